Context: an optimization exercise on an open-source flow, tuned for small area. The choices shown serve that exercise and are no tape-out recipe.
Where RTL was checked, it was by simulation tests only, not by an equivalence proof against the original.
The runs stand in the order in which they began. Some may have run side by side, so a run need not build on the results above it, and the first need not be the original design.
The series may have gaps, and a smaller design here may also do less where the tests do not look.
Only the layout flow was run in runs 3, 8, 11 and 12; the RTL was not checked for function there.
Power and IR drop assume default switching activity.

--- run.sh ---
#!/bin/bash
# synth_recipe.tcl (not shown) runs the flow's synth.tcl, then flattens the netlist and writes it again
# the make line also repeats each setting of config.mk as NAME=value (left out here)
make -C /OpenROAD-flow-scripts/flow DESIGN_CONFIG=/design/flow/config.mk WORK_HOME=/design/flow/orfs CLKGATE_MAP_FILE= SYNTH_SCRIPT=/design/flow/synth_recipe.tcl finish
--- config.mk ---
export PLATFORM = sky130hd
export DESIGN_NAME = wal_video
export DESIGN_NICKNAME = wal_video
export VERILOG_FILES = /design/flow/design.v
export SDC_FILE = /design/flow/constraint.sdc
export NUM_CORES = 4
export LEC_CHECK = 0
export CAP_MARGIN = 20
export CORE_MARGIN = 2
export CORE_UTILIZATION = 40
export SLEW_MARGIN = 20
export SYNTH_MEMORY_MAX_BITS = 32768
--- constraint.sdc ---
create_clock -name core_clock -period 18.0 [get_ports {clk}]
set_input_delay 3.6000 -clock core_clock [delete_from_list [all_inputs] [get_ports {clk}]]
set_output_delay 3.6000 -clock core_clock [all_outputs]
set_load 0.01 [all_outputs]
--- design.v ---
`timescale 1ns / 1ps
module sprite_rom(
        input [7:0]	  addr,
		output logic [63:0]  data );
	always_comb begin
		case (addr)
			8'd0: data = 64'h0000000001000000;
			8'd1: data = 64'h0000100012101000;
			8'd2: data = 64'h0001210132212100;
			8'd3: data = 64'h0013231233232100;
			8'd4: data = 64'h0012323233332100;
			8'd5: data = 64'h0012323333333100;
			8'd6: data = 64'h0013333333333100;
			8'd7: data = 64'h0013313333133100;
			8'd8: data = 64'h0013141331413100;
			8'd9: data = 64'h0012313333133100;
			8'd10: data = 64'h0012333333332100;
			8'd11: data = 64'h0012333333332100;
			8'd12: data = 64'h0012313333332100;
			8'd13: data = 64'h0001331111321000;
			8'd14: data = 64'h0000133333310000;
			8'd15: data = 64'h0000011111100000;
			8'd16: data = 64'h0000001331000000;
			8'd17: data = 64'h0000013333100000;
			8'd18: data = 64'h0000133333310000;
			8'd19: data = 64'h0001333333331000;
			8'd20: data = 64'h0013333333333100;
			8'd21: data = 64'h0133113333113310;
			8'd22: data = 64'h0131013333101310;
			8'd23: data = 64'h0010013333100100;
			8'd24: data = 64'h0000013333100000;
			8'd25: data = 64'h0000013333100000;
			8'd26: data = 64'h0000133113310000;
			8'd27: data = 64'h0000131001310000;
			8'd28: data = 64'h0000131001310000;
			8'd29: data = 64'h0000131001310000;
			8'd30: data = 64'h0000131001310000;
			8'd31: data = 64'h0000111001110000;
			8'd32: data = 64'h0001100000000000;
			8'd33: data = 64'h0013310000000000;
			8'd34: data = 64'h0112331000000000;
			8'd35: data = 64'h1231233100000000;
			8'd36: data = 64'h0123123310000000;
			8'd37: data = 64'h1313313311100000;
			8'd38: data = 64'h1231331333310000;
			8'd39: data = 64'h0123323333331000;
			8'd40: data = 64'h1312332331333100;
			8'd41: data = 64'h1231333314133100;
			8'd42: data = 64'h0133333331333100;
			8'd43: data = 64'h0123333333333100;
			8'd44: data = 64'h0012333133333100;
			8'd45: data = 64'h0001233311131000;
			8'd46: data = 64'h0000132223310000;
			8'd47: data = 64'h0000011111100000;
			8'd48: data = 64'h0000001331000000;
			8'd49: data = 64'h0000001331000000;
			8'd50: data = 64'h0000001331000000;
			8'd51: data = 64'h0000011331000000;
			8'd52: data = 64'h0000131333100000;
			8'd53: data = 64'h0001331333310000;
			8'd54: data = 64'h0013311331331000;
			8'd55: data = 64'h0013101331131000;
			8'd56: data = 64'h0001001331010000;
			8'd57: data = 64'h0000001331000000;
			8'd58: data = 64'h0000001331000000;
			8'd59: data = 64'h0000013331100000;
			8'd60: data = 64'h0000133313310000;
			8'd61: data = 64'h0001333101331000;
			8'd62: data = 64'h0001331000131000;
			8'd63: data = 64'h0000110000011000;
			8'd64: data = 64'h0000000000000000;
			8'd65: data = 64'h0000000000000000;
			8'd66: data = 64'h0000000000000000;
			8'd67: data = 64'h0000000000000000;
			8'd68: data = 64'h0000000000000000;
			8'd69: data = 64'h0000000000000000;
			8'd70: data = 64'h0000000000000000;
			8'd71: data = 64'h0000000000000000;
			8'd72: data = 64'h0000000000000000;
			8'd73: data = 64'h0000000000000000;
			8'd74: data = 64'h0000000000000000;
			8'd75: data = 64'h0000000000000000;
			8'd76: data = 64'h0000000000000000;
			8'd77: data = 64'h0000000000000000;
			8'd78: data = 64'h0000000000000000;
			8'd79: data = 64'h0000000000000000;
			8'd80: data = 64'h0000000000000000;
			8'd81: data = 64'h0000000000000000;
			8'd82: data = 64'h0000000000000000;
			8'd83: data = 64'h0000000000000000;
			8'd84: data = 64'h0000000000000000;
			8'd85: data = 64'h0000000000000000;
			8'd86: data = 64'h0000000000000000;
			8'd87: data = 64'h0000000000000000;
			8'd88: data = 64'h0000000000000000;
			8'd89: data = 64'h0000000000000000;
			8'd90: data = 64'h0000000000000000;
			8'd91: data = 64'h0000000000000000;
			8'd92: data = 64'h0000000000000000;
			8'd93: data = 64'h0000000000000000;
			8'd94: data = 64'h0000000000000000;
			8'd95: data = 64'h0000000000000000;
			8'd96: data = 64'h0000001000000000;
			8'd97: data = 64'h0000013100000000;
			8'd98: data = 64'h0000132310000000;
			8'd99: data = 64'h0001113111110000;
			8'd100: data = 64'h0013321333321000;
			8'd101: data = 64'h0133231333233100;
			8'd102: data = 64'h1332331332333310;
			8'd103: data = 64'h1323313123333331;
			8'd104: data = 64'h0111133311111131;
			8'd105: data = 64'h0013313333133110;
			8'd106: data = 64'h0013121331213100;
			8'd107: data = 64'h0013333333333100;
			8'd108: data = 64'h0013333333133100;
			8'd109: data = 64'h0131331111231000;
			8'd110: data = 64'h0133133332210000;
			8'd111: data = 64'h1331011111100000;
			8'd112: data = 64'h1310001331000000;
			8'd113: data = 64'h0100013333100000;
			8'd114: data = 64'h0000133333310000;
			8'd115: data = 64'h0001333333331000;
			8'd116: data = 64'h0013333333333100;
			8'd117: data = 64'h0133113333113310;
			8'd118: data = 64'h0131013333101310;
			8'd119: data = 64'h0010013333100100;
			8'd120: data = 64'h0000013333100000;
			8'd121: data = 64'h0000013333100000;
			8'd122: data = 64'h0000133113310000;
			8'd123: data = 64'h0000131001310000;
			8'd124: data = 64'h0000131001310000;
			8'd125: data = 64'h0000131001310000;
			8'd126: data = 64'h0000131001310000;
			8'd127: data = 64'h0000111001110000;
			8'd128: data = 64'h0000000000000000;
			8'd129: data = 64'h0000000000000000;
			8'd130: data = 64'h0000011111010000;
			8'd131: data = 64'h0000133233131000;
			8'd132: data = 64'h0001332333133100;
			8'd133: data = 64'h0013323331333210;
			8'd134: data = 64'h0133233111332331;
			8'd135: data = 64'h1332311333123331;
			8'd136: data = 64'h1321133333311110;
			8'd137: data = 64'h1213333331333100;
			8'd138: data = 64'h1313323312133100;
			8'd139: data = 64'h1313232333333100;
			8'd140: data = 64'h1313323133333100;
			8'd141: data = 64'h1331333311131000;
			8'd142: data = 64'h1310133333310000;
			8'd143: data = 64'h0100011111100000;
			8'd144: data = 64'h0000001331000000;
			8'd145: data = 64'h0000001331000000;
			8'd146: data = 64'h0000001331000000;
			8'd147: data = 64'h0000011331000000;
			8'd148: data = 64'h0000131333100000;
			8'd149: data = 64'h0001331333310000;
			8'd150: data = 64'h0013311331331000;
			8'd151: data = 64'h0013101331131000;
			8'd152: data = 64'h0001001331010000;
			8'd153: data = 64'h0000001331000000;
			8'd154: data = 64'h0000001331000000;
			8'd155: data = 64'h0000013331100000;
			8'd156: data = 64'h0000133313310000;
			8'd157: data = 64'h0001333101331000;
			8'd158: data = 64'h0001331000131000;
			8'd159: data = 64'h0000110000011000;
			8'd160: data = 64'h0000000000000000;
			8'd161: data = 64'h0000000000000000;
			8'd162: data = 64'h0000000000000000;
			8'd163: data = 64'h0000000000000000;
			8'd164: data = 64'h0000000000000000;
			8'd165: data = 64'h0000000000000000;
			8'd166: data = 64'h0000000000000000;
			8'd167: data = 64'h0000000000000000;
			8'd168: data = 64'h0000000000000000;
			8'd169: data = 64'h0000000000000000;
			8'd170: data = 64'h0000000000000000;
			8'd171: data = 64'h0000000000000000;
			8'd172: data = 64'h0000000000000000;
			8'd173: data = 64'h0000000000000000;
			8'd174: data = 64'h0000000000000000;
			8'd175: data = 64'h0000000000000000;
			8'd176: data = 64'h0000000000000000;
			8'd177: data = 64'h0000000000000000;
			8'd178: data = 64'h0000000000000000;
			8'd179: data = 64'h0000000000000000;
			8'd180: data = 64'h0000000000000000;
			8'd181: data = 64'h0000000000000000;
			8'd182: data = 64'h0000000000000000;
			8'd183: data = 64'h0000000000000000;
			8'd184: data = 64'h0000000000000000;
			8'd185: data = 64'h0000000000000000;
			8'd186: data = 64'h0000000000000000;
			8'd187: data = 64'h0000000000000000;
			8'd188: data = 64'h0000000000000000;
			8'd189: data = 64'h0000000000000000;
			8'd190: data = 64'h0000000000000000;
			8'd191: data = 64'h0000000000000000;
			8'd192: data = 64'h0000000000000000;
			8'd193: data = 64'h0000000000000000;
			8'd194: data = 64'h0000000000000000;
			8'd195: data = 64'h0000000000000000;
			8'd196: data = 64'h0000000000000000;
			8'd197: data = 64'h0000000000000000;
			8'd198: data = 64'h0000000000000000;
			8'd199: data = 64'h0000000000000000;
			8'd200: data = 64'h0000000000000000;
			8'd201: data = 64'h0000000000000000;
			8'd202: data = 64'h0000000000000000;
			8'd203: data = 64'h0000000000000000;
			8'd204: data = 64'h0000000000000000;
			8'd205: data = 64'h0000000000000000;
			8'd206: data = 64'h0000000000000000;
			8'd207: data = 64'h0000000000000000;
			8'd208: data = 64'h0000000000000000;
			8'd209: data = 64'h0000000000000000;
			8'd210: data = 64'h0000000000000000;
			8'd211: data = 64'h0000000000000000;
			8'd212: data = 64'h0000000000000000;
			8'd213: data = 64'h0000000000000000;
			8'd214: data = 64'h0000000000000000;
			8'd215: data = 64'h0000000000000000;
			8'd216: data = 64'h0000000000000000;
			8'd217: data = 64'h0000000000000000;
			8'd218: data = 64'h0000000000000000;
			8'd219: data = 64'h0000000000000000;
			8'd220: data = 64'h0000000000000000;
			8'd221: data = 64'h0000000000000000;
			8'd222: data = 64'h0000000000000000;
			8'd223: data = 64'h0000000000000000;
			8'd224: data = 64'h0000000000000000;
			8'd225: data = 64'h0000000000000000;
			8'd226: data = 64'h0000000000000000;
			8'd227: data = 64'h0000000000000000;
			8'd228: data = 64'h0000000000000000;
			8'd229: data = 64'h0000000000000000;
			8'd230: data = 64'h0000000000000000;
			8'd231: data = 64'h0000000000000000;
			8'd232: data = 64'h0000000000000000;
			8'd233: data = 64'h0000000000000000;
			8'd234: data = 64'h0000000000000000;
			8'd235: data = 64'h0000000000000000;
			8'd236: data = 64'h0000000000000000;
			8'd237: data = 64'h0000000000000000;
			8'd238: data = 64'h0000000000000000;
			8'd239: data = 64'h0000000000000000;
			8'd240: data = 64'h0000000000000000;
			8'd241: data = 64'h0000000000000000;
			8'd242: data = 64'h0000000000000000;
			8'd243: data = 64'h0000000000000000;
			8'd244: data = 64'h0000000000000000;
			8'd245: data = 64'h0000000000000000;
			8'd246: data = 64'h0000000000000000;
			8'd247: data = 64'h0000000000000000;
			8'd248: data = 64'h0000000000000000;
			8'd249: data = 64'h0000000000000000;
			8'd250: data = 64'h0000000000000000;
			8'd251: data = 64'h0000000000000000;
			8'd252: data = 64'h0000000000000000;
			8'd253: data = 64'h0000000000000000;
			8'd254: data = 64'h0000000000000000;
			8'd255: data = 64'h0000000000000000;
			default: data = 64'h0;
		endcase
	end
endmodule
`timescale 1ns / 1ps
module tile_rom(
        input [7:0]	  addr,
		output logic [7:0]  data );
	always_comb begin
		case (addr)
			8'd0: data = 8'b10000011;
			8'd1: data = 8'b01100011;
			8'd2: data = 8'b01110000;
			8'd3: data = 8'b00010000;
			8'd4: data = 8'b00011000;
			8'd5: data = 8'b00001110;
			8'd6: data = 8'b00000010;
			8'd7: data = 8'b00000011;
			8'd8: data = 8'b10000011;
			8'd9: data = 8'b01100011;
			8'd10: data = 8'b01110000;
			8'd11: data = 8'b00010000;
			8'd12: data = 8'b00011000;
			8'd13: data = 8'b00001110;
			8'd14: data = 8'b00000010;
			8'd15: data = 8'b00000011;
			8'd16: data = 8'b10000011;
			8'd17: data = 8'b01100011;
			8'd18: data = 8'b01110000;
			8'd19: data = 8'b00010000;
			8'd20: data = 8'b00011000;
			8'd21: data = 8'b00001110;
			8'd22: data = 8'b00000010;
			8'd23: data = 8'b00000011;
			8'd24: data = 8'b10000011;
			8'd25: data = 8'b01100011;
			8'd26: data = 8'b01110000;
			8'd27: data = 8'b00010000;
			8'd28: data = 8'b00011000;
			8'd29: data = 8'b00001110;
			8'd30: data = 8'b00000010;
			8'd31: data = 8'b00000011;
			8'd32: data = 8'b11111111;
			8'd33: data = 8'b10100001;
			8'd34: data = 8'b10010001;
			8'd35: data = 8'b10100011;
			8'd36: data = 8'b11000101;
			8'd37: data = 8'b10001001;
			8'd38: data = 8'b10010001;
			8'd39: data = 8'b10001001;
			8'd40: data = 8'b11111111;
			8'd41: data = 8'b10100001;
			8'd42: data = 8'b10010001;
			8'd43: data = 8'b10100011;
			8'd44: data = 8'b11000101;
			8'd45: data = 8'b10001001;
			8'd46: data = 8'b10010001;
			8'd47: data = 8'b10001001;
			8'd48: data = 8'b11111111;
			8'd49: data = 8'b10100001;
			8'd50: data = 8'b10010001;
			8'd51: data = 8'b10100011;
			8'd52: data = 8'b11000101;
			8'd53: data = 8'b10001001;
			8'd54: data = 8'b10010001;
			8'd55: data = 8'b10001001;
			8'd56: data = 8'b11111111;
			8'd57: data = 8'b10100001;
			8'd58: data = 8'b10010001;
			8'd59: data = 8'b10100011;
			8'd60: data = 8'b11000101;
			8'd61: data = 8'b10001001;
			8'd62: data = 8'b10010001;
			8'd63: data = 8'b10001001;
			8'd64: data = 8'b01000100;
			8'd65: data = 8'b00101000;
			8'd66: data = 8'b00010000;
			8'd67: data = 8'b00101000;
			8'd68: data = 8'b01000100;
			8'd69: data = 8'b10000010;
			8'd70: data = 8'b01000001;
			8'd71: data = 8'b00100010;
			8'd72: data = 8'b00010100;
			8'd73: data = 8'b00001000;
			8'd74: data = 8'b00001000;
			8'd75: data = 8'b00010100;
			8'd76: data = 8'b00100010;
			8'd77: data = 8'b01000001;
			8'd78: data = 8'b10000010;
			8'd79: data = 8'b01000100;
			8'd80: data = 8'b00000100;
			8'd81: data = 8'b00001010;
			8'd82: data = 8'b00000100;
			8'd83: data = 8'b00000000;
			8'd84: data = 8'b00100000;
			8'd85: data = 8'b01010000;
			8'd86: data = 8'b00100000;
			8'd87: data = 8'b00000000;
			8'd88: data = 8'b00000100;
			8'd89: data = 8'b00001010;
			8'd90: data = 8'b00000100;
			8'd91: data = 8'b00000000;
			8'd92: data = 8'b00100000;
			8'd93: data = 8'b01010000;
			8'd94: data = 8'b00100000;
			8'd95: data = 8'b00000000;
			8'd96: data = 8'b00000000;
			8'd97: data = 8'b00000000;
			8'd98: data = 8'b00011000;
			8'd99: data = 8'b00011000;
			8'd100: data = 8'b00011000;
			8'd101: data = 8'b00011000;
			8'd102: data = 8'b01111110;
			8'd103: data = 8'b01000010;
			8'd104: data = 8'b00100100;
			8'd105: data = 8'b00011000;
			8'd106: data = 8'b00000000;
			8'd107: data = 8'b00000000;
			8'd108: data = 8'b00000000;
			8'd109: data = 8'b01111110;
			8'd110: data = 8'b10000001;
			8'd111: data = 8'b10000001;
			8'd112: data = 8'b11111111;
			8'd113: data = 8'b10000001;
			8'd114: data = 8'b10000001;
			8'd115: data = 8'b10000001;
			8'd116: data = 8'b10011001;
			8'd117: data = 8'b10100101;
			8'd118: data = 8'b10100101;
			8'd119: data = 8'b10011001;
			8'd120: data = 8'b10010001;
			8'd121: data = 8'b10011001;
			8'd122: data = 8'b10010001;
			8'd123: data = 8'b10011001;
			8'd124: data = 8'b10000001;
			8'd125: data = 8'b10000001;
			8'd126: data = 8'b10000001;
			8'd127: data = 8'b11111111;
			8'd128: data = 8'b00010000;
			8'd129: data = 8'b00100000;
			8'd130: data = 8'b00010000;
			8'd131: data = 8'b00001000;
			8'd132: data = 8'b00010000;
			8'd133: data = 8'b00101000;
			8'd134: data = 8'b01000100;
			8'd135: data = 8'b00101000;
			8'd136: data = 8'b00010000;
			8'd137: data = 8'b00001000;
			8'd138: data = 8'b00000100;
			8'd139: data = 8'b00001000;
			8'd140: data = 8'b00010000;
			8'd141: data = 8'b00100000;
			8'd142: data = 8'b00010000;
			8'd143: data = 8'b00001000;
			8'd144: data = 8'b00000000;
			8'd145: data = 8'b00000000;
			8'd146: data = 8'b00000000;
			8'd147: data = 8'b00000000;
			8'd148: data = 8'b00000000;
			8'd149: data = 8'b00000000;
			8'd150: data = 8'b00000000;
			8'd151: data = 8'b00000000;
			8'd152: data = 8'b00000000;
			8'd153: data = 8'b00000000;
			8'd154: data = 8'b00000000;
			8'd155: data = 8'b00000000;
			8'd156: data = 8'b00000000;
			8'd157: data = 8'b00000000;
			8'd158: data = 8'b00000000;
			8'd159: data = 8'b00000000;
			8'd160: data = 8'b00000000;
			8'd161: data = 8'b00000000;
			8'd162: data = 8'b00000000;
			8'd163: data = 8'b00000000;
			8'd164: data = 8'b00000000;
			8'd165: data = 8'b00000000;
			8'd166: data = 8'b00000000;
			8'd167: data = 8'b00000000;
			8'd168: data = 8'b00000000;
			8'd169: data = 8'b00000000;
			8'd170: data = 8'b00000000;
			8'd171: data = 8'b00000000;
			8'd172: data = 8'b00000000;
			8'd173: data = 8'b00000000;
			8'd174: data = 8'b00000000;
			8'd175: data = 8'b00000000;
			8'd176: data = 8'b00000000;
			8'd177: data = 8'b00000000;
			8'd178: data = 8'b00000000;
			8'd179: data = 8'b00000000;
			8'd180: data = 8'b00000000;
			8'd181: data = 8'b00000000;
			8'd182: data = 8'b00000000;
			8'd183: data = 8'b00000000;
			8'd184: data = 8'b00000000;
			8'd185: data = 8'b00000000;
			8'd186: data = 8'b00000000;
			8'd187: data = 8'b00000000;
			8'd188: data = 8'b00000000;
			8'd189: data = 8'b00000000;
			8'd190: data = 8'b00000000;
			8'd191: data = 8'b00000000;
			8'd192: data = 8'b00000000;
			8'd193: data = 8'b00000000;
			8'd194: data = 8'b00000000;
			8'd195: data = 8'b00000000;
			8'd196: data = 8'b00000000;
			8'd197: data = 8'b00000000;
			8'd198: data = 8'b00000000;
			8'd199: data = 8'b00000000;
			8'd200: data = 8'b00000000;
			8'd201: data = 8'b00000000;
			8'd202: data = 8'b00000000;
			8'd203: data = 8'b00000000;
			8'd204: data = 8'b00000000;
			8'd205: data = 8'b00000000;
			8'd206: data = 8'b00000000;
			8'd207: data = 8'b00000000;
			8'd208: data = 8'b00000000;
			8'd209: data = 8'b00000000;
			8'd210: data = 8'b00000000;
			8'd211: data = 8'b00000000;
			8'd212: data = 8'b00000000;
			8'd213: data = 8'b00000000;
			8'd214: data = 8'b00000000;
			8'd215: data = 8'b00000000;
			8'd216: data = 8'b00000000;
			8'd217: data = 8'b00000000;
			8'd218: data = 8'b00000000;
			8'd219: data = 8'b00000000;
			8'd220: data = 8'b00000000;
			8'd221: data = 8'b00000000;
			8'd222: data = 8'b00000000;
			8'd223: data = 8'b00000000;
			8'd224: data = 8'b00000000;
			8'd225: data = 8'b00000000;
			8'd226: data = 8'b00000000;
			8'd227: data = 8'b00000000;
			8'd228: data = 8'b00000000;
			8'd229: data = 8'b00000000;
			8'd230: data = 8'b00000000;
			8'd231: data = 8'b00000000;
			8'd232: data = 8'b00000000;
			8'd233: data = 8'b00000000;
			8'd234: data = 8'b00000000;
			8'd235: data = 8'b00000000;
			8'd236: data = 8'b00000000;
			8'd237: data = 8'b00000000;
			8'd238: data = 8'b00000000;
			8'd239: data = 8'b00000000;
			8'd240: data = 8'b00000000;
			8'd241: data = 8'b00000000;
			8'd242: data = 8'b00000000;
			8'd243: data = 8'b00000000;
			8'd244: data = 8'b00000000;
			8'd245: data = 8'b00000000;
			8'd246: data = 8'b00000000;
			8'd247: data = 8'b00000000;
			8'd248: data = 8'b00000000;
			8'd249: data = 8'b00000000;
			8'd250: data = 8'b00000000;
			8'd251: data = 8'b00000000;
			8'd252: data = 8'b00000000;
			8'd253: data = 8'b00000000;
			8'd254: data = 8'b00000000;
			8'd255: data = 8'b00000000;
			default: data = 8'b0;
		endcase
	end
endmodule
module  vga_controller ( input        pixel_clk,         
                                      reset,             
                         output logic hs,                
								      vs,                
									  active_nblank,     
									  sync,       
						 output [9:0] drawX,      
						              drawY );    
    parameter [9:0] hpixels = 10'b1100011111;
    parameter [9:0] vlines = 10'b1000001100;
    logic [9:0] hc, vc;
	 logic display;
    assign sync = 1'b0;
   always_ff @ (posedge pixel_clk)
	begin: counter_proc
		  if ( reset ) 
			begin 
				 hc <= 10'b0000000000;
				 vc <= 10'b0000000000;
			end
		  else 
			 if ( hc == hpixels )   
			  begin 
					hc <= 10'b0000000000;
					if ( vc == vlines )    
						 vc <= 10'b0000000000;
					else 
						 vc <= (vc + 1);
			  end
			 else 
				  hc <= (hc + 1);   
	 end 
    assign drawX = hc;
    assign drawY = vc;
    always_ff @ (posedge pixel_clk)
    begin : hsync_proc
        if ( reset ) 
            hs <= 1'b0;
        else  
            if ((((hc + 1) >= 10'b1010010000) & ((hc + 1) < 10'b1011110000))) 
                hs <= 1'b0;
            else 
				    hs <= 1'b1;
    end
    always_ff @ (posedge pixel_clk)
    begin : vsync_proc
        if ( reset ) 
           vs <= 1'b0;
        else 
            if ( ((vc + 1) == 9'b111101010) | ((vc + 1) == 9'b111101011) ) 
			       vs <= 1'b0;
            else 
			       vs <= 1'b1;
    end
    always_comb
    begin 
        if ( (hc >= 10'b1010000000) | (vc >= 10'b0111100000) ) 
            display = 1'b0;
        else 
            display = 1'b1;
    end 
    assign active_nblank = display;    
endmodule
module  color_mapper ( input  logic [9:0] DrawX, DrawY,
                       output logic [3:0]  Red, Green, Blue,
                       output logic [11:0] VRAM_ADDR_IN,
                       input logic [31:0] VRAM_DATA_OUT,
                       input logic [31:0] SCENE_SELECT,
                       input logic [9:0][31:0] SPRITE_REG
                       );
	logic [11:0] fg_color;
	logic [11:0] bg_color;
	logic [7:0] ELM0, ELM1, ELM2, ELM3;
	logic shape_on;
	logic [10:0] shape_x;
	logic [10:0] shape_y;
	localparam logic [10:0] shape_size_x = 8;
	localparam logic [10:0] shape_size_y = 16;
	logic [7:0] current_elm;
	logic [11:0] vram_op;
	logic [7:0] tile_addr;
	logic [7:0] tile_data;
    assign vram_op = DrawX[9:3] + (DrawY[9:4]*80);
    assign VRAM_ADDR_IN = vram_op[11:2] + (SCENE_SELECT[7:0] << 9) + (SCENE_SELECT[7:0] << 6) + (SCENE_SELECT[7:0] << 4) + (SCENE_SELECT[7:0] << 3);
    logic sprite_on;
    logic [11:0] sprite_color;
	logic [10:0] sprite_x;
	logic [10:0] sprite_y;
	localparam logic [10:0] sprite_size_x = 16;
	localparam logic [10:0] sprite_size_y = 32; 
	logic [7:0] sprite_addr;
	logic [63:0] sprite_data;
	logic [6:0] active_sprite;
	int i;
	logic found;  
	sprite_rom sr(.addr(sprite_addr), .data(sprite_data));
    tile_rom tr(.addr(tile_addr), .data(tile_data));
 always_comb
    begin:Ball_on_proc
        ELM3 = VRAM_DATA_OUT[31:24];
        ELM2 = VRAM_DATA_OUT[23:16];
        ELM1 = VRAM_DATA_OUT[15:8];
        ELM0 = VRAM_DATA_OUT[7:0];
        case ( DrawX[4:3] )
            0 : current_elm = ELM0;
            1 : current_elm = ELM1;
            2 : current_elm = ELM2;
            3 : current_elm = ELM3;
            default : current_elm = 8'b0;
        endcase
        case ( current_elm[6:0] )
            0 : begin  
                fg_color = 'h630;
                bg_color = 'h0;
            end 
            1 : begin  
                fg_color = 'h630;
                bg_color = 'h0;
            end 
            2 : begin  
                fg_color = 'hf00;
                bg_color = 'ha20;
            end
            3 : begin  
                fg_color = 'h00f;
                bg_color = 'h019;
            end
            4 : begin  
                fg_color = 'hc60;
                bg_color = 'hf00;
            end
            5 : begin  
                fg_color = 'h0bf;
                bg_color = 'h00f;
            end
            6 : begin  
                fg_color = 'h000;
                bg_color = 'ha30;
            end
            7 : begin  
                fg_color = 'h000;
                bg_color = 'ha30;
            end
            8 : begin  
                fg_color = 'h070;
                bg_color = 'h330;
            end
            default : begin
                fg_color = 'hfff;
                bg_color = 'h0;
            end
        endcase
        shape_x = DrawX[9:3];
        shape_y = DrawY[9:4];
        tile_addr = DrawY[3:0] + (current_elm[3:0] << 4);
        shape_on = tile_data[3'd7-DrawX[2:0]];
        sprite_addr = 0;
        active_sprite = 'h7f;
        sprite_x = 0;
        found = 1'b0;
        for(i=0; i<10; i++) begin
            if( !found && SPRITE_REG[i][31] == 1'b1 && DrawX >= SPRITE_REG[i][23:12] && DrawX < SPRITE_REG[i][23:12] + sprite_size_x 
                && DrawY >= SPRITE_REG[i][11:0] && DrawY < SPRITE_REG[i][11:0] + sprite_size_y ) begin
                if( SPRITE_REG[i][30:24] == 2 )
                    sprite_addr = DrawY - SPRITE_REG[i][11:0] + 'h20;
                else if( SPRITE_REG[i][30:24] == 5 )
                    sprite_addr = DrawY - SPRITE_REG[i][11:0] + 'h80;
                else
                    sprite_addr = DrawY - SPRITE_REG[i][11:0] + (SPRITE_REG[i][30:24] << 5);
                active_sprite = SPRITE_REG[i][30:24];
                sprite_x = SPRITE_REG[i][23:12];
                found = 1'b1;
            end
        end
        case (active_sprite)
            0 : begin 
                case (sprite_data[(DrawX - sprite_x) << 2 +: 4])
                    0 : begin
                        sprite_color = 12'h0;
                        sprite_on = 0;
                    end
                    1 : begin
                        sprite_color = 12'h000;
                        sprite_on = 1;
                    end
                    2 : begin
                        sprite_color = 12'hf40;
                        sprite_on = 1;
                    end
                    3 : begin
                        sprite_color = 12'hf30;
                        sprite_on = 1;
                    end
                    4 : begin
                        sprite_color = 12'hef8;
                        sprite_on = 1;
                    end
                    default : begin
                        sprite_color = 12'h0;
                        sprite_on = 0;
                    end
                endcase
            end
            1 : begin
                case (sprite_data[(DrawX - sprite_x) << 2 +: 4])
                    0 : begin
                        sprite_color = 12'h0;
                        sprite_on = 0;
                    end
                    1 : begin
                        sprite_color = 12'h000;
                        sprite_on = 1;
                    end
                    2 : begin
                        sprite_color = 12'hf40;
                        sprite_on = 1;
                    end
                    3 : begin
                        sprite_color = 12'hf30;
                        sprite_on = 1;
                    end
                    4 : begin
                        sprite_color = 12'hef8;
                        sprite_on = 1;
                    end
                    default : begin
                        sprite_color = 12'h0;
                        sprite_on = 0;
                    end
                endcase
            end
            2 : begin
                case (sprite_data[( 10'd15 - (DrawX - sprite_x) ) << 2 +: 4])
                    0 : begin
                        sprite_color = 12'h0;
                        sprite_on = 0;
                    end
                    1 : begin
                        sprite_color = 12'h000;
                        sprite_on = 1;
                    end
                    2 : begin
                        sprite_color = 12'hf40;
                        sprite_on = 1;
                    end
                    3 : begin
                        sprite_color = 12'hf30;
                        sprite_on = 1;
                    end
                    4 : begin
                        sprite_color = 12'hef8;
                        sprite_on = 1;
                    end
                    default : begin
                        sprite_color = 12'h0;
                        sprite_on = 0;
                    end
                endcase
            end
            3 : begin
                case (sprite_data[(DrawX - sprite_x) << 2 +: 4])
                    0 : begin
                        sprite_color = 12'h0;
                        sprite_on = 0;
                    end
                    1 : begin
                        sprite_color = 12'h000;
                        sprite_on = 1;
                    end
                    2 : begin
                        sprite_color = 12'h1cf;
                        sprite_on = 1;
                    end
                    3 : begin
                        sprite_color = 12'h0af;
                        sprite_on = 1;
                    end
                    default : begin
                        sprite_color = 12'h0;
                        sprite_on = 0;
                    end
                endcase
            end
            4 : begin
                case (sprite_data[(DrawX - sprite_x) << 2 +: 4])
                    0 : begin
                        sprite_color = 12'h0;
                        sprite_on = 0;
                    end
                    1 : begin
                        sprite_color = 12'h000;
                        sprite_on = 1;
                    end
                    2 : begin
                        sprite_color = 12'h1cf;
                        sprite_on = 1;
                    end
                    3 : begin
                        sprite_color = 12'h0af;
                        sprite_on = 1;
                    end
                    default : begin
                        sprite_color = 12'h0;
                        sprite_on = 0;
                    end
                endcase
            end
            5 : begin
                case (sprite_data[( 10'd15 - (DrawX - sprite_x) ) << 2 +: 4])
                    0 : begin
                        sprite_color = 12'h0;
                        sprite_on = 0;
                    end
                    1 : begin
                        sprite_color = 12'h000;
                        sprite_on = 1;
                    end
                    2 : begin
                        sprite_color = 12'h1cf;
                        sprite_on = 1;
                    end
                    3 : begin
                        sprite_color = 12'h0af;
                        sprite_on = 1;
                    end
                    default : begin
                        sprite_color = 12'h0;
                        sprite_on = 0;
                    end
                endcase
            end
            default : begin
                sprite_on = 0;
                sprite_color = 12'h0;
            end
        endcase
     end 
    always_comb
    begin:RGB_Display
        if( sprite_on == 1'b1 ) begin
            Red = sprite_color[11:8];
            Green = sprite_color[9:4];
            Blue = sprite_color[3:0];
        end
        else if ( shape_on == 1'b1 ) begin 
            Red = fg_color[11:8];
            Green = fg_color[9:4];
            Blue = fg_color[3:0];
        end 
        else begin 
            Red = bg_color[11:8];
            Green = bg_color[9:4];
            Blue = bg_color[3:0];
        end      
    end 
endmodule
module wal_video (
    input  logic        clk,
    input  logic        rst,         
    input  logic        reg_we,
    input  logic [3:0]  reg_addr,    
    input  logic [31:0] reg_wdata,
    output logic [11:0] vram_addr,
    input  logic [31:0] vram_rdata,
    output logic        hs,
    output logic        vs,
    output logic        vde,
    output logic [3:0]  red,
    output logic [3:0]  green,
    output logic [3:0]  blue
);
    logic [31:0] scene_select;
    logic [9:0][31:0] sprite_reg;
    logic [9:0]  drawX, drawY;
    logic        sync;
    always_ff @(posedge clk) begin
        if (reg_we) begin
            if (reg_addr == 4'd10)
                scene_select <= reg_wdata;
            else if (reg_addr < 4'd10)
                sprite_reg[reg_addr] <= reg_wdata;
        end
    end
    vga_controller vga (
        .pixel_clk(clk),
        .reset(rst),
        .hs(hs),
        .vs(vs),
        .active_nblank(vde),
        .sync(sync),
        .drawX(drawX),
        .drawY(drawY)
    );
    color_mapper color_instance (
        .DrawX(drawX),
        .DrawY(drawY),
        .Red(red),
        .Green(green),
        .Blue(blue),
        .SCENE_SELECT(scene_select),
        .VRAM_ADDR_IN(vram_addr),
        .VRAM_DATA_OUT(vram_rdata),
        .SPRITE_REG(sprite_reg)
    );
endmodule
==> results of run 1 <==
[metal layers]
metal	routed length (µm)	share of wire (%)	GRT usage (%)
met1	62000	42	36.6
met2	66600	45	44.9
met3	10900	7.4	3.65
met4	8460	5.7	13.5
met5	0	0	0
[how the worst max path moves through the flow]
stage | slack, ns | cells after the start | start | endpoint
2_1_floorplan | 6.11 | 4 | reg_addr[0] | sprite_reg[0]
3_3_place_gp | 3.89 | 29 | vga.vc[2] | blue[2]
3_5_place_dp | 3.92 | 29 | vga.vc[2] | blue[2]
4_1_cts | 3.23 | 29 | vga.vc[2] | blue[2]
5_1_grt | 2.52 | 29 | vga.vc[2] | blue[1]
6_report | 2.94 | 29 | vga.vc[2] | blue[2]
[per-stage QoR]
stage	cells	area, µm²	total power (W)	setup WS, ns	utilization (%)
final	5964	44400	0.00241	2.94	44.2
after global routing	5962	44400	0.00251	2.52	44.2
after CTS	5961	44300	0.00243	3.23	44.2
after detailed placement	5882	42900	0.00150	3.92	42.7
after global placement	5882	42900	0.00149	3.89	42.7
after floorplan	4573	40600	0.00135	6.11	-
[report_power, final]
group          internal (W)  switching (W)
Combinational      0.000210       0.000279
Clock              0.000534       0.000391
Sequential         0.000949      0.0000505
Total               0.00169       0.000720
[layout make-up]
type                            count  area (µm²)
Tap cell                         1357        1700
Fill cell                        9924       56100
Clock inverter                     30         350
Inverter                          414        1550
Timing Repair Buffer              171        1530
Sequential cell                   350       10300
Antenna cell                        2        5.00
Multi-Input combinational cell   3591       27800
Clock buffer                       49        1110
[logic make-up (layout without fill, tap and decap cells)]
family / count (synthesis) / in the layout
adder cells (fa/ha/maj): 538 / 538
multiplexers: 289 / 289
other: 0 / 2
flip-flops: 350 / 350
AO/OA/AOI/OAI: 1218 / 1218
AND/OR/NAND/NOR: 1302 / 1302
XOR/XNOR: 244 / 244
buffers and inverters: 632 / 664
[placed cells by master, fill, tap and decap left out, drive strengths merged, types with 111 or more instances in the layout]
master  instances
a21oi         259
edfxtp        328
ha            451
inv           416
mux2          260
nand2         362
nand3         154
nor2          289
nor3          111
o21ai         251
xnor2         183
[critical path: cells and delay by family (launching register included)]
family,cells,cell delay [ns]
AOI/OAI and AO/OA,13,3.69
and+or+nand+nor,7,2.90
buffers and inverters,6,2.18
adders and majority gates,3,1.27
DFF,1,0.75
==> metrics.md, run 1 <==
| Metric | Value |
|---|---|
| Status | finished clean |
| HP Class | reg2reg |
| Syn Nets | slightly above 5000 |
| Drt via density | roughly 6.2 |
| Synth async-reset ratio | 0% |
| Pwr/cell area | 54.4 nW/µm² |
| Die H | between 300 and 400 µm |
| Cell Area, Synth | 40600 µm² |
| Ys Warns | 5 |
| Port-buffer cells | 93 |
| Hold Path Cell Cnt | 2 |
| Critical path class | reg2out |
| Fin nets | ~5200 |
| Fmax | ~66 MHz |
| Leak | 18.1 nW |
| Slowest cell delay on critical path | roughly 0.79 ns |
| Initial antenna violation count | 3 |
| Routed vias | ~37000 |
| Reg2reg path depth | 9 |
| Max stage delay cell, worst path | a2111oi_1 |
| Die area | 104000 µm² |
| Iter 0 DRT Violations | 3913 |
| CP required | between 10 and 15 ns |
| Global route total overflow | 0 |
| Largest register FFs | 320 |
| Critical path capture point type | primary output |
| Detail Placement HPWL | 107 mm |
| Register bit total from synthesis | 350 |
| Chip Width | 323 µm |
| Worst Hold Slack | ~0.54 ns |
| Max VDD drop | approximately 0.080 mV |
| # rows | 116 |
| Worst slew pin tran | around 1.3 ns |
| Hold path start | sprite_reg[319] |
| Startpoint Class | flip-flop |
| Core ar. | between 100000 and 150000 µm² |
| PostCTS Resize Cnt | 0 |
| Syn Inst Count | 4573 |
| Main combinational cell family by area after synthesis | compound AO/OA/AOI/OAI gates |
| Clk pin slew, worst setup/hold paths | 0.06 ns |
| Number of global-route vias before repair | about 35000 |
| Clock root cell | clkbuf_16 |
| Number of CTS-inserted buffers | between 40 and 50 |
| TritonCTS clock tree | done |
| Flop-to-flop setup slack | about 14 ns |
| Routed Antenna Nets | 0 |
| Global-route wire length before repair | ~220 mm |
| Worst hold endpoint | sprite_reg[319] |
| DRC | 0 |
| Most frequent cell after synthesis | ha_1 |
| RSZ-0062 raised after global routing | false |
| GRT Total Usage | 27.8% |
| Post-CTS Setup Inserts | 0 |
| Post-synth EDFFs | approximately 330 |
| Slew Limit Fails | 0 |
| Clock Skew | ~0.035 ns |
| Setup TNS | 0 ns |
| WL final | roughly 150 mm |
| Final min period | roughly 15 ns |
| Most frequent cells after synthesis | ha_1 (451), inv_1 (410), nand2_1 (360) |
| Largest net degree at the start of global routing | ~180 |
| I/O Pins | 98 |
| Synth Area in XOR/XNOR | between 5 and 6% |
| Synth area leader | edfxtp_1 |
| H-tree Lvls | 2 |
| Synth top area cells | edfxtp_1 (24%), ha_1 (14%), mux2_2 (7.2%) |
| Share of layout cells above drive strength 1 | between 10% and 20% |
| Clock latency on the worst-skew pair | 0.60 ns |
| Yosys top cell area share | around 24% |
| Simple-gate area share of the yosys netlist | around 16% |
| Seq/Total Area, Yosys | roughly 25% |
| Final worst path period share | a little over four fifths |
| Max Cap Viol | 0 |
| R2r endpoint | vga.vc[9] |
| Post-DR wirelength/cell | roughly 25 µm |
| Reg-to-reg startpoint | vga.vc[2] |
| GPL Wtd Cong | a little over 1 |
| Synth Area in Adders | between 10% and 20% |
| Most used flip-flop cell after synthesis | edfxtp_1 |
| Hold buffers post-CTS | 0 |
| WP data arrival | roughly 11 ns |
| Mux cell area share after synthesis | around 8% |
| Endpoints failing hold | 0 |
| TritonRoute pass-1 iters | 6 |
| Clock Tree Buf Depth | 3 |
| Synth Area in Compound Gates | about a fifth |
| Starting Density | between 40 and 50% |
| Setup violators final | 0 |
| Netlist cell types | around 120 |
| Clock sink total | 350 |
| Max Fanout on Critical Path | 34 |
| Slew Limit Headroom | ~16% |
| Area Overhead vs Synth | 9.20% |
| Synth Area per Inst | between 8 and 9 µm² |
==> run 2, diff against run 1 <==
==> design.v (replaced) <==
module sprite_rom (
    input  logic [1:0] img,
    input  logic [4:0] dy,
    input  logic [3:0] c,
    output logic [2:0] code
);
    always_comb begin
        case ({img, dy, c})
            11'd6: code = 3'd1;
            11'd19: code = 3'd1;
            11'd21: code = 3'd1;
            11'd22: code = 3'd2;
            11'd23: code = 3'd1;
            11'd27: code = 3'd1;
            11'd34: code = 3'd1;
            11'd35: code = 3'd2;
            11'd36: code = 3'd1;
            11'd37: code = 3'd2;
            11'd38: code = 3'd2;
            11'd39: code = 3'd3;
            11'd40: code = 3'd1;
            11'd42: code = 3'd1;
            11'd43: code = 3'd2;
            11'd44: code = 3'd1;
            11'd50: code = 3'd1;
            11'd51: code = 3'd2;
            11'd52: code = 3'd3;
            11'd53: code = 3'd2;
            11'd54: code = 3'd3;
            11'd55: code = 3'd3;
            11'd56: code = 3'd2;
            11'd57: code = 3'd1;
            11'd58: code = 3'd3;
            11'd59: code = 3'd2;
            11'd60: code = 3'd3;
            11'd61: code = 3'd1;
            11'd66: code = 3'd1;
            11'd67: code = 3'd2;
            11'd68: code = 3'd3;
            11'd69: code = 3'd3;
            11'd70: code = 3'd3;
            11'd71: code = 3'd3;
            11'd72: code = 3'd2;
            11'd73: code = 3'd3;
            11'd74: code = 3'd2;
            11'd75: code = 3'd3;
            11'd76: code = 3'd2;
            11'd77: code = 3'd1;
            11'd82: code = 3'd1;
            11'd83: code = 3'd3;
            11'd84: code = 3'd3;
            11'd85: code = 3'd3;
            11'd86: code = 3'd3;
            11'd87: code = 3'd3;
            11'd88: code = 3'd3;
            11'd89: code = 3'd3;
            11'd90: code = 3'd2;
            11'd91: code = 3'd3;
            11'd92: code = 3'd2;
            11'd93: code = 3'd1;
            11'd98: code = 3'd1;
            11'd99: code = 3'd3;
            11'd100: code = 3'd3;
            11'd101: code = 3'd3;
            11'd102: code = 3'd3;
            11'd103: code = 3'd3;
            11'd104: code = 3'd3;
            11'd105: code = 3'd3;
            11'd106: code = 3'd3;
            11'd107: code = 3'd3;
            11'd108: code = 3'd3;
            11'd109: code = 3'd1;
            11'd114: code = 3'd1;
            11'd115: code = 3'd3;
            11'd116: code = 3'd3;
            11'd117: code = 3'd1;
            11'd118: code = 3'd3;
            11'd119: code = 3'd3;
            11'd120: code = 3'd3;
            11'd121: code = 3'd3;
            11'd122: code = 3'd1;
            11'd123: code = 3'd3;
            11'd124: code = 3'd3;
            11'd125: code = 3'd1;
            11'd130: code = 3'd1;
            11'd131: code = 3'd3;
            11'd132: code = 3'd1;
            11'd133: code = 3'd4;
            11'd134: code = 3'd1;
            11'd135: code = 3'd3;
            11'd136: code = 3'd3;
            11'd137: code = 3'd1;
            11'd138: code = 3'd4;
            11'd139: code = 3'd1;
            11'd140: code = 3'd3;
            11'd141: code = 3'd1;
            11'd146: code = 3'd1;
            11'd147: code = 3'd3;
            11'd148: code = 3'd3;
            11'd149: code = 3'd1;
            11'd150: code = 3'd3;
            11'd151: code = 3'd3;
            11'd152: code = 3'd3;
            11'd153: code = 3'd3;
            11'd154: code = 3'd1;
            11'd155: code = 3'd3;
            11'd156: code = 3'd2;
            11'd157: code = 3'd1;
            11'd162: code = 3'd1;
            11'd163: code = 3'd2;
            11'd164: code = 3'd3;
            11'd165: code = 3'd3;
            11'd166: code = 3'd3;
            11'd167: code = 3'd3;
            11'd168: code = 3'd3;
            11'd169: code = 3'd3;
            11'd170: code = 3'd3;
            11'd171: code = 3'd3;
            11'd172: code = 3'd2;
            11'd173: code = 3'd1;
            11'd178: code = 3'd1;
            11'd179: code = 3'd2;
            11'd180: code = 3'd3;
            11'd181: code = 3'd3;
            11'd182: code = 3'd3;
            11'd183: code = 3'd3;
            11'd184: code = 3'd3;
            11'd185: code = 3'd3;
            11'd186: code = 3'd3;
            11'd187: code = 3'd3;
            11'd188: code = 3'd2;
            11'd189: code = 3'd1;
            11'd194: code = 3'd1;
            11'd195: code = 3'd2;
            11'd196: code = 3'd3;
            11'd197: code = 3'd3;
            11'd198: code = 3'd3;
            11'd199: code = 3'd3;
            11'd200: code = 3'd3;
            11'd201: code = 3'd3;
            11'd202: code = 3'd1;
            11'd203: code = 3'd3;
            11'd204: code = 3'd2;
            11'd205: code = 3'd1;
            11'd211: code = 3'd1;
            11'd212: code = 3'd2;
            11'd213: code = 3'd3;
            11'd214: code = 3'd1;
            11'd215: code = 3'd1;
            11'd216: code = 3'd1;
            11'd217: code = 3'd1;
            11'd218: code = 3'd3;
            11'd219: code = 3'd3;
            11'd220: code = 3'd1;
            11'd228: code = 3'd1;
            11'd229: code = 3'd3;
            11'd230: code = 3'd3;
            11'd231: code = 3'd3;
            11'd232: code = 3'd3;
            11'd233: code = 3'd3;
            11'd234: code = 3'd3;
            11'd235: code = 3'd1;
            11'd245: code = 3'd1;
            11'd246: code = 3'd1;
            11'd247: code = 3'd1;
            11'd248: code = 3'd1;
            11'd249: code = 3'd1;
            11'd250: code = 3'd1;
            11'd262: code = 3'd1;
            11'd263: code = 3'd3;
            11'd264: code = 3'd3;
            11'd265: code = 3'd1;
            11'd277: code = 3'd1;
            11'd278: code = 3'd3;
            11'd279: code = 3'd3;
            11'd280: code = 3'd3;
            11'd281: code = 3'd3;
            11'd282: code = 3'd1;
            11'd292: code = 3'd1;
            11'd293: code = 3'd3;
            11'd294: code = 3'd3;
            11'd295: code = 3'd3;
            11'd296: code = 3'd3;
            11'd297: code = 3'd3;
            11'd298: code = 3'd3;
            11'd299: code = 3'd1;
            11'd307: code = 3'd1;
            11'd308: code = 3'd3;
            11'd309: code = 3'd3;
            11'd310: code = 3'd3;
            11'd311: code = 3'd3;
            11'd312: code = 3'd3;
            11'd313: code = 3'd3;
            11'd314: code = 3'd3;
            11'd315: code = 3'd3;
            11'd316: code = 3'd1;
            11'd322: code = 3'd1;
            11'd323: code = 3'd3;
            11'd324: code = 3'd3;
            11'd325: code = 3'd3;
            11'd326: code = 3'd3;
            11'd327: code = 3'd3;
            11'd328: code = 3'd3;
            11'd329: code = 3'd3;
            11'd330: code = 3'd3;
            11'd331: code = 3'd3;
            11'd332: code = 3'd3;
            11'd333: code = 3'd1;
            11'd337: code = 3'd1;
            11'd338: code = 3'd3;
            11'd339: code = 3'd3;
            11'd340: code = 3'd1;
            11'd341: code = 3'd1;
            11'd342: code = 3'd3;
            11'd343: code = 3'd3;
            11'd344: code = 3'd3;
            11'd345: code = 3'd3;
            11'd346: code = 3'd1;
            11'd347: code = 3'd1;
            11'd348: code = 3'd3;
            11'd349: code = 3'd3;
            11'd350: code = 3'd1;
            11'd353: code = 3'd1;
            11'd354: code = 3'd3;
            11'd355: code = 3'd1;
            11'd357: code = 3'd1;
            11'd358: code = 3'd3;
            11'd359: code = 3'd3;
            11'd360: code = 3'd3;
            11'd361: code = 3'd3;
            11'd362: code = 3'd1;
            11'd364: code = 3'd1;
            11'd365: code = 3'd3;
            11'd366: code = 3'd1;
            11'd370: code = 3'd1;
            11'd373: code = 3'd1;
            11'd374: code = 3'd3;
            11'd375: code = 3'd3;
            11'd376: code = 3'd3;
            11'd377: code = 3'd3;
            11'd378: code = 3'd1;
            11'd381: code = 3'd1;
            11'd389: code = 3'd1;
            11'd390: code = 3'd3;
            11'd391: code = 3'd3;
            11'd392: code = 3'd3;
            11'd393: code = 3'd3;
            11'd394: code = 3'd1;
            11'd405: code = 3'd1;
            11'd406: code = 3'd3;
            11'd407: code = 3'd3;
            11'd408: code = 3'd3;
            11'd409: code = 3'd3;
            11'd410: code = 3'd1;
            11'd420: code = 3'd1;
            11'd421: code = 3'd3;
            11'd422: code = 3'd3;
            11'd423: code = 3'd1;
            11'd424: code = 3'd1;
            11'd425: code = 3'd3;
            11'd426: code = 3'd3;
            11'd427: code = 3'd1;
            11'd436: code = 3'd1;
            11'd437: code = 3'd3;
            11'd438: code = 3'd1;
            11'd441: code = 3'd1;
            11'd442: code = 3'd3;
            11'd443: code = 3'd1;
            11'd452: code = 3'd1;
            11'd453: code = 3'd3;
            11'd454: code = 3'd1;
            11'd457: code = 3'd1;
            11'd458: code = 3'd3;
            11'd459: code = 3'd1;
            11'd468: code = 3'd1;
            11'd469: code = 3'd3;
            11'd470: code = 3'd1;
            11'd473: code = 3'd1;
            11'd474: code = 3'd3;
            11'd475: code = 3'd1;
            11'd484: code = 3'd1;
            11'd485: code = 3'd3;
            11'd486: code = 3'd1;
            11'd489: code = 3'd1;
            11'd490: code = 3'd3;
            11'd491: code = 3'd1;
            11'd500: code = 3'd1;
            11'd501: code = 3'd1;
            11'd502: code = 3'd1;
            11'd505: code = 3'd1;
            11'd506: code = 3'd1;
            11'd507: code = 3'd1;
            11'd523: code = 3'd1;
            11'd524: code = 3'd1;
            11'd538: code = 3'd1;
            11'd539: code = 3'd3;
            11'd540: code = 3'd3;
            11'd541: code = 3'd1;
            11'd553: code = 3'd1;
            11'd554: code = 3'd3;
            11'd555: code = 3'd3;
            11'd556: code = 3'd2;
            11'd557: code = 3'd1;
            11'd558: code = 3'd1;
            11'd568: code = 3'd1;
            11'd569: code = 3'd3;
            11'd570: code = 3'd3;
            11'd571: code = 3'd2;
            11'd572: code = 3'd1;
            11'd573: code = 3'd3;
            11'd574: code = 3'd2;
            11'd575: code = 3'd1;
            11'd583: code = 3'd1;
            11'd584: code = 3'd3;
            11'd585: code = 3'd3;
            11'd586: code = 3'd2;
            11'd587: code = 3'd1;
            11'd588: code = 3'd3;
            11'd589: code = 3'd2;
            11'd590: code = 3'd1;
            11'd597: code = 3'd1;
            11'd598: code = 3'd1;
            11'd599: code = 3'd1;
            11'd600: code = 3'd3;
            11'd601: code = 3'd3;
            11'd602: code = 3'd1;
            11'd603: code = 3'd3;
            11'd604: code = 3'd3;
            11'd605: code = 3'd1;
            11'd606: code = 3'd3;
            11'd607: code = 3'd1;
            11'd612: code = 3'd1;
            11'd613: code = 3'd3;
            11'd614: code = 3'd3;
            11'd615: code = 3'd3;
            11'd616: code = 3'd3;
            11'd617: code = 3'd1;
            11'd618: code = 3'd3;
            11'd619: code = 3'd3;
            11'd620: code = 3'd1;
            11'd621: code = 3'd3;
            11'd622: code = 3'd2;
            11'd623: code = 3'd1;
            11'd627: code = 3'd1;
            11'd628: code = 3'd3;
            11'd629: code = 3'd3;
            11'd630: code = 3'd3;
            11'd631: code = 3'd3;
            11'd632: code = 3'd3;
            11'd633: code = 3'd3;
            11'd634: code = 3'd2;
            11'd635: code = 3'd3;
            11'd636: code = 3'd3;
            11'd637: code = 3'd2;
            11'd638: code = 3'd1;
            11'd642: code = 3'd1;
            11'd643: code = 3'd3;
            11'd644: code = 3'd3;
            11'd645: code = 3'd3;
            11'd646: code = 3'd1;
            11'd647: code = 3'd3;
            11'd648: code = 3'd3;
            11'd649: code = 3'd2;
            11'd650: code = 3'd3;
            11'd651: code = 3'd3;
            11'd652: code = 3'd2;
            11'd653: code = 3'd1;
            11'd654: code = 3'd3;
            11'd655: code = 3'd1;
            11'd658: code = 3'd1;
            11'd659: code = 3'd3;
            11'd660: code = 3'd3;
            11'd661: code = 3'd1;
            11'd662: code = 3'd4;
            11'd663: code = 3'd1;
            11'd664: code = 3'd3;
            11'd665: code = 3'd3;
            11'd666: code = 3'd3;
            11'd667: code = 3'd3;
            11'd668: code = 3'd1;
            11'd669: code = 3'd3;
            11'd670: code = 3'd2;
            11'd671: code = 3'd1;
            11'd674: code = 3'd1;
            11'd675: code = 3'd3;
            11'd676: code = 3'd3;
            11'd677: code = 3'd3;
            11'd678: code = 3'd1;
            11'd679: code = 3'd3;
            11'd680: code = 3'd3;
            11'd681: code = 3'd3;
            11'd682: code = 3'd3;
            11'd683: code = 3'd3;
            11'd684: code = 3'd3;
            11'd685: code = 3'd3;
            11'd686: code = 3'd1;
            11'd690: code = 3'd1;
            11'd691: code = 3'd3;
            11'd692: code = 3'd3;
            11'd693: code = 3'd3;
            11'd694: code = 3'd3;
            11'd695: code = 3'd3;
            11'd696: code = 3'd3;
            11'd697: code = 3'd3;
            11'd698: code = 3'd3;
            11'd699: code = 3'd3;
            11'd700: code = 3'd3;
            11'd701: code = 3'd2;
            11'd702: code = 3'd1;
            11'd706: code = 3'd1;
            11'd707: code = 3'd3;
            11'd708: code = 3'd3;
            11'd709: code = 3'd3;
            11'd710: code = 3'd3;
            11'd711: code = 3'd3;
            11'd712: code = 3'd1;
            11'd713: code = 3'd3;
            11'd714: code = 3'd3;
            11'd715: code = 3'd3;
            11'd716: code = 3'd2;
            11'd717: code = 3'd1;
            11'd723: code = 3'd1;
            11'd724: code = 3'd3;
            11'd725: code = 3'd1;
            11'd726: code = 3'd1;
            11'd727: code = 3'd1;
            11'd728: code = 3'd3;
            11'd729: code = 3'd3;
            11'd730: code = 3'd3;
            11'd731: code = 3'd2;
            11'd732: code = 3'd1;
            11'd740: code = 3'd1;
            11'd741: code = 3'd3;
            11'd742: code = 3'd3;
            11'd743: code = 3'd2;
            11'd744: code = 3'd2;
            11'd745: code = 3'd2;
            11'd746: code = 3'd3;
            11'd747: code = 3'd1;
            11'd757: code = 3'd1;
            11'd758: code = 3'd1;
            11'd759: code = 3'd1;
            11'd760: code = 3'd1;
            11'd761: code = 3'd1;
            11'd762: code = 3'd1;
            11'd774: code = 3'd1;
            11'd775: code = 3'd3;
            11'd776: code = 3'd3;
            11'd777: code = 3'd1;
            11'd790: code = 3'd1;
            11'd791: code = 3'd3;
            11'd792: code = 3'd3;
            11'd793: code = 3'd1;
            11'd806: code = 3'd1;
            11'd807: code = 3'd3;
            11'd808: code = 3'd3;
            11'd809: code = 3'd1;
            11'd822: code = 3'd1;
            11'd823: code = 3'd3;
            11'd824: code = 3'd3;
            11'd825: code = 3'd1;
            11'd826: code = 3'd1;
            11'd837: code = 3'd1;
            11'd838: code = 3'd3;
            11'd839: code = 3'd3;
            11'd840: code = 3'd3;
            11'd841: code = 3'd1;
            11'd842: code = 3'd3;
            11'd843: code = 3'd1;
            11'd852: code = 3'd1;
            11'd853: code = 3'd3;
            11'd854: code = 3'd3;
            11'd855: code = 3'd3;
            11'd856: code = 3'd3;
            11'd857: code = 3'd1;
            11'd858: code = 3'd3;
            11'd859: code = 3'd3;
            11'd860: code = 3'd1;
            11'd867: code = 3'd1;
            11'd868: code = 3'd3;
            11'd869: code = 3'd3;
            11'd870: code = 3'd1;
            11'd871: code = 3'd3;
            11'd872: code = 3'd3;
            11'd873: code = 3'd1;
            11'd874: code = 3'd1;
            11'd875: code = 3'd3;
            11'd876: code = 3'd3;
            11'd877: code = 3'd1;
            11'd883: code = 3'd1;
            11'd884: code = 3'd3;
            11'd885: code = 3'd1;
            11'd886: code = 3'd1;
            11'd887: code = 3'd3;
            11'd888: code = 3'd3;
            11'd889: code = 3'd1;
            11'd891: code = 3'd1;
            11'd892: code = 3'd3;
            11'd893: code = 3'd1;
            11'd900: code = 3'd1;
            11'd902: code = 3'd1;
            11'd903: code = 3'd3;
            11'd904: code = 3'd3;
            11'd905: code = 3'd1;
            11'd908: code = 3'd1;
            11'd918: code = 3'd1;
            11'd919: code = 3'd3;
            11'd920: code = 3'd3;
            11'd921: code = 3'd1;
            11'd934: code = 3'd1;
            11'd935: code = 3'd3;
            11'd936: code = 3'd3;
            11'd937: code = 3'd1;
            11'd949: code = 3'd1;
            11'd950: code = 3'd1;
            11'd951: code = 3'd3;
            11'd952: code = 3'd3;
            11'd953: code = 3'd3;
            11'd954: code = 3'd1;
            11'd964: code = 3'd1;
            11'd965: code = 3'd3;
            11'd966: code = 3'd3;
            11'd967: code = 3'd1;
            11'd968: code = 3'd3;
            11'd969: code = 3'd3;
            11'd970: code = 3'd3;
            11'd971: code = 3'd1;
            11'd979: code = 3'd1;
            11'd980: code = 3'd3;
            11'd981: code = 3'd3;
            11'd982: code = 3'd1;
            11'd984: code = 3'd1;
            11'd985: code = 3'd3;
            11'd986: code = 3'd3;
            11'd987: code = 3'd3;
            11'd988: code = 3'd1;
            11'd995: code = 3'd1;
            11'd996: code = 3'd3;
            11'd997: code = 3'd1;
            11'd1001: code = 3'd1;
            11'd1002: code = 3'd3;
            11'd1003: code = 3'd3;
            11'd1004: code = 3'd1;
            11'd1011: code = 3'd1;
            11'd1012: code = 3'd1;
            11'd1018: code = 3'd1;
            11'd1019: code = 3'd1;
            11'd1033: code = 3'd1;
            11'd1048: code = 3'd1;
            11'd1049: code = 3'd3;
            11'd1050: code = 3'd1;
            11'd1063: code = 3'd1;
            11'd1064: code = 3'd3;
            11'd1065: code = 3'd2;
            11'd1066: code = 3'd3;
            11'd1067: code = 3'd1;
            11'd1076: code = 3'd1;
            11'd1077: code = 3'd1;
            11'd1078: code = 3'd1;
            11'd1079: code = 3'd1;
            11'd1080: code = 3'd1;
            11'd1081: code = 3'd3;
            11'd1082: code = 3'd1;
            11'd1083: code = 3'd1;
            11'd1084: code = 3'd1;
            11'd1091: code = 3'd1;
            11'd1092: code = 3'd2;
            11'd1093: code = 3'd3;
            11'd1094: code = 3'd3;
            11'd1095: code = 3'd3;
            11'd1096: code = 3'd3;
            11'd1097: code = 3'd1;
            11'd1098: code = 3'd2;
            11'd1099: code = 3'd3;
            11'd1100: code = 3'd3;
            11'd1101: code = 3'd1;
            11'd1106: code = 3'd1;
            11'd1107: code = 3'd3;
            11'd1108: code = 3'd3;
            11'd1109: code = 3'd2;
            11'd1110: code = 3'd3;
            11'd1111: code = 3'd3;
            11'd1112: code = 3'd3;
            11'd1113: code = 3'd1;
            11'd1114: code = 3'd3;
            11'd1115: code = 3'd2;
            11'd1116: code = 3'd3;
            11'd1117: code = 3'd3;
            11'd1118: code = 3'd1;
            11'd1121: code = 3'd1;
            11'd1122: code = 3'd3;
            11'd1123: code = 3'd3;
            11'd1124: code = 3'd3;
            11'd1125: code = 3'd3;
            11'd1126: code = 3'd2;
            11'd1127: code = 3'd3;
            11'd1128: code = 3'd3;
            11'd1129: code = 3'd1;
            11'd1130: code = 3'd3;
            11'd1131: code = 3'd3;
            11'd1132: code = 3'd2;
            11'd1133: code = 3'd3;
            11'd1134: code = 3'd3;
            11'd1135: code = 3'd1;
            11'd1136: code = 3'd1;
            11'd1137: code = 3'd3;
            11'd1138: code = 3'd3;
            11'd1139: code = 3'd3;
            11'd1140: code = 3'd3;
            11'd1141: code = 3'd3;
            11'd1142: code = 3'd3;
            11'd1143: code = 3'd2;
            11'd1144: code = 3'd1;
            11'd1145: code = 3'd3;
            11'd1146: code = 3'd1;
            11'd1147: code = 3'd3;
            11'd1148: code = 3'd3;
            11'd1149: code = 3'd2;
            11'd1150: code = 3'd3;
            11'd1151: code = 3'd1;
            11'd1152: code = 3'd1;
            11'd1153: code = 3'd3;
            11'd1154: code = 3'd1;
            11'd1155: code = 3'd1;
            11'd1156: code = 3'd1;
            11'd1157: code = 3'd1;
            11'd1158: code = 3'd1;
            11'd1159: code = 3'd1;
            11'd1160: code = 3'd3;
            11'd1161: code = 3'd3;
            11'd1162: code = 3'd3;
            11'd1163: code = 3'd1;
            11'd1164: code = 3'd1;
            11'd1165: code = 3'd1;
            11'd1166: code = 3'd1;
            11'd1169: code = 3'd1;
            11'd1170: code = 3'd1;
            11'd1171: code = 3'd3;
            11'd1172: code = 3'd3;
            11'd1173: code = 3'd1;
            11'd1174: code = 3'd3;
            11'd1175: code = 3'd3;
            11'd1176: code = 3'd3;
            11'd1177: code = 3'd3;
            11'd1178: code = 3'd1;
            11'd1179: code = 3'd3;
            11'd1180: code = 3'd3;
            11'd1181: code = 3'd1;
            11'd1186: code = 3'd1;
            11'd1187: code = 3'd3;
            11'd1188: code = 3'd1;
            11'd1189: code = 3'd2;
            11'd1190: code = 3'd1;
            11'd1191: code = 3'd3;
            11'd1192: code = 3'd3;
            11'd1193: code = 3'd1;
            11'd1194: code = 3'd2;
            11'd1195: code = 3'd1;
            11'd1196: code = 3'd3;
            11'd1197: code = 3'd1;
            11'd1202: code = 3'd1;
            11'd1203: code = 3'd3;
            11'd1204: code = 3'd3;
            11'd1205: code = 3'd3;
            11'd1206: code = 3'd3;
            11'd1207: code = 3'd3;
            11'd1208: code = 3'd3;
            11'd1209: code = 3'd3;
            11'd1210: code = 3'd3;
            11'd1211: code = 3'd3;
            11'd1212: code = 3'd3;
            11'd1213: code = 3'd1;
            11'd1218: code = 3'd1;
            11'd1219: code = 3'd3;
            11'd1220: code = 3'd3;
            11'd1221: code = 3'd1;
            11'd1222: code = 3'd3;
            11'd1223: code = 3'd3;
            11'd1224: code = 3'd3;
            11'd1225: code = 3'd3;
            11'd1226: code = 3'd3;
            11'd1227: code = 3'd3;
            11'd1228: code = 3'd3;
            11'd1229: code = 3'd1;
            11'd1235: code = 3'd1;
            11'd1236: code = 3'd3;
            11'd1237: code = 3'd2;
            11'd1238: code = 3'd1;
            11'd1239: code = 3'd1;
            11'd1240: code = 3'd1;
            11'd1241: code = 3'd1;
            11'd1242: code = 3'd3;
            11'd1243: code = 3'd3;
            11'd1244: code = 3'd1;
            11'd1245: code = 3'd3;
            11'd1246: code = 3'd1;
            11'd1252: code = 3'd1;
            11'd1253: code = 3'd2;
            11'd1254: code = 3'd2;
            11'd1255: code = 3'd3;
            11'd1256: code = 3'd3;
            11'd1257: code = 3'd3;
            11'd1258: code = 3'd3;
            11'd1259: code = 3'd1;
            11'd1260: code = 3'd3;
            11'd1261: code = 3'd3;
            11'd1262: code = 3'd1;
            11'd1269: code = 3'd1;
            11'd1270: code = 3'd1;
            11'd1271: code = 3'd1;
            11'd1272: code = 3'd1;
            11'd1273: code = 3'd1;
            11'd1274: code = 3'd1;
            11'd1276: code = 3'd1;
            11'd1277: code = 3'd3;
            11'd1278: code = 3'd3;
            11'd1279: code = 3'd1;
            11'd1286: code = 3'd1;
            11'd1287: code = 3'd3;
            11'd1288: code = 3'd3;
            11'd1289: code = 3'd1;
            11'd1293: code = 3'd1;
            11'd1294: code = 3'd3;
            11'd1295: code = 3'd1;
            11'd1301: code = 3'd1;
            11'd1302: code = 3'd3;
            11'd1303: code = 3'd3;
            11'd1304: code = 3'd3;
            11'd1305: code = 3'd3;
            11'd1306: code = 3'd1;
            11'd1310: code = 3'd1;
            11'd1316: code = 3'd1;
            11'd1317: code = 3'd3;
            11'd1318: code = 3'd3;
            11'd1319: code = 3'd3;
            11'd1320: code = 3'd3;
            11'd1321: code = 3'd3;
            11'd1322: code = 3'd3;
            11'd1323: code = 3'd1;
            11'd1331: code = 3'd1;
            11'd1332: code = 3'd3;
            11'd1333: code = 3'd3;
            11'd1334: code = 3'd3;
            11'd1335: code = 3'd3;
            11'd1336: code = 3'd3;
            11'd1337: code = 3'd3;
            11'd1338: code = 3'd3;
            11'd1339: code = 3'd3;
            11'd1340: code = 3'd1;
            11'd1346: code = 3'd1;
            11'd1347: code = 3'd3;
            11'd1348: code = 3'd3;
            11'd1349: code = 3'd3;
            11'd1350: code = 3'd3;
            11'd1351: code = 3'd3;
            11'd1352: code = 3'd3;
            11'd1353: code = 3'd3;
            11'd1354: code = 3'd3;
            11'd1355: code = 3'd3;
            11'd1356: code = 3'd3;
            11'd1357: code = 3'd1;
            11'd1361: code = 3'd1;
            11'd1362: code = 3'd3;
            11'd1363: code = 3'd3;
            11'd1364: code = 3'd1;
            11'd1365: code = 3'd1;
            11'd1366: code = 3'd3;
            11'd1367: code = 3'd3;
            11'd1368: code = 3'd3;
            11'd1369: code = 3'd3;
            11'd1370: code = 3'd1;
            11'd1371: code = 3'd1;
            11'd1372: code = 3'd3;
            11'd1373: code = 3'd3;
            11'd1374: code = 3'd1;
            11'd1377: code = 3'd1;
            11'd1378: code = 3'd3;
            11'd1379: code = 3'd1;
            11'd1381: code = 3'd1;
            11'd1382: code = 3'd3;
            11'd1383: code = 3'd3;
            11'd1384: code = 3'd3;
            11'd1385: code = 3'd3;
            11'd1386: code = 3'd1;
            11'd1388: code = 3'd1;
            11'd1389: code = 3'd3;
            11'd1390: code = 3'd1;
            11'd1394: code = 3'd1;
            11'd1397: code = 3'd1;
            11'd1398: code = 3'd3;
            11'd1399: code = 3'd3;
            11'd1400: code = 3'd3;
            11'd1401: code = 3'd3;
            11'd1402: code = 3'd1;
            11'd1405: code = 3'd1;
            11'd1413: code = 3'd1;
            11'd1414: code = 3'd3;
            11'd1415: code = 3'd3;
            11'd1416: code = 3'd3;
            11'd1417: code = 3'd3;
            11'd1418: code = 3'd1;
            11'd1429: code = 3'd1;
            11'd1430: code = 3'd3;
            11'd1431: code = 3'd3;
            11'd1432: code = 3'd3;
            11'd1433: code = 3'd3;
            11'd1434: code = 3'd1;
            11'd1444: code = 3'd1;
            11'd1445: code = 3'd3;
            11'd1446: code = 3'd3;
            11'd1447: code = 3'd1;
            11'd1448: code = 3'd1;
            11'd1449: code = 3'd3;
            11'd1450: code = 3'd3;
            11'd1451: code = 3'd1;
            11'd1460: code = 3'd1;
            11'd1461: code = 3'd3;
            11'd1462: code = 3'd1;
            11'd1465: code = 3'd1;
            11'd1466: code = 3'd3;
            11'd1467: code = 3'd1;
            11'd1476: code = 3'd1;
            11'd1477: code = 3'd3;
            11'd1478: code = 3'd1;
            11'd1481: code = 3'd1;
            11'd1482: code = 3'd3;
            11'd1483: code = 3'd1;
            11'd1492: code = 3'd1;
            11'd1493: code = 3'd3;
            11'd1494: code = 3'd1;
            11'd1497: code = 3'd1;
            11'd1498: code = 3'd3;
            11'd1499: code = 3'd1;
            11'd1508: code = 3'd1;
            11'd1509: code = 3'd3;
            11'd1510: code = 3'd1;
            11'd1513: code = 3'd1;
            11'd1514: code = 3'd3;
            11'd1515: code = 3'd1;
            11'd1524: code = 3'd1;
            11'd1525: code = 3'd1;
            11'd1526: code = 3'd1;
            11'd1529: code = 3'd1;
            11'd1530: code = 3'd1;
            11'd1531: code = 3'd1;
            11'd1572: code = 3'd1;
            11'd1574: code = 3'd1;
            11'd1575: code = 3'd1;
            11'd1576: code = 3'd1;
            11'd1577: code = 3'd1;
            11'd1578: code = 3'd1;
            11'd1587: code = 3'd1;
            11'd1588: code = 3'd3;
            11'd1589: code = 3'd1;
            11'd1590: code = 3'd3;
            11'd1591: code = 3'd3;
            11'd1592: code = 3'd2;
            11'd1593: code = 3'd3;
            11'd1594: code = 3'd3;
            11'd1595: code = 3'd1;
            11'd1602: code = 3'd1;
            11'd1603: code = 3'd3;
            11'd1604: code = 3'd3;
            11'd1605: code = 3'd1;
            11'd1606: code = 3'd3;
            11'd1607: code = 3'd3;
            11'd1608: code = 3'd3;
            11'd1609: code = 3'd2;
            11'd1610: code = 3'd3;
            11'd1611: code = 3'd3;
            11'd1612: code = 3'd1;
            11'd1617: code = 3'd1;
            11'd1618: code = 3'd2;
            11'd1619: code = 3'd3;
            11'd1620: code = 3'd3;
            11'd1621: code = 3'd3;
            11'd1622: code = 3'd1;
            11'd1623: code = 3'd3;
            11'd1624: code = 3'd3;
            11'd1625: code = 3'd3;
            11'd1626: code = 3'd2;
            11'd1627: code = 3'd3;
            11'd1628: code = 3'd3;
            11'd1629: code = 3'd1;
            11'd1632: code = 3'd1;
            11'd1633: code = 3'd3;
            11'd1634: code = 3'd3;
            11'd1635: code = 3'd2;
            11'd1636: code = 3'd3;
            11'd1637: code = 3'd3;
            11'd1638: code = 3'd1;
            11'd1639: code = 3'd1;
            11'd1640: code = 3'd1;
            11'd1641: code = 3'd3;
            11'd1642: code = 3'd3;
            11'd1643: code = 3'd2;
            11'd1644: code = 3'd3;
            11'd1645: code = 3'd3;
            11'd1646: code = 3'd1;
            11'd1648: code = 3'd1;
            11'd1649: code = 3'd3;
            11'd1650: code = 3'd3;
            11'd1651: code = 3'd3;
            11'd1652: code = 3'd2;
            11'd1653: code = 3'd1;
            11'd1654: code = 3'd3;
            11'd1655: code = 3'd3;
            11'd1656: code = 3'd3;
            11'd1657: code = 3'd1;
            11'd1658: code = 3'd1;
            11'd1659: code = 3'd3;
            11'd1660: code = 3'd2;
            11'd1661: code = 3'd3;
            11'd1662: code = 3'd3;
            11'd1663: code = 3'd1;
            11'd1665: code = 3'd1;
            11'd1666: code = 3'd1;
            11'd1667: code = 3'd1;
            11'd1668: code = 3'd1;
            11'd1669: code = 3'd3;
            11'd1670: code = 3'd3;
            11'd1671: code = 3'd3;
            11'd1672: code = 3'd3;
            11'd1673: code = 3'd3;
            11'd1674: code = 3'd3;
            11'd1675: code = 3'd1;
            11'd1676: code = 3'd1;
            11'd1677: code = 3'd2;
            11'd1678: code = 3'd3;
            11'd1679: code = 3'd1;
            11'd1682: code = 3'd1;
            11'd1683: code = 3'd3;
            11'd1684: code = 3'd3;
            11'd1685: code = 3'd3;
            11'd1686: code = 3'd1;
            11'd1687: code = 3'd3;
            11'd1688: code = 3'd3;
            11'd1689: code = 3'd3;
            11'd1690: code = 3'd3;
            11'd1691: code = 3'd3;
            11'd1692: code = 3'd3;
            11'd1693: code = 3'd1;
            11'd1694: code = 3'd2;
            11'd1695: code = 3'd1;
            11'd1698: code = 3'd1;
            11'd1699: code = 3'd3;
            11'd1700: code = 3'd3;
            11'd1701: code = 3'd1;
            11'd1702: code = 3'd2;
            11'd1703: code = 3'd1;
            11'd1704: code = 3'd3;
            11'd1705: code = 3'd3;
            11'd1706: code = 3'd2;
            11'd1707: code = 3'd3;
            11'd1708: code = 3'd3;
            11'd1709: code = 3'd1;
            11'd1710: code = 3'd3;
            11'd1711: code = 3'd1;
            11'd1714: code = 3'd1;
            11'd1715: code = 3'd3;
            11'd1716: code = 3'd3;
            11'd1717: code = 3'd3;
            11'd1718: code = 3'd3;
            11'd1719: code = 3'd3;
            11'd1720: code = 3'd3;
            11'd1721: code = 3'd2;
            11'd1722: code = 3'd3;
            11'd1723: code = 3'd2;
            11'd1724: code = 3'd3;
            11'd1725: code = 3'd1;
            11'd1726: code = 3'd3;
            11'd1727: code = 3'd1;
            11'd1730: code = 3'd1;
            11'd1731: code = 3'd3;
            11'd1732: code = 3'd3;
            11'd1733: code = 3'd3;
            11'd1734: code = 3'd3;
            11'd1735: code = 3'd3;
            11'd1736: code = 3'd1;
            11'd1737: code = 3'd3;
            11'd1738: code = 3'd2;
            11'd1739: code = 3'd3;
            11'd1740: code = 3'd3;
            11'd1741: code = 3'd1;
            11'd1742: code = 3'd3;
            11'd1743: code = 3'd1;
            11'd1747: code = 3'd1;
            11'd1748: code = 3'd3;
            11'd1749: code = 3'd1;
            11'd1750: code = 3'd1;
            11'd1751: code = 3'd1;
            11'd1752: code = 3'd3;
            11'd1753: code = 3'd3;
            11'd1754: code = 3'd3;
            11'd1755: code = 3'd3;
            11'd1756: code = 3'd1;
            11'd1757: code = 3'd3;
            11'd1758: code = 3'd3;
            11'd1759: code = 3'd1;
            11'd1764: code = 3'd1;
            11'd1765: code = 3'd3;
            11'd1766: code = 3'd3;
            11'd1767: code = 3'd3;
            11'd1768: code = 3'd3;
            11'd1769: code = 3'd3;
            11'd1770: code = 3'd3;
            11'd1771: code = 3'd1;
            11'd1773: code = 3'd1;
            11'd1774: code = 3'd3;
            11'd1775: code = 3'd1;
            11'd1781: code = 3'd1;
            11'd1782: code = 3'd1;
            11'd1783: code = 3'd1;
            11'd1784: code = 3'd1;
            11'd1785: code = 3'd1;
            11'd1786: code = 3'd1;
            11'd1790: code = 3'd1;
            11'd1798: code = 3'd1;
            11'd1799: code = 3'd3;
            11'd1800: code = 3'd3;
            11'd1801: code = 3'd1;
            11'd1814: code = 3'd1;
            11'd1815: code = 3'd3;
            11'd1816: code = 3'd3;
            11'd1817: code = 3'd1;
            11'd1830: code = 3'd1;
            11'd1831: code = 3'd3;
            11'd1832: code = 3'd3;
            11'd1833: code = 3'd1;
            11'd1846: code = 3'd1;
            11'd1847: code = 3'd3;
            11'd1848: code = 3'd3;
            11'd1849: code = 3'd1;
            11'd1850: code = 3'd1;
            11'd1861: code = 3'd1;
            11'd1862: code = 3'd3;
            11'd1863: code = 3'd3;
            11'd1864: code = 3'd3;
            11'd1865: code = 3'd1;
            11'd1866: code = 3'd3;
            11'd1867: code = 3'd1;
            11'd1876: code = 3'd1;
            11'd1877: code = 3'd3;
            11'd1878: code = 3'd3;
            11'd1879: code = 3'd3;
            11'd1880: code = 3'd3;
            11'd1881: code = 3'd1;
            11'd1882: code = 3'd3;
            11'd1883: code = 3'd3;
            11'd1884: code = 3'd1;
            11'd1891: code = 3'd1;
            11'd1892: code = 3'd3;
            11'd1893: code = 3'd3;
            11'd1894: code = 3'd1;
            11'd1895: code = 3'd3;
            11'd1896: code = 3'd3;
            11'd1897: code = 3'd1;
            11'd1898: code = 3'd1;
            11'd1899: code = 3'd3;
            11'd1900: code = 3'd3;
            11'd1901: code = 3'd1;
            11'd1907: code = 3'd1;
            11'd1908: code = 3'd3;
            11'd1909: code = 3'd1;
            11'd1910: code = 3'd1;
            11'd1911: code = 3'd3;
            11'd1912: code = 3'd3;
            11'd1913: code = 3'd1;
            11'd1915: code = 3'd1;
            11'd1916: code = 3'd3;
            11'd1917: code = 3'd1;
            11'd1924: code = 3'd1;
            11'd1926: code = 3'd1;
            11'd1927: code = 3'd3;
            11'd1928: code = 3'd3;
            11'd1929: code = 3'd1;
            11'd1932: code = 3'd1;
            11'd1942: code = 3'd1;
            11'd1943: code = 3'd3;
            11'd1944: code = 3'd3;
            11'd1945: code = 3'd1;
            11'd1958: code = 3'd1;
            11'd1959: code = 3'd3;
            11'd1960: code = 3'd3;
            11'd1961: code = 3'd1;
            11'd1973: code = 3'd1;
            11'd1974: code = 3'd1;
            11'd1975: code = 3'd3;
            11'd1976: code = 3'd3;
            11'd1977: code = 3'd3;
            11'd1978: code = 3'd1;
            11'd1988: code = 3'd1;
            11'd1989: code = 3'd3;
            11'd1990: code = 3'd3;
            11'd1991: code = 3'd1;
            11'd1992: code = 3'd3;
            11'd1993: code = 3'd3;
            11'd1994: code = 3'd3;
            11'd1995: code = 3'd1;
            11'd2003: code = 3'd1;
            11'd2004: code = 3'd3;
            11'd2005: code = 3'd3;
            11'd2006: code = 3'd1;
            11'd2008: code = 3'd1;
            11'd2009: code = 3'd3;
            11'd2010: code = 3'd3;
            11'd2011: code = 3'd3;
            11'd2012: code = 3'd1;
            11'd2019: code = 3'd1;
            11'd2020: code = 3'd3;
            11'd2021: code = 3'd1;
            11'd2025: code = 3'd1;
            11'd2026: code = 3'd3;
            11'd2027: code = 3'd3;
            11'd2028: code = 3'd1;
            11'd2035: code = 3'd1;
            11'd2036: code = 3'd1;
            11'd2042: code = 3'd1;
            11'd2043: code = 3'd1;
            default: code = 3'd0;
        endcase
    end
endmodule
module tile_rom (
    input  logic [3:0] t,
    input  logic [3:0] y,
    input  logic [2:0] x,
    output logic       fg
);
    always_comb begin
        case ({t, y, x})
            11'd0: fg = 1'b1;
            11'd6: fg = 1'b1;
            11'd7: fg = 1'b1;
            11'd9: fg = 1'b1;
            11'd10: fg = 1'b1;
            11'd14: fg = 1'b1;
            11'd15: fg = 1'b1;
            11'd17: fg = 1'b1;
            11'd18: fg = 1'b1;
            11'd19: fg = 1'b1;
            11'd27: fg = 1'b1;
            11'd35: fg = 1'b1;
            11'd36: fg = 1'b1;
            11'd44: fg = 1'b1;
            11'd45: fg = 1'b1;
            11'd46: fg = 1'b1;
            11'd54: fg = 1'b1;
            11'd62: fg = 1'b1;
            11'd63: fg = 1'b1;
            11'd64: fg = 1'b1;
            11'd70: fg = 1'b1;
            11'd71: fg = 1'b1;
            11'd73: fg = 1'b1;
            11'd74: fg = 1'b1;
            11'd78: fg = 1'b1;
            11'd79: fg = 1'b1;
            11'd81: fg = 1'b1;
            11'd82: fg = 1'b1;
            11'd83: fg = 1'b1;
            11'd91: fg = 1'b1;
            11'd99: fg = 1'b1;
            11'd100: fg = 1'b1;
            11'd108: fg = 1'b1;
            11'd109: fg = 1'b1;
            11'd110: fg = 1'b1;
            11'd118: fg = 1'b1;
            11'd126: fg = 1'b1;
            11'd127: fg = 1'b1;
            11'd128: fg = 1'b1;
            11'd134: fg = 1'b1;
            11'd135: fg = 1'b1;
            11'd137: fg = 1'b1;
            11'd138: fg = 1'b1;
            11'd142: fg = 1'b1;
            11'd143: fg = 1'b1;
            11'd145: fg = 1'b1;
            11'd146: fg = 1'b1;
            11'd147: fg = 1'b1;
            11'd155: fg = 1'b1;
            11'd163: fg = 1'b1;
            11'd164: fg = 1'b1;
            11'd172: fg = 1'b1;
            11'd173: fg = 1'b1;
            11'd174: fg = 1'b1;
            11'd182: fg = 1'b1;
            11'd190: fg = 1'b1;
            11'd191: fg = 1'b1;
            11'd192: fg = 1'b1;
            11'd198: fg = 1'b1;
            11'd199: fg = 1'b1;
            11'd201: fg = 1'b1;
            11'd202: fg = 1'b1;
            11'd206: fg = 1'b1;
            11'd207: fg = 1'b1;
            11'd209: fg = 1'b1;
            11'd210: fg = 1'b1;
            11'd211: fg = 1'b1;
            11'd219: fg = 1'b1;
            11'd227: fg = 1'b1;
            11'd228: fg = 1'b1;
            11'd236: fg = 1'b1;
            11'd237: fg = 1'b1;
            11'd238: fg = 1'b1;
            11'd246: fg = 1'b1;
            11'd254: fg = 1'b1;
            11'd255: fg = 1'b1;
            11'd256: fg = 1'b1;
            11'd257: fg = 1'b1;
            11'd258: fg = 1'b1;
            11'd259: fg = 1'b1;
            11'd260: fg = 1'b1;
            11'd261: fg = 1'b1;
            11'd262: fg = 1'b1;
            11'd263: fg = 1'b1;
            11'd264: fg = 1'b1;
            11'd266: fg = 1'b1;
            11'd271: fg = 1'b1;
            11'd272: fg = 1'b1;
            11'd275: fg = 1'b1;
            11'd279: fg = 1'b1;
            11'd280: fg = 1'b1;
            11'd282: fg = 1'b1;
            11'd286: fg = 1'b1;
            11'd287: fg = 1'b1;
            11'd288: fg = 1'b1;
            11'd289: fg = 1'b1;
            11'd293: fg = 1'b1;
            11'd295: fg = 1'b1;
            11'd296: fg = 1'b1;
            11'd300: fg = 1'b1;
            11'd303: fg = 1'b1;
            11'd304: fg = 1'b1;
            11'd307: fg = 1'b1;
            11'd311: fg = 1'b1;
            11'd312: fg = 1'b1;
            11'd316: fg = 1'b1;
            11'd319: fg = 1'b1;
            11'd320: fg = 1'b1;
            11'd321: fg = 1'b1;
            11'd322: fg = 1'b1;
            11'd323: fg = 1'b1;
            11'd324: fg = 1'b1;
            11'd325: fg = 1'b1;
            11'd326: fg = 1'b1;
            11'd327: fg = 1'b1;
            11'd328: fg = 1'b1;
            11'd330: fg = 1'b1;
            11'd335: fg = 1'b1;
            11'd336: fg = 1'b1;
            11'd339: fg = 1'b1;
            11'd343: fg = 1'b1;
            11'd344: fg = 1'b1;
            11'd346: fg = 1'b1;
            11'd350: fg = 1'b1;
            11'd351: fg = 1'b1;
            11'd352: fg = 1'b1;
            11'd353: fg = 1'b1;
            11'd357: fg = 1'b1;
            11'd359: fg = 1'b1;
            11'd360: fg = 1'b1;
            11'd364: fg = 1'b1;
            11'd367: fg = 1'b1;
            11'd368: fg = 1'b1;
            11'd371: fg = 1'b1;
            11'd375: fg = 1'b1;
            11'd376: fg = 1'b1;
            11'd380: fg = 1'b1;
            11'd383: fg = 1'b1;
            11'd384: fg = 1'b1;
            11'd385: fg = 1'b1;
            11'd386: fg = 1'b1;
            11'd387: fg = 1'b1;
            11'd388: fg = 1'b1;
            11'd389: fg = 1'b1;
            11'd390: fg = 1'b1;
            11'd391: fg = 1'b1;
            11'd392: fg = 1'b1;
            11'd394: fg = 1'b1;
            11'd399: fg = 1'b1;
            11'd400: fg = 1'b1;
            11'd403: fg = 1'b1;
            11'd407: fg = 1'b1;
            11'd408: fg = 1'b1;
            11'd410: fg = 1'b1;
            11'd414: fg = 1'b1;
            11'd415: fg = 1'b1;
            11'd416: fg = 1'b1;
            11'd417: fg = 1'b1;
            11'd421: fg = 1'b1;
            11'd423: fg = 1'b1;
            11'd424: fg = 1'b1;
            11'd428: fg = 1'b1;
            11'd431: fg = 1'b1;
            11'd432: fg = 1'b1;
            11'd435: fg = 1'b1;
            11'd439: fg = 1'b1;
            11'd440: fg = 1'b1;
            11'd444: fg = 1'b1;
            11'd447: fg = 1'b1;
            11'd448: fg = 1'b1;
            11'd449: fg = 1'b1;
            11'd450: fg = 1'b1;
            11'd451: fg = 1'b1;
            11'd452: fg = 1'b1;
            11'd453: fg = 1'b1;
            11'd454: fg = 1'b1;
            11'd455: fg = 1'b1;
            11'd456: fg = 1'b1;
            11'd458: fg = 1'b1;
            11'd463: fg = 1'b1;
            11'd464: fg = 1'b1;
            11'd467: fg = 1'b1;
            11'd471: fg = 1'b1;
            11'd472: fg = 1'b1;
            11'd474: fg = 1'b1;
            11'd478: fg = 1'b1;
            11'd479: fg = 1'b1;
            11'd480: fg = 1'b1;
            11'd481: fg = 1'b1;
            11'd485: fg = 1'b1;
            11'd487: fg = 1'b1;
            11'd488: fg = 1'b1;
            11'd492: fg = 1'b1;
            11'd495: fg = 1'b1;
            11'd496: fg = 1'b1;
            11'd499: fg = 1'b1;
            11'd503: fg = 1'b1;
            11'd504: fg = 1'b1;
            11'd508: fg = 1'b1;
            11'd511: fg = 1'b1;
            11'd513: fg = 1'b1;
            11'd517: fg = 1'b1;
            11'd522: fg = 1'b1;
            11'd524: fg = 1'b1;
            11'd531: fg = 1'b1;
            11'd538: fg = 1'b1;
            11'd540: fg = 1'b1;
            11'd545: fg = 1'b1;
            11'd549: fg = 1'b1;
            11'd552: fg = 1'b1;
            11'd558: fg = 1'b1;
            11'd561: fg = 1'b1;
            11'd567: fg = 1'b1;
            11'd570: fg = 1'b1;
            11'd574: fg = 1'b1;
            11'd579: fg = 1'b1;
            11'd581: fg = 1'b1;
            11'd588: fg = 1'b1;
            11'd596: fg = 1'b1;
            11'd603: fg = 1'b1;
            11'd605: fg = 1'b1;
            11'd610: fg = 1'b1;
            11'd614: fg = 1'b1;
            11'd617: fg = 1'b1;
            11'd623: fg = 1'b1;
            11'd624: fg = 1'b1;
            11'd630: fg = 1'b1;
            11'd633: fg = 1'b1;
            11'd637: fg = 1'b1;
            11'd645: fg = 1'b1;
            11'd652: fg = 1'b1;
            11'd654: fg = 1'b1;
            11'd661: fg = 1'b1;
            11'd674: fg = 1'b1;
            11'd681: fg = 1'b1;
            11'd683: fg = 1'b1;
            11'd690: fg = 1'b1;
            11'd709: fg = 1'b1;
            11'd716: fg = 1'b1;
            11'd718: fg = 1'b1;
            11'd725: fg = 1'b1;
            11'd738: fg = 1'b1;
            11'd745: fg = 1'b1;
            11'd747: fg = 1'b1;
            11'd754: fg = 1'b1;
            11'd787: fg = 1'b1;
            11'd788: fg = 1'b1;
            11'd795: fg = 1'b1;
            11'd796: fg = 1'b1;
            11'd803: fg = 1'b1;
            11'd804: fg = 1'b1;
            11'd811: fg = 1'b1;
            11'd812: fg = 1'b1;
            11'd817: fg = 1'b1;
            11'd818: fg = 1'b1;
            11'd819: fg = 1'b1;
            11'd820: fg = 1'b1;
            11'd821: fg = 1'b1;
            11'd822: fg = 1'b1;
            11'd825: fg = 1'b1;
            11'd830: fg = 1'b1;
            11'd834: fg = 1'b1;
            11'd837: fg = 1'b1;
            11'd843: fg = 1'b1;
            11'd844: fg = 1'b1;
            11'd873: fg = 1'b1;
            11'd874: fg = 1'b1;
            11'd875: fg = 1'b1;
            11'd876: fg = 1'b1;
            11'd877: fg = 1'b1;
            11'd878: fg = 1'b1;
            11'd880: fg = 1'b1;
            11'd887: fg = 1'b1;
            11'd888: fg = 1'b1;
            11'd895: fg = 1'b1;
            11'd896: fg = 1'b1;
            11'd897: fg = 1'b1;
            11'd898: fg = 1'b1;
            11'd899: fg = 1'b1;
            11'd900: fg = 1'b1;
            11'd901: fg = 1'b1;
            11'd902: fg = 1'b1;
            11'd903: fg = 1'b1;
            11'd904: fg = 1'b1;
            11'd911: fg = 1'b1;
            11'd912: fg = 1'b1;
            11'd919: fg = 1'b1;
            11'd920: fg = 1'b1;
            11'd927: fg = 1'b1;
            11'd928: fg = 1'b1;
            11'd931: fg = 1'b1;
            11'd932: fg = 1'b1;
            11'd935: fg = 1'b1;
            11'd936: fg = 1'b1;
            11'd938: fg = 1'b1;
            11'd941: fg = 1'b1;
            11'd943: fg = 1'b1;
            11'd944: fg = 1'b1;
            11'd946: fg = 1'b1;
            11'd949: fg = 1'b1;
            11'd951: fg = 1'b1;
            11'd952: fg = 1'b1;
            11'd955: fg = 1'b1;
            11'd956: fg = 1'b1;
            11'd959: fg = 1'b1;
            11'd960: fg = 1'b1;
            11'd963: fg = 1'b1;
            11'd967: fg = 1'b1;
            11'd968: fg = 1'b1;
            11'd971: fg = 1'b1;
            11'd972: fg = 1'b1;
            11'd975: fg = 1'b1;
            11'd976: fg = 1'b1;
            11'd979: fg = 1'b1;
            11'd983: fg = 1'b1;
            11'd984: fg = 1'b1;
            11'd987: fg = 1'b1;
            11'd988: fg = 1'b1;
            11'd991: fg = 1'b1;
            11'd992: fg = 1'b1;
            11'd999: fg = 1'b1;
            11'd1000: fg = 1'b1;
            11'd1007: fg = 1'b1;
            11'd1008: fg = 1'b1;
            11'd1015: fg = 1'b1;
            11'd1016: fg = 1'b1;
            11'd1017: fg = 1'b1;
            11'd1018: fg = 1'b1;
            11'd1019: fg = 1'b1;
            11'd1020: fg = 1'b1;
            11'd1021: fg = 1'b1;
            11'd1022: fg = 1'b1;
            11'd1023: fg = 1'b1;
            11'd1027: fg = 1'b1;
            11'd1034: fg = 1'b1;
            11'd1043: fg = 1'b1;
            11'd1052: fg = 1'b1;
            11'd1059: fg = 1'b1;
            11'd1066: fg = 1'b1;
            11'd1068: fg = 1'b1;
            11'd1073: fg = 1'b1;
            11'd1077: fg = 1'b1;
            11'd1082: fg = 1'b1;
            11'd1084: fg = 1'b1;
            11'd1091: fg = 1'b1;
            11'd1100: fg = 1'b1;
            11'd1109: fg = 1'b1;
            11'd1116: fg = 1'b1;
            11'd1123: fg = 1'b1;
            11'd1130: fg = 1'b1;
            11'd1139: fg = 1'b1;
            11'd1148: fg = 1'b1;
            default: fg = 1'b0;
        endcase
    end
endmodule
module vga_controller (
    input  logic       clk,
    input  logic       rst,
    output logic [9:0] x,        
    output logic [9:0] y,        
    output logic [9:0] yn,       
    output logic       hs,
    output logic       vs,
    output logic       vde
);
    logic       xlast;
    logic [9:0] xn;
    assign xlast = (x == 10'd799);
    assign xn = (rst | xlast) ? 10'd0 : x + 10'd1;
    assign yn = rst ? 10'd0 : xlast ? ((y == 10'd524) ? 10'd0 : y + 10'd1) : y;
    always_ff @(posedge clk) begin
        x <= xn;
        y <= yn;
        hs <= ~rst & ~((x >= 10'd655) & (x <= 10'd750));
        vs <= ~rst & ~((y == 10'd489) | (y == 10'd490));
    end
    assign vde = (x < 10'd640) & (y < 10'd480);
endmodule
module color_mapper (
    input  logic [9:0]      x,
    input  logic [9:0]      y,
    input  logic [7:0]      scene,
    output logic [11:0]     vram_addr,
    input  logic [31:0]     vram_rdata,
    input  logic [9:0]      hit,       
    input  logic [9:0][2:0] ty,        
    input  logic [9:0][3:0] sxl,       
    input  logic [9:0][4:0] syl,       
    output logic [3:0]      red,
    output logic [3:0]      green,
    output logic [3:0]      blue
);
    assign vram_addr = {7'd0, x[9:5]} + {y[8:4], 4'd0} + {2'd0, y[8:4], 2'd0}
                     + {scene, 3'd0} + {scene[7:0], 4'd0} + {scene[5:0], 6'd0} + {scene[2:0], 9'd0};
    logic [6:0] t;
    always_comb begin
        case (x[4:3])
            2'd0: t = vram_rdata[6:0];
            2'd1: t = vram_rdata[14:8];
            2'd2: t = vram_rdata[22:16];
            default: t = vram_rdata[30:24];
        endcase
    end
    logic tfg;
    tile_rom tr (.t(t[3:0]), .y(y[3:0]), .x(x[2:0]), .fg(tfg));
    logic [11:0] tcol;
    always_comb begin
        case (t)
            7'd0, 7'd1: tcol = tfg ? 12'h630 : 12'h000;
            7'd2:       tcol = tfg ? 12'hf00 : 12'ha20;
            7'd3:       tcol = tfg ? 12'h00f : 12'h019;
            7'd4:       tcol = tfg ? 12'hc60 : 12'hf00;
            7'd5:       tcol = tfg ? 12'h0bf : 12'h00f;
            7'd6, 7'd7: tcol = tfg ? 12'h000 : 12'ha30;
            7'd8:       tcol = tfg ? 12'h070 : 12'h330;
            default:    tcol = tfg ? 12'hfff : 12'h000;
        endcase
    end
    logic [9:0] win;
    always_comb begin
        for (int i = 0; i < 10; i++) begin
            win[i] = hit[i];
            for (int j = 0; j < i; j++)
                if (hit[j]) win[i] = 1'b0;
        end
    end
    logic       any;
    logic [2:0] wty;
    logic [3:0] wsx;
    logic [4:0] wsy;
    always_comb begin
        any = |hit;
        wty = 3'd0;
        wsx = 4'd0;
        wsy = 5'd0;
        for (int i = 0; i < 10; i++) begin
            wty = wty | (ty[i]  & {3{win[i]}});
            wsx = wsx | (sxl[i] & {4{win[i]}});
            wsy = wsy | (syl[i] & {5{win[i]}});
        end
    end
    logic [3:0] dx, c;
    logic [4:0] dy;
    logic [2:0] code;
    assign dx = x[3:0] - wsx;
    assign dy = y[4:0] - wsy;
    assign c  = dx ^ {4{wty[0]}};
    sprite_rom sr (.img(wty[2:1]), .dy(dy), .c(c), .code(code));
    logic        son;
    logic [11:0] scol;
    always_comb begin
        son  = 1'b0;
        scol = 12'h000;
        if (wty[2]) begin
            case (code)
                3'd1: begin son = 1'b1; scol = 12'h000; end
                3'd2: begin son = 1'b1; scol = 12'h1cf; end
                3'd3: begin son = 1'b1; scol = 12'h0af; end
                default: ;
            endcase
        end else begin
            case (code)
                3'd1: begin son = 1'b1; scol = 12'h000; end
                3'd2: begin son = 1'b1; scol = 12'hf40; end
                3'd3: begin son = 1'b1; scol = 12'hf30; end
                3'd4: begin son = 1'b1; scol = 12'hef8; end
                default: ;
            endcase
        end
        if (~any | (~wty[1] & wty[0])) son = 1'b0;
    end
    assign {red, green, blue} = son ? scol : tcol;
endmodule
module wal_video (
    input  logic        clk,
    input  logic        rst,         
    input  logic        reg_we,
    input  logic [3:0]  reg_addr,    
    input  logic [31:0] reg_wdata,
    output logic [11:0] vram_addr,
    input  logic [31:0] vram_rdata,
    output logic        hs,
    output logic        vs,
    output logic        vde,
    output logic [3:0]  red,
    output logic [3:0]  green,
    output logic [3:0]  blue
);
    logic [9:0] x, y, yn;
    vga_controller vga (
        .clk(clk), .rst(rst), .x(x), .y(y), .yn(yn),
        .hs(hs), .vs(vs), .vde(vde)
    );
    logic [7:0]      scene;
    logic [9:0][9:0] sx;
    logic [9:0][8:0] sy;
    logic [9:0][2:0] ty;
    logic [9:0]      fx, fy, hx, hit;
    logic [9:0][3:0] sxl;
    logic [9:0][4:0] syl;
    logic [11:0] wsx, wsy;
    logic [6:0]  wtype;
    logic        wvalid, wfx, wfy;
    logic [2:0]  wty;
    logic [11:0] ddx, ddy;
    assign wsx    = reg_wdata[23:12];
    assign wsy    = reg_wdata[11:0];
    assign wtype  = reg_wdata[30:24];
    assign wvalid = reg_wdata[31] & (wsx < 12'd640) & (wsy < 12'd480);
    assign ddx    = {2'd0, x} - wsx;
    assign ddy    = {2'd0, yn} - wsy;
    assign wfx    = ~rst & (ddx < 12'd16);
    assign wfy    = wvalid & (ddy < 12'd32);
    always_comb begin
        case (wtype)
            7'd0:    wty = 3'b000;
            7'd1:    wty = 3'b010;
            7'd2:    wty = 3'b011;
            7'd3:    wty = 3'b100;
            7'd4:    wty = 3'b110;
            7'd5:    wty = 3'b111;
            default: wty = 3'b001;
        endcase
    end
    always_ff @(posedge clk) begin
        if (reg_we && reg_addr == 4'd10)
            scene <= reg_wdata[7:0];
    end
    for (genvar i = 0; i < 10; i++) begin : g_spr
        logic we;
        assign we = reg_we && (reg_addr == 4'(i));
        assign hx[i]  = (x == sx[i]) | (fx[i] & (x[3:0] != sx[i][3:0]));
        assign hit[i] = hx[i] & fy[i];
        assign sxl[i] = sx[i][3:0];
        assign syl[i] = sy[i][4:0];
        always_ff @(posedge clk) begin
            if (we) begin
                sx[i] <= wsx[9:0];
                sy[i] <= wvalid ? wsy[8:0] : 9'h1ff;
                ty[i] <= wty;
                fx[i] <= wfx;
                fy[i] <= wfy;
            end else begin
                fx[i] <= ~rst & hx[i];
                fy[i] <= (yn[8:0] == sy[i]) | (fy[i] & (yn != 10'd0) & (yn[4:0] != sy[i][4:0]));
            end
        end
    end
    color_mapper cm (
        .x(x), .y(y), .scene(scene),
        .vram_addr(vram_addr), .vram_rdata(vram_rdata),
        .hit(hit), .ty(ty), .sxl(sxl), .syl(syl),
        .red(red), .green(green), .blue(blue)
    );
endmodule
--- a/config.mk
+++ b/config.mk
@@ -6,4 +6,5 @@
 export NUM_CORES = 4
 export LEC_CHECK = 0
+export ABC_AREA = 1
 export CAP_MARGIN = 20
 export CORE_MARGIN = 2
==> run 2 against run 1 <==
Design area is 50% lower. Critical path type unchanged. Wire length is 54% lower. Register-to-register slack worse by 2.1 ns. Largest power group unchanged. Critical endpoint is now red[3]. Total power is 35% lower. Non-clock buffer count is 51 lower. Clock-buffer cell count is 18 lower. Still clean on timing, DRC and antenna. Clock power is 36% lower. Via count is 51% lower. Largest cell class unchanged. Global-route usage is 1.3 points lower. Critical path depth is 7 higher. Die area is 51% lower.
==> metrics.md, run 2 <==
| Metric | Value |
|---|---|
| Most common cell after layout, fill and taps aside | nand2_1 |
| Final worst path period share | 71.1% (-13 points) |
| Sw Share | 27.4% (-2.5 points) |
| Ys Warns | 5 (unchanged) |
| TritonRoute pass-1 iters | 7 (+1) |
| Drt via density | 5.41 (-12%) |
| Post-CTS Setup Inserts | 0 (unchanged) |
| Syn Inst Count | 2566 (-44%) |
| Clk pin slew, worst setup/hold paths | 0.06 ns (about the same) |
| Die area | 51000 µm² (-51%) |
| Max VDD drop | 0.0802 mV (+0.74%) |
| Synth Area in Adders | 6.30% (-12 points) |
| Critical path capture point type | primary output |
| Clock latency on the worst-skew pair | 0.55 ns (-0.05 ns) |
| Combinational power share | 17.3% (-3.0 points) |
| Cell Area, Synth | 19700 µm² (-52%) |
| Initial antenna violation count | 0 (-3) |
| Endpoints failing hold | 0 (unchanged) |
| Slew Limit Fails | 0 (unchanged) |
| Max Fanout on Critical Path | 18 (-47%) |
| Global route total overflow | 0 (unchanged) |
| Setup violators final | 0 (unchanged) |
| Startpoint Class | flip-flop |
| Register bit total from synthesis | 270 (-23%) |
| Global-route wire length before repair | 103 mm (-53%) |
| Main combinational cell family by area after synthesis | simple AND/OR/NAND/NOR gates |
| Mux cell area share after synthesis | 0% (-8.0 points) |
| Largest net degree at the start of global routing | 53 (-70%) |
| Number of global-route vias before repair | 17300 (-51%) |
| Leading cell types in the layout, fill and taps excluded | nand2_1 (734), inv_1 (328), nor2_1 (237), edfxtp_1 (228), nand3_1 (200) |
| RSZ-0062 raised after global routing | false |
| Util after Layout | 45.5% (+1.3 points) |
| Fmax | 78.1 MHz (+18%) |
| Syn Nets | 2724 (-47%) |
| Synth Area in Compound Gates | 9.67% (-11 points) |
| WL final | 68.1 mm (-54%) |
| Seq/Total Area, Yosys | 39.1% (+14 points) |
| Fin nets | 2806 (-46%) |
| Final min period | 12.80 ns (-2.26 ns) |
| Setup WS pre-CTS | 5.99 ns (+2.07 ns) |
| TritonCTS clock tree | done |
| Starting Density | 40.4% (-0.090 points) |
| Slowest cell delay on critical path | 0.88 ns (+0.09 ns) |
| Yosys top cell area share | 34.8% (+11 points) |
| H-tree Lvls | 1 (-1) |
| Setup TNS | 0 ns (unchanged) |
| PostCTS Resize Cnt | 0 (unchanged) |
| Hold buffers post-CTS | 0 (unchanged) |
| Chip Width | 226 µm (-30%) |
| Reg2reg path depth | 20 (+11) |
| Pwr/cell area | 70.3 nW/µm² (+29%) |
| Final setup margin | 5.20 ns (+2.26 ns) |
| # rows | 81 (-30%) |
| Critical path class | reg2out |
| Power share of the clock group | 38.1% (-0.2 points) |
| Routed Antenna Nets | 0 (unchanged) |
| Number of CTS-inserted buffers | 27 (-37%) |
| GRT Total Usage | 26.4% (-1.3 points) |
| Leak | 9.95 nW (-45%) |
| Largest register FFs | 100 (-69%) |
| Reg area | 7690 µm² (-25%) |
| Most used flip-flop cell after synthesis | edfxtp_1 |
| WP data arrival | 9.20 ns (-2.26 ns) |
| Die H | 226 µm (-30%) |
| Post-synth EDFFs | 228 (-30%) |
| Share of layout cells above drive strength 1 | 5.89% (-5.5 points) |
| Clock root cell | clkbuf_16 |
| I/O Pins | 98 (unchanged) |
| HP Class | reg2reg |
| Netlist cell types | 63 (-49%) |
| Synth area leader | edfxtp_1 |
| Simple-gate area share of the yosys netlist | 29.4% (+13 points) |
| Core ar. | 48700 µm² (-51%) |
| Clock Skew | 0.0145 ns (-0.0206 ns) |
| Clock Tree Buf Depth | 3 (unchanged) |
| Max Cap Viol | 0 (unchanged) |
| Int Power | 0.00113 W (-33%) |
| Slew Limit Headroom | 36.6% (+21 points) |
| Port-buffer cells | 93 (unchanged) |
| Iter 0 DRT Violations | 1471 (-62%) |
| Routed vias | 18000 (-51%) |
| Hold Path Cell Cnt | 4 (+2) |
| Synth top area cells | edfxtp_1 (35%), nand2_1 (14%), inv_1 (6.3%) |
| DRC | 0 (unchanged) |
| Worst slew pin tran | 0.941 ns (-0.322 ns) |
| Sequential power share | 44.6% (+3.2 points) |
| Status | finished clean |
| Area Overhead vs Synth | 12.7% |
| Post-DR wirelength/cell | 20.4 µm (-18%) |
| GPL Wtd Cong | 0.994 (-1.2%) |
| Detail Placement HPWL | 51.8 mm (-52%) |
| CP required | 14.40 ns (about the same) |
| Area of the multi-input gates | 10300 µm² (-63%) |
| Most frequent cell after synthesis | nand2_1 |
| Flop-to-flop setup slack | 12.38 ns (-2.09 ns) |
| Synth async-reset ratio | 0% (unchanged) |
| Most frequent cells after synthesis | nand2_1 (734), inv_1 (328), nor2_1 (247) |
| Max stage delay cell, worst path | dfxtp_1 |
| Sw Pwr | 0.000427 W (-41%) |
| Filler instances | 4849 (-51%) |
| Clock sink total | 270 (-23%) |
| Synth Area per Inst | 7.67 µm² (-14%) |
| Most used cell, CP | nand2_1 |
| Synth Area in XOR/XNOR | 6.77% (+1.5 points) |
[run 2: logic make-up (layout without fill, tap and decap cells)]
| group | count (synthesis) | count (layout) |
|---|---|---|
| flops | 270 | 270 |
| buf+inv | 417 | 517 |
| compound gates | 308 | 308 |
| simple gates | 1332 | 1332 |
| xor+xnor | 152 | 152 |
| fa+ha+maj | 87 | 87 |
| other cells | 0 | 1 |
[run 2: cell type report]
cell class,instances,share of cell area (%)
Antenna cell,1,0.0113
Clock buffer,31,3.21
Clock inverter,16,0.965
Inverter,350,5.94
Multi-Input combinational cell,1879,46.3
Sequential cell,270,34.7
Tap cell,664,3.75
Timing Repair Buffer,120,5.11
[run 2: metrics by stage]
step	hold slack [ns]	instances	power (W)	area, µm²
after global routing	0.637	3330	0.00162	22200
after CTS	0.597	3330	0.00156	22200
after floorplan	0.532	2566	0.000878	19700
final	0.589	3331	0.00156	22200
after detailed placement	0.585	3283	0.000974	21200
after global placement	0.564	3283	0.000977	21200
[run 2: worst max-delay path, delay by kind of cell, from the launching register on]
kind / cells / cell delay [ns]
flip-flops: 1 / 0.88
AO/OA/AOI/OAI: 6 / 1.44
adder cells (fa/ha/maj): 2 / 1.07
AND/OR/NAND/NOR: 23 / 3.79
buffers and inverters: 5 / 1.41
[run 2: power by group through the flow]
stage,logic [W],registers (W),clock network (W)
finish,0.000270,0.000695,0.000593
global route,0.000297,0.000696,0.000623
CTS,0.000267,0.000695,0.000600
detailed placement,0.000266,0.000709,0
global placement,0.000269,0.000708,0
floorplan,0.000171,0.000707,0
[run 2: per-layer routing]
layer / share of wire (%) / global-route usage, % / routed length (µm)
met1: 44 / 35.2 / 29700
met2: 47 / 45.2 / 32000
met3: 6.4 / 2.71 / 4340
met4: 3.0 / 8.18 / 2010
met5: 0 / 0 / 0
[run 2: final timing paths]
| kind | startpoint | end |
|---|---|---|
| worst min register to register | fx[4] | fx[4] |
| worst min-delay path | fx[4] | fx[4] |
| worst max-delay path | vga.x[7] | red[3] |
| worst max register to register | vga.x[1] | fy[5] |
==> run 3, diff against run 2 <==
--- a/design.v
+++ b/design.v
@@ -1122,367 +1122,288 @@
     end
 endmodule
-module tile_rom (
-    input  logic [3:0] t,
-    input  logic [3:0] y,
-    input  logic [2:0] x,
-    output logic       fg
-);
-    always_comb begin
-        case ({t, y, x})
-            11'd0: fg = 1'b1;
-            11'd6: fg = 1'b1;
-            11'd7: fg = 1'b1;
-            11'd9: fg = 1'b1;
-            11'd10: fg = 1'b1;
-            11'd14: fg = 1'b1;
-            11'd15: fg = 1'b1;
-            11'd17: fg = 1'b1;
-            11'd18: fg = 1'b1;
-            11'd19: fg = 1'b1;
-            11'd27: fg = 1'b1;
-            11'd35: fg = 1'b1;
-            11'd36: fg = 1'b1;
-            11'd44: fg = 1'b1;
-            11'd45: fg = 1'b1;
-            11'd46: fg = 1'b1;
-            11'd54: fg = 1'b1;
-            11'd62: fg = 1'b1;
-            11'd63: fg = 1'b1;
-            11'd64: fg = 1'b1;
-            11'd70: fg = 1'b1;
-            11'd71: fg = 1'b1;
-            11'd73: fg = 1'b1;
-            11'd74: fg = 1'b1;
-            11'd78: fg = 1'b1;
-            11'd79: fg = 1'b1;
-            11'd81: fg = 1'b1;
-            11'd82: fg = 1'b1;
-            11'd83: fg = 1'b1;
-            11'd91: fg = 1'b1;
-            11'd99: fg = 1'b1;
-            11'd100: fg = 1'b1;
-            11'd108: fg = 1'b1;
-            11'd109: fg = 1'b1;
-            11'd110: fg = 1'b1;
-            11'd118: fg = 1'b1;
-            11'd126: fg = 1'b1;
-            11'd127: fg = 1'b1;
-            11'd128: fg = 1'b1;
-            11'd134: fg = 1'b1;
-            11'd135: fg = 1'b1;
-            11'd137: fg = 1'b1;
-            11'd138: fg = 1'b1;
-            11'd142: fg = 1'b1;
-            11'd143: fg = 1'b1;
-            11'd145: fg = 1'b1;
-            11'd146: fg = 1'b1;
-            11'd147: fg = 1'b1;
-            11'd155: fg = 1'b1;
-            11'd163: fg = 1'b1;
-            11'd164: fg = 1'b1;
-            11'd172: fg = 1'b1;
-            11'd173: fg = 1'b1;
-            11'd174: fg = 1'b1;
-            11'd182: fg = 1'b1;
-            11'd190: fg = 1'b1;
-            11'd191: fg = 1'b1;
-            11'd192: fg = 1'b1;
-            11'd198: fg = 1'b1;
-            11'd199: fg = 1'b1;
-            11'd201: fg = 1'b1;
-            11'd202: fg = 1'b1;
-            11'd206: fg = 1'b1;
-            11'd207: fg = 1'b1;
-            11'd209: fg = 1'b1;
-            11'd210: fg = 1'b1;
-            11'd211: fg = 1'b1;
-            11'd219: fg = 1'b1;
-            11'd227: fg = 1'b1;
-            11'd228: fg = 1'b1;
-            11'd236: fg = 1'b1;
-            11'd237: fg = 1'b1;
-            11'd238: fg = 1'b1;
-            11'd246: fg = 1'b1;
-            11'd254: fg = 1'b1;
-            11'd255: fg = 1'b1;
-            11'd256: fg = 1'b1;
-            11'd257: fg = 1'b1;
-            11'd258: fg = 1'b1;
-            11'd259: fg = 1'b1;
-            11'd260: fg = 1'b1;
-            11'd261: fg = 1'b1;
-            11'd262: fg = 1'b1;
-            11'd263: fg = 1'b1;
-            11'd264: fg = 1'b1;
-            11'd266: fg = 1'b1;
-            11'd271: fg = 1'b1;
-            11'd272: fg = 1'b1;
-            11'd275: fg = 1'b1;
-            11'd279: fg = 1'b1;
-            11'd280: fg = 1'b1;
-            11'd282: fg = 1'b1;
-            11'd286: fg = 1'b1;
-            11'd287: fg = 1'b1;
-            11'd288: fg = 1'b1;
-            11'd289: fg = 1'b1;
-            11'd293: fg = 1'b1;
-            11'd295: fg = 1'b1;
-            11'd296: fg = 1'b1;
-            11'd300: fg = 1'b1;
-            11'd303: fg = 1'b1;
-            11'd304: fg = 1'b1;
-            11'd307: fg = 1'b1;
-            11'd311: fg = 1'b1;
-            11'd312: fg = 1'b1;
-            11'd316: fg = 1'b1;
-            11'd319: fg = 1'b1;
-            11'd320: fg = 1'b1;
-            11'd321: fg = 1'b1;
-            11'd322: fg = 1'b1;
-            11'd323: fg = 1'b1;
-            11'd324: fg = 1'b1;
-            11'd325: fg = 1'b1;
-            11'd326: fg = 1'b1;
-            11'd327: fg = 1'b1;
-            11'd328: fg = 1'b1;
-            11'd330: fg = 1'b1;
-            11'd335: fg = 1'b1;
-            11'd336: fg = 1'b1;
-            11'd339: fg = 1'b1;
-            11'd343: fg = 1'b1;
-            11'd344: fg = 1'b1;
-            11'd346: fg = 1'b1;
-            11'd350: fg = 1'b1;
-            11'd351: fg = 1'b1;
-            11'd352: fg = 1'b1;
-            11'd353: fg = 1'b1;
-            11'd357: fg = 1'b1;
-            11'd359: fg = 1'b1;
-            11'd360: fg = 1'b1;
-            11'd364: fg = 1'b1;
-            11'd367: fg = 1'b1;
-            11'd368: fg = 1'b1;
-            11'd371: fg = 1'b1;
-            11'd375: fg = 1'b1;
-            11'd376: fg = 1'b1;
-            11'd380: fg = 1'b1;
-            11'd383: fg = 1'b1;
-            11'd384: fg = 1'b1;
-            11'd385: fg = 1'b1;
-            11'd386: fg = 1'b1;
-            11'd387: fg = 1'b1;
-            11'd388: fg = 1'b1;
-            11'd389: fg = 1'b1;
-            11'd390: fg = 1'b1;
-            11'd391: fg = 1'b1;
-            11'd392: fg = 1'b1;
-            11'd394: fg = 1'b1;
-            11'd399: fg = 1'b1;
-            11'd400: fg = 1'b1;
-            11'd403: fg = 1'b1;
-            11'd407: fg = 1'b1;
-            11'd408: fg = 1'b1;
-            11'd410: fg = 1'b1;
-            11'd414: fg = 1'b1;
-            11'd415: fg = 1'b1;
-            11'd416: fg = 1'b1;
-            11'd417: fg = 1'b1;
-            11'd421: fg = 1'b1;
-            11'd423: fg = 1'b1;
-            11'd424: fg = 1'b1;
-            11'd428: fg = 1'b1;
-            11'd431: fg = 1'b1;
-            11'd432: fg = 1'b1;
-            11'd435: fg = 1'b1;
-            11'd439: fg = 1'b1;
-            11'd440: fg = 1'b1;
-            11'd444: fg = 1'b1;
-            11'd447: fg = 1'b1;
-            11'd448: fg = 1'b1;
-            11'd449: fg = 1'b1;
-            11'd450: fg = 1'b1;
-            11'd451: fg = 1'b1;
-            11'd452: fg = 1'b1;
-            11'd453: fg = 1'b1;
-            11'd454: fg = 1'b1;
-            11'd455: fg = 1'b1;
-            11'd456: fg = 1'b1;
-            11'd458: fg = 1'b1;
-            11'd463: fg = 1'b1;
-            11'd464: fg = 1'b1;
-            11'd467: fg = 1'b1;
-            11'd471: fg = 1'b1;
-            11'd472: fg = 1'b1;
-            11'd474: fg = 1'b1;
-            11'd478: fg = 1'b1;
-            11'd479: fg = 1'b1;
-            11'd480: fg = 1'b1;
-            11'd481: fg = 1'b1;
-            11'd485: fg = 1'b1;
-            11'd487: fg = 1'b1;
-            11'd488: fg = 1'b1;
-            11'd492: fg = 1'b1;
-            11'd495: fg = 1'b1;
-            11'd496: fg = 1'b1;
-            11'd499: fg = 1'b1;
-            11'd503: fg = 1'b1;
-            11'd504: fg = 1'b1;
-            11'd508: fg = 1'b1;
-            11'd511: fg = 1'b1;
-            11'd513: fg = 1'b1;
-            11'd517: fg = 1'b1;
-            11'd522: fg = 1'b1;
-            11'd524: fg = 1'b1;
-            11'd531: fg = 1'b1;
-            11'd538: fg = 1'b1;
-            11'd540: fg = 1'b1;
-            11'd545: fg = 1'b1;
-            11'd549: fg = 1'b1;
-            11'd552: fg = 1'b1;
-            11'd558: fg = 1'b1;
-            11'd561: fg = 1'b1;
-            11'd567: fg = 1'b1;
-            11'd570: fg = 1'b1;
-            11'd574: fg = 1'b1;
-            11'd579: fg = 1'b1;
-            11'd581: fg = 1'b1;
-            11'd588: fg = 1'b1;
-            11'd596: fg = 1'b1;
-            11'd603: fg = 1'b1;
-            11'd605: fg = 1'b1;
-            11'd610: fg = 1'b1;
-            11'd614: fg = 1'b1;
-            11'd617: fg = 1'b1;
-            11'd623: fg = 1'b1;
-            11'd624: fg = 1'b1;
-            11'd630: fg = 1'b1;
-            11'd633: fg = 1'b1;
-            11'd637: fg = 1'b1;
-            11'd645: fg = 1'b1;
-            11'd652: fg = 1'b1;
-            11'd654: fg = 1'b1;
-            11'd661: fg = 1'b1;
-            11'd674: fg = 1'b1;
-            11'd681: fg = 1'b1;
-            11'd683: fg = 1'b1;
-            11'd690: fg = 1'b1;
-            11'd709: fg = 1'b1;
-            11'd716: fg = 1'b1;
-            11'd718: fg = 1'b1;
-            11'd725: fg = 1'b1;
-            11'd738: fg = 1'b1;
-            11'd745: fg = 1'b1;
-            11'd747: fg = 1'b1;
-            11'd754: fg = 1'b1;
-            11'd787: fg = 1'b1;
-            11'd788: fg = 1'b1;
-            11'd795: fg = 1'b1;
-            11'd796: fg = 1'b1;
-            11'd803: fg = 1'b1;
-            11'd804: fg = 1'b1;
-            11'd811: fg = 1'b1;
-            11'd812: fg = 1'b1;
-            11'd817: fg = 1'b1;
-            11'd818: fg = 1'b1;
-            11'd819: fg = 1'b1;
-            11'd820: fg = 1'b1;
-            11'd821: fg = 1'b1;
-            11'd822: fg = 1'b1;
-            11'd825: fg = 1'b1;
-            11'd830: fg = 1'b1;
-            11'd834: fg = 1'b1;
-            11'd837: fg = 1'b1;
-            11'd843: fg = 1'b1;
-            11'd844: fg = 1'b1;
-            11'd873: fg = 1'b1;
-            11'd874: fg = 1'b1;
-            11'd875: fg = 1'b1;
-            11'd876: fg = 1'b1;
-            11'd877: fg = 1'b1;
-            11'd878: fg = 1'b1;
-            11'd880: fg = 1'b1;
-            11'd887: fg = 1'b1;
-            11'd888: fg = 1'b1;
-            11'd895: fg = 1'b1;
-            11'd896: fg = 1'b1;
-            11'd897: fg = 1'b1;
-            11'd898: fg = 1'b1;
-            11'd899: fg = 1'b1;
-            11'd900: fg = 1'b1;
-            11'd901: fg = 1'b1;
-            11'd902: fg = 1'b1;
-            11'd903: fg = 1'b1;
-            11'd904: fg = 1'b1;
-            11'd911: fg = 1'b1;
-            11'd912: fg = 1'b1;
-            11'd919: fg = 1'b1;
-            11'd920: fg = 1'b1;
-            11'd927: fg = 1'b1;
-            11'd928: fg = 1'b1;
-            11'd931: fg = 1'b1;
-            11'd932: fg = 1'b1;
-            11'd935: fg = 1'b1;
-            11'd936: fg = 1'b1;
-            11'd938: fg = 1'b1;
-            11'd941: fg = 1'b1;
-            11'd943: fg = 1'b1;
-            11'd944: fg = 1'b1;
-            11'd946: fg = 1'b1;
-            11'd949: fg = 1'b1;
-            11'd951: fg = 1'b1;
-            11'd952: fg = 1'b1;
-            11'd955: fg = 1'b1;
-            11'd956: fg = 1'b1;
-            11'd959: fg = 1'b1;
-            11'd960: fg = 1'b1;
-            11'd963: fg = 1'b1;
-            11'd967: fg = 1'b1;
-            11'd968: fg = 1'b1;
-            11'd971: fg = 1'b1;
-            11'd972: fg = 1'b1;
-            11'd975: fg = 1'b1;
-            11'd976: fg = 1'b1;
-            11'd979: fg = 1'b1;
-            11'd983: fg = 1'b1;
-            11'd984: fg = 1'b1;
-            11'd987: fg = 1'b1;
-            11'd988: fg = 1'b1;
-            11'd991: fg = 1'b1;
-            11'd992: fg = 1'b1;
-            11'd999: fg = 1'b1;
-            11'd1000: fg = 1'b1;
-            11'd1007: fg = 1'b1;
-            11'd1008: fg = 1'b1;
-            11'd1015: fg = 1'b1;
-            11'd1016: fg = 1'b1;
-            11'd1017: fg = 1'b1;
-            11'd1018: fg = 1'b1;
-            11'd1019: fg = 1'b1;
-            11'd1020: fg = 1'b1;
-            11'd1021: fg = 1'b1;
-            11'd1022: fg = 1'b1;
-            11'd1023: fg = 1'b1;
-            11'd1027: fg = 1'b1;
-            11'd1034: fg = 1'b1;
-            11'd1043: fg = 1'b1;
-            11'd1052: fg = 1'b1;
-            11'd1059: fg = 1'b1;
-            11'd1066: fg = 1'b1;
-            11'd1068: fg = 1'b1;
-            11'd1073: fg = 1'b1;
-            11'd1077: fg = 1'b1;
-            11'd1082: fg = 1'b1;
-            11'd1084: fg = 1'b1;
-            11'd1091: fg = 1'b1;
-            11'd1100: fg = 1'b1;
-            11'd1109: fg = 1'b1;
-            11'd1116: fg = 1'b1;
-            11'd1123: fg = 1'b1;
-            11'd1130: fg = 1'b1;
-            11'd1139: fg = 1'b1;
-            11'd1148: fg = 1'b1;
-            default: fg = 1'b0;
-        endcase
-    end
+module tile_rom(t, y, x, fg);
+  input [3:0] t;
+  wire [3:0] t;
+  input [3:0] y;
+  wire [3:0] y;
+  input [2:0] x;
+  wire [2:0] x;
+  output fg;
+  wire fg;
+  wire _0_;
+  wire _100_;
+  wire _101_;
+  wire _102_;
+  wire _103_;
+  wire _104_;
+  wire _105_;
+  wire _106_;
+  wire _107_;
+  wire _108_;
+  wire _109_;
+  wire _10_;
+  wire _110_;
+  wire _111_;
+  wire _112_;
+  wire _113_;
+  wire _114_;
+  wire _115_;
+  wire _116_;
+  wire _117_;
+  wire _118_;
+  wire _119_;
+  wire _11_;
+  wire _120_;
+  wire _121_;
+  wire _122_;
+  wire _123_;
+  wire _124_;
+  wire _125_;
+  wire _126_;
+  wire _127_;
+  wire _128_;
+  wire _129_;
+  wire _12_;
+  wire _130_;
+  wire _131_;
+  wire _132_;
+  wire _133_;
+  wire _134_;
+  wire _135_;
+  wire _136_;
+  wire _13_;
+  wire _14_;
+  wire _15_;
+  wire _16_;
+  wire _17_;
+  wire _18_;
+  wire _19_;
+  wire _1_;
+  wire _20_;
+  wire _21_;
+  wire _22_;
+  wire _23_;
+  wire _24_;
+  wire _25_;
+  wire _26_;
+  wire _27_;
+  wire _28_;
+  wire _29_;
+  wire _2_;
+  wire _30_;
+  wire _31_;
+  wire _32_;
+  wire _33_;
+  wire _34_;
+  wire _35_;
+  wire _36_;
+  wire _37_;
+  wire _38_;
+  wire _39_;
+  wire _3_;
+  wire _40_;
+  wire _41_;
+  wire _42_;
+  wire _43_;
+  wire _44_;
+  wire _45_;
+  wire _46_;
+  wire _47_;
+  wire _48_;
+  wire _49_;
+  wire _4_;
+  wire _50_;
+  wire _51_;
+  wire _52_;
+  wire _53_;
+  wire _54_;
+  wire _55_;
+  wire _56_;
+  wire _57_;
+  wire _58_;
+  wire _59_;
+  wire _5_;
+  wire _60_;
+  wire _61_;
+  wire _62_;
+  wire _63_;
+  wire _64_;
+  wire _65_;
+  wire _66_;
+  wire _67_;
+  wire _68_;
+  wire _69_;
+  wire _6_;
+  wire _70_;
+  wire _71_;
+  wire _72_;
+  wire _73_;
+  wire _74_;
+  wire _75_;
+  wire _76_;
+  wire _77_;
+  wire _78_;
+  wire _79_;
+  wire _7_;
+  wire _80_;
+  wire _81_;
+  wire _82_;
+  wire _83_;
+  wire _84_;
+  wire _85_;
+  wire _86_;
+  wire _87_;
+  wire _88_;
+  wire _89_;
+  wire _8_;
+  wire _90_;
+  wire _91_;
+  wire _92_;
+  wire _93_;
+  wire _94_;
+  wire _95_;
+  wire _96_;
+  wire _97_;
+  wire _98_;
+  wire _99_;
+  wire _9_;
+  assign _124_ = 4'h4 >> { x[2], y[0] };
+  assign _123_ = 4'h1 >> { _124_, x[1] };
+  assign _122_ = 4'h4 >> { y[2], x[0] };
+  assign _121_ = 4'h4 >> { _122_, _123_ };
+  assign _120_ = 4'h8 >> x[1:0];
+  assign _119_ = 4'h1 >> x[1:0];
+  assign _118_ = 4'h1 >> { _119_, _120_ };
+  assign _117_ = 4'h4 >> y[1:0];
+  assign _116_ = 4'h8 >> { _117_, _118_ };
+  assign _115_ = 4'h8 >> x[2:1];
+  assign _114_ = 4'h8 >> { y[0], x[0] };
+  assign _113_ = 4'h4 >> { _114_, _115_ };
+  assign _112_ = 4'h2 >> { _113_, t[1] };
+  assign _111_ = 4'h4 >> { _112_, _116_ };
+  assign _110_ = 4'h4 >> { _111_, _121_ };
+  assign _109_ = 4'h4 >> { y[2], x[2] };
+  assign _108_ = 4'h1 >> { x[2], x[0] };
+  assign _107_ = 4'h2 >> { _108_, y[1] };
+  assign _106_ = 4'h2 >> { _107_, _109_ };
+  assign _105_ = 4'h8 >> { _106_, _120_ };
+  assign _104_ = 4'h2 >> { y[2], x[2] };
+  assign _103_ = 4'h4 >> { y[1], x[1] };
+  assign _102_ = 4'h2 >> y[1:0];
+  assign _101_ = 4'h4 >> { _102_, x[0] };
+  assign _100_ = 4'h1 >> { _101_, _103_ };
+  assign _99_ = 4'h2 >> { _100_, _104_ };
+  assign _98_ = 4'h1 >> { _99_, _105_ };
+  assign _97_ = 4'h8 >> { _98_, _110_ };
+  assign _96_ = 4'h1 >> { _97_, t[2] };
+  assign _95_ = 4'h1 >> { _96_, t[3] };
+  assign _94_ = 4'h2 >> { y[1], x[1] };
+  assign _93_ = 4'h2 >> { y[0], x[0] };
+  assign _92_ = 4'h2 >> y[2:1];
+  assign _91_ = 4'h2 >> { _92_, _93_ };
+  assign _90_ = 4'h4 >> { y[0], x[0] };
+  assign _89_ = 4'h1 >> { _90_, _104_ };
+  assign _88_ = 4'h1 >> { _89_, y[2] };
+  assign _87_ = 4'h1 >> { _88_, _91_ };
+  assign _86_ = 4'h1 >> { _87_, _94_ };
+  assign _85_ = 4'h1 >> { _103_, _109_ };
+  assign _84_ = 4'h1 >> { _85_, _93_ };
+  assign _83_ = 4'h4 >> { _94_, _109_ };
+  assign _82_ = 4'h8 >> { _83_, _89_ };
+  assign _81_ = 4'h1 >> { _82_, t[3] };
+  assign _80_ = 4'h4 >> { _81_, _84_ };
+  assign _79_ = 4'h4 >> { _80_, _86_ };
+  assign _78_ = 4'h4 >> y[3:2];
+  assign _77_ = 4'h2 >> y[3:2];
+  assign _76_ = 4'h1 >> { _77_, _78_ };
+  assign _75_ = 4'h2 >> { _76_, _117_ };
+  assign _74_ = 4'h8 >> { x[2], y[0] };
+  assign _73_ = 4'h1 >> { _74_, x[1] };
+  assign _72_ = 4'h8 >> y[1:0];
+  assign _71_ = 4'h2 >> { _72_, x[1] };
+  assign _70_ = 4'h4 >> { _76_, _103_ };
+  assign _69_ = 4'h4 >> { _70_, _71_ };
+  assign _68_ = 4'h1 >> { _69_, _73_ };
+  assign _67_ = 4'h4 >> { _78_, _124_ };
+  assign _66_ = 4'h1 >> { _67_, _68_ };
+  assign _65_ = 4'h2 >> { _66_, _75_ };
+  assign _64_ = 4'h1 >> { _68_, _75_ };
+  assign _63_ = 4'h8 >> { x[2], x[0] };
+  assign _62_ = 4'h1 >> { _63_, _108_ };
+  assign _61_ = 4'h2 >> { _62_, _78_ };
+  assign _60_ = 4'h2 >> { _61_, _90_ };
+  assign _59_ = 4'h1 >> { _60_, _93_ };
+  assign _58_ = 4'h1 >> { t[2], t[0] };
+  assign _57_ = 4'h8 >> { _58_, t[3] };
+  assign _56_ = 4'h4 >> { _57_, _115_ };
+  assign _55_ = 4'h4 >> { _56_, _59_ };
+  assign _54_ = 4'h4 >> { _55_, _64_ };
+  assign _53_ = 4'h4 >> { _54_, _65_ };
+  assign _52_ = 4'h1 >> { _53_, _79_ };
+  assign _51_ = 4'h1 >> { _52_, t[1] };
+  assign _50_ = 4'h1 >> { _51_, _95_ };
+  assign _49_ = 4'h4 >> { _72_, y[3] };
+  assign _48_ = 4'h8 >> { _72_, y[2] };
+  assign _47_ = 4'h1 >> y[1:0];
+  assign _46_ = 4'h4 >> { _47_, y[3] };
+  assign _45_ = 4'h1 >> { _46_, _48_ };
+  assign _44_ = 4'h2 >> { _47_, _109_ };
+  assign _43_ = 4'h2 >> { _44_, _45_ };
+  assign _42_ = 4'h1 >> { _43_, _49_ };
+  assign _41_ = 4'h1 >> { _42_, _104_ };
+  assign _40_ = 4'h2 >> { y[3], x[0] };
+  assign _39_ = 4'h4 >> { _40_, _91_ };
+  assign _38_ = 4'h1 >> { _39_, x[1] };
+  assign _37_ = 4'h4 >> { _38_, _41_ };
+  assign _36_ = 4'h8 >> { _41_, x[1] };
+  assign _35_ = 4'h1 >> { _36_, t[0] };
+  assign _34_ = 4'h4 >> { _35_, _37_ };
+  assign _33_ = 4'h1 >> { _107_, y[2] };
+  assign _32_ = 4'h4 >> { y[3], t[0] };
+  assign _31_ = 4'h4 >> { _32_, _33_ };
+  assign _30_ = 4'h4 >> { _106_, _119_ };
+  assign _29_ = 4'h1 >> { _30_, _31_ };
+  assign _28_ = 4'h8 >> { _29_, _59_ };
+  assign _27_ = 4'h4 >> { y[1], x[0] };
+  assign _26_ = 4'h4 >> { _104_, _120_ };
+  assign _25_ = 4'h4 >> { _26_, _27_ };
+  assign _24_ = 4'h2 >> { _25_, t[0] };
+  assign _23_ = 4'h1 >> { _24_, _31_ };
+  assign _22_ = 4'h1 >> { _23_, _59_ };
+  assign _21_ = 4'h1 >> { _22_, t[1] };
+  assign _20_ = 4'h4 >> { _21_, _28_ };
+  assign _19_ = 4'h4 >> { _20_, _34_ };
+  assign _18_ = 4'h4 >> { _62_, _67_ };
+  assign _17_ = 4'h2 >> { _77_, _118_ };
+  assign _16_ = 4'h1 >> { _17_, _18_ };
+  assign _15_ = 4'h2 >> { _45_, t[0] };
+  assign _14_ = 4'h1 >> { _15_, _16_ };
+  assign _13_ = 4'h8 >> y[2:1];
+  assign _12_ = 4'h8 >> { _13_, y[3] };
+  assign _11_ = 4'h1 >> { _12_, t[0] };
+  assign _10_ = 4'h8 >> { _77_, _118_ };
+  assign _9_ = 4'h4 >> { _10_, _45_ };
+  assign _8_ = 4'h1 >> { _9_, _11_ };
+  assign _7_ = 4'h4 >> { _8_, _14_ };
+  assign _6_ = 4'h8 >> { _47_, _61_ };
+  assign _5_ = 4'h2 >> { _118_, y[2] };
+  assign _4_ = 4'h1 >> { y[3], y[1] };
+  assign _3_ = 4'h4 >> { _4_, _5_ };
+  assign _2_ = 4'h4 >> { _118_, y[2] };
+  assign _1_ = 4'h4 >> { _48_, _118_ };
+  assign _0_ = 4'h2 >> { _102_, y[3] };
+  assign _136_ = 4'h1 >> { _0_, _1_ };
+  assign _135_ = 4'h4 >> { _136_, _2_ };
+  assign _134_ = 4'h4 >> { _135_, _3_ };
+  assign _133_ = 4'h1 >> { _134_, _6_ };
+  assign _132_ = 4'h2 >> { _72_, _118_ };
+  assign _131_ = 4'h1 >> { _132_, _62_ };
+  assign _130_ = 4'h1 >> { _131_, t[0] };
+  assign _129_ = 4'h4 >> { _130_, _133_ };
+  assign _128_ = 4'h1 >> { _129_, _7_ };
+  assign _127_ = 4'h2 >> { _128_, t[1] };
+  assign _126_ = 4'h2 >> { _127_, t[2] };
+  assign _125_ = 4'h4 >> { _126_, _19_ };
+  assign fg = 4'h1 >> { _125_, _50_ };
 endmodule
 module vga_controller (
--- a/config.mk
+++ b/config.mk
@@ -9,5 +9,5 @@
 export CAP_MARGIN = 20
 export CORE_MARGIN = 2
-export CORE_UTILIZATION = 40
+export CORE_UTILIZATION = 70
 export SLEW_MARGIN = 20
 export SYNTH_MEMORY_MAX_BITS = 32768
==> run 3 against run 2 <==
Area after synthesis fell by 4.4%. Total power grew 3.6%. Design area is 5.7% lower. Worst setup slack got worse by 0.79 ns. Die area shrank 45%. Combinational power is 1% lower. Critical endpoint is now red[1].
==> metrics.md, run 3 <==
| Metric | Value |
|---|---|
| CP Capture Point | red[1] |
| Filler instances | 1593 (-67%) |
| Startpoint Class | flip-flop |
| Hold buffers post-CTS | 0 (unchanged) |
| Slew Limit Headroom | 16.0% (-21 points) |
| Core ar. | 26700 µm² (-45%) |
| Synth Area per Inst | 7.88 µm² (+2.8%) |
| Placed cells | 2766 (-16%) |
| Layout Cells excl Fill | 2819 (-15%) |
| Placed cell area | 19900 µm² (-6.3%) |
| Most common cell after layout, fill and taps aside | nand2_1 |
| R2r endpoint | fy[3] |
| Ys Warns | 4 (-1) |
| Iter 0 DRT Violations | 4048 (+180%) |
| Clk pin slew, worst setup/hold paths | 0.06 ns (about the same) |
| Slowest cell delay on critical path | 0.98 ns (+0.10 ns) |
| Largest register FFs | 100 (unchanged) |
| RSZ-0062 raised after global routing | false |
| Cell Area, Synth | 18800 µm² (-4.4%) |
| Register bit total from synthesis | 270 (unchanged) |
| Combinational power share | 16.4% (-0.9 points) |
| Critical path class | reg2out |
| WP data arrival | 9.99 ns (+0.79 ns) |
| Clock Skew | 0.0236 ns (+0.00911 ns) |
| Setup violators final | 0 (unchanged) |
| Max stage delay cell, worst path | dfxtp_1 |
| Final worst path period share | 75.5% (+4.4 points) |
| Number of CTS-inserted buffers | 28 (+3.7%) |
| HP Class | reg2reg |
| DRC | 0 (unchanged) |
| Synth top area cells | edfxtp_1 (36%), nand2_1 (14%), nand3_1 (6.4%) |
| Most frequent cells after synthesis | nand2_1 (706), inv_1 (274), nand3_1 (240) |
| Clock Tree Buf Depth | 3 (unchanged) |
| Sw Share | 28.1% (+0.73 points) |
| Endpoints failing hold | 0 (unchanged) |
| Max Cap Viol | 0 (unchanged) |
| Reg-to-reg startpoint | vga.x[0] |
| Synth area leader | edfxtp_1 |
| Global route total overflow | 0 (unchanged) |
| Die area | 28200 µm² (-45%) |
| Most used cell, CP | nand2_1 |
| CP required | 14.40 ns (about the same) |
| Syn Nets | 2547 (-6.5%) |
| Clock sink total | 270 (unchanged) |
| Leading cell types in the layout, fill and taps excluded | nand2_1 (706), inv_1 (274), nand3_1 (240), edfxtp_1 (228), nor2_1 (162) |
| Status | finished clean |
| Sw Pwr | 0.000454 W (+6.3%) |
| Worst Hold Slack | 0.602 ns (+0.0131 ns) |
| Yosys top cell area share | 36.4% (+1.6 points) |
| GPL Wtd Cong | 0.990 (-0.34%) |
| Number of global-route vias before repair | 18700 (+8.2%) |
| Drt via density | 6.87 (+27%) |
| Reg2reg path depth | 21 (+5.0%) |
| GRT Total Usage | 50.5% (+24 points) |
| Routed Antenna Nets | 0 (unchanged) |
| Most used flip-flop cell after synthesis | edfxtp_1 |
| Most frequent cell after synthesis | nand2_1 |
| Critical path capture point type | primary output |
| Pwr/cell area | 77.2 nW/µm² (+9.8%) |
| Area Overhead vs Synth | 11.2% |
| Syn Inst Count | 2386 (-7.0%) |
| WL final | 71.8 mm (+5.5%) |
| Fmax | 73.6 MHz (-5.8%) |
| Share of layout cells above drive strength 1 | 5.81% (-0.075 points) |
| Setup TNS | 0 ns (unchanged) |
| Die H | 168 µm (-26%) |
| Flop-to-flop setup slack | 10.83 ns (-1.55 ns) |
| Routed vias | 19400 (+7.6%) |
| Post-DR wirelength/cell | 25.5 µm (+25%) |
| H-tree Lvls | 1 (unchanged) |
| Detail Placement HPWL | 46.0 mm (-11%) |
| Max VDD drop | 0.0998 mV (+24%) |
| Port-buffer cells | 93 (unchanged) |
| TritonRoute pass-1 iters | 8 (+1) |
| Starting Density | 70.6% (+30 points) |
| Clock root cell | clkbuf_16 |
| Design Area, Final | 20900 µm² (-5.7%) |
| Worst slew pin tran | 1.25 ns (+0.308 ns) |
| Crit path launch | vga.x[0] |
| Post-CTS Setup Inserts | 0 (unchanged) |
| Initial antenna violation count | 0 (unchanged) |
| Seq/Total Area, Yosys | 40.9% (+1.8 points) |
| Hold path start | fx[5] |
| Leak | 9.64 nW (-3.2%) |
| Chip Width | 168 µm (-26%) |
| # rows | 60 (-26%) |
| Power share of the clock group | 40.2% (+2.1 points) |
| Largest net degree at the start of global routing | 53 (unchanged) |
| Synth async-reset ratio | 0% (unchanged) |
| PostCTS Resize Cnt | 0 (unchanged) |
| I/O Pins | 98 (unchanged) |
| Netlist cell types | 62 (-1.6%) |
| Max Fanout on Critical Path | 18 (unchanged) |
| Global-route wire length before repair | 108 mm (+5.0%) |
| Slew Limit Fails | 0 (unchanged) |
| Fin nets | 2616 (-6.8%) |
| Int Power | 0.00116 W (+2.5%) |
| Clock latency on the worst-skew pair | 0.57 ns (+0.02 ns) |
| Post-synth EDFFs | 228 (unchanged) |
| TritonCTS clock tree | done |
| Sequential power share | 43.4% (-1.2 points) |
| Final min period | 13.59 ns (+0.791 ns) |
## run 3: cell count changes in the layout (fill, tap and decap cells not counted), sizes merged, moves of 11 or more
cell / previous run / this run
a21oi: 91 / 73
inv: 343 / 290
nand2: 766 / 729
nand3: 214 / 246
nand4: 41 / 18
nor2: 253 / 185
nor4: 24 / 13
o21ai: 103 / 119
xor2: 95 / 83
## run 3: layer usage
metal / vias to the layer above / track usage [%] / part of all wire (%)
met1: 8679 / 62.2 / 32
met2: 2025 / 77.1 / 43
met4: 0 / 36.3 / 9.5
li1: 8020 / - / -
met3: 652 / 13.7 / 15
met5: - / 0 / 0
## run 3: how the worst min path moves through the flow
stage | cells after the start | endpoint
5_1_grt | 4 | fx[5]
6_report | 4 | fx[5]
3_5_place_dp | 2 | fy[9]
2_1_floorplan | 2 | fy[4]
4_1_cts | 4 | fx[5]
3_3_place_gp | 4 | fx[4]
## run 3: critical path: cells and delay by family, from the launching register on
family | cells | cell delay, ns
flip-flops | 1 | 0.98
AO/OA/AOI/OAI | 7 | 2.13
AND/OR/NAND/NOR | 22 | 3.15
buffers and inverters | 5 | 1.71
adder cells (fa/ha/maj) | 4 | 1.44
## run 3: cell type report
class	count	area, µm²	share of cell area, %
clock buffers	31	712	3.40
diodes	1	2.50	0.0120
inverters	295	1110	5.29
flip-flops and latches	270	7690	36.8
multi-input cells	1744	9580	45.8
clock inverters	21	302	1.44
repair buffers	116	1100	5.28
well taps	341	427	2.04
## run 3: stage by stage
step | util (%) | setup WS [ns] | total power [W]
floorplan | - | 8.75 | 0.000871
global placement | 74.7 | 6.24 | 0.000950
detailed placement | 74.7 | 6.00 | 0.000957
CTS | 78.5 | 5.20 | 0.00159
global route | 78.5 | 4.20 | 0.00164
finish | 78.5 | 4.41 | 0.00161
## run 3: cells by family after synthesis
| logic type | count (synthesis) | share of synthesized area (%) |
|---|---|---|
| and+or+nand+nor | 1217 | 27.7 |
| xor gates and xnor gates | 147 | 6.84 |
| adders and majority gates | 90 | 6.79 |
| DFF | 270 | 40.9 |
| buffers and inverters | 372 | 8.43 |
| AOI/OAI and AO/OA | 290 | 9.41 |
## run 3: power by group through the flow
stage                     logic, W  clock network [W]  registers (W)
after floorplan           0.000164                  0       0.000707
after global placement    0.000240                  0       0.000710
after detailed placement  0.000246                  0       0.000712
after CTS                 0.000252           0.000637       0.000699
after global routing      0.000283           0.000661       0.000700
final                     0.000266           0.000648       0.000700
==> run 4, diff against run 3 <==
==> design.v (replaced) <==
module sprite_rom(img, dy, c, code);
  input [1:0] img;
  wire [1:0] img;
  input [4:0] dy;
  wire [4:0] dy;
  input [3:0] c;
  wire [3:0] c;
  output [2:0] code;
  wire [2:0] code;
  wire _0_;
  wire _100_;
  wire _101_;
  wire _102_;
  wire _103_;
  wire _104_;
  wire _105_;
  wire _106_;
  wire _107_;
  wire _108_;
  wire _109_;
  wire _10_;
  wire _110_;
  wire _111_;
  wire _112_;
  wire _113_;
  wire _114_;
  wire _115_;
  wire _116_;
  wire _117_;
  wire _118_;
  wire _119_;
  wire _11_;
  wire _120_;
  wire _121_;
  wire _122_;
  wire _123_;
  wire _124_;
  wire _125_;
  wire _126_;
  wire _127_;
  wire _128_;
  wire _129_;
  wire _12_;
  wire _130_;
  wire _131_;
  wire _132_;
  wire _133_;
  wire _134_;
  wire _135_;
  wire _136_;
  wire _137_;
  wire _138_;
  wire _139_;
  wire _13_;
  wire _140_;
  wire _141_;
  wire _142_;
  wire _143_;
  wire _144_;
  wire _145_;
  wire _146_;
  wire _147_;
  wire _148_;
  wire _149_;
  wire _14_;
  wire _150_;
  wire _151_;
  wire _152_;
  wire _153_;
  wire _154_;
  wire _155_;
  wire _156_;
  wire _157_;
  wire _158_;
  wire _159_;
  wire _15_;
  wire _160_;
  wire _161_;
  wire _162_;
  wire _163_;
  wire _164_;
  wire _165_;
  wire _166_;
  wire _167_;
  wire _168_;
  wire _169_;
  wire _16_;
  wire _170_;
  wire _171_;
  wire _172_;
  wire _173_;
  wire _174_;
  wire _175_;
  wire _176_;
  wire _177_;
  wire _178_;
  wire _179_;
  wire _17_;
  wire _180_;
  wire _181_;
  wire _182_;
  wire _183_;
  wire _184_;
  wire _185_;
  wire _186_;
  wire _187_;
  wire _188_;
  wire _189_;
  wire _18_;
  wire _190_;
  wire _191_;
  wire _192_;
  wire _193_;
  wire _194_;
  wire _195_;
  wire _196_;
  wire _197_;
  wire _198_;
  wire _199_;
  wire _19_;
  wire _1_;
  wire _200_;
  wire _201_;
  wire _202_;
  wire _203_;
  wire _204_;
  wire _205_;
  wire _206_;
  wire _207_;
  wire _208_;
  wire _209_;
  wire _20_;
  wire _210_;
  wire _211_;
  wire _212_;
  wire _213_;
  wire _214_;
  wire _215_;
  wire _216_;
  wire _217_;
  wire _218_;
  wire _219_;
  wire _21_;
  wire _220_;
  wire _221_;
  wire _222_;
  wire _223_;
  wire _224_;
  wire _225_;
  wire _226_;
  wire _227_;
  wire _228_;
  wire _229_;
  wire _22_;
  wire _230_;
  wire _231_;
  wire _232_;
  wire _233_;
  wire _234_;
  wire _235_;
  wire _236_;
  wire _237_;
  wire _238_;
  wire _239_;
  wire _23_;
  wire _240_;
  wire _241_;
  wire _242_;
  wire _243_;
  wire _244_;
  wire _245_;
  wire _246_;
  wire _247_;
  wire _248_;
  wire _249_;
  wire _24_;
  wire _250_;
  wire _251_;
  wire _252_;
  wire _253_;
  wire _254_;
  wire _255_;
  wire _256_;
  wire _257_;
  wire _258_;
  wire _259_;
  wire _25_;
  wire _260_;
  wire _261_;
  wire _262_;
  wire _263_;
  wire _264_;
  wire _265_;
  wire _266_;
  wire _267_;
  wire _268_;
  wire _269_;
  wire _26_;
  wire _270_;
  wire _271_;
  wire _272_;
  wire _273_;
  wire _274_;
  wire _275_;
  wire _276_;
  wire _277_;
  wire _278_;
  wire _279_;
  wire _27_;
  wire _280_;
  wire _281_;
  wire _282_;
  wire _283_;
  wire _284_;
  wire _285_;
  wire _286_;
  wire _287_;
  wire _288_;
  wire _289_;
  wire _28_;
  wire _290_;
  wire _291_;
  wire _292_;
  wire _293_;
  wire _294_;
  wire _295_;
  wire _296_;
  wire _297_;
  wire _298_;
  wire _299_;
  wire _29_;
  wire _2_;
  wire _300_;
  wire _301_;
  wire _302_;
  wire _303_;
  wire _304_;
  wire _305_;
  wire _306_;
  wire _307_;
  wire _308_;
  wire _309_;
  wire _30_;
  wire _310_;
  wire _311_;
  wire _312_;
  wire _313_;
  wire _314_;
  wire _315_;
  wire _316_;
  wire _317_;
  wire _318_;
  wire _319_;
  wire _31_;
  wire _320_;
  wire _321_;
  wire _322_;
  wire _323_;
  wire _324_;
  wire _325_;
  wire _326_;
  wire _327_;
  wire _328_;
  wire _329_;
  wire _32_;
  wire _330_;
  wire _331_;
  wire _332_;
  wire _333_;
  wire _334_;
  wire _335_;
  wire _336_;
  wire _337_;
  wire _338_;
  wire _339_;
  wire _33_;
  wire _340_;
  wire _341_;
  wire _342_;
  wire _343_;
  wire _344_;
  wire _345_;
  wire _346_;
  wire _347_;
  wire _348_;
  wire _349_;
  wire _34_;
  wire _350_;
  wire _351_;
  wire _352_;
  wire _353_;
  wire _354_;
  wire _355_;
  wire _356_;
  wire _357_;
  wire _358_;
  wire _359_;
  wire _35_;
  wire _360_;
  wire _361_;
  wire _362_;
  wire _363_;
  wire _364_;
  wire _365_;
  wire _366_;
  wire _367_;
  wire _368_;
  wire _369_;
  wire _36_;
  wire _370_;
  wire _371_;
  wire _372_;
  wire _373_;
  wire _374_;
  wire _375_;
  wire _376_;
  wire _377_;
  wire _378_;
  wire _379_;
  wire _37_;
  wire _380_;
  wire _381_;
  wire _382_;
  wire _383_;
  wire _384_;
  wire _385_;
  wire _386_;
  wire _387_;
  wire _388_;
  wire _389_;
  wire _38_;
  wire _390_;
  wire _391_;
  wire _392_;
  wire _393_;
  wire _394_;
  wire _395_;
  wire _396_;
  wire _397_;
  wire _398_;
  wire _399_;
  wire _39_;
  wire _3_;
  wire _400_;
  wire _401_;
  wire _402_;
  wire _403_;
  wire _404_;
  wire _405_;
  wire _406_;
  wire _407_;
  wire _408_;
  wire _409_;
  wire _40_;
  wire _410_;
  wire _411_;
  wire _412_;
  wire _413_;
  wire _414_;
  wire _415_;
  wire _416_;
  wire _417_;
  wire _418_;
  wire _419_;
  wire _41_;
  wire _420_;
  wire _421_;
  wire _422_;
  wire _423_;
  wire _424_;
  wire _425_;
  wire _426_;
  wire _427_;
  wire _428_;
  wire _429_;
  wire _42_;
  wire _430_;
  wire _431_;
  wire _432_;
  wire _433_;
  wire _434_;
  wire _435_;
  wire _436_;
  wire _437_;
  wire _438_;
  wire _439_;
  wire _43_;
  wire _440_;
  wire _441_;
  wire _442_;
  wire _443_;
  wire _444_;
  wire _445_;
  wire _446_;
  wire _447_;
  wire _448_;
  wire _449_;
  wire _44_;
  wire _450_;
  wire _451_;
  wire _452_;
  wire _453_;
  wire _454_;
  wire _455_;
  wire _456_;
  wire _457_;
  wire _458_;
  wire _459_;
  wire _45_;
  wire _460_;
  wire _461_;
  wire _462_;
  wire _463_;
  wire _464_;
  wire _465_;
  wire _466_;
  wire _467_;
  wire _468_;
  wire _469_;
  wire _46_;
  wire _470_;
  wire _471_;
  wire _472_;
  wire _473_;
  wire _474_;
  wire _475_;
  wire _476_;
  wire _477_;
  wire _478_;
  wire _479_;
  wire _47_;
  wire _480_;
  wire _481_;
  wire _482_;
  wire _48_;
  wire _49_;
  wire _4_;
  wire _50_;
  wire _51_;
  wire _52_;
  wire _53_;
  wire _54_;
  wire _55_;
  wire _56_;
  wire _57_;
  wire _58_;
  wire _59_;
  wire _5_;
  wire _60_;
  wire _61_;
  wire _62_;
  wire _63_;
  wire _64_;
  wire _65_;
  wire _66_;
  wire _67_;
  wire _68_;
  wire _69_;
  wire _6_;
  wire _70_;
  wire _71_;
  wire _72_;
  wire _73_;
  wire _74_;
  wire _75_;
  wire _76_;
  wire _77_;
  wire _78_;
  wire _79_;
  wire _7_;
  wire _80_;
  wire _81_;
  wire _82_;
  wire _83_;
  wire _84_;
  wire _85_;
  wire _86_;
  wire _87_;
  wire _88_;
  wire _89_;
  wire _8_;
  wire _90_;
  wire _91_;
  wire _92_;
  wire _93_;
  wire _94_;
  wire _95_;
  wire _96_;
  wire _97_;
  wire _98_;
  wire _99_;
  wire _9_;
  assign _468_ = 4'h8 >> dy[3:2];
  assign _467_ = 4'h1 >> c[1:0];
  assign _466_ = 4'h8 >> { _467_, c[2] };
  assign _465_ = 4'h2 >> { dy[0], c[0] };
  assign _464_ = 4'h8 >> { c[1], c[2] };
  assign _463_ = 4'h1 >> { c[1], c[2] };
  assign _462_ = 4'h1 >> { _463_, _464_ };
  assign _461_ = 4'h8 >> { _462_, _465_ };
  assign _460_ = 4'h1 >> { _461_, _466_ };
  assign _459_ = 4'h1 >> { _460_, dy[1] };
  assign _458_ = 4'h4 >> c[1:0];
  assign _457_ = 4'h8 >> { _458_, dy[1] };
  assign _456_ = 4'h2 >> c[1:0];
  assign _455_ = 4'h8 >> dy[1:0];
  assign _454_ = 4'h1 >> { _455_, c[2] };
  assign _453_ = 4'h8 >> { _454_, _456_ };
  assign _452_ = 4'h1 >> { _453_, _457_ };
  assign _451_ = 4'h4 >> { _452_, _459_ };
  assign _450_ = 4'h1 >> { _451_, _468_ };
  assign _449_ = 4'h8 >> c[3:2];
  assign _448_ = 4'h1 >> c[3:2];
  assign _447_ = 4'h1 >> { _448_, _449_ };
  assign _446_ = 4'h1 >> { _447_, _466_ };
  assign _445_ = 4'h2 >> { _446_, dy[2] };
  assign _444_ = 4'h1 >> { c[3], c[0] };
  assign _443_ = 4'h8 >> { c[3], c[1] };
  assign _442_ = 4'h1 >> { c[3], c[1] };
  assign _441_ = 4'h1 >> { _442_, _443_ };
  assign _440_ = 4'h8 >> { _441_, _447_ };
  assign _439_ = 4'h4 >> { _440_, _444_ };
  assign _438_ = 4'h1 >> { _439_, _445_ };
  assign _437_ = 4'h2 >> { dy[3], c[0] };
  assign _436_ = 4'h4 >> { _455_, _464_ };
  assign _435_ = 4'h8 >> { _436_, _437_ };
  assign _434_ = 4'h1 >> { _435_, _438_ };
  assign _433_ = 4'h4 >> { _434_, _450_ };
  assign _432_ = 4'h1 >> { _456_, _458_ };
  assign _431_ = 4'h4 >> { c[3], c[1] };
  assign _430_ = 4'h1 >> { _431_, _464_ };
  assign _429_ = 4'h4 >> { _430_, dy[0] };
  assign _428_ = 4'h8 >> { _429_, _432_ };
  assign _427_ = 4'h1 >> dy[1:0];
  assign _426_ = 4'h4 >> { _427_, c[0] };
  assign _425_ = 4'h4 >> { _426_, c[1] };
  assign _424_ = 4'h4 >> { _447_, _455_ };
  assign _423_ = 4'h4 >> { _424_, _425_ };
  assign _422_ = 4'h4 >> { _423_, _428_ };
  assign _421_ = 4'h2 >> dy[1:0];
  assign _420_ = 4'h8 >> { _421_, c[2] };
  assign _419_ = 4'h4 >> { _441_, _456_ };
  assign _418_ = 4'h8 >> { _419_, _420_ };
  assign _417_ = 4'h4 >> { _456_, c[3] };
  assign _416_ = 4'h8 >> { _417_, _421_ };
  assign _415_ = 4'h8 >> c[1:0];
  assign _414_ = 4'h2 >> { _415_, _448_ };
  assign _413_ = 4'h2 >> { _414_, dy[3] };
  assign _412_ = 4'h4 >> { _413_, _416_ };
  assign _411_ = 4'h4 >> { _412_, _418_ };
  assign _410_ = 4'h8 >> { _458_, c[3] };
  assign _409_ = 4'h1 >> { _410_, _417_ };
  assign _408_ = 4'h4 >> { _409_, _411_ };
  assign _407_ = 4'h8 >> dy[2:1];
  assign _406_ = 4'h4 >> { _407_, _408_ };
  assign _405_ = 4'h4 >> { _406_, _422_ };
  assign _404_ = 4'h1 >> { c[0], c[2] };
  assign _403_ = 4'h4 >> dy[1:0];
  assign _402_ = 4'h8 >> { _403_, _467_ };
  assign _401_ = 4'h1 >> { _402_, _442_ };
  assign _400_ = 4'h2 >> { _401_, _404_ };
  assign _399_ = 4'h4 >> { dy[0], c[0] };
  assign _398_ = 4'h1 >> { _399_, dy[1] };
  assign _397_ = 4'h2 >> { _455_, _464_ };
  assign _396_ = 4'h4 >> { _397_, _398_ };
  assign _395_ = 4'h1 >> { _396_, _400_ };
  assign _394_ = 4'h1 >> dy[3:2];
  assign _393_ = 4'h4 >> { _394_, dy[1] };
  assign _392_ = 4'h8 >> { _393_, _395_ };
  assign _391_ = 4'h2 >> { _467_, dy[1] };
  assign _390_ = 4'h8 >> { dy[2], dy[0] };
  assign _389_ = 4'h8 >> { _441_, dy[3] };
  assign _388_ = 4'h8 >> { _389_, _390_ };
  assign _387_ = 4'h2 >> dy[3:2];
  assign _386_ = 4'h1 >> { _387_, _390_ };
  assign _385_ = 4'h8 >> { _386_, _410_ };
  assign _384_ = 4'h1 >> { dy[2], dy[0] };
  assign _383_ = 4'h8 >> { c[3], c[0] };
  assign _382_ = 4'h2 >> { _383_, dy[3] };
  assign _381_ = 4'h2 >> { _382_, _384_ };
  assign _380_ = 4'h1 >> { _381_, _385_ };
  assign _379_ = 4'h4 >> { _380_, _388_ };
  assign _378_ = 4'h1 >> { _379_, _391_ };
  assign _377_ = 4'h4 >> { _415_, c[2] };
  assign _376_ = 4'h1 >> { _377_, _466_ };
  assign _375_ = 4'h4 >> { _376_, _447_ };
  assign _374_ = 4'h2 >> { dy[3], c[3] };
  assign _373_ = 4'h1 >> { dy[1], c[3] };
  assign _372_ = 4'h8 >> { _373_, dy[3] };
  assign _371_ = 4'h1 >> { _372_, _374_ };
  assign _370_ = 4'h1 >> { _371_, dy[2] };
  assign _369_ = 4'h1 >> { _399_, _415_ };
  assign _368_ = 4'h8 >> { _369_, _370_ };
  assign _367_ = 4'h1 >> { _368_, _375_ };
  assign _366_ = 4'h4 >> { _367_, _378_ };
  assign _365_ = 4'h4 >> { _366_, _392_ };
  assign _364_ = 4'h4 >> { _365_, _405_ };
  assign _363_ = 4'h4 >> { _449_, c[1] };
  assign _362_ = 4'h1 >> { _363_, _370_ };
  assign _361_ = 4'h1 >> { _362_, _399_ };
  assign _360_ = 4'h1 >> { _361_, _364_ };
  assign _359_ = 4'h1 >> { _410_, dy[0] };
  assign _358_ = 4'h8 >> { _359_, _360_ };
  assign _357_ = 4'h1 >> { _359_, _360_ };
  assign _356_ = 4'h4 >> { _369_, dy[1] };
  assign _355_ = 4'h4 >> { _356_, _466_ };
  assign _354_ = 4'h2 >> { _355_, _468_ };
  assign _353_ = 4'h4 >> { _354_, _357_ };
  assign _352_ = 4'h4 >> { _353_, _358_ };
  assign _351_ = 4'h2 >> { _352_, _433_ };
  assign _350_ = 4'h2 >> { _351_, dy[4] };
  assign _349_ = 4'h8 >> { dy[0], c[0] };
  assign _348_ = 4'h8 >> { _349_, _449_ };
  assign _347_ = 4'h1 >> { _387_, _414_ };
  assign _346_ = 4'h4 >> { _347_, _348_ };
  assign _345_ = 4'h8 >> { _437_, _462_ };
  assign _344_ = 4'h8 >> { _377_, _427_ };
  assign _343_ = 4'h4 >> { _394_, _455_ };
  assign _342_ = 4'h1 >> { _343_, _468_ };
  assign _341_ = 4'h4 >> { _342_, _344_ };
  assign _340_ = 4'h4 >> { _341_, _345_ };
  assign _339_ = 4'h8 >> { _340_, _346_ };
  assign _338_ = 4'h8 >> { _465_, dy[1] };
  assign _337_ = 4'h1 >> { _338_, _374_ };
  assign _336_ = 4'h4 >> { _337_, _425_ };
  assign _335_ = 4'h2 >> { _336_, c[2] };
  assign _334_ = 4'h2 >> { c[3], c[1] };
  assign _333_ = 4'h4 >> { _399_, dy[1] };
  assign _332_ = 4'h8 >> { _333_, _334_ };
  assign _331_ = 4'h1 >> { _332_, _335_ };
  assign _330_ = 4'h8 >> { _331_, _339_ };
  assign _329_ = 4'h2 >> { _376_, _427_ };
  assign _328_ = 4'h2 >> { _329_, dy[2] };
  assign _327_ = 4'h4 >> { _328_, _422_ };
  assign _326_ = 4'h4 >> { _327_, _432_ };
  assign _325_ = 4'h4 >> { _326_, _334_ };
  assign _324_ = 4'h8 >> { _325_, _365_ };
  assign _323_ = 4'h4 >> { _356_, _447_ };
  assign _322_ = 4'h8 >> { _417_, _427_ };
  assign _321_ = 4'h2 >> { _322_, _387_ };
  assign _320_ = 4'h8 >> { _321_, _395_ };
  assign _319_ = 4'h4 >> { _320_, _323_ };
  assign _318_ = 4'h4 >> { _319_, _324_ };
  assign _317_ = 4'h1 >> { _318_, _330_ };
  assign _316_ = 4'h8 >> { _415_, _449_ };
  assign _315_ = 4'h1 >> { _316_, _317_ };
  assign _314_ = 4'h4 >> { img[1], dy[4] };
  assign _313_ = 4'h8 >> { _456_, dy[0] };
  assign _312_ = 4'h1 >> { _313_, _458_ };
  assign _311_ = 4'h8 >> { _312_, _327_ };
  assign _310_ = 4'h8 >> { _411_, dy[2] };
  assign _309_ = 4'h4 >> { _310_, _311_ };
  assign _308_ = 4'h4 >> { _309_, _455_ };
  assign _307_ = 4'h2 >> { _308_, _314_ };
  assign _306_ = 4'h4 >> { _307_, _315_ };
  assign _305_ = 4'h4 >> { _427_, _447_ };
  assign _304_ = 4'h4 >> { _305_, _441_ };
  assign _303_ = 4'h2 >> { _304_, _387_ };
  assign _302_ = 4'h8 >> { _455_, c[3] };
  assign _301_ = 4'h2 >> { _464_, dy[0] };
  assign _300_ = 4'h1 >> { _301_, _302_ };
  assign _299_ = 4'h2 >> { _300_, c[1] };
  assign _298_ = 4'h8 >> { c[0], c[2] };
  assign _297_ = 4'h1 >> { _298_, _404_ };
  assign _296_ = 4'h4 >> { _403_, _458_ };
  assign _295_ = 4'h8 >> { _296_, _297_ };
  assign _294_ = 4'h1 >> { _348_, _448_ };
  assign _293_ = 4'h8 >> { _383_, c[1] };
  assign _292_ = 4'h1 >> { _293_, _373_ };
  assign _291_ = 4'h8 >> { _292_, _294_ };
  assign _290_ = 4'h4 >> { _291_, _295_ };
  assign _289_ = 4'h4 >> { _290_, _299_ };
  assign _288_ = 4'h8 >> { _289_, _303_ };
  assign _287_ = 4'h8 >> { _384_, _444_ };
  assign _286_ = 4'h1 >> { dy[1], c[0] };
  assign _285_ = 4'h2 >> { _286_, _449_ };
  assign _284_ = 4'h1 >> { _285_, _287_ };
  assign _283_ = 4'h4 >> { _427_, _442_ };
  assign _282_ = 4'h1 >> { _283_, c[1] };
  assign _281_ = 4'h1 >> { _282_, _284_ };
  assign _280_ = 4'h2 >> { _281_, _411_ };
  assign _279_ = 4'h4 >> { _280_, _327_ };
  assign _278_ = 4'h1 >> { _403_, _421_ };
  assign _277_ = 4'h2 >> { _278_, _466_ };
  assign _276_ = 4'h8 >> { _455_, _458_ };
  assign _275_ = 4'h1 >> { _276_, _277_ };
  assign _274_ = 4'h2 >> { _275_, _370_ };
  assign _273_ = 4'h8 >> { _455_, _456_ };
  assign _272_ = 4'h8 >> { _273_, _374_ };
  assign _271_ = 4'h1 >> { _349_, dy[1] };
  assign _270_ = 4'h1 >> { dy[3], c[2] };
  assign _269_ = 4'h8 >> { _270_, _443_ };
  assign _268_ = 4'h4 >> { _269_, _271_ };
  assign _267_ = 4'h1 >> { img[1], dy[4] };
  assign _266_ = 4'h4 >> { _267_, _268_ };
  assign _265_ = 4'h4 >> { _266_, _272_ };
  assign _264_ = 4'h4 >> { _265_, _274_ };
  assign _263_ = 4'h4 >> { _264_, _279_ };
  assign _262_ = 4'h4 >> { _263_, _288_ };
  assign _261_ = 4'h2 >> { _262_, img[0] };
  assign _260_ = 4'h4 >> { _261_, _306_ };
  assign _259_ = 4'h4 >> { _260_, _350_ };
  assign _258_ = 4'h1 >> { _399_, _465_ };
  assign _257_ = 4'h2 >> { _258_, _464_ };
  assign _256_ = 4'h8 >> { _257_, _302_ };
  assign _255_ = 4'h1 >> { _360_, _427_ };
  assign _254_ = 4'h1 >> { _255_, _256_ };
  assign _253_ = 4'h8 >> { dy[2], c[1] };
  assign _252_ = 4'h1 >> { _253_, _463_ };
  assign _251_ = 4'h2 >> { _327_, _427_ };
  assign _250_ = 4'h4 >> { _251_, _408_ };
  assign _249_ = 4'h4 >> { _250_, _252_ };
  assign _248_ = 4'h2 >> { _426_, dy[2] };
  assign _247_ = 4'h1 >> { _383_, _444_ };
  assign _246_ = 4'h4 >> { _398_, _443_ };
  assign _245_ = 4'h2 >> { _246_, _247_ };
  assign _244_ = 4'h2 >> { _245_, _384_ };
  assign _243_ = 4'h1 >> { _244_, _248_ };
  assign _242_ = 4'h1 >> { _305_, dy[3] };
  assign _241_ = 4'h8 >> { _302_, _404_ };
  assign _240_ = 4'h1 >> { _241_, _453_ };
  assign _239_ = 4'h8 >> { _240_, _242_ };
  assign _238_ = 4'h1 >> { _239_, _243_ };
  assign _237_ = 4'h2 >> { _271_, _326_ };
  assign _236_ = 4'h4 >> { _376_, _429_ };
  assign _235_ = 4'h1 >> dy[2:1];
  assign _234_ = 4'h4 >> { _235_, _236_ };
  assign _233_ = 4'h1 >> { _234_, _365_ };
  assign _232_ = 4'h4 >> { _233_, _237_ };
  assign _231_ = 4'h1 >> { _232_, _238_ };
  assign _230_ = 4'h1 >> { _231_, _249_ };
  assign _229_ = 4'h4 >> { _270_, dy[2] };
  assign _228_ = 4'h8 >> { _229_, _230_ };
  assign _227_ = 4'h1 >> { _228_, _468_ };
  assign _226_ = 4'h1 >> { _227_, _254_ };
  assign _225_ = 4'h1 >> { _230_, _394_ };
  assign _224_ = 4'h2 >> { _225_, _314_ };
  assign _223_ = 4'h4 >> { _224_, _226_ };
  assign _222_ = 4'h1 >> { _346_, _441_ };
  assign _221_ = 4'h2 >> { _389_, _447_ };
  assign _220_ = 4'h4 >> { _421_, _443_ };
  assign _219_ = 4'h1 >> { _444_, _456_ };
  assign _218_ = 4'h2 >> { _219_, _403_ };
  assign _217_ = 4'h1 >> { _218_, _220_ };
  assign _216_ = 4'h4 >> { _217_, _221_ };
  assign _215_ = 4'h1 >> { _216_, _222_ };
  assign _214_ = 4'h1 >> { _215_, _329_ };
  assign _213_ = 4'h4 >> { _214_, _250_ };
  assign _212_ = 4'h1 >> { _409_, _455_ };
  assign _211_ = 4'h2 >> { _212_, _468_ };
  assign _210_ = 4'h4 >> { img[1], dy[1] };
  assign _209_ = 4'h1 >> { _210_, _447_ };
  assign _208_ = 4'h4 >> { _209_, _301_ };
  assign _207_ = 4'h1 >> { _208_, _234_ };
  assign _206_ = 4'h1 >> { _441_, dy[1] };
  assign _205_ = 4'h2 >> { _206_, _447_ };
  assign _204_ = 4'h4 >> { _205_, _428_ };
  assign _203_ = 4'h2 >> { _455_, dy[3] };
  assign _202_ = 4'h1 >> { _427_, dy[3] };
  assign _201_ = 4'h2 >> { _202_, _297_ };
  assign _200_ = 4'h4 >> { _201_, _203_ };
  assign _199_ = 4'h4 >> { _200_, _204_ };
  assign _198_ = 4'h8 >> { _199_, _207_ };
  assign _197_ = 4'h2 >> { _200_, _204_ };
  assign _196_ = 4'h1 >> { _197_, dy[2] };
  assign _195_ = 4'h4 >> { _196_, _198_ };
  assign _194_ = 4'h1 >> { _195_, _211_ };
  assign _193_ = 4'h4 >> { _194_, _213_ };
  assign _192_ = 4'h2 >> { _193_, dy[4] };
  assign _191_ = 4'h4 >> { _267_, _364_ };
  assign _190_ = 4'h1 >> { _191_, img[0] };
  assign _189_ = 4'h4 >> { _190_, _192_ };
  assign _188_ = 4'h4 >> { _189_, _223_ };
  assign code[1] = 4'he >> { _188_, _259_ };
  assign _187_ = 4'h8 >> { _333_, _464_ };
  assign _186_ = 4'h8 >> { _415_, dy[1] };
  assign _185_ = 4'h1 >> { _186_, _463_ };
  assign _184_ = 4'h1 >> { _185_, _364_ };
  assign _183_ = 4'h1 >> { _184_, _187_ };
  assign _182_ = 4'h1 >> { _183_, _433_ };
  assign _181_ = 4'h1 >> { _273_, _425_ };
  assign _180_ = 4'h1 >> { _253_, _407_ };
  assign _179_ = 4'h8 >> { _180_, _181_ };
  assign _178_ = 4'h2 >> { _179_, _449_ };
  assign _177_ = 4'h4 >> dy[3:2];
  assign _176_ = 4'h8 >> { _296_, _460_ };
  assign _175_ = 4'h2 >> { _398_, _448_ };
  assign _174_ = 4'h2 >> { _175_, dy[3] };
  assign _173_ = 4'h8 >> { _455_, _466_ };
  assign _172_ = 4'h2 >> { _463_, c[3] };
  assign _171_ = 4'h8 >> { _172_, _349_ };
  assign _170_ = 4'h1 >> { _171_, _173_ };
  assign _169_ = 4'h8 >> { _170_, _174_ };
  assign _168_ = 4'h4 >> { _169_, _176_ };
  assign _167_ = 4'h1 >> { _168_, _177_ };
  assign _166_ = 4'h1 >> { _167_, _178_ };
  assign _165_ = 4'h4 >> { _166_, _182_ };
  assign _164_ = 4'h2 >> { _320_, _406_ };
  assign _163_ = 4'h4 >> { _420_, _467_ };
  assign _162_ = 4'h8 >> { _377_, _455_ };
  assign _161_ = 4'h4 >> { _373_, _415_ };
  assign _160_ = 4'h1 >> { _161_, _448_ };
  assign _159_ = 4'h1 >> { _160_, _162_ };
  assign _158_ = 4'h1 >> { _283_, _302_ };
  assign _157_ = 4'h4 >> { _172_, _297_ };
  assign _156_ = 4'h4 >> { _157_, _158_ };
  assign _155_ = 4'h1 >> { _156_, _159_ };
  assign _154_ = 4'h1 >> { _155_, _163_ };
  assign _153_ = 4'h2 >> { _154_, _387_ };
  assign _152_ = 4'h1 >> { _432_, dy[0] };
  assign _151_ = 4'h2 >> { _152_, _462_ };
  assign _150_ = 4'h1 >> { _151_, dy[1] };
  assign _149_ = 4'h1 >> { _257_, _402_ };
  assign _148_ = 4'h4 >> { _149_, _162_ };
  assign _147_ = 4'h8 >> { _148_, _370_ };
  assign _146_ = 4'h4 >> { _147_, _150_ };
  assign _145_ = 4'h1 >> { _146_, _153_ };
  assign _144_ = 4'h1 >> { _145_, _164_ };
  assign _143_ = 4'h2 >> { _144_, _267_ };
  assign _142_ = 4'h4 >> { _143_, _165_ };
  assign _141_ = 4'h8 >> { _443_, c[2] };
  assign _140_ = 4'h8 >> { _141_, _279_ };
  assign _139_ = 4'h4 >> { _463_, c[3] };
  assign _138_ = 4'h1 >> { _139_, _140_ };
  assign _137_ = 4'h1 >> { _138_, _250_ };
  assign _136_ = 4'h2 >> { _280_, _431_ };
  assign _135_ = 4'h8 >> { _136_, _250_ };
  assign _134_ = 4'h1 >> { _171_, _466_ };
  assign _133_ = 4'h2 >> { _134_, dy[1] };
  assign _132_ = 4'h4 >> { _443_, c[2] };
  assign _131_ = 4'h8 >> { _132_, _426_ };
  assign _130_ = 4'h2 >> { _131_, _174_ };
  assign _129_ = 4'h4 >> { _130_, _133_ };
  assign _128_ = 4'h1 >> { _129_, _177_ };
  assign _127_ = 4'h1 >> { _377_, _447_ };
  assign _126_ = 4'h2 >> { _390_, dy[1] };
  assign _125_ = 4'h8 >> { _399_, _431_ };
  assign _124_ = 4'h2 >> { _125_, _126_ };
  assign _123_ = 4'h4 >> { _124_, _461_ };
  assign _122_ = 4'h4 >> { _123_, _127_ };
  assign _121_ = 4'h2 >> { _122_, _128_ };
  assign _120_ = 4'h1 >> { _200_, _457_ };
  assign _119_ = 4'h4 >> { _177_, _399_ };
  assign _118_ = 4'h8 >> { _119_, _447_ };
  assign _117_ = 4'h4 >> { _118_, _120_ };
  assign _116_ = 4'h1 >> { _117_, _121_ };
  assign _115_ = 4'h4 >> { _116_, _135_ };
  assign _114_ = 4'h4 >> { _115_, _137_ };
  assign _113_ = 4'h1 >> { dy[0], c[0] };
  assign _112_ = 4'h2 >> { _113_, _141_ };
  assign _111_ = 4'h4 >> { _112_, _278_ };
  assign _110_ = 4'h8 >> { _403_, _415_ };
  assign _109_ = 4'h1 >> { _110_, _173_ };
  assign _108_ = 4'h8 >> { _283_, _456_ };
  assign _107_ = 4'h2 >> c[3:2];
  assign _106_ = 4'h1 >> { _107_, _431_ };
  assign _105_ = 4'h8 >> { _106_, _333_ };
  assign _104_ = 4'h1 >> { _105_, _108_ };
  assign _103_ = 4'h8 >> { _104_, _109_ };
  assign _102_ = 4'h4 >> { _103_, _111_ };
  assign _101_ = 4'h8 >> { _102_, _303_ };
  assign _100_ = 4'h2 >> { _101_, _314_ };
  assign _99_ = 4'h4 >> { _100_, _114_ };
  assign _98_ = 4'h8 >> { _158_, _468_ };
  assign _97_ = 4'h4 >> { _246_, _417_ };
  assign _96_ = 4'h2 >> { _97_, _387_ };
  assign _95_ = 4'h1 >> { _96_, _98_ };
  assign _94_ = 4'h2 >> { _419_, _424_ };
  assign _93_ = 4'h2 >> { _345_, _376_ };
  assign _92_ = 4'h4 >> { _93_, _94_ };
  assign _91_ = 4'h1 >> { _92_, _95_ };
  assign _90_ = 4'h2 >> { _181_, _339_ };
  assign _89_ = 4'h8 >> { _126_, _399_ };
  assign _88_ = 4'h1 >> { _89_, _468_ };
  assign _87_ = 4'h2 >> { _88_, _132_ };
  assign _86_ = 4'h2 >> { _271_, _468_ };
  assign _85_ = 4'h2 >> { _86_, _440_ };
  assign _84_ = 4'h2 >> { _85_, dy[4] };
  assign _83_ = 4'h4 >> { _84_, _87_ };
  assign _82_ = 4'h4 >> { _83_, _90_ };
  assign _81_ = 4'h4 >> { _82_, _91_ };
  assign _80_ = 4'h2 >> { _81_, img[0] };
  assign _79_ = 4'h4 >> { _80_, _99_ };
  assign _78_ = 4'h4 >> { _79_, _142_ };
  assign _77_ = 4'h4 >> { _441_, dy[1] };
  assign _76_ = 4'h4 >> { _77_, _309_ };
  assign _75_ = 4'h1 >> { _76_, _447_ };
  assign _74_ = 4'h8 >> { _431_, dy[0] };
  assign _73_ = 4'h1 >> { _74_, _152_ };
  assign _72_ = 4'h1 >> { _73_, dy[2] };
  assign _71_ = 4'h4 >> { _271_, dy[3] };
  assign _70_ = 4'h8 >> { _390_, _444_ };
  assign _69_ = 4'h8 >> { dy[1], c[0] };
  assign _68_ = 4'h4 >> { _69_, _334_ };
  assign _67_ = 4'h1 >> { _68_, _70_ };
  assign _66_ = 4'h4 >> { _67_, _71_ };
  assign _65_ = 4'h4 >> { _66_, _72_ };
  assign _64_ = 4'h4 >> { _65_, _75_ };
  assign _63_ = 4'h2 >> { _128_, _205_ };
  assign _62_ = 4'h1 >> { _373_, _442_ };
  assign _61_ = 4'h4 >> { _62_, _113_ };
  assign _60_ = 4'h1 >> { _61_, c[2] };
  assign _59_ = 4'h8 >> { _421_, _443_ };
  assign _58_ = 4'h4 >> { _387_, _449_ };
  assign _57_ = 4'h4 >> { _58_, _59_ };
  assign _56_ = 4'h4 >> { _57_, _60_ };
  assign _55_ = 4'h8 >> { _107_, _283_ };
  assign _54_ = 4'h2 >> { dy[3], dy[1] };
  assign _53_ = 4'h8 >> { _54_, _462_ };
  assign _52_ = 4'h1 >> { _53_, _55_ };
  assign _51_ = 4'h1 >> { _52_, c[0] };
  assign _50_ = 4'h1 >> { _219_, _442_ };
  assign _49_ = 4'h8 >> { _50_, _342_ };
  assign _48_ = 4'h2 >> { _49_, _267_ };
  assign _47_ = 4'h4 >> { _48_, _51_ };
  assign _46_ = 4'h4 >> { _47_, _56_ };
  assign _45_ = 4'h4 >> { _46_, _63_ };
  assign _44_ = 4'h4 >> { _45_, _64_ };
  assign _43_ = 4'h2 >> { _50_, _327_ };
  assign _42_ = 4'h2 >> { _43_, _303_ };
  assign _41_ = 4'h4 >> { _303_, _455_ };
  assign _40_ = 4'h1 >> { _203_, dy[2] };
  assign _39_ = 4'h4 >> { _447_, _468_ };
  assign _38_ = 4'h4 >> { _39_, _40_ };
  assign _37_ = 4'h1 >> { _38_, _41_ };
  assign _36_ = 4'h2 >> { _37_, _247_ };
  assign _469_ = 4'h8 >> { _247_, _441_ };
  assign _470_ = 4'h2 >> { _469_, _447_ };
  assign _471_ = 4'h2 >> { _470_, dy[3] };
  assign _472_ = 4'h2 >> { _471_, _346_ };
  assign _473_ = 4'h8 >> { _472_, _207_ };
  assign _474_ = 4'h2 >> { _473_, dy[4] };
  assign _475_ = 4'h4 >> { _474_, _36_ };
  assign _476_ = 4'h4 >> { _475_, _42_ };
  assign _477_ = 4'h8 >> { _286_, _429_ };
  assign _478_ = 4'h8 >> { _258_, c[2] };
  assign _479_ = 4'h8 >> { _441_, dy[1] };
  assign _480_ = 4'h8 >> { _479_, _478_ };
  assign _481_ = 4'h8 >> { _59_, c[0] };
  assign _482_ = 4'h1 >> { _481_, dy[3] };
  assign _0_ = 4'h4 >> { _482_, _480_ };
  assign _1_ = 4'h4 >> { _0_, _477_ };
  assign _2_ = 4'h8 >> { _200_, _430_ };
  assign _3_ = 4'h4 >> { _316_, _455_ };
  assign _4_ = 4'h4 >> { _403_, c[3] };
  assign _5_ = 4'h4 >> { _4_, _432_ };
  assign _6_ = 4'h1 >> { _5_, _3_ };
  assign _7_ = 4'h8 >> { _6_, _174_ };
  assign _8_ = 4'h4 >> { _7_, _2_ };
  assign _9_ = 4'h1 >> { _8_, _1_ };
  assign _10_ = 4'h2 >> { _113_, dy[1] };
  assign _11_ = 4'h2 >> { _10_, _139_ };
  assign _12_ = 4'h2 >> { _416_, dy[2] };
  assign _13_ = 4'h4 >> { _12_, _11_ };
  assign _14_ = 4'h4 >> { _13_, _304_ };
  assign _15_ = 4'h4 >> { _14_, _9_ };
  assign _16_ = 4'h4 >> { _174_, _391_ };
  assign _17_ = 4'h2 >> { _218_, _294_ };
  assign _18_ = 4'h1 >> { _10_, _270_ };
  assign _19_ = 4'h4 >> { _398_, _456_ };
  assign _20_ = 4'h1 >> { _19_, _18_ };
  assign _21_ = 4'h8 >> { _20_, _17_ };
  assign _22_ = 4'h1 >> { _21_, _389_ };
  assign _23_ = 4'h4 >> { _22_, _16_ };
  assign _24_ = 4'h1 >> { _112_, dy[2] };
  assign _25_ = 4'h4 >> { _24_, _23_ };
  assign _26_ = 4'h2 >> { _25_, _314_ };
  assign _27_ = 4'h4 >> { _26_, _15_ };
  assign _28_ = 4'h1 >> { _27_, img[0] };
  assign _29_ = 4'h4 >> { _28_, _476_ };
  assign _30_ = 4'h4 >> { _29_, _44_ };
  assign code[0] = 4'he >> { _30_, _78_ };
  assign _31_ = 4'h8 >> { _258_, c[3] };
  assign _32_ = 4'h1 >> { _31_, _107_ };
  assign _33_ = 4'h8 >> { _177_, _267_ };
  assign _34_ = 4'h4 >> { _33_, _478_ };
  assign _35_ = 4'h4 >> { _34_, _32_ };
  assign code[2] = 4'h4 >> { _35_, code[1] };
endmodule
module tile_rom(t, y, x, fg);
  input [3:0] t;
  wire [3:0] t;
  input [3:0] y;
  wire [3:0] y;
  input [2:0] x;
  wire [2:0] x;
  output fg;
  wire fg;
  wire _0_;
  wire _100_;
  wire _101_;
  wire _102_;
  wire _103_;
  wire _104_;
  wire _105_;
  wire _106_;
  wire _107_;
  wire _108_;
  wire _109_;
  wire _10_;
  wire _110_;
  wire _111_;
  wire _112_;
  wire _113_;
  wire _114_;
  wire _115_;
  wire _116_;
  wire _117_;
  wire _118_;
  wire _119_;
  wire _11_;
  wire _120_;
  wire _121_;
  wire _122_;
  wire _123_;
  wire _124_;
  wire _125_;
  wire _126_;
  wire _127_;
  wire _128_;
  wire _129_;
  wire _12_;
  wire _130_;
  wire _131_;
  wire _132_;
  wire _133_;
  wire _134_;
  wire _135_;
  wire _136_;
  wire _13_;
  wire _14_;
  wire _15_;
  wire _16_;
  wire _17_;
  wire _18_;
  wire _19_;
  wire _1_;
  wire _20_;
  wire _21_;
  wire _22_;
  wire _23_;
  wire _24_;
  wire _25_;
  wire _26_;
  wire _27_;
  wire _28_;
  wire _29_;
  wire _2_;
  wire _30_;
  wire _31_;
  wire _32_;
  wire _33_;
  wire _34_;
  wire _35_;
  wire _36_;
  wire _37_;
  wire _38_;
  wire _39_;
  wire _3_;
  wire _40_;
  wire _41_;
  wire _42_;
  wire _43_;
  wire _44_;
  wire _45_;
  wire _46_;
  wire _47_;
  wire _48_;
  wire _49_;
  wire _4_;
  wire _50_;
  wire _51_;
  wire _52_;
  wire _53_;
  wire _54_;
  wire _55_;
  wire _56_;
  wire _57_;
  wire _58_;
  wire _59_;
  wire _5_;
  wire _60_;
  wire _61_;
  wire _62_;
  wire _63_;
  wire _64_;
  wire _65_;
  wire _66_;
  wire _67_;
  wire _68_;
  wire _69_;
  wire _6_;
  wire _70_;
  wire _71_;
  wire _72_;
  wire _73_;
  wire _74_;
  wire _75_;
  wire _76_;
  wire _77_;
  wire _78_;
  wire _79_;
  wire _7_;
  wire _80_;
  wire _81_;
  wire _82_;
  wire _83_;
  wire _84_;
  wire _85_;
  wire _86_;
  wire _87_;
  wire _88_;
  wire _89_;
  wire _8_;
  wire _90_;
  wire _91_;
  wire _92_;
  wire _93_;
  wire _94_;
  wire _95_;
  wire _96_;
  wire _97_;
  wire _98_;
  wire _99_;
  wire _9_;
  assign _124_ = 4'h4 >> { x[2], y[0] };
  assign _123_ = 4'h1 >> { _124_, x[1] };
  assign _122_ = 4'h4 >> { y[2], x[0] };
  assign _121_ = 4'h4 >> { _122_, _123_ };
  assign _120_ = 4'h8 >> x[1:0];
  assign _119_ = 4'h1 >> x[1:0];
  assign _118_ = 4'h1 >> { _119_, _120_ };
  assign _117_ = 4'h4 >> y[1:0];
  assign _116_ = 4'h8 >> { _117_, _118_ };
  assign _115_ = 4'h8 >> x[2:1];
  assign _114_ = 4'h8 >> { y[0], x[0] };
  assign _113_ = 4'h4 >> { _114_, _115_ };
  assign _112_ = 4'h2 >> { _113_, t[1] };
  assign _111_ = 4'h4 >> { _112_, _116_ };
  assign _110_ = 4'h4 >> { _111_, _121_ };
  assign _109_ = 4'h4 >> { y[2], x[2] };
  assign _108_ = 4'h1 >> { x[2], x[0] };
  assign _107_ = 4'h2 >> { _108_, y[1] };
  assign _106_ = 4'h2 >> { _107_, _109_ };
  assign _105_ = 4'h8 >> { _106_, _120_ };
  assign _104_ = 4'h2 >> { y[2], x[2] };
  assign _103_ = 4'h4 >> { y[1], x[1] };
  assign _102_ = 4'h2 >> y[1:0];
  assign _101_ = 4'h4 >> { _102_, x[0] };
  assign _100_ = 4'h1 >> { _101_, _103_ };
  assign _99_ = 4'h2 >> { _100_, _104_ };
  assign _98_ = 4'h1 >> { _99_, _105_ };
  assign _97_ = 4'h8 >> { _98_, _110_ };
  assign _96_ = 4'h1 >> { _97_, t[2] };
  assign _95_ = 4'h1 >> { _96_, t[3] };
  assign _94_ = 4'h2 >> { y[1], x[1] };
  assign _93_ = 4'h2 >> { y[0], x[0] };
  assign _92_ = 4'h2 >> y[2:1];
  assign _91_ = 4'h2 >> { _92_, _93_ };
  assign _90_ = 4'h4 >> { y[0], x[0] };
  assign _89_ = 4'h1 >> { _90_, _104_ };
  assign _88_ = 4'h1 >> { _89_, y[2] };
  assign _87_ = 4'h1 >> { _88_, _91_ };
  assign _86_ = 4'h1 >> { _87_, _94_ };
  assign _85_ = 4'h1 >> { _103_, _109_ };
  assign _84_ = 4'h1 >> { _85_, _93_ };
  assign _83_ = 4'h4 >> { _94_, _109_ };
  assign _82_ = 4'h8 >> { _83_, _89_ };
  assign _81_ = 4'h1 >> { _82_, t[3] };
  assign _80_ = 4'h4 >> { _81_, _84_ };
  assign _79_ = 4'h4 >> { _80_, _86_ };
  assign _78_ = 4'h4 >> y[3:2];
  assign _77_ = 4'h2 >> y[3:2];
  assign _76_ = 4'h1 >> { _77_, _78_ };
  assign _75_ = 4'h2 >> { _76_, _117_ };
  assign _74_ = 4'h8 >> { x[2], y[0] };
  assign _73_ = 4'h1 >> { _74_, x[1] };
  assign _72_ = 4'h8 >> y[1:0];
  assign _71_ = 4'h2 >> { _72_, x[1] };
  assign _70_ = 4'h4 >> { _76_, _103_ };
  assign _69_ = 4'h4 >> { _70_, _71_ };
  assign _68_ = 4'h1 >> { _69_, _73_ };
  assign _67_ = 4'h4 >> { _78_, _124_ };
  assign _66_ = 4'h1 >> { _67_, _68_ };
  assign _65_ = 4'h2 >> { _66_, _75_ };
  assign _64_ = 4'h1 >> { _68_, _75_ };
  assign _63_ = 4'h8 >> { x[2], x[0] };
  assign _62_ = 4'h1 >> { _63_, _108_ };
  assign _61_ = 4'h2 >> { _62_, _78_ };
  assign _60_ = 4'h2 >> { _61_, _90_ };
  assign _59_ = 4'h1 >> { _60_, _93_ };
  assign _58_ = 4'h1 >> { t[2], t[0] };
  assign _57_ = 4'h8 >> { _58_, t[3] };
  assign _56_ = 4'h4 >> { _57_, _115_ };
  assign _55_ = 4'h4 >> { _56_, _59_ };
  assign _54_ = 4'h4 >> { _55_, _64_ };
  assign _53_ = 4'h4 >> { _54_, _65_ };
  assign _52_ = 4'h1 >> { _53_, _79_ };
  assign _51_ = 4'h1 >> { _52_, t[1] };
  assign _50_ = 4'h1 >> { _51_, _95_ };
  assign _49_ = 4'h4 >> { _72_, y[3] };
  assign _48_ = 4'h8 >> { _72_, y[2] };
  assign _47_ = 4'h1 >> y[1:0];
  assign _46_ = 4'h4 >> { _47_, y[3] };
  assign _45_ = 4'h1 >> { _46_, _48_ };
  assign _44_ = 4'h2 >> { _47_, _109_ };
  assign _43_ = 4'h2 >> { _44_, _45_ };
  assign _42_ = 4'h1 >> { _43_, _49_ };
  assign _41_ = 4'h1 >> { _42_, _104_ };
  assign _40_ = 4'h2 >> { y[3], x[0] };
  assign _39_ = 4'h4 >> { _40_, _91_ };
  assign _38_ = 4'h1 >> { _39_, x[1] };
  assign _37_ = 4'h4 >> { _38_, _41_ };
  assign _36_ = 4'h8 >> { _41_, x[1] };
  assign _35_ = 4'h1 >> { _36_, t[0] };
  assign _34_ = 4'h4 >> { _35_, _37_ };
  assign _33_ = 4'h1 >> { _107_, y[2] };
  assign _32_ = 4'h4 >> { y[3], t[0] };
  assign _31_ = 4'h4 >> { _32_, _33_ };
  assign _30_ = 4'h4 >> { _106_, _119_ };
  assign _29_ = 4'h1 >> { _30_, _31_ };
  assign _28_ = 4'h8 >> { _29_, _59_ };
  assign _27_ = 4'h4 >> { y[1], x[0] };
  assign _26_ = 4'h4 >> { _104_, _120_ };
  assign _25_ = 4'h4 >> { _26_, _27_ };
  assign _24_ = 4'h2 >> { _25_, t[0] };
  assign _23_ = 4'h1 >> { _24_, _31_ };
  assign _22_ = 4'h1 >> { _23_, _59_ };
  assign _21_ = 4'h1 >> { _22_, t[1] };
  assign _20_ = 4'h4 >> { _21_, _28_ };
  assign _19_ = 4'h4 >> { _20_, _34_ };
  assign _18_ = 4'h4 >> { _62_, _67_ };
  assign _17_ = 4'h2 >> { _77_, _118_ };
  assign _16_ = 4'h1 >> { _17_, _18_ };
  assign _15_ = 4'h2 >> { _45_, t[0] };
  assign _14_ = 4'h1 >> { _15_, _16_ };
  assign _13_ = 4'h8 >> y[2:1];
  assign _12_ = 4'h8 >> { _13_, y[3] };
  assign _11_ = 4'h1 >> { _12_, t[0] };
  assign _10_ = 4'h8 >> { _77_, _118_ };
  assign _9_ = 4'h4 >> { _10_, _45_ };
  assign _8_ = 4'h1 >> { _9_, _11_ };
  assign _7_ = 4'h4 >> { _8_, _14_ };
  assign _6_ = 4'h8 >> { _47_, _61_ };
  assign _5_ = 4'h2 >> { _118_, y[2] };
  assign _4_ = 4'h1 >> { y[3], y[1] };
  assign _3_ = 4'h4 >> { _4_, _5_ };
  assign _2_ = 4'h4 >> { _118_, y[2] };
  assign _1_ = 4'h4 >> { _48_, _118_ };
  assign _0_ = 4'h2 >> { _102_, y[3] };
  assign _136_ = 4'h1 >> { _0_, _1_ };
  assign _135_ = 4'h4 >> { _136_, _2_ };
  assign _134_ = 4'h4 >> { _135_, _3_ };
  assign _133_ = 4'h1 >> { _134_, _6_ };
  assign _132_ = 4'h2 >> { _72_, _118_ };
  assign _131_ = 4'h1 >> { _132_, _62_ };
  assign _130_ = 4'h1 >> { _131_, t[0] };
  assign _129_ = 4'h4 >> { _130_, _133_ };
  assign _128_ = 4'h1 >> { _129_, _7_ };
  assign _127_ = 4'h2 >> { _128_, t[1] };
  assign _126_ = 4'h2 >> { _127_, t[2] };
  assign _125_ = 4'h4 >> { _126_, _19_ };
  assign fg = 4'h1 >> { _125_, _50_ };
endmodule
module vga_controller (
    input  logic       clk,
    input  logic       rst,
    output logic [9:0] x,        
    output logic [9:0] y,        
    output logic [9:0] yn,       
    output logic       hs,
    output logic       vs,
    output logic       vde
);
    logic       xlast, ylast;
    logic [9:0] xi, yi;
    logic [10:0] cx, cy;
    assign cx[0] = 1'b1;
    assign cy[0] = 1'b1;
    for (genvar i = 0; i < 10; i++) begin : g_inc
        assign xi[i]   = x[i] ^ cx[i];
        assign cx[i+1] = x[i] & cx[i];
        assign yi[i]   = y[i] ^ cy[i];
        assign cy[i+1] = y[i] & cy[i];
    end
    assign xlast = (x == 10'd799);
    assign ylast = (y == 10'd524);
    assign yn = rst ? 10'd0 : xlast ? (ylast ? 10'd0 : yi) : y;
    always_ff @(posedge clk) begin
        x  <= (rst | xlast) ? 10'd0 : xi;
        y  <= yn;
        hs <= ~rst & ~((x >= 10'd655) & (x <= 10'd750));
        vs <= ~rst & ~((y == 10'd489) | (y == 10'd490));
    end
    assign vde = ~(x[9] & (x[8] | x[7])) & ~y[9] & ~(y[8] & y[7] & y[6] & y[5]);
endmodule
module rca #(parameter int W = 8) (
    input  logic [W-1:0] a,
    input  logic [W-1:0] b,
    input  logic         ci,
    output logic [W-1:0] s,
    output logic         co
);
    logic [W:0] c;
    assign c[0] = ci;
    for (genvar i = 0; i < W; i++) begin : g
        assign s[i]   = a[i] ^ b[i] ^ c[i];
        assign c[i+1] = (a[i] & b[i]) | (c[i] & (a[i] ^ b[i]));
    end
    assign co = c[W];
endmodule
module color_mapper (
    input  logic [9:0]      x,
    input  logic [9:0]      y,
    input  logic [7:0]      scene,
    output logic [11:0]     vram_addr,
    input  logic [31:0]     vram_rdata,
    input  logic [9:0]      hit,       
    input  logic [9:0][2:0] ty,        
    input  logic [9:0][3:0] sxl,       
    input  logic [9:0][4:0] syl,       
    output logic [3:0]      red,
    output logic [3:0]      green,
    output logic [3:0]      blue
);
    logic [9:0] u, v;
    logic [7:0] hi;
    logic       co1, co2, co3;
    rca #(10) a_u (.a({scene[4:0], y[8:4]}), .b(~{1'b0, scene, 1'b0}), .ci(1'b1), .s(u), .co(co1));
    rca #(10) a_v (.a(u), .b({7'd0, x[9:7]}), .ci(1'b0), .s(v), .co(co2));
    rca #(8)  a_h (.a(v[9:2]), .b(u[7:0]), .ci(1'b0), .s(hi), .co(co3));
    assign vram_addr = {hi, v[1:0], x[6:5]};
    logic [6:0] t;
    always_comb begin
        case (x[4:3])
            2'd0: t = vram_rdata[6:0];
            2'd1: t = vram_rdata[14:8];
            2'd2: t = vram_rdata[22:16];
            default: t = vram_rdata[30:24];
        endcase
    end
    logic tfg;
    tile_rom tr (.t(t[3:0]), .y(y[3:0]), .x(x[2:0]), .fg(tfg));
    logic [11:0] tcol;
    always_comb begin
        case (t)
            7'd0, 7'd1: tcol = tfg ? 12'h630 : 12'h000;
            7'd2:       tcol = tfg ? 12'hf00 : 12'ha20;
            7'd3:       tcol = tfg ? 12'h00f : 12'h019;
            7'd4:       tcol = tfg ? 12'hc60 : 12'hf00;
            7'd5:       tcol = tfg ? 12'h0bf : 12'h00f;
            7'd6, 7'd7: tcol = tfg ? 12'h000 : 12'ha30;
            7'd8:       tcol = tfg ? 12'h070 : 12'h330;
            default:    tcol = tfg ? 12'hfff : 12'h000;
        endcase
    end
    logic [9:0] win, prior;
    assign prior[0] = 1'b0;
    for (genvar i = 1; i < 10; i++) begin : g_pri
        assign prior[i] = prior[i-1] | hit[i-1];
    end
    assign win = hit & ~prior;
    logic       any;
    logic [2:0] wty;
    logic [3:0] wsx;
    logic [4:0] wsy;
    always_comb begin
        wty = 3'd0;
        wsx = 4'd0;
        wsy = 5'd0;
        for (int i = 0; i < 10; i++) begin
            wty = wty | (ty[i]  & {3{win[i]}});
            wsx = wsx | (sxl[i] & {4{win[i]}});
            wsy = wsy | (syl[i] & {5{win[i]}});
        end
    end
    assign any = prior[9] | hit[9];
    logic [3:0] dx, c;
    logic [4:0] dy;
    logic [2:0] code;
    logic       cox, coy;
    rca #(4) a_dx (.a(x[3:0]), .b(~wsx), .ci(1'b1), .s(dx), .co(cox));
    rca #(5) a_dy (.a(y[4:0]), .b(~wsy), .ci(1'b1), .s(dy), .co(coy));
    assign c = dx ^ {4{wty[0]}};
    sprite_rom sr (.img(wty[2:1]), .dy(dy), .c(c), .code(code));
    logic        son;
    logic [11:0] scol;
    always_comb begin
        son  = 1'b0;
        scol = 12'h000;
        if (wty[2]) begin
            case (code)
                3'd1: begin son = 1'b1; scol = 12'h000; end
                3'd2: begin son = 1'b1; scol = 12'h1cf; end
                3'd3: begin son = 1'b1; scol = 12'h0af; end
                default: ;
            endcase
        end else begin
            case (code)
                3'd1: begin son = 1'b1; scol = 12'h000; end
                3'd2: begin son = 1'b1; scol = 12'hf40; end
                3'd3: begin son = 1'b1; scol = 12'hf30; end
                3'd4: begin son = 1'b1; scol = 12'hef8; end
                default: ;
            endcase
        end
        if (~any | (~wty[1] & wty[0])) son = 1'b0;
    end
    assign {red, green, blue} = son ? scol : tcol;
endmodule
module wal_video (
    input  logic        clk,
    input  logic        rst,         
    input  logic        reg_we,
    input  logic [3:0]  reg_addr,    
    input  logic [31:0] reg_wdata,
    output logic [11:0] vram_addr,
    input  logic [31:0] vram_rdata,
    output logic        hs,
    output logic        vs,
    output logic        vde,
    output logic [3:0]  red,
    output logic [3:0]  green,
    output logic [3:0]  blue
);
    logic [9:0] x, y, yn;
    vga_controller vga (
        .clk(clk), .rst(rst), .x(x), .y(y), .yn(yn),
        .hs(hs), .vs(vs), .vde(vde)
    );
    logic [7:0]      scene;
    logic [9:0][9:0] sx;
    logic [9:0][8:0] sy;
    logic [9:0][2:0] ty;
    logic [9:0]      fx, fy, hx, hit;
    logic [9:0][3:0] sxl;
    logic [9:0][4:0] syl;
    logic [11:0] wsx, wsy;
    logic [6:0]  wtype;
    logic        wvalid, wfx, wfy;
    logic [2:0]  wty;
    logic [9:0]  ddx;
    logic [8:0]  ddy;
    assign wsx    = reg_wdata[23:12];
    assign wsy    = reg_wdata[11:0];
    assign wtype  = reg_wdata[30:24];
    assign wvalid = reg_wdata[31] & (wsx[11:10] == 2'd0) & ~(wsx[9] & (wsx[8] | wsx[7]))
                  & (wsy[11:9] == 3'd0) & ~(wsy[8] & wsy[7] & wsy[6] & wsy[5]);
    logic        cdx, cdy;
    rca #(10) a_dx (.a(x), .b(~wsx[9:0]), .ci(1'b1), .s(ddx), .co(cdx));
    rca #(9)  a_dy (.a(yn[8:0]), .b(~wsy[8:0]), .ci(1'b1), .s(ddy), .co(cdy));
    assign wfx    = ~rst & (ddx[9:4] == 6'd0);
    assign wfy    = wvalid & (ddy[8:5] == 4'd0);
    always_comb begin
        case (wtype)
            7'd0:    wty = 3'b000;
            7'd1:    wty = 3'b010;
            7'd2:    wty = 3'b011;
            7'd3:    wty = 3'b100;
            7'd4:    wty = 3'b110;
            7'd5:    wty = 3'b111;
            default: wty = 3'b001;
        endcase
    end
    always_ff @(posedge clk) begin
        if (reg_we && reg_addr == 4'd10)
            scene <= reg_wdata[7:0];
    end
    for (genvar i = 0; i < 10; i++) begin : g_spr
        logic we;
        assign we = reg_we && (reg_addr == 4'(i));
        assign hx[i]  = (x == sx[i]) | (fx[i] & (x[3:0] != sx[i][3:0]));
        assign hit[i] = hx[i] & fy[i];
        assign sxl[i] = sx[i][3:0];
        assign syl[i] = sy[i][4:0];
        always_ff @(posedge clk) begin
            if (we) begin
                sx[i] <= wsx[9:0];
                sy[i] <= wvalid ? wsy[8:0] : 9'h1ff;
                ty[i] <= wty;
                fx[i] <= wfx;
                fy[i] <= wfy;
            end else begin
                fx[i] <= ~rst & hx[i];
                fy[i] <= (yn[8:0] == sy[i]) | (fy[i] & (yn != 10'd0) & (yn[4:0] != sy[i][4:0]));
            end
        end
    end
    color_mapper cm (
        .x(x), .y(y), .scene(scene),
        .vram_addr(vram_addr), .vram_rdata(vram_rdata),
        .hit(hit), .ty(ty), .sxl(sxl), .syl(syl),
        .red(red), .green(green), .blue(blue)
    );
endmodule
==> flow/run.sh (new file) <==
#!/bin/bash
# Own layout flow: the standard layout (standard.sh), except that
#  - synthesis maps the combinational logic with an area-oriented ABC script
#    (flow/area.script); everything else in synthesis, including the
#    registers, is the standard synthesis (flow/my_synth.tcl is
#    synth_recipe.tcl with the abc call's script swapped);
#  - port buffers are the smallest buffer (sky130_fd_sc_hd__buf_1).
set -euo pipefail
W=$(pwd)
F=$W/flow
sed "s#SYNTH_SCRIPT=[^ ]*#SYNTH_SCRIPT=$F/my_synth.tcl#" standard.sh > $W/my_standard.sh
grep -q "SYNTH_SCRIPT=$F/my_synth.tcl" $W/my_standard.sh
export MY_ABC_SCRIPT=$F/area.script
export BUFFER_PORTS_ARGS="-buffer_cell sky130_fd_sc_hd__buf_1"
bash $W/my_standard.sh finish > $W/flow_make.log 2>&1
==> flow/area.script (new file) <==
strash
dch
amap
strash
dch
amap
topo
==> flow/my_synth.tcl (new file) <==
proc synth {args} { yosys synth -nofsm -noshare {*}$args }
proc abc {args} {
  set i [lsearch -exact $args -script]
  if {$i >= 0} { set args [lreplace $args $i [expr {$i+1}] -script $::env(MY_ABC_SCRIPT)] }
  yosys abc {*}$args
}
source $::env(SCRIPTS_DIR)/synth.tcl
# left out here: clear keep_hierarchy, flatten, clean up, hide names made inside functions, write 1_2_yosys.v
==> standard.sh (new file) <==
#!/bin/bash
# synth_recipe.tcl (not shown) runs the flow's synth.tcl, then flattens the netlist and writes it again
# the make line also repeats each setting of config.mk as NAME=value (left out here)
make -C /OpenROAD-flow-scripts/flow DESIGN_CONFIG=/design/flow/config.mk WORK_HOME=/design/flow/orfs CLKGATE_MAP_FILE= SYNTH_SCRIPT=/design/flow/synth_recipe.tcl "${@:-finish}"
--- a/config.mk
+++ b/config.mk
@@ -9,5 +9,5 @@
 export CAP_MARGIN = 20
 export CORE_MARGIN = 2
-export CORE_UTILIZATION = 70
+export CORE_UTILIZATION = 40
 export SLEW_MARGIN = 20
 export SYNTH_MEMORY_MAX_BITS = 32768
removed: run.sh
==> run 4 against run 3 <==
Via count decreased by 30%. Clock skew shrank 0.0076 ns. Global-route usage shrank 25 points. Utilization down 32 points. First-iteration DRC count decreased by 65%. Largest power group unchanged. Register-to-register slack worse by 0.37 ns. Clock power down 11%. Critical endpoint is now blue[2]. Worst setup slack got worse by 2.8 ns. Critical path depth rose by 12. Worst hold slack gained 0.015 ns. Area after synthesis shrank 18%.
==> metrics.md, run 4 <==
| Metric | Value |
|---|---|
| Max Cap Viol | 0 (unchanged) |
| Hold buffers post-CTS | 0 (unchanged) |
| Slew Limit Fails | 0 (unchanged) |
| Core ar. | 37800 µm² (+42%) |
| Number of global-route vias before repair | 13000 (-30%) |
| Final worst path period share | 91.2% (+16 points) |
| Worst slew pin tran | 0.959 ns (-0.290 ns) |
| Syn Inst Count | 1536 (-36%) |
| Detail Placement HPWL | 38.1 mm (-17%) |
| I/O Pins | 98 (unchanged) |
| Crit path buffers/inverters | 14 (+9) |
| Status | finished clean |
| HP Class | reg2reg |
| Die area | 40100 µm² (+42%) |
| Startpoint Class | flip-flop |
| Initial antenna violation count | 2 (+2) |
| Synth Area per Inst | 10.0 µm² (+27%) |
| Drt via density | 6.07 (-12%) |
| Routed Antenna Nets | 0 (unchanged) |
| Yosys top cell area share | 44.4% (+8.0 points) |
| Reg-to-reg startpoint | vga.x[2] |
| Ys Warns | 3 (-1) |
| Leak | 6.04 nW (-37%) |
| Critical path capture point type | primary output |
| Chip Width | 200 µm (+19%) |
| Max stage delay cell, worst path | dfxtp_1 |
| TritonRoute pass-1 iters | 8 (unchanged) |
| Max VDD drop | 0.0759 mV (-24%) |
| Worst hold endpoint | fy[5] |
| Clock root cell | clkbuf_16 |
| Most common cell after layout, fill and taps aside | edfxtp_1 |
| GRT Total Usage | 25.9% (-25 points) |
| Seq/Total Area, Yosys | 49.9% (+9.0 points) |
| CP top delay family | compound AO/OA/AOI/OAI gates |
| Synth area leader | edfxtp_1 |
| Port-buffer cells | 93 (unchanged) |
| Leading cell types in the layout, fill and taps excluded | edfxtp_1 (228), clkinv_1 (204), nor2_1 (204), o21ai_0 (97), nand2_1 (96) |
| Register bit total from synthesis | 270 (unchanged) |
| Fin nets | 1876 (-28%) |
| Most used cell, CP | nor2_1 |
| Slew Limit Headroom | 35.8% (+20 points) |
| Global route total overflow | 0 (unchanged) |
| Post-CTS Setup Inserts | 0 (unchanged) |
| PostCTS Resize Cnt | 0 (unchanged) |
| Share of layout cells above drive strength 1 | 6.17% (+0.36 points) |
| Synth async-reset ratio | 0% (unchanged) |
| WL final | 53.0 mm (-26%) |
| H-tree Lvls | 1 (unchanged) |
| Routed vias | 13600 (-30%) |
| Number of CTS-inserted buffers | 29 (+3.6%) |
| Design Area, Final | 17800 µm² (-15%) |
| # rows | 71 (+18%) |
| Hold Path Cell Cnt | 3 (-1) |
| Placed cell area | 16800 µm² (-15%) |
| Setup violators final | 0 (unchanged) |
| Clock latency on the worst-skew pair | 0.57 ns (about the same) |
| Critical path class | reg2out |
| Global-route wire length before repair | 80.3 mm (-26%) |
| Netlist cell types | 55 (-11%) |
| Final min period | 16.41 ns (+2.82 ns) |
| Clock Tree Buf Depth | 3 (unchanged) |
| Slowest cell delay on critical path | 0.75 ns (-0.23 ns) |
| Reg2reg path depth | 23 (+9.5%) |
| Most frequent cell after synthesis | edfxtp_1 |
| CP required | 14.40 ns (about the same) |
| Clk pin slew, worst setup/hold paths | 0.06 ns (about the same) |
| Fmax | 60.9 MHz (-17%) |
| Cell Area, Synth | 15400 µm² (-18%) |
| Iter 0 DRT Violations | 1398 (-65%) |
| Clock Skew | 0.0160 ns (-0.00762 ns) |
| Util after Layout | 46.9% (-32 points) |
| WP data arrival | 12.81 ns (+2.82 ns) |
| Filler instances | 3609 (+130%) |
| DRC | 0 (unchanged) |
| Endpoints failing hold | 0 (unchanged) |
| Post-DR wirelength/cell | 23.6 µm (-7.4%) |
| Most frequent cells after synthesis | edfxtp_1 (228), nor2_1 (212), clkinv_1 (202) |
| GPL Wtd Cong | 0.950 (-4.0%) |
| Pwr/cell area | 79.6 nW/µm² (+3.2%) |
| Syn Nets | 1701 (-33%) |
| Largest net degree at the start of global routing | 27 (-49%) |
| Hold path start | fy[5] |
| Flop-to-flop setup slack | 10.46 ns (-0.37 ns) |
| Largest register FFs | 100 (unchanged) |
| Clock sink total | 270 (unchanged) |
| Post-synth EDFFs | 228 (unchanged) |
| TritonCTS clock tree | done |
| RSZ-0062 raised after global routing | false |
| R2r endpoint | fy[9] |
| Die H | 200 µm (+19%) |
| Starting Density | 40.7% (-30 points) |
| Max Fanout on Critical Path | 20 (+2) |
| Synth top area cells | edfxtp_1 (44%), dfxtp_1 (5.5%), ha_1 (5.4%) |
| Area Overhead vs Synth | 15.2% |
| Most used flip-flop cell after synthesis | edfxtp_1 |
| Setup TNS | 0 ns (unchanged) |
-- run 4: changes by cell type after synthesis, moves of 26 or more --
cell       previous run  this run
nand2_1             706        96
inv_1               274         0
nand3_1             240        14
clkinv_1              7       202
xor2_1               83         3
xnor2_1              64         1
o221ai_1              3        53
o22ai_1               6        49
nor3_1               16        56
nor2_1              173       212
a2111oi_0             3        29
-- run 4: power breakdown --
| group | internal [W] | leakage (nW) | switching, W | total [W] |
|---|---|---|---|---|
| registers | 0.000688 | 2.63 | 0.00000764 | 0.000696 |
| logic | 0.0000453 | 2.97 | 0.0000978 | 0.000143 |
| clock network | 0.000330 | 0.443 | 0.000246 | 0.000576 |
-- run 4: layer usage --
metal / vias to the layer above / GRT usage [%] / part of all wire (%)
met4: 0 / 6.22 / 2.7
met1: 6659 / 37.5 / 45
met5: - / 0 / 0
met2: 573 / 41.4 / 45
met3: 108 / 3.38 / 7.5
li1: 6299 / - / -
-- run 4: worst max-delay path by stage --
| stage | start | to | slack [ns] | cells after the start |
|---|---|---|---|---|
| 2_1_floorplan | vga.x[3] | blue[2] | 3.97 | 44 |
| 3_3_place_gp | vga.x[3] | blue[1] | 2.51 | 50 |
| 3_5_place_dp | vga.x[3] | blue[2] | 2.51 | 50 |
| 4_1_cts | vga.x[9] | blue[2] | 1.86 | 51 |
| 5_1_grt | vga.x[3] | blue[2] | 0.76 | 50 |
| 6_report | vga.x[3] | blue[2] | 1.59 | 50 |
-- run 4: kinds of logic (layout without fill, tap and decap cells) --
kind of cell,after synthesis,in the layout,share of synthesized area (%)
buffers and inverters,205,403,5.06
adder cells (fa/ha/maj),94,94,8.99
AND/OR/NAND/NOR,454,454,12.9
XOR/XNOR,4,4,0.227
AO/OA/AOI/OAI,509,509,22.9
flip-flops,270,270,49.9
other,0,2,0
-- run 4: worst reg2reg max path: stages (launching register included) --
cell and delay, ns:
dfxtp_1 0.79, clkinv_1 0.65, nor3_1 0.45, nand2_1 0.43, clkinv_1 0.41, a31oi_1 0.42, o221ai_1 0.20, buf_4 0.23
clkinv_1 0.40, ha_1 0.44, a21boi_0 0.17, o21a_1 0.13, o21a_1 0.11, o21a_1 0.11, nor2_1 0.07, fa_1 0.42
fa_1 0.43, fa_1 0.41, xor2_1 0.16, nor2_1 0.09, a21oi_1 0.05, nor3_1 0.31, clkinv_1 0.34, o22ai_1 0.22
-- run 4: through the flow --
step | worst slack (ns) | instances | hold WS, ns | power [W]
2_1_floorplan | 3.97 | 1536 | 0.539 | 0.000790
3_3_place_gp | 2.51 | 2191 | 0.598 | 0.000849
3_5_place_dp | 2.51 | 2191 | 0.607 | 0.000848
4_1_cts | 1.86 | 2245 | 0.620 | 0.00142
5_1_grt | 0.756 | 2247 | 0.659 | 0.00146
6_report | 1.59 | 2247 | 0.617 | 0.00141
-- run 4: final cells by class --
class,instances,area [µm²],area share (%)
Antenna cell,2,5.00,0.0282
Clock buffer,45,826,4.65
Clock inverter,9,85.1,0.479
Inverter,202,758,4.27
Multi-Input combinational cell,1061,7000,39.4
Sequential cell,270,7690,43.3
Tap cell,511,639,3.60
Timing Repair Buffer,147,754,4.25
==> run 5, diff against run 4 <==
==> run.sh (new file) <==
#!/bin/bash
# synth_recipe.tcl (not shown) runs the flow's synth.tcl, then flattens the netlist and writes it again
# the make line also repeats each setting of config.mk as NAME=value (left out here)
make -C /OpenROAD-flow-scripts/flow DESIGN_CONFIG=/design/flow/config.mk WORK_HOME=/design/flow/orfs CLKGATE_MAP_FILE= SYNTH_SCRIPT=/design/flow/synth_recipe.tcl finish
removed: flow/run.sh
removed: flow/area.script
removed: flow/my_synth.tcl
removed: standard.sh
==> run 5 against run 4 <==
Non-clock buffer count shrank 23. Wire length grew 3.5%. Combinational power grew 21%. Flip-flop and latch count is the same. Critical path type unchanged.
==> metrics.md, run 5 <==
| Metric | Value |
|---|---|
| Status | finished clean |
| Synth async-reset ratio | 0% (unchanged) |
| Register bit total from synthesis | 270 (unchanged) |
| CP required | 14.40 ns (about the same) |
| Synth top area cells | edfxtp_1 (40%), nand2_1 (8.2%), xor2_1 (5.6%) |
| Max VDD drop | 0.0669 mV (-12%) |
| Endpoints failing hold | 0 (unchanged) |
| Largest register FFs | 100 (unchanged) |
| I/O Pins | 98 (unchanged) |
| Starting Density | 40.5% (-0.21 points) |
| Chip Width | 210 µm (+4.9%) |
| Post-CTS Setup Inserts | 0 (unchanged) |
| Routed Antenna Nets | 0 (unchanged) |
| Most frequent cells after synthesis | nand2_1 (370), edfxtp_1 (228), inv_1 (220) |
| Slowest cell delay on critical path | 0.84 ns (+0.09 ns) |
| GPL Wtd Cong | 0.944 (-0.65%) |
| Max Fanout on Critical Path | 19 (-5.0%) |
| Number of global-route vias before repair | 13800 (+5.9%) |
| Max stage delay cell, worst path | dfxtp_1 |
| Seq/Total Area, Yosys | 45.2% (-4.6 points) |
| # rows | 75 (+5.6%) |
| RSZ-0062 raised after global routing | false |
| Routed vias | 14100 (+3.4%) |
| Die H | 210 µm (+4.9%) |
| Clock root cell | clkbuf_16 |
| Max Cap Viol | 0 (unchanged) |
| PostCTS Resize Cnt | 0 (unchanged) |
| Largest net degree at the start of global routing | 27 (unchanged) |
| TritonRoute pass-1 iters | 6 (-2) |
| DRC | 0 (unchanged) |
| Hold path start | fx[7] |
| Setup TNS | 0 ns (unchanged) |
| Setup violators final | 0 (unchanged) |
| Crit. path cell count | 43 (-14%) |
| Slew Limit Fails | 0 (unchanged) |
| Post-DR wirelength/cell | 21.5 µm (-8.7%) |
| Initial antenna violation count | 0 (-2) |
| Clk pin slew, worst setup/hold paths | 0.06 ns (about the same) |
| Drt via density | 5.54 (-8.8%) |
| Reg-to-reg startpoint | vga.x[4] |
| Final worst path period share | 74.1% (-17 points) |
| Global route total overflow | 0 (unchanged) |
| Critical path class | reg2out |
| Flop-to-flop setup slack | 12.08 ns (+1.62 ns) |
| Final min period | 13.34 ns (-3.07 ns) |
| Core ar. | 41900 µm² (+11%) |
| Clock latency on the worst-skew pair | 0.57 ns (about the same) |
| Synth area leader | edfxtp_1 |
| Die area | 44200 µm² (+10%) |
| Global-route wire length before repair | 83.2 mm (+3.6%) |
| Startpoint Class | flip-flop |
| Placed cells | 2492 (+14%) |
| Leading cell types in the layout, fill and taps excluded | nand2_1 (370), edfxtp_1 (228), inv_1 (220), nor2_1 (174), nand3_1 (113) |
| Reg2reg path depth | 23 (unchanged) |
| Worst hold endpoint | fx[7] |
| Yosys top cell area share | 40.3% (-4.1 points) |
| Worst slew pin tran | 1.07 ns (+0.112 ns) |
| HP Class | reg2reg |
| Most frequent cell after synthesis | nand2_1 |
| Cell Area, Synth | 17000 µm² (+10%) |
| Fin nets | 2149 (+15%) |
| Slew Limit Headroom | 27.9% (-7.9 points) |
| Clock Tree Buf Depth | 3 (unchanged) |
| Hold Path Cell Cnt | 2 (-1) |
| Post-synth EDFFs | 228 (unchanged) |
| WL final | 54.9 mm (+3.5%) |
| Clock sink total | 270 (unchanged) |
| TritonCTS clock tree | done |
| Most common cell after layout, fill and taps aside | nand2_1 |
| H-tree Lvls | 1 (unchanged) |
| Port-buffer cells | 93 (unchanged) |
| Syn Inst Count | 1878 (+22%) |
| Share of layout cells above drive strength 1 | 8.32% (+2.2 points) |
| GRT Total Usage | 24.8% (-1.1 points) |
| Setup WS pre-CTS | 5.36 ns (+2.86 ns) |
| Clock Skew | 0.0124 ns (-0.00366 ns) |
| Most used flip-flop cell after synthesis | edfxtp_1 |
| Number of CTS-inserted buffers | 29 (unchanged) |
| Area Overhead vs Synth | 14.5% |
| Filler instances | 4011 (+11%) |
| Pwr/cell area | 74.9 nW/µm² (-6.0%) |
| Final setup margin | 4.66 ns (+3.07 ns) |
| Crit path buffers/inverters | 8 (-6) |
| Fmax | 75.0 MHz (+23%) |
| Ys Warns | 3 (unchanged) |
| WP data arrival | 9.74 ns (-3.07 ns) |
| Hold buffers post-CTS | 0 (unchanged) |
| CP top delay family | simple AND/OR/NAND/NOR gates |
| Leak | 8.59 nW (+42%) |
| Detail Placement HPWL | 39.9 mm (+4.8%) |
| R2r endpoint | fy[1] |
| Layout Cells excl Fill | 2547 (+13%) |
| Netlist cell types | 63 (+15%) |
| Most used cell, CP | nand2_1 |
| Syn Nets | 2043 (+20%) |
| Synth Area per Inst | 9.05 µm² (-9.8%) |
| Iter 0 DRT Violations | 1536 (+9.9%) |
| Critical path capture point type | primary output |
-- run 5: cell count changes in the layout (fill, tap and decap cells not counted), sizes merged, moves of 36 or more --
cell | previous run | this run
a21oi | 91 | 54
buf | 147 | 31
clkdlybuf4s50 | 0 | 93
clkinv | 208 | 13
inv | 1 | 236
nand2 | 96 | 396
nand3 | 14 | 136
nor3 | 56 | 19
o221ai | 53 | 2
o22ai | 49 | 13
xnor2 | 1 | 47
xor2 | 3 | 108
-- run 5: cell families after synthesis --
family | Yosys count | synth area share (%)
buffers and inverters | 289 | 7.31
muxes | 3 | 0.177
AOI/OAI and AO/OA | 246 | 9.01
xor gates and xnor gates | 155 | 7.98
DFF | 270 | 45.2
and+or+nand+nor | 821 | 22.2
adders and majority gates | 94 | 8.15
-- run 5: worst max path at each step --
stage	from	end	slack [ns]
after floorplan	vga.x[5]	blue[2]	8.56
after detailed placement	vga.x[4]	green[0]	5.36
final	vga.x[4]	green[0]	4.66
after global routing	vga.x[4]	green[0]	4.12
after global placement	vga.x[4]	green[0]	5.34
after CTS	vga.x[4]	green[0]	4.74
-- run 5: routing by layer --
layer,GRT usage [%],vias to the layer above,share of wire [%]
li1,-,6582,-
met1,35.9,6821,44
met2,39.7,605,45
met3,2.77,96,7.9
met4,6.53,0,2.6
met5,0,-,0
-- run 5: final cells by class --
cell class	count	area (µm²)	share of cell area, %
Inverter	240	907	4.66
Tap cell	539	674	3.46
Timing Repair Buffer	124	1160	5.97
Multi-Input combinational cell	1319	8110	41.6
Clock inverter	11	114	0.585
Antenna cell	1	2.50	0.0128
Sequential cell	270	7690	39.5
Clock buffer	43	818	4.20
-- run 5: stage by stage --
step	hold WS, ns	power, W	area [µm²]	utilization [%]
3_3_place_gp	0.487	0.000878	18500	44.2
2_1_floorplan	0.472	0.000804	17000	-
5_1_grt	0.577	0.00150	19500	46.4
3_5_place_dp	0.522	0.000877	18500	44.2
4_1_cts	0.535	0.00146	19500	46.4
6_report	0.529	0.00146	19500	46.4
-- run 5: where the power goes --
part	leakage [nW]	internal [W]	switching, W	total (W)
sequential	2.63	0.000688	0.00000681	0.000695
combinational	5.51	0.0000647	0.000108	0.000173
clock	0.456	0.000343	0.000249	0.000591
-- run 5: worst reg2reg max path: cells and delay by family (launching register included) --
kind | cells | cell delay (ns)
adders and majority gates | 4 | 1.59
buffers and inverters | 6 | 1.30
and+or+nand+nor | 4 | 0.96
DFF | 1 | 0.84
AOI/OAI and AO/OA | 7 | 0.79
xor gates and xnor gates | 2 | 0.30
==> run 6, diff against run 5 <==
==> flow/run.sh (new file) <==
#!/bin/bash
# Own layout flow: the standard layout (standard.sh), except that
#  - synthesis maps the combinational logic with an area-oriented ABC script
#    (flow/area.script); everything else in synthesis, including the
#    registers, is the standard synthesis (flow/my_synth.tcl is
#    synth_recipe.tcl with the abc call's script swapped);
#  - port buffers are the smallest buffer (sky130_fd_sc_hd__buf_1).
set -euo pipefail
W=$(pwd)
F=$W/flow
sed "s#SYNTH_SCRIPT=[^ ]*#SYNTH_SCRIPT=$F/my_synth.tcl#" standard.sh > $W/my_standard.sh
grep -q "SYNTH_SCRIPT=$F/my_synth.tcl" $W/my_standard.sh
export MY_ABC_SCRIPT=$F/area.script
export BUFFER_PORTS_ARGS="-buffer_cell sky130_fd_sc_hd__buf_1"
bash $W/my_standard.sh finish > $W/flow_make.log 2>&1
==> flow/area.script (new file) <==
strash
ifraig
scorr
dc2
dch -f
amap -m -F 2 -A 6
strash
dch -f
amap -m -F 2 -A 6
topo
==> flow/my_synth.tcl (new file) <==
proc synth {args} { yosys synth -nofsm -noshare {*}$args }
proc abc {args} {
  set i [lsearch -exact $args -script]
  if {$i >= 0} { set args [lreplace $args $i [expr {$i+1}] -script $::env(MY_ABC_SCRIPT)] }
  yosys abc {*}$args
}
source $::env(SCRIPTS_DIR)/synth.tcl
# left out here: clear keep_hierarchy, flatten, clean up, hide names made inside functions, write 1_2_yosys.v
==> standard.sh (new file) <==
#!/bin/bash
# synth_recipe.tcl (not shown) runs the flow's synth.tcl, then flattens the netlist and writes it again
# the make line also repeats each setting of config.mk as NAME=value (left out here)
make -C /OpenROAD-flow-scripts/flow DESIGN_CONFIG=/design/flow/config.mk WORK_HOME=/design/flow/orfs CLKGATE_MAP_FILE= SYNTH_SCRIPT=/design/flow/synth_recipe.tcl "${@:-finish}"
--- a/config.mk
+++ b/config.mk
@@ -7,7 +7,9 @@
 export LEC_CHECK = 0
 export ABC_AREA = 1
-export CAP_MARGIN = 20
+export CAP_MARGIN = 0
 export CORE_MARGIN = 2
 export CORE_UTILIZATION = 40
-export SLEW_MARGIN = 20
+export CTS_CLUSTER_DIAMETER = 80
+export CTS_CLUSTER_SIZE = 30
+export SLEW_MARGIN = 0
 export SYNTH_MEMORY_MAX_BITS = 32768
removed: run.sh
==> run 6 against run 5 <==
Still clean. Area after synthesis is 9.7% lower. Final cell count shrank 14%. Total power down 15%. Clock power decreased by 32%. Combinational power down 17%. Sequential share of layout area is 5.2 points higher. Clock skew rose by 0.0063 ns. Highest routed layer unchanged.
==> metrics.md, run 6 <==
| Metric | Value |
|---|---|
| Status | finished clean |
| Sw Pwr | 0.000316 W (-13%) |
| Drt via density | 6.19 (+12%) |
| Routed Antenna Nets | 0 (unchanged) |
| Most used flip-flop cell after synthesis | edfxtp_1 |
| CP required | 14.40 ns (about the same) |
| Most common cell after layout, fill and taps aside | edfxtp_1 |
| Netlist cell types | 56 (-11%) |
| Leading cell types in the layout, fill and taps excluded | edfxtp_1 (228), clkinv_1 (196), nor2_1 (183), a21oi_1 (103), o21ai_0 (102) |
| Util after Layout | 45.6% (-0.86 points) |
| Most used cell, CP | nor2_1 |
| Pwr/cell area | 72.2 nW/µm² (-3.6%) |
| Post-DR wirelength/cell | 23.5 µm (+9.1%) |
| Seq/Total Area, Yosys | 50.1% (+4.9 points) |
| # rows | 71 (-5.3%) |
| Core ar. | 37800 µm² (-10%) |
| Final worst path period share | 90.2% (+16 points) |
| Yosys top cell area share | 44.6% (+4.3 points) |
| DRC | 0 (unchanged) |
| Setup violators final | 0 (unchanged) |
| Leak | 5.70 nW (-34%) |
| GPL Wtd Cong | 0.934 (-1.1%) |
| Global-route wire length before repair | 76.8 mm (-7.7%) |
| Synth area leader | edfxtp_1 |
| Clock Tree Buf Depth | 3 (unchanged) |
| Area Overhead vs Synth | 12.1% |
| Final min period | 16.24 ns (+2.90 ns) |
| Cell Area, Synth | 15400 µm² (-9.7%) |
| Slowest cell delay on critical path | 0.74 ns (-0.10 ns) |
| H-tree Lvls | 1 (unchanged) |
| Chip Width | 200 µm (-4.9%) |
| TritonCTS clock tree | done |
| Critical path capture point type | primary output |
| Synth Area per Inst | 10.1 µm² (+12%) |
| Max Fanout on Critical Path | 20 (+1) |
| RSZ-0062 raised after global routing | false |
| Sequential power share | 56.0% (+8.4 points) |
| Clk pin slew, worst setup/hold paths | 0.12 ns (+0.06 ns) |
| Startpoint Class | flip-flop |
| Combinational power share | 11.5% (-0.3 points) |
| Synth async-reset ratio | 0% (unchanged) |
| Detail Placement HPWL | 36.8 mm (-7.8%) |
| Power share of the clock group | 32.5% (-8.0 points) |
| Fin nets | 1828 (-15%) |
| Endpoints failing hold | 0 (unchanged) |
| Clock latency on the worst-skew pair | 0.50 ns (-0.07 ns) |
| Flop-to-flop setup slack | 10.95 ns (-1.13 ns) |
| Area of the multi-input gates | 6960 µm² (-14%) |
| Max Cap Viol | 0 (unchanged) |
| Register bit total from synthesis | 270 (unchanged) |
| Post-synth EDFFs | 228 (unchanged) |
| Filler instances | 3558 (-11%) |
| Largest register FFs | 100 (unchanged) |
| Clock Skew | 0.0186 ns (+0.00628 ns) |
| Iter 0 DRT Violations | 1578 (+2.7%) |
| Clock root cell | clkbuf_16 |
| Port-buffer cells | 93 (unchanged) |
| Most frequent cell after synthesis | edfxtp_1 |
| HP Class | reg2reg |
| Post-CTS Setup Inserts | 0 (unchanged) |
| Largest net degree at the start of global routing | 31 (+15%) |
| WP data arrival | 12.64 ns (+2.90 ns) |
| Worst slew pin tran | 1.04 ns (-0.0291 ns) |
| Reg area | 7690 µm² (unchanged) |
| Slew Limit Headroom | 28.7% (+0.80 points) |
| Number of global-route vias before repair | 12900 (-6.7%) |
| Sw Share | 25.5% (+0.58 points) |
| Initial antenna violation count | 1 (+1) |
| Share of layout cells above drive strength 1 | 4.61% (-3.7 points) |
| Slew Limit Fails | 0 (unchanged) |
| Setup TNS | 0 ns (unchanged) |
| Int Power | 0.000925 W (-16%) |
| Starting Density | 40.7% (+0.12 points) |
| Syn Inst Count | 1515 (-19%) |
| Hold buffers post-CTS | 0 (unchanged) |
| Clock sink total | 270 (unchanged) |
| TritonRoute pass-1 iters | 6 (unchanged) |
| Most frequent cells after synthesis | edfxtp_1 (228), clkinv_1 (196), nor2_1 (183) |
| Number of CTS-inserted buffers | 14 (-52%) |
| Die H | 200 µm (-4.9%) |
| Die area | 40000 µm² (-9.5%) |
| Critical path class | reg2out |
| Ys Warns | 3 (unchanged) |
| Synth top area cells | edfxtp_1 (45%), dfxtp_1 (5.5%), ha_1 (5.4%) |
| Max VDD drop | 0.103 mV (+54%) |
| PostCTS Resize Cnt | 0 (unchanged) |
| Syn Nets | 1680 (-18%) |
| GRT Total Usage | 25.6% (+0.80 points) |
| Fmax | 61.6 MHz (-18%) |
| Global route total overflow | 0 (unchanged) |
| Routed vias | 13500 (-4.1%) |
| WL final | 51.3 mm (-6.5%) |
| Max stage delay cell, worst path | clkinv_1 |
| I/O Pins | 98 (unchanged) |
-- run 6: changes by cell type after synthesis, sizes merged, moves of 23 or more --
cell | before | now
buf | 34 | 3
nand2 | 396 | 94
clkinv | 5 | 196
inv | 235 | 0
nand4 | 29 | 4
nor3 | 19 | 67
a221oi | 17 | 40
a21oi | 54 | 103
nand3 | 136 | 9
o221ai | 2 | 34
o22ai | 13 | 54
xor2 | 108 | 1
xnor2 | 47 | 0
-- run 6: critical path: cells and delay by family, from the launching register on --
family                   cells  cell delay [ns]
AO/OA/AOI/OAI               20             5.30
buffers and inverters       11             2.71
AND/OR/NAND/NOR             16             2.28
adder cells (fa/ha/maj)      4             1.15
flip-flops                   1             0.73
-- run 6: kinds of logic after synthesis --
logic type / Yosys count / synth area share (%)
compound gates: 533 / 23.8
xor+xnor: 1 / 0.0571
fa+ha+maj: 94 / 9.03
buf+inv: 199 / 4.94
flops: 270 / 50.1
simple gates: 418 / 12.1
-- run 6: layout make-up --
cell class,count,share of cell area [%]
Tap cell,511,3.72
Timing Repair Buffer,135,3.86
Clock buffer,16,2.26
Multi-Input combinational cell,1046,40.5
Antenna cell,2,0.0291
Inverter,196,4.28
Clock inverter,8,0.713
Sequential cell,270,44.7
-- run 6: routing by layer --
layer	routed length, µm	up-vias	track usage, %
li1	-	6182	-
met1	21900	6532	36.4
met2	23400	706	41.3
met3	4580	103	3.48
met4	1400	0	7.00
met5	0	-	0
-- run 6: final timing paths --
check / from / cells after the start / endpoint
worst min-delay path: fy[6] / 3 / fy[6]
worst min register to register: fy[6] / 3 / fy[6]
worst max register to register: vga.x[3] / 24 / fy[2]
worst max-delay path: vga.x[3] / 51 / blue[1]
-- run 6: power groups by stage --
stage	logic [W]	registers, W	clock network [W]
final	0.000143	0.000695	0.000403
after global routing	0.000157	0.000697	0.000431
after CTS	0.000141	0.000695	0.000409
after detailed placement	0.000140	0.000709	0
after global placement	0.000141	0.000709	0
after floorplan	0.0000851	0.000707	0
-- run 6: per-stage QoR --
step | std cells | power, W | setup WS (ns) | hold slack (ns) | area (µm²)
2_1_floorplan | 1515 | 0.000792 | 4.17 | 0.506 | 15400
5_1_grt | 2183 | 0.00128 | 0.611 | 0.628 | 17200
3_5_place_dp | 2158 | 0.000849 | 2.59 | 0.584 | 16700
4_1_cts | 2182 | 0.00124 | 1.99 | 0.609 | 17200
3_3_place_gp | 2158 | 0.000850 | 2.73 | 0.569 | 16700
6_report | 2184 | 0.00124 | 1.76 | 0.609 | 17200
==> run 7, diff against run 6 <==
--- a/config.mk
+++ b/config.mk
@@ -10,6 +10,7 @@
 export CORE_MARGIN = 2
 export CORE_UTILIZATION = 40
-export CTS_CLUSTER_DIAMETER = 80
-export CTS_CLUSTER_SIZE = 30
+export CTS_BUF_LIST = sky130_fd_sc_hd__clkbuf_4 sky130_fd_sc_hd__clkbuf_8
+export CTS_CLUSTER_DIAMETER = 60
+export CTS_CLUSTER_SIZE = 20
 export SLEW_MARGIN = 0
 export SYNTH_MEMORY_MAX_BITS = 32768
==> run 7 against run 6 <==
Flip-flop and latch count unchanged. Die area did not move. Utilization about the same. Final cell count up 0.78%. Critical path depth is the same. Maximum frequency decreased by 0.47%. Area after synthesis unchanged. Worst hold slack worse by 0.0019 ns. Register-to-register slack improved by 0.04 ns. Highest routed layer unchanged.
==> metrics.md, run 7 <==
| Metric | Value |
|---|---|
| Synth top area cells | edfxtp_1 (45%), dfxtp_1 (5.5%), ha_1 (5.4%) |
| Ys Warns | 3 (unchanged) |
| Syn Inst Count | 1515 (unchanged) |
| TritonRoute pass-1 iters | 8 (+2) |
| Leading cell types in the layout, fill and taps excluded | edfxtp_1 (228), clkinv_1 (196), nor2_1 (183), a21oi_1 (103), o21ai_0 (102) |
| Clock sink total | 270 (unchanged) |
| WP data arrival | 12.71 ns (+0.07 ns) |
| Clock Tree Buf Depth | 3 (unchanged) |
| CP required | 14.40 ns (about the same) |
| Status | finished clean |
| I/O Pins | 98 (unchanged) |
| HP Class | reg2reg |
| Hold path start | fy[6] |
| Largest register FFs | 100 (unchanged) |
| DRC | 0 (unchanged) |
| Max Fanout on Critical Path | 20 (unchanged) |
| Post-DR wirelength/cell | 23.4 µm (-0.47%) |
| Netlist cell types | 56 (unchanged) |
| Starting Density | 40.7% (unchanged) |
| Share of layout cells above drive strength 1 | 5.62% (+1.0 points) |
| Filler instances | 3579 (+0.59%) |
| Worst slew pin tran | 1.03 ns (-0.0156 ns) |
| Final min period | 16.31 ns (+0.0759 ns) |
| Global-route wire length before repair | 77.0 mm (+0.24%) |
| Most used cell, CP | nor2_1 |
| Most frequent cells after synthesis | edfxtp_1 (228), clkinv_1 (196), nor2_1 (183) |
| Crit path buffers/inverters | 11 (unchanged) |
| PostCTS Resize Cnt | 0 (unchanged) |
| Setup TNS | 0 ns (unchanged) |
| TritonCTS clock tree | done |
| Slew Limit Headroom | 29.8% (+1.1 points) |
| Core ar. | 37800 µm² (unchanged) |
| Port-buffer cells | 93 (unchanged) |
| Flop-to-flop setup slack | 10.99 ns (+0.04 ns) |
| R2r endpoint | fy[2] |
| Clk pin slew, worst setup/hold paths | 0.12 ns (about the same) |
| GPL Wtd Cong | 0.934 (unchanged) |
| Reg2reg path depth | 24 (unchanged) |
| Clock root cell | clkbuf_8 |
| Initial antenna violation count | 1 (unchanged) |
| Area Overhead vs Synth | 12.1% (about the same) |
| Synth Area per Inst | 10.1 µm² (unchanged) |
| RSZ-0062 raised after global routing | false |
| Endpoints failing hold | 0 (unchanged) |
| Routed vias | 13600 (+0.38%) |
| Critical path class | reg2out |
| Synth area leader | edfxtp_1 |
| Reg-to-reg startpoint | vga.x[2] |
| Register bit total from synthesis | 270 (unchanged) |
| H-tree Lvls | 1 (unchanged) |
| Fin nets | 1837 (+0.49%) |
| Slowest cell delay on critical path | 0.73 ns (about the same) |
| Fmax | 61.3 MHz (-0.47%) |
| Global route total overflow | 0 (unchanged) |
| Hold Path Cell Cnt | 3 (unchanged) |
| Die H | 200 µm (unchanged) |
| Die area | 40000 µm² (unchanged) |
| Most frequent cell after synthesis | edfxtp_1 |
| Util after Layout | 45.6% (about the same) |
| Clock Skew | 0.0429 ns (+0.0242 ns) |
| Iter 0 DRT Violations | 1466 (-7.1%) |
| CP top delay family | compound AO/OA/AOI/OAI gates |
| Clock latency on the worst-skew pair | 0.59 ns (+0.09 ns) |
| Hold buffers post-CTS | 0 (unchanged) |
| Synth async-reset ratio | 0% (unchanged) |
| Setup violators final | 0 (unchanged) |
| Layout Cells excl Fill | 2201 (+0.78%) |
| Critical path capture point type | primary output |
| Pwr/cell area | 71.4 nW/µm² (-1.1%) |
| Startpoint Class | flip-flop |
| Leak | 5.71 nW (+0.32%) |
| Total power | 0.00123 W (-1.0%) |
| Placed cells | 2158 (unchanged) |
| Drt via density | 6.17 (-0.39%) |
| Chip Width | 200 µm (unchanged) |
| GRT Total Usage | 25.7% (+0.046 points) |
| WL final | 51.5 mm (+0.31%) |
| Max VDD drop | 0.0723 mV (-30%) |
| Final worst path period share | 90.6% (+0.42 points) |
| Largest net degree at the start of global routing | 27 (-13%) |
| Most common cell after layout, fill and taps aside | edfxtp_1 |
| Yosys top cell area share | 44.6% (unchanged) |
| Syn Nets | 1680 (unchanged) |
| Post-CTS Setup Inserts | 0 (unchanged) |
| # rows | 71 (unchanged) |
| Number of CTS-inserted buffers | 23 (+9) |
| Seq/Total Area, Yosys | 50.1% (unchanged) |
| Post-synth EDFFs | 228 (unchanged) |
| Most used flip-flop cell after synthesis | edfxtp_1 |
| Slew Limit Fails | 0 (unchanged) |
| Detail Placement HPWL | 36.8 mm (unchanged) |
| Cell Area, Synth | 15400 µm² (unchanged) |
| Routed Antenna Nets | 0 (unchanged) |
| Number of global-route vias before repair | 12900 (+0.14%) |
| Max Cap Viol | 0 (unchanged) |
| Worst hold endpoint | fy[6] |
| Max stage delay cell, worst path | dfxtp_1 |
[run 7: cell types whose count changed in the layout (fill, tap and decap cells not counted)]
cell	before	now
clkbuf_8	1	24
clkbuf_16	15	0
clkbuf_4	0	3
clkinv_8	0	3
inv_8	0	3
bufinv_16	2	0
clkinv_4	1	3
clkinv_2	2	1
diode_2	2	1
inv_4	0	1
inv_6	0	1
[run 7: layout make-up]
type                    instances  area [µm²]  area share, %
well taps                     511         639           3.71
flip-flops and latches        270        7690           44.7
repair buffers                135         664           3.86
multi-input cells            1046        6960           40.4
clock buffers                  27         353           2.05
clock inverters                15         173           1.00
inverters                     196         736           4.27
diodes                          1        2.50         0.0145
[run 7: per-stage QoR]
step | setup slack [ns] | area, µm² | hold WS [ns]
5_1_grt | 0.552 | 17200 | 0.629
2_1_floorplan | 4.17 | 15400 | 0.506
3_5_place_dp | 2.59 | 16700 | 0.584
4_1_cts | 1.92 | 17200 | 0.609
3_3_place_gp | 2.73 | 16700 | 0.569
6_report | 1.69 | 17200 | 0.607
[run 7: cell families after synthesis]
group	after synthesis	synth area share [%]
fa+ha+maj	94	9.03
simple gates	418	12.1
xor+xnor	1	0.0571
flops	270	50.1
buf+inv	199	4.94
compound gates	533	23.8
[run 7: power breakdown]
group / switching (W) / internal, W
clock network: 0.000242 / 0.000149
logic: 0.0000980 / 0.0000454
registers: 0.00000818 / 0.000687
[run 7: worst min-delay path, cell delays in order, from the launching register on]
cell      delay (ns)
dfxtp_1         0.32
clkinv_1        0.07
o21a_1          0.12
o31ai_1         0.06
[run 7: how the worst max path moves through the flow]
stage          cells after the start  endpoint  slack, ns      from
2_1_floorplan                     46   blue[2]       4.17  vga.x[1]
3_5_place_dp                      51   blue[1]       2.59  vga.x[3]
6_report                          51   blue[1]       1.69  vga.x[3]
5_1_grt                           51   blue[2]       0.55  vga.x[3]
3_3_place_gp                      51   blue[1]       2.73  vga.x[3]
4_1_cts                           51   blue[1]       1.92  vga.x[3]
[run 7: layer usage]
metal	global-route usage [%]	vias to the layer above	part of all wire [%]
met1	36.5	6553	43
met2	41.0	702	45
li1	-	6196	-
met4	7.57	0	3.2
met3	3.56	124	8.5
met5	0	-	0
==> run 8, diff against run 7 <==
--- a/design.v
+++ b/design.v
@@ -978,4 +978,152 @@
   assign code[2] = 4'h4 >> { _35_, code[1] };
 endmodule
+module colour_out(t, tfg, code, water, act, rgb);
+  input [6:0] t;
+  wire [6:0] t;
+  input tfg;
+  wire tfg;
+  input [2:0] code;
+  wire [2:0] code;
+  input water;
+  wire water;
+  input act;
+  wire act;
+  output [11:0] rgb;
+  wire [11:0] rgb;
+  wire _0_;
+  wire _10_;
+  wire _11_;
+  wire _12_;
+  wire _13_;
+  wire _14_;
+  wire _15_;
+  wire _16_;
+  wire _17_;
+  wire _18_;
+  wire _19_;
+  wire _1_;
+  wire _20_;
+  wire _21_;
+  wire _22_;
+  wire _23_;
+  wire _24_;
+  wire _25_;
+  wire _26_;
+  wire _27_;
+  wire _28_;
+  wire _29_;
+  wire _2_;
+  wire _30_;
+  wire _31_;
+  wire _32_;
+  wire _33_;
+  wire _34_;
+  wire _35_;
+  wire _36_;
+  wire _37_;
+  wire _38_;
+  wire _39_;
+  wire _3_;
+  wire _40_;
+  wire _41_;
+  wire _42_;
+  wire _43_;
+  wire _44_;
+  wire _45_;
+  wire _46_;
+  wire _47_;
+  wire _48_;
+  wire _49_;
+  wire _4_;
+  wire _50_;
+  wire _51_;
+  wire _52_;
+  wire _53_;
+  wire _54_;
+  wire _55_;
+  wire _56_;
+  wire _57_;
+  wire _58_;
+  wire _59_;
+  wire _5_;
+  wire _60_;
+  wire _6_;
+  wire _7_;
+  wire _8_;
+  wire _9_;
+  assign _60_ = 4'h4 >> { _0_, _33_ };
+  assign _59_ = 4'h1 >> { _60_, _23_ };
+  assign rgb[8] = 4'h8 >> { _59_, _7_ };
+  assign _58_ = 4'h2 >> { _5_, tfg };
+  assign _57_ = 4'h2 >> { _58_, _22_ };
+  assign _56_ = 4'h4 >> { _57_, _10_ };
+  assign _55_ = 4'h4 >> { _13_, _28_ };
+  assign _54_ = 4'h1 >> { _55_, _27_ };
+  assign _53_ = 4'h2 >> { _54_, t[0] };
+  assign _52_ = 4'h1 >> { _57_, _15_ };
+  assign _51_ = 4'h1 >> { _52_, _53_ };
+  assign _50_ = 4'h8 >> { code[1], water };
+  assign _49_ = 4'h1 >> { _50_, _22_ };
+  assign rgb[1] = 4'h1 >> { _49_, _51_ };
+  assign _48_ = 4'h4 >> { _56_, _3_ };
+  assign _47_ = 4'h8 >> { _48_, _4_ };
+  assign rgb[0] = 4'he >> { _47_, rgb[1] };
+  assign rgb[3] = 4'he >> { rgb[0], _23_ };
+  assign rgb[7] = 4'h4 >> { rgb[3], _56_ };
+  assign _46_ = 4'h1 >> { _57_, _0_ };
+  assign rgb[6] = 4'h4 >> { _46_, _9_ };
+  assign _45_ = 4'h8 >> code[1:0];
+  assign _44_ = 4'h2 >> { _45_, _34_ };
+  assign rgb[5] = 4'h1 >> { _44_, _48_ };
+  assign _43_ = 4'h4 >> { _4_, _21_ };
+  assign _42_ = 4'h2 >> { _43_, _56_ };
+  assign _41_ = 4'h1 >> { _26_, _34_ };
+  assign _40_ = 4'h8 >> { _0_, _33_ };
+  assign _39_ = 4'h1 >> { _40_, _23_ };
+  assign _38_ = 4'h4 >> { _39_, _41_ };
+  assign rgb[4] = 4'h1 >> { _38_, _42_ };
+  assign _37_ = 4'h2 >> { _3_, _14_ };
+  assign rgb[11] = 4'h1 >> { _37_, _32_ };
+  assign _36_ = 4'h1 >> code[1:0];
+  assign _35_ = 4'h4 >> { act, code[2] };
+  assign _34_ = 4'h4 >> { _35_, _36_ };
+  assign _33_ = 4'h4 >> { code[1], water };
+  assign _32_ = 4'h2 >> { _33_, _34_ };
+  assign _31_ = 4'h1 >> { t[5], t[6] };
+  assign _30_ = 4'h4 >> { _31_, t[4] };
+  assign _29_ = 4'h4 >> { _30_, t[3] };
+  assign _28_ = 4'h4 >> { _29_, t[1] };
+  assign _27_ = 4'h8 >> { _28_, t[2] };
+  assign _26_ = 4'h4 >> { _27_, t[0] };
+  assign _25_ = 4'h4 >> { code[2], water };
+  assign _24_ = 4'h8 >> { _25_, act };
+  assign _23_ = 4'h8 >> { _24_, _36_ };
+  assign _22_ = 4'h1 >> { _23_, _34_ };
+  assign _21_ = 4'h1 >> { t[2], t[0] };
+  assign _20_ = 4'h2 >> { _21_, _29_ };
+  assign _19_ = 4'h4 >> { _21_, t[1] };
+  assign _18_ = 4'h8 >> { _19_, _30_ };
+  assign _17_ = 4'h2 >> { _18_, tfg };
+  assign _16_ = 4'h4 >> { _17_, _20_ };
+  assign _15_ = 4'h2 >> { _16_, _22_ };
+  assign _14_ = 4'h4 >> { _15_, _26_ };
+  assign _13_ = 4'h4 >> { tfg, t[2] };
+  assign _12_ = 4'h8 >> { _13_, _28_ };
+  assign _11_ = 4'h2 >> { _12_, _14_ };
+  assign rgb[10] = 4'h1 >> { _11_, _32_ };
+  assign _10_ = 4'h8 >> { _18_, t[3] };
+  assign _9_ = 4'h2 >> { _10_, _14_ };
+  assign _8_ = 4'h8 >> { _15_, tfg };
+  assign _7_ = 4'h1 >> { _8_, _9_ };
+  assign _6_ = 4'h2 >> { t[2], t[0] };
+  assign _5_ = 4'h8 >> { _29_, t[1] };
+  assign _4_ = 4'h4 >> { _5_, tfg };
+  assign _3_ = 4'h4 >> { _4_, _6_ };
+  assign _2_ = 4'h1 >> { _3_, _12_ };
+  assign _1_ = 4'h4 >> { _2_, _7_ };
+  assign rgb[9] = 4'h1 >> { _1_, _32_ };
+  assign _0_ = 4'h8 >> { _35_, code[0] };
+  assign rgb[2] = rgb[1];
+endmodule
 module tile_rom(t, y, x, fg);
   input [3:0] t;
@@ -1342,17 +1490,4 @@
     logic tfg;
     tile_rom tr (.t(t[3:0]), .y(y[3:0]), .x(x[2:0]), .fg(tfg));
-    logic [11:0] tcol;
-    always_comb begin
-        case (t)
-            7'd0, 7'd1: tcol = tfg ? 12'h630 : 12'h000;
-            7'd2:       tcol = tfg ? 12'hf00 : 12'ha20;
-            7'd3:       tcol = tfg ? 12'h00f : 12'h019;
-            7'd4:       tcol = tfg ? 12'hc60 : 12'hf00;
-            7'd5:       tcol = tfg ? 12'h0bf : 12'h00f;
-            7'd6, 7'd7: tcol = tfg ? 12'h000 : 12'ha30;
-            7'd8:       tcol = tfg ? 12'h070 : 12'h330;
-            default:    tcol = tfg ? 12'hfff : 12'h000;
-        endcase
-    end
     logic [9:0] win, prior;
     assign prior[0] = 1'b0;
@@ -1384,28 +1519,9 @@
     assign c = dx ^ {4{wty[0]}};
     sprite_rom sr (.img(wty[2:1]), .dy(dy), .c(c), .code(code));
-    logic        son;
-    logic [11:0] scol;
-    always_comb begin
-        son  = 1'b0;
-        scol = 12'h000;
-        if (wty[2]) begin
-            case (code)
-                3'd1: begin son = 1'b1; scol = 12'h000; end
-                3'd2: begin son = 1'b1; scol = 12'h1cf; end
-                3'd3: begin son = 1'b1; scol = 12'h0af; end
-                default: ;
-            endcase
-        end else begin
-            case (code)
-                3'd1: begin son = 1'b1; scol = 12'h000; end
-                3'd2: begin son = 1'b1; scol = 12'hf40; end
-                3'd3: begin son = 1'b1; scol = 12'hf30; end
-                3'd4: begin son = 1'b1; scol = 12'hef8; end
-                default: ;
-            endcase
-        end
-        if (~any | (~wty[1] & wty[0])) son = 1'b0;
-    end
-    assign {red, green, blue} = son ? scol : tcol;
+    colour_out co (
+        .t(t), .tfg(tfg), .code(code), .water(wty[2]),
+        .act(any & ~(~wty[1] & wty[0])),    
+        .rgb({red, green, blue})
+    );
 endmodule
 module wal_video (
--- a/flow/run.sh
+++ b/flow/run.sh
@@ -5,4 +5,6 @@
 #    registers, is the standard synthesis (flow/my_synth.tcl is
 #    synth_recipe.tcl with the abc call's script swapped);
+#  - synthesis leaves adders to ABC instead of mapping them to the
+#    library's full/half-adder cells (ADDER_MAP_FILE empty);
 #  - port buffers are the smallest buffer (sky130_fd_sc_hd__buf_1).
 set -euo pipefail
@@ -12,4 +14,5 @@
 grep -q "SYNTH_SCRIPT=$F/my_synth.tcl" $W/my_standard.sh
 export MY_ABC_SCRIPT=$F/area.script
+export ADDER_MAP_FILE=
 export BUFFER_PORTS_ARGS="-buffer_cell sky130_fd_sc_hd__buf_1"
 bash $W/my_standard.sh finish > $W/flow_make.log 2>&1
--- a/config.mk
+++ b/config.mk
@@ -10,7 +10,6 @@
 export CORE_MARGIN = 2
 export CORE_UTILIZATION = 40
-export CTS_BUF_LIST = sky130_fd_sc_hd__clkbuf_4 sky130_fd_sc_hd__clkbuf_8
-export CTS_CLUSTER_DIAMETER = 60
-export CTS_CLUSTER_SIZE = 20
+export CTS_CLUSTER_DIAMETER = 70
+export CTS_CLUSTER_SIZE = 24
 export SLEW_MARGIN = 0
 export SYNTH_MEMORY_MAX_BITS = 32768
==> run 8 against run 7 <==
Sequential share of layout area grew 0.53 points. Register-to-register slack gained 0.19 ns. Synthesized cell count grew 5.9%. Combinational power grew 22%. Wire length grew 4.6%. Die area shrank 3.4%. Highest routed layer unchanged.
==> metrics.md, run 8 <==
| Metric | Value |
|---|---|
| Status | finished clean |
| GPL Wtd Cong | 1.04 (+12%) |
| Util after Layout | 46.6% (+0.98 points) |
| Layout Cells excl Fill | 2275 (+3.4%) |
| Number of CTS-inserted buffers | 19 (-17%) |
| Fin nets | 1865 (+1.5%) |
| Most frequent cell after synthesis | nor2_1 |
| DRC | 0 (unchanged) |
| Area Overhead vs Synth | 14.8% |
| Syn Inst Count | 1605 (+5.9%) |
| Reg2reg path depth | 22 (-8.3%) |
| Max stage delay cell, worst path | nor3_1 |
| Chip Width | 197 µm (-1.7%) |
| Largest net degree at the start of global routing | 30 (+11%) |
| Global route total overflow | 0 (unchanged) |
| Die H | 197 µm (-1.7%) |
| Clock Tree Buf Depth | 3 (unchanged) |
| Number of global-route vias before repair | 13200 (+2.1%) |
| Routed vias | 14200 (+5.0%) |
| Port-buffer cells | 93 (unchanged) |
| Core ar. | 36500 µm² (-3.3%) |
| Max VDD drop | 0.0909 mV (+26%) |
| Most used flip-flop cell after synthesis | edfxtp_1 |
| Final worst path period share | 89.7% (-0.95 points) |
| Die area | 38600 µm² (-3.4%) |
| Clock latency on the worst-skew pair | 0.52 ns (-0.07 ns) |
| Crit path launch | vga.x[3] |
| Drt via density | 6.26 (+1.5%) |
| Slowest cell delay on critical path | 0.89 ns (+0.16 ns) |
| Clock Skew | 0.0131 ns (-0.0298 ns) |
| Pwr/cell area | 77.3 nW/µm² (+8.3%) |
| Fmax | 61.9 MHz (+1.1%) |
| R2r endpoint | fy[4] |
| Filler instances | 3491 (-2.5%) |
| Ys Warns | 3 (unchanged) |
| Clk pin slew, worst setup/hold paths | 0.10 ns (-0.02 ns) |
| Most used cell, CP | nor2_1 |
| Hold buffers post-CTS | 0 (unchanged) |
| Synth top area cells | edfxtp_1 (46%), nor2_1 (6.9%), dfxtp_1 (5.7%) |
| Flop-to-flop setup slack | 11.18 ns (+0.19 ns) |
| Max Cap Viol | 0 (unchanged) |
| Synth area leader | edfxtp_1 |
| Detail Placement HPWL | 39.1 mm (+6.3%) |
| Leading cell types in the layout, fill and taps excluded | nor2_1 (273), edfxtp_1 (228), clkinv_1 (189), a21oi_1 (144), o21ai_0 (120) |
| Leak | 5.51 nW (-3.6%) |
| WP data arrival | 12.54 ns (-0.17 ns) |
| Critical path class | reg2out |
| Final setup margin | 1.86 ns (+0.170 ns) |
| HP Class | reg2reg |
| Post-CTS Setup Inserts | 0 (unchanged) |
| Slew Limit Fails | 0 (unchanged) |
| Setup violators final | 0 (unchanged) |
| Most common cell after layout, fill and taps aside | nor2_1 |
| Post-synth EDFFs | 228 (unchanged) |
| Yosys top cell area share | 46.2% (+1.6 points) |
| CP Capture Point | green[3] |
| I/O Pins | 98 (unchanged) |
| Iter 0 DRT Violations | 1911 (+30%) |
| RSZ-0062 raised after global routing | false |
| # rows | 70 (-1.4%) |
| WL final | 53.9 mm (+4.6%) |
| Initial antenna violation count | 0 (-1) |
| Syn Nets | 1676 (-0.24%) |
| Final min period | 16.14 ns (-0.170 ns) |
| TritonCTS clock tree | done |
| Synth async-reset ratio | 0% (unchanged) |
| Routed Antenna Nets | 0 (unchanged) |
| Most frequent cells after synthesis | nor2_1 (273), edfxtp_1 (228), clkinv_1 (188) |
| Worst slew pin tran | 1.18 ns (+0.155 ns) |
| Placed cells | 2241 (+3.8%) |
| Global-route wire length before repair | 80.7 mm (+4.7%) |
| GRT Total Usage | 27.5% (+1.8 points) |
| Share of layout cells above drive strength 1 | 6.70% (+1.1 points) |
| Synth Area per Inst | 9.24 µm² (-8.9%) |
| Endpoints failing hold | 0 (unchanged) |
| TritonRoute pass-1 iters | 8 (unchanged) |
| Startpoint Class | flip-flop |
| Slew Limit Headroom | 19.2% (-11 points) |
| Setup TNS | 0 ns (unchanged) |
| Cell Area, Synth | 14800 µm² (-3.4%) |
| Diode count | 0 (-1) |
| Clock root cell | clkbuf_16 |
| PostCTS Resize Cnt | 0 (unchanged) |
| Register bit total from synthesis | 270 (unchanged) |
| Post-DR wirelength/cell | 23.7 µm (+1.2%) |
| Setup WS pre-CTS | 2.76 ns (+0.172 ns) |
| H-tree Lvls | 1 (unchanged) |
| Reg-to-reg startpoint | vga.x[2] |
| Clock sink total | 270 (unchanged) |
| Critical path capture point type | primary output |
| Max Fanout on Critical Path | 15 (-25%) |
| CP required | 14.40 ns (about the same) |
| Starting Density | 40.6% (-0.074 points) |
| Seq/Total Area, Yosys | 51.9% (+1.8 points) |
| Netlist cell types | 54 (-3.6%) |
| Largest register FFs | 100 (unchanged) |
[run 8: cell types whose count changed in the layout (fill, tap and decap cells not counted), moves of 8 or more]
cell       previous run  this run
a21oi_1             103       144
a32oi_1              12         4
buf_4                42        78
clkbuf_16             0        19
clkbuf_8             24         0
fa_1                 28         0
ha_1                 66         0
nand2_1              94       111
nor2_1              183       273
o21ai_0             102       120
o22ai_1              54        78
o31ai_1              16         0
o32ai_1               6        18
[run 8: logic make-up after synthesis]
kind of cell | count (synthesis) | synth area share (%)
simple gates | 522 | 15.0
flops | 270 | 51.9
buf+inv | 191 | 4.91
compound gates | 622 | 28.2
[run 8: area by class of cell]
type | count | area [µm²] | share of cell area [%]
flip-flops and latches | 270 | 7690 | 45.2
multi-input cells | 1144 | 6460 | 38.0
repair buffers | 171 | 935 | 5.49
inverters | 188 | 706 | 4.15
well taps | 468 | 586 | 3.44
clock buffers | 20 | 479 | 2.82
clock inverters | 14 | 158 | 0.927
[run 8: worst max-delay path: cells and delay by family, from the launching register on]
family	cells	cell delay, ns
compound gates	22	6.01
flops	1	0.79
buf+inv	9	2.22
simple gates	14	2.98
[run 8: through the flow]
stage,instance area [µm²],total power [W],hold slack [ns]
2_1_floorplan,14800,0.000801,0.484
6_report,17000,0.00132,0.621
5_1_grt,17000,0.00136,0.622
3_5_place_dp,16400,0.000878,0.584
3_3_place_gp,16400,0.000881,0.560
4_1_cts,17000,0.00132,0.609
[run 8: worst min-delay path by stage]
stage / depth (start not counted) / end / slack, ns / start
2_1_floorplan: 1 / vga.y[9] / 0.48 / vga.y[9]
3_3_place_gp: 2 / fy[3] / 0.56 / fy[3]
3_5_place_dp: 2 / fy[3] / 0.58 / fy[3]
4_1_cts: 2 / fy[3] / 0.61 / fy[3]
5_1_grt: 2 / fy[3] / 0.62 / fy[3]
6_report: 2 / fy[3] / 0.62 / fy[3]
[run 8: power by group]
group	total, W	leakage (nW)	switching, W	internal [W]
Clock	0.000448	0.307	0.000238	0.000209
Combinational	0.000175	2.57	0.000120	0.0000541
Sequential	0.000694	2.63	0.00000674	0.000687
[run 8: layer usage]
metal,track usage [%],vias up,part of all wire (%)
met5,0,-,0
li1,-,6658,-
met3,2.98,98,8.9
met1,40.1,6750,44
met2,43.1,741,44
met4,8.64,0,3.1
==> run 9, diff against run 8 <==
--- a/design.v
+++ b/design.v
@@ -1416,5 +1416,4 @@
     output logic [9:0] x,        
     output logic [9:0] y,        
-    output logic [9:0] yn,       
     output logic       hs,
     output logic       vs,
@@ -1422,5 +1421,5 @@
 );
     logic       xlast, ylast;
-    logic [9:0] xi, yi;
+    logic [9:0] xi, yi, yn;
     logic [10:0] cx, cy;
     assign cx[0] = 1'b1;
@@ -1540,7 +1539,7 @@
     output logic [3:0]  blue
 );
-    logic [9:0] x, y, yn;
+    logic [9:0] x, y;
     vga_controller vga (
-        .clk(clk), .rst(rst), .x(x), .y(y), .yn(yn),
+        .clk(clk), .rst(rst), .x(x), .y(y),
         .hs(hs), .vs(vs), .vde(vde)
     );
@@ -1549,13 +1548,11 @@
     logic [9:0][8:0] sy;
     logic [9:0][2:0] ty;
-    logic [9:0]      fx, fy, hx, hit;
+    logic [9:0]      hit;
     logic [9:0][3:0] sxl;
     logic [9:0][4:0] syl;
     logic [11:0] wsx, wsy;
     logic [6:0]  wtype;
-    logic        wvalid, wfx, wfy;
+    logic        wvalid;
     logic [2:0]  wty;
-    logic [9:0]  ddx;
-    logic [8:0]  ddy;
     assign wsx    = reg_wdata[23:12];
     assign wsy    = reg_wdata[11:0];
@@ -1563,9 +1560,4 @@
     assign wvalid = reg_wdata[31] & (wsx[11:10] == 2'd0) & ~(wsx[9] & (wsx[8] | wsx[7]))
                   & (wsy[11:9] == 3'd0) & ~(wsy[8] & wsy[7] & wsy[6] & wsy[5]);
-    logic        cdx, cdy;
-    rca #(10) a_dx (.a(x), .b(~wsx[9:0]), .ci(1'b1), .s(ddx), .co(cdx));
-    rca #(9)  a_dy (.a(yn[8:0]), .b(~wsy[8:0]), .ci(1'b1), .s(ddy), .co(cdy));
-    assign wfx    = ~rst & (ddx[9:4] == 6'd0);
-    assign wfy    = wvalid & (ddy[8:5] == 4'd0);
     always_comb begin
         case (wtype)
@@ -1583,9 +1575,21 @@
             scene <= reg_wdata[7:0];
     end
+    logic [5:0] xh1;
+    logic [3:0] yh1;
+    logic       cxh, cyh;
+    rca #(6) a_xh (.a(x[9:4]), .b(6'h3f), .ci(1'b0), .s(xh1), .co(cxh));
+    rca #(4) a_yh (.a(y[8:5]), .b(4'hf), .ci(1'b0), .s(yh1), .co(cyh));
     for (genvar i = 0; i < 10; i++) begin : g_spr
-        logic we;
-        assign we = reg_we && (reg_addr == 4'(i));
-        assign hx[i]  = (x == sx[i]) | (fx[i] & (x[3:0] != sx[i][3:0]));
-        assign hit[i] = hx[i] & fy[i];
+        logic we, ltx, lty, hx, hy, nbx, nby;
+        logic [3:0] dxs;
+        logic [4:0] dys;
+        assign we  = reg_we && (reg_addr == 4'(i));
+        rca #(4) a_lx (.a(x[3:0]), .b(~sx[i][3:0]), .ci(1'b1), .s(dxs), .co(nbx));
+        rca #(5) a_ly (.a(y[4:0]), .b(~sy[i][4:0]), .ci(1'b1), .s(dys), .co(nby));
+        assign ltx = ~nbx;
+        assign lty = ~nby;
+        assign hx  = ltx ? (xh1 == sx[i][9:4]) : (x[9:4] == sx[i][9:4]);
+        assign hy  = lty ? (yh1 == sy[i][8:5]) : (y[8:5] == sy[i][8:5]);
+        assign hit[i] = hx & hy;
         assign sxl[i] = sx[i][3:0];
         assign syl[i] = sy[i][4:0];
@@ -1593,11 +1597,6 @@
             if (we) begin
                 sx[i] <= wsx[9:0];
-                sy[i] <= wvalid ? wsy[8:0] : 9'h1ff;
+                sy[i] <= wvalid ? wsy[8:0] : 9'd480;
                 ty[i] <= wty;
-                fx[i] <= wfx;
-                fy[i] <= wfy;
-            end else begin
-                fx[i] <= ~rst & hx[i];
-                fy[i] <= (yn[8:0] == sy[i]) | (fy[i] & (yn != 10'd0) & (yn[4:0] != sy[i][4:0]));
             end
         end
--- a/config.mk
+++ b/config.mk
@@ -12,4 +12,5 @@
 export CTS_CLUSTER_DIAMETER = 70
 export CTS_CLUSTER_SIZE = 24
+export GPL_TIMING_DRIVEN = 0
 export SLEW_MARGIN = 0
 export SYNTH_MEMORY_MAX_BITS = 32768
==> run 9 against run 8 <==
Still clean on timing, DRC and antenna. Via count rose by 0.65%. Worst hold slack got worse by 0.10 ns. Global-route usage fell by 0.22 points. Worst setup slack got worse by 0.81 ns. Synthesized cell count rose by 2.7%. Flip-flop and latch count fell by 20. Register-to-register slack improved by 2.0 ns. Sequential power fell by 6.8%. Sequential share of layout area fell by 1.7 points. Non-clock buffer count fell by 31. First-iteration DRC count fell by 8.9%.
==> metrics.md, run 9 <==
| Metric | Value |
|---|---|
| Detail Placement HPWL | 39.4 mm (+0.74%) |
| Core ar. | 35700 µm² (-2.1%) |
| Clk pin slew, worst setup/hold paths | 0.08 ns (-0.02 ns) |
| Ys Warns | 3 (unchanged) |
| Yosys top cell area share | 47.0% (+0.81 points) |
| Clock Skew | 0.0116 ns (-0.00147 ns) |
| Fin nets | 1881 (+0.86%) |
| Starting Density | 40.8% (+0.17 points) |
| CP required | 14.40 ns (about the same) |
| Global-route wire length before repair | 78.9 mm (-2.2%) |
| Syn Inst Count | 1649 (+2.7%) |
| Filler instances | 3442 (-1.4%) |
| Max Fanout on Critical Path | 11 (-4) |
| DRC | 0 (unchanged) |
| Clock sink total | 250 (-7.4%) |
| Diode count | 0 (unchanged) |
| Post-synth EDFFs | 228 (unchanged) |
| Clock root cell | clkbuf_16 |
| Port-buffer cells | 93 (unchanged) |
| WP data arrival | 13.35 ns (+0.81 ns) |
| Final worst path period share | 94.2% (+4.5 points) |
| Hold Path Cell Cnt | 1 (-1) |
| Reg-to-reg startpoint | vga.x[1] |
| Die H | 195 µm (-0.85%) |
| Reg area | 7290 µm² (-5.2%) |
| Util after Layout | 46.9% (+0.29 points) |
| Startpoint Class | flip-flop |
| Post-DR wirelength/cell | 23.5 µm (-0.81%) |
| Chip Width | 195 µm (-0.85%) |
| Synth Area per Inst | 8.84 µm² (-4.3%) |
| Clock latency on the worst-skew pair | 0.51 ns (about the same) |
| TritonCTS clock tree | done |
| Synth top area cells | edfxtp_1 (47%), nor2_1 (7.7%), a21oi_1 (6.1%) |
| H-tree Lvls | 1 (unchanged) |
| Most used cell, CP | nor2_1 |
| Critical path capture point type | primary output |
| Initial antenna violation count | 0 (unchanged) |
| GRT Total Usage | 27.3% (-0.22 points) |
| Fmax | 59.0 MHz (-4.8%) |
| Max Cap Viol | 0 (unchanged) |
| Hold path start | vga.y[9] |
| Most frequent cell after synthesis | nor2_1 |
| Routed vias | 14300 (+0.65%) |
| Worst slew pin tran | 1.39 ns (+0.206 ns) |
| Leading cell types in the layout, fill and taps excluded | nor2_1 (294), edfxtp_1 (228), clkinv_1 (184), a21oi_1 (174), o22ai_1 (118) |
| Drt via density | 6.28 (+0.29%) |
| Netlist cell types | 51 (-5.6%) |
| Flop-to-flop setup slack | 13.13 ns (+1.95 ns) |
| Status | finished clean |
| Slowest cell delay on critical path | 0.77 ns (-0.12 ns) |
| Iter 0 DRT Violations | 1741 (-8.9%) |
| Leak | 5.08 nW (-7.7%) |
| Slew Limit Headroom | 7.10% (-12 points) |
| Area of the multi-input gates | 6670 µm² (+3.3%) |
| Global route total overflow | 0 (unchanged) |
| Most used flip-flop cell after synthesis | edfxtp_1 |
| Synth area leader | edfxtp_1 |
| Share of layout cells above drive strength 1 | 6.97% (+0.27 points) |
| Setup TNS | 0 ns (unchanged) |
| WL final | 53.6 mm (-0.46%) |
| Syn Nets | 1720 (+2.6%) |
| Area Overhead vs Synth | 15.0% |
| Pwr/cell area | 72.5 nW/µm² (-6.3%) |
| Seq/Total Area, Yosys | 50.0% (-1.8 points) |
| Max stage delay cell, worst path | nor3_1 |
| Final min period | 16.95 ns (+0.811 ns) |
| R2r endpoint | vga.y[9] |
| Routed Antenna Nets | 0 (unchanged) |
| Cell Area, Synth | 14600 µm² (-1.7%) |
| Endpoints failing hold | 0 (unchanged) |
| GPL Wtd Cong | 0.958 (-8.2%) |
| Die area | 38000 µm² (-1.7%) |
| # rows | 69 (-1.4%) |
| Setup violators final | 0 (unchanged) |
| CP top delay family | simple AND/OR/NAND/NOR gates |
| Max VDD drop | 0.0683 mV (-25%) |
| Most frequent cells after synthesis | nor2_1 (297), edfxtp_1 (228), clkinv_1 (197) |
| Most common cell after layout, fill and taps aside | nor2_1 |
| Largest net degree at the start of global routing | 34 (+13%) |
| Slew Limit Fails | 0 (unchanged) |
| Reg2reg path depth | 18 (-18%) |
| Critical path class | reg2out |
| HP Class | reg2reg |
| Register bit total from synthesis | 250 (-7.4%) |
| Worst hold endpoint | vga.y[9] |
| RSZ-0062 raised after global routing | false |
| TritonRoute pass-1 iters | 6 (-2) |
| Number of global-route vias before repair | 13000 (-1.4%) |
| Synth async-reset ratio | 0% (unchanged) |
| Clock Tree Buf Depth | 3 (unchanged) |
| Largest register FFs | 100 (unchanged) |
| I/O Pins | 98 (unchanged) |
| Crit path buffers/inverters | 8 (-1) |
| Number of CTS-inserted buffers | 18 (-1) |
[run 9: cell count changes after synthesis, moves of 10 or more]
cell       change
a21oi_1       +33
a22o_1        +10
nor2_1        +24
o32ai_1       -12
o211ai_1      -10
a221oi_1      -19
o22ai_1       +42
o221ai_1      -21
a2111oi_0     -14
dfxtp_1       -20
[run 9: logic make-up after synthesis]
group                     synth area share (%)
buffers and inverters                     5.23
DFF                                       50.0
AOI/OAI and AO/OA                         28.1
and+or+nand+nor                           16.1
xor gates and xnor gates                 0.541
[run 9: worst max-delay path by stage]
stage,depth (start not counted),endpoint,slack (ns),startpoint
CTS,48,green[3],0.22,vga.x[2]
global placement,42,green[3],-2.19,vga.x[3]
detailed placement,48,green[3],-1.05,vga.x[3]
floorplan,46,green[3],4.24,vga.y[1]
global route,55,green[3],0.12,vga.x[6]
finish,55,green[3],1.05,vga.x[6]
[run 9: cell type report]
type	count	share of cell area, %
buffer	3	0.134
clock buffer	19	2.71
clock inverter	13	0.948
inverter	197	4.70
multi-input combinational	1199	39.8
sequential	250	43.5
tap	461	3.44
timing repair buffer	137	4.59
timing repair inverter	4	0.119
[run 9: layer usage]
| layer | part of all wire, % | global-route usage (%) | routed length (µm) |
|---|---|---|---|
| met4 | 2.5 | 7.52 | 1330 |
| met5 | 0 | 0 | 0 |
| met1 | 44 | 39.7 | 23500 |
| met2 | 43 | 41.2 | 23100 |
| met3 | 11 | 5.76 | 5660 |
[run 9: stage by stage]
| stage | cell area [µm²] | total power, W | cells | hold slack, ns | setup slack (ns) |
|---|---|---|---|---|---|
| floorplan | 14600 | 0.000738 | 1649 | 0.455 | 4.24 |
| global placement | 15500 | 0.000791 | 2203 | 0.485 | -2.19 |
| detailed placement | 15800 | 0.000791 | 2227 | 0.488 | -1.05 |
| CTS | 16500 | 0.00121 | 2259 | 0.509 | 0.222 |
| global route | 16800 | 0.00125 | 2283 | 0.566 | 0.116 |
| finish | 16800 | 0.00121 | 2283 | 0.520 | 1.05 |
[run 9: report_power, final]
group	switching, W	total [W]	internal (W)
Clock	0.000228	0.000426	0.000198
Combinational	0.0000993	0.000141	0.0000414
Sequential	0.00000760	0.000647	0.000640
[run 9: repair_timing]
| action | CTS | global route |
|---|---|---|
| setup buffers | 0 | 20 |
| gates resized for setup | 9 | 28 |
| hold buffers | 0 | 0 |
| gates cloned | 0 | 4 |
| setup endpoints to repair | 12 | 12 |
[run 9: worst register-to-register path, delay by kind of cell (launching register included)]
kind / cells / cell delay [ns]
AO/OA/AOI/OAI: 2 / 0.23
AND/OR/NAND/NOR: 10 / 2.43
buffers and inverters: 6 / 1.44
flip-flops: 1 / 0.70
==> run 10, diff against run 9 <==
--- a/config.mk
+++ b/config.mk
@@ -12,5 +12,4 @@
 export CTS_CLUSTER_DIAMETER = 70
 export CTS_CLUSTER_SIZE = 24
-export GPL_TIMING_DRIVEN = 0
 export SLEW_MARGIN = 0
 export SYNTH_MEMORY_MAX_BITS = 32768
==> run 10 against run 9 <==
Still clean. Synthesized cell count is the same. Clock-buffer cell count grew 1. Utilization shrank 0.20 points. Critical path type unchanged. Highest routed layer unchanged.
==> metrics.md, run 10 <==
| Metric | Value |
|---|---|
| Status | finished clean |
| Layout Cells excl Fill | 2298 (+0.66%) |
| Area Overhead vs Synth | 14.5% |
| Drt via density | 6.22 (-1.0%) |
| Max Cap Viol | 0 (unchanged) |
| Initial antenna violation count | 1 (+1) |
| Clock Skew | 0.0103 ns (-0.00127 ns) |
| Port-buffer cells | 93 (unchanged) |
| H-tree Lvls | 1 (unchanged) |
| Number of global-route vias before repair | 13100 (+1.2%) |
| Clock Tree Buf Depth | 3 (unchanged) |
| Slew Limit Fails | 0 (unchanged) |
| Starting Density | 40.8% (unchanged) |
| PostCTS Resize Cnt | 0 (-9) |
| DR WL met3 | 6.03 mm (+6.6%) |
| Synth Area in Adders | 0% (unchanged) |
| Routed Antenna Nets | 0 (unchanged) |
| Total power | 0.00125 W (+3.2%) |
| Pwr/cell area | 75.1 nW/µm² (+3.6%) |
| WL met1 | 23.5 mm (-0.31%) |
| Syn Nets | 1720 (unchanged) |
| Register bit total from synthesis | 250 (unchanged) |
| Clock root cell | clkbuf_16 |
| GPL Wtd Cong | 0.980 (+2.3%) |
| Number of CTS-inserted buffers | 19 (+1) |
| Critical path capture point type | primary output |
| Chip Width | 195 µm (unchanged) |
| GRT Total Usage | 27.9% (+0.57 points) |
| Synth Area in XOR/XNOR | 0.541% (unchanged) |
| Yosys top cell area share | 47.0% (unchanged) |
| Synth top area cells | edfxtp_1 (47%), nor2_1 (7.7%), a21oi_1 (6.1%) |
| Leading cell types in the layout, fill and taps excluded | nor2_1 (297), edfxtp_1 (228), clkinv_1 (198), a21oi_1 (177), o22ai_1 (120) |
| WP data arrival | 13.35 ns (about the same) |
| Placed cell area | 16000 µm² (+1.1%) |
| Synth area leader | edfxtp_1 |
| TritonCTS clock tree | done |
| Global-route wire length before repair | 80.7 mm (+2.3%) |
| Fmax | 59.0 MHz (about the same) |
| Synth Area per Inst | 8.84 µm² (unchanged) |
| Max VDD drop | 0.0934 mV (+37%) |
| Clock latency on the worst-skew pair | 0.50 ns (about the same) |
| HP Class | reg2reg |
| Cell Area, Synth | 14600 µm² (unchanged) |
| Placed cells | 2265 (+1.7%) |
| Most common cell after layout, fill and taps aside | nor2_1 |
| Leak | 5.18 nW (+1.9%) |
| Routed wl met2 | 23.4 mm (+1.3%) |
| Routed vias | 14300 (-0.38%) |
| Post-synth EDFFs | 228 (unchanged) |
| DRC | 0 (unchanged) |
| Clk pin slew, worst setup/hold paths | 0.07 ns (about the same) |
| Die H | 195 µm (unchanged) |
| Iter 0 DRT Violations | 1774 (+1.9%) |
| TritonRoute pass-1 iters | 7 (+1) |
| Top sig layer | met4 |
| Ys Warns | 3 (unchanged) |
| Final worst path period share | 94.2% (about the same) |
| Design Area, Final | 16700 µm² (-0.43%) |
| Worst slew pin tran | 1.16 ns (-0.228 ns) |
| Final min period | 16.95 ns (-0.00358 ns) |
| Endpoints failing hold | 0 (unchanged) |
| Max stage delay cell, worst path | clkinv_1 |
| Hold buffers post-CTS | 0 (unchanged) |
| Synth async-reset ratio | 0% (unchanged) |
| Filler instances | 3478 (+1.0%) |
| Die area | 38000 µm² (unchanged) |
| Clock sink total | 250 (unchanged) |
| Fin nets | 1896 (+0.80%) |
| Simple-gate area share of the yosys netlist | 16.1% (unchanged) |
| Slew Limit Headroom | 22.7% (+16 points) |
| Slowest cell delay on critical path | 0.77 ns (about the same) |
| Detail Placement HPWL | 39.7 mm (+0.82%) |
| Global route total overflow | 0 (unchanged) |
| Critical path class | reg2out |
| CP required | 14.40 ns (about the same) |
| Core ar. | 35700 µm² (unchanged) |
| Setup violators final | 0 (unchanged) |
| Startpoint Class | flip-flop |
| I/O Pins | 98 (unchanged) |
| Most frequent cells after synthesis | nor2_1 (297), edfxtp_1 (228), clkinv_1 (197) |
| Largest register FFs | 100 (unchanged) |
| WL final | 54.1 mm (+0.81%) |
| Share of layout cells above drive strength 1 | 5.82% (-1.1 points) |
| Setup TNS | 0 ns (unchanged) |
| Most used cell, CP | a21oi_1 |
| # rows | 69 (unchanged) |
| Main combinational cell family by area after synthesis | compound AO/OA/AOI/OAI gates |
| RSZ-0062 raised after global routing | false |
| Most frequent cell after synthesis | nor2_1 |
| Most used flip-flop cell after synthesis | edfxtp_1 |
| Post-DR wirelength/cell | 23.5 µm (+0.15%) |
| Synth Area in Compound Gates | 28.1% (unchanged) |
| Post-CTS Setup Inserts | 0 (unchanged) |
| Netlist cell types | 51 (unchanged) |
| Syn Inst Count | 1649 (unchanged) |
| Max Fanout on Critical Path | 24 (+13) |
| Largest net degree at the start of global routing | 34 (unchanged) |
| Mux cell area share after synthesis | 0% (unchanged) |
| Seq/Total Area, Yosys | 50.0% (unchanged) |
| Util after Layout | 46.7% (-0.20 points) |
| Diode count | 0 (unchanged) |
## run 10: metal layers
layer	track usage, %	vias up
li1	-	6702
met2	42.4	803
met5	0	-
met3	5.28	91
met1	41.0	6689
met4	6.62	0
## run 10: logic make-up after synthesis
family / after synthesis
AOI/OAI and AO/OA: 639
xor gates and xnor gates: 9
buffers and inverters: 200
DFF: 250
and+or+nand+nor: 551
## run 10: cell type report
class                           count  area (µm²)  share of cell area (%)
Multi-Input combinational cell   1199        6570                    39.4
Tap cell                          461         577                    3.46
Inverter                          197         739                    4.43
Clock buffer                       20         479                    2.87
Sequential cell                   250        7290                    43.7
Clock inverter                     13         189                    1.13
Timing Repair Buffer              158         837                    5.02
## run 10: path summary, 6_finish.rpt
kind	start	endpoint	slack, ns	depth (start not counted)
setup / recovery	vga.y[2]	green[3]	1.05	46
hold / removal	vga.y[9]	vga.y[9]	0.51	1
setup reg to reg	vga.x[0]	vga.y[9]	13.30	18
hold reg to reg	vga.y[9]	vga.y[9]	0.51	1
## run 10: power breakdown
part | switching (W) | total (W) | internal [W]
Sequential | 0.00000563 | 0.000645 | 0.000640
Combinational | 0.000101 | 0.000143 | 0.0000423
Clock | 0.000228 | 0.000464 | 0.000236
Total | 0.000335 | 0.00125 | 0.000918
## run 10: metrics by stage
step,hold WS (ns),setup slack (ns)
2_1_floorplan,0.455,4.24
3_3_place_gp,0.485,2.11
3_5_place_dp,0.498,2.05
4_1_cts,0.519,1.52
5_1_grt,0.566,0.00180
6_report,0.508,1.05
## run 10: critical path, delay by kind of cell (launching register included)
family	cells	cell delay (ns)
DFF	1	0.74
and+or+nand+nor	12	2.35
buffers and inverters	8	2.82
AOI/OAI and AO/OA	26	6.92
==> run 11, diff against run 10 <==
--- a/design.v
+++ b/design.v
@@ -403,34 +403,7 @@
   wire _454_;
   wire _455_;
-  wire _456_;
-  wire _457_;
-  wire _458_;
-  wire _459_;
   wire _45_;
-  wire _460_;
-  wire _461_;
-  wire _462_;
-  wire _463_;
-  wire _464_;
-  wire _465_;
-  wire _466_;
-  wire _467_;
-  wire _468_;
-  wire _469_;
   wire _46_;
-  wire _470_;
-  wire _471_;
-  wire _472_;
-  wire _473_;
-  wire _474_;
-  wire _475_;
-  wire _476_;
-  wire _477_;
-  wire _478_;
-  wire _479_;
   wire _47_;
-  wire _480_;
-  wire _481_;
-  wire _482_;
   wire _48_;
   wire _49_;
@@ -491,490 +464,463 @@
   wire _99_;
   wire _9_;
-  assign _468_ = 4'h8 >> dy[3:2];
-  assign _467_ = 4'h1 >> c[1:0];
-  assign _466_ = 4'h8 >> { _467_, c[2] };
-  assign _465_ = 4'h2 >> { dy[0], c[0] };
-  assign _464_ = 4'h8 >> { c[1], c[2] };
-  assign _463_ = 4'h1 >> { c[1], c[2] };
-  assign _462_ = 4'h1 >> { _463_, _464_ };
-  assign _461_ = 4'h8 >> { _462_, _465_ };
-  assign _460_ = 4'h1 >> { _461_, _466_ };
-  assign _459_ = 4'h1 >> { _460_, dy[1] };
-  assign _458_ = 4'h4 >> c[1:0];
-  assign _457_ = 4'h8 >> { _458_, dy[1] };
-  assign _456_ = 4'h2 >> c[1:0];
-  assign _455_ = 4'h8 >> dy[1:0];
-  assign _454_ = 4'h1 >> { _455_, c[2] };
-  assign _453_ = 4'h8 >> { _454_, _456_ };
-  assign _452_ = 4'h1 >> { _453_, _457_ };
-  assign _451_ = 4'h4 >> { _452_, _459_ };
-  assign _450_ = 4'h1 >> { _451_, _468_ };
-  assign _449_ = 4'h8 >> c[3:2];
-  assign _448_ = 4'h1 >> c[3:2];
-  assign _447_ = 4'h1 >> { _448_, _449_ };
-  assign _446_ = 4'h1 >> { _447_, _466_ };
-  assign _445_ = 4'h2 >> { _446_, dy[2] };
-  assign _444_ = 4'h1 >> { c[3], c[0] };
-  assign _443_ = 4'h8 >> { c[3], c[1] };
-  assign _442_ = 4'h1 >> { c[3], c[1] };
-  assign _441_ = 4'h1 >> { _442_, _443_ };
-  assign _440_ = 4'h8 >> { _441_, _447_ };
-  assign _439_ = 4'h4 >> { _440_, _444_ };
-  assign _438_ = 4'h1 >> { _439_, _445_ };
-  assign _437_ = 4'h2 >> { dy[3], c[0] };
-  assign _436_ = 4'h4 >> { _455_, _464_ };
-  assign _435_ = 4'h8 >> { _436_, _437_ };
-  assign _434_ = 4'h1 >> { _435_, _438_ };
-  assign _433_ = 4'h4 >> { _434_, _450_ };
-  assign _432_ = 4'h1 >> { _456_, _458_ };
-  assign _431_ = 4'h4 >> { c[3], c[1] };
-  assign _430_ = 4'h1 >> { _431_, _464_ };
-  assign _429_ = 4'h4 >> { _430_, dy[0] };
-  assign _428_ = 4'h8 >> { _429_, _432_ };
-  assign _427_ = 4'h1 >> dy[1:0];
-  assign _426_ = 4'h4 >> { _427_, c[0] };
-  assign _425_ = 4'h4 >> { _426_, c[1] };
-  assign _424_ = 4'h4 >> { _447_, _455_ };
-  assign _423_ = 4'h4 >> { _424_, _425_ };
-  assign _422_ = 4'h4 >> { _423_, _428_ };
-  assign _421_ = 4'h2 >> dy[1:0];
-  assign _420_ = 4'h8 >> { _421_, c[2] };
-  assign _419_ = 4'h4 >> { _441_, _456_ };
-  assign _418_ = 4'h8 >> { _419_, _420_ };
-  assign _417_ = 4'h4 >> { _456_, c[3] };
-  assign _416_ = 4'h8 >> { _417_, _421_ };
-  assign _415_ = 4'h8 >> c[1:0];
-  assign _414_ = 4'h2 >> { _415_, _448_ };
-  assign _413_ = 4'h2 >> { _414_, dy[3] };
-  assign _412_ = 4'h4 >> { _413_, _416_ };
-  assign _411_ = 4'h4 >> { _412_, _418_ };
-  assign _410_ = 4'h8 >> { _458_, c[3] };
-  assign _409_ = 4'h1 >> { _410_, _417_ };
-  assign _408_ = 4'h4 >> { _409_, _411_ };
-  assign _407_ = 4'h8 >> dy[2:1];
-  assign _406_ = 4'h4 >> { _407_, _408_ };
-  assign _405_ = 4'h4 >> { _406_, _422_ };
-  assign _404_ = 4'h1 >> { c[0], c[2] };
-  assign _403_ = 4'h4 >> dy[1:0];
-  assign _402_ = 4'h8 >> { _403_, _467_ };
-  assign _401_ = 4'h1 >> { _402_, _442_ };
-  assign _400_ = 4'h2 >> { _401_, _404_ };
-  assign _399_ = 4'h4 >> { dy[0], c[0] };
-  assign _398_ = 4'h1 >> { _399_, dy[1] };
-  assign _397_ = 4'h2 >> { _455_, _464_ };
-  assign _396_ = 4'h4 >> { _397_, _398_ };
-  assign _395_ = 4'h1 >> { _396_, _400_ };
-  assign _394_ = 4'h1 >> dy[3:2];
-  assign _393_ = 4'h4 >> { _394_, dy[1] };
-  assign _392_ = 4'h8 >> { _393_, _395_ };
-  assign _391_ = 4'h2 >> { _467_, dy[1] };
-  assign _390_ = 4'h8 >> { dy[2], dy[0] };
-  assign _389_ = 4'h8 >> { _441_, dy[3] };
-  assign _388_ = 4'h8 >> { _389_, _390_ };
-  assign _387_ = 4'h2 >> dy[3:2];
-  assign _386_ = 4'h1 >> { _387_, _390_ };
-  assign _385_ = 4'h8 >> { _386_, _410_ };
-  assign _384_ = 4'h1 >> { dy[2], dy[0] };
-  assign _383_ = 4'h8 >> { c[3], c[0] };
-  assign _382_ = 4'h2 >> { _383_, dy[3] };
-  assign _381_ = 4'h2 >> { _382_, _384_ };
-  assign _380_ = 4'h1 >> { _381_, _385_ };
-  assign _379_ = 4'h4 >> { _380_, _388_ };
-  assign _378_ = 4'h1 >> { _379_, _391_ };
-  assign _377_ = 4'h4 >> { _415_, c[2] };
-  assign _376_ = 4'h1 >> { _377_, _466_ };
-  assign _375_ = 4'h4 >> { _376_, _447_ };
-  assign _374_ = 4'h2 >> { dy[3], c[3] };
-  assign _373_ = 4'h1 >> { dy[1], c[3] };
-  assign _372_ = 4'h8 >> { _373_, dy[3] };
-  assign _371_ = 4'h1 >> { _372_, _374_ };
-  assign _370_ = 4'h1 >> { _371_, dy[2] };
-  assign _369_ = 4'h1 >> { _399_, _415_ };
-  assign _368_ = 4'h8 >> { _369_, _370_ };
-  assign _367_ = 4'h1 >> { _368_, _375_ };
-  assign _366_ = 4'h4 >> { _367_, _378_ };
-  assign _365_ = 4'h4 >> { _366_, _392_ };
-  assign _364_ = 4'h4 >> { _365_, _405_ };
-  assign _363_ = 4'h4 >> { _449_, c[1] };
-  assign _362_ = 4'h1 >> { _363_, _370_ };
-  assign _361_ = 4'h1 >> { _362_, _399_ };
-  assign _360_ = 4'h1 >> { _361_, _364_ };
-  assign _359_ = 4'h1 >> { _410_, dy[0] };
-  assign _358_ = 4'h8 >> { _359_, _360_ };
-  assign _357_ = 4'h1 >> { _359_, _360_ };
-  assign _356_ = 4'h4 >> { _369_, dy[1] };
-  assign _355_ = 4'h4 >> { _356_, _466_ };
-  assign _354_ = 4'h2 >> { _355_, _468_ };
-  assign _353_ = 4'h4 >> { _354_, _357_ };
-  assign _352_ = 4'h4 >> { _353_, _358_ };
-  assign _351_ = 4'h2 >> { _352_, _433_ };
-  assign _350_ = 4'h2 >> { _351_, dy[4] };
-  assign _349_ = 4'h8 >> { dy[0], c[0] };
-  assign _348_ = 4'h8 >> { _349_, _449_ };
-  assign _347_ = 4'h1 >> { _387_, _414_ };
-  assign _346_ = 4'h4 >> { _347_, _348_ };
-  assign _345_ = 4'h8 >> { _437_, _462_ };
-  assign _344_ = 4'h8 >> { _377_, _427_ };
-  assign _343_ = 4'h4 >> { _394_, _455_ };
-  assign _342_ = 4'h1 >> { _343_, _468_ };
-  assign _341_ = 4'h4 >> { _342_, _344_ };
-  assign _340_ = 4'h4 >> { _341_, _345_ };
-  assign _339_ = 4'h8 >> { _340_, _346_ };
-  assign _338_ = 4'h8 >> { _465_, dy[1] };
-  assign _337_ = 4'h1 >> { _338_, _374_ };
-  assign _336_ = 4'h4 >> { _337_, _425_ };
-  assign _335_ = 4'h2 >> { _336_, c[2] };
-  assign _334_ = 4'h2 >> { c[3], c[1] };
-  assign _333_ = 4'h4 >> { _399_, dy[1] };
-  assign _332_ = 4'h8 >> { _333_, _334_ };
-  assign _331_ = 4'h1 >> { _332_, _335_ };
-  assign _330_ = 4'h8 >> { _331_, _339_ };
-  assign _329_ = 4'h2 >> { _376_, _427_ };
-  assign _328_ = 4'h2 >> { _329_, dy[2] };
-  assign _327_ = 4'h4 >> { _328_, _422_ };
-  assign _326_ = 4'h4 >> { _327_, _432_ };
-  assign _325_ = 4'h4 >> { _326_, _334_ };
-  assign _324_ = 4'h8 >> { _325_, _365_ };
-  assign _323_ = 4'h4 >> { _356_, _447_ };
-  assign _322_ = 4'h8 >> { _417_, _427_ };
-  assign _321_ = 4'h2 >> { _322_, _387_ };
-  assign _320_ = 4'h8 >> { _321_, _395_ };
-  assign _319_ = 4'h4 >> { _320_, _323_ };
-  assign _318_ = 4'h4 >> { _319_, _324_ };
-  assign _317_ = 4'h1 >> { _318_, _330_ };
-  assign _316_ = 4'h8 >> { _415_, _449_ };
-  assign _315_ = 4'h1 >> { _316_, _317_ };
-  assign _314_ = 4'h4 >> { img[1], dy[4] };
-  assign _313_ = 4'h8 >> { _456_, dy[0] };
-  assign _312_ = 4'h1 >> { _313_, _458_ };
-  assign _311_ = 4'h8 >> { _312_, _327_ };
-  assign _310_ = 4'h8 >> { _411_, dy[2] };
-  assign _309_ = 4'h4 >> { _310_, _311_ };
-  assign _308_ = 4'h4 >> { _309_, _455_ };
-  assign _307_ = 4'h2 >> { _308_, _314_ };
-  assign _306_ = 4'h4 >> { _307_, _315_ };
-  assign _305_ = 4'h4 >> { _427_, _447_ };
-  assign _304_ = 4'h4 >> { _305_, _441_ };
-  assign _303_ = 4'h2 >> { _304_, _387_ };
-  assign _302_ = 4'h8 >> { _455_, c[3] };
-  assign _301_ = 4'h2 >> { _464_, dy[0] };
-  assign _300_ = 4'h1 >> { _301_, _302_ };
-  assign _299_ = 4'h2 >> { _300_, c[1] };
-  assign _298_ = 4'h8 >> { c[0], c[2] };
-  assign _297_ = 4'h1 >> { _298_, _404_ };
-  assign _296_ = 4'h4 >> { _403_, _458_ };
-  assign _295_ = 4'h8 >> { _296_, _297_ };
-  assign _294_ = 4'h1 >> { _348_, _448_ };
-  assign _293_ = 4'h8 >> { _383_, c[1] };
-  assign _292_ = 4'h1 >> { _293_, _373_ };
-  assign _291_ = 4'h8 >> { _292_, _294_ };
-  assign _290_ = 4'h4 >> { _291_, _295_ };
-  assign _289_ = 4'h4 >> { _290_, _299_ };
-  assign _288_ = 4'h8 >> { _289_, _303_ };
-  assign _287_ = 4'h8 >> { _384_, _444_ };
-  assign _286_ = 4'h1 >> { dy[1], c[0] };
-  assign _285_ = 4'h2 >> { _286_, _449_ };
-  assign _284_ = 4'h1 >> { _285_, _287_ };
-  assign _283_ = 4'h4 >> { _427_, _442_ };
-  assign _282_ = 4'h1 >> { _283_, c[1] };
-  assign _281_ = 4'h1 >> { _282_, _284_ };
-  assign _280_ = 4'h2 >> { _281_, _411_ };
-  assign _279_ = 4'h4 >> { _280_, _327_ };
-  assign _278_ = 4'h1 >> { _403_, _421_ };
-  assign _277_ = 4'h2 >> { _278_, _466_ };
-  assign _276_ = 4'h8 >> { _455_, _458_ };
-  assign _275_ = 4'h1 >> { _276_, _277_ };
-  assign _274_ = 4'h2 >> { _275_, _370_ };
-  assign _273_ = 4'h8 >> { _455_, _456_ };
-  assign _272_ = 4'h8 >> { _273_, _374_ };
-  assign _271_ = 4'h1 >> { _349_, dy[1] };
-  assign _270_ = 4'h1 >> { dy[3], c[2] };
-  assign _269_ = 4'h8 >> { _270_, _443_ };
-  assign _268_ = 4'h4 >> { _269_, _271_ };
-  assign _267_ = 4'h1 >> { img[1], dy[4] };
-  assign _266_ = 4'h4 >> { _267_, _268_ };
-  assign _265_ = 4'h4 >> { _266_, _272_ };
-  assign _264_ = 4'h4 >> { _265_, _274_ };
-  assign _263_ = 4'h4 >> { _264_, _279_ };
-  assign _262_ = 4'h4 >> { _263_, _288_ };
-  assign _261_ = 4'h2 >> { _262_, img[0] };
-  assign _260_ = 4'h4 >> { _261_, _306_ };
-  assign _259_ = 4'h4 >> { _260_, _350_ };
-  assign _258_ = 4'h1 >> { _399_, _465_ };
-  assign _257_ = 4'h2 >> { _258_, _464_ };
-  assign _256_ = 4'h8 >> { _257_, _302_ };
-  assign _255_ = 4'h1 >> { _360_, _427_ };
-  assign _254_ = 4'h1 >> { _255_, _256_ };
-  assign _253_ = 4'h8 >> { dy[2], c[1] };
-  assign _252_ = 4'h1 >> { _253_, _463_ };
-  assign _251_ = 4'h2 >> { _327_, _427_ };
-  assign _250_ = 4'h4 >> { _251_, _408_ };
-  assign _249_ = 4'h4 >> { _250_, _252_ };
-  assign _248_ = 4'h2 >> { _426_, dy[2] };
-  assign _247_ = 4'h1 >> { _383_, _444_ };
-  assign _246_ = 4'h4 >> { _398_, _443_ };
-  assign _245_ = 4'h2 >> { _246_, _247_ };
-  assign _244_ = 4'h2 >> { _245_, _384_ };
-  assign _243_ = 4'h1 >> { _244_, _248_ };
-  assign _242_ = 4'h1 >> { _305_, dy[3] };
-  assign _241_ = 4'h8 >> { _302_, _404_ };
-  assign _240_ = 4'h1 >> { _241_, _453_ };
-  assign _239_ = 4'h8 >> { _240_, _242_ };
-  assign _238_ = 4'h1 >> { _239_, _243_ };
-  assign _237_ = 4'h2 >> { _271_, _326_ };
-  assign _236_ = 4'h4 >> { _376_, _429_ };
-  assign _235_ = 4'h1 >> dy[2:1];
-  assign _234_ = 4'h4 >> { _235_, _236_ };
-  assign _233_ = 4'h1 >> { _234_, _365_ };
-  assign _232_ = 4'h4 >> { _233_, _237_ };
-  assign _231_ = 4'h1 >> { _232_, _238_ };
-  assign _230_ = 4'h1 >> { _231_, _249_ };
-  assign _229_ = 4'h4 >> { _270_, dy[2] };
-  assign _228_ = 4'h8 >> { _229_, _230_ };
-  assign _227_ = 4'h1 >> { _228_, _468_ };
-  assign _226_ = 4'h1 >> { _227_, _254_ };
-  assign _225_ = 4'h1 >> { _230_, _394_ };
-  assign _224_ = 4'h2 >> { _225_, _314_ };
-  assign _223_ = 4'h4 >> { _224_, _226_ };
-  assign _222_ = 4'h1 >> { _346_, _441_ };
-  assign _221_ = 4'h2 >> { _389_, _447_ };
-  assign _220_ = 4'h4 >> { _421_, _443_ };
-  assign _219_ = 4'h1 >> { _444_, _456_ };
-  assign _218_ = 4'h2 >> { _219_, _403_ };
-  assign _217_ = 4'h1 >> { _218_, _220_ };
-  assign _216_ = 4'h4 >> { _217_, _221_ };
-  assign _215_ = 4'h1 >> { _216_, _222_ };
-  assign _214_ = 4'h1 >> { _215_, _329_ };
-  assign _213_ = 4'h4 >> { _214_, _250_ };
-  assign _212_ = 4'h1 >> { _409_, _455_ };
-  assign _211_ = 4'h2 >> { _212_, _468_ };
-  assign _210_ = 4'h4 >> { img[1], dy[1] };
-  assign _209_ = 4'h1 >> { _210_, _447_ };
-  assign _208_ = 4'h4 >> { _209_, _301_ };
-  assign _207_ = 4'h1 >> { _208_, _234_ };
-  assign _206_ = 4'h1 >> { _441_, dy[1] };
-  assign _205_ = 4'h2 >> { _206_, _447_ };
-  assign _204_ = 4'h4 >> { _205_, _428_ };
-  assign _203_ = 4'h2 >> { _455_, dy[3] };
-  assign _202_ = 4'h1 >> { _427_, dy[3] };
-  assign _201_ = 4'h2 >> { _202_, _297_ };
-  assign _200_ = 4'h4 >> { _201_, _203_ };
-  assign _199_ = 4'h4 >> { _200_, _204_ };
-  assign _198_ = 4'h8 >> { _199_, _207_ };
-  assign _197_ = 4'h2 >> { _200_, _204_ };
-  assign _196_ = 4'h1 >> { _197_, dy[2] };
-  assign _195_ = 4'h4 >> { _196_, _198_ };
-  assign _194_ = 4'h1 >> { _195_, _211_ };
-  assign _193_ = 4'h4 >> { _194_, _213_ };
-  assign _192_ = 4'h2 >> { _193_, dy[4] };
-  assign _191_ = 4'h4 >> { _267_, _364_ };
-  assign _190_ = 4'h1 >> { _191_, img[0] };
-  assign _189_ = 4'h4 >> { _190_, _192_ };
-  assign _188_ = 4'h4 >> { _189_, _223_ };
-  assign code[1] = 4'he >> { _188_, _259_ };
-  assign _187_ = 4'h8 >> { _333_, _464_ };
-  assign _186_ = 4'h8 >> { _415_, dy[1] };
-  assign _185_ = 4'h1 >> { _186_, _463_ };
-  assign _184_ = 4'h1 >> { _185_, _364_ };
-  assign _183_ = 4'h1 >> { _184_, _187_ };
-  assign _182_ = 4'h1 >> { _183_, _433_ };
-  assign _181_ = 4'h1 >> { _273_, _425_ };
-  assign _180_ = 4'h1 >> { _253_, _407_ };
-  assign _179_ = 4'h8 >> { _180_, _181_ };
-  assign _178_ = 4'h2 >> { _179_, _449_ };
-  assign _177_ = 4'h4 >> dy[3:2];
-  assign _176_ = 4'h8 >> { _296_, _460_ };
-  assign _175_ = 4'h2 >> { _398_, _448_ };
-  assign _174_ = 4'h2 >> { _175_, dy[3] };
-  assign _173_ = 4'h8 >> { _455_, _466_ };
-  assign _172_ = 4'h2 >> { _463_, c[3] };
-  assign _171_ = 4'h8 >> { _172_, _349_ };
-  assign _170_ = 4'h1 >> { _171_, _173_ };
-  assign _169_ = 4'h8 >> { _170_, _174_ };
-  assign _168_ = 4'h4 >> { _169_, _176_ };
-  assign _167_ = 4'h1 >> { _168_, _177_ };
-  assign _166_ = 4'h1 >> { _167_, _178_ };
-  assign _165_ = 4'h4 >> { _166_, _182_ };
-  assign _164_ = 4'h2 >> { _320_, _406_ };
-  assign _163_ = 4'h4 >> { _420_, _467_ };
-  assign _162_ = 4'h8 >> { _377_, _455_ };
-  assign _161_ = 4'h4 >> { _373_, _415_ };
-  assign _160_ = 4'h1 >> { _161_, _448_ };
-  assign _159_ = 4'h1 >> { _160_, _162_ };
-  assign _158_ = 4'h1 >> { _283_, _302_ };
-  assign _157_ = 4'h4 >> { _172_, _297_ };
-  assign _156_ = 4'h4 >> { _157_, _158_ };
-  assign _155_ = 4'h1 >> { _156_, _159_ };
-  assign _154_ = 4'h1 >> { _155_, _163_ };
-  assign _153_ = 4'h2 >> { _154_, _387_ };
-  assign _152_ = 4'h1 >> { _432_, dy[0] };
-  assign _151_ = 4'h2 >> { _152_, _462_ };
-  assign _150_ = 4'h1 >> { _151_, dy[1] };
-  assign _149_ = 4'h1 >> { _257_, _402_ };
-  assign _148_ = 4'h4 >> { _149_, _162_ };
-  assign _147_ = 4'h8 >> { _148_, _370_ };
-  assign _146_ = 4'h4 >> { _147_, _150_ };
-  assign _145_ = 4'h1 >> { _146_, _153_ };
-  assign _144_ = 4'h1 >> { _145_, _164_ };
-  assign _143_ = 4'h2 >> { _144_, _267_ };
-  assign _142_ = 4'h4 >> { _143_, _165_ };
-  assign _141_ = 4'h8 >> { _443_, c[2] };
-  assign _140_ = 4'h8 >> { _141_, _279_ };
-  assign _139_ = 4'h4 >> { _463_, c[3] };
-  assign _138_ = 4'h1 >> { _139_, _140_ };
-  assign _137_ = 4'h1 >> { _138_, _250_ };
-  assign _136_ = 4'h2 >> { _280_, _431_ };
-  assign _135_ = 4'h8 >> { _136_, _250_ };
-  assign _134_ = 4'h1 >> { _171_, _466_ };
-  assign _133_ = 4'h2 >> { _134_, dy[1] };
-  assign _132_ = 4'h4 >> { _443_, c[2] };
-  assign _131_ = 4'h8 >> { _132_, _426_ };
-  assign _130_ = 4'h2 >> { _131_, _174_ };
-  assign _129_ = 4'h4 >> { _130_, _133_ };
-  assign _128_ = 4'h1 >> { _129_, _177_ };
-  assign _127_ = 4'h1 >> { _377_, _447_ };
-  assign _126_ = 4'h2 >> { _390_, dy[1] };
-  assign _125_ = 4'h8 >> { _399_, _431_ };
-  assign _124_ = 4'h2 >> { _125_, _126_ };
-  assign _123_ = 4'h4 >> { _124_, _461_ };
-  assign _122_ = 4'h4 >> { _123_, _127_ };
-  assign _121_ = 4'h2 >> { _122_, _128_ };
-  assign _120_ = 4'h1 >> { _200_, _457_ };
-  assign _119_ = 4'h4 >> { _177_, _399_ };
-  assign _118_ = 4'h8 >> { _119_, _447_ };
-  assign _117_ = 4'h4 >> { _118_, _120_ };
-  assign _116_ = 4'h1 >> { _117_, _121_ };
-  assign _115_ = 4'h4 >> { _116_, _135_ };
-  assign _114_ = 4'h4 >> { _115_, _137_ };
-  assign _113_ = 4'h1 >> { dy[0], c[0] };
-  assign _112_ = 4'h2 >> { _113_, _141_ };
-  assign _111_ = 4'h4 >> { _112_, _278_ };
-  assign _110_ = 4'h8 >> { _403_, _415_ };
-  assign _109_ = 4'h1 >> { _110_, _173_ };
-  assign _108_ = 4'h8 >> { _283_, _456_ };
-  assign _107_ = 4'h2 >> c[3:2];
-  assign _106_ = 4'h1 >> { _107_, _431_ };
-  assign _105_ = 4'h8 >> { _106_, _333_ };
-  assign _104_ = 4'h1 >> { _105_, _108_ };
-  assign _103_ = 4'h8 >> { _104_, _109_ };
-  assign _102_ = 4'h4 >> { _103_, _111_ };
-  assign _101_ = 4'h8 >> { _102_, _303_ };
-  assign _100_ = 4'h2 >> { _101_, _314_ };
-  assign _99_ = 4'h4 >> { _100_, _114_ };
-  assign _98_ = 4'h8 >> { _158_, _468_ };
-  assign _97_ = 4'h4 >> { _246_, _417_ };
-  assign _96_ = 4'h2 >> { _97_, _387_ };
-  assign _95_ = 4'h1 >> { _96_, _98_ };
-  assign _94_ = 4'h2 >> { _419_, _424_ };
-  assign _93_ = 4'h2 >> { _345_, _376_ };
-  assign _92_ = 4'h4 >> { _93_, _94_ };
-  assign _91_ = 4'h1 >> { _92_, _95_ };
-  assign _90_ = 4'h2 >> { _181_, _339_ };
-  assign _89_ = 4'h8 >> { _126_, _399_ };
-  assign _88_ = 4'h1 >> { _89_, _468_ };
-  assign _87_ = 4'h2 >> { _88_, _132_ };
-  assign _86_ = 4'h2 >> { _271_, _468_ };
-  assign _85_ = 4'h2 >> { _86_, _440_ };
-  assign _84_ = 4'h2 >> { _85_, dy[4] };
-  assign _83_ = 4'h4 >> { _84_, _87_ };
-  assign _82_ = 4'h4 >> { _83_, _90_ };
-  assign _81_ = 4'h4 >> { _82_, _91_ };
-  assign _80_ = 4'h2 >> { _81_, img[0] };
-  assign _79_ = 4'h4 >> { _80_, _99_ };
-  assign _78_ = 4'h4 >> { _79_, _142_ };
-  assign _77_ = 4'h4 >> { _441_, dy[1] };
-  assign _76_ = 4'h4 >> { _77_, _309_ };
-  assign _75_ = 4'h1 >> { _76_, _447_ };
-  assign _74_ = 4'h8 >> { _431_, dy[0] };
-  assign _73_ = 4'h1 >> { _74_, _152_ };
-  assign _72_ = 4'h1 >> { _73_, dy[2] };
-  assign _71_ = 4'h4 >> { _271_, dy[3] };
-  assign _70_ = 4'h8 >> { _390_, _444_ };
-  assign _69_ = 4'h8 >> { dy[1], c[0] };
-  assign _68_ = 4'h4 >> { _69_, _334_ };
-  assign _67_ = 4'h1 >> { _68_, _70_ };
-  assign _66_ = 4'h4 >> { _67_, _71_ };
-  assign _65_ = 4'h4 >> { _66_, _72_ };
-  assign _64_ = 4'h4 >> { _65_, _75_ };
-  assign _63_ = 4'h2 >> { _128_, _205_ };
-  assign _62_ = 4'h1 >> { _373_, _442_ };
-  assign _61_ = 4'h4 >> { _62_, _113_ };
-  assign _60_ = 4'h1 >> { _61_, c[2] };
-  assign _59_ = 4'h8 >> { _421_, _443_ };
-  assign _58_ = 4'h4 >> { _387_, _449_ };
-  assign _57_ = 4'h4 >> { _58_, _59_ };
-  assign _56_ = 4'h4 >> { _57_, _60_ };
-  assign _55_ = 4'h8 >> { _107_, _283_ };
-  assign _54_ = 4'h2 >> { dy[3], dy[1] };
-  assign _53_ = 4'h8 >> { _54_, _462_ };
-  assign _52_ = 4'h1 >> { _53_, _55_ };
-  assign _51_ = 4'h1 >> { _52_, c[0] };
-  assign _50_ = 4'h1 >> { _219_, _442_ };
-  assign _49_ = 4'h8 >> { _50_, _342_ };
-  assign _48_ = 4'h2 >> { _49_, _267_ };
+  assign _441_ = 4'h2 >> c[3:2];
+  assign _440_ = 4'h4 >> c[3:2];
+  assign _439_ = 4'h1 >> { _440_, _441_ };
+  assign _438_ = 4'h8 >> c[1:0];
+  assign _437_ = 4'h8 >> { dy[0], c[3] };
+  assign _436_ = 4'h1 >> { dy[0], c[3] };
+  assign _435_ = 4'h1 >> { _436_, _437_ };
+  assign _434_ = 4'h2 >> { _435_, _438_ };
+  assign _433_ = 4'h2 >> c[1:0];
+  assign _432_ = 4'h4 >> { _433_, c[3] };
+  assign _431_ = 4'h4 >> { _435_, c[1] };
+  assign _430_ = 4'h4 >> { _431_, _432_ };
+  assign _429_ = 4'h1 >> { _430_, _434_ };
+  assign _428_ = 4'h4 >> { _429_, _439_ };
+  assign _427_ = 4'h4 >> c[1:0];
+  assign _426_ = 4'h4 >> { _427_, c[2] };
+  assign _425_ = 4'h8 >> { c[1], c[2] };
+  assign _424_ = 4'h8 >> { _425_, c[3] };
+  assign _423_ = 4'h1 >> { _424_, dy[0] };
+  assign _422_ = 4'h4 >> { _423_, _426_ };
+  assign _421_ = 4'h1 >> c[1:0];
+  assign _420_ = 4'h2 >> { _421_, dy[0] };
+  assign _419_ = 4'h8 >> { _420_, _439_ };
+  assign _418_ = 4'h1 >> { _419_, _422_ };
+  assign _417_ = 4'h8 >> { c[3], c[0] };
+  assign _416_ = 4'h1 >> dy[1:0];
+  assign _415_ = 4'h8 >> { _416_, _433_ };
+  assign _414_ = 4'h8 >> { _415_, c[2] };
+  assign _413_ = 4'h8 >> { dy[0], c[0] };
+  assign _412_ = 4'h1 >> { _413_, _414_ };
+  assign _411_ = 4'h1 >> { _412_, _417_ };
+  assign _410_ = 4'h2 >> { dy[0], c[0] };
+  assign _409_ = 4'h8 >> c[3:2];
+  assign _408_ = 4'h8 >> { _409_, _410_ };
+  assign _407_ = 4'h1 >> { _408_, _424_ };
+  assign _406_ = 4'h1 >> { _407_, dy[1] };
+  assign _405_ = 4'h2 >> { _406_, dy[2] };
+  assign _404_ = 4'h4 >> { _405_, _411_ };
+  assign _403_ = 4'h4 >> { _404_, _418_ };
+  assign _402_ = 4'h8 >> { _403_, _429_ };
+  assign _401_ = 4'h8 >> { dy[2], c[1] };
+  assign _400_ = 4'h8 >> { _401_, c[3] };
+  assign _399_ = 4'h8 >> dy[2:1];
+  assign _398_ = 4'h1 >> { _399_, _400_ };
+  assign _397_ = 4'h4 >> { _398_, _402_ };
+  assign _396_ = 4'h1 >> { _397_, _428_ };
+  assign _395_ = 4'h1 >> { _421_, _438_ };
+  assign _394_ = 4'h2 >> { c[3], c[1] };
+  assign _393_ = 4'h4 >> { c[3], c[1] };
+  assign _392_ = 4'h1 >> { _393_, _394_ };
+  assign _391_ = 4'h4 >> { _392_, _395_ };
+  assign _390_ = 4'h8 >> { _391_, dy[1] };
+  assign _389_ = 4'h2 >> { _390_, c[3] };
+  assign _388_ = 4'h2 >> { dy[0], c[2] };
+  assign _387_ = 4'h1 >> { _388_, _389_ };
+  assign _386_ = 4'h8 >> { _387_, _396_ };
+  assign _385_ = 4'h2 >> { _386_, dy[3] };
+  assign _384_ = 4'h4 >> { _392_, dy[1] };
+  assign _383_ = 4'h8 >> { dy[2], c[2] };
+  assign _382_ = 4'h8 >> { _383_, dy[1] };
+  assign _381_ = 4'h4 >> { _382_, _392_ };
+  assign _380_ = 4'h1 >> { _381_, _384_ };
+  assign _379_ = 4'h2 >> { c[0], c[2] };
+  assign _378_ = 4'h1 >> { _379_, _437_ };
+  assign _377_ = 4'h1 >> { _378_, dy[1] };
+  assign _376_ = 4'h8 >> { _410_, _441_ };
+  assign _375_ = 4'h2 >> { _376_, dy[2] };
+  assign _374_ = 4'h4 >> { _375_, _377_ };
+  assign _373_ = 4'h2 >> { _410_, c[3] };
+  assign _372_ = 4'h8 >> { _373_, _374_ };
+  assign _371_ = 4'h4 >> { _372_, _380_ };
+  assign _370_ = 4'h2 >> { _371_, _385_ };
+  assign _369_ = 4'h1 >> { c[3], c[0] };
+  assign _368_ = 4'h1 >> { _369_, _417_ };
+  assign _367_ = 4'h8 >> { _368_, _395_ };
+  assign _366_ = 4'h8 >> { _399_, dy[0] };
+  assign _365_ = 4'h8 >> { _366_, _367_ };
+  assign _364_ = 4'h1 >> { dy[0], c[0] };
+  assign _363_ = 4'h2 >> { _364_, dy[1] };
+  assign _362_ = 4'h8 >> { _394_, _399_ };
+  assign _361_ = 4'h4 >> { _416_, dy[2] };
+  assign _360_ = 4'h1 >> { _361_, _439_ };
+  assign _359_ = 4'h1 >> { dy[2], c[2] };
+  assign _358_ = 4'h1 >> { _364_, _433_ };
+  assign _357_ = 4'h2 >> { _358_, _359_ };
+  assign _356_ = 4'h8 >> { _357_, _360_ };
+  assign _355_ = 4'h1 >> { _356_, _362_ };
+  assign _354_ = 4'h8 >> { _355_, _363_ };
+  assign _353_ = 4'h2 >> dy[3:2];
+  assign _352_ = 4'h4 >> { _394_, c[0] };
+  assign _351_ = 4'h1 >> { _352_, _353_ };
+  assign _350_ = 4'h4 >> { _351_, _354_ };
+  assign _349_ = 4'h1 >> { _350_, _365_ };
+  assign _348_ = 4'h1 >> { _349_, img[1] };
+  assign _347_ = 4'h4 >> { _395_, dy[0] };
+  assign _346_ = 4'h2 >> { _347_, dy[1] };
+  assign _345_ = 4'h8 >> { _346_, c[0] };
+  assign _344_ = 4'h8 >> { _416_, _421_ };
+  assign _343_ = 4'h1 >> { _344_, _345_ };
+  assign _342_ = 4'h4 >> { _343_, c[2] };
+  assign _341_ = 4'h8 >> { _342_, _433_ };
+  assign _340_ = 4'h8 >> { _417_, _425_ };
+  assign _339_ = 4'h8 >> dy[1:0];
+  assign _338_ = 4'h2 >> { _339_, c[3] };
+  assign _337_ = 4'h1 >> { _413_, c[2] };
+  assign _336_ = 4'h4 >> { _337_, _338_ };
+  assign _335_ = 4'h2 >> { _336_, _405_ };
+  assign _334_ = 4'h4 >> { _335_, _340_ };
+  assign _333_ = 4'h4 >> { _334_, _341_ };
+  assign _332_ = 4'h8 >> { _355_, img[1] };
+  assign _331_ = 4'h4 >> { _332_, _333_ };
+  assign _330_ = 4'h1 >> { _331_, _348_ };
+  assign _329_ = 4'h1 >> { _330_, _370_ };
+  assign _328_ = 4'h2 >> { c[1], c[2] };
+  assign _327_ = 4'h1 >> { _328_, dy[0] };
+  assign _326_ = 4'h8 >> { _327_, _343_ };
+  assign _325_ = 4'h2 >> { _326_, _374_ };
+  assign _324_ = 4'h4 >> { _325_, _409_ };
+  assign _323_ = 4'h2 >> { _324_, _403_ };
+  assign _322_ = 4'h8 >> { _368_, dy[1] };
+  assign _321_ = 4'h4 >> { img[1], dy[0] };
+  assign _320_ = 4'h4 >> { _321_, _322_ };
+  assign _319_ = 4'h1 >> dy[2:1];
+  assign _318_ = 4'h8 >> { _319_, _367_ };
+  assign _317_ = 4'h1 >> { _318_, _320_ };
+  assign _316_ = 4'h2 >> { _384_, dy[2] };
+  assign _315_ = 4'h4 >> { _368_, _392_ };
+  assign _314_ = 4'h1 >> { _315_, _360_ };
+  assign _313_ = 4'h1 >> { _314_, _316_ };
+  assign _312_ = 4'h8 >> { _313_, _317_ };
+  assign _311_ = 4'h8 >> { _364_, _440_ };
+  assign _310_ = 4'h8 >> { _359_, _415_ };
+  assign _309_ = 4'h2 >> { _310_, dy[3] };
+  assign _308_ = 4'h4 >> { _309_, _311_ };
+  assign _307_ = 4'h4 >> { _308_, _312_ };
+  assign _306_ = 4'h4 >> { _307_, _323_ };
+  assign _305_ = 4'h4 >> { _314_, img[1] };
+  assign _304_ = 4'h1 >> { img[0], dy[4] };
+  assign _303_ = 4'h4 >> { _304_, _305_ };
+  assign _302_ = 4'h4 >> { _303_, _306_ };
+  assign _301_ = 4'h4 >> { _302_, _329_ };
+  assign _300_ = 4'h1 >> { _439_, dy[3] };
+  assign _299_ = 4'h2 >> { _300_, _346_ };
+  assign _298_ = 4'h1 >> { _439_, dy[2] };
+  assign _297_ = 4'h4 >> { _298_, _339_ };
+  assign _296_ = 4'h1 >> dy[3:2];
+  assign _295_ = 4'h4 >> { c[1], c[2] };
+  assign _294_ = 4'h1 >> { _295_, _328_ };
+  assign _293_ = 4'h2 >> { _395_, _416_ };
+  assign _292_ = 4'h4 >> { _293_, _294_ };
+  assign _291_ = 4'h1 >> c[3:2];
+  assign _290_ = 4'h4 >> { _291_, _438_ };
+  assign _289_ = 4'h8 >> { c[0], c[2] };
+  assign _288_ = 4'h4 >> { dy[0], c[3] };
+  assign _287_ = 4'h1 >> { _288_, _416_ };
+  assign _286_ = 4'h8 >> { _287_, _289_ };
+  assign _285_ = 4'h1 >> { _286_, _290_ };
+  assign _284_ = 4'h4 >> { _285_, _292_ };
+  assign _283_ = 4'h8 >> { _284_, _296_ };
+  assign _282_ = 4'h1 >> { _283_, _297_ };
+  assign _281_ = 4'h2 >> { _439_, dy[3] };
+  assign _280_ = 4'h4 >> { _281_, _315_ };
+  assign _279_ = 4'h2 >> { _280_, _282_ };
+  assign _278_ = 4'h2 >> { dy[3], dy[0] };
+  assign _277_ = 4'h1 >> { _278_, _368_ };
+  assign _276_ = 4'h1 >> { _277_, _279_ };
+  assign _275_ = 4'h4 >> { _416_, dy[3] };
+  assign _274_ = 4'h8 >> { _275_, _282_ };
+  assign _273_ = 4'h1 >> { _274_, _276_ };
+  assign _272_ = 4'h8 >> { _273_, _439_ };
+  assign _271_ = 4'h4 >> { _314_, dy[3] };
+  assign _270_ = 4'h4 >> { _271_, _272_ };
+  assign _269_ = 4'h1 >> { _270_, _299_ };
+  assign _268_ = 4'h4 >> { _392_, dy[2] };
+  assign _267_ = 4'h1 >> { _268_, _269_ };
+  assign _266_ = 4'h1 >> { _298_, _353_ };
+  assign _265_ = 4'h1 >> { _266_, _392_ };
+  assign _264_ = 4'h1 >> { _319_, _425_ };
+  assign _263_ = 4'h4 >> { img[1], dy[1] };
+  assign _262_ = 4'h8 >> { _388_, c[1] };
+  assign _261_ = 4'h8 >> { _262_, _263_ };
+  assign _260_ = 4'h1 >> { _261_, _264_ };
+  assign _259_ = 4'h1 >> { _260_, _273_ };
+  assign _258_ = 4'h1 >> { _259_, _265_ };
+  assign _257_ = 4'h2 >> { _258_, dy[4] };
+  assign _256_ = 4'h4 >> { _257_, _267_ };
+  assign _255_ = 4'h1 >> { img[1], dy[4] };
+  assign _254_ = 4'h4 >> { _368_, dy[2] };
+  assign _253_ = 4'h1 >> { _290_, _340_ };
+  assign _252_ = 4'h4 >> { _253_, _325_ };
+  assign _251_ = 4'h2 >> dy[1:0];
+  assign _250_ = 4'h8 >> { _251_, c[2] };
+  assign _249_ = 4'h4 >> { _409_, _421_ };
+  assign _248_ = 4'h2 >> { _249_, _250_ };
+  assign _247_ = 4'h4 >> { _248_, _430_ };
+  assign _246_ = 4'h8 >> { dy[1], c[1] };
+  assign _245_ = 4'h1 >> { _339_, _416_ };
+  assign _244_ = 4'h2 >> { _319_, _432_ };
+  assign _243_ = 4'h8 >> { _244_, _245_ };
+  assign _242_ = 4'h1 >> { _290_, _409_ };
+  assign _241_ = 4'h4 >> { _242_, _243_ };
+  assign _240_ = 4'h1 >> { _241_, _405_ };
+  assign _239_ = 4'h8 >> { _240_, _246_ };
+  assign _238_ = 4'h1 >> { _239_, _247_ };
+  assign _237_ = 4'h8 >> { _238_, _252_ };
+  assign _236_ = 4'h1 >> { _237_, _254_ };
+  assign _235_ = 4'h1 >> { _284_, dy[2] };
+  assign _234_ = 4'h1 >> { _235_, _236_ };
+  assign _233_ = 4'h8 >> { _392_, c[0] };
+  assign _232_ = 4'h4 >> { _339_, _439_ };
+  assign _231_ = 4'h4 >> { _232_, _233_ };
+  assign _230_ = 4'h1 >> { _231_, dy[3] };
+  assign _229_ = 4'h2 >> { _230_, _234_ };
+  assign _228_ = 4'h1 >> { _352_, _417_ };
+  assign _227_ = 4'h4 >> { _388_, dy[2] };
+  assign _226_ = 4'h4 >> { _227_, _228_ };
+  assign _225_ = 4'h8 >> { _226_, _229_ };
+  assign _224_ = 4'h4 >> { _388_, c[0] };
+  assign _223_ = 4'h1 >> { _224_, _424_ };
+  assign _222_ = 4'h1 >> { _223_, _234_ };
+  assign _221_ = 4'h1 >> { _289_, _426_ };
+  assign _220_ = 4'h1 >> { _221_, dy[1] };
+  assign _219_ = 4'h8 >> { _220_, dy[0] };
+  assign _218_ = 4'h2 >> { _264_, _416_ };
+  assign _217_ = 4'h8 >> { _294_, _319_ };
+  assign _216_ = 4'h1 >> { _217_, dy[3] };
+  assign _215_ = 4'h4 >> { _216_, _218_ };
+  assign _214_ = 4'h4 >> { _215_, _219_ };
+  assign _213_ = 4'h1 >> { dy[1], c[1] };
+  assign _212_ = 4'h1 >> { _213_, _246_ };
+  assign _211_ = 4'h8 >> { _212_, _410_ };
+  assign _210_ = 4'h2 >> { _211_, c[3] };
+  assign _209_ = 4'h1 >> { _210_, _382_ };
+  assign _208_ = 4'h8 >> { _421_, dy[1] };
+  assign _207_ = 4'h8 >> { _208_, _388_ };
+  assign _206_ = 4'h1 >> { _208_, _388_ };
+  assign _205_ = 4'h1 >> { _206_, dy[2] };
+  assign _204_ = 4'h4 >> { _205_, _207_ };
+  assign _203_ = 4'h1 >> { _204_, _209_ };
+  assign _202_ = 4'h8 >> { _203_, _214_ };
+  assign _201_ = 4'h4 >> { _202_, _222_ };
+  assign _200_ = 4'h1 >> { _424_, _437_ };
+  assign _199_ = 4'h2 >> { _200_, _383_ };
+  assign _198_ = 4'h2 >> { _199_, dy[3] };
+  assign _197_ = 4'h8 >> { _198_, _237_ };
+  assign _196_ = 4'h1 >> { _197_, _201_ };
+  assign _195_ = 4'h1 >> { _196_, _225_ };
+  assign _194_ = 4'h2 >> { _195_, _255_ };
+  assign _193_ = 4'h2 >> { _194_, img[0] };
+  assign _192_ = 4'h1 >> { _193_, _256_ };
+  assign _191_ = 4'h4 >> { img[1], dy[4] };
+  assign _190_ = 4'h1 >> { _426_, _433_ };
+  assign _189_ = 4'h8 >> { _190_, dy[1] };
+  assign _188_ = 4'h8 >> { _189_, _252_ };
+  assign _187_ = 4'h8 >> { _391_, _439_ };
+  assign _186_ = 4'h2 >> { _187_, _353_ };
+  assign _185_ = 4'h2 >> { _190_, _232_ };
+  assign _184_ = 4'h1 >> { _358_, dy[1] };
+  assign _183_ = 4'h8 >> { _184_, _439_ };
+  assign _182_ = 4'h8 >> { _250_, _427_ };
+  assign _181_ = 4'h8 >> { _416_, _432_ };
+  assign _180_ = 4'h1 >> { _181_, _182_ };
+  assign _179_ = 4'h4 >> { _180_, _183_ };
+  assign _178_ = 4'h4 >> { _179_, _185_ };
+  assign _177_ = 4'h8 >> { _178_, _186_ };
+  assign _176_ = 4'h4 >> { _177_, _188_ };
+  assign _175_ = 4'h2 >> { _176_, _191_ };
+  assign _174_ = 4'h4 >> { _175_, _229_ };
+  assign _173_ = 4'h1 >> { _174_, _192_ };
+  assign _172_ = 4'h1 >> { _173_, _301_ };
+  assign _171_ = 4'h8 >> dy[3:2];
+  assign _170_ = 4'h8 >> { _171_, _343_ };
+  assign _169_ = 4'h8 >> { _213_, _379_ };
+  assign _168_ = 4'h4 >> dy[2:1];
+  assign _167_ = 4'h2 >> { _168_, _427_ };
+  assign _166_ = 4'h1 >> { _167_, _169_ };
+  assign _165_ = 4'h4 >> { _166_, _341_ };
+  assign _164_ = 4'h1 >> { _165_, _170_ };
+  assign _163_ = 4'h2 >> { _339_, _392_ };
+  assign _162_ = 4'h2 >> { _433_, dy[0] };
+  assign _161_ = 4'h1 >> { _162_, dy[1] };
+  assign _160_ = 4'h1 >> { _161_, _163_ };
+  assign _159_ = 4'h1 >> { _160_, _211_ };
+  assign _158_ = 4'h2 >> { _159_, _171_ };
+  assign _157_ = 4'h1 >> { _294_, dy[2] };
+  assign _156_ = 4'h2 >> { dy[3], c[0] };
+  assign _155_ = 4'h4 >> { _156_, _425_ };
+  assign _154_ = 4'h4 >> { _155_, _245_ };
+  assign _153_ = 4'h1 >> { _249_, _291_ };
+  assign _152_ = 4'h4 >> { _153_, _154_ };
+  assign _151_ = 4'h4 >> { _152_, _157_ };
+  assign _150_ = 4'h4 >> { _151_, _158_ };
+  assign _149_ = 4'h4 >> { _150_, _164_ };
+  assign _148_ = 4'h8 >> { img[0], dy[4] };
+  assign _147_ = 4'h4 >> { _148_, _149_ };
+  assign code[1] = 4'h1 >> { _147_, _172_ };
+  assign _146_ = 4'h1 >> { _401_, _440_ };
+  assign _145_ = 4'h1 >> { _146_, _211_ };
+  assign _144_ = 4'h2 >> { _234_, _240_ };
+  assign _143_ = 4'h4 >> { _234_, c[2] };
+  assign _142_ = 4'h2 >> { _143_, _363_ };
+  assign _141_ = 4'h4 >> { _142_, _144_ };
+  assign _140_ = 4'h1 >> { _141_, _145_ };
+  assign _139_ = 4'h1 >> { _140_, dy[3] };
+  assign _138_ = 4'h4 >> { _427_, dy[0] };
+  assign _137_ = 4'h4 >> { _138_, _355_ };
+  assign _136_ = 4'h1 >> { _137_, _386_ };
+  assign _135_ = 4'h1 >> { _296_, _340_ };
+  assign _134_ = 4'h4 >> { _135_, _243_ };
+  assign _133_ = 4'h4 >> { _134_, _136_ };
+  assign _132_ = 4'h4 >> { _291_, c[1] };
+  assign _131_ = 4'h4 >> { _132_, _184_ };
+  assign _130_ = 4'h2 >> { _134_, _136_ };
+  assign _129_ = 4'h1 >> { _130_, _131_ };
+  assign _128_ = 4'h4 >> { _129_, _133_ };
+  assign _127_ = 4'h1 >> { _128_, _139_ };
+  assign _126_ = 4'h1 >> { _335_, dy[1] };
+  assign _125_ = 4'h8 >> { _126_, _364_ };
+  assign _124_ = 4'h1 >> { _364_, _413_ };
+  assign _123_ = 4'h1 >> { _124_, _380_ };
+  assign _122_ = 4'h1 >> { _123_, _125_ };
+  assign _121_ = 4'h4 >> { _424_, dy[2] };
+  assign _120_ = 4'h2 >> { _424_, dy[3] };
+  assign _119_ = 4'h1 >> { _120_, _121_ };
+  assign _118_ = 4'h4 >> { _119_, _122_ };
+  assign _117_ = 4'h8 >> { _121_, _122_ };
+  assign _116_ = 4'h1 >> { _117_, _118_ };
+  assign _115_ = 4'h4 >> { _116_, _127_ };
+  assign _114_ = 4'h2 >> { _115_, _191_ };
+  assign _113_ = 4'h1 >> { _392_, _427_ };
+  assign _112_ = 4'h4 >> { _113_, _234_ };
+  assign _111_ = 4'h2 >> { _112_, _439_ };
+  assign _110_ = 4'h1 >> { _138_, _413_ };
+  assign _109_ = 4'h2 >> { _110_, _440_ };
+  assign _108_ = 4'h1 >> { _182_, _414_ };
+  assign _107_ = 4'h4 >> { _108_, _109_ };
+  assign _106_ = 4'h1 >> { _107_, dy[2] };
+  assign _105_ = 4'h2 >> { _124_, _393_ };
+  assign _104_ = 4'h1 >> { _294_, c[0] };
+  assign _103_ = 4'h1 >> { _104_, _105_ };
+  assign _102_ = 4'h1 >> { _103_, dy[3] };
+  assign _101_ = 4'h8 >> { _102_, c[3] };
+  assign _100_ = 4'h4 >> { _171_, _416_ };
+  assign _99_ = 4'h1 >> { _100_, _296_ };
+  assign _98_ = 4'h8 >> { _168_, _437_ };
+  assign _97_ = 4'h1 >> { _98_, _99_ };
+  assign _96_ = 4'h1 >> { _97_, _101_ };
+  assign _95_ = 4'h4 >> { _96_, _106_ };
+  assign _94_ = 4'h4 >> { _95_, _111_ };
+  assign _93_ = 4'h4 >> { _385_, _439_ };
+  assign _92_ = 4'h1 >> { _93_, _102_ };
+  assign _91_ = 4'h2 >> { _92_, dy[1] };
+  assign _90_ = 4'h1 >> { _228_, _392_ };
+  assign _89_ = 4'h8 >> { _90_, _99_ };
+  assign _88_ = 4'h8 >> { _124_, _319_ };
+  assign _87_ = 4'h2 >> { _364_, c[1] };
+  assign _86_ = 4'h2 >> { _87_, dy[1] };
+  assign _85_ = 4'h2 >> { _421_, _441_ };
+  assign _84_ = 4'h4 >> { _85_, _86_ };
+  assign _83_ = 4'h4 >> { _84_, _88_ };
+  assign _82_ = 4'h4 >> { _251_, c[2] };
+  assign _81_ = 4'h8 >> { _82_, _438_ };
+  assign _80_ = 4'h2 >> { _81_, _255_ };
+  assign _79_ = 4'h4 >> { _80_, _83_ };
+  assign _78_ = 4'h4 >> { _79_, _89_ };
+  assign _77_ = 4'h4 >> { _78_, _91_ };
+  assign _76_ = 4'h4 >> { _77_, _94_ };
+  assign _75_ = 4'h2 >> { _270_, _395_ };
+  assign _74_ = 4'h4 >> { _157_, dy[1] };
+  assign _73_ = 4'h4 >> { _74_, _75_ };
+  assign _72_ = 4'h1 >> { _263_, _339_ };
+  assign _71_ = 4'h8 >> { _72_, _439_ };
+  assign _70_ = 4'h1 >> { _71_, _239_ };
+  assign _69_ = 4'h4 >> { _70_, _279_ };
+  assign _68_ = 4'h4 >> { _69_, _73_ };
+  assign _67_ = 4'h8 >> { _416_, _439_ };
+  assign _66_ = 4'h8 >> { _67_, _294_ };
+  assign _65_ = 4'h8 >> { _339_, _368_ };
+  assign _64_ = 4'h8 >> { _65_, _439_ };
+  assign _63_ = 4'h1 >> { _64_, _390_ };
+  assign _62_ = 4'h4 >> { _63_, _66_ };
+  assign _61_ = 4'h8 >> { _62_, _186_ };
+  assign _60_ = 4'h2 >> { _61_, dy[4] };
+  assign _59_ = 4'h4 >> { _60_, _68_ };
+  assign _58_ = 4'h1 >> { _59_, img[0] };
+  assign _57_ = 4'h4 >> { _58_, _76_ };
+  assign _56_ = 4'h4 >> { _57_, _114_ };
+  assign _55_ = 4'h4 >> { _65_, _156_ };
+  assign _54_ = 4'h2 >> { _55_, _157_ };
+  assign _53_ = 4'h4 >> { _54_, _222_ };
+  assign _52_ = 4'h1 >> { _413_, dy[1] };
+  assign _51_ = 4'h2 >> { _52_, _425_ };
+  assign _50_ = 4'h1 >> { _369_, c[1] };
+  assign _49_ = 4'h8 >> { _50_, _339_ };
+  assign _48_ = 4'h1 >> { _49_, _408_ };
   assign _47_ = 4'h4 >> { _48_, _51_ };
-  assign _46_ = 4'h4 >> { _47_, _56_ };
-  assign _45_ = 4'h4 >> { _46_, _63_ };
-  assign _44_ = 4'h4 >> { _45_, _64_ };
-  assign _43_ = 4'h2 >> { _50_, _327_ };
-  assign _42_ = 4'h2 >> { _43_, _303_ };
-  assign _41_ = 4'h4 >> { _303_, _455_ };
-  assign _40_ = 4'h1 >> { _203_, dy[2] };
-  assign _39_ = 4'h4 >> { _447_, _468_ };
-  assign _38_ = 4'h4 >> { _39_, _40_ };
-  assign _37_ = 4'h1 >> { _38_, _41_ };
-  assign _36_ = 4'h2 >> { _37_, _247_ };
-  assign _469_ = 4'h8 >> { _247_, _441_ };
-  assign _470_ = 4'h2 >> { _469_, _447_ };
-  assign _471_ = 4'h2 >> { _470_, dy[3] };
-  assign _472_ = 4'h2 >> { _471_, _346_ };
-  assign _473_ = 4'h8 >> { _472_, _207_ };
-  assign _474_ = 4'h2 >> { _473_, dy[4] };
-  assign _475_ = 4'h4 >> { _474_, _36_ };
-  assign _476_ = 4'h4 >> { _475_, _42_ };
-  assign _477_ = 4'h8 >> { _286_, _429_ };
-  assign _478_ = 4'h8 >> { _258_, c[2] };
-  assign _479_ = 4'h8 >> { _441_, dy[1] };
-  assign _480_ = 4'h8 >> { _479_, _478_ };
-  assign _481_ = 4'h8 >> { _59_, c[0] };
-  assign _482_ = 4'h1 >> { _481_, dy[3] };
-  assign _0_ = 4'h4 >> { _482_, _480_ };
-  assign _1_ = 4'h4 >> { _0_, _477_ };
-  assign _2_ = 4'h8 >> { _200_, _430_ };
-  assign _3_ = 4'h4 >> { _316_, _455_ };
-  assign _4_ = 4'h4 >> { _403_, c[3] };
-  assign _5_ = 4'h4 >> { _4_, _432_ };
-  assign _6_ = 4'h1 >> { _5_, _3_ };
-  assign _7_ = 4'h8 >> { _6_, _174_ };
-  assign _8_ = 4'h4 >> { _7_, _2_ };
-  assign _9_ = 4'h1 >> { _8_, _1_ };
-  assign _10_ = 4'h2 >> { _113_, dy[1] };
-  assign _11_ = 4'h2 >> { _10_, _139_ };
-  assign _12_ = 4'h2 >> { _416_, dy[2] };
-  assign _13_ = 4'h4 >> { _12_, _11_ };
-  assign _14_ = 4'h4 >> { _13_, _304_ };
-  assign _15_ = 4'h4 >> { _14_, _9_ };
-  assign _16_ = 4'h4 >> { _174_, _391_ };
-  assign _17_ = 4'h2 >> { _218_, _294_ };
-  assign _18_ = 4'h1 >> { _10_, _270_ };
-  assign _19_ = 4'h4 >> { _398_, _456_ };
-  assign _20_ = 4'h1 >> { _19_, _18_ };
-  assign _21_ = 4'h8 >> { _20_, _17_ };
-  assign _22_ = 4'h1 >> { _21_, _389_ };
-  assign _23_ = 4'h4 >> { _22_, _16_ };
-  assign _24_ = 4'h1 >> { _112_, dy[2] };
-  assign _25_ = 4'h4 >> { _24_, _23_ };
-  assign _26_ = 4'h2 >> { _25_, _314_ };
-  assign _27_ = 4'h4 >> { _26_, _15_ };
-  assign _28_ = 4'h1 >> { _27_, img[0] };
-  assign _29_ = 4'h4 >> { _28_, _476_ };
-  assign _30_ = 4'h4 >> { _29_, _44_ };
-  assign code[0] = 4'he >> { _30_, _78_ };
-  assign _31_ = 4'h8 >> { _258_, c[3] };
-  assign _32_ = 4'h1 >> { _31_, _107_ };
-  assign _33_ = 4'h8 >> { _177_, _267_ };
-  assign _34_ = 4'h4 >> { _33_, _478_ };
-  assign _35_ = 4'h4 >> { _34_, _32_ };
-  assign code[2] = 4'h4 >> { _35_, code[1] };
+  assign _46_ = 4'h4 >> { _47_, _188_ };
+  assign _45_ = 4'h2 >> { _343_, c[2] };
+  assign _44_ = 4'h8 >> { _325_, _342_ };
+  assign _43_ = 4'h1 >> { _44_, _45_ };
+  assign _42_ = 4'h1 >> { _43_, dy[3] };
+  assign _41_ = 4'h8 >> { _42_, _46_ };
+  assign _40_ = 4'h1 >> { _171_, _416_ };
+  assign _39_ = 4'h1 >> { _40_, _46_ };
+  assign _38_ = 4'h1 >> { _39_, _41_ };
+  assign _37_ = 4'h4 >> { _38_, _111_ };
+  assign _36_ = 4'h4 >> { _37_, _53_ };
+  assign _35_ = 4'h2 >> { _36_, dy[4] };
+  assign _34_ = 4'h8 >> { _132_, _309_ };
+  assign _33_ = 4'h1 >> { _34_, _106_ };
+  assign _32_ = 4'h8 >> { _33_, _370_ };
+  assign _31_ = 4'h4 >> { _32_, _225_ };
+  assign _30_ = 4'h4 >> { _126_, _401_ };
+  assign _29_ = 4'h1 >> { _359_, _383_ };
+  assign _28_ = 4'h8 >> { _208_, dy[0] };
+  assign _27_ = 4'h4 >> { _28_, _29_ };
+  assign _26_ = 4'h4 >> { _410_, _441_ };
+  assign _25_ = 4'h4 >> { _26_, _212_ };
+  assign _24_ = 4'h8 >> { _251_, _426_ };
+  assign _23_ = 4'h1 >> { _24_, dy[3] };
+  assign _22_ = 4'h4 >> { _23_, _25_ };
+  assign _21_ = 4'h4 >> { _22_, _27_ };
+  assign _20_ = 4'h4 >> { _21_, _240_ };
+  assign _19_ = 4'h4 >> { _20_, _30_ };
+  assign _18_ = 4'h8 >> { _281_, _319_ };
+  assign _17_ = 4'h2 >> { _18_, _191_ };
+  assign _16_ = 4'h4 >> { _17_, _19_ };
+  assign _15_ = 4'h4 >> { _16_, _31_ };
+  assign _14_ = 4'h4 >> { _52_, _87_ };
+  assign _13_ = 4'h1 >> { _14_, _82_ };
+  assign _12_ = 4'h8 >> { _13_, _335_ };
+  assign _11_ = 4'h1 >> { _12_, _437_ };
+  assign _10_ = 4'h2 >> { _340_, c[3] };
+  assign _9_ = 4'h4 >> { _10_, _208_ };
+  assign _442_ = 4'h4 >> { _9_, _220_ };
+  assign _443_ = 4'h4 >> { _442_, _11_ };
+  assign _444_ = 4'h8 >> { _443_, _188_ };
+  assign _445_ = 4'h2 >> { _442_, _11_ };
+  assign _446_ = 4'h8 >> { _289_, _372_ };
+  assign _447_ = 4'h4 >> { _365_, c[2] };
+  assign _448_ = 4'h2 >> { _447_, _216_ };
+  assign _449_ = 4'h4 >> { _448_, _446_ };
+  assign _450_ = 4'h4 >> { _449_, _445_ };
+  assign _451_ = 4'h4 >> { _450_, _444_ };
+  assign _452_ = 4'h2 >> { _343_, _409_ };
+  assign _453_ = 4'h4 >> { _182_, dy[2] };
+  assign _454_ = 4'h2 >> { _132_, _309_ };
+  assign _455_ = 4'h4 >> { _454_, _453_ };
+  assign _0_ = 4'h4 >> { _455_, _452_ };
+  assign _1_ = 4'h4 >> { _0_, _396_ };
+  assign _2_ = 4'h2 >> { _1_, _255_ };
+  assign _3_ = 4'h4 >> { _2_, _451_ };
+  assign _4_ = 4'h2 >> { _3_, img[0] };
+  assign _5_ = 4'h4 >> { _4_, _15_ };
+  assign _6_ = 4'h4 >> { _5_, _35_ };
+  assign code[0] = 4'he >> { _6_, _56_ };
+  assign _7_ = 4'h8 >> { _255_, _281_ };
+  assign _8_ = 4'h8 >> { _7_, _106_ };
+  assign code[2] = 4'h8 >> { _8_, _172_ };
 endmodule
 module colour_out(t, tfg, code, water, act, rgb);
--- a/flow/run.sh
+++ b/flow/run.sh
@@ -7,5 +7,8 @@
 #  - synthesis leaves adders to ABC instead of mapping them to the
 #    library's full/half-adder cells (ADDER_MAP_FILE empty);
-#  - port buffers are the smallest buffer (sky130_fd_sc_hd__buf_1).
+#  - port buffers are the smallest buffer (sky130_fd_sc_hd__buf_1);
+#  - clock tree synthesis without dummy loads (CTS_ARGS: the standard
+#    arguments with CTS_CLUSTER_SIZE / CTS_CLUSTER_DIAMETER from config.mk,
+#    plus -dont_use_dummy_load).
 set -euo pipefail
 W=$(pwd)
@@ -16,3 +19,4 @@
 export ADDER_MAP_FILE=
 export BUFFER_PORTS_ARGS="-buffer_cell sky130_fd_sc_hd__buf_1"
+export CTS_ARGS="-sink_clustering_enable -repair_clock_nets -sink_clustering_size 24 -sink_clustering_max_diameter 70 -dont_use_dummy_load"
 bash $W/my_standard.sh finish > $W/flow_make.log 2>&1
==> run 11 against run 10 <==
Still clean. Die area fell by 0.33%. Worst hold slack got worse by 0.0030 ns. Global-route usage fell by 1.2 points. First-iteration DRC count fell by 9.9%. Sequential power barely moved. Worst setup slack improved by 0.59 ns. Clock skew fell by 0.0056 ns. Via count fell by 0.59%. Clock power fell by 27%. Combinational power barely moved. Area after synthesis fell by 0.34%. Design area fell by 1.0%. Critical path type unchanged. Largest power group unchanged.
==> metrics.md, run 11 <==
| Metric | Value |
|---|---|
| Reg area | 7290 µm² (unchanged) |
| Leak | 5.17 nW (about the same) |
| Max Fanout on Critical Path | 19 (-21%) |
| Placed cells | 2273 (+0.35%) |
| Total power | 0.00113 W (-10%) |
| RSZ-0062 raised after global routing | false |
| Layout Cells excl Fill | 2289 (-0.39%) |
| Max stage delay cell, worst path | dfxtp_1 |
| Largest register FFs | 100 (unchanged) |
| Setup TNS | 0 ns (unchanged) |
| WP data arrival | 12.76 ns (-0.59 ns) |
| Int Power | 0.000844 W (-8.0%) |
| Sw Pwr | 0.000282 W (-16%) |
| Synth async-reset ratio | 0% (unchanged) |
| Ys Warns | 3 (unchanged) |
| Synth top area cells | edfxtp_1 (47%), nor2_1 (7.7%), a21oi_1 (5.7%) |
| CP required | 14.40 ns (about the same) |
| HP Class | reg2reg |
| Worst slew pin tran | 1.23 ns (+0.0719 ns) |
| Post-DR wirelength/cell | 22.7 µm (-3.7%) |
| Filler instances | 3457 (-0.60%) |
| Fin nets | 1901 (+0.26%) |
| Synth area leader | edfxtp_1 |
| Combinational power share | 12.6% (+1.2 points) |
| Iter 0 DRT Violations | 1598 (-9.9%) |
| Netlist cell types | 53 (+3.9%) |
| Sw Share | 25.0% (-1.7 points) |
| Number of CTS-inserted buffers | 16 (-3) |
| Leading cell types in the layout, fill and taps excluded | nor2_1 (297), edfxtp_1 (228), clkinv_1 (198), a21oi_1 (162), o21ai_0 (139) |
| Global route total overflow | 0 (unchanged) |
| Clock root cell | clkbuf_16 |
| Die area | 37800 µm² (-0.33%) |
| Port-buffer cells | 93 (unchanged) |
| Clock latency on the worst-skew pair | 0.47 ns (-0.03 ns) |
| Synth Area per Inst | 8.86 µm² (+0.26%) |
| Most used flip-flop cell after synthesis | edfxtp_1 |
| WL final | 51.8 mm (-4.1%) |
| Drt via density | 6.20 (-0.20%) |
| Post-synth EDFFs | 228 (unchanged) |
| Startpoint Class | flip-flop |
| Seq/Total Area, Yosys | 50.2% (+0.17 points) |
| TritonCTS clock tree | done |
| Most common cell after layout, fill and taps aside | nor2_1 |
| Setup violators final | 0 (unchanged) |
| I/O Pins | 98 (unchanged) |
| Yosys top cell area share | 47.2% (+0.16 points) |
| Slew Limit Fails | 0 (unchanged) |
| Worst Hold Slack | 0.505 ns (-0.00303 ns) |
| # rows | 69 (unchanged) |
| Max Cap Viol | 0 (unchanged) |
| Fmax | 61.1 MHz (+3.6%) |
| Syn Inst Count | 1639 (-0.61%) |
| TritonRoute pass-1 iters | 6 (-1) |
| Initial antenna violation count | 0 (-1) |
| DRC | 0 (unchanged) |
| Clock Tree Buf Depth | 3 (unchanged) |
| Clk pin slew, worst setup/hold paths | 0.09 ns (+0.02 ns) |
| GPL Wtd Cong | 0.932 (-4.9%) |
| Most used cell, CP | nor2_1 |
| Status | finished clean |
| Final worst path period share | 90.9% (-3.3 points) |
| H-tree Lvls | 1 (unchanged) |
| Global-route wire length before repair | 77.6 mm (-3.8%) |
| Die H | 195 µm (-0.17%) |
| Max VDD drop | 0.0577 mV (-38%) |
| Clock sink total | 250 (unchanged) |
| Sequential power share | 57.3% (+5.8 points) |
| Clock Skew | 0.00474 ns (-0.00557 ns) |
| Cell Area, Synth | 14500 µm² (-0.34%) |
| Slew Limit Headroom | 17.9% (-4.8 points) |
| Routed Antenna Nets | 0 (unchanged) |
| Area Overhead vs Synth | 13.8% |
| Post-CTS Setup Inserts | 0 (unchanged) |
| Register bit total from synthesis | 250 (unchanged) |
| Critical path capture point type | primary output |
| Most frequent cell after synthesis | nor2_1 |
| Core ar. | 35700 µm² (-0.24%) |
| Starting Density | 40.7% (-0.042 points) |
| Syn Nets | 1710 (-0.58%) |
| Number of global-route vias before repair | 13100 (+0.076%) |
| Chip Width | 195 µm (-0.17%) |
| Detail Placement HPWL | 37.5 mm (-5.6%) |
| Critical path class | reg2out |
| Final min period | 16.36 ns (-0.594 ns) |
| Area of the multi-input gates | 6540 µm² (-0.57%) |
| Power share of the clock group | 30.2% (-6.9 points) |
| Pwr/cell area | 68.2 nW/µm² (-9.2%) |
| Share of layout cells above drive strength 1 | 6.18% (+0.36 points) |
| GRT Total Usage | 26.6% (-1.2 points) |
| Diode count | 0 (unchanged) |
| Endpoints failing hold | 0 (unchanged) |
| Slowest cell delay on critical path | 0.65 ns (-0.12 ns) |
| Final setup margin | 1.64 ns (+0.594 ns) |
| Routed vias | 14200 (-0.59%) |
| Largest net degree at the start of global routing | 30 (-12%) |
| Most frequent cells after synthesis | nor2_1 (297), edfxtp_1 (228), clkinv_1 (198) |
| Setup WS pre-CTS | 2.09 ns (+0.0390 ns) |
==> run 11: cell count changes after synthesis, moves of 4 or more <==
| cell | previous run | this run |
|---|---|---|
| o21ai_0 | 119 | 139 |
| a21oi_1 | 177 | 164 |
| o22ai_1 | 120 | 111 |
| a221oi_1 | 20 | 27 |
| a222oi_1 | 26 | 20 |
| o221ai_1 | 19 | 25 |
| a311oi_1 | 5 | 0 |
| nor3_1 | 64 | 59 |
| nor4_1 | 17 | 12 |
| a2111oi_0 | 9 | 13 |
| nand2_1 | 113 | 109 |
| nand3_1 | 15 | 11 |
| o211a_1 | 0 | 4 |
==> run 11: what timing repair did <==
item | 4_1_cts | 5_1_grt
setup endpoints to repair | 0 | 2
gates resized for setup | 0 | 1
hold buffers | 0 | 0
==> run 11: worst max-delay path: cells and delay by family (launching register included) <==
kind	cells	cell delay, ns
AOI/OAI and AO/OA	31	6.67
DFF	1	0.65
buffers and inverters	12	2.36
and+or+nand+nor	17	2.55
==> run 11: power groups by stage <==
| stage | clock [W] | sequential [W] | combinational, W |
|---|---|---|---|
| 2_1_floorplan | 0 | 0.000658 | 0.0000792 |
| 3_3_place_gp | 0 | 0.000658 | 0.000139 |
| 3_5_place_dp | 0 | 0.000659 | 0.000137 |
| 4_1_cts | 0.000346 | 0.000645 | 0.000138 |
| 5_1_grt | 0.000363 | 0.000647 | 0.000154 |
| 6_report | 0.000340 | 0.000646 | 0.000141 |
==> run 11: cells by family (layout without fill, tap and decap cells) <==
family / count (synthesis) / count (layout) / share of synthesized area [%]
AOI/OAI and AO/OA: 643 / 643 / 28.4
and+or+nand+nor: 537 / 537 / 15.6
DFF: 250 / 250 / 50.2
buffers and inverters: 201 / 390 / 5.27
xor gates and xnor gates: 8 / 8 / 0.483
==> run 11: layout make-up <==
cell class	instances	area share (%)
clock buffer	16	2.42
sequential	250	44.1
inverter	198	4.50
tap	461	3.49
timing repair buffer	176	5.89
multi-input combinational	1188	39.6
==> run 11: final timing paths <==
check	startpoint	endpoint	slack, ns	cells after the start
worst max-delay path	vga.x[1]	blue[3]	1.64	60
worst min-delay path	vga.y[9]	vga.y[9]	0.51	1
worst max register to register	vga.x[1]	vga.y[9]	13.41	20
worst min register to register	vga.y[9]	vga.y[9]	0.51	1
==> run 11: metrics by stage <==
stage	area (µm²)	util, %
3_3_place_gp	16100	45.2
6_report	16500	46.3
5_1_grt	16500	46.3
3_5_place_dp	16100	45.2
4_1_cts	16500	46.3
2_1_floorplan	14500	-
==> run 11: layer usage <==
| metal | vias to the layer above | wire length, µm | track usage (%) |
|---|---|---|---|
| met5 | - | 0 | 0 |
| met1 | 6694 | 22700 | 38.6 |
| li1 | 6637 | - | - |
| met4 | 0 | 1420 | 7.64 |
| met3 | 102 | 4910 | 3.68 |
| met2 | 768 | 22800 | 41.6 |
==> run 12, diff against run 11 <==
--- a/flow/run.sh
+++ b/flow/run.sh
@@ -7,4 +7,6 @@
 #  - synthesis leaves adders to ABC instead of mapping them to the
 #    library's full/half-adder cells (ADDER_MAP_FILE empty);
+#  - the resizer may swap a cell for one of another footprint
+#    (MATCH_CELL_FOOTPRINT=0);
 #  - port buffers are the smallest buffer (sky130_fd_sc_hd__buf_1);
 #  - clock tree synthesis without dummy loads (CTS_ARGS: the standard
@@ -14,5 +16,5 @@
 W=$(pwd)
 F=$W/flow
-sed "s#SYNTH_SCRIPT=[^ ]*#SYNTH_SCRIPT=$F/my_synth.tcl#" standard.sh > $W/my_standard.sh
+sed -e "s#SYNTH_SCRIPT=[^ ]*#SYNTH_SCRIPT=$F/my_synth.tcl MATCH_CELL_FOOTPRINT=0#" standard.sh > $W/my_standard.sh
 grep -q "SYNTH_SCRIPT=$F/my_synth.tcl" $W/my_standard.sh
 export MY_ABC_SCRIPT=$F/area.script
==> run 12 against run 11 <==
Still clean. Worst setup slack is the same. Maximum frequency unchanged. Sequential share of layout area unchanged. Critical endpoint unchanged. Largest cell class unchanged. Largest power group unchanged.
==> metrics.md, run 12 <==
| Metric | Value |
|---|---|
| Global-route track usage on met3 | 3.68% (unchanged) |
| TritonCTS clock tree | done |
| CP Capture Point | blue[3] |
| Slew Limit Fails | 0 (unchanged) |
| Clock latency on the worst-skew pair | 0.47 ns (about the same) |
| Combinational power share | 12.6% (about the same) |
| Power share of the clock group | 30.2% (about the same) |
| Startpoint Class | flip-flop |
| Critical path capture point type | primary output |
| I/O Pins | 98 (unchanged) |
| Max VDD drop | 0.0577 mV (unchanged) |
| Seq/Total Area, Yosys | 50.2% (unchanged) |
| Most frequent cells after synthesis | nor2_1 (297), edfxtp_1 (228), clkinv_1 (198) |
| WL final | 51.8 mm (unchanged) |
| Filler instances | 3457 (unchanged) |
| Max stage delay cell, worst path | dfxtp_1 |
| Crit path launch | vga.x[1] |
| Cell Area, Synth | 14500 µm² (unchanged) |
| GPL Wtd Cong | 0.932 (unchanged) |
| Synth top area cells | edfxtp_1 (47%), nor2_1 (7.7%), a21oi_1 (5.7%) |
| Grt met1 use | 38.6% (unchanged) |
| Max Fanout on Critical Path | 19 (unchanged) |
| Most used flip-flop cell after synthesis | edfxtp_1 |
| Global route total overflow | 0 (unchanged) |
| Chip Width | 195 µm (unchanged) |
| Met2 Resource Use GR | 41.6% (unchanged) |
| Total power | 0.00113 W (unchanged) |
| Crit. path cell count | 60 (unchanged) |
| Detail Placement HPWL | 37.5 mm (unchanged) |
| WP data arrival | 12.76 ns (about the same) |
| Share of layout cells above drive strength 1 | 6.18% (unchanged) |
| HP Class | reg2reg |
| CP required | 14.40 ns (about the same) |
| Fmax | 61.1 MHz (unchanged) |
| Critical path class | reg2out |
| RSZ-0062 raised after global routing | false |
| Largest net degree at the start of global routing | 30 (unchanged) |
| Setup TNS | 0 ns (unchanged) |
| Slew Limit Headroom | 17.9% (unchanged) |
| Iter 0 DRT Violations | 1598 (unchanged) |
| Initial antenna violation count | 0 (unchanged) |
| Ys Warns | 3 (unchanged) |
| Routed Antenna Nets | 0 (unchanged) |
| Number of global-route vias before repair | 13100 (unchanged) |
| Pwr/cell area | 68.2 nW/µm² (unchanged) |
| Final worst path period share | 90.9% (unchanged) |
| Setup violators final | 0 (unchanged) |
| Worst Hold Slack | 0.505 ns (unchanged) |
| Leak | 5.17 nW (unchanged) |
| Yosys top cell area share | 47.2% (unchanged) |
| Hold buffers post-CTS | 0 (unchanged) |
| Sw Share | 25.0% (unchanged) |
| Endpoints failing hold | 0 (unchanged) |
| H-tree Lvls | 1 (unchanged) |
| Clk pin slew, worst setup/hold paths | 0.09 ns (about the same) |
| CP top delay family | compound AO/OA/AOI/OAI gates |
| Syn Nets | 1710 (unchanged) |
| Sw Pwr | 0.000282 W (unchanged) |
| Largest register FFs | 100 (unchanged) |
| Number of CTS-inserted buffers | 16 (unchanged) |
| Core ar. | 35700 µm² (unchanged) |
| Syn Inst Count | 1639 (unchanged) |
| Register bit total from synthesis | 250 (unchanged) |
| Netlist cell types | 53 (unchanged) |
| Flop-to-flop setup slack | 13.41 ns (about the same) |
| Max Cap Viol | 0 (unchanged) |
| # rows | 69 (unchanged) |
| Global-route wire length before repair | 77.6 mm (unchanged) |
| Drt via density | 6.20 (unchanged) |
| DRC | 0 (unchanged) |
| Diode count | 0 (unchanged) |
| Clock Skew | 0.00474 ns (unchanged) |
| Post-DR wirelength/cell | 22.7 µm (unchanged) |
| Clock root cell | clkbuf_16 |
| Die H | 195 µm (unchanged) |
| Sequential power share | 57.3% (about the same) |
| Reg-to-reg startpoint | vga.x[1] |
| Synth Area per Inst | 8.86 µm² (unchanged) |
| Routed vias | 14200 (unchanged) |
| Reg2reg path depth | 20 (unchanged) |
| Most frequent cell after synthesis | nor2_1 |
| Crit path buffers/inverters | 12 (unchanged) |
| Post-synth EDFFs | 228 (unchanged) |
| Grt peak-use layer | met2 |
| Clock Tree Buf Depth | 3 (unchanged) |
| Most used cell, CP | nor2_1 |
| R2r endpoint | vga.y[9] |
| Starting Density | 40.7% (unchanged) |
| Final min period | 16.36 ns (unchanged) |
| Synth area leader | edfxtp_1 |
| Leading cell types in the layout, fill and taps excluded | nor2_1 (297), edfxtp_1 (228), clkinv_1 (198), a21oi_1 (162), o21ai_0 (139) |
| Int Power | 0.000844 W (unchanged) |
| Status | finished clean |
| GRT Total Usage | 26.6% (unchanged) |
| Clock sink total | 250 (unchanged) |
| Slowest cell delay on critical path | 0.65 ns (about the same) |
| TritonRoute pass-1 iters | 6 (unchanged) |
| Synth async-reset ratio | 0% (unchanged) |
| Die area | 37800 µm² (unchanged) |
| Fin nets | 1901 (unchanged) |
| Worst slew pin tran | 1.23 ns (unchanged) |
| Port-buffer cells | 93 (unchanged) |
| Most common cell after layout, fill and taps aside | nor2_1 |
| Area Overhead vs Synth | 13.8% (unchanged) |
## run 12: power by group through the flow
stage,Combinational (W),Clock [W],Sequential [W]
after floorplan,0.0000792,0,0.000658
after global placement,0.000139,0,0.000658
after detailed placement,0.000137,0,0.000659
after CTS,0.000138,0.000346,0.000645
after global routing,0.000154,0.000363,0.000647
final,0.000141,0.000340,0.000646
## run 12: stage by stage
stage	cell area (µm²)	cells	util [%]	setup slack (ns)
after floorplan	14500	1639	-	3.22
after global placement	16100	2273	45.2	2.14
after detailed placement	16100	2273	45.2	2.09
after CTS	16500	2289	46.3	1.51
after global routing	16500	2289	46.3	0.311
final	16500	2289	46.3	1.64
## run 12: area by class of cell
cell class | count | area, µm² | area share [%]
Sequential cell | 250 | 7290 | 44.1
Clock buffer | 16 | 400 | 2.42
Timing Repair Buffer | 176 | 972 | 5.89
Tap cell | 461 | 577 | 3.49
Inverter | 198 | 743 | 4.50
Multi-Input combinational cell | 1188 | 6540 | 39.6
## run 12: worst register-to-register path, stage by stage (launching register included)
cell      delay [ns]
dfxtp_1         0.65
clkinv_1        0.33
nor2_1          0.24
clkinv_1        0.16
nor2_1          0.22
clkinv_1        0.16
nor3_1          0.49
nand2_1         0.14
nor3_1          0.17
nand2_1         0.13
nor2_1          0.19
clkinv_1        0.14
nor4_1          0.41
clkinv_1        0.17
nor2_1          0.16
clkinv_1        0.11
nor2_1          0.14
clkinv_1        0.11
nor2_1          0.17
o21ai_0         0.11
a21oi_1         0.13
## run 12: routing by layer
metal | vias to the layer above | wire length, µm
li1 | 6637 | -
met1 | 6694 | 22700
met2 | 768 | 22800
met3 | 102 | 4910
met4 | 0 | 1420
met5 | - | 0
## run 12: repair_timing
item	4_1_cts	5_1_grt
endpoints found under the setup margin	0	2
hold endpoints to repair	0	0
gates resized for setup	0	1
setup buffers	0	0
## run 12: how the worst min path moves through the flow
| stage | start | end | slack [ns] | cells past startpoint |
|---|---|---|---|---|
| 3_3_place_gp | vga.y[9] | vga.y[9] | 0.46 | 1 |
| 2_1_floorplan | vga.y[9] | vga.y[9] | 0.45 | 1 |
| 4_1_cts | vga.y[9] | vga.y[9] | 0.50 | 1 |
| 3_5_place_dp | vga.y[9] | vga.y[9] | 0.49 | 1 |
| 6_report | vga.y[9] | vga.y[9] | 0.51 | 1 |
| 5_1_grt | vga.y[9] | vga.y[9] | 0.53 | 1 |
## run 12: cells by family after synthesis
kind of cell / count (synthesis) / share of synthesized area [%]
and+or+nand+nor: 537 / 15.6
xor gates and xnor gates: 8 / 0.483
buffers and inverters: 201 / 5.27
DFF: 250 / 50.2
AOI/OAI and AO/OA: 643 / 28.4
==> run 13, diff against run 12 <==
--- a/design.v
+++ b/design.v
@@ -1367,19 +1367,17 @@
 );
     logic       xlast, ylast;
-    logic [9:0] xi, yi, yn;
-    logic [10:0] cx, cy;
-    assign cx[0] = 1'b1;
-    assign cy[0] = 1'b1;
-    for (genvar i = 0; i < 10; i++) begin : g_inc
-        assign xi[i]   = x[i] ^ cx[i];
-        assign cx[i+1] = x[i] & cx[i];
-        assign yi[i]   = y[i] ^ cy[i];
-        assign cy[i+1] = y[i] & cy[i];
-    end
+    logic [9:0] ci, inc, yn;
+    logic [10:0] c;
     assign xlast = (x == 10'd799);
     assign ylast = (y == 10'd524);
-    assign yn = rst ? 10'd0 : xlast ? (ylast ? 10'd0 : yi) : y;
+    assign ci   = xlast ? y : x;
+    assign c[0] = 1'b1;
+    for (genvar i = 0; i < 10; i++) begin : g_inc
+        assign inc[i]  = ci[i] ^ c[i];
+        assign c[i+1]  = ci[i] & c[i];
+    end
+    assign yn = rst ? 10'd0 : xlast ? (ylast ? 10'd0 : inc) : y;
     always_ff @(posedge clk) begin
-        x  <= (rst | xlast) ? 10'd0 : xi;
+        x  <= (rst | xlast) ? 10'd0 : inc;
         y  <= yn;
         hs <= ~rst & ~((x >= 10'd655) & (x <= 10'd750));
--- a/flow/run.sh
+++ b/flow/run.sh
@@ -7,6 +7,4 @@
 #  - synthesis leaves adders to ABC instead of mapping them to the
 #    library's full/half-adder cells (ADDER_MAP_FILE empty);
-#  - the resizer may swap a cell for one of another footprint
-#    (MATCH_CELL_FOOTPRINT=0);
 #  - port buffers are the smallest buffer (sky130_fd_sc_hd__buf_1);
 #  - clock tree synthesis without dummy loads (CTS_ARGS: the standard
@@ -16,5 +14,5 @@
 W=$(pwd)
 F=$W/flow
-sed -e "s#SYNTH_SCRIPT=[^ ]*#SYNTH_SCRIPT=$F/my_synth.tcl MATCH_CELL_FOOTPRINT=0#" standard.sh > $W/my_standard.sh
+sed "s#SYNTH_SCRIPT=[^ ]*#SYNTH_SCRIPT=$F/my_synth.tcl#" standard.sh > $W/my_standard.sh
 grep -q "SYNTH_SCRIPT=$F/my_synth.tcl" $W/my_standard.sh
 export MY_ABC_SCRIPT=$F/area.script
--- a/config.mk
+++ b/config.mk
@@ -12,4 +12,5 @@
 export CTS_CLUSTER_DIAMETER = 70
 export CTS_CLUSTER_SIZE = 24
+export PLACE_DENSITY = 0.8
 export SLEW_MARGIN = 0
 export SYNTH_MEMORY_MAX_BITS = 32768
==> run 13 against run 12 <==
Still clean. Clock power fell by 4%. Global-route usage fell by 1.7 points. Design area fell by 0.92%. Wire length fell by 5.5%. Flip-flop and latch count did not move. Maximum frequency fell by 1.8%. Die area fell by 0.31%. Sequential share of layout area rose by 0.41 points. Critical path type unchanged. Critical endpoint unchanged.
==> metrics.md, run 13 <==
| Metric | Value |
|---|---|
| Clock Skew | 0.0241 ns (+0.0193 ns) |
| Synth async-reset ratio | 0% (unchanged) |
| Critical path class | reg2out |
| H-tree Lvls | 1 (unchanged) |
| Syn Nets | 1686 (-1.4%) |
| Die H | 194 µm (-0.16%) |
| Area Overhead vs Synth | 13.1% |
| Leading cell types in the layout, fill and taps excluded | nor2_1 (283), edfxtp_1 (228), clkinv_1 (171), a21oi_1 (165), o21ai_0 (148) |
| Initial antenna violation count | 0 (unchanged) |
| Share of layout cells above drive strength 1 | 5.57% (-0.61 points) |
| Chip Width | 194 µm (-0.16%) |
| Most frequent cells after synthesis | nor2_1 (283), edfxtp_1 (228), clkinv_1 (171) |
| Mux cell area share after synthesis | 0% (unchanged) |
| Leak | 5.09 nW (-1.6%) |
| Die area | 37700 µm² (-0.31%) |
| Post-CTS Setup Inserts | 0 (unchanged) |
| Setup WS pre-CTS | 2.34 ns (+0.250 ns) |
| PostCTS Resize Cnt | 0 (unchanged) |
| Worst slew pin tran | 1.27 ns (+0.0376 ns) |
| Worst Hold Slack | 0.534 ns (+0.0283 ns) |
| Fmax | 60.1 MHz (-1.8%) |
| Seq/Total Area, Yosys | 50.4% (+0.16 points) |
| Slowest cell delay on critical path | 0.71 ns (+0.06 ns) |
| Cell Area, Synth | 14500 µm² (-0.32%) |
| Detail Placement HPWL | 35.4 mm (-5.6%) |
| Synth Area in XOR/XNOR | 0.726% (+0.24 points) |
| Drt via density | 6.35 (+2.4%) |
| Startpoint Class | flip-flop |
| Netlist cell types | 56 (+5.7%) |
| Setup violators final | 0 (unchanged) |
| CP required | 14.40 ns (about the same) |
| Register bit total from synthesis | 250 (unchanged) |
| Starting Density | 40.7% (about the same) |
| Area of the multi-input gates | 6580 µm² (+0.59%) |
| Critical path capture point type | primary output |
| Synth top area cells | edfxtp_1 (47%), nor2_1 (7.3%), a21oi_1 (5.7%) |
| Final min period | 16.65 ns (+0.294 ns) |
| Placed cell area | 16000 µm² (-0.78%) |
| Slew Limit Fails | 0 (unchanged) |
| TritonCTS clock tree | done |
| Number of CTS-inserted buffers | 15 (-1) |
| Max Cap Viol | 0 (unchanged) |
| Hold buffers post-CTS | 0 (unchanged) |
| Endpoints failing hold | 0 (unchanged) |
| Syn Inst Count | 1615 (-1.5%) |
| Reg area | 7290 µm² (unchanged) |
| Clock Tree Buf Depth | 3 (unchanged) |
| Post-DR wirelength/cell | 21.7 µm (-4.1%) |
| Post-synth EDFFs | 228 (unchanged) |
| Final setup margin | 1.35 ns (-0.294 ns) |
| # rows | 69 (unchanged) |
| Clock latency on the worst-skew pair | 0.47 ns (about the same) |
| Simple-gate area share of the yosys netlist | 15.4% (-0.23 points) |
| Largest net degree at the start of global routing | 27 (-10%) |
| Clock sink total | 250 (unchanged) |
| GPL Wtd Cong | 0.988 (+6.0%) |
| TritonRoute pass-1 iters | 6 (unchanged) |
| Util after Layout | 46.0% (-0.32 points) |
| Iter 0 DRT Violations | 1976 (+24%) |
| Max Fanout on Critical Path | 16 (-3) |
| Global-route wire length before repair | 74.6 mm (-3.8%) |
| RSZ-0062 raised after global routing | false |
| Design Area, Final | 16400 µm² (-0.92%) |
| Max VDD drop | 0.0538 mV (-6.8%) |
| Core ar. | 35600 µm² (-0.24%) |
| Ys Warns | 3 (unchanged) |
| HP Class | reg2reg |
| WP data arrival | 13.05 ns (+0.29 ns) |
| Yosys top cell area share | 47.3% (+0.15 points) |
| Slew Limit Headroom | 14.6% (-3.2 points) |
| Most common cell after layout, fill and taps aside | nor2_1 |
| Final worst path period share | 92.5% (+1.6 points) |
| Port-buffer cells | 93 (unchanged) |
| DRC | 0 (unchanged) |
| Status | finished clean |
| Most used cell, CP | nor2_1 |
| GRT Total Usage | 25.0% (-1.7 points) |
| Fin nets | 1867 (-1.8%) |
| Pwr/cell area | 67.8 nW/µm² (-0.55%) |
| Clock root cell | clkbuf_16 |
| Filler instances | 3347 (-3.2%) |
| Number of global-route vias before repair | 13600 (+3.5%) |
| Largest register FFs | 100 (unchanged) |
| Clk pin slew, worst setup/hold paths | 0.10 ns (about the same) |
| WL final | 49.0 mm (-5.5%) |
| I/O Pins | 98 (unchanged) |
| Main combinational cell family by area after synthesis | compound AO/OA/AOI/OAI gates |
| Most frequent cell after synthesis | nor2_1 |
| Routed Antenna Nets | 0 (unchanged) |
| Setup TNS | 0 ns (unchanged) |
| Synth area leader | edfxtp_1 |
| Synth Area in Compound Gates | 28.9% (+0.51 points) |
| Max stage delay cell, worst path | dfxtp_1 |
| Routed vias | 14300 (+0.94%) |
| Most used flip-flop cell after synthesis | edfxtp_1 |
| Global route total overflow | 0 (unchanged) |
| Synth Area per Inst | 8.96 µm² (+1.2%) |
| Synth Area in Adders | 0% (unchanged) |
## run 13: power breakdown
group	total (W)	leakage, nW	switching, W	internal [W]
sequential	0.000647	2.23	0.00000701	0.000640
combinational	0.000136	2.67	0.0000903	0.0000452
clock	0.000328	0.185	0.000179	0.000149
## run 13: cell type report
class                      count  share of cell area (%)
multi-input combinational   1191                    40.2
clock buffer                  15                    2.29
sequential                   250                    44.5
tap                          461                    3.53
antenna                        1                  0.0153
inverter                     171                    3.92
timing repair buffer         167                    5.53
## run 13: critical path, delay by kind of cell, from the launching register on
family	cells	cell delay [ns]
compound gates	29	4.81
xor+xnor	1	0.19
buf+inv	9	2.48
flops	1	0.71
simple gates	23	4.37
## run 13: layer usage
layer  vias up  GRT usage [%]  wire (µm)
met5         -              0          0
met4         0           9.57       1770
met3       146           4.07       5320
met2       921           41.3      22800
met1      6688           32.9      19100
li1       6579              -          -
## run 13: cells by family (layout without fill, tap and decap cells)
kind of cell,after synthesis,in the layout
other,0,1
DFF,250,250
and+or+nand+nor,520,520
AOI/OAI and AO/OA,659,659
xor gates and xnor gates,12,12
buffers and inverters,174,353
## run 13: path summary, 6_finish.rpt
| kind | from | to | slack (ns) | depth (start not counted) |
|---|---|---|---|---|
| hold reg to reg | vga.y[9] | vga.y[9] | 0.53 | 2 |
| setup / recovery | vga.y[0] | blue[3] | 1.35 | 62 |
| setup reg to reg | vga.x[2] | vga.y[9] | 13.47 | 16 |
| hold / removal | vga.y[9] | vga.y[9] | 0.53 | 2 |
## run 13: stage by stage
step / total power, W / instances
floorplan: 0.000736 / 1615
global placement: 0.000791 / 2240
detailed placement: 0.000791 / 2240
CTS: 0.00111 / 2255
global route: 0.00114 / 2255
finish: 0.00111 / 2256
==> run 14, diff against run 13 <==
--- a/config.mk
+++ b/config.mk
@@ -12,5 +12,4 @@
 export CTS_CLUSTER_DIAMETER = 70
 export CTS_CLUSTER_SIZE = 24
-export PLACE_DENSITY = 0.8
 export SLEW_MARGIN = 0
 export SYNTH_MEMORY_MAX_BITS = 32768
==> run 14 against run 13 <==
Still clean. Global-route usage up 0.44 points. Sequential share of layout area down 0.47 points. Sequential power about the same. Area after synthesis unchanged. Critical path depth down 5. Worst setup slack better by 0.050 ns. Die area unchanged. Clock power up 17%. Maximum frequency up 0.30%. Final cell count up 0.53%. Wire length up 0.43%. Combinational power about the same. Critical path type unchanged.
==> metrics.md, run 14 <==
| Metric | Value |
|---|---|
| Slew Limit Headroom | 21.8% (+7.2 points) |
| Leading cell types in the layout, fill and taps excluded | nor2_1 (283), edfxtp_1 (228), clkinv_1 (171), a21oi_1 (164), o21ai_0 (148) |
| Startpoint Class | flip-flop |
| Hold Path Cell Cnt | 2 (unchanged) |
| Final min period | 16.60 ns (-0.0496 ns) |
| Chip Width | 194 µm (unchanged) |
| Core ar. | 35600 µm² (unchanged) |
| Iter 0 DRT Violations | 1628 (-18%) |
| HP Class | reg2reg |
| Fmax | 60.2 MHz (+0.30%) |
| CP required | 14.40 ns (about the same) |
| GRT Total Usage | 25.4% (+0.44 points) |
| Most common cell after layout, fill and taps aside | nor2_1 |
| Post-CTS Setup Inserts | 0 (unchanged) |
| Die H | 194 µm (unchanged) |
| Worst slew pin tran | 1.16 ns (-0.109 ns) |
| Setup violators final | 0 (unchanged) |
| Reg-to-reg startpoint | vga.x[3] |
| Drt via density | 6.15 (-3.1%) |
| Leak | 5.17 nW (+1.7%) |
| Post-DR wirelength/cell | 21.7 µm (-0.10%) |
| Initial antenna violation count | 4 (+4) |
| Most frequent cells after synthesis | nor2_1 (283), edfxtp_1 (228), clkinv_1 (171) |
| Global route total overflow | 0 (unchanged) |
| Max Fanout on Critical Path | 21 (+5) |
| Synth top area cells | edfxtp_1 (47%), nor2_1 (7.3%), a21oi_1 (5.7%) |
| Area Overhead vs Synth | 14.3% |
| Worst Hold Slack | 0.539 ns (+0.00517 ns) |
| Register bit total from synthesis | 250 (unchanged) |
| Number of global-route vias before repair | 12900 (-5.6%) |
| Max stage delay cell, worst path | o21ai_0 |
| Post-synth EDFFs | 228 (unchanged) |
| Hold buffers post-CTS | 0 (unchanged) |
| Setup TNS | 0 ns (unchanged) |
| Clock Skew | 0.0399 ns (+0.0158 ns) |
| Starting Density | 40.7% (unchanged) |
| Endpoints failing hold | 0 (unchanged) |
| TritonRoute pass-1 iters | 6 (unchanged) |
| # rows | 69 (unchanged) |
| Seq/Total Area, Yosys | 50.4% (unchanged) |
| Layout Cells excl Fill | 2268 (+0.53%) |
| Pwr/cell area | 70.6 nW/µm² (+4.0%) |
| H-tree Lvls | 1 (unchanged) |
| Synth Area per Inst | 8.96 µm² (unchanged) |
| TritonCTS clock tree | done |
| Clk pin slew, worst setup/hold paths | 0.08 ns (-0.02 ns) |
| I/O Pins | 98 (unchanged) |
| Worst hold endpoint | vga.y[9] |
| Hold path start | vga.y[9] |
| Slew Limit Fails | 0 (unchanged) |
| Most used cell, CP | o21ai_0 |
| Most frequent cell after synthesis | nor2_1 |
| Clock latency on the worst-skew pair | 0.47 ns (about the same) |
| Critical path class | reg2out |
| Global-route wire length before repair | 74.9 mm (+0.35%) |
| Detail Placement HPWL | 37.8 mm (+6.9%) |
| Most used flip-flop cell after synthesis | edfxtp_1 |
| Netlist cell types | 56 (unchanged) |
| DRC | 0 (unchanged) |
| Synth async-reset ratio | 0% (unchanged) |
| Largest net degree at the start of global routing | 27 (unchanged) |
| Reg2reg path depth | 16 (unchanged) |
| Status | finished clean |
| Syn Nets | 1686 (unchanged) |
| Yosys top cell area share | 47.3% (unchanged) |
| Clock sink total | 250 (unchanged) |
| R2r endpoint | vga.y[9] |
| Max Cap Viol | 0 (unchanged) |
| Total power | 0.00117 W (+5.1%) |
| Clock root cell | clkbuf_16 |
| Critical path capture point type | primary output |
| WP data arrival | 13.00 ns (-0.05 ns) |
| Final worst path period share | 92.2% (-0.28 points) |
| GPL Wtd Cong | 0.942 (-4.7%) |
| Slowest cell delay on critical path | 0.89 ns (+0.18 ns) |
| Share of layout cells above drive strength 1 | 6.20% (+0.63 points) |
| Cell Area, Synth | 14500 µm² (unchanged) |
| Largest register FFs | 100 (unchanged) |
| Max VDD drop | 0.0571 mV (+6.2%) |
| Syn Inst Count | 1615 (unchanged) |
| RSZ-0062 raised after global routing | false |
| Die area | 37700 µm² (unchanged) |
| Routed Antenna Nets | 0 (unchanged) |
| Flop-to-flop setup slack | 13.65 ns (+0.18 ns) |
| Port-buffer cells | 93 (unchanged) |
| Routed vias | 14000 (-2.6%) |
| Placed cells | 2246 (+0.27%) |
| Clock Tree Buf Depth | 3 (unchanged) |
| WL final | 49.2 mm (+0.43%) |
| Ys Warns | 3 (unchanged) |
| Fin nets | 1878 (+0.59%) |
| Synth area leader | edfxtp_1 |
| Number of CTS-inserted buffers | 20 (+5) |
| PostCTS Resize Cnt | 0 (unchanged) |
## run 14: metrics by stage
| step | utilization (%) | area, µm² | setup WS, ns |
|---|---|---|---|
| 2_1_floorplan | - | 14500 | 3.82 |
| 4_1_cts | 46.5 | 16500 | 1.61 |
| 3_5_place_dp | 45.1 | 16000 | 2.15 |
| 3_3_place_gp | 45.1 | 16000 | 1.99 |
| 6_report | 46.5 | 16500 | 1.40 |
| 5_1_grt | 46.5 | 16500 | 0.0278 |
## run 14: kinds of logic after synthesis
logic type	count (synthesis)	share of synthesized area, %
AOI/OAI and AO/OA	659	28.9
buffers and inverters	174	4.59
and+or+nand+nor	520	15.4
xor gates and xnor gates	12	0.726
DFF	250	50.4
## run 14: critical path: cells and delay by family (launching register included)
kind / cells / cell delay [ns]
AO/OA/AOI/OAI: 30 / 6.60
AND/OR/NAND/NOR: 18 / 3.06
flip-flops: 1 / 0.67
buffers and inverters: 9 / 2.16
## run 14: layout make-up
| type | count | area (µm²) |
|---|---|---|
| diodes | 2 | 5.00 |
| clock buffers | 20 | 500 |
| fillers | 3437 | 19000 |
| inverters | 171 | 642 |
| multi-input cells | 1191 | 6580 |
| flip-flops and latches | 250 | 7290 |
| well taps | 461 | 577 |
| repair buffers | 173 | 950 |
## run 14: worst max path at each step
stage                     endpoint     start  cells past startpoint  slack [ns]
after floorplan           green[3]  vga.y[2]                     55        3.82
after global placement     blue[3]  vga.y[0]                     67        1.99
after detailed placement  green[3]  vga.x[1]                     63        2.15
after CTS                 green[3]  vga.y[0]                     62        1.61
after global routing      green[3]  vga.y[0]                     67        0.03
final                      blue[3]  vga.x[3]                     57        1.40
## run 14: where the power goes
group	internal, W	total [W]	switching (W)
clock	0.000196	0.000384	0.000188
sequential	0.000640	0.000646	0.00000603
combinational	0.0000453	0.000137	0.0000913
## run 14: layer usage
metal | vias up | global-route usage, % | wire length, µm
li1 | 6618 | - | -
met1 | 6610 | 35.6 | 21500
met2 | 640 | 40.8 | 22300
met3 | 89 | 4.47 | 4240
met4 | 2 | 6.43 | 1230
met5 | - | 0 | 12
==> run 15, diff against run 14 <==
==> design.v (replaced) <==
module sprite_rom(img, dy, c, code);
  input [1:0] img;
  wire [1:0] img;
  input [4:0] dy;
  wire [4:0] dy;
  input [3:0] c;
  wire [3:0] c;
  output [2:0] code;
  wire [2:0] code;
  wire _0_;
  wire _100_;
  wire _101_;
  wire _102_;
  wire _103_;
  wire _104_;
  wire _105_;
  wire _106_;
  wire _107_;
  wire _108_;
  wire _109_;
  wire _10_;
  wire _110_;
  wire _111_;
  wire _112_;
  wire _113_;
  wire _114_;
  wire _115_;
  wire _116_;
  wire _117_;
  wire _118_;
  wire _119_;
  wire _11_;
  wire _120_;
  wire _121_;
  wire _122_;
  wire _123_;
  wire _124_;
  wire _125_;
  wire _126_;
  wire _127_;
  wire _128_;
  wire _129_;
  wire _12_;
  wire _130_;
  wire _131_;
  wire _132_;
  wire _133_;
  wire _134_;
  wire _135_;
  wire _136_;
  wire _137_;
  wire _138_;
  wire _139_;
  wire _13_;
  wire _140_;
  wire _141_;
  wire _142_;
  wire _143_;
  wire _144_;
  wire _145_;
  wire _146_;
  wire _147_;
  wire _148_;
  wire _149_;
  wire _14_;
  wire _150_;
  wire _151_;
  wire _152_;
  wire _153_;
  wire _154_;
  wire _155_;
  wire _156_;
  wire _157_;
  wire _158_;
  wire _159_;
  wire _15_;
  wire _160_;
  wire _161_;
  wire _162_;
  wire _163_;
  wire _164_;
  wire _165_;
  wire _166_;
  wire _167_;
  wire _168_;
  wire _169_;
  wire _16_;
  wire _170_;
  wire _171_;
  wire _172_;
  wire _173_;
  wire _174_;
  wire _175_;
  wire _176_;
  wire _177_;
  wire _178_;
  wire _179_;
  wire _17_;
  wire _180_;
  wire _181_;
  wire _182_;
  wire _183_;
  wire _184_;
  wire _185_;
  wire _186_;
  wire _187_;
  wire _188_;
  wire _189_;
  wire _18_;
  wire _190_;
  wire _191_;
  wire _192_;
  wire _193_;
  wire _194_;
  wire _195_;
  wire _196_;
  wire _197_;
  wire _198_;
  wire _199_;
  wire _19_;
  wire _1_;
  wire _200_;
  wire _201_;
  wire _202_;
  wire _203_;
  wire _204_;
  wire _205_;
  wire _206_;
  wire _207_;
  wire _208_;
  wire _209_;
  wire _20_;
  wire _210_;
  wire _211_;
  wire _212_;
  wire _213_;
  wire _214_;
  wire _215_;
  wire _216_;
  wire _217_;
  wire _218_;
  wire _219_;
  wire _21_;
  wire _220_;
  wire _221_;
  wire _222_;
  wire _223_;
  wire _224_;
  wire _225_;
  wire _226_;
  wire _227_;
  wire _228_;
  wire _229_;
  wire _22_;
  wire _230_;
  wire _231_;
  wire _232_;
  wire _233_;
  wire _234_;
  wire _235_;
  wire _236_;
  wire _237_;
  wire _238_;
  wire _239_;
  wire _23_;
  wire _240_;
  wire _241_;
  wire _242_;
  wire _243_;
  wire _244_;
  wire _245_;
  wire _246_;
  wire _247_;
  wire _248_;
  wire _249_;
  wire _24_;
  wire _250_;
  wire _251_;
  wire _252_;
  wire _253_;
  wire _254_;
  wire _255_;
  wire _256_;
  wire _257_;
  wire _258_;
  wire _259_;
  wire _25_;
  wire _260_;
  wire _261_;
  wire _262_;
  wire _263_;
  wire _264_;
  wire _265_;
  wire _266_;
  wire _267_;
  wire _268_;
  wire _269_;
  wire _26_;
  wire _270_;
  wire _271_;
  wire _272_;
  wire _273_;
  wire _274_;
  wire _275_;
  wire _276_;
  wire _277_;
  wire _278_;
  wire _279_;
  wire _27_;
  wire _280_;
  wire _281_;
  wire _282_;
  wire _283_;
  wire _284_;
  wire _285_;
  wire _286_;
  wire _287_;
  wire _288_;
  wire _289_;
  wire _28_;
  wire _290_;
  wire _291_;
  wire _292_;
  wire _293_;
  wire _294_;
  wire _295_;
  wire _296_;
  wire _297_;
  wire _298_;
  wire _299_;
  wire _29_;
  wire _2_;
  wire _300_;
  wire _301_;
  wire _302_;
  wire _303_;
  wire _304_;
  wire _305_;
  wire _306_;
  wire _307_;
  wire _308_;
  wire _309_;
  wire _30_;
  wire _310_;
  wire _311_;
  wire _312_;
  wire _313_;
  wire _314_;
  wire _315_;
  wire _316_;
  wire _317_;
  wire _318_;
  wire _319_;
  wire _31_;
  wire _320_;
  wire _321_;
  wire _322_;
  wire _323_;
  wire _324_;
  wire _325_;
  wire _326_;
  wire _327_;
  wire _328_;
  wire _329_;
  wire _32_;
  wire _330_;
  wire _331_;
  wire _332_;
  wire _333_;
  wire _334_;
  wire _335_;
  wire _336_;
  wire _337_;
  wire _338_;
  wire _339_;
  wire _33_;
  wire _340_;
  wire _341_;
  wire _342_;
  wire _343_;
  wire _344_;
  wire _345_;
  wire _346_;
  wire _347_;
  wire _348_;
  wire _349_;
  wire _34_;
  wire _350_;
  wire _351_;
  wire _352_;
  wire _353_;
  wire _354_;
  wire _355_;
  wire _356_;
  wire _357_;
  wire _358_;
  wire _359_;
  wire _35_;
  wire _360_;
  wire _361_;
  wire _362_;
  wire _363_;
  wire _364_;
  wire _365_;
  wire _366_;
  wire _367_;
  wire _368_;
  wire _369_;
  wire _36_;
  wire _370_;
  wire _371_;
  wire _372_;
  wire _373_;
  wire _374_;
  wire _375_;
  wire _376_;
  wire _377_;
  wire _378_;
  wire _379_;
  wire _37_;
  wire _380_;
  wire _381_;
  wire _382_;
  wire _383_;
  wire _384_;
  wire _385_;
  wire _386_;
  wire _387_;
  wire _388_;
  wire _389_;
  wire _38_;
  wire _390_;
  wire _391_;
  wire _392_;
  wire _393_;
  wire _394_;
  wire _395_;
  wire _396_;
  wire _397_;
  wire _398_;
  wire _399_;
  wire _39_;
  wire _3_;
  wire _400_;
  wire _401_;
  wire _402_;
  wire _403_;
  wire _404_;
  wire _405_;
  wire _406_;
  wire _407_;
  wire _408_;
  wire _409_;
  wire _40_;
  wire _410_;
  wire _411_;
  wire _412_;
  wire _413_;
  wire _414_;
  wire _415_;
  wire _416_;
  wire _417_;
  wire _418_;
  wire _419_;
  wire _41_;
  wire _420_;
  wire _421_;
  wire _42_;
  wire _43_;
  wire _44_;
  wire _45_;
  wire _46_;
  wire _47_;
  wire _48_;
  wire _49_;
  wire _4_;
  wire _50_;
  wire _51_;
  wire _52_;
  wire _53_;
  wire _54_;
  wire _55_;
  wire _56_;
  wire _57_;
  wire _58_;
  wire _59_;
  wire _5_;
  wire _60_;
  wire _61_;
  wire _62_;
  wire _63_;
  wire _64_;
  wire _65_;
  wire _66_;
  wire _67_;
  wire _68_;
  wire _69_;
  wire _6_;
  wire _70_;
  wire _71_;
  wire _72_;
  wire _73_;
  wire _74_;
  wire _75_;
  wire _76_;
  wire _77_;
  wire _78_;
  wire _79_;
  wire _7_;
  wire _80_;
  wire _81_;
  wire _82_;
  wire _83_;
  wire _84_;
  wire _85_;
  wire _86_;
  wire _87_;
  wire _88_;
  wire _89_;
  wire _8_;
  wire _90_;
  wire _91_;
  wire _92_;
  wire _93_;
  wire _94_;
  wire _95_;
  wire _96_;
  wire _97_;
  wire _98_;
  wire _99_;
  wire _9_;
  assign _407_ = 4'h8 >> { c[1], c[2] };
  assign _406_ = 4'h1 >> { c[1], c[2] };
  assign _405_ = 4'h1 >> { _406_, _407_ };
  assign _404_ = 4'h8 >> { c[0], c[2] };
  assign _403_ = 4'h1 >> { c[0], c[2] };
  assign _402_ = 4'h1 >> { _403_, _404_ };
  assign _401_ = 4'h8 >> { _402_, _405_ };
  assign _400_ = 4'h8 >> { c[3], c[1] };
  assign _399_ = 4'h1 >> { c[3], c[1] };
  assign _398_ = 4'h1 >> { _399_, _400_ };
  assign _397_ = 4'h1 >> { c[3], c[0] };
  assign _396_ = 4'h8 >> { c[3], c[0] };
  assign _395_ = 4'h1 >> { _396_, _397_ };
  assign _394_ = 4'h8 >> { _395_, _398_ };
  assign _393_ = 4'h4 >> c[3:2];
  assign _392_ = 4'h2 >> c[3:2];
  assign _391_ = 4'h1 >> { _392_, _393_ };
  assign _390_ = 4'h1 >> dy[2:1];
  assign _389_ = 4'h1 >> { _390_, _391_ };
  assign _388_ = 4'h1 >> { _389_, _394_ };
  assign _387_ = 4'h4 >> { dy[0], c[0] };
  assign _386_ = 4'h2 >> { dy[0], c[0] };
  assign _385_ = 4'h1 >> { _386_, _387_ };
  assign _384_ = 4'h4 >> { _385_, _393_ };
  assign _383_ = 4'h1 >> { _385_, _392_ };
  assign _382_ = 4'h1 >> { _383_, _384_ };
  assign _381_ = 4'h8 >> { _382_, dy[0] };
  assign _380_ = 4'h2 >> { _381_, _388_ };
  assign _379_ = 4'h1 >> { _395_, dy[0] };
  assign _378_ = 4'h1 >> { _379_, _380_ };
  assign _377_ = 4'h1 >> dy[1:0];
  assign _376_ = 4'h4 >> { _377_, _397_ };
  assign _375_ = 4'h1 >> { _376_, dy[2] };
  assign _374_ = 4'h1 >> { _387_, _404_ };
  assign _373_ = 4'h1 >> { _385_, dy[1] };
  assign _372_ = 4'h4 >> { _373_, _374_ };
  assign _371_ = 4'h1 >> { _372_, _375_ };
  assign _370_ = 4'h1 >> { _371_, _378_ };
  assign _369_ = 4'h1 >> { _370_, _405_ };
  assign _368_ = 4'h1 >> { _369_, _401_ };
  assign _367_ = 4'h8 >> c[1:0];
  assign _366_ = 4'h1 >> { _387_, dy[1] };
  assign _365_ = 4'h4 >> { _366_, _367_ };
  assign _364_ = 4'h2 >> { _365_, _391_ };
  assign _363_ = 4'h8 >> dy[1:0];
  assign _362_ = 4'h2 >> c[1:0];
  assign _361_ = 4'h8 >> { _362_, _363_ };
  assign _360_ = 4'h1 >> { _361_, _391_ };
  assign _359_ = 4'h1 >> { _360_, _364_ };
  assign _358_ = 4'h4 >> dy[1:0];
  assign _357_ = 4'h4 >> { _358_, c[1] };
  assign _356_ = 4'h8 >> { dy[1], c[1] };
  assign _355_ = 4'h8 >> { _356_, dy[0] };
  assign _354_ = 4'h1 >> { _355_, _357_ };
  assign _353_ = 4'h8 >> { _403_, c[3] };
  assign _352_ = 4'h4 >> { _353_, _354_ };
  assign _351_ = 4'h1 >> { _352_, _359_ };
  assign _350_ = 4'h4 >> { _391_, _405_ };
  assign _349_ = 4'h1 >> { _370_, dy[3] };
  assign _348_ = 4'h1 >> { _349_, _390_ };
  assign _347_ = 4'h4 >> { _348_, _368_ };
  assign _346_ = 4'h4 >> { _377_, dy[3] };
  assign _345_ = 4'h8 >> { _363_, dy[2] };
  assign _344_ = 4'h2 >> dy[3:2];
  assign _343_ = 4'h1 >> { _344_, _390_ };
  assign _342_ = 4'h4 >> { _343_, _345_ };
  assign _341_ = 4'h1 >> { _342_, _398_ };
  assign _340_ = 4'h1 >> { _341_, _346_ };
  assign _339_ = 4'h4 >> { _340_, _347_ };
  assign _338_ = 4'h8 >> c[3:2];
  assign _337_ = 4'h4 >> dy[3:2];
  assign _336_ = 4'h1 >> { _337_, _344_ };
  assign _335_ = 4'h1 >> { _336_, _338_ };
  assign _334_ = 4'h1 >> { _335_, _377_ };
  assign _333_ = 4'h2 >> { _334_, _339_ };
  assign _332_ = 4'h4 >> c[1:0];
  assign _331_ = 4'h1 >> { _332_, _362_ };
  assign _330_ = 4'h1 >> { _331_, c[3] };
  assign _329_ = 4'h8 >> { _367_, dy[1] };
  assign _328_ = 4'h1 >> { _329_, dy[3] };
  assign _327_ = 4'h4 >> { _328_, _330_ };
  assign _326_ = 4'h1 >> { _327_, _380_ };
  assign _325_ = 4'h2 >> { dy[3], dy[1] };
  assign _324_ = 4'h4 >> { _325_, _326_ };
  assign _323_ = 4'h2 >> { _367_, c[3] };
  assign _322_ = 4'h2 >> { _391_, dy[1] };
  assign _321_ = 4'h1 >> { _322_, _323_ };
  assign _320_ = 4'h8 >> { _338_, _355_ };
  assign _319_ = 4'h8 >> { _357_, _402_ };
  assign _318_ = 4'h1 >> { _319_, _320_ };
  assign _317_ = 4'h4 >> { _318_, _321_ };
  assign _316_ = 4'h4 >> { _405_, c[0] };
  assign _315_ = 4'h1 >> { _316_, dy[1] };
  assign _314_ = 4'h4 >> { _315_, _317_ };
  assign _313_ = 4'h1 >> { _314_, _324_ };
  assign _312_ = 4'h2 >> { _313_, _385_ };
  assign _311_ = 4'h4 >> { _356_, _374_ };
  assign _310_ = 4'h8 >> dy[3:2];
  assign _309_ = 4'h4 >> { _310_, _355_ };
  assign _308_ = 4'h1 >> { _309_, _311_ };
  assign _307_ = 4'h2 >> { _387_, c[2] };
  assign _306_ = 4'h4 >> { _307_, c[3] };
  assign _305_ = 4'h2 >> dy[1:0];
  assign _304_ = 4'h4 >> { c[3], c[0] };
  assign _303_ = 4'h8 >> { _304_, _305_ };
  assign _302_ = 4'h1 >> { _393_, _407_ };
  assign _301_ = 4'h4 >> { _302_, _303_ };
  assign _300_ = 4'h4 >> { _301_, _306_ };
  assign _299_ = 4'h1 >> { _300_, _308_ };
  assign _298_ = 4'h2 >> { _377_, _393_ };
  assign _297_ = 4'h2 >> { _298_, _395_ };
  assign _296_ = 4'h2 >> { _297_, _337_ };
  assign _295_ = 4'h8 >> { _316_, _325_ };
  assign _294_ = 4'h4 >> { _395_, _404_ };
  assign _293_ = 4'h2 >> { _294_, _344_ };
  assign _292_ = 4'h1 >> { _293_, _295_ };
  assign _291_ = 4'h4 >> { _292_, _296_ };
  assign _290_ = 4'h4 >> { _291_, _299_ };
  assign _289_ = 4'h4 >> { _290_, _312_ };
  assign _288_ = 4'h4 >> { _289_, _333_ };
  assign _287_ = 4'h1 >> { _288_, _350_ };
  assign _286_ = 4'h2 >> { _370_, dy[3] };
  assign _285_ = 4'h1 >> { _401_, dy[0] };
  assign _284_ = 4'h2 >> { _407_, dy[0] };
  assign _283_ = 4'h2 >> { _284_, c[2] };
  assign _282_ = 4'h4 >> { _283_, _285_ };
  assign _281_ = 4'h1 >> { _282_, _404_ };
  assign _280_ = 4'h2 >> { _281_, _323_ };
  assign _279_ = 4'h8 >> { _398_, dy[0] };
  assign _278_ = 4'h2 >> { _285_, dy[1] };
  assign _277_ = 4'h1 >> { _278_, _279_ };
  assign _276_ = 4'h8 >> { _277_, _326_ };
  assign _275_ = 4'h2 >> { _276_, dy[2] };
  assign _274_ = 4'h4 >> { _275_, _280_ };
  assign _273_ = 4'h2 >> { _305_, c[2] };
  assign _272_ = 4'h1 >> { _273_, _401_ };
  assign _271_ = 4'h4 >> { _390_, dy[0] };
  assign _270_ = 4'h4 >> { _271_, _272_ };
  assign _269_ = 4'h2 >> { _270_, dy[3] };
  assign _268_ = 4'h4 >> { _269_, _274_ };
  assign _267_ = 4'h8 >> { _268_, c[0] };
  assign _266_ = 4'h1 >> { _267_, _286_ };
  assign _265_ = 4'h2 >> { _266_, _287_ };
  assign _264_ = 4'h8 >> { _339_, dy[3] };
  assign _263_ = 4'h1 >> { _362_, _405_ };
  assign _262_ = 4'h4 >> { _263_, _402_ };
  assign _261_ = 4'h1 >> { dy[1], c[1] };
  assign _260_ = 4'h1 >> { _261_, _356_ };
  assign _259_ = 4'h4 >> { _260_, _385_ };
  assign _258_ = 4'h2 >> { _260_, _307_ };
  assign _257_ = 4'h1 >> { _258_, _365_ };
  assign _256_ = 4'h4 >> { _257_, _259_ };
  assign _255_ = 4'h1 >> { _256_, dy[3] };
  assign _254_ = 4'h1 >> { _255_, _262_ };
  assign _253_ = 4'h4 >> { _254_, _264_ };
  assign _252_ = 4'h1 >> { _253_, _265_ };
  assign _251_ = 4'h2 >> { _272_, dy[3] };
  assign _250_ = 4'h1 >> { _251_, dy[1] };
  assign _249_ = 4'h2 >> { _250_, _275_ };
  assign _248_ = 4'h1 >> { _251_, c[3] };
  assign _247_ = 4'h1 >> { _363_, dy[2] };
  assign _246_ = 4'h2 >> { _247_, _394_ };
  assign _245_ = 4'h8 >> { _246_, _250_ };
  assign _244_ = 4'h4 >> { _245_, _275_ };
  assign _243_ = 4'h1 >> { _244_, _248_ };
  assign _242_ = 4'h4 >> { _243_, _249_ };
  assign _241_ = 4'h4 >> { _242_, _252_ };
  assign _240_ = 4'h1 >> { _241_, _351_ };
  assign _239_ = 4'h8 >> { _240_, _368_ };
  assign _238_ = 4'h8 >> { _331_, _350_ };
  assign _237_ = 4'h2 >> { _238_, _344_ };
  assign _236_ = 4'h8 >> { _377_, _391_ };
  assign _235_ = 4'h4 >> { _236_, _405_ };
  assign _234_ = 4'h2 >> { _235_, _237_ };
  assign _233_ = 4'h8 >> { _386_, _405_ };
  assign _232_ = 4'h2 >> { _233_, _325_ };
  assign _231_ = 4'h1 >> { _232_, _234_ };
  assign _230_ = 4'h1 >> { _387_, dy[2] };
  assign _229_ = 4'h1 >> { _230_, _388_ };
  assign _228_ = 4'h4 >> { _229_, _231_ };
  assign _227_ = 4'h4 >> { _228_, _239_ };
  assign _226_ = 4'h1 >> { img[1], dy[4] };
  assign _225_ = 4'h8 >> { _365_, _400_ };
  assign _224_ = 4'h2 >> { _225_, _326_ };
  assign _223_ = 4'h4 >> { _224_, _275_ };
  assign _222_ = 4'h2 >> { _223_, _226_ };
  assign _221_ = 4'h4 >> { _222_, _227_ };
  assign _220_ = 4'h2 >> { dy[0], c[2] };
  assign _219_ = 4'h8 >> { _220_, _261_ };
  assign _218_ = 4'h8 >> { _219_, c[0] };
  assign _217_ = 4'h2 >> { _218_, _268_ };
  assign _216_ = 4'h8 >> { _377_, _388_ };
  assign _215_ = 4'h2 >> { _216_, _234_ };
  assign _214_ = 4'h8 >> { _363_, c[0] };
  assign _213_ = 4'h1 >> { _214_, c[2] };
  assign _212_ = 4'h8 >> { _363_, _393_ };
  assign _211_ = 4'h1 >> { _212_, _362_ };
  assign _210_ = 4'h4 >> { _211_, _236_ };
  assign _209_ = 4'h2 >> { _210_, _213_ };
  assign _208_ = 4'h2 >> { _209_, _215_ };
  assign _207_ = 4'h1 >> { _208_, _217_ };
  assign _206_ = 4'h1 >> { _207_, _370_ };
  assign _205_ = 4'h1 >> { _367_, dy[3] };
  assign _204_ = 4'h8 >> { _205_, _298_ };
  assign _203_ = 4'h8 >> { _204_, _230_ };
  assign _202_ = 4'h4 >> { img[1], dy[4] };
  assign _201_ = 4'h4 >> { _202_, _203_ };
  assign _200_ = 4'h4 >> { _201_, _206_ };
  assign _199_ = 4'h4 >> { _339_, _391_ };
  assign _198_ = 4'h2 >> { _199_, dy[4] };
  assign _197_ = 4'h8 >> { _246_, dy[3] };
  assign _196_ = 4'h4 >> { _390_, _395_ };
  assign _195_ = 4'h1 >> { _196_, _346_ };
  assign _194_ = 4'h1 >> { _195_, _398_ };
  assign _193_ = 4'h2 >> { _246_, _391_ };
  assign _192_ = 4'h1 >> { _193_, _194_ };
  assign _191_ = 4'h4 >> { _192_, _197_ };
  assign _190_ = 4'h8 >> { dy[0], c[0] };
  assign _189_ = 4'h2 >> { _190_, _388_ };
  assign _188_ = 4'h2 >> { dy[3], c[3] };
  assign _187_ = 4'h8 >> { img[1], c[2] };
  assign _186_ = 4'h8 >> { _187_, _390_ };
  assign _185_ = 4'h8 >> { _186_, _188_ };
  assign _184_ = 4'h8 >> { _185_, _189_ };
  assign _183_ = 4'h1 >> { _184_, _191_ };
  assign _182_ = 4'h2 >> { _183_, _263_ };
  assign _181_ = 4'h8 >> { _182_, _349_ };
  assign _180_ = 4'h1 >> { _377_, _398_ };
  assign _179_ = 4'h2 >> { _379_, dy[1] };
  assign _178_ = 4'h1 >> { _179_, _180_ };
  assign _177_ = 4'h8 >> { _178_, _215_ };
  assign _176_ = 4'h1 >> { _177_, _181_ };
  assign _175_ = 4'h8 >> { _176_, _198_ };
  assign _174_ = 4'h1 >> { _175_, img[0] };
  assign _173_ = 4'h4 >> { _174_, _200_ };
  assign _172_ = 4'h4 >> { _173_, _221_ };
  assign _171_ = 4'h2 >> { _361_, dy[2] };
  assign _170_ = 4'h8 >> { _171_, dy[0] };
  assign _169_ = 4'h8 >> { _396_, _405_ };
  assign _168_ = 4'h1 >> { _329_, _363_ };
  assign _167_ = 4'h1 >> { _168_, _169_ };
  assign _166_ = 4'h4 >> { _167_, _170_ };
  assign _165_ = 4'h4 >> { _166_, _391_ };
  assign _164_ = 4'h1 >> { _165_, _215_ };
  assign _163_ = 4'h1 >> { _164_, _240_ };
  assign _162_ = 4'h2 >> { _363_, _407_ };
  assign _161_ = 4'h4 >> { _162_, _366_ };
  assign _160_ = 4'h2 >> { _161_, _163_ };
  assign _159_ = 4'h4 >> { _160_, _218_ };
  assign _158_ = 4'h4 >> { _388_, _404_ };
  assign _157_ = 4'h1 >> { _158_, _241_ };
  assign _156_ = 4'h1 >> { _268_, _401_ };
  assign _155_ = 4'h1 >> { _156_, _157_ };
  assign _154_ = 4'h1 >> { _365_, _398_ };
  assign _153_ = 4'h8 >> { _154_, _368_ };
  assign _152_ = 4'h2 >> { _153_, _337_ };
  assign _151_ = 4'h4 >> { _152_, _155_ };
  assign _150_ = 4'h2 >> { _386_, c[3] };
  assign _149_ = 4'h4 >> { _150_, _331_ };
  assign _148_ = 4'h1 >> { _149_, _241_ };
  assign _147_ = 4'h4 >> { _404_, dy[2] };
  assign _146_ = 4'h1 >> { _147_, _345_ };
  assign _145_ = 4'h8 >> { _146_, _269_ };
  assign _144_ = 4'h4 >> { _145_, _148_ };
  assign _143_ = 4'h2 >> { _144_, _202_ };
  assign _142_ = 4'h4 >> { _143_, _151_ };
  assign _141_ = 4'h4 >> { _142_, _159_ };
  assign _140_ = 4'h8 >> { _305_, _405_ };
  assign _139_ = 4'h2 >> { _140_, _317_ };
  assign _138_ = 4'h8 >> { _139_, _234_ };
  assign _137_ = 4'h2 >> { _138_, _226_ };
  assign _136_ = 4'h4 >> { _137_, _241_ };
  assign _135_ = 4'h2 >> { _363_, dy[2] };
  assign _134_ = 4'h8 >> { _135_, _180_ };
  assign _133_ = 4'h8 >> { _405_, c[0] };
  assign _132_ = 4'h1 >> { _133_, _310_ };
  assign _131_ = 4'h1 >> { _132_, _365_ };
  assign _130_ = 4'h4 >> { _131_, _134_ };
  assign _129_ = 4'h8 >> { dy[3], c[0] };
  assign _128_ = 4'h4 >> { _129_, _358_ };
  assign _127_ = 4'h8 >> { dy[2], c[2] };
  assign _126_ = 4'h4 >> { _127_, _377_ };
  assign _125_ = 4'h4 >> { _126_, _129_ };
  assign _124_ = 4'h1 >> { _125_, _128_ };
  assign _123_ = 4'h1 >> { _403_, c[1] };
  assign _122_ = 4'h8 >> { _123_, _124_ };
  assign _121_ = 4'h1 >> { _122_, _388_ };
  assign _120_ = 4'h1 >> { _260_, c[0] };
  assign _119_ = 4'h1 >> { _310_, _406_ };
  assign _118_ = 4'h8 >> { _119_, _120_ };
  assign _117_ = 4'h2 >> { _118_, _121_ };
  assign _116_ = 4'h4 >> { _117_, _130_ };
  assign _115_ = 4'h2 >> { _116_, dy[4] };
  assign _114_ = 4'h2 >> { _115_, img[0] };
  assign _113_ = 4'h4 >> { _114_, _136_ };
  assign _112_ = 4'h4 >> { _113_, _141_ };
  assign code[1] = 4'he >> { _112_, _172_ };
  assign _111_ = 4'h1 >> { dy[1], c[0] };
  assign _110_ = 4'h1 >> { _124_, _304_ };
  assign _109_ = 4'h1 >> { _110_, _111_ };
  assign _108_ = 4'h4 >> { _109_, _160_ };
  assign _107_ = 4'h8 >> { _111_, _160_ };
  assign _106_ = 4'h1 >> { _107_, _213_ };
  assign _105_ = 4'h4 >> { _106_, _108_ };
  assign _104_ = 4'h8 >> { _105_, _344_ };
  assign _103_ = 4'h2 >> { _105_, _317_ };
  assign _102_ = 4'h2 >> { _103_, _161_ };
  assign _101_ = 4'h2 >> { _102_, _337_ };
  assign _100_ = 4'h1 >> { _101_, _104_ };
  assign _99_ = 4'h1 >> { _214_, _406_ };
  assign _98_ = 4'h2 >> { _99_, _380_ };
  assign _97_ = 4'h4 >> { _219_, _380_ };
  assign _96_ = 4'h1 >> { _97_, _98_ };
  assign _95_ = 4'h4 >> { _96_, _100_ };
  assign _94_ = 4'h8 >> { dy[1], c[2] };
  assign _93_ = 4'h2 >> { _94_, _354_ };
  assign _92_ = 4'h1 >> { _93_, _370_ };
  assign _91_ = 4'h2 >> { _284_, _370_ };
  assign _90_ = 4'h1 >> { _91_, _406_ };
  assign _89_ = 4'h1 >> { _90_, dy[1] };
  assign _88_ = 4'h1 >> { _89_, _92_ };
  assign _87_ = 4'h1 >> { _88_, _227_ };
  assign _86_ = 4'h2 >> { _385_, _407_ };
  assign _85_ = 4'h2 >> { _86_, _188_ };
  assign _84_ = 4'h4 >> { _85_, _225_ };
  assign _83_ = 4'h4 >> { _84_, _87_ };
  assign _82_ = 4'h8 >> { _367_, dy[0] };
  assign _81_ = 4'h1 >> { _82_, _357_ };
  assign _80_ = 4'h8 >> { _81_, _287_ };
  assign _79_ = 4'h2 >> { _80_, c[3] };
  assign _78_ = 4'h2 >> { _402_, dy[0] };
  assign _77_ = 4'h1 >> { _78_, dy[1] };
  assign _76_ = 4'h1 >> { _77_, _323_ };
  assign _75_ = 4'h4 >> { _76_, _282_ };
  assign _74_ = 4'h8 >> { _75_, _231_ };
  assign _73_ = 4'h1 >> { _403_, c[3] };
  assign _72_ = 4'h8 >> { _73_, _260_ };
  assign _71_ = 4'h1 >> { _260_, _392_ };
  assign _70_ = 4'h2 >> { _71_, _385_ };
  assign _69_ = 4'h4 >> { _70_, _72_ };
  assign _68_ = 4'h4 >> { _69_, _231_ };
  assign _67_ = 4'h8 >> { _350_, _366_ };
  assign _66_ = 4'h2 >> { _67_, dy[2] };
  assign _65_ = 4'h4 >> { _66_, _68_ };
  assign _64_ = 4'h4 >> { _65_, _74_ };
  assign _63_ = 4'h1 >> { _64_, _299_ };
  assign _62_ = 4'h2 >> { _63_, dy[3] };
  assign _61_ = 4'h4 >> { _62_, _79_ };
  assign _60_ = 4'h4 >> { _61_, _163_ };
  assign _59_ = 4'h8 >> { _226_, img[0] };
  assign _58_ = 4'h4 >> { _59_, _60_ };
  assign _57_ = 4'h4 >> { _58_, _83_ };
  assign _56_ = 4'h4 >> { _57_, _95_ };
  assign _55_ = 4'h8 >> { _144_, c[3] };
  assign _54_ = 4'h8 >> { _55_, _105_ };
  assign _53_ = 4'h2 >> { _322_, c[1] };
  assign _52_ = 4'h1 >> { _350_, c[1] };
  assign _51_ = 4'h4 >> { _52_, _236_ };
  assign _50_ = 4'h1 >> { _51_, _53_ };
  assign _49_ = 4'h8 >> { _50_, _368_ };
  assign _48_ = 4'h2 >> { _49_, _337_ };
  assign _47_ = 4'h4 >> { _48_, _54_ };
  assign _46_ = 4'h8 >> { _94_, c[3] };
  assign _45_ = 4'h1 >> { _46_, _225_ };
  assign _44_ = 4'h1 >> { _45_, _189_ };
  assign _43_ = 4'h2 >> { _44_, _62_ };
  assign _42_ = 4'h1 >> { _120_, _190_ };
  assign _41_ = 4'h1 >> { _42_, _370_ };
  assign _40_ = 4'h1 >> { _393_, dy[2] };
  assign _39_ = 4'h4 >> { _260_, dy[0] };
  assign _38_ = 4'h4 >> { _39_, _40_ };
  assign _37_ = 4'h4 >> { _345_, c[2] };
  assign _36_ = 4'h2 >> { _345_, _392_ };
  assign _35_ = 4'h1 >> { _36_, _37_ };
  assign _34_ = 4'h4 >> { _35_, _38_ };
  assign _33_ = 4'h4 >> { _34_, _41_ };
  assign _32_ = 4'h1 >> { _33_, _231_ };
  assign _31_ = 4'h2 >> { _32_, _202_ };
  assign _30_ = 4'h4 >> { _31_, _43_ };
  assign _29_ = 4'h4 >> { _30_, _47_ };
  assign _28_ = 4'h1 >> { _121_, c[1] };
  assign _27_ = 4'h2 >> { _28_, _392_ };
  assign _26_ = 4'h1 >> { _163_, _406_ };
  assign _25_ = 4'h2 >> { _407_, c[3] };
  assign _24_ = 4'h4 >> { _25_, _26_ };
  assign _23_ = 4'h1 >> { _24_, _27_ };
  assign _22_ = 4'h1 >> { _23_, _310_ };
  assign _21_ = 4'h8 >> { _263_, dy[1] };
  assign _20_ = 4'h8 >> { _338_, _363_ };
  assign _19_ = 4'h8 >> { _190_, _407_ };
  assign _18_ = 4'h1 >> { _19_, _20_ };
  assign _17_ = 4'h4 >> { _18_, _236_ };
  assign _16_ = 4'h8 >> { _17_, _171_ };
  assign _15_ = 4'h4 >> { _16_, _21_ };
  assign _14_ = 4'h8 >> { _15_, _326_ };
  assign _13_ = 4'h4 >> { _337_, c[0] };
  assign _12_ = 4'h8 >> { _13_, _219_ };
  assign _11_ = 4'h2 >> { _12_, dy[4] };
  assign _10_ = 4'h4 >> { _11_, _14_ };
  assign _9_ = 4'h4 >> { _10_, _22_ };
  assign _8_ = 4'h2 >> { _9_, img[0] };
  assign _7_ = 4'h4 >> { _8_, _29_ };
  assign _6_ = 4'h4 >> { _226_, _287_ };
  assign _5_ = 4'h4 >> { _183_, _234_ };
  assign _4_ = 4'h1 >> { _322_, _363_ };
  assign _3_ = 4'h2 >> { _4_, _237_ };
  assign _2_ = 4'h4 >> { _3_, _368_ };
  assign _1_ = 4'h1 >> { _2_, _5_ };
  assign _0_ = 4'h2 >> { _1_, _198_ };
  assign _421_ = 4'h1 >> { _377_, dy[3] };
  assign _420_ = 4'h2 >> { _421_, _385_ };
  assign _419_ = 4'h1 >> { _420_, c[2] };
  assign _418_ = 4'h1 >> { _419_, _166_ };
  assign _417_ = 4'h2 >> { _418_, _317_ };
  assign _416_ = 4'h2 >> { _417_, _202_ };
  assign _415_ = 4'h4 >> { _416_, _64_ };
  assign _414_ = 4'h4 >> { _415_, _152_ };
  assign _413_ = 4'h1 >> { _414_, img[0] };
  assign _412_ = 4'h4 >> { _413_, _0_ };
  assign _411_ = 4'h4 >> { _412_, _6_ };
  assign _410_ = 4'h1 >> { _411_, _7_ };
  assign code[0] = 4'h1 >> { _410_, _56_ };
  assign _409_ = 4'h8 >> { _226_, _337_ };
  assign _408_ = 4'h8 >> { _409_, _382_ };
  assign code[2] = 4'h4 >> { _408_, code[1] };
endmodule
module colour_out(t, tfg, code, water, act, rgb);
  input [6:0] t;
  wire [6:0] t;
  input tfg;
  wire tfg;
  input [2:0] code;
  wire [2:0] code;
  input water;
  wire water;
  input act;
  wire act;
  output [11:0] rgb;
  wire [11:0] rgb;
  wire _0_;
  wire _10_;
  wire _11_;
  wire _12_;
  wire _13_;
  wire _14_;
  wire _15_;
  wire _16_;
  wire _17_;
  wire _18_;
  wire _19_;
  wire _1_;
  wire _20_;
  wire _21_;
  wire _22_;
  wire _23_;
  wire _24_;
  wire _25_;
  wire _26_;
  wire _27_;
  wire _28_;
  wire _29_;
  wire _2_;
  wire _30_;
  wire _31_;
  wire _32_;
  wire _33_;
  wire _34_;
  wire _35_;
  wire _36_;
  wire _37_;
  wire _38_;
  wire _39_;
  wire _3_;
  wire _40_;
  wire _41_;
  wire _42_;
  wire _43_;
  wire _44_;
  wire _45_;
  wire _46_;
  wire _47_;
  wire _48_;
  wire _49_;
  wire _4_;
  wire _50_;
  wire _51_;
  wire _52_;
  wire _53_;
  wire _54_;
  wire _55_;
  wire _56_;
  wire _57_;
  wire _5_;
  wire _6_;
  wire _7_;
  wire _8_;
  wire _9_;
  assign _52_ = 4'h2 >> { rgb[11], _4_ };
  assign rgb[0] = 4'he >> { _52_, _54_ };
  assign _51_ = 4'h2 >> { _22_, _27_ };
  assign _50_ = 4'h2 >> { _51_, rgb[0] };
  assign rgb[7] = 4'he >> { _50_, _7_ };
  assign _49_ = 4'h4 >> { rgb[7], _11_ };
  assign _48_ = 4'h1 >> { _2_, _21_ };
  assign _47_ = 4'h1 >> { _48_, _49_ };
  assign _46_ = 4'h1 >> { _47_, _54_ };
  assign _45_ = 4'h4 >> { _11_, code[0] };
  assign _44_ = 4'h1 >> { _45_, _7_ };
  assign rgb[6] = 4'h7 >> { _44_, _57_ };
  assign _43_ = 4'h1 >> { rgb[6], rgb[11] };
  assign _42_ = 4'h2 >> { _43_, _46_ };
  assign _41_ = 4'h8 >> { _46_, t[3] };
  assign _40_ = 4'h2 >> { _41_, _43_ };
  assign rgb[8] = 4'h1 >> { _40_, _42_ };
  assign _39_ = 4'h8 >> { _11_, code[0] };
  assign rgb[5] = 4'hd >> { _39_, _47_ };
  assign _38_ = 4'h8 >> { _24_, _27_ };
  assign _37_ = 4'h8 >> { _38_, t[0] };
  assign _36_ = 4'h4 >> { _39_, water };
  assign _35_ = 4'h1 >> { _36_, _13_ };
  assign _34_ = 4'h4 >> { _35_, _37_ };
  assign rgb[4] = 4'hb >> { _34_, _49_ };
  assign rgb[3] = 4'he >> { rgb[0], _7_ };
  assign rgb[1] = 4'h2 >> { _38_, rgb[0] };
  assign _33_ = 4'h1 >> code[1:0];
  assign _32_ = 4'h4 >> { act, code[2] };
  assign _31_ = 4'h4 >> { _32_, _33_ };
  assign _30_ = 4'h1 >> { t[5], t[6] };
  assign _29_ = 4'h4 >> { _30_, t[4] };
  assign _28_ = 4'h4 >> { _29_, _31_ };
  assign _27_ = 4'h4 >> { _28_, t[3] };
  assign _26_ = 4'h2 >> { _31_, tfg };
  assign _25_ = 4'h4 >> { _26_, _27_ };
  assign _24_ = 4'h2 >> { tfg, t[1] };
  assign _23_ = 4'h1 >> { _24_, t[3] };
  assign _22_ = 4'h4 >> { tfg, t[1] };
  assign _21_ = 4'h2 >> { _22_, _23_ };
  assign _20_ = 4'h1 >> { t[2], t[0] };
  assign _19_ = 4'h2 >> { _20_, t[3] };
  assign _18_ = 4'h1 >> t[2:1];
  assign _17_ = 4'h8 >> t[2:1];
  assign _16_ = 4'h1 >> { _17_, _18_ };
  assign _15_ = 4'h1 >> { _16_, _19_ };
  assign _14_ = 4'h8 >> { _15_, _28_ };
  assign _13_ = 4'h4 >> { _14_, _21_ };
  assign _12_ = 4'h2 >> { _13_, _25_ };
  assign _11_ = 4'h8 >> { _32_, code[1] };
  assign _10_ = 4'h4 >> { _11_, water };
  assign _9_ = 4'h4 >> { code[2], water };
  assign _8_ = 4'h8 >> { _9_, act };
  assign _7_ = 4'h8 >> { _8_, _33_ };
  assign _6_ = 4'h1 >> { _7_, _10_ };
  assign _5_ = 4'h4 >> { _6_, _12_ };
  assign _4_ = 4'h8 >> { _16_, _27_ };
  assign _3_ = 4'h4 >> { _4_, t[0] };
  assign _2_ = 4'h1 >> { _3_, _13_ };
  assign _1_ = 4'h2 >> { _2_, _23_ };
  assign rgb[10] = 4'hd >> { _1_, _5_ };
  assign _0_ = 4'h8 >> { _3_, _22_ };
  assign _57_ = 4'h1 >> { _0_, _25_ };
  assign _56_ = 4'h4 >> { _57_, _2_ };
  assign rgb[9] = 4'hd >> { _56_, _5_ };
  assign _55_ = 4'h1 >> { _11_, _12_ };
  assign _54_ = 4'h2 >> { _55_, _6_ };
  assign _53_ = 4'h1 >> { _2_, _18_ };
  assign rgb[11] = 4'hd >> { _53_, _5_ };
  assign rgb[2] = rgb[1];
endmodule
module tile_rom(t, y, x, fg);
  input [3:0] t;
  wire [3:0] t;
  input [3:0] y;
  wire [3:0] y;
  input [2:0] x;
  wire [2:0] x;
  output fg;
  wire fg;
  wire _0_;
  wire _100_;
  wire _101_;
  wire _102_;
  wire _103_;
  wire _104_;
  wire _105_;
  wire _106_;
  wire _107_;
  wire _108_;
  wire _109_;
  wire _10_;
  wire _110_;
  wire _111_;
  wire _112_;
  wire _113_;
  wire _114_;
  wire _115_;
  wire _116_;
  wire _117_;
  wire _118_;
  wire _119_;
  wire _11_;
  wire _120_;
  wire _121_;
  wire _122_;
  wire _123_;
  wire _124_;
  wire _125_;
  wire _126_;
  wire _127_;
  wire _128_;
  wire _129_;
  wire _12_;
  wire _130_;
  wire _131_;
  wire _132_;
  wire _133_;
  wire _134_;
  wire _135_;
  wire _136_;
  wire _13_;
  wire _14_;
  wire _15_;
  wire _16_;
  wire _17_;
  wire _18_;
  wire _19_;
  wire _1_;
  wire _20_;
  wire _21_;
  wire _22_;
  wire _23_;
  wire _24_;
  wire _25_;
  wire _26_;
  wire _27_;
  wire _28_;
  wire _29_;
  wire _2_;
  wire _30_;
  wire _31_;
  wire _32_;
  wire _33_;
  wire _34_;
  wire _35_;
  wire _36_;
  wire _37_;
  wire _38_;
  wire _39_;
  wire _3_;
  wire _40_;
  wire _41_;
  wire _42_;
  wire _43_;
  wire _44_;
  wire _45_;
  wire _46_;
  wire _47_;
  wire _48_;
  wire _49_;
  wire _4_;
  wire _50_;
  wire _51_;
  wire _52_;
  wire _53_;
  wire _54_;
  wire _55_;
  wire _56_;
  wire _57_;
  wire _58_;
  wire _59_;
  wire _5_;
  wire _60_;
  wire _61_;
  wire _62_;
  wire _63_;
  wire _64_;
  wire _65_;
  wire _66_;
  wire _67_;
  wire _68_;
  wire _69_;
  wire _6_;
  wire _70_;
  wire _71_;
  wire _72_;
  wire _73_;
  wire _74_;
  wire _75_;
  wire _76_;
  wire _77_;
  wire _78_;
  wire _79_;
  wire _7_;
  wire _80_;
  wire _81_;
  wire _82_;
  wire _83_;
  wire _84_;
  wire _85_;
  wire _86_;
  wire _87_;
  wire _88_;
  wire _89_;
  wire _8_;
  wire _90_;
  wire _91_;
  wire _92_;
  wire _93_;
  wire _94_;
  wire _95_;
  wire _96_;
  wire _97_;
  wire _98_;
  wire _99_;
  wire _9_;
  assign _124_ = 4'h4 >> { x[2], y[0] };
  assign _123_ = 4'h1 >> { _124_, x[1] };
  assign _122_ = 4'h4 >> { y[2], x[0] };
  assign _121_ = 4'h4 >> { _122_, _123_ };
  assign _120_ = 4'h8 >> x[1:0];
  assign _119_ = 4'h1 >> x[1:0];
  assign _118_ = 4'h1 >> { _119_, _120_ };
  assign _117_ = 4'h4 >> y[1:0];
  assign _116_ = 4'h8 >> { _117_, _118_ };
  assign _115_ = 4'h8 >> x[2:1];
  assign _114_ = 4'h8 >> { y[0], x[0] };
  assign _113_ = 4'h4 >> { _114_, _115_ };
  assign _112_ = 4'h2 >> { _113_, t[1] };
  assign _111_ = 4'h4 >> { _112_, _116_ };
  assign _110_ = 4'h4 >> { _111_, _121_ };
  assign _109_ = 4'h4 >> { y[2], x[2] };
  assign _108_ = 4'h1 >> { x[2], x[0] };
  assign _107_ = 4'h2 >> { _108_, y[1] };
  assign _106_ = 4'h2 >> { _107_, _109_ };
  assign _105_ = 4'h8 >> { _106_, _120_ };
  assign _104_ = 4'h2 >> { y[2], x[2] };
  assign _103_ = 4'h4 >> { y[1], x[1] };
  assign _102_ = 4'h2 >> y[1:0];
  assign _101_ = 4'h4 >> { _102_, x[0] };
  assign _100_ = 4'h1 >> { _101_, _103_ };
  assign _99_ = 4'h2 >> { _100_, _104_ };
  assign _98_ = 4'h1 >> { _99_, _105_ };
  assign _97_ = 4'h8 >> { _98_, _110_ };
  assign _96_ = 4'h1 >> { _97_, t[2] };
  assign _95_ = 4'h1 >> { _96_, t[3] };
  assign _94_ = 4'h2 >> { y[1], x[1] };
  assign _93_ = 4'h2 >> { y[0], x[0] };
  assign _92_ = 4'h2 >> y[2:1];
  assign _91_ = 4'h2 >> { _92_, _93_ };
  assign _90_ = 4'h4 >> { y[0], x[0] };
  assign _89_ = 4'h1 >> { _90_, _104_ };
  assign _88_ = 4'h1 >> { _89_, y[2] };
  assign _87_ = 4'h1 >> { _88_, _91_ };
  assign _86_ = 4'h1 >> { _87_, _94_ };
  assign _85_ = 4'h1 >> { _103_, _109_ };
  assign _84_ = 4'h1 >> { _85_, _93_ };
  assign _83_ = 4'h4 >> { _94_, _109_ };
  assign _82_ = 4'h8 >> { _83_, _89_ };
  assign _81_ = 4'h1 >> { _82_, t[3] };
  assign _80_ = 4'h4 >> { _81_, _84_ };
  assign _79_ = 4'h4 >> { _80_, _86_ };
  assign _78_ = 4'h4 >> y[3:2];
  assign _77_ = 4'h2 >> y[3:2];
  assign _76_ = 4'h1 >> { _77_, _78_ };
  assign _75_ = 4'h2 >> { _76_, _117_ };
  assign _74_ = 4'h8 >> { x[2], y[0] };
  assign _73_ = 4'h1 >> { _74_, x[1] };
  assign _72_ = 4'h8 >> y[1:0];
  assign _71_ = 4'h2 >> { _72_, x[1] };
  assign _70_ = 4'h4 >> { _76_, _103_ };
  assign _69_ = 4'h4 >> { _70_, _71_ };
  assign _68_ = 4'h1 >> { _69_, _73_ };
  assign _67_ = 4'h4 >> { _78_, _124_ };
  assign _66_ = 4'h1 >> { _67_, _68_ };
  assign _65_ = 4'h2 >> { _66_, _75_ };
  assign _64_ = 4'h1 >> { _68_, _75_ };
  assign _63_ = 4'h8 >> { x[2], x[0] };
  assign _62_ = 4'h1 >> { _63_, _108_ };
  assign _61_ = 4'h2 >> { _62_, _78_ };
  assign _60_ = 4'h2 >> { _61_, _90_ };
  assign _59_ = 4'h1 >> { _60_, _93_ };
  assign _58_ = 4'h1 >> { t[2], t[0] };
  assign _57_ = 4'h8 >> { _58_, t[3] };
  assign _56_ = 4'h4 >> { _57_, _115_ };
  assign _55_ = 4'h4 >> { _56_, _59_ };
  assign _54_ = 4'h4 >> { _55_, _64_ };
  assign _53_ = 4'h4 >> { _54_, _65_ };
  assign _52_ = 4'h1 >> { _53_, _79_ };
  assign _51_ = 4'h1 >> { _52_, t[1] };
  assign _50_ = 4'h1 >> { _51_, _95_ };
  assign _49_ = 4'h4 >> { _72_, y[3] };
  assign _48_ = 4'h8 >> { _72_, y[2] };
  assign _47_ = 4'h1 >> y[1:0];
  assign _46_ = 4'h4 >> { _47_, y[3] };
  assign _45_ = 4'h1 >> { _46_, _48_ };
  assign _44_ = 4'h2 >> { _47_, _109_ };
  assign _43_ = 4'h2 >> { _44_, _45_ };
  assign _42_ = 4'h1 >> { _43_, _49_ };
  assign _41_ = 4'h1 >> { _42_, _104_ };
  assign _40_ = 4'h2 >> { y[3], x[0] };
  assign _39_ = 4'h4 >> { _40_, _91_ };
  assign _38_ = 4'h1 >> { _39_, x[1] };
  assign _37_ = 4'h4 >> { _38_, _41_ };
  assign _36_ = 4'h8 >> { _41_, x[1] };
  assign _35_ = 4'h1 >> { _36_, t[0] };
  assign _34_ = 4'h4 >> { _35_, _37_ };
  assign _33_ = 4'h1 >> { _107_, y[2] };
  assign _32_ = 4'h4 >> { y[3], t[0] };
  assign _31_ = 4'h4 >> { _32_, _33_ };
  assign _30_ = 4'h4 >> { _106_, _119_ };
  assign _29_ = 4'h1 >> { _30_, _31_ };
  assign _28_ = 4'h8 >> { _29_, _59_ };
  assign _27_ = 4'h4 >> { y[1], x[0] };
  assign _26_ = 4'h4 >> { _104_, _120_ };
  assign _25_ = 4'h4 >> { _26_, _27_ };
  assign _24_ = 4'h2 >> { _25_, t[0] };
  assign _23_ = 4'h1 >> { _24_, _31_ };
  assign _22_ = 4'h1 >> { _23_, _59_ };
  assign _21_ = 4'h1 >> { _22_, t[1] };
  assign _20_ = 4'h4 >> { _21_, _28_ };
  assign _19_ = 4'h4 >> { _20_, _34_ };
  assign _18_ = 4'h4 >> { _62_, _67_ };
  assign _17_ = 4'h2 >> { _77_, _118_ };
  assign _16_ = 4'h1 >> { _17_, _18_ };
  assign _15_ = 4'h2 >> { _45_, t[0] };
  assign _14_ = 4'h1 >> { _15_, _16_ };
  assign _13_ = 4'h8 >> y[2:1];
  assign _12_ = 4'h8 >> { _13_, y[3] };
  assign _11_ = 4'h1 >> { _12_, t[0] };
  assign _10_ = 4'h8 >> { _77_, _118_ };
  assign _9_ = 4'h4 >> { _10_, _45_ };
  assign _8_ = 4'h1 >> { _9_, _11_ };
  assign _7_ = 4'h4 >> { _8_, _14_ };
  assign _6_ = 4'h8 >> { _47_, _61_ };
  assign _5_ = 4'h2 >> { _118_, y[2] };
  assign _4_ = 4'h1 >> { y[3], y[1] };
  assign _3_ = 4'h4 >> { _4_, _5_ };
  assign _2_ = 4'h4 >> { _118_, y[2] };
  assign _1_ = 4'h4 >> { _48_, _118_ };
  assign _0_ = 4'h2 >> { _102_, y[3] };
  assign _136_ = 4'h1 >> { _0_, _1_ };
  assign _135_ = 4'h4 >> { _136_, _2_ };
  assign _134_ = 4'h4 >> { _135_, _3_ };
  assign _133_ = 4'h1 >> { _134_, _6_ };
  assign _132_ = 4'h2 >> { _72_, _118_ };
  assign _131_ = 4'h1 >> { _132_, _62_ };
  assign _130_ = 4'h1 >> { _131_, t[0] };
  assign _129_ = 4'h4 >> { _130_, _133_ };
  assign _128_ = 4'h1 >> { _129_, _7_ };
  assign _127_ = 4'h2 >> { _128_, t[1] };
  assign _126_ = 4'h2 >> { _127_, t[2] };
  assign _125_ = 4'h4 >> { _126_, _19_ };
  assign fg = 4'h1 >> { _125_, _50_ };
endmodule
module vga_controller (
    input  logic       clk,
    input  logic       rst,
    output logic [9:0] x,        
    output logic [9:0] y,        
    output logic       hs,
    output logic       vs,
    output logic       vde
);
    logic       xlast, ylast;
    logic [9:0] ci, inc, yn;
    logic [10:0] c;
    assign xlast = (x == 10'd799);
    assign ylast = (y == 10'd524);
    assign ci   = xlast ? y : x;
    assign c[0] = 1'b1;
    for (genvar i = 0; i < 10; i++) begin : g_inc
        assign inc[i]  = ci[i] ^ c[i];
        assign c[i+1]  = ci[i] & c[i];
    end
    assign yn = rst ? 10'd0 : xlast ? (ylast ? 10'd0 : inc) : y;
    always_ff @(posedge clk) begin
        x  <= (rst | xlast) ? 10'd0 : inc;
        y  <= yn;
        hs <= ~rst & ~((x >= 10'd655) & (x <= 10'd750));
        vs <= ~rst & ~((y == 10'd489) | (y == 10'd490));
    end
    assign vde = ~(x[9] & (x[8] | x[7])) & ~y[9] & ~(y[8] & y[7] & y[6] & y[5]);
endmodule
module rca #(parameter int W = 8) (
    input  logic [W-1:0] a,
    input  logic [W-1:0] b,
    input  logic         ci,
    output logic [W-1:0] s,
    output logic         co
);
    logic [W:0] c;
    assign c[0] = ci;
    for (genvar i = 0; i < W; i++) begin : g
        assign s[i]   = a[i] ^ b[i] ^ c[i];
        assign c[i+1] = (a[i] & b[i]) | (c[i] & (a[i] ^ b[i]));
    end
    assign co = c[W];
endmodule
module color_mapper (
    input  logic [9:0]      x,
    input  logic [9:0]      y,
    input  logic [7:0]      scene,
    output logic [11:0]     vram_addr,
    input  logic [31:0]     vram_rdata,
    input  logic [9:0]      hit,       
    input  logic [9:0][2:0] ty,        
    input  logic [9:0][3:0] sxl,       
    input  logic [9:0][4:0] syl,       
    output logic [3:0]      red,
    output logic [3:0]      green,
    output logic [3:0]      blue
);
    logic [9:0] u, v;
    logic [7:0] hi;
    logic       co1, co2, co3;
    rca #(10) a_u (.a({scene[4:0], y[8:4]}), .b(~{1'b0, scene, 1'b0}), .ci(1'b1), .s(u), .co(co1));
    rca #(10) a_v (.a(u), .b({7'd0, x[9:7]}), .ci(1'b0), .s(v), .co(co2));
    rca #(8)  a_h (.a(v[9:2]), .b(u[7:0]), .ci(1'b0), .s(hi), .co(co3));
    assign vram_addr = {hi, v[1:0], x[6:5]};
    logic [6:0] t;
    always_comb begin
        case (x[4:3])
            2'd0: t = vram_rdata[6:0];
            2'd1: t = vram_rdata[14:8];
            2'd2: t = vram_rdata[22:16];
            default: t = vram_rdata[30:24];
        endcase
    end
    logic tfg;
    tile_rom tr (.t(t[3:0]), .y(y[3:0]), .x(x[2:0]), .fg(tfg));
    logic [9:0] win, prior;
    assign prior[0] = 1'b0;
    for (genvar i = 1; i < 10; i++) begin : g_pri
        assign prior[i] = prior[i-1] | hit[i-1];
    end
    assign win = hit & ~prior;
    logic       any;
    logic [2:0] wty;
    logic [3:0] wsx;
    logic [4:0] wsy;
    always_comb begin
        wty = 3'd0;
        wsx = 4'd0;
        wsy = 5'd0;
        for (int i = 0; i < 10; i++) begin
            wty = wty | (ty[i]  & {3{win[i]}});
            wsx = wsx | (sxl[i] & {4{win[i]}});
            wsy = wsy | (syl[i] & {5{win[i]}});
        end
    end
    assign any = prior[9] | hit[9];
    logic [3:0] dx, c;
    logic [4:0] dy;
    logic [2:0] code;
    logic       cox, coy;
    rca #(4) a_dx (.a(x[3:0]), .b(~wsx), .ci(1'b1), .s(dx), .co(cox));
    rca #(5) a_dy (.a(y[4:0]), .b(~wsy), .ci(1'b1), .s(dy), .co(coy));
    assign c = dx ^ {4{wty[0]}};
    sprite_rom sr (.img(wty[2:1]), .dy(dy), .c(c), .code(code));
    colour_out co (
        .t(t), .tfg(tfg), .code(code), .water(wty[2]),
        .act(any & ~(~wty[1] & wty[0])),    
        .rgb({red, green, blue})
    );
endmodule
module wal_video (
    input  logic        clk,
    input  logic        rst,         
    input  logic        reg_we,
    input  logic [3:0]  reg_addr,    
    input  logic [31:0] reg_wdata,
    output logic [11:0] vram_addr,
    input  logic [31:0] vram_rdata,
    output logic        hs,
    output logic        vs,
    output logic        vde,
    output logic [3:0]  red,
    output logic [3:0]  green,
    output logic [3:0]  blue
);
    logic [9:0] x, y;
    vga_controller vga (
        .clk(clk), .rst(rst), .x(x), .y(y),
        .hs(hs), .vs(vs), .vde(vde)
    );
    logic [7:0]      scene;
    logic [9:0][9:0] sx;
    logic [9:0][8:0] sy;
    logic [9:0][2:0] ty;
    logic [9:0]      hit;
    logic [9:0][3:0] sxl;
    logic [9:0][4:0] syl;
    logic [11:0] wsx, wsy;
    logic [6:0]  wtype;
    logic        wvalid;
    logic [2:0]  wty;
    assign wsx    = reg_wdata[23:12];
    assign wsy    = reg_wdata[11:0];
    assign wtype  = reg_wdata[30:24];
    assign wvalid = reg_wdata[31] & (wsx[11:10] == 2'd0) & ~(wsx[9] & (wsx[8] | wsx[7]))
                  & (wsy[11:9] == 3'd0) & ~(wsy[8] & wsy[7] & wsy[6] & wsy[5]);
    always_comb begin
        case (wtype)
            7'd0:    wty = 3'b000;
            7'd1:    wty = 3'b010;
            7'd2:    wty = 3'b011;
            7'd3:    wty = 3'b100;
            7'd4:    wty = 3'b110;
            7'd5:    wty = 3'b111;
            default: wty = 3'b001;
        endcase
    end
    always_ff @(posedge clk) begin
        if (reg_we && reg_addr == 4'd10)
            scene <= reg_wdata[7:0];
    end
    logic [5:0] xh1;
    logic [3:0] yh1;
    logic       cxh, cyh;
    rca #(6) a_xh (.a(x[9:4]), .b(6'h3f), .ci(1'b0), .s(xh1), .co(cxh));
    rca #(4) a_yh (.a(y[8:5]), .b(4'hf), .ci(1'b0), .s(yh1), .co(cyh));
    for (genvar i = 0; i < 10; i++) begin : g_spr
        logic we, ltx, lty, hx, hy, nbx, nby;
        logic [3:0] dxs;
        logic [4:0] dys;
        assign we  = reg_we && (reg_addr == 4'(i));
        rca #(4) a_lx (.a(x[3:0]), .b(~sx[i][3:0]), .ci(1'b1), .s(dxs), .co(nbx));
        rca #(5) a_ly (.a(y[4:0]), .b(~sy[i][4:0]), .ci(1'b1), .s(dys), .co(nby));
        assign ltx = ~nbx;
        assign lty = ~nby;
        assign hx  = ltx ? (xh1 == sx[i][9:4]) : (x[9:4] == sx[i][9:4]);
        assign hy  = lty ? (yh1 == sy[i][8:5]) : (y[8:5] == sy[i][8:5]);
        assign hit[i] = hx & hy;
        assign sxl[i] = sx[i][3:0];
        assign syl[i] = sy[i][4:0];
        always_ff @(posedge clk) begin
            if (we) begin
                sx[i] <= wsx[9:0];
                sy[i] <= wvalid ? wsy[8:0] : 9'd480;
                ty[i] <= wty;
            end
        end
    end
    color_mapper cm (
        .x(x), .y(y), .scene(scene),
        .vram_addr(vram_addr), .vram_rdata(vram_rdata),
        .hit(hit), .ty(ty), .sxl(sxl), .syl(syl),
        .red(red), .green(green), .blue(blue)
    );
endmodule
==> flow/area.script (replaced) <==
strash
ifraig
scorr
dc2
dch -f
amap -m -F 2 -A 6
strash
dch -f
amap -m -F 2 -A 6
strash
dch -f
amap -m -F 2 -A 6
topo
--- a/config.mk
+++ b/config.mk
@@ -7,9 +7,10 @@
 export LEC_CHECK = 0
 export ABC_AREA = 1
-export CAP_MARGIN = 0
+export CAP_MARGIN = 20
 export CORE_MARGIN = 2
 export CORE_UTILIZATION = 40
 export CTS_CLUSTER_DIAMETER = 70
 export CTS_CLUSTER_SIZE = 24
-export SLEW_MARGIN = 0
+export PLACE_DENSITY = 0.95
+export SLEW_MARGIN = 20
 export SYNTH_MEMORY_MAX_BITS = 32768
==> run 15 against run 14 <==
Critical path type unchanged. Final cell count up 1.2%. Register-to-register slack better by 0.42 ns. Critical endpoint is now red[0]. Clock-buffer cell count down 5.
==> metrics.md, run 15 <==
| Metric | Value |
|---|---|
| Diode count | 0 (-2) |
| Routed Antenna Nets | 0 (unchanged) |
| HP Class | reg2reg |
| Leak | 5.56 nW (+7.4%) |
| Max stage delay cell, worst path | a2111oi_0 |
| Clock sink total | 250 (unchanged) |
| Fin nets | 1908 (+1.6%) |
| Status | finished clean |
| Clock Tree Buf Depth | 3 (unchanged) |
| Leading cell types in the layout, fill and taps excluded | nor2_1 (262), edfxtp_1 (228), buf_4 (171), clkinv_1 (151), o21ai_0 (144) |
| Crit path buffers/inverters | 17 (+8) |
| Routed vias | 15400 (+10%) |
| TritonCTS clock tree | done |
| Die H | 192 µm (-0.91%) |
| Largest net degree at the start of global routing | 29 (+7.4%) |
| Post-synth EDFFs | 228 (unchanged) |
| Cell Area, Synth | 14200 µm² (-1.9%) |
| Post-DR wirelength/cell | 23.5 µm (+8.3%) |
| Endpoints failing hold | 0 (unchanged) |
| Setup WS pre-CTS | 1.27 ns (-0.879 ns) |
| Fmax | 58.6 MHz (-2.7%) |
| Most used flip-flop cell after synthesis | edfxtp_1 |
| Slowest cell delay on critical path | 0.91 ns (+0.02 ns) |
| TritonRoute pass-1 iters | 17 (+11) |
| Starting Density | 40.2% (-0.46 points) |
| Filler instances | 3015 (-12%) |
| Setup violators final | 0 (unchanged) |
| Register bit total from synthesis | 250 (unchanged) |
| Placed cell area | 16400 µm² (+2.5%) |
| Placed cells | 2279 (+1.5%) |
| Worst slew pin tran | 1.15 ns (-0.0154 ns) |
| Core ar. | 35300 µm² (-0.73%) |
| Area Overhead vs Synth | 19.1% |
| Most frequent cells after synthesis | nor2_1 (263), edfxtp_1 (228), clkinv_1 (154) |
| CP required | 14.40 ns (about the same) |
| Final setup margin | 0.940 ns (-0.459 ns) |
| I/O Pins | 98 (unchanged) |
| Synth Area per Inst | 9.11 µm² (+1.7%) |
| Final min period | 17.06 ns (+0.459 ns) |
| Yosys top cell area share | 48.2% (+0.89 points) |
| DRC | 0 (unchanged) |
| Largest register FFs | 100 (unchanged) |
| Synth async-reset ratio | 0% (unchanged) |
| Layout Cells excl Fill | 2296 (+1.2%) |
| Util after Layout | 47.9% (+1.4 points) |
| Number of CTS-inserted buffers | 15 (-25%) |
| GRT Total Usage | 28.4% (+3.0 points) |
| Number of global-route vias before repair | 14800 (+15%) |
| Startpoint Class | flip-flop |
| Synth area leader | edfxtp_1 |
| Most frequent cell after synthesis | nor2_1 |
| Slew Limit Fails | 0 (unchanged) |
| WP data arrival | 13.46 ns (+0.46 ns) |
| Total power | 0.00114 W (-2.5%) |
| Global-route wire length before repair | 81.1 mm (+8.3%) |
| Seq/Total Area, Yosys | 51.3% (+0.95 points) |
| Max VDD drop | 0.0504 mV (-12%) |
| Synth top area cells | edfxtp_1 (48%), nor2_1 (6.9%), o22ai_1 (6.0%) |
| Slew Limit Headroom | 23.5% (+1.7 points) |
| Max Cap Viol | 0 (unchanged) |
| Critical path class | reg2out |
| Clock latency on the worst-skew pair | 0.50 ns (+0.03 ns) |
| Most common cell after layout, fill and taps aside | nor2_1 |
| Global route total overflow | 0 (unchanged) |
| H-tree Lvls | 1 (unchanged) |
| Iter 0 DRT Violations | 3152 (+94%) |
| Detail Placement HPWL | 37.8 mm (about the same) |
| Hold buffers post-CTS | 0 (unchanged) |
| Drt via density | 6.71 (+9.0%) |
| GPL Wtd Cong | 1.01 (+7.6%) |
| Initial antenna violation count | 0 (-4) |
| Critical path capture point type | primary output |
| Ys Warns | 3 (unchanged) |
| Share of layout cells above drive strength 1 | 11.8% (+5.6 points) |
| Netlist cell types | 51 (-8.9%) |
| Design Area, Final | 16900 µm² (+2.2%) |
| Syn Nets | 1630 (-3.3%) |
| Port-buffer cells | 93 (unchanged) |
| Die area | 37000 µm² (-1.8%) |
| CP top delay family | compound AO/OA/AOI/OAI gates |
| Clock Skew | 0.0124 ns (-0.0275 ns) |
| WL final | 54.0 mm (+9.6%) |
| Max Fanout on Critical Path | 28 (+33%) |
| # rows | 69 (unchanged) |
| Clk pin slew, worst setup/hold paths | 0.10 ns (+0.02 ns) |
| Clock root cell | clkbuf_16 |
| Pwr/cell area | 67.3 nW/µm² (-4.6%) |
| Final worst path period share | 94.8% (+2.6 points) |
| Chip Width | 192 µm (-0.91%) |
| Syn Inst Count | 1559 (-3.5%) |
run 15: cell count changes in the layout (fill, tap and decap cells not counted), sizes merged, moves of 7 or more:
| cell | previous run | this run |
|---|---|---|
| o31ai | 10 | 2 |
| clkinv | 171 | 151 |
| a221oi | 32 | 22 |
| a2111oi | 7 | 16 |
| nand2 | 107 | 133 |
| o21a | 18 | 11 |
| a21oi | 165 | 124 |
| nor2 | 283 | 263 |
| o22ai | 122 | 136 |
| a22oi | 18 | 25 |
| a222oi | 19 | 26 |
| buf | 173 | 264 |
| nor3 | 50 | 42 |
run 15: routing by layer:
metal / up-vias / share of wire [%] / GRT usage [%]
li1: 6599 / - / -
met1: 6888 / 33 / 33.9
met2: 1480 / 44 / 45.8
met3: 441 / 17 / 9.62
met4: 0 / 7.1 / 13.8
met5: - / 0 / 0
run 15: cell type report:
type,count,area (µm²),area share [%]
tap,461,577,3.41
clock buffer,15,375,2.22
timing repair buffer,264,1630,9.66
multi-input combinational,1152,6450,38.1
sequential,250,7290,43.1
inverter,154,586,3.46
run 15: final timing paths:
kind / slack [ns] / depth (start not counted) / to / start
setup reg to reg: 14.07 / 18 / vga.y[9] / vga.x[1]
hold / removal: 0.53 / 2 / vga.y[9] / vga.y[9]
setup / recovery: 0.94 / 66 / red[0] / vga.y[3]
hold reg to reg: 0.53 / 2 / vga.y[9] / vga.y[9]
run 15: what timing repair did:
| action | in CTS | in global routing |
|---|---|---|
| buffers inserted | 0 | 2 |
| endpoints found under the setup margin | 0 | 12 |
| gates resized for setup | 0 | 30 |
run 15: per-stage QoR:
stage          hold WS (ns)  setup TNS, ns
4_1_cts               0.534              0
3_3_place_gp          0.511              0
5_1_grt               0.569         -0.143
3_5_place_dp          0.521              0
6_report              0.535              0
2_1_floorplan         0.481              0
run 15: logic make-up after synthesis:
logic type                count (synthesis)  synth area share (%)
AOI/OAI and AO/OA                       625                  28.4
and+or+nand+nor                         512                  15.2
DFF                                     250                  51.3
buffers and inverters                   157                  4.23
xor gates and xnor gates                 15                 0.925
run 15: where the power goes:
group          switching, W  internal, W
logic              0.000104    0.0000593
clock network      0.000179     0.000149
registers        0.00000637     0.000640
run 15: tightest hold or removal path: cells and delay by family, from the launching register on:
family | cells | cell delay [ns]
DFF | 1 | 0.35
AOI/OAI and AO/OA | 1 | 0.07
buffers and inverters | 1 | 0.07
==> run 16, diff against run 15 <==
--- a/config.mk
+++ b/config.mk
@@ -7,10 +7,10 @@
 export LEC_CHECK = 0
 export ABC_AREA = 1
-export CAP_MARGIN = 20
+export CAP_MARGIN = 5
 export CORE_MARGIN = 2
 export CORE_UTILIZATION = 40
 export CTS_CLUSTER_DIAMETER = 70
 export CTS_CLUSTER_SIZE = 24
-export PLACE_DENSITY = 0.95
-export SLEW_MARGIN = 20
+export PLACE_DENSITY = 0.9
+export SLEW_MARGIN = 5
 export SYNTH_MEMORY_MAX_BITS = 32768
==> run 16 against run 15 <==
Non-clock buffer count shrank 34. Sequential share of layout area grew 0.70 points. Utilization shrank 0.74 points.
==> metrics.md, run 16 <==
| Metric | Value |
|---|---|
| Synth async-reset ratio | 0% (unchanged) |
| Final setup margin | 0.955 ns (+0.0149 ns) |
| Reg2reg path depth | 18 (unchanged) |
| Hold buffers post-CTS | 0 (unchanged) |
| Startpoint Class | flip-flop |
| DRC | 0 (unchanged) |
| Netlist cell types | 51 (unchanged) |
| Final worst path period share | 94.7% (about the same) |
| # rows | 69 (unchanged) |
| Routed Antenna Nets | 0 (unchanged) |
| Max VDD drop | 0.0544 mV (+8.1%) |
| TritonCTS clock tree | done |
| Reg-to-reg startpoint | vga.x[0] |
| GRT Total Usage | 26.3% (-2.0 points) |
| Most frequent cells after synthesis | nor2_1 (263), edfxtp_1 (228), clkinv_1 (154) |
| Clock Skew | 0.0202 ns (+0.00784 ns) |
| Starting Density | 40.2% (unchanged) |
| Syn Inst Count | 1559 (unchanged) |
| Clock sink total | 250 (unchanged) |
| Slowest cell delay on critical path | 0.50 ns (-0.41 ns) |
| Worst slew pin tran | 1.24 ns (+0.0958 ns) |
| Synth Area per Inst | 9.11 µm² (unchanged) |
| Fin nets | 1874 (-1.8%) |
| Most frequent cell after synthesis | nor2_1 |
| Critical path capture point type | primary output |
| Register bit total from synthesis | 250 (unchanged) |
| Hold path start | vga.y[9] |
| Iter 0 DRT Violations | 2222 (-30%) |
| Seq/Total Area, Yosys | 51.3% (unchanged) |
| R2r endpoint | vga.y[9] |
| Post-DR wirelength/cell | 22.0 µm (-6.2%) |
| WL final | 49.9 mm (-7.6%) |
| Clock root cell | clkbuf_16 |
| Number of global-route vias before repair | 14000 (-5.4%) |
| Max stage delay cell, worst path | or4_1 |
| Largest net degree at the start of global routing | 25 (-14%) |
| Total power | 0.00113 W (-1.1%) |
| Setup TNS | 0 ns (unchanged) |
| Share of layout cells above drive strength 1 | 10.1% (-1.7 points) |
| Port-buffer cells | 93 (unchanged) |
| Clk pin slew, worst setup/hold paths | 0.09 ns (about the same) |
| Slew Limit Fails | 0 (unchanged) |
| Chip Width | 192 µm (unchanged) |
| Area Overhead vs Synth | 17.2% |
| H-tree Lvls | 1 (unchanged) |
| Diode count | 0 (unchanged) |
| Ys Warns | 3 (unchanged) |
| Most used flip-flop cell after synthesis | edfxtp_1 |
| Die area | 37000 µm² (unchanged) |
| Cell Area, Synth | 14200 µm² (unchanged) |
| Fmax | 58.7 MHz (about the same) |
| Worst hold endpoint | vga.y[9] |
| WP data arrival | 13.45 ns (about the same) |
| Flop-to-flop setup slack | 14.17 ns (+0.10 ns) |
| Worst Hold Slack | 0.536 ns (+0.00139 ns) |
| Drt via density | 6.47 (-3.6%) |
| CP required | 14.40 ns (about the same) |
| Most used cell, CP | nor2_1 |
| Pwr/cell area | 67.6 nW/µm² (+0.45%) |
| Global route total overflow | 0 (unchanged) |
| GPL Wtd Cong | 0.985 (-2.8%) |
| Post-CTS Setup Inserts | 0 (unchanged) |
| Syn Nets | 1630 (unchanged) |
| Largest register FFs | 100 (unchanged) |
| I/O Pins | 98 (unchanged) |
| Global-route wire length before repair | 75.6 mm (-6.8%) |
| Initial antenna violation count | 0 (unchanged) |
| Final min period | 17.05 ns (-0.0149 ns) |
| Hold Path Cell Cnt | 2 (unchanged) |
| TritonRoute pass-1 iters | 9 (-8) |
| RSZ-0062 raised after global routing | false |
| Leak | 5.40 nW (-2.9%) |
| Leading cell types in the layout, fill and taps excluded | nor2_1 (263), edfxtp_1 (228), clkinv_1 (150), o21ai_0 (147), buf_4 (137) |
| Slew Limit Headroom | 16.4% (-7.1 points) |
| Setup WS pre-CTS | 1.33 ns (+0.0689 ns) |
| Number of CTS-inserted buffers | 15 (unchanged) |
| Util after Layout | 47.2% (-0.74 points) |
| Routed vias | 14600 (-5.0%) |
| Synth top area cells | edfxtp_1 (48%), nor2_1 (6.9%), o22ai_1 (6.0%) |
| Max Cap Viol | 0 (unchanged) |
| Die H | 192 µm (unchanged) |
| Clock Tree Buf Depth | 3 (unchanged) |
| Endpoints failing hold | 0 (unchanged) |
| Most common cell after layout, fill and taps aside | nor2_1 |
| Setup violators final | 0 (unchanged) |
| Max Fanout on Critical Path | 19 (-32%) |
| Core ar. | 35300 µm² (unchanged) |
| Post-synth EDFFs | 228 (unchanged) |
| HP Class | reg2reg |
| Status | finished clean |
| Critical path class | reg2out |
| Yosys top cell area share | 48.2% (unchanged) |
| Synth area leader | edfxtp_1 |
| Detail Placement HPWL | 36.1 mm (-4.7%) |
| Clock latency on the worst-skew pair | 0.49 ns (about the same) |
-- run 16: through the flow --
stage / std cells / cell area [µm²]
floorplan: 1559 / 14200
global placement: 2247 / 16200
detailed placement: 2247 / 16200
CTS: 2262 / 16600
global route: 2262 / 16600
finish: 2262 / 16600
-- run 16: kinds of logic (layout without fill, tap and decap cells) --
group	count (synthesis)	in the layout	share of synthesized area [%]
compound gates	625	625	28.4
xor+xnor	15	15	0.925
buf+inv	157	399	4.23
flops	250	250	51.3
simple gates	512	512	15.2
-- run 16: worst max-delay path by stage --
stage,startpoint,end,slack (ns),depth (start not counted)
after floorplan,vga.y[2],red[0],1.88,65
after global placement,vga.y[0],red[0],1.53,66
after detailed placement,vga.x[1],red[0],1.33,73
after CTS,vga.y[0],red[0],0.65,70
after global routing,vga.x[1],red[0],0.004,74
final,vga.x[1],red[0],0.95,74
-- run 16: what timing repair did --
item | in CTS | in global routing
setup endpoints to repair | 0 | 9
gates resized for setup | 0 | 26
hold endpoints to repair | 0 | 0
-- run 16: worst max-delay path, delay by kind of cell, from the launching register on --
kind,cells,cell delay [ns]
compound gates,37,6.41
simple gates,23,3.92
buf+inv,14,2.15
flops,1,0.45
-- run 16: metal layers --
layer / up-vias / track usage (%) / share of wire, %
met2: 1151 / 42.9 / 45
met1: 6726 / 33.2 / 36
met5: - / 0 / 0
li1: 6526 / - / -
met4: 0 / 11.5 / 4.5
met3: 233 / 6.46 / 14
-- run 16: report_power, final --
| group | switching [W] | internal (W) |
|---|---|---|
| Sequential | 0.00000654 | 0.000640 |
| Combinational | 0.0000973 | 0.0000533 |
| Clock | 0.000179 | 0.000150 |
| Total | 0.000283 | 0.000843 |
-- run 16: final cells by class --
type / instances / area [µm²]
clock buffer: 15 / 375
fill: 3198 / 18700
inverter: 154 / 593
multi-input combinational: 1152 / 6430
sequential: 250 / 7290
tap: 461 / 577
timing repair buffer: 230 / 1380
==> run 17, diff against run 16 <==
--- a/config.mk
+++ b/config.mk
@@ -7,5 +7,5 @@
 export LEC_CHECK = 0
 export ABC_AREA = 1
-export CAP_MARGIN = 5
+export CAP_MARGIN = 0
 export CORE_MARGIN = 2
 export CORE_UTILIZATION = 40
@@ -13,4 +13,4 @@
 export CTS_CLUSTER_SIZE = 24
 export PLACE_DENSITY = 0.9
-export SLEW_MARGIN = 5
+export SLEW_MARGIN = 0
 export SYNTH_MEMORY_MAX_BITS = 32768
==> run 17 against run 16 <==
Combinational power barely moved. Clock skew did not move. Synthesized cell count did not move. Critical path type unchanged. Sequential share of layout area did not move. Clock-buffer cell count did not move. Largest power group unchanged.
==> metrics.md, run 17 <==
| Metric | Value |
|---|---|
| PostCTS Resize Cnt | 0 (unchanged) |
| Register bit total from synthesis | 250 (unchanged) |
| Placed cells | 2247 (unchanged) |
| Post-synth EDFFs | 228 (unchanged) |
| TritonCTS clock tree | done |
| Worst slew pin tran | 1.24 ns (unchanged) |
| Final min period | 17.05 ns (unchanged) |
| Cell Area, Synth | 14200 µm² (unchanged) |
| Pwr/cell area | 67.6 nW/µm² (unchanged) |
| Critical path capture point type | primary output |
| Number of CTS-inserted buffers | 15 (unchanged) |
| Detail Placement HPWL | 36.1 mm (unchanged) |
| Netlist cell types | 51 (unchanged) |
| Endpoints failing hold | 0 (unchanged) |
| Slowest cell delay on critical path | 0.50 ns (about the same) |
| Main combinational cell family by area after synthesis | compound AO/OA/AOI/OAI gates |
| Ys Warns | 3 (unchanged) |
| Clk pin slew, worst setup/hold paths | 0.09 ns (about the same) |
| CP required | 14.40 ns (about the same) |
| Max stage delay cell, worst path | or4_1 |
| Synth Area in Compound Gates | 28.4% (unchanged) |
| TritonRoute pass-1 iters | 9 (unchanged) |
| Port-buffer cells | 93 (unchanged) |
| Clock root cell | clkbuf_16 |
| Slew Limit Headroom | 16.4% (unchanged) |
| Die area | 37000 µm² (unchanged) |
| Slew Limit Fails | 0 (unchanged) |
| Core ar. | 35300 µm² (unchanged) |
| Reg-to-reg startpoint | vga.x[0] |
| Chip Width | 192 µm (unchanged) |
| Most used flip-flop cell after synthesis | edfxtp_1 |
| Hold buffers post-CTS | 0 (unchanged) |
| Setup TNS | 0 ns (unchanged) |
| Final worst path period share | 94.7% (unchanged) |
| HP Class | reg2reg |
| Post-CTS Setup Inserts | 0 (unchanged) |
| Leading cell types in the layout, fill and taps excluded | nor2_1 (263), edfxtp_1 (228), clkinv_1 (150), o21ai_0 (147), buf_4 (137) |
| Most common cell after layout, fill and taps aside | nor2_1 |
| Clock sink total | 250 (unchanged) |
| Hold path start | vga.y[9] |
| Area Overhead vs Synth | 17.2% (unchanged) |
| Syn Inst Count | 1559 (unchanged) |
| WP data arrival | 13.45 ns (about the same) |
| Synth Area per Inst | 9.11 µm² (unchanged) |
| Routed Antenna Nets | 0 (unchanged) |
| Share of layout cells above drive strength 1 | 10.1% (unchanged) |
| Number of global-route vias before repair | 14000 (unchanged) |
| Drt via density | 6.47 (unchanged) |
| RSZ-0062 raised after global routing | false |
| Clock Tree Buf Depth | 3 (unchanged) |
| Synth area leader | edfxtp_1 |
| Layout Cells excl Fill | 2262 (unchanged) |
| Global-route wire length before repair | 75.6 mm (unchanged) |
| Yosys top cell area share | 48.2% (unchanged) |
| Fmax | 58.7 MHz (unchanged) |
| DRC | 0 (unchanged) |
| Synth Area in Adders | 0% (unchanged) |
| Max Cap Viol | 0 (unchanged) |
| Simple-gate area share of the yosys netlist | 15.2% (unchanged) |
| Clock Skew | 0.0202 ns (unchanged) |
| Max VDD drop | 0.0544 mV (unchanged) |
| Starting Density | 40.2% (unchanged) |
| Global route total overflow | 0 (unchanged) |
| GPL Wtd Cong | 0.985 (unchanged) |
| Diode count | 0 (unchanged) |
| Leak | 5.40 nW (unchanged) |
| Synth Area in XOR/XNOR | 0.925% (unchanged) |
| Most used cell, CP | nor2_1 |
| Syn Nets | 1630 (unchanged) |
| Clock latency on the worst-skew pair | 0.49 ns (about the same) |
| Status | finished clean |
| Iter 0 DRT Violations | 2222 (unchanged) |
| GRT Total Usage | 26.3% (unchanged) |
| # rows | 69 (unchanged) |
| Fin nets | 1874 (unchanged) |
| Die H | 192 µm (unchanged) |
| Mux cell area share after synthesis | 0% (unchanged) |
| Largest register FFs | 100 (unchanged) |
| Critical path class | reg2out |
| Post-DR wirelength/cell | 22.0 µm (unchanged) |
| Setup WS pre-CTS | 1.33 ns (unchanged) |
| Synth async-reset ratio | 0% (unchanged) |
| Max Fanout on Critical Path | 19 (unchanged) |
| WL final | 49.9 mm (unchanged) |
| Initial antenna violation count | 0 (unchanged) |
| Largest net degree at the start of global routing | 25 (unchanged) |
| Most frequent cell after synthesis | nor2_1 |
| Final setup margin | 0.955 ns (unchanged) |
| Routed vias | 14600 (unchanged) |
| Startpoint Class | flip-flop |
| H-tree Lvls | 1 (unchanged) |
| Crit path launch | vga.x[1] |
| Synth top area cells | edfxtp_1 (48%), nor2_1 (6.9%), o22ai_1 (6.0%) |
| Most frequent cells after synthesis | nor2_1 (263), edfxtp_1 (228), clkinv_1 (154) |
| Setup violators final | 0 (unchanged) |
| I/O Pins | 98 (unchanged) |
| Seq/Total Area, Yosys | 51.3% (unchanged) |
[run 17: cell counts after synthesis]
No cell type changed its count.
[run 17: worst paths after layout]
path | end | slack (ns) | cells after the start
max | red[0] | 0.95 | 74
min | vga.y[9] | 0.54 | 2
max reg2reg | vga.y[9] | 14.17 | 18
min reg2reg | vga.y[9] | 0.54 | 2
[run 17: routing by layer]
layer  global-route usage, %  share of wire [%]
met1                    33.2                 36
met2                    42.9                 45
met3                    6.46                 14
met4                    11.5                4.5
met5                       0                  0
[run 17: report_power, final]
group / switching (W) / total (W) / internal [W]
Clock: 0.000179 / 0.000329 / 0.000150
Sequential: 0.00000654 / 0.000646 / 0.000640
Combinational: 0.0000973 / 0.000151 / 0.0000533
Total: 0.000283 / 0.00113 / 0.000843
[run 17: cell families after synthesis]
family          Yosys count
simple gates            512
buf+inv                 157
compound gates          625
flops                   250
xor+xnor                 15
[run 17: metrics by stage]
| stage | area, µm² | power, W | hold slack, ns | utilization, % |
|---|---|---|---|---|
| 6_report | 16600 | 0.00113 | 0.536 | 47.2 |
| 5_1_grt | 16600 | 0.00116 | 0.585 | 47.2 |
| 4_1_cts | 16600 | 0.00112 | 0.542 | 46.9 |
| 3_5_place_dp | 16200 | 0.000803 | 0.525 | 45.9 |
| 3_3_place_gp | 16200 | 0.000800 | 0.516 | 45.9 |
| 2_1_floorplan | 14200 | 0.000735 | 0.481 | - |
[run 17: area by class of cell]
cell class	count	area, µm²
inverters	154	593
fillers	3198	18700
flip-flops and latches	250	7290
well taps	461	577
repair buffers	230	1380
multi-input cells	1152	6430
clock buffers	15	375
[run 17: worst max-delay path, delay by kind of cell, from the launching register on]
family          cells  cell delay (ns)
simple gates       23             3.92
flops               1             0.45
compound gates     37             6.41
buf+inv            14             2.15
==> run 18, diff against run 17 <==
==> design.v: back to that of run 13 <==
==> flow/area.script (replaced) <==
strash
ifraig
scorr
dc2
dch -f
amap -m -F 2 -A 6
strash
dch -f
amap -m -F 2 -A 6
topo
--- a/config.mk
+++ b/config.mk
@@ -12,5 +12,5 @@
 export CTS_CLUSTER_DIAMETER = 70
 export CTS_CLUSTER_SIZE = 24
-export PLACE_DENSITY = 0.9
+export PLACE_DENSITY = 0.95
 export SLEW_MARGIN = 0
 export SYNTH_MEMORY_MAX_BITS = 32768
==> run 18 against run 17 <==
Sequential power barely moved. Utilization fell by 1.6 points. Critical path type unchanged. Combinational power fell by 13%. Maximum frequency rose by 0.70%. Worst hold slack improved by 0.0052 ns. Still clean. Largest cell class unchanged.
==> metrics.md, run 18 <==
| Metric | Value |
|---|---|
| TritonRoute pass-1 iters | 9 (unchanged) |
| Leak | 4.97 nW (-7.8%) |
| Routed Antenna Nets | 0 (unchanged) |
| Share of layout cells above drive strength 1 | 4.51% (-5.6 points) |
| Fin nets | 1846 (-1.5%) |
| Max VDD drop | 0.0466 mV (-14%) |
| Number of CTS-inserted buffers | 14 (-1) |
| Startpoint Class | flip-flop |
| Most frequent cell after synthesis | nor2_1 |
| Cell Area, Synth | 14500 µm² (+1.9%) |
| Crit path buffers/inverters | 8 (-6) |
| Drt via density | 6.57 (+1.6%) |
| Design Area, Final | 16200 µm² (-2.8%) |
| Endpoints failing hold | 0 (unchanged) |
| WP data arrival | 13.33 ns (-0.12 ns) |
| Synth top area cells | edfxtp_1 (47%), nor2_1 (7.3%), a21oi_1 (5.7%) |
| Register bit total from synthesis | 250 (unchanged) |
| Setup TNS | 0 ns (unchanged) |
| Post-CTS Setup Inserts | 0 (unchanged) |
| Crit path launch | vga.y[1] |
| Clock Skew | 0.00608 ns (-0.0141 ns) |
| CP top delay family | compound AO/OA/AOI/OAI gates |
| DRC | 0 (unchanged) |
| Number of global-route vias before repair | 13800 (-1.4%) |
| Critical path capture point type | primary output |
| Max stage delay cell, worst path | clkinv_1 |
| WL final | 49.3 mm (-1.1%) |
| Syn Inst Count | 1615 (+3.6%) |
| CP required | 14.40 ns (about the same) |
| Seq/Total Area, Yosys | 50.4% (-0.95 points) |
| Synth async-reset ratio | 0% (unchanged) |
| Synth Area per Inst | 8.96 µm² (-1.6%) |
| Hold path start | vga.y[9] |
| Die H | 194 µm (+0.92%) |
| Clock latency on the worst-skew pair | 0.49 ns (about the same) |
| Slew Limit Headroom | 14.5% (-1.9 points) |
| Clock root cell | clkbuf_16 |
| Core ar. | 35600 µm² (+0.73%) |
| GRT Total Usage | 24.8% (-1.5 points) |
| Setup WS pre-CTS | 2.00 ns (+0.662 ns) |
| Chip Width | 194 µm (+0.92%) |
| Slew Limit Fails | 0 (unchanged) |
| Post-synth EDFFs | 228 (unchanged) |
| Iter 0 DRT Violations | 2515 (+13%) |
| Reg2reg path depth | 16 (-2) |
| Slowest cell delay on critical path | 0.93 ns (+0.43 ns) |
| Starting Density | 40.7% (+0.46 points) |
| Status | finished clean |
| TritonCTS clock tree | done |
| Netlist cell types | 56 (+9.8%) |
| Port-buffer cells | 93 (unchanged) |
| Max Cap Viol | 0 (unchanged) |
| Most frequent cells after synthesis | nor2_1 (283), edfxtp_1 (228), clkinv_1 (171) |
| Clock sink total | 250 (unchanged) |
| H-tree Lvls | 1 (unchanged) |
| Most common cell after layout, fill and taps aside | nor2_1 |
| HP Class | reg2reg |
| Grt met1 use | 32.5% (-0.67 points) |
| Pwr/cell area | 67.4 nW/µm² (-0.33%) |
| Largest register FFs | 100 (unchanged) |
| Die area | 37700 µm² (+1.8%) |
| Ys Warns | 3 (unchanged) |
| Reg-to-reg startpoint | vga.x[3] |
| # rows | 69 (unchanged) |
| GPL Wtd Cong | 0.966 (-1.9%) |
| Setup violators final | 0 (unchanged) |
| Hold Path Cell Cnt | 2 (unchanged) |
| Final min period | 16.93 ns (-0.119 ns) |
| Flop-to-flop setup slack | 13.55 ns (-0.62 ns) |
| Fmax | 59.1 MHz (+0.70%) |
| Clock Tree Buf Depth | 3 (unchanged) |
| Global route total overflow | 0 (unchanged) |
| Post-DR wirelength/cell | 22.1 µm (+0.14%) |
| Detail Placement HPWL | 34.7 mm (-3.8%) |
| Area Overhead vs Synth | 11.9% |
| Syn Nets | 1686 (+3.4%) |
| Max Fanout on Critical Path | 24 (+5) |
| Leading cell types in the layout, fill and taps excluded | nor2_1 (283), edfxtp_1 (228), clkinv_1 (171), a21oi_1 (165), o21ai_0 (147) |
| Yosys top cell area share | 47.3% (-0.89 points) |
| Largest net degree at the start of global routing | 27 (+8.0%) |
| R2r endpoint | vga.y[9] |
| I/O Pins | 98 (unchanged) |
| Final worst path period share | 94.0% (-0.66 points) |
| RSZ-0062 raised after global routing | false |
| Most used cell, CP | nor2_1 |
| Clk pin slew, worst setup/hold paths | 0.10 ns (about the same) |
| Final setup margin | 1.07 ns (+0.119 ns) |
| Grt peak-use layer | met2 |
| Critical path class | reg2out |
| Global-route wire length before repair | 74.5 mm (-1.5%) |
| Synth area leader | edfxtp_1 |
| Placed cell area | 15800 µm² (-2.2%) |
| Worst hold endpoint | vga.y[9] |
| Worst slew pin tran | 1.28 ns (+0.0395 ns) |
| Met2 Resource Use GR | 40.2% (-2.8 points) |
| Util after Layout | 45.5% (-1.6 points) |
| Routed vias | 14700 (+0.40%) |
| Filler instances | 3247 (+1.5%) |
| Global-route track usage on met3 | 4.85% (-1.6 points) |
| Most used flip-flop cell after synthesis | edfxtp_1 |
| Initial antenna violation count | 3 (+3) |
run 18: cell count changes after synthesis, sizes merged, moves of 6 or more:
cell | previous run | this run
nor3 | 42 | 50
xnor2 | 11 | 5
a2111oi | 16 | 7
o21a | 11 | 18
nor2 | 263 | 283
nand2 | 133 | 107
a22oi | 25 | 18
o31ai | 2 | 10
a222oi | 26 | 19
clkinv | 154 | 171
a221oi | 22 | 32
a31oi | 12 | 18
o22ai | 136 | 122
a21oi | 124 | 165
run 18: report_power, final:
part	switching [W]	total, W	leakage [nW]	internal [W]
combinational	0.0000894	0.000131	2.57	0.0000421
clock	0.000173	0.000313	0.173	0.000140
sequential	0.00000694	0.000647	2.23	0.000640
total	0.000269	0.00109	4.97	0.000822
run 18: layout make-up:
| cell class | count | area, µm² | area share, % |
|---|---|---|---|
| sequential | 250 | 7290 | 45.0 |
| multi-input combinational | 1191 | 6580 | 40.6 |
| timing repair buffer | 147 | 754 | 4.66 |
| inverter | 171 | 642 | 3.96 |
| tap | 461 | 577 | 3.56 |
| clock buffer | 14 | 350 | 2.16 |
| antenna | 1 | 2.50 | 0.0155 |
run 18: logic make-up (layout without fill, tap and decap cells):
logic type | after synthesis | after routing | share of synthesized area, %
simple gates | 520 | 520 | 15.4
xor+xnor | 12 | 12 | 0.726
buf+inv | 174 | 332 | 4.59
compound gates | 659 | 659 | 28.9
other cells | 0 | 1 | 0
flops | 250 | 250 | 50.4
run 18: worst max path at each step:
stage                          end  depth (start not counted)
after CTS                 green[3]                         56
after global placement     blue[3]                         56
final                       red[1]                         55
after floorplan           green[3]                         55
after global routing       blue[3]                         57
after detailed placement  green[3]                         56
run 18: repair_timing:
item | CTS | global route
gates resized for setup | 0 | 1
hold buffers | 0 | 0
endpoints found under the setup margin | 0 | 2
run 18: layer usage:
layer	up-vias	part of all wire (%)	routed length, µm
li1	6561	-	-
met1	6718	37	18300
met2	1193	45	22300
met3	219	13	6540
met4	4	4.2	2090
met5	-	0.067	33
run 18: stage by stage:
stage / cells / hold WS (ns) / total power (W)
global route: 2235 / 0.575 / 0.00112
finish: 2235 / 0.541 / 0.00109
global placement: 2220 / 0.507 / 0.000786
floorplan: 1615 / 0.479 / 0.000736
CTS: 2234 / 0.538 / 0.00109
detailed placement: 2220 / 0.527 / 0.000786
run 18: worst reg2reg max path: stages, from the launching register on:
cell and delay (ns):
dfxtp_1 0.68, clkinv_1 0.67, nor3_1 0.59, nand3_1 0.12, or4_1 0.54, o21ai_0 0.32
or2_0 0.25, or3_1 0.19, nor2_1 0.09, nand2_1 0.09, clkinv_1 0.07, nand2_1 0.08
clkinv_1 0.09, nand2_1 0.13, nor2_1 0.10, a21oi_1 0.19, o22ai_1 0.11
==> run 19, diff against run 18 <==
--- a/config.mk
+++ b/config.mk
@@ -9,8 +9,8 @@
 export CAP_MARGIN = 0
 export CORE_MARGIN = 2
-export CORE_UTILIZATION = 40
+export CORE_UTILIZATION = 55
 export CTS_CLUSTER_DIAMETER = 70
 export CTS_CLUSTER_SIZE = 24
-export PLACE_DENSITY = 0.95
+export PLACE_DENSITY = 0.9
 export SLEW_MARGIN = 0
 export SYNTH_MEMORY_MAX_BITS = 32768
==> run 19 against run 18 <==
Still clean. Critical path type unchanged. Sequential power is essentially flat. Critical endpoint unchanged. Largest power group unchanged. Total power up 1.2%. Area after synthesis stayed put. Design area shrank 0.48%.
==> metrics.md, run 19 <==
| Metric | Value |
|---|---|
| Status | finished clean |
| Slew Limit Fails | 0 (unchanged) |
| Routed Antenna Nets | 0 (unchanged) |
| Ys Warns | 3 (unchanged) |
| Crit path buffers/inverters | 12 (+4) |
| Share of layout cells above drive strength 1 | 4.88% (+0.37 points) |
| TritonCTS clock tree | done |
| Fin nets | 1854 (+0.43%) |
| Number of CTS-inserted buffers | 15 (+1) |
| Syn Nets | 1686 (unchanged) |
| Max Fanout on Critical Path | 20 (-17%) |
| Yosys top cell area share | 47.3% (unchanged) |
| Chip Width | 166 µm (-14%) |
| Post-synth EDFFs | 228 (unchanged) |
| Core ar. | 25900 µm² (-27%) |
| Routed vias | 14700 (-0.13%) |
| Fmax | 59.7 MHz (+1.0%) |
| Die H | 166 µm (-14%) |
| Synth Area in Compound Gates | 28.9% (unchanged) |
| Seq/Total Area, Yosys | 50.4% (unchanged) |
| Max stage delay cell, worst path | dfxtp_1 |
| Pwr/cell area | 68.5 nW/µm² (+1.7%) |
| Largest net degree at the start of global routing | 27 (unchanged) |
| Netlist cell types | 56 (unchanged) |
| GRT Total Usage | 32.9% (+8.1 points) |
| Slew Limit Headroom | 20.2% (+5.7 points) |
| Synth area leader | edfxtp_1 |
| Max VDD drop | 0.0611 mV (+31%) |
| GPL Wtd Cong | 1.01 (+4.7%) |
| Critical path class | reg2out |
| WL final | 47.5 mm (-3.7%) |
| Hold buffers post-CTS | 0 (unchanged) |
| Combinational power share | 12.0% (about the same) |
| Mux cell area share after synthesis | 0% (unchanged) |
| Int Power | 0.000832 W (+1.2%) |
| Endpoints failing hold | 0 (unchanged) |
| Clock Skew | 0.0186 ns (+0.0125 ns) |
| Most common cell after layout, fill and taps aside | nor2_1 |
| Most used cell, CP | nor2_1 |
| HP Class | reg2reg |
| Final min period | 16.76 ns (-0.168 ns) |
| RSZ-0062 raised after global routing | false |
| Setup TNS | 0 ns (unchanged) |
| Synth Area in XOR/XNOR | 0.726% (unchanged) |
| Synth async-reset ratio | 0% (unchanged) |
| Register bit total from synthesis | 250 (unchanged) |
| Area Overhead vs Synth | 11.3% |
| Clock latency on the worst-skew pair | 0.47 ns (-0.02 ns) |
| Most used flip-flop cell after synthesis | edfxtp_1 |
| Synth Area in Adders | 0% (unchanged) |
| Slowest cell delay on critical path | 0.77 ns (-0.16 ns) |
| # rows | 59 (-14%) |
| Final worst path period share | 93.1% (-0.94 points) |
| Global route total overflow | 0 (unchanged) |
| CP top delay family | compound AO/OA/AOI/OAI gates |
| Most frequent cells after synthesis | nor2_1 (283), edfxtp_1 (228), clkinv_1 (171) |
| Max Cap Viol | 0 (unchanged) |
| Synth Area per Inst | 8.96 µm² (unchanged) |
| Main combinational cell family by area after synthesis | compound AO/OA/AOI/OAI gates |
| Post-CTS Setup Inserts | 0 (unchanged) |
| DRC | 0 (unchanged) |
| TritonRoute pass-1 iters | 10 (+1) |
| Clock Tree Buf Depth | 3 (unchanged) |
| Setup WS pre-CTS | 2.31 ns (+0.314 ns) |
| Starting Density | 55.9% (+15 points) |
| Number of global-route vias before repair | 13500 (-2.0%) |
| Syn Inst Count | 1615 (unchanged) |
| Iter 0 DRT Violations | 2661 (+5.8%) |
| H-tree Lvls | 1 (unchanged) |
| Largest register FFs | 100 (unchanged) |
| Leading cell types in the layout, fill and taps excluded | nor2_1 (283), edfxtp_1 (228), clkinv_1 (171), a21oi_1 (165), o21ai_0 (148) |
| Critical path capture point type | primary output |
| Startpoint Class | flip-flop |
| Clock sink total | 250 (unchanged) |
| Sw Pwr | 0.000272 W (+1.2%) |
| Synth top area cells | edfxtp_1 (47%), nor2_1 (7.3%), a21oi_1 (5.7%) |
| Worst slew pin tran | 1.19 ns (-0.0937 ns) |
| Final setup margin | 1.24 ns (+0.168 ns) |
| Sw Share | 24.7% (about the same) |
| Post-DR wirelength/cell | 22.4 µm (+1.5%) |
| I/O Pins | 98 (unchanged) |
| Global-route wire length before repair | 72.5 mm (-2.6%) |
| Initial antenna violation count | 3 (unchanged) |
| Leak | 5.02 nW (+1.0%) |
| Detail Placement HPWL | 34.7 mm (about the same) |
| Cell Area, Synth | 14500 µm² (unchanged) |
| Clk pin slew, worst setup/hold paths | 0.08 ns (-0.02 ns) |
| Die area | 27600 µm² (-27%) |
| Clock root cell | clkbuf_16 |
| Drt via density | 6.93 (+5.3%) |
| WP data arrival | 13.16 ns (-0.17 ns) |
| Sequential power share | 58.6% (-0.7 points) |
| Power share of the clock group | 29.4% (+0.7 points) |
| Port-buffer cells | 93 (unchanged) |
| CP required | 14.40 ns (about the same) |
| Setup violators final | 0 (unchanged) |
| Simple-gate area share of the yosys netlist | 15.4% (unchanged) |
| Most frequent cell after synthesis | nor2_1 |
| PostCTS Resize Cnt | 0 (unchanged) |
-- run 19: cell families (layout without fill, tap and decap cells) --
family,count (synthesis),in the layout
other,0,3
buffers and inverters,174,340
and+or+nand+nor,520,520
xor gates and xnor gates,12,12
AOI/OAI and AO/OA,659,659
DFF,250,250
-- run 19: power by group through the flow --
stage	clock [W]	combinational [W]	sequential [W]
3_3_place_gp	0	0.000127	0.000659
2_1_floorplan	0	0.0000779	0.000658
5_1_grt	0.000341	0.000144	0.000648
4_1_cts	0.000324	0.000127	0.000646
6_report	0.000325	0.000132	0.000647
3_5_place_dp	0	0.000127	0.000660
-- run 19: stage by stage --
stage	util [%]	std cells	hold slack (ns)	instance area (µm²)	total power, W
finish	62.2	2119	0.542	16100	0.00110
global placement	60.7	2101	0.506	15700	0.000786
CTS	62.2	2116	0.532	16100	0.00110
detailed placement	60.7	2101	0.518	15700	0.000786
global route	62.2	2119	0.557	16100	0.00113
floorplan	-	1615	0.479	14500	0.000736
-- run 19: worst paths after layout --
check | end | cells after the start | slack (ns) | start
max | red[1] | 63 | 1.24 | vga.y[2]
min | vga.y[9] | 2 | 0.54 | vga.y[9]
max reg2reg | vga.y[9] | 16 | 13.58 | vga.x[2]
min reg2reg | vga.y[9] | 2 | 0.54 | vga.y[9]
-- run 19: per-layer routing --
layer / up-vias / global-route usage, % / wire (µm)
met5: - / 0 / 0
met1: 6673 / 43.6 / 16900
met3: 194 / 6.63 / 6870
met2: 1265 / 53.8 / 21600
li1: 6544 / - / -
met4: 0 / 12.6 / 2080
-- run 19: worst min-delay path: cells and delay by family, from the launching register on --
| family | cells | cell delay [ns] |
|---|---|---|
| AOI/OAI and AO/OA | 1 | 0.07 |
| buffers and inverters | 1 | 0.06 |
| DFF | 1 | 0.36 |
-- run 19: cell type report --
cell class	count	area [µm²]
Tap cell	335	419
Fill cell	2103	9800
Multi-Input combinational cell	1191	6580
Clock buffer	15	375
Antenna cell	3	7.51
Timing Repair Buffer	154	807
Inverter	171	642
Sequential cell	250	7290

==> re-timing with driven ports <==
No port has a modelled driver above. Below, the same layouts with a new extraction and two added sets of constraints.
Step 1: set_driving_cell puts a clkbuf_16 on clk and a buf_2 on each other input, an assumption about the parent block.
Step 2 adds t to the input delays and takes it off the output delays; t is the mean of the earliest and latest rising clock arrival at the registers after step 1. Input paths then give back, and output paths get back, about the clock's delay inside the block.
Three values: no drivers, after step 1, after step 2; two values: the first two.
run | t, ns | slack for setup (ns) | hold WS [ns] | worst setup path after step 2 | cell pins on the clock port's net
run 1 | 0.654 | 2.939 / 2.873 / 3.527 | 0.542 / 0.542 / 0.542 | register to output | 1
run 2 | 0.591 | 5.199 / 5.151 / 5.742 | 0.589 / 0.589 / 0.589 | register to output | 1
run 3 | 0.611 | 4.408 / 4.351 / 4.962 | 0.602 / 0.602 / 0.602 | register to output | 1
run 4 | 0.610 | 1.590 / 1.541 / 2.151 | 0.617 / 0.617 / 0.617 | register to output | 1
run 5 | 0.617 | 4.663 / 4.611 / 5.228 | 0.529 / 0.529 / 0.529 | register to output | 1
run 6 | 0.542 | 1.762 / 1.713 / 2.255 | 0.609 / 0.609 / 0.609 | register to output | 1
run 7 | 0.621 | 1.686 / 1.638 / 2.259 | 0.607 / 0.607 / 0.607 | register to output | 1
run 8 | 0.562 | 1.856 / 1.807 / 2.370 | 0.621 / 0.621 / 0.621 | register to output | 1
run 9 | 0.559 | 1.045 / 1.002 / 1.562 | 0.520 / 0.520 / 0.520 | register to output | 1
run 10 | 0.561 | 1.049 / 1.001 / 1.562 | 0.508 / 0.508 / 0.508 | register to output | 1
run 11 | 0.531 | 1.643 / 1.600 / 2.131 | 0.505 / 0.505 / 0.505 | register to output | 1
run 12 | 0.531 | 1.643 / 1.600 / 2.131 | 0.505 / 0.505 / 0.505 | register to output | 1
run 13 | 0.526 | 1.349 / 1.306 / 1.832 | 0.534 / 0.534 / 0.534 | register to output | 1
run 14 | 0.541 | 1.399 / 1.348 / 1.889 | 0.539 / 0.539 / 0.539 | register to output | 1
run 15 | 0.520 | 0.940 / 0.894 / 1.413 | 0.535 / 0.535 / 0.535 | register to output | 1
run 16 | 0.527 | 0.955 / 0.912 / 1.439 | 0.536 / 0.536 / 0.536 | register to output | 1
run 17 | 0.527 | 0.955 / 0.912 / 1.439 | 0.536 / 0.536 / 0.536 | register to output | 1
run 18 | 0.517 | 1.074 / 1.031 / 1.548 | 0.541 / 0.541 / 0.541 | register to output | 1
run 19 | 0.532 | 1.242 / 1.192 / 1.725 | 0.542 / 0.542 / 0.542 | register to output | 1
After both steps setup and hold are still met in every run listed.
